From an optimization exercise on the open Yosys and OpenROAD flow, aimed at small area, a short achievable clock period and few clock cycles per item; shortcuts taken in it are not production practice.
RTL that was checked went through simulation tests only; none was proved equivalent to the original.
Runs are listed by start time; runs that overlapped did not see each other's results, and the first one shown may already differ from the original design.
The series may have gaps, and a smaller design here may also do less where the tests do not look.
For runs 4 and 22, only the layout was checked, not whether the RTL still works.

<file path="design/flow/run.sh">
#!/bin/bash
# synth_recipe.tcl (not shown) runs the flow's synth.tcl, then flattens the netlist and writes it again
# the make line also repeats each setting of config.mk as NAME=value (left out here)
make -C /OpenROAD-flow-scripts/flow DESIGN_CONFIG=/design/flow/config.mk WORK_HOME=/design/flow/orfs CLKGATE_MAP_FILE= SYNTH_SCRIPT=/design/flow/synth_recipe.tcl finish
</file>
<file path="design/flow/config.mk">
export PLATFORM = sky130hd
export DESIGN_NAME = INV
export DESIGN_NICKNAME = INV
export VERILOG_FILES = /design/flow/design.v
export SDC_FILE = /design/flow/constraint.sdc
export NUM_CORES = 4
export LEC_CHECK = 0
export CAP_MARGIN = 20
export CORE_MARGIN = 2
export CORE_UTILIZATION = 40
export SLEW_MARGIN = 20
</file>
<file path="design/flow/constraint.sdc">
create_clock -name core_clock -period 12.0 [get_ports {clk}]
set_input_delay 2.4000 -clock core_clock [delete_from_list [all_inputs] [get_ports {clk}]]
set_output_delay 2.4000 -clock core_clock [all_outputs]
set_load 0.01 [all_outputs]
</file>
<file path="design/flow/design.v">
module MUL #(
    parameter DATA_W = 32,
    parameter INT_BITS = 8,  
    parameter FRAC_BITS = 24
 ) (
     input  wire [DATA_W-1:0]         a,
     input  wire [DATA_W-1:0]         b,
     output wire [DATA_W-1:0]         p
 );
    wire signed [2*DATA_W-1:0] mult_full;
    assign mult_full = $signed(a) * $signed(b);  
    assign p = mult_full >>> FRAC_BITS;  
endmodule
module INV #(
    parameter DATA_W    = 32,
    parameter INT_BITS  = 8,
    parameter FRAC_BITS = 24,
    parameter N_ITER    = 3
)(
    input  wire                 clk,
    input  wire                 rstn,
    input  wire                 start,
    input  wire [DATA_W-1:0]    dd,      
    output reg  [DATA_W-1:0]    q,       
    output reg                  done
);
    localparam IDLE  = 3'd0;
    localparam INIT  = 3'd1;
    localparam MUL1  = 3'd2;
    localparam SUB   = 3'd3;
    localparam MUL2  = 3'd4;
    localparam CHECK = 3'd5;
    localparam DONE  = 3'd6;
    reg [2:0] state;
    reg [1:0] iter;
    reg [DATA_W-1:0] x;       
    reg [DATA_W-1:0] t1;      
    reg [DATA_W-1:0] t2;      
    wire signed [2*DATA_W-1:0] mult_full;
    wire signed [2*DATA_W-1:0] mult2_full;
    assign mult_full = $signed(dd) * $signed(x);
    assign mult2_full = $signed(x) * $signed(t2);
    always @(posedge clk or negedge rstn) begin
        if (!rstn) begin
            state <= IDLE;
            done  <= 1'b0;
        end else begin
            case (state)
                IDLE: begin
                    done <= 1'b0;
                    if (start) begin
                        iter  <= 0;
                        state <= INIT;
                    end
                end
                INIT: begin
                    x     <= (1 << FRAC_BITS);  
                    state <= MUL1;
                end
                MUL1: begin
                    t1    <= mult_full >>> FRAC_BITS;  
                    state <= SUB;
                end
                SUB: begin
                    t2    <= (2 << FRAC_BITS) - t1;
                    state <= MUL2;
                end
                MUL2: begin
                    x     <= mult2_full >>> FRAC_BITS;
                    state <= CHECK;
                end
                CHECK: begin
                    if (iter == N_ITER-1)
                        state <= DONE;
                    else begin
                        iter  <= iter + 1;
                        state <= MUL1;
                    end
                end
                DONE: begin
                    q    <= x;
                    done <= 1'b1;
                    if (!start)
                        state <= IDLE;
                end
            endcase
        end
    end
endmodule
</file>
==> summary.txt, run 1 <==
Mapped Area 69,700 µm²; post-route ant nets 0; synth unique cells 65; Worst Path Max Fanout 24; Critical Path AT 11.05 ns; register area share after synthesis ~5.7%; Synth async-reset ratio 2.99%; max-cap viol count 0; flop-to-flop setup slack 2.56 ns; EDFF count, synth 130; average size of a mapped cell 9.60 µm²; fin nets 9,430; setup bufs post-CTS 0; initial antenna violation count 11; cell taking the most area after synthesis fa_1; Synth Flop Type edfxtp_1; Starting Density about 40%; core area 174,000 µm²; # port buffers 67; gr ovfl total 0; CP required 12.22 ns; DRC errors left 0; min-delay src x[14]; Slew HR 14.3%; synth-to-layout area growth 5.49%; worst min path class reg2reg; setup_tns 0 ns; crit path kind in2reg; routed vias/inst 5.05; placed instance area between 70,000 and 80,000 µm²; startpoint types primary input; Critical Path Most Common Cell fa_1; CTS Root Cell clkbuf_16; 1st-iter DRT viols 2,739; R2R Path End x[25]; Fmax 92.3 MHz; Period minus WS final 10.83 ns; die area approximately 180,000 µm²; final worst path period share about nine tenths; TritonCTS clock tree done; RR Startpoint t2[5]; dpl hpwl 153 mm; slowest stage cell, crit path o311ai_1; # setup viols final 0; worst setup path endpoint t1[31]; layout cells sized above 1 2.83%; Mapped Cells 7,268; status complete, no violations; Yosys top cell area share 56.4%; first-pass GRT wire length between 300 and 400 mm; Yosys reg bits around 130; FILL cells 17,000; final hold vios 0; Tightest Pin Transition around 1.3 ns; H-tree levels 4; DRT Wirelength 192 mm; routability cong. 0.879; commonest non-fill, non-tap cells in the layout fa_1 (1,964), inv_1 (1,769), nand2_1 (1,114), and2_1 (877), ha_1 (344); RSZ-0062 raised after global routing no; Wirelength per Cell 20.3 µm; # clock sinks approximately 130; Setup crit end kind register; IO Count 68; largest net degree at the start of global routing between 60 and 70; Clock Skew 0.0217 ns; Synth area leaders fa_1 (56%), inv_1 (9.5%), and2_1 (7.9%), ha_1 (6.2%), nand2_1 (6.0%); Non-Filler Instances 9,426; Die Height 422 µm; Reg2Reg Depth 23; routed vias between 40,000 and 50,000; post-cts sizing count 0; post-route cell area approximately 74,000 µm²; total track usage 22.5%; Reg clk slew, reported paths approximately 0.070 ns; Die X 422 µm; Final Max Tran Viols 0; hold_buf cts 0; first drt pass iteration count 5; worst-case clock buffer depth 2; vias in the first global route 53,300; leading cell type in the layout, fill and taps excluded fa_1; placed cell count 9,392; clk latency of the worst-skew pair ~0.50 ns; synth warn 1; CTS buffer count 17; crit-path max cell delay 1.03 ns; row cnt 153; CP startpoint dd[11]
==> area by class of cell <==
| class | count | area [µm²] | area share [%] |
|---|---|---|---|
| Multi-Input combinational cell | 4951 | 57600 | 78.2 |
| Inverter | 1769 | 6640 | 9.03 |
| Sequential cell | 134 | 4000 | 5.44 |
| Tap cell | 2325 | 2910 | 3.95 |
| Timing Repair Buffer | 214 | 1830 | 2.49 |
| Clock buffer | 17 | 425 | 0.578 |
| Clock inverter | 15 | 199 | 0.270 |
| Antenna cell | 1 | 2.50 | 0.00340 |
==> state kept, by name (all words and copies together) (netlist names) <==
register,flops
t1,32
done,1
t2,32
q,32
iter,2
state,3
x,32
==> Yosys cell counts (23+ instances only) <==
cell type,n
fa_1,1964
inv_1,1769
nand2_1,1114
and2_1,877
clkbuf_1,395
ha_1,344
edfxtp_1,130
xnor2_1,93
a21oi_1,85
nor2_1,75
o21ai_0,48
xor2_1,44
nor2b_1,43
a21o_1,27
nand2b_1,27
nand3_1,23
nor3_1,23
==> worst min-delay path by stage <==
stage / endpoint / depth (start not counted)
after floorplan: q[0] / 0
after global routing: q[10] / 0
after CTS: q[10] / 0
final: q[14] / 0
after detailed placement: q[14] / 0
after global placement: q[10] / 0
==> worst max-delay path, delay by kind of cell <==
kind / cells / cell delay, ns
simple gates: 3 / 0.50
buf+inv: 7 / 1.51
fa+ha+maj: 9 / 4.25
xor+xnor: 1 / 0.12
compound gates: 5 / 2.26
==> through the flow <==
| step | util [%] | hold WS [ns] | setup WS, ns |
|---|---|---|---|
| 2_1_floorplan | - | 0.424 | 2.51 |
| 3_3_place_gp | 42.0 | 0.435 | 0.976 |
| 3_5_place_dp | 42.0 | 0.433 | 0.859 |
| 4_1_cts | 42.4 | 0.451 | 1.36 |
| 5_1_grt | 42.4 | 0.458 | 0.938 |
| 6_report | 42.4 | 0.453 | 1.17 |
==> layer usage <==
metal | routed length [µm] | vias up | track usage [%] | part of all wire (%)
li1 | - | 20300 | - | -
met1 | 77100 | 25600 | 29.3 | 40
met2 | 98500 | 1402 | 39.5 | 51
met3 | 9950 | 264 | 2.39 | 5.2
met4 | 6070 | 12 | 6.89 | 3.2
met5 | 84 | - | 0 | 0.044
==> cells by family (layout without fill, tap and decap cells) <==
| family | Yosys count | count (layout) | synth area share [%] |
|---|---|---|---|
| buf+inv | 2183 | 2015 | 11.8 |
| xor+xnor | 137 | 137 | 1.72 |
| simple gates | 2257 | 2257 | 16.0 |
| other cells | 0 | 1 | 0 |
| fa+ha+maj | 2308 | 2308 | 62.6 |
| mux | 1 | 1 | 0.0144 |
| flops | 134 | 134 | 5.74 |
| compound gates | 248 | 248 | 2.24 |
Testbench counts, summed over its fixed seeds: cycles 27,200, items 1,600.
Power of run 1 is not shown: default switching activity piles up to over one toggle a cycle in this logic, so the estimate is an artifact.
==> run 2: changes to the inputs <==
==> design/flow/design.v (replaced) <==
module INV #(
    parameter DATA_W    = 32,
    parameter INT_BITS  = 8,
    parameter FRAC_BITS = 24,
    parameter N_ITER    = 3
)(
    input  wire                 clk,
    input  wire                 rstn,
    input  wire                 start,
    input  wire [DATA_W-1:0]    dd,      
    output reg  [DATA_W-1:0]    q,       
    output reg                  done
);
    localparam [DATA_W-1:0] TWO = 2 << FRAC_BITS;
    reg [2:0]        ph;      
    reg [DATA_W-1:0] d;       
    reg [DATA_W-1:0] x;       
    reg [DATA_W-1:0] t;       
    wire [DATA_W-1:0]          b = ph[0] ? d : t;
    wire signed [2*DATA_W-1:0] p = $signed(x) * $signed(b);
    wire [DATA_W-1:0]          r = p[FRAC_BITS +: DATA_W];
    always @(posedge clk or negedge rstn) begin
        if (!rstn) begin
            ph   <= 3'd0;
            done <= 1'b0;
        end else begin
            case (ph)
                3'd0: if (start) ph <= 3'd1;
                3'd4: begin ph <= 3'd5; done <= 1'b1; end
                3'd5: if (!start) begin ph <= 3'd0; done <= 1'b0; end
                default: ph <= ph + 3'd1;
            endcase
        end
    end
    always @(posedge clk) begin
        case (ph)
            3'd0: begin d <= dd; x <= TWO - dd; end
            3'd1, 3'd3: t <= TWO - r;
            3'd2: x <= r;
            3'd4: q <= r;
            default: ;
        endcase
    end
endmodule
==> summary.txt, run 2 <==
status complete, no violations; TritonCTS clock tree done; min setup slack post-route between 1 and 1.5 ns; Yosys top cell area share 50.0%; commonest non-fill, non-tap cells in the layout fa_1 (982), inv_1 (912), nand2_1 (573), and2_1 (398), ha_1 (179); cell taking the most area after synthesis fa_1; slowest stage cell, crit path dfrtp_2; Starting Density roughly two fifths; worst min path class reg2reg; Synth Flop Type edfxtp_1; synth unique cells 75; synth warn 1; crit path kind reg2reg; CP delay by family, top adder cells; post-route cell area 41,900 µm²; worst-case clock buffer depth 2; final worst path period share between 80% and 90%; core area 98,000 µm²; Mapped Cells ~4,100; die area 101,000 µm²; first drt pass iteration count 5; initial antenna violation count 2; CP required 12.14 ns; setup_tns 0 ns; largest net degree at the start of global routing 63; # clock sinks 132; routed vias 27,300; Critical Path AT 10.90 ns; Final Max Tran Viols 0; most common cell in the netlist fa_1; dpl hpwl 86.4 mm; RR Startpoint ph[0]; CP startpoint ph[0]; Yosys reg bits 132; Worst Path Max Fanout 30; min-delay src done; hold_buf cts 0; max-cap viol count 0; 1st-iter DRT viols 1,559; RSZ-0062 raised after global routing no; Place WS 1.42 ns; synth-to-layout area growth 6.51%; fin nets slightly above 5,000; CTS Root Cell clkbuf_16; routability cong. 0.903; Slew HR a little under a third; top cells by count, synth fa_1 (982), inv_1 (912), nand2_1 (574); post-cts sizing count 0; routed vias/inst between 5 and 6; register area share after synthesis between 10% and 20%; placed instance area slightly above 40,000 µm²; gr ovfl total 0; EDFF count, synth 128; Synth async-reset ratio 3.03%; layout cells sized above 1 4.06%; startpoint types register; final hold vios 0; IO Count ~70; Tightest Pin Transition 1.04 ns; average size of a mapped cell 9.67 µm²; DRT Wirelength 108 mm; H-tree levels 4; Period minus WS final 10.76 ns; row cnt 115; Clock Skew 0.0125 ns; setup bufs post-CTS 0; Reg clk slew, reported paths 0.06 ns; clk latency of the worst-skew pair 0.43 ns; CTS buffer count 17; vias in the first global route around 30,000; Crit path buffers/inverters 4; Die Height 318 µm; Critical Path Most Common Cell fa_1; crit-path max cell delay between 0.8 and 0.9 ns; Wirelength per Cell 20.3 µm; leading cell type in the layout, fill and taps excluded fa_1; Synth area leaders fa_1 (50%), edfxtp_1 (9.8%), inv_1 (8.7%), and2_1 (6.3%), ha_1 (5.7%); Die X 318 µm; Mapped Area 39,300 µm²; # port buffers 67; # setup viols final 0; first-pass GRT wire length 173 mm; post-route ant nets 0; Setup crit end kind register; Fmax 93.0 MHz; DRC errors left 0; total track usage 22.2%
-- run 2: cells by family (layout without fill, tap and decap cells) --
kind of cell	count (synthesis)	count (layout)	share of synthesized area [%]
buf+inv	1130	1072	10.8
other cells	0	1	0
simple gates	1279	1279	16.2
compound gates	225	225	3.89
xor+xnor	104	104	2.33
flops	132	132	10.0
mux	38	38	1.09
fa+ha+maj	1161	1161	55.7
-- run 2: worst paths after layout --
| path | depth (start not counted) | slack [ns] | to |
|---|---|---|---|
| hold reg to reg | 2 | 0.57 | done |
| setup reg to reg | 26 | 1.24 | t[30] |
| setup / recovery | 26 | 1.24 | t[30] |
| min in group asynchronous | 1 | 2.19 | ph[1] |
| hold / removal | 2 | 0.57 | done |
| max in group asynchronous | 1 | 9.60 | ph[0] |
-- run 2: layer usage --
layer | GRT usage (%) | vias to the layer above | part of all wire [%]
met3 | 2.60 | 143 | 5.1
met5 | 0.520 | - | 0.059
li1 | - | 11900 | -
met2 | 38.6 | 765 | 50
met4 | 6.02 | 2 | 2.9
met1 | 29.4 | 14600 | 42
-- run 2: per-stage QoR --
step,cells,util [%],hold WS [ns]
floorplan,4069,-,0.516
global placement,5263,42.1,0.545
detailed placement,5265,42.1,0.564
CTS,5297,42.7,0.578
global route,5298,42.8,0.605
finish,5299,42.8,0.574
-- run 2: layout make-up --
type / instances / area, µm²
tap: 1287 / 1610
clock inverter: 15 / 161
sequential: 132 / 3950
inverter: 912 / 3420
multi-input combinational: 2807 / 31200
timing repair buffer: 128 / 1150
antenna: 1 / 2.50
clock buffer: 17 / 425
fill: 9452 / 56100
-- run 2: worst reg2reg max path, stage by stage, from the launching register on --
cell       delay [ns]
dfrtp_2          0.83
buf_4            0.35
mux2_2           0.70
nand2_1          0.24
fa_1             0.57
inv_1            0.06
fa_1             0.55
fa_1             0.42
fa_1             0.50
fa_1             0.56
fa_1             0.44
fa_1             0.50
inv_1            0.05
fa_1             0.48
inv_1            0.04
ha_1             0.40
a21oi_1          0.31
o21ai_0          0.25
a2111oi_0        0.58
o211ai_1         0.28
a41oi_1          0.61
o21ba_2          0.25
xnor2_1          0.21
nor4_1           0.54
nand3_1          0.28
a211oi_1         0.36
xnor2_1          0.10
Testbench counts for the RTL of run 2, summed over its fixed seeds: cycles 9,600, items 1,600.
Power of run 2 is left out for the same reason.
==> run 3: changes to the inputs <==
--- a/design/flow/config.mk
+++ b/design/flow/config.mk
@@ -7,2 +7,3 @@
 export LEC_CHECK = 0
+export ABC_CLOCK_PERIOD_IN_PS = 5000
 export CAP_MARGIN = 20
@@ -10,2 +11,3 @@
 export CORE_UTILIZATION = 40
+export SETUP_SLACK_MARGIN = 5
 export SLEW_MARGIN = 20
==> summary.txt, run 3 <==
status complete, no violations; CP required 12.17 ns; # setup viols final 0; # clock sinks 132; cell taking the most area after synthesis fa_1; RSZ-0062 raised after global routing yes; dpl hpwl 86.7 mm; Setup crit end kind register; Synth area leaders fa_1 (50%), edfxtp_1 (9.8%), inv_1 (8.7%), and2_1 (6.3%), ha_1 (5.7%); hold_buf cts 0; RR Startpoint ph[0]; Synth Flop Type edfxtp_1; max-cap viol count 0; routability cong. about 0.9; routed wl met2 63.5 mm; Slew HR about two fifths; row cnt 115; DR WL met3 ~12 mm; Critical Path AT roughly 9.4 ns; IO Count 68; Clock Skew approximately 0.013 ns; EDFF count, synth about 130; crit path kind reg2reg; Fmax about 110 MHz; H-tree levels 4; CTS buffer count 17; Mapped Cells 4,069; Yosys reg bits ~130; vias in the first global route between 30,000 and 40,000; first drt pass iteration count 6; routed vias roughly 30,000; CP delay by family, top adder cells; gr ovfl total 0; DRT met1 WL 48.0 mm; # port buffers 67; CTS Root Cell clkbuf_16; total track usage between 20% and 30%; commonest non-fill, non-tap cells in the layout fa_1 (941), inv_1 (887), nand2_1 (555), and2_1 (381), buf_4 (225); routed vias/inst 5.36; Wirelength per Cell 23.3 µm; Worst Path Max Fanout 10; first-pass GRT wire length approximately 190 mm; Tightest Pin Transition approximately 0.89 ns; top sig layer met5; most common cell in the netlist fa_1; synth-to-layout area growth 20.4%; average size of a mapped cell 9.67 µm²; layout cells sized above 1 17.9%; synth warn 1; Starting Density 40.1%; Reg clk slew, reported paths 0.06 ns; CP startpoint ph[0]; Synth async-reset ratio just over 3%; slowest stage cell, crit path fa_1; Final Max Tran Viols 0; Die X 318 µm; register area share after synthesis 10.0%; clk latency of the worst-skew pair 0.43 ns; worst min path class reg2reg; initial antenna violation count 11; min-delay src done; Die Height 318 µm; final hold vios 0; DRT Wirelength 130 mm; startpoint types register; 1st-iter DRT viols 2,243; synth unique cells 75; post-route ant nets 0; core area 98,000 µm²; fin nets roughly 5,500; largest net degree at the start of global routing between 60 and 70; crit-path max cell delay 0.60 ns; die area 101,000 µm²; Period minus WS final roughly 9.2 ns; top cells by count, synth fa_1 (982), inv_1 (912), nand2_1 (574); Crit path buffers/inverters 5; DRC errors left 0; TritonCTS clock tree done; setup_tns 0 ns; worst-case clock buffer depth 2; leading cell type in the layout, fill and taps excluded fa_1; Yosys top cell area share 50.0%; Mapped Area 39,300 µm²; Critical Path Most Common Cell fa_1; final worst path period share 76.9%
==> run 3: cell count changes in the layout (fill, tap and decap cells not counted), sizes merged <==
cell | previous run | this run
buf | 61 | 304
bufbuf | 0 | 4
bufinv | 0 | 1
clkbuf | 17 | 18
clkinv | 3 | 6
clkinvlp | 4 | 5
diode | 1 | 5
inv | 920 | 915
mux2 | 32 | 57
==> run 3: final cells by class <==
| type | count | area [µm²] |
|---|---|---|
| Antenna cell | 5 | 12.5 |
| Clock buffer | 17 | 425 |
| Clock inverter | 15 | 129 |
| Fill cell | 8806 | 50600 |
| Inverter | 912 | 3440 |
| Multi-Input combinational cell | 2832 | 34100 |
| Sequential cell | 132 | 3950 |
| Tap cell | 1287 | 1610 |
| Timing Repair Buffer | 376 | 3710 |
==> run 3: final timing paths <==
| path | endpoint | slack, ns | cells after the start |
|---|---|---|---|
| max | t[23] | 2.77 | 26 |
| min | done | 0.59 | 2 |
| max reg2reg | t[23] | 2.77 | 26 |
| min reg2reg | done | 0.59 | 2 |
| max in group asynchronous | ph[0] | 9.56 | 1 |
| min in group asynchronous | ph[1] | 2.21 | 1 |
==> run 3: what timing repair did <==
action                     4_1_cts  5_1_grt
setup endpoints to repair       96       96
resized for setup              330      187
buffers inserted               129      115
pin swaps                       84       99
cloned                          26        8
==> run 3: logic make-up after synthesis <==
logic type | count (synthesis) | share of synthesized area, %
buffers and inverters | 1130 | 10.8
and+or+nand+nor | 1279 | 16.2
AOI/OAI and AO/OA | 225 | 3.89
xor gates and xnor gates | 104 | 2.33
DFF | 132 | 10.0
adders and majority gates | 1161 | 55.7
muxes | 38 | 1.09
==> run 3: worst min-delay path, delay by kind of cell, from the launching register on <==
kind            cells  cell delay, ns
compound gates      2            0.16
flops               1            0.39
==> run 3: stage by stage <==
step,setup slack [ns],utilization [%],hold slack [ns],instance area (µm²),instances
floorplan,3.05,-,0.516,40200,4069
global placement,1.90,42.7,0.549,41800,5261
detailed placement,1.71,42.7,0.587,41800,5261
CTS,2.80,46.5,0.601,45600,5448
global route,2.56,48.3,0.649,47300,5571
finish,2.77,48.3,0.595,47400,5576
==> run 3: metal layers <==
| metal | track usage (%) | up-vias |
|---|---|---|
| met5 | 0 | - |
| met4 | 10.6 | 14 |
| met3 | 4.45 | 328 |
| met2 | 42.8 | 1380 |
| met1 | 32.6 | 15800 |
| li1 | - | 12400 |
Power of run 3 is left out for the same reason.
## Run 4: large edit since run 3, in outline
design/flow/design.v: 44 -> 1554 lines; modules unchanged: 0
  INV: edited, 44 -> 1554 lines, shown in part
==> module INV, changes in run 4, first 40 of 1529 lines <==
@@ -13,10 +13,1520 @@
 );
-    localparam [DATA_W-1:0] TWO = 2 << FRAC_BITS;
-    reg [2:0]        ph;      
-    reg [DATA_W-1:0] d;       
-    reg [DATA_W-1:0] x;       
-    reg [DATA_W-1:0] t;       
-    wire [DATA_W-1:0]          b = ph[0] ? d : t;
-    wire signed [2*DATA_W-1:0] p = $signed(x) * $signed(b);
-    wire [DATA_W-1:0]          r = p[FRAC_BITS +: DATA_W];
+    localparam [31:0] TWO = 32'h0200_0000;
+    reg [2:0]  ph;      
+    reg [31:0] d;       
+    reg [31:0] x;       
+    reg [31:0] t;       
+    wire [31:0] ma = ph[0] ? d : t;
+    wire m1 = 1'b0 ^ x[0];
+    wire m2 = (x[1] & ~x[0] & ~1'b0) | (~x[1] & x[0] & 1'b0);
+    wire m3 = x[1];
+    wire m4 = ((m1 & ma[0]) | (m2 & 1'b0)) ^ m3;
+    wire m5 = ((m1 & ma[1]) | (m2 & ma[0])) ^ m3;
+    wire m6 = ((m1 & ma[2]) | (m2 & ma[1])) ^ m3;
+    wire m7 = ((m1 & ma[3]) | (m2 & ma[2])) ^ m3;
+    wire m8 = ((m1 & ma[4]) | (m2 & ma[3])) ^ m3;
+    wire m9 = ((m1 & ma[5]) | (m2 & ma[4])) ^ m3;
+    wire m10 = ((m1 & ma[6]) | (m2 & ma[5])) ^ m3;
+    wire m11 = ((m1 & ma[7]) | (m2 & ma[6])) ^ m3;
+    wire m12 = ((m1 & ma[8]) | (m2 & ma[7])) ^ m3;
+    wire m13 = ((m1 & ma[9]) | (m2 & ma[8])) ^ m3;
+    wire m14 = ((m1 & ma[10]) | (m2 & ma[9])) ^ m3;
+    wire m15 = ((m1 & ma[11]) | (m2 & ma[10])) ^ m3;
+    wire m16 = ((m1 & ma[12]) | (m2 & ma[11])) ^ m3;
+    wire m17 = ((m1 & ma[13]) | (m2 & ma[12])) ^ m3;
+    wire m18 = ((m1 & ma[14]) | (m2 & ma[13])) ^ m3;
+    wire m19 = ((m1 & ma[15]) | (m2 & ma[14])) ^ m3;
+    wire m20 = ((m1 & ma[16]) | (m2 & ma[15])) ^ m3;
+    wire m21 = ((m1 & ma[17]) | (m2 & ma[16])) ^ m3;
+    wire m22 = ((m1 & ma[18]) | (m2 & ma[17])) ^ m3;
+    wire m23 = ((m1 & ma[19]) | (m2 & ma[18])) ^ m3;
+    wire m24 = ((m1 & ma[20]) | (m2 & ma[19])) ^ m3;
--- a/design/flow/config.mk
+++ b/design/flow/config.mk
@@ -7,3 +7,2 @@
 export LEC_CHECK = 0
-export ABC_CLOCK_PERIOD_IN_PS = 5000
 export CAP_MARGIN = 20
@@ -11,3 +10,2 @@
 export CORE_UTILIZATION = 40
-export SETUP_SLACK_MARGIN = 5
 export SLEW_MARGIN = 20
==> summary.txt, run 4 <==
status complete, no violations; commonest non-fill, non-tap cells in the layout nand2_1 (740), a21oi_1 (640), nor2_1 (638), o21ai_0 (402), fa_1 (400); Non-Filler Instances 6,556; Die Height 320 µm; top cells by count, synth nand2_1 (744), nor2_1 (647), a21oi_1 (640); gr ovfl total 0; fin nets 5,803; DRC errors left 0; CTS buffer count 17; RSZ-0062 raised after global routing no; diode count 0; worst min path class reg2reg; vias in the first global route 38,200; Place WS 1.70 ns; Yosys top cell area share 20.1%; Yosys reg bits 132; Synth area leaders fa_1 (20%), edfxtp_1 (9.6%), a21oi_1 (8.0%), nand2_1 (7.0%), nor2_1 (6.1%); row cnt 115; Die X 320 µm; Reg clk slew, reported paths about 0.06 ns; DRT Wirelength roughly 160 mm; routed vias between 40,000 and 50,000; adder-cell share of the synthesized area 29.5%; leading cell type in the layout, fill and taps excluded nand2_1; Setup crit end kind register; first-pass GRT wire length 248 mm; post-route ant nets 0; Mapped Cells 5,674; Mapped Area 39,900 µm²; TritonCTS clock tree done; synth-to-layout area growth 4.75%; Slew HR 16.5%; proportion of synthesized area in mux cells around 2%; cell taking the most area after synthesis fa_1; Synth Flop Type edfxtp_1; 1st-iter DRT viols roughly 6,200; Wirelength per Cell 25.2 µm; Fmax between 90 and 100 MHz; min setup slack post-route 1.47 ns; core area between 90,000 and 100,000 µm²; H-tree levels 4; routability cong. 0.995; crit path kind reg2reg; hold_buf cts 0; Worst Path Max Fanout 57; dpl hpwl around 120 mm; largest net degree at the start of global routing 170; CTS Root Cell clkbuf_16; xor/xnor share of the synthesized area under 10%; routed vias/inst 6.48; startpoint types register; average size of a mapped cell 7.03 µm²; register area share after synthesis 9.89%; Clock Skew between 0.008 and 0.009 ns; post-cts sizing count 0; Post-Synth Simple-Gate Area 17.3%; Period minus WS final 10.53 ns; synth warn 1; worst-case clock buffer depth 2; Critical Path AT ~11 ns; most common cell in the netlist nand2_1; total track usage 31.4%; final hold vios 0; first drt pass iteration count 7; # port buffers 67; placed cell count 6,522; initial antenna violation count 2; Tightest Pin Transition approximately 1.3 ns; Synth async-reset ratio 3.03%; setup bufs post-CTS 0; EDFF count, synth between 100 and 150; # setup viols final 0; IO Count 68; # clock sinks 132; clk latency of the worst-skew pair 0.43 ns; die area 102,000 µm²; largest family of logic cells by synthesized area adder cells; CP required 12.16 ns; Synth Area in Compound Gates 28.6%; Starting Density 40.4%; max-cap viol count 0; final worst path period share 87.8%; Final Max Tran Viols 0; setup_tns 0 ns; synth unique cells 91; layout cells sized above 1 under 10%
[run 4: cell types whose count changed in the layout (fill, tap and decap cells not counted), moves of 97 or more]
cell,change
a21oi_1,+601
nor2_1,+575
fa_1,-541
inv_1,-499
o21ai_0,+387
and2_1,-368
o22ai_1,+333
maj3_1,+234
nand2_1,+185
o221ai_1,+128
a221oi_1,+101
nand3_1,+97
[run 4: routing by layer]
layer | wire, µm | part of all wire, % | vias to the layer above | GRT usage, %
met3 | 22800 | 14 | 347 | 8.89
met2 | 68200 | 41 | 2713 | 45.6
met1 | 68300 | 41 | 20400 | 44.9
met4 | 5720 | 3.5 | 2 | 9.94
li1 | - | - | 19000 | -
met5 | 13 | 0.0079 | - | 0
[run 4: critical path, stage by stage (launching register included)]
cell and delay (ns):
dfrtp_4 1.18, buf_4 0.43, mux2_2 0.59, buf_4 0.35, maj3_1 0.40, o22ai_1 0.15
a21oi_1 0.08, fa_1 0.55, fa_1 0.60, fa_1 0.48, fa_1 0.61, fa_1 0.44
ha_1 0.45, nand2_1 0.15, or4_1 0.63, or2_2 0.31, o32a_1 0.34, nand2_1 0.10
xnor2_1 0.25, ha_1 0.28, o211ai_1 0.17, nor4_2 0.38, nand4bb_1 0.39, o41ai_2 0.56
nand3_1 0.16, xor2_1 0.18
[run 4: worst paths after layout]
path,from,end,slack (ns),cells past startpoint
min in group asynchronous,rstn,ph[1],2.20,1
setup / recovery,ph[0],t[30],1.47,25
hold / removal,ph[1],ph[1],0.57,1
hold reg to reg,ph[1],ph[1],0.57,1
setup reg to reg,ph[0],t[30],1.47,25
max in group asynchronous,rstn,ph[0],9.59,1
[run 4: area by class of cell]
class	count	area, µm²
tap	1287	1610
timing repair buffer	247	2080
inverter	390	1460
fill	10000	56800
clock inverter	15	134
sequential	132	3950
multi-input combinational	4468	32100
clock buffer	17	425
[run 4: metrics by stage]
step / util, % / area, µm² / hold slack [ns]
6_report: 42.4 / 41800 / 0.571
5_1_grt: 42.4 / 41800 / 0.593
4_1_cts: 42.3 / 41700 / 0.570
3_5_place_dp: 41.8 / 41200 / 0.542
3_3_place_gp: 41.7 / 41100 / 0.539
2_1_floorplan: - / 39900 / 0.516
[run 4: logic make-up (layout without fill, tap and decap cells)]
| family | Yosys count | in the layout |
|---|---|---|
| compound gates | 1858 | 1858 |
| simple gates | 1671 | 1671 |
| buf+inv | 1074 | 669 |
| fa+ha+maj | 746 | 746 |
| flops | 132 | 132 |
| xor+xnor | 118 | 118 |
| mux | 75 | 75 |
Power of run 4 is left out for the same reason.
==> run 5: too many edits to list; what changed since run 4 <==
design/flow/design.v: 1554 -> 1639 lines; modules unchanged: 0
  INV: edited, 1554 -> 1639 lines, shown in part
==> module INV, changes in run 5, first 40 of 3065 lines <==
@@ -10,3 +10,3 @@
     input  wire [DATA_W-1:0]    dd,      
-    output reg  [DATA_W-1:0]    q,       
+    output wire [DATA_W-1:0]    q,       
     output reg                  done
@@ -15,6 +15,7 @@
     reg [2:0]  ph;      
-    reg [31:0] d;       
+    reg [32:0] nd;      
     reg [31:0] x;       
     reg [31:0] t;       
-    wire [31:0] ma = ph[0] ? d : t;
+    wire        tstep = ph[0];                  
+    wire [32:0] ma    = tstep ? nd : {t[31], t};
     wire m1 = 1'b0 ^ x[0];
@@ -54,1479 +55,1564 @@
     wire m35 = ((m1 & ma[31]) | (m2 & ma[30])) ^ m3;
-    wire m36 = ((m1 & ma[31]) | (m2 & ma[31])) ^ m3;
-    wire m37 = ~m36;
-    wire m38 = x[1] ^ x[2];
-    wire m39 = (x[3] & ~x[2] & ~x[1]) | (~x[3] & x[2] & x[1]);
-    wire m40 = x[3];
-    wire m41 = ((m38 & ma[0]) | (m39 & 1'b0)) ^ m40;
-    wire m42 = ((m38 & ma[1]) | (m39 & ma[0])) ^ m40;
-    wire m43 = ((m38 & ma[2]) | (m39 & ma[1])) ^ m40;
-    wire m44 = ((m38 & ma[3]) | (m39 & ma[2])) ^ m40;
-    wire m45 = ((m38 & ma[4]) | (m39 & ma[3])) ^ m40;
-    wire m46 = ((m38 & ma[5]) | (m39 & ma[4])) ^ m40;
-    wire m47 = ((m38 & ma[6]) | (m39 & ma[5])) ^ m40;
-    wire m48 = ((m38 & ma[7]) | (m39 & ma[6])) ^ m40;
-    wire m49 = ((m38 & ma[8]) | (m39 & ma[7])) ^ m40;
-    wire m50 = ((m38 & ma[9]) | (m39 & ma[8])) ^ m40;
-    wire m51 = ((m38 & ma[10]) | (m39 & ma[9])) ^ m40;
-    wire m52 = ((m38 & ma[11]) | (m39 & ma[10])) ^ m40;
-    wire m53 = ((m38 & ma[12]) | (m39 & ma[11])) ^ m40;
-    wire m54 = ((m38 & ma[13]) | (m39 & ma[12])) ^ m40;
-    wire m55 = ((m38 & ma[14]) | (m39 & ma[13])) ^ m40;
-    wire m56 = ((m38 & ma[15]) | (m39 & ma[14])) ^ m40;
-    wire m57 = ((m38 & ma[16]) | (m39 & ma[15])) ^ m40;
-    wire m58 = ((m38 & ma[17]) | (m39 & ma[16])) ^ m40;
--- a/design/flow/config.mk
+++ b/design/flow/config.mk
@@ -7,2 +7,3 @@
 export LEC_CHECK = 0
+export ABC_AREA = 1
 export CAP_MARGIN = 20
==> summary.txt, run 5 <==
first drt pass iteration count 7; Starting Density 40.2%; Clock Skew between 0.009 and 0.01 ns; crit path kind reg2reg; slowest stage cell, crit path dfrtp_4; synth-to-layout area growth 6.62%; Setup crit end kind register; WHS 0.547 ns; RR Startpoint ph[0]; setup_tns 0 ns; routed vias 27,900; Final Max Tran Viols 0; worst-case clock buffer depth 2; Reg clk slew, reported paths 0.07 ns; flop-to-flop setup slack 2.83 ns; synth unique cells between 40 and 50; post-route cell area 31,700 µm²; post-cts sizing count 0; RSZ-0062 raised after global routing no; CP required 12.13 ns; cell taking the most area after synthesis fa_1; fin nets 4,214; Synth Flop Type edfxtp_1; Synth async-reset ratio 3.96%; Critical Path AT 9.29 ns; Util after Layout 42.8%; hold_buf cts 0; 1st-iter DRT viols around 3,300; max FFs per register 33; TritonCTS clock tree done; setup bufs post-CTS 0; core area 74,100 µm²; Reg2Reg Depth 27; Slew HR 29.6%; dpl hpwl 89.3 mm; max-cap viol count 0; diode count 0; IO Count 68; post-route ant nets 0; # clock sinks 101; die area 76,600 µm²; final hold vios 0; register area share after synthesis 10.1%; Yosys top cell area share 29.1%; largest register by flop count nd; routed vias/inst 6.07; # port buffers 67; synth warn 1; clk latency of the worst-skew pair 0.37 ns; worst hold stages 2; routability cong. 1.06; top cells by count, synth inv_1 (638), xor2_1 (545), o22ai_1 (494); R2R Path End t[26]; CTS Root Cell clkbuf_16; Mapped Area between 20,000 and 30,000 µm²; vias in the first global route 28,700; Period minus WS final 9.17 ns; # setup viols final 0; Hold Path Sink done; startpoint types register; placed instance area 31,500 µm²; Mapped Cells 3,719; FILL cells 7,484; worst min path class reg2reg; Critical Path Most Common Cell nand2_1; largest net degree at the start of global routing 36; Yosys reg bits between 100 and 150; status complete, no violations; commonest non-fill, non-tap cells in the layout inv_1 (630), xor2_1 (545), o22ai_1 (494), fa_1 (433), nand2_1 (424); average size of a mapped cell ~8 µm²; CTS buffer count 9; total track usage 32.6%; row cnt 100; most common cell in the netlist inv_1; Die X between 200 and 300 µm; area of the multi-input gates roughly 23,000 µm²; initial antenna violation count 1; Die Height 277 µm; DRT Wirelength 126 mm; Tightest Pin Transition 1.03 ns; EDFF count, synth just under 100; DRC errors left 0; first-pass GRT wire length 186 mm; Wirelength per Cell 27.4 µm; crit-path max cell delay 0.74 ns; FF+latch area 3020 µm²; Worst Path Max Fanout 21; gr ovfl total 0; final worst path period share between 70% and 80%; H-tree levels 3; top flop regs nd x33, t x32, x x32; Fmax 109 MHz; min-delay src done; Synth area leaders fa_1 (29%), xor2_1 (16%), o22ai_1 (10%), edfxtp_1 (9.8%), inv_1 (8.0%); layout cells sized above 1 4.93%; leading cell type in the layout, fill and taps excluded inv_1
run 5: layout make-up:
class / count / share of cell area, %
Sequential cell: 101 / 9.51
Clock buffer: 9 / 0.710
Timing Repair Buffer: 171 / 4.57
Multi-Input combinational cell: 2684 / 73.4
Tap cell: 969 / 3.82
Clock inverter: 7 / 0.181
Inverter: 660 / 7.81
run 5: kinds of logic (layout without fill, tap and decap cells):
group | Yosys count | count (layout) | synth area share (%)
and+or+nand+nor | 843 | 843 | 11.9
AOI/OAI and AO/OA | 716 | 716 | 14.4
muxes | 19 | 19 | 0.639
adders and majority gates | 552 | 552 | 34.1
DFF | 101 | 101 | 10.1
xor gates and xnor gates | 554 | 554 | 16.4
buffers and inverters | 934 | 847 | 12.5
run 5: worst max path at each step:
stage | from | to | slack, ns | cells past startpoint
floorplan | ph[0] | t[27] | 5.13 | 25
global placement | ph[0] | t[28] | 2.69 | 24
detailed placement | ph[0] | t[26] | 3.15 | 27
CTS | ph[0] | t[26] | 3.09 | 27
global route | ph[0] | t[26] | 2.67 | 27
finish | ph[0] | t[26] | 2.83 | 27
run 5: stage by stage:
step,instances,setup WS (ns)
floorplan,3719,5.13
global placement,4585,2.69
detailed placement,4585,3.15
CTS,4601,3.09
global route,4601,2.67
finish,4601,2.83
run 5: routing by layer:
layer	vias to the layer above	wire [µm]	part of all wire [%]	global-route usage, %
li1	11800	-	-	-
met1	13700	46800	37	40.3
met2	1939	55400	44	51.2
met3	503	15000	12	9.41
met4	4	8530	6.8	17.9
met5	-	38	0.030	0.125
run 5: worst max-delay path, delay by kind of cell, from the launching register on:
kind            cells  cell delay, ns
simple gates       12            2.12
fa+ha+maj           7            3.78
buf+inv             6            1.30
compound gates      2            0.94
flops               1            0.74
Testbench counts for the RTL of run 5, summed over its fixed seeds: cycles 9,600, items 1,600.
Power of run 5 is left out for the same reason.
==> run 6: changes to the inputs <==
--- a/design/flow/config.mk
+++ b/design/flow/config.mk
@@ -11,2 +11,3 @@
 export CORE_UTILIZATION = 40
+export SETUP_SLACK_MARGIN = 5
 export SLEW_MARGIN = 20
==> summary.txt, run 6 <==
FF+latch area around 3000 µm²; leading cell type in the layout, fill and taps excluded inv_1; hold_buf cts 0; dpl hpwl 89.3 mm; Reg clk slew, reported paths 0.07 ns; vias in the first global route 29,200; Synth area leaders fa_1 (29%), xor2_1 (16%), o22ai_1 (10%), edfxtp_1 (9.8%), inv_1 (8.0%); EDFF count, synth 97; FILL cells around 7,000; worst-case clock buffer depth 2; routed vias/inst about 6.1; fin nets approximately 4,400; Synth async-reset ratio 3.96%; Slew HR approximately 41%; # setup viols final 0; total track usage 33.4%; # clock sinks 101; status complete, no violations; Die X ~280 µm; final hold vios 0; IO Count between 60 and 70; # port buffers 67; synth-to-layout area growth 20.7%; core area 74,100 µm²; synth warn 1; Mapped Cells between 3,000 and 4,000; most common cell in the netlist inv_1; row cnt 100; max FFs per register 33; Starting Density 40.2%; top flop regs nd x33, t x32, x x32; post-route ant nets 0; slowest stage cell, crit path fa_2; register area share after synthesis 10.1%; Clock Skew around 0.0086 ns; WHS around 0.55 ns; die area 76,600 µm²; initial antenna violation count 3; first-pass GRT wire length roughly 190 mm; Worst Path Max Fanout 8; Critical Path Most Common Cell inv_1; largest net degree at the start of global routing 36; RSZ-0062 raised after global routing yes; 1st-iter DRT viols 3,500; TritonCTS clock tree done; Period minus WS final 7.00 ns; top cells by count, synth inv_1 (638), xor2_1 (545), o22ai_1 (494); CTS Root Cell clkbuf_16; CTS buffer count 9; routability cong. between 1 and 1.5; clk latency of the worst-skew pair 0.37 ns; worst min path class reg2reg; Critical Path AT roughly 7.1 ns; final worst path period share 58.3%; routed vias 29,200; area of the multi-input gates 24,600 µm²; Final Max Tran Viols 0; first drt pass iteration count 10; Synth Flop Type edfxtp_1; Yosys top cell area share roughly 29%; setup_tns 0 ns; Yosys reg bits roughly 100; Setup crit end kind register; max-cap viol count 0; H-tree levels 3; Tightest Pin Transition a little under 0.9 ns; cell taking the most area after synthesis fa_1; Mapped Area 29,800 µm²; CP required between 10 and 15 ns; average size of a mapped cell 8.00 µm²; Wirelength per Cell 28.1 µm; Fmax between 100 and 150 MHz; layout cells sized above 1 16.5%; synth unique cells 44; largest register by flop count nd; Die Height 277 µm; commonest non-fill, non-tap cells in the layout inv_1 (604), xor2_1 (526), o22ai_1 (473), fa_1 (419), nand2_1 (388); startpoint types register; crit-path max cell delay approximately 0.66 ns; DRT Wirelength 135 mm; gr ovfl total 0; crit path kind reg2reg; DRC errors left 0
run 6: cell counts after synthesis:
Identical to the previous run, type by type.
run 6: routing by layer:
layer / global-route usage, % / routed length (µm) / share of wire [%] / vias to the layer above
li1: - / - / - / 12200
met1: 40.9 / 47500 / 35 / 14100
met2: 51.8 / 57800 / 43 / 2244
met3: 10.6 / 18300 / 14 / 661
met4: 19.2 / 10900 / 8.1 / 8
met5: 0.188 / 140 / 0.10 / -
run 6: worst max-delay path: cells and delay by family, from the launching register on:
kind                     cells  cell delay (ns)
adder cells (fa/ha/maj)      7             3.59
AO/OA/AOI/OAI                2             0.15
flip-flops                   1             0.46
XOR/XNOR                     1             0.19
AND/OR/NAND/NOR             11             1.24
buffers and inverters       11             1.12
run 6: final timing paths:
path | to | slack [ns] | startpoint | depth (start not counted)
hold / removal | done | 0.55 | done | 2
setup / recovery | t[24] | 5.00 | x[5] | 32
hold reg to reg | done | 0.55 | done | 2
min in group asynchronous | done | 2.22 | rstn | 1
setup reg to reg | t[24] | 5.00 | x[5] | 32
max in group asynchronous | ph[0] | 9.59 | rstn | 1
run 6: area by class of cell:
class	instances	area share [%]
Timing Repair inverter	3	0.0557
Antenna cell	1	0.00697
Clock buffer	9	0.627
Timing Repair Buffer	359	11.6
Multi-Input combinational cell	2684	68.5
Inverter	660	7.25
Sequential cell	101	8.40
Clock inverter	7	0.160
Tap cell	969	3.37
run 6: cell families (layout without fill, tap and decap cells):
family / after synthesis / after routing / share of synthesized area [%]
DFF: 101 / 101 / 10.1
muxes: 19 / 19 / 0.639
buffers and inverters: 934 / 1038 / 12.5
other: 0 / 1 / 0
and+or+nand+nor: 843 / 843 / 11.9
AOI/OAI and AO/OA: 716 / 716 / 14.4
xor gates and xnor gates: 554 / 554 / 16.4
adders and majority gates: 552 / 552 / 34.1
run 6: per-stage QoR:
step | setup slack [ns] | instances | instance area [µm²] | utilization (%)
detailed placement | 3.15 | 4585 | 31500 | 42.5
finish | 5.00 | 4793 | 35900 | 48.5
floorplan | 5.13 | 3719 | 29800 | -
global placement | 2.69 | 4585 | 31500 | 42.5
global route | 4.86 | 4792 | 35900 | 48.5
CTS | 5.00 | 4660 | 33300 | 45.0
run 6: timing repair:
action | CTS | global route
setup endpoints to repair | 64 | 64
cloned | 7 | 20
pin swaps | 16 | 114
resized for setup | 239 | 332
setup buffers | 52 | 112
Power of run 6 is left out for the same reason.
==> run 7: changes to the inputs <==
--- a/design/flow/design.v
+++ b/design/flow/design.v
@@ -17,5 +17,4 @@
     reg [31:0] x;       
-    reg [31:0] t;       
-    wire        tstep = ph[0];                  
-    wire [32:0] ma    = tstep ? nd : {t[31], t};
+    reg [32:0] ma;      
+    reg        tstep;   
     wire m1 = 1'b0 ^ x[0];
@@ -1632,5 +1631,7 @@
         case (ph)
-            3'd0: begin nd <= -{dd[31], dd}; x <= TWO - dd; end
-            3'd1, 3'd3: t <= r;
-            3'd2, 3'd4: x <= r;
+            3'd0: begin nd <= -{dd[31], dd}; x <= TWO - dd;
+                        ma <= -{dd[31], dd}; tstep <= 1'b1; end
+            3'd1, 3'd3: begin ma <= {r[31], r}; tstep <= 1'b0; end
+            3'd2: begin x <= r; ma <= nd; tstep <= 1'b1; end
+            3'd4: x <= r;
             default: ;
==> summary.txt, run 7 <==
status complete, no violations; Starting Density about 40%; synth unique cells 51; min setup slack post-route 4.87 ns; leading cell type in the layout, fill and taps excluded inv_1; xor/xnor share of the synthesized area 16.1%; Critical Path Most Common Cell nand2_1; post-route cell area 34,700 µm²; Mapped Cells 3,738; most common cell in the netlist inv_1; adder-cell share of the synthesized area 34.1%; placed instance area 31,300 µm²; FILL cells 7,305; diode count 0; crit path kind reg2reg; CP startpoint x[7]; max-cap viol count 0; setup_tns 0 ns; average size of a mapped cell 7.98 µm²; R2R Path End ma[24]; final hold vios 0; vias in the first global route 28,100; register area share after synthesis 10.3%; min-delay src nd[21]; proportion of synthesized area in mux cells 0%; Yosys top cell area share 29.1%; worst hold stages 2; RR Startpoint x[7]; dpl hpwl 90.1 mm; synth-to-layout area growth 16.5%; Fmax approximately 140 MHz; CP required 12.13 ns; RSZ-0062 raised after global routing yes; H-tree levels 3; die area 76,800 µm²; layout cells sized above 1 13.0%; crit-path max cell delay roughly 0.67 ns; core area around 74,000 µm²; routability cong. just under 1; IO Count slightly below 70; Yosys reg bits 103; cell taking the most area after synthesis fa_1; TritonCTS clock tree done; Period minus WS final 7.13 ns; Wirelength per Cell around 28 µm; # setup viols final 0; Synth Area in Compound Gates 15.1%; Hold Path Sink ma[21]; Final Max Tran Viols 0; clk latency of the worst-skew pair 0.38 ns; row cnt 100; commonest non-fill, non-tap cells in the layout inv_1 (623), xor2_1 (529), o22ai_1 (483), fa_1 (424), nand2_1 (419); top cells by count, synth inv_1 (646), xor2_1 (533), o22ai_1 (491); first-pass GRT wire length 188 mm; total track usage 33.2%; DRT Wirelength 134 mm; slowest stage cell, crit path xor2_1; worst-case clock buffer depth 2; # clock sinks between 100 and 150; Mapped Area 29,800 µm²; Post-Synth Simple-Gate Area 12.1%; Synth area leaders fa_1 (29%), xor2_1 (16%), o22ai_1 (10%), edfxtp_1 (10%), inv_1 (8.1%); CP delay by family, top adder cells; Tightest Pin Transition approximately 1.0 ns; flop-to-flop setup slack approximately 4.9 ns; post-route ant nets 0; first drt pass iteration count 7; Critical Path AT 7.26 ns; Slew HR 32.0%; DRC errors left 0; startpoint types register; gr ovfl total 0; CTS Root Cell clkbuf_16; # port buffers 67; Die Height 277 µm; Place WS around 3.4 ns; largest net degree at the start of global routing 40; Crit path buffers/inverters 7; Clock Skew 0.0148 ns; Reg clk slew, reported paths 0.09 ns; EDFF count, synth 99; final worst path period share 59.4%; Setup crit end kind register; synth warn 1; fin nets about 4,400; Synth Flop Type edfxtp_1; routed vias/inst around 6; CTS buffer count 9; Die X between 200 and 300 µm; worst min path class reg2reg; 1st-iter DRT viols between 3,000 and 4,000; Worst Path Max Fanout 12; top flop regs ma x33, nd x33, x x32; Reg2Reg Depth 28; routed vias roughly 29,000; largest family of logic cells by synthesized area adder cells; hold_buf cts 0; Synth async-reset ratio 3.88%; initial antenna violation count 1
run 7: cell type report:
type | count | area (µm²) | area share, %
flip-flops and latches | 103 | 3070 | 8.84
inverters | 671 | 2610 | 7.51
repair buffers | 294 | 3390 | 9.77
clock inverters | 7 | 86.3 | 0.248
clock buffers | 9 | 225 | 0.648
multi-input cells | 2689 | 24100 | 69.5
well taps | 969 | 1210 | 3.49
run 7: timing repair:
action	4_1_cts	5_1_grt
gates resized for setup	222	191
gates cloned	7	20
buffers inserted	24	83
endpoints found under the setup margin	65	65
pin swaps	22	75
run 7: how the worst max path moves through the flow:
stage                  end  slack (ns)  depth (start not counted)
global route        ma[19]        4.79                         29
detailed placement  ma[32]        3.42                         27
CTS                 ma[32]        4.95                         28
finish              ma[24]        4.87                         28
floorplan           ma[13]        5.58                         25
global placement    ma[32]        3.46                         27
run 7: per-layer routing:
layer  GRT usage, %  vias up  wire (µm)
met1           42.3    13900      49400
met4           15.1        2       9090
met2           53.4     2140      59200
met5              0        -         43
met3           7.89      539      16300
li1               -    12100          -
run 7: stage by stage:
stage          instances  util, %  hold slack [ns]
6_report            4742     46.9            0.537
2_1_floorplan       3738        -            0.492
3_3_place_gp        4592     42.3            0.521
3_5_place_dp        4592     42.3            0.523
4_1_cts             4639     44.4            0.542
5_1_grt             4742     46.9            0.560
run 7: tightest hold or removal path, delay by kind of cell (launching register included):
kind / cells / cell delay [ns]
and+or+nand+nor: 2 / 0.12
DFF: 1 / 0.32
run 7: cell families (layout without fill, tap and decap cells):
| logic type | Yosys count | in the layout |
|---|---|---|
| buf+inv | 948 | 981 |
| simple gates | 839 | 841 |
| compound gates | 750 | 750 |
| fa+ha+maj | 552 | 552 |
| xor+xnor | 546 | 546 |
| flops | 103 | 103 |
Testbench counts for the RTL of run 7, summed over its fixed seeds: cycles 9,600, items 1,600.
Power of run 7 is left out for the same reason.
## Run 8: large edit since run 7, in outline
design/flow/design.v: 1640 -> 1660 lines; modules unchanged: 0
  INV: edited, 1640 -> 1640 lines, shown in part
  FA: new, 4 lines
  FAX: new, 6 lines
  XOR2: new, 3 lines
  MAJ3: new, 3 lines
  HA: new, 4 lines
==> module INV as of run 8, first 44 of 1640 lines <==
module INV #(
    parameter DATA_W    = 32,
    parameter INT_BITS  = 8,
    parameter FRAC_BITS = 24,
    parameter N_ITER    = 3
)(
    input  wire                 clk,
    input  wire                 rstn,
    input  wire                 start,
    input  wire [DATA_W-1:0]    dd,      
    output wire [DATA_W-1:0]    q,       
    output reg                  done
);
    localparam [31:0] TWO = 32'h0200_0000;
    reg [2:0]  ph;      
    reg [32:0] nd;      
    reg [31:0] x;       
    reg [32:0] ma;      
    reg        tstep;   
    wire m1 = 1'b0 ^ x[0];
    wire m2 = (x[1] & ~x[0] & ~1'b0) | (~x[1] & x[0] & 1'b0);
    wire m3 = x[1];
    wire m4 = ((m1 & ma[0]) | (m2 & 1'b0)) ^ m3;
    wire m5 = ((m1 & ma[1]) | (m2 & ma[0])) ^ m3;
    wire m6 = ((m1 & ma[2]) | (m2 & ma[1])) ^ m3;
    wire m7 = ((m1 & ma[3]) | (m2 & ma[2])) ^ m3;
    wire m8 = ((m1 & ma[4]) | (m2 & ma[3])) ^ m3;
    wire m9 = ((m1 & ma[5]) | (m2 & ma[4])) ^ m3;
    wire m10 = ((m1 & ma[6]) | (m2 & ma[5])) ^ m3;
    wire m11 = ((m1 & ma[7]) | (m2 & ma[6])) ^ m3;
    wire m12 = ((m1 & ma[8]) | (m2 & ma[7])) ^ m3;
    wire m13 = ((m1 & ma[9]) | (m2 & ma[8])) ^ m3;
    wire m14 = ((m1 & ma[10]) | (m2 & ma[9])) ^ m3;
    wire m15 = ((m1 & ma[11]) | (m2 & ma[10])) ^ m3;
    wire m16 = ((m1 & ma[12]) | (m2 & ma[11])) ^ m3;
    wire m17 = ((m1 & ma[13]) | (m2 & ma[12])) ^ m3;
    wire m18 = ((m1 & ma[14]) | (m2 & ma[13])) ^ m3;
    wire m19 = ((m1 & ma[15]) | (m2 & ma[14])) ^ m3;
    wire m20 = ((m1 & ma[16]) | (m2 & ma[15])) ^ m3;
    wire m21 = ((m1 & ma[17]) | (m2 & ma[16])) ^ m3;
    wire m22 = ((m1 & ma[18]) | (m2 & ma[17])) ^ m3;
    wire m23 = ((m1 & ma[19]) | (m2 & ma[18])) ^ m3;
    wire m24 = ((m1 & ma[20]) | (m2 & ma[19])) ^ m3;
    wire m25 = ((m1 & ma[21]) | (m2 & ma[20])) ^ m3;
==> module FA as of run 8 <==
module FA (input a, input b, input c, output s, output co);
    assign s  = a ^ b ^ c;
    assign co = (a & b) | (a & c) | (b & c);
endmodule
==> module FAX as of run 8 <==
module FAX (input a, input b, input c, output s, output co);
    wire t;
    XOR2 u_x0 (.a(a), .b(b), .y(t));
    XOR2 u_x1 (.a(t), .b(c), .y(s));
    MAJ3 u_m (.a(a), .b(b), .c(c), .y(co));
endmodule
==> module XOR2 as of run 8 <==
module XOR2 (input a, input b, output y);
    assign y = a ^ b;
endmodule
==> module MAJ3 as of run 8 <==
module MAJ3 (input a, input b, input c, output y);
    assign y = (a & b) | (a & c) | (b & c);
endmodule
==> module HA as of run 8 <==
module HA (input a, input b, output s, output co);
    assign s  = a ^ b;
    assign co = a & b;
endmodule
--- a/design/flow/config.mk
+++ b/design/flow/config.mk
@@ -13 +13,3 @@
 export SLEW_MARGIN = 20
+export SYNTH_HIERARCHICAL = 1
+export SYNTH_MINIMUM_KEEP_SIZE = 0
==> summary.txt, run 8 <==
status complete, no violations; xor/xnor share of the synthesized area 15.1%; top flop regs ma x33, nd x33, x x32; Critical Path AT roughly 7.0 ns; IO Count 68; dpl hpwl about 86 mm; Crit path buffers/inverters 3; first-pass GRT wire length between 150 and 200 mm; Slew HR 31.5%; CP delay by family, top adder cells; Post-Synth Simple-Gate Area 16.4%; startpoint types register; average size of a mapped cell ~8.1 µm²; H-tree levels 3; synth warn 7; core area 73,200 µm²; Period minus WS final 6.87 ns; largest family of logic cells by synthesized area adder cells; Mapped Cells roughly 3,700; die area between 70,000 and 80,000 µm²; # clock sinks 103; Die X 276 µm; crit-path max cell delay 0.58 ns; largest net degree at the start of global routing 67; layout cells sized above 1 8.38%; Synth area leaders fa_1 (31%), xor2_1 (15%), edfxtp_1 (10%), o22ai_1 (9.8%), nand2_1 (9.3%); Yosys top cell area share 31.1%; routed vias/inst 6.03; WHS 0.529 ns; vias in the first global route 27,900; TritonCTS clock tree done; Die Height 276 µm; commonest non-fill, non-tap cells in the layout nand2_1 (720), xor2_1 (501), o22ai_1 (465), fa_1 (456), inv_1 (375); final worst path period share 57.3%; first drt pass iteration count 6; gr ovfl total 0; Synth async-reset ratio slightly below 4%; Yosys reg bits between 100 and 150; CP required 12.13 ns; RSZ-0062 raised after global routing no; cell breakdown of the critical path inv_4, buf_4, a211oi_1, a21oi_2, fa_1, fa_1, fa_1, fa_1, fa_1, fa_1, ha_2, nand2_1, nor2_2, inv_1, nor2_1, nand2_1, nor3_2, nand2_1, nand2_1, nand2_1, nand3_1, nand2_1; initial antenna violation count 1; cell taking the most area after synthesis fa_1; Worst Path Max Fanout 20; proportion of synthesized area in mux cells 0%; post-route ant nets 0; Reg clk slew, reported paths 0.08 ns; Setup crit end kind register; Tightest Pin Transition 1.03 ns; Final Max Tran Viols 0; leading cell type in the layout, fill and taps excluded nand2_1; final hold vios 0; total track usage 31.7%; # setup viols final 0; worst-case clock buffer depth 2; CTS Root Cell clkbuf_16; CTS buffer count 9; routability cong. slightly above 1; crit path kind reg2reg; top cells by count, synth nand2_1 (736), xor2_1 (504), o22ai_1 (466); Mapped Area 29,600 µm²; synth unique cells 45; synth-to-layout area growth 9.70%; fin nets 4,199; Clock Skew 0.0122 ns; register area share after synthesis 10.4%; most common cell in the netlist nand2_1; adder-cell share of the synthesized area between 30% and 40%; EDFF count, synth 99; slowest stage cell, crit path fa_1; worst min path class reg2reg; Starting Density 40.5%; flop-to-flop setup slack 5.13 ns; row cnt 99; FILL cells 7,315; Synth Area in Compound Gates 13.2%; routed vias 27,500; setup_tns 0 ns; DRC errors left 0; Util after Layout 44.4%; Place WS 3.89 ns; clk latency of the worst-skew pair 0.38 ns; Synth Flop Type edfxtp_1; min setup slack post-route 5.13 ns; Fmax 146 MHz; 1st-iter DRT viols 2,918; # port buffers 67; max-cap viol count 0; DRT Wirelength 124 mm; Wirelength per Cell between 20 and 30 µm
==> run 8: stage by stage <==
step	std cells	area, µm²
floorplan	3681	29700
detailed placement	4510	31000
global route	4563	32500
finish	4565	32500
CTS	4539	31700
global placement	4510	31000
==> run 8: routing by layer <==
metal / GRT usage (%) / vias to the layer above / wire length, µm
met4: 13.8 / 0 / 6150
met2: 50.2 / 1811 / 55400
li1: - / 11800 / -
met3: 7.80 / 375 / 14900
met5: 0 / - / 0
met1: 41.3 / 13600 / 47700
==> run 8: worst paths after layout <==
path,startpoint,to,cells after the start
worst min-delay path,done,done,2
worst max register to register,ma[32],ma[30],22
worst min register to register,done,done,2
min in group asynchronous,rstn,done,1
max in group asynchronous,rstn,ph[1],1
worst max-delay path,ma[32],ma[30],22
==> run 8: cell type report <==
type	count	area, µm²	area share [%]
clock inverters	6	60.1	0.185
diodes	2	5.00	0.0154
flip-flops and latches	103	3070	9.45
multi-input cells	2893	24300	74.8
well taps	959	1200	3.69
inverters	401	1510	4.65
clock buffers	10	229	0.704
repair buffers	191	2110	6.50
==> run 8: kinds of logic after synthesis <==
kind of cell	after synthesis
and+or+nand+nor	1157
adders and majority gates	565
xor gates and xnor gates	511
AOI/OAI and AO/OA	648
buffers and inverters	685
DFF	103
other	1
==> run 8: tightest hold or removal path: stages, from the launching register on <==
cell and delay, ns:
dfrtp_1 0.35, o21ai_0 0.07, o21ai_0 0.07
==> run 8: modules after synthesis (local to each module, per instance) <==
module | cells | cell area [µm²]
HA | 1 | 12.5
FA | 1 | 20.0
INV | 3166 | 19900
==> run 8: timing repair <==
item                       CTS  global route
pin swaps                    1             3
gates resized for setup     61           131
setup endpoints to repair   65            65
cloned                       1             8
hold buffers                 0             0
buffers inserted            12            16
Testbench counts for the RTL of run 8, summed over its fixed seeds: cycles 9,600, items 1,600.
Power of run 8 is left out for the same reason.
--- run 9: outline of the changes from run 8 ---
design/flow/design.v: 1660 -> 1590 lines; modules unchanged: 5
  INV: edited, 1640 -> 1570 lines, shown in part
==> module INV as of run 9, first 41 of 1570 lines <==
module INV #(
    parameter DATA_W    = 32,
    parameter INT_BITS  = 8,
    parameter FRAC_BITS = 24,
    parameter N_ITER    = 3
)(
    input  wire                 clk,
    input  wire                 rstn,
    input  wire                 start,
    input  wire [DATA_W-1:0]    dd,      
    output wire [DATA_W-1:0]    q,       
    output reg                  done
);
    localparam [31:0] TWO = 32'h0200_0000;
    reg [2:0]  ph;      
    reg [31:0] d;       
    reg [31:0] x;       
    reg [31:0] a;       
    reg [15:0] b_one, b_two, b_neg;    
    reg        tstep;   
    wire [31:0] nb   = (ph == 3'd0) ? dd : (ph == 3'd2) ? d : x;
    wire        nneg = (ph == 3'd0) | (ph == 3'd2);
    wire [32:0] nbw  = {nb, 1'b0};
    wire [15:0] e_one, e_two, e_neg;
    genvar k;
    generate for (k = 0; k < 16; k = k + 1) begin : enc
        assign e_one[k] = nbw[2*k+1] ^ nbw[2*k];
        assign e_two[k] = (nbw[2*k+2] & ~nbw[2*k+1] & ~nbw[2*k]) |
                          (~nbw[2*k+2] & nbw[2*k+1] & nbw[2*k]);
        assign e_neg[k] = nbw[2*k+2] ^ nneg;
    end endgenerate
    wire m1 = ((b_one[0] & a[0]) | (b_two[0] & 1'b0)) ^ b_neg[0];
    wire m2 = ((b_one[0] & a[1]) | (b_two[0] & a[0])) ^ b_neg[0];
    wire m3 = ((b_one[0] & a[2]) | (b_two[0] & a[1])) ^ b_neg[0];
    wire m4 = ((b_one[0] & a[3]) | (b_two[0] & a[2])) ^ b_neg[0];
    wire m5 = ((b_one[0] & a[4]) | (b_two[0] & a[3])) ^ b_neg[0];
    wire m6 = ((b_one[0] & a[5]) | (b_two[0] & a[4])) ^ b_neg[0];
    wire m7 = ((b_one[0] & a[6]) | (b_two[0] & a[5])) ^ b_neg[0];
    wire m8 = ((b_one[0] & a[7]) | (b_two[0] & a[6])) ^ b_neg[0];
    wire m9 = ((b_one[0] & a[8]) | (b_two[0] & a[7])) ^ b_neg[0];
    wire m10 = ((b_one[0] & a[9]) | (b_two[0] & a[8])) ^ b_neg[0];
removed: design/flow/run.sh
==> design/flow/flow/run.sh (new file) <==
#!/bin/bash
set -e
cp standard.sh standard_sh_copy.log
cp config.mk config_orig_copy.log
cat >> config.mk <<'EOC'
export SETUP_SLACK_MARGIN = 6.5
EOC
bash standard.sh > standard_flow.log 2>&1
==> design/flow/standard.sh (new file) <==
#!/bin/bash
# synth_recipe.tcl (not shown) runs the flow's synth.tcl, then flattens the netlist and writes it again
# the make line also repeats each setting of config.mk as NAME=value (left out here)
make -C /OpenROAD-flow-scripts/flow DESIGN_CONFIG=/design/flow/config.mk WORK_HOME=/design/flow/orfs CLKGATE_MAP_FILE= SYNTH_SCRIPT=/design/flow/synth_recipe.tcl "${@:-finish}"
--- a/design/flow/config.mk
+++ b/design/flow/config.mk
@@ -11,3 +11,2 @@
 export CORE_UTILIZATION = 40
-export SETUP_SLACK_MARGIN = 5
 export SLEW_MARGIN = 20
@@ -15 +14,2 @@
 export SYNTH_MINIMUM_KEEP_SIZE = 0
+export SETUP_SLACK_MARGIN = 6.5
==> summary.txt, run 9 <==
Crit path buffers/inverters 3; synth unique cells 51; placed instance area 31,300 µm²; first drt pass iteration count 8; Synth async-reset ratio 2.68%; status complete, no violations; worst min path class reg2reg; routed vias 27,800; max-cap viol count 0; dpl hpwl approximately 83 mm; initial antenna violation count 2; register area share after synthesis 12.2%; WHS approximately 0.51 ns; Critical Path AT 6.15 ns; top cells by count, synth nand2_1 (682), xor2_1 (545), o22ai_1 (485); # port buffers 67; layout cells sized above 1 20.6%; FF+latch area about 3700 µm²; Die X 277 µm; H-tree levels 4; die area roughly 77,000 µm²; final hold vios 0; final worst path period share 49.5%; Reg clk slew, reported paths 0.07 ns; Yosys reg bits 149; CTS buffer count 17; synth warn 7; CTS Root Cell clkbuf_16; CP delay by family, top adder cells; # setup viols final 0; routability cong. 0.977; Setup crit end kind register; 1st-iter DRT viols 3,588; routed vias/inst 6.00; vias in the first global route around 28,000; EDFF count, synth 64; average size of a mapped cell 8.25 µm²; FILL cells approximately 7,000; post-route ant nets 0; fin nets between 4,000 and 5,000; commonest non-fill, non-tap cells in the layout nand2_1 (554), xor2_1 (526), o22ai_1 (440), fa_1 (412), inv_1 (339); Period minus WS final 5.94 ns; Worst Path Max Fanout 8; crit-path max cell delay just over 0.6 ns; core area 74,200 µm²; Mapped Cells approximately 3,600; Synth Flop Type dfxtp_1; startpoint types register; Wirelength per Cell 26.6 µm; Slew HR 32.7%; RSZ-0062 raised after global routing yes; hold_buf cts 0; DRC errors left 0; DRT Wirelength about 120 mm; synth-to-layout area growth 20.9%; clk latency of the worst-skew pair 0.47 ns; post-route cell area 36,100 µm²; Synth area leaders fa_1 (30%), xor2_1 (16%), o22ai_1 (10%), nand2_1 (8.6%), edfxtp_1 (6.4%); cell taking the most area after synthesis fa_1; Die Height 277 µm; worst-case clock buffer depth 2; largest net degree at the start of global routing 70; top flop regs a x32, d x32, x x32; setup_tns 0 ns; TritonCTS clock tree done; Tightest Pin Transition 1.00 ns; most common cell in the netlist nand2_1; gr ovfl total 0; row cnt 100; Mapped Area 29,900 µm²; slowest stage cell, crit path fa_2; total track usage 32.0%; IO Count 68; Fmax approximately 170 MHz; crit path kind reg2reg; area of the multi-input gates 25,700 µm²; Final Max Tran Viols 0; first-pass GRT wire length about 180 mm; # clock sinks 149; Clock Skew 0.0269 ns; CP required 12.21 ns; leading cell type in the layout, fill and taps excluded nand2_1; cell breakdown of the critical path buf_12, clkinvlp_4, o22ai_2, xor2_1, fa_1, fa_2, fa_1, fa_2, fa_2, fa_2, ha_4, nand2_4, nor2_4, inv_2, nor2_4, nand2_2, nor3_2, nand2_2, nand2_2, nand2_2, nand3_2, nand2_1; Starting Density 40.2%; Yosys top cell area share roughly 30%
run 9: cell types whose count changed in the layout (fill, tap and decap cells not counted), moves of 35 or more:
cell      delta
nor2_1      -95
a21oi_1     -38
fa_1        -44
edfxtp_1    -35
nand2_1    -166
nand2_2     +75
o22ai_2     +41
dfxtp_1     +41
inv_1       -36
run 9: per-module statistics from Yosys (local to each module, per instance):
module | copies in the design | cell area, µm² | flops+latches | cells inside
HA | 42 | 12.5 | 0 | 1
INV | 1 | 20300 | 149 | 3125
FA | 450 | 20.0 | 0 | 1
run 9: worst reg2reg max path, stage by stage (launching register included):
cell        delay, ns
dfxtp_2          0.34
buf_12           0.14
clkinvlp_4       0.26
o22ai_2          0.24
xor2_1           0.21
fa_1             0.49
fa_2             0.62
fa_1             0.44
fa_2             0.45
fa_2             0.58
fa_2             0.47
ha_4             0.34
nand2_4          0.09
nor2_4           0.16
inv_2            0.07
nor2_4           0.10
nand2_2          0.07
nor3_2           0.19
nand2_2          0.12
nand2_2          0.10
nand2_2          0.06
nand3_2          0.07
nand2_1          0.07
run 9: repair_timing:
| item | in CTS | in global routing |
|---|---|---|
| endpoints found under the setup margin | 64 | 64 |
| pin swaps | 239 | 69 |
| buffers inserted | 84 | 15 |
| resized for setup | 613 | 131 |
| cloned | 20 | 2 |
run 9: layout make-up:
| cell class | instances | area share [%] |
|---|---|---|
| well taps | 969 | 3.36 |
| clock buffers | 19 | 1.23 |
| multi-input cells | 2792 | 71.3 |
| flip-flops and latches | 149 | 10.3 |
| repair buffers | 258 | 8.61 |
| inverters | 419 | 4.60 |
| diodes | 1 | 0.00694 |
| repair inverters | 8 | 0.160 |
| clock inverters | 13 | 0.409 |
run 9: kinds of logic after synthesis:
kind of cell	share of synthesized area [%]
flops	12.2
simple gates	14.0
mux	0.0671
xor+xnor	16.7
buf+inv	8.89
compound gates	13.7
other cells	0.0126
fa+ha+maj	34.4
run 9: worst paths after layout:
kind	depth (start not counted)	from	to	slack, ns
min	2	x[31]	b_neg[15]	0.51
min reg2reg	2	x[31]	b_neg[15]	0.51
max	22	a[31]	x[30]	6.06
min in group asynchronous	1	rstn	done	2.13
max in group asynchronous	1	rstn	ph[0]	9.71
max reg2reg	22	a[31]	x[30]	6.06
run 9: metrics by stage:
step | utilization [%] | worst slack, ns | instances
6_report | 48.6 | 6.06 | 4628
5_1_grt | 48.6 | 5.95 | 4627
4_1_cts | 47.6 | 6.19 | 4610
3_5_place_dp | 42.2 | 5.14 | 4474
3_3_place_gp | 42.2 | 5.17 | 4474
2_1_floorplan | - | 6.49 | 3629
run 9: metal layers:
metal	global-route usage, %	routed length [µm]	vias to the layer above
met4	15.6	7040	0
met3	8.93	15500	396
li1	-	-	11800
met2	48.3	53300	1969
met5	0	0	-
met1	42.3	47200	13600
Testbench counts for the RTL of run 9, summed over its fixed seeds: cycles 9,600, items 1,600.
Power of run 9 is left out for the same reason.
==> run 10: changes to the inputs <==
==> design/flow/run.sh (new file) <==
#!/bin/bash
# synth_recipe.tcl (not shown) runs the flow's synth.tcl, then flattens the netlist and writes it again
# the make line also repeats each setting of config.mk as NAME=value (left out here)
make -C /OpenROAD-flow-scripts/flow DESIGN_CONFIG=/design/flow/config.mk WORK_HOME=/design/flow/orfs CLKGATE_MAP_FILE= SYNTH_SCRIPT=/design/flow/synth_recipe.tcl finish
--- a/design/flow/config.mk
+++ b/design/flow/config.mk
@@ -11,2 +11,3 @@
 export CORE_UTILIZATION = 40
+export SETUP_SLACK_MARGIN = 5
 export SLEW_MARGIN = 20
@@ -14,2 +15 @@
 export SYNTH_MINIMUM_KEEP_SIZE = 0
-export SETUP_SLACK_MARGIN = 6.5
removed: design/flow/flow/run.sh
removed: design/flow/standard.sh
==> summary.txt, run 10 <==
crit-path max cell delay between 0.7 and 0.8 ns; Synth Flop Type dfxtp_1; synth unique cells 51; initial antenna violation count 0; FILL cells about 7,400; row cnt 100; gr ovfl total 0; crit path kind reg2reg; CTS buffer count 17; clk latency of the worst-skew pair 0.46 ns; proportion of synthesized area in mux cells less than 1%; Crit path buffers/inverters 3; Setup crit end kind register; synth-to-layout area growth 6.94%; flop-to-flop setup slack 5.16 ns; routability cong. 1.00; Post-Synth Simple-Gate Area 14.0%; worst min path class reg2reg; top flop regs a x32, d x32, x x32; Final Max Tran Viols 0; largest family of logic cells by synthesized area adder cells; fin nets 4,110; Wirelength per Cell approximately 26 µm; register area share after synthesis 12.2%; Critical Path AT 7.15 ns; Reg clk slew, reported paths 0.08 ns; RSZ-0062 raised after global routing no; Mapped Cells 3,617; Synth Area in Compound Gates 13.7%; Yosys top cell area share a little under a third; H-tree levels 4; # setup viols final 0; post-route ant nets 0; CP required between 10 and 15 ns; vias in the first global route 27,300; CTS Root Cell clkbuf_16; Yosys reg bits 149; DRT Wirelength between 100 and 150 mm; core area 74,200 µm²; largest net degree at the start of global routing 80; Die X 277 µm; 1st-iter DRT viols 3,055; cell taking the most area after synthesis fa_1; # clock sinks 149; IO Count slightly below 70; xor/xnor share of the synthesized area ~17%; hold_buf cts 0; average size of a mapped cell slightly above 8 µm²; cell breakdown of the critical path inv_2, o22ai_1, xor2_1, fa_1, fa_1, fa_1, fa_1, fa_1, fa_1, ha_1, nand2_1, nor2_1, inv_1, nor2_2, nand2_1, inv_1, nand2_1, nand2_1, xor2_1, nand2_1, nand2_1; Slew HR 28.0%; Mapped Area 29,900 µm²; setup_tns 0 ns; Fmax 146 MHz; # port buffers 67; dpl hpwl around 80 mm; status complete, no violations; routed vias 26,700; worst-case clock buffer depth 2; Die Height 277 µm; leading cell type in the layout, fill and taps excluded nand2_1; first drt pass iteration count 6; TritonCTS clock tree done; most common cell in the netlist nand2_1; slowest stage cell, crit path inv_2; adder-cell share of the synthesized area 34.4%; Synth area leaders fa_1 (30%), xor2_1 (16%), o22ai_1 (10%), nand2_1 (8.6%), edfxtp_1 (6.4%); commonest non-fill, non-tap cells in the layout nand2_1 (682), xor2_1 (545), o22ai_1 (485), fa_1 (450), inv_1 (389); EDFF count, synth 64; final hold vios 0; total track usage between 30% and 40%; top cells by count, synth nand2_1 (682), xor2_1 (545), o22ai_1 (485); CP delay by family, top adder cells; Synth async-reset ratio between 2 and 3%; diode count 0; DRC errors left 0; Clock Skew 0.0158 ns; routed vias/inst a little under 6; Starting Density 40.2%; Period minus WS final 6.84 ns; startpoint types register; die area 76,800 µm²; first-pass GRT wire length roughly 170 mm; max-cap viol count 0; Tightest Pin Transition 1.08 ns; layout cells sized above 1 5.32%; final worst path period share between 50% and 60%; Worst Path Max Fanout 32; synth warn 7
-- run 10: cell types whose count changed in the layout (fill, tap and decap cells not counted), sizes merged --
cell,before,now
clkbuf,21,20
diode,1,0
inv,400,414
clkinv,17,14
bufinv,2,0
bufbuf,12,0
buf,177,78
clkinvlp,21,3
-- run 10: kinds of logic after synthesis --
logic type,Yosys count
compound gates,647
flops,149
xor+xnor,568
simple gates,1011
mux,2
other cells,1
fa+ha+maj,551
buf+inv,688
-- run 10: timing repair --
action,CTS,global route
resized for setup,0,11
setup buffers,0,3
setup endpoints to repair,0,26
-- run 10: layout make-up --
type                    count  area (µm²)  area share [%]
multi-input cells        2792       23600            73.9
flip-flops and latches    149        3670            11.5
inverters                 419        1590            4.99
repair buffers            145        1260            3.95
well taps                 969        1210            3.80
clock buffers              20         479            1.50
clock inverters            12         106           0.333
-- run 10: metal layers --
| layer | part of all wire, % | GRT usage (%) | vias up |
|---|---|---|---|
| met1 | 40 | 40.5 | 12900 |
| met5 | 0 | 0 | - |
| met3 | 12 | 8.08 | 351 |
| met2 | 44 | 46.6 | 1872 |
| met4 | 4.8 | 12.4 | 0 |
| li1 | - | - | 11600 |
-- run 10: Yosys stat by module (local to each module, per instance) --
module  flops+latches  copies in the design
FA                  0                   450
HA                  0                    42
INV               149                     1
-- run 10: worst register-to-register path: cells and delay by family (launching register included) --
kind / cells / cell delay [ns]
XOR/XNOR: 2 / 0.50
AO/OA/AOI/OAI: 1 / 0.19
adder cells (fa/ha/maj): 7 / 3.56
AND/OR/NAND/NOR: 8 / 1.11
buffers and inverters: 3 / 0.95
flip-flops: 1 / 0.36
-- run 10: stage by stage --
stage	utilization, %	hold WS [ns]	cells	setup slack, ns	instance area [µm²]
after floorplan	-	0.456	3629	6.22	29900
after global routing	43.0	0.521	4506	5.01	31900
after global placement	42.2	0.482	4471	5.14	31300
after detailed placement	42.2	0.475	4471	5.16	31300
after CTS	43.0	0.491	4503	5.14	31900
final	43.0	0.495	4506	5.16	31900
-- run 10: worst paths after layout --
path / cells after the start / to / startpoint
worst max-delay path: 21 / x[7] / a[15]
worst min-delay path: 2 / b_one[0] / d[0]
worst max register to register: 21 / x[7] / a[15]
worst min register to register: 2 / b_one[0] / d[0]
max in group asynchronous: 1 / ph[2] / rstn
min in group asynchronous: 1 / ph[1] / rstn
Power of run 10 is left out for the same reason.
==> run 11: changes to the inputs <==
--- a/design/flow/design.v
+++ b/design/flow/design.v
@@ -15,3 +15,2 @@
     reg [2:0]  ph;      
-    reg [31:0] d;       
     reg [31:0] x;       
@@ -20,3 +19,3 @@
     reg        tstep;   
-    wire [31:0] nb   = (ph == 3'd0) ? dd : (ph == 3'd2) ? d : x;
+    wire [31:0] nb   = (ph == 3'd0) | (ph == 3'd2) ? dd : x;
     wire        nneg = (ph == 3'd0) | (ph == 3'd2);
@@ -1564,3 +1563,3 @@
         case (ph)
-            3'd0: begin d <= dd; x <= TWO - dd; end
+            3'd0: x <= TWO - dd;
             3'd2, 3'd4: x <= r;
==> summary.txt, run 11 <==
status complete, no violations; routed wl met2 51.4 mm; clk latency of the worst-skew pair 0.45 ns; routability cong. between 0.9 and 1; DRT Wirelength ~120 mm; Final Max Tran Viols 0; Mapped Area 28,600 µm²; cell taking the most area after synthesis fa_1; final hold vios 0; register area share after synthesis 9.39%; Tightest Pin Transition 1.01 ns; crit path kind reg2reg; top cells by count, synth nand2_1 (683), xor2_1 (538), o22ai_1 (485); fin nets approximately 4,000; Yosys top cell area share between 30% and 40%; CTS buffer count 17; DR WL met3 about 13 mm; commonest non-fill, non-tap cells in the layout nand2_1 (683), xor2_1 (538), o22ai_1 (485), fa_1 (450), inv_1 (384); # port buffers 67; Setup crit end kind register; TritonCTS clock tree done; worst-case clock buffer depth 2; Mapped Cells approximately 3,500; layout cells sized above 1 under 10%; DRT met1 WL 45.8 mm; FILL cells approximately 7,200; CP required 12.19 ns; Starting Density 40.6%; die area approximately 74,000 µm²; top flop regs a x32, x x32; leading cell type in the layout, fill and taps excluded nand2_1; core area 70,400 µm²; worst min path class reg2reg; gr ovfl total 0; initial antenna violation count 0; # setup viols final 0; H-tree levels 4; CTS Root Cell clkbuf_16; Die Height around 270 µm; hold_buf cts 0; top sig layer met5; row cnt between 90 and 100; Period minus WS final around 6.8 ns; synth unique cells 43; Slew HR 31.7%; 1st-iter DRT viols 3,533; IO Count 68; DRC errors left 0; first-pass GRT wire length between 150 and 200 mm; synth warn 7; largest net degree at the start of global routing 44; Critical Path AT ~7 ns; routed vias between 20,000 and 30,000; Reg clk slew, reported paths 0.06 ns; Die X 271 µm; vias in the first global route approximately 27,000; final worst path period share 56.8%; Clock Skew 0.00960 ns; # clock sinks roughly 120; total track usage 31.4%; max-cap viol count 0; average size of a mapped cell 8.08 µm²; Synth async-reset ratio 3.42%; dpl hpwl between 80 and 90 mm; startpoint types register; Fmax approximately 150 MHz; synth-to-layout area growth 7.48%; setup_tns 0 ns; Yosys reg bits 117; Worst Path Max Fanout 34; EDFF count, synth 32; Wirelength per Cell between 20 and 30 µm; Synth area leaders fa_1 (32%), xor2_1 (16%), o22ai_1 (11%), nand2_1 (9.0%), dfxtp_1 (5.7%); most common cell in the netlist nand2_1; first drt pass iteration count 6; post-route ant nets 0; Synth Flop Type dfxtp_1; RSZ-0062 raised after global routing no; routed vias/inst 5.89
## run 11: stage by stage
stage	cells	worst slack, ns	hold slack (ns)	cell area (µm²)	utilization [%]
after floorplan	3547	6.24	0.528	28600	-
after global placement	4369	4.95	0.505	30000	42.7
after detailed placement	4369	4.90	0.496	30000	42.7
after CTS	4403	5.01	0.517	30600	43.5
after global routing	4411	5.00	0.551	30700	43.6
final	4412	5.19	0.506	30700	43.6
## run 11: path summary, 6_finish.rpt
kind	startpoint	to	slack, ns	cells after the start
max	b_neg[2]	x[29]	5.19	20
min	done	done	0.51	2
max reg2reg	b_neg[2]	x[29]	5.19	20
min reg2reg	done	done	0.51	2
max in group asynchronous	rstn	ph[0]	9.70	1
min in group asynchronous	rstn	done	2.14	1
## run 11: layout make-up
type                    instances  area (µm²)  area share (%)
diodes                          1        2.50         0.00815
clock buffers                  21         472            1.54
clock inverters                11        73.8           0.240
inverters                     407        1550            5.05
multi-input cells            2757       23300            76.0
flip-flops and latches        117        2710            8.82
well taps                     940        1180            3.83
repair buffers                158        1380            4.50
## run 11: worst max-delay path, cell delays in order, from the launching register on
cell and delay (ns):
dfxtp_2 0.31, buf_4 0.60, xor2_1 0.50, fa_1 0.52, fa_1 0.49, fa_1 0.58
fa_1 0.46, fa_1 0.59, fa_1 0.47, ha_1 0.47, nand2_1 0.15, nor2_1 0.22
inv_1 0.08, nor2_2 0.23, nand2_1 0.17, nor2_1 0.14, nand2_1 0.11, nand2_1 0.10
nand2_1 0.06, nand3_1 0.17, nand2_1 0.10
## run 11: timing repair
action	CTS	global route
endpoints found under the hold margin	0	0
endpoints found under the setup margin	4	16
cloned	0	0
setup buffers	2	8
gates resized for setup	4	14
## run 11: per-layer routing
layer,vias to the layer above,track usage (%)
met1,12600,41.8
met4,2,13.0
met2,1747,49.0
met5,-,0.770
met3,336,7.39
li1,11300,-
## run 11: kinds of logic (layout without fill, tap and decap cells)
kind of cell / after synthesis / in the layout / share of synthesized area [%]
simple gates: 1003 / 1003 / 14.5
mux: 14 / 14 / 0.490
xor+xnor: 557 / 557 / 17.1
buf+inv: 673 / 597 / 9.09
fa+ha+maj: 551 / 551 / 36.0
flops: 117 / 117 / 9.39
other cells: 1 / 14 / 0.0131
compound gates: 619 / 619 / 13.5
## run 11: Yosys stat by module, one instance, submodules excluded
module	flops+latches	cells inside	area, µm²	times used
INV	117	3043	19000	1
FA	0	1	20.0	450
HA	0	1	12.5	42
Testbench counts for the RTL of run 11, summed over its fixed seeds: cycles 9,600, items 1,600.
Power of run 11 is left out for the same reason.
==> run 12: changes to the inputs <==
--- a/design/flow/config.mk
+++ b/design/flow/config.mk
@@ -10,3 +10,4 @@
 export CORE_MARGIN = 2
-export CORE_UTILIZATION = 40
+export CORE_UTILIZATION = 60
+export PLACE_DENSITY = 0.75
 export SETUP_SLACK_MARGIN = 5
==> summary.txt, run 12 <==
cell taking the most area after synthesis fa_1; row cnt 79; top flop regs a x32, x x32; # port buffers 67; # setup viols final 0; WHS between 0.5 and 0.6 ns; leading cell type in the layout, fill and taps excluded nand2_1; register area share after synthesis 9.39%; EDFF count, synth 32; crit path kind reg2reg; Synth async-reset ratio 3.42%; layout cells sized above 1 6.28%; total track usage 46.7%; Non-Filler Instances between 4,000 and 5,000; TritonCTS clock tree done; H-tree levels 4; routed wl met2 47.1 mm; Tightest Pin Transition roughly 1.1 ns; Clock Skew 0.0115 ns; gr ovfl total 0; Slew HR 25.8%; placed cell count ~4,000; RSZ-0062 raised after global routing no; DRT Wirelength about 110 mm; routed vias 27,700; commonest non-fill, non-tap cells in the layout nand2_1 (683), xor2_1 (538), o22ai_1 (485), fa_1 (450), inv_1 (379); hold_buf cts 0; worst hold stages 2; final hold vios 0; DR WL met3 18.3 mm; CTS buffer count 17; setup_tns 0 ns; Die X approximately 220 µm; final worst path period share roughly 58%; FILL cells between 4,000 and 5,000; Util after Layout approximately two thirds; Reg2Reg Depth 21; Mapped Area 28,600 µm²; DRC errors left 0; most common cell in the netlist nand2_1; top sig layer met5; vias in the first global route 28,600; post-route ant nets 0; Final Max Tran Viols 0; dpl hpwl 79.6 mm; synth-to-layout area growth 6.49%; Synth Flop Type dfxtp_1; flop-to-flop setup slack 5.06 ns; Worst Path Max Fanout 31; die area 49,400 µm²; Starting Density 61.1%; average size of a mapped cell 8.08 µm²; synth warn 7; routed vias/inst 6.76; CTS Root Cell clkbuf_16; 1st-iter DRT viols 4,405; startpoint types register; first-pass GRT wire length between 150 and 200 mm; worst-case clock buffer depth 2; synth unique cells 43; Period minus WS final 6.94 ns; Critical Path AT 7.14 ns; worst min path class reg2reg; CP required 12.20 ns; core area between 40,000 and 50,000 µm²; Reg clk slew, reported paths ~0.060 ns; # clock sinks 117; status complete, no violations; IO Count 68; Mapped Cells 3,535; clk latency of the worst-skew pair between 0.4 and 0.5 ns; Wirelength per Cell 28.1 µm; fin nets 4,058; DRT met1 WL 41.0 mm; top cells by count, synth nand2_1 (683), xor2_1 (538), o22ai_1 (485); Die Height 222 µm; Yosys top cell area share 31.5%; first drt pass iteration count 7; Yosys reg bits 117; max-cap viol count 0; routability cong. 1.07; initial antenna violation count 3; largest net degree at the start of global routing 47; Fmax ~140 MHz; Setup crit end kind register; Synth area leaders fa_1 (32%), xor2_1 (16%), o22ai_1 (11%), nand2_1 (9.0%), dfxtp_1 (5.7%)
-- run 12: cell counts after synthesis --
No cell type changed its count.
-- run 12: layout make-up --
| class | instances | area, µm² | area share, % |
|---|---|---|---|
| Clock buffer | 18 | 439 | 1.44 |
| Multi-Input combinational cell | 2757 | 23400 | 76.8 |
| Clock inverter | 14 | 128 | 0.419 |
| Antenna cell | 1 | 2.50 | 0.00822 |
| Sequential cell | 117 | 2710 | 8.90 |
| Inverter | 407 | 1580 | 5.18 |
| Timing Repair Buffer | 172 | 1460 | 4.79 |
| Tap cell | 607 | 759 | 2.50 |
-- run 12: per-module statistics from Yosys, one instance, submodules excluded --
| module | area, µm² | copies in the design | flip-flops and latches |
|---|---|---|---|
| FA | 20.0 | 450 | 0 |
| HA | 12.5 | 42 | 0 |
| INV | 19000 | 1 | 117 |
-- run 12: repair_timing --
item                       4_1_cts  5_1_grt
setup endpoints to repair       20       33
buffers inserted                 3       22
gates resized for setup          4       18
-- run 12: critical path, stage by stage (launching register included) --
cell	delay (ns)
dfxtp_1	0.59
inv_1	0.07
buf_4	0.32
o22ai_1	0.27
xor2_1	0.20
fa_1	0.49
fa_1	0.51
fa_1	0.55
fa_1	0.51
fa_1	0.66
fa_1	0.45
ha_1	0.45
nand2_1	0.14
nor2_1	0.23
nand2_1	0.19
nor3_2	0.26
and2_1	0.17
nand2_1	0.17
nand2_1	0.13
nand2_1	0.07
nand3_1	0.13
nand2_1	0.08
-- run 12: metrics by stage --
stage          area, µm²  setup slack (ns)
2_1_floorplan      28600              6.24
6_report           30400              5.06
4_1_cts            30200              5.05
3_3_place_gp       29600              4.62
3_5_place_dp       29600              4.69
5_1_grt            30400              5.00
-- run 12: logic make-up after synthesis --
kind of cell,Yosys count,synth area share [%]
fa+ha+maj,551,36.0
mux,14,0.490
other cells,1,0.0131
xor+xnor,557,17.1
simple gates,1003,14.5
buf+inv,673,9.09
flops,117,9.39
compound gates,619,13.5
-- run 12: routing by layer --
layer / vias up / track usage (%)
met4: 2 / 25.6
met1: 13100 / 59.0
met2: 2585 / 68.3
met3: 666 / 18.8
li1: 11300 / -
met5: - / 0
-- run 12: final timing paths --
| kind | to | startpoint |
|---|---|---|
| setup / recovery | x[25] | b_one[5] |
| hold / removal | done | done |
| setup reg to reg | x[25] | b_one[5] |
| hold reg to reg | done | done |
| max in group asynchronous | ph[0] | rstn |
| min in group asynchronous | done | rstn |
Power of run 12 is left out for the same reason.
==> run 13: changes to the inputs <==
==> design/flow/flow/run.sh (new file) <==
#!/bin/bash
set -euo pipefail
cat >> config.mk <<'EOC'
export SETUP_SLACK_MARGIN = 6.5
EOC
bash standard.sh > standard_flow.log 2>&1
==> design/flow/standard.sh (new file) <==
#!/bin/bash
# synth_recipe.tcl (not shown) runs the flow's synth.tcl, then flattens the netlist and writes it again
# the make line also repeats each setting of config.mk as NAME=value (left out here)
make -C /OpenROAD-flow-scripts/flow DESIGN_CONFIG=/design/flow/config.mk WORK_HOME=/design/flow/orfs CLKGATE_MAP_FILE= SYNTH_SCRIPT=/design/flow/synth_recipe.tcl "${@:-finish}"
--- a/design/flow/config.mk
+++ b/design/flow/config.mk
@@ -10,5 +10,3 @@
 export CORE_MARGIN = 2
-export CORE_UTILIZATION = 60
-export PLACE_DENSITY = 0.75
-export SETUP_SLACK_MARGIN = 5
+export CORE_UTILIZATION = 40
 export SLEW_MARGIN = 20
@@ -16 +14,2 @@
 export SYNTH_MINIMUM_KEEP_SIZE = 0
+export SETUP_SLACK_MARGIN = 6.5
removed: design/flow/run.sh
==> summary.txt, run 13 <==
dpl hpwl 80.6 mm; row cnt 97; Yosys reg bits 117; Mapped Area 28,600 µm²; Reg clk slew, reported paths 0.07 ns; final hold vios 0; Clock Skew 0.0113 ns; Tightest Pin Transition 1.10 ns; fin nets 4,136; IO Count 68; first drt pass iteration count 6; Die X 271 µm; GR peak layer met2; top cells by count, synth nand2_1 (683), xor2_1 (538), o22ai_1 (485); 1st-iter DRT viols roughly 3,300; largest net degree at the start of global routing 44; die area 73,600 µm²; clk latency of the worst-skew pair 0.45 ns; setup_tns 0 ns; FF+latch area approximately 2700 µm²; Period minus WS final approximately 6.0 ns; status complete, no violations; layout cells sized above 1 22.8%; initial antenna violation count 2; synth warn 7; Slew HR 26.5%; FILL cells 6,695; register area share after synthesis 9.39%; Synth area leaders fa_1 (32%), xor2_1 (16%), o22ai_1 (11%), nand2_1 (9.0%), dfxtp_1 (5.7%); EDFF count, synth 32; Place WS 5.16 ns; first-pass GRT wire length about 180 mm; Final Max Tran Viols 0; Mapped Cells 3,535; worst min path class reg2reg; cell taking the most area after synthesis fa_1; gr ovfl total 0; routability cong. 0.976; Starting Density between 40% and 50%; most common cell in the netlist nand2_1; # port buffers 67; crit path kind reg2reg; CTS buffer count 17; # setup viols final 0; GRT met3 Usage under 10%; commonest non-fill, non-tap cells in the layout nand2_1 (527), xor2_1 (515), o22ai_1 (440), fa_1 (403), inv_1 (336); Synth async-reset ratio under 10%; Die Height 271 µm; Yosys top cell area share 31.5%; average size of a mapped cell 8.08 µm²; TritonCTS clock tree done; DRC errors left 0; Wirelength per Cell approximately 26 µm; RSZ-0062 raised after global routing yes; Critical Path AT 6.23 ns; grt met1 use 42.0%; final worst path period share around half; startpoint types register; routed vias around 27,000; hold_buf cts 0; vias in the first global route approximately 27,000; synth unique cells 43; core area 70,400 µm²; # clock sinks 117; CTS Root Cell clkbuf_16; leading cell type in the layout, fill and taps excluded nand2_1; CP required 12.20 ns; max-cap viol count 0; post-route ant nets 0; Setup crit end kind register; Worst Path Max Fanout 32; min setup slack post-route 5.97 ns; Fmax between 150 and 200 MHz; total track usage 31.9%; area of the multi-input gates 26,000 µm²; worst-case clock buffer depth 2; diode count 0; DRT Wirelength 118 mm; routed vias/inst 5.96; H-tree levels 4; Synth Flop Type dfxtp_1; top flop regs a x32, x x32; synth-to-layout area growth 22.5%; met2 GRT Util between 40 and 50%
-- run 13: worst paths after layout --
kind | startpoint | end | slack [ns] | depth (start not counted)
max in group asynchronous | rstn | ph[0] | 9.68 | 1
max reg2reg | a[17] | x[25] | 5.97 | 23
max | a[17] | x[25] | 5.97 | 23
min reg2reg | done | done | 0.51 | 2
min | done | done | 0.51 | 2
min in group asynchronous | rstn | ph[1] | 2.15 | 1
-- run 13: per-module statistics from Yosys (local to each module, per instance) --
module / area (µm²) / flops+latches / copies in the design
HA: 12.5 / 0 / 42
FA: 20.0 / 0 / 450
INV: 19000 / 117 / 1
-- run 13: routing by layer --
metal / routed length [µm] / up-vias
met1: 45900 / 13100
met3: 13800 / 352
met2: 52300 / 1908
li1: - / 11500
met5: 0 / -
met4: 6030 / 0
-- run 13: area by class of cell --
cell class | count | share of cell area (%)
clock inverter | 14 | 0.397
timing repair buffer | 248 | 8.25
timing repair inverter | 2 | 0.0286
tap | 940 | 3.36
clock buffer | 18 | 1.29
sequential | 117 | 7.85
multi-input combinational | 2757 | 74.2
inverter | 407 | 4.58
-- run 13: cells by family after synthesis --
group	Yosys count	share of synthesized area (%)
xor gates and xnor gates	557	17.1
DFF	117	9.39
buffers and inverters	673	9.09
AOI/OAI and AO/OA	619	13.5
and+or+nand+nor	1003	14.5
muxes	14	0.490
other	1	0.0131
adders and majority gates	551	36.0
-- run 13: through the flow --
step                      area (µm²)  cells  hold WS, ns  utilization [%]
final                          35000   4503        0.515             49.7
after global routing           35000   4503        0.563             49.7
after CTS                      33900   4480        0.525             48.1
after detailed placement       30000   4368        0.504             42.6
after global placement         30000   4368        0.507             42.6
after floorplan                28700   3547        0.528                -
-- run 13: repair_timing --
| action | in CTS | in global routing |
|---|---|---|
| pin swaps | 222 | 127 |
| gates resized for setup | 634 | 235 |
| endpoints found under the setup margin | 64 | 64 |
| setup buffers | 69 | 23 |
| gates cloned | 11 | 0 |
-- run 13: critical path: stages, from the launching register on --
cell and delay [ns]:
dfxtp_1 0.30, inv_1 0.04, clkbuf_8 0.23, o22ai_1 0.32
xor2_1 0.22, fa_1 0.49, fa_2 0.61, fa_1 0.46
fa_2 0.57, fa_1 0.47, fa_2 0.50, ha_4 0.35
nand2_4 0.09, nor2_4 0.13, inv_4 0.06, nor2_4 0.10
inv_2 0.08, nor2_4 0.13, and2_4 0.17, nand2_4 0.06
nand2_2 0.08, nand2_2 0.07, nand3_2 0.10, nand2_2 0.06
Power of run 13 is left out for the same reason.
==> run 14: changes to the inputs <==
--- a/design/flow/design.v
+++ b/design/flow/design.v
@@ -14,4 +14,4 @@
     localparam [31:0] TWO = 32'h0200_0000;
+    localparam [31:0] ONE = 32'h0100_0000;
     reg [2:0]  ph;      
-    reg [31:0] x;       
     reg [31:0] a;       
@@ -19,3 +19,4 @@
     reg        tstep;   
-    wire [31:0] nb   = (ph == 3'd0) | (ph == 3'd2) ? dd : x;
+    wire [31:0] nb   = (ph == 3'd0) | (ph == 3'd2) ? dd :
+                       (ph == 3'd4) | (ph == 3'd5) ? ONE : a;
     wire        nneg = (ph == 3'd0) | (ph == 3'd2);
@@ -1542,3 +1543,3 @@
     wire [31:0] r  = p[55:24];
-    assign q = x;
+    assign q = a;
     always @(posedge clk or negedge rstn) begin
@@ -1562,7 +1563,2 @@
         a     <= (ph == 3'd0) ? TWO - dd : r;
-        case (ph)
-            3'd0: x <= TWO - dd;
-            3'd2, 3'd4: x <= r;
-            default: ;
-        endcase
     end
==> design/flow/run.sh (new file) <==
#!/bin/bash
# synth_recipe.tcl (not shown) runs the flow's synth.tcl, then flattens the netlist and writes it again
# the make line also repeats each setting of config.mk as NAME=value (left out here)
make -C /OpenROAD-flow-scripts/flow DESIGN_CONFIG=/design/flow/config.mk WORK_HOME=/design/flow/orfs CLKGATE_MAP_FILE= SYNTH_SCRIPT=/design/flow/synth_recipe.tcl finish
--- a/design/flow/config.mk
+++ b/design/flow/config.mk
@@ -11,2 +11,3 @@
 export CORE_UTILIZATION = 40
+export SETUP_SLACK_MARGIN = 5
 export SLEW_MARGIN = 20
@@ -14,2 +15 @@
 export SYNTH_MINIMUM_KEEP_SIZE = 0
-export SETUP_SLACK_MARGIN = 6.5
removed: design/flow/flow/run.sh
removed: design/flow/standard.sh
==> summary.txt, run 14 <==
status complete, no violations; Synth async-reset ratio 4.71%; Clock Skew between 0.015 and 0.02 ns; Non-Filler Instances 4,189; most common cell in the netlist nand2_1; grt met1 use 43.0%; synth-to-layout area growth 6.48%; vias in the first global route 26,100; Mapped Area 27,300 µm²; CP required ~12 ns; worst min path class reg2reg; met2 GRT Util 50.8%; DRC errors left 0; Period minus WS final just under 7 ns; Mapped Cells 3,397; leading cell type in the layout, fill and taps excluded nand2_1; Place WS 5.08 ns; GRT met3 Usage under 10%; first-pass GRT wire length around 170 mm; initial antenna violation count 1; worst-case clock buffer depth 2; DRT Wirelength roughly 120 mm; crit-path max cell delay approximately 0.6 ns; largest register by flop count a; adder-cell share of the synthesized area a little under two fifths; Starting Density between 40% and 50%; layout cells sized above 1 6.00%; final hold vios 0; final worst path period share 56.4%; FF+latch area 1750 µm²; Reg clk slew, reported paths 0.08 ns; CTS Root Cell clkbuf_16; GR peak layer met2; # clock sinks 85; Critical Path AT between 7 and 8 ns; CTS buffer count 9; WHS 0.517 ns; Worst Path Max Fanout 27; fin nets 3,897; Tightest Pin Transition 0.965 ns; CP delay by family, top adder cells; Post-Synth Simple-Gate Area around 14%; Yosys reg bits 85; dpl hpwl 80.4 mm; commonest non-fill, non-tap cells in the layout nand2_1 (608), xor2_1 (510), o22ai_1 (506), fa_1 (450), inv_1 (355); min setup slack post-route 5.23 ns; synth unique cells 50; largest net degree at the start of global routing 46; Setup crit end kind register; clk latency of the worst-skew pair about 0.36 ns; area of the multi-input gates 23,000 µm²; slowest stage cell, crit path dfxtp_2; H-tree levels 3; post-route ant nets 0; core area 67,400 µm²; first drt pass iteration count 8; Die X between 200 and 300 µm; Yosys top cell area share between 30% and 40%; EDFF count, synth 0; gr ovfl total 0; Synth area leaders fa_1 (33%), xor2_1 (16%), o22ai_1 (12%), nand2_1 (8.4%), dfxtp_1 (5.9%); cell breakdown of the critical path buf_6, xor2_1, fa_1, fa_1, fa_1, fa_1, fa_1, fa_1, ha_1, nand2_1, nor2_1, nand2_1, nor3_1, and2_1, nand2_1, nand2_1, nand2_1, nand3_1, nand2_1; # port buffers 67; proportion of synthesized area in mux cells less than 1%; FILL cells 6,765; Die Height approximately 270 µm; routed vias/inst 6.11; routed vias 25,600; xor/xnor share of the synthesized area around 17%; startpoint types register; average size of a mapped cell 8.03 µm²; IO Count 68; RSZ-0062 raised after global routing no; setup_tns 0 ns; cell taking the most area after synthesis fa_1; Synth Flop Type dfxtp_1; 1st-iter DRT viols around 2,800; max FFs per register 32; die area 70,300 µm²; total track usage roughly a third; diode count 0; crit path kind reg2reg; Final Max Tran Viols 0; largest family of logic cells by synthesized area adder cells; Wirelength per Cell 27.8 µm; register area share after synthesis ~6.3%; synth warn 7; Slew HR 35.0%; Crit path buffers/inverters 1; top cells by count, synth nand2_1 (608), xor2_1 (510), o22ai_1 (506); Synth Area in Compound Gates 15.0%; routability cong. 1.06; Fmax 148 MHz; row cnt 95; TritonCTS clock tree done; max-cap viol count 0; placed cell count 4,167; hold_buf cts 0; # setup viols final 0
==> run 14: changes by cell type in the layout (fill, tap and decap cells not counted), sizes merged, moves of 11 or more <==
cell    delta
buf       -83
clkbuf    -11
edfxtp    -32
inv       -25
nand2     -85
nand3     -19
nor2      +11
o21ai     -32
o22ai     +45
xor2      -28
==> run 14: area by class of cell <==
cell class              instances  share of cell area (%)
clock buffers                   9                   0.776
clock inverters                 7                   0.353
inverters                     394                    5.17
multi-input cells            2666                    79.3
flip-flops and latches         85                    6.01
well taps                     873                    3.76
repair buffers                155                    4.65
==> run 14: cell families after synthesis <==
kind of cell             Yosys count
AND/OR/NAND/NOR                  917
flip-flops                        85
other                              1
adder cells (fa/ha/maj)          551
AO/OA/AOI/OAI                    645
XOR/XNOR                         532
buffers and inverters            658
multiplexers                       8
==> run 14: path summary, 6_finish.rpt <==
check | startpoint | end | slack, ns | cells after the start
worst max-delay path | b_neg[1] | a[26] | 5.23 | 19
worst min-delay path | done | done | 0.52 | 1
worst max register to register | b_neg[1] | a[26] | 5.23 | 19
worst min register to register | done | done | 0.52 | 1
max in group asynchronous | rstn | ph[2] | 9.58 | 1
min in group asynchronous | rstn | ph[1] | 2.24 | 1
==> run 14: per-layer routing <==
layer  part of all wire [%]  wire length, µm
met5                      0                0
met4                    6.1             7140
met3                     12            13900
met1                     39            45100
met2                     43            50100
==> run 14: what timing repair did <==
item,4_1_cts,5_1_grt
setup endpoints to repair,0,16
setup buffers,0,6
hold endpoints to repair,0,0
resized for setup,0,12
==> run 14: worst register-to-register path, delay by kind of cell, from the launching register on <==
kind	cells	cell delay (ns)
xor gates and xnor gates	1	0.57
adders and majority gates	7	3.66
buffers and inverters	1	0.42
DFF	1	0.60
and+or+nand+nor	10	1.39
==> run 14: per-stage QoR <==
stage / util [%] / instance area [µm²]
2_1_floorplan: - / 27300
3_3_place_gp: 42.5 / 28600
3_5_place_dp: 42.5 / 28600
4_1_cts: 43.0 / 29000
5_1_grt: 43.1 / 29000
6_report: 43.1 / 29000
==> run 14: Yosys stat by module, one instance, submodules excluded <==
module,times used,cells
FA,450,1
INV,1,2905
HA,42,1
Testbench counts for the RTL of run 14, summed over its fixed seeds: cycles 9,600, items 1,600.
Power of run 14 is left out for the same reason.
==> run 15: changes to the inputs <==
==> design/flow/flow/run.sh (new file) <==
#!/bin/bash
set -euo pipefail
cat >> config.mk <<'EOC'
export SETUP_SLACK_MARGIN = 6.0
EOC
bash standard.sh > standard_flow.log 2>&1
==> design/flow/standard.sh (new file) <==
#!/bin/bash
# synth_recipe.tcl (not shown) runs the flow's synth.tcl, then flattens the netlist and writes it again
# the make line also repeats each setting of config.mk as NAME=value (left out here)
make -C /OpenROAD-flow-scripts/flow DESIGN_CONFIG=/design/flow/config.mk WORK_HOME=/design/flow/orfs CLKGATE_MAP_FILE= SYNTH_SCRIPT=/design/flow/synth_recipe.tcl "${@:-finish}"
--- a/design/flow/config.mk
+++ b/design/flow/config.mk
@@ -11,3 +11,2 @@
 export CORE_UTILIZATION = 40
-export SETUP_SLACK_MARGIN = 5
 export SLEW_MARGIN = 20
@@ -15 +14,2 @@
 export SYNTH_MINIMUM_KEEP_SIZE = 0
+export SETUP_SLACK_MARGIN = 6.0
removed: design/flow/run.sh
==> summary.txt, run 15 <==
top cells by count, synth nand2_1 (608), xor2_1 (510), o22ai_1 (506); Synth area leaders fa_1 (33%), xor2_1 (16%), o22ai_1 (12%), nand2_1 (8.4%), dfxtp_1 (5.9%); worst-case clock buffer depth 2; synth warn 7; most common cell in the netlist nand2_1; Clock Skew approximately 0.015 ns; final hold vios 0; Yosys reg bits 85; cell taking the most area after synthesis fa_1; post-route ant nets 0; DRC errors left 0; Synth Flop Type dfxtp_1; Wirelength per Cell around 28 µm; TritonCTS clock tree done; synth-to-layout area growth 13.7%; post-route cell area 31,000 µm²; gr ovfl total 0; core area 67,400 µm²; Fmax 167 MHz; Die X 265 µm; setup_tns 0 ns; Critical Path AT 6.24 ns; hold_buf cts 0; Mapped Cells 3,397; initial antenna violation count 1; vias in the first global route 26,200; synth unique cells 50; # clock sinks 85; placed instance area ~29,000 µm²; startpoint types register; FILL cells 6,535; DRT Wirelength between 100 and 150 mm; Setup crit end kind register; Tightest Pin Transition 0.918 ns; routed vias 26,000; routed vias/inst ~6; CTS buffer count 9; max-cap viol count 0; 1st-iter DRT viols 3,068; average size of a mapped cell 8.03 µm²; largest register by flop count a; crit path kind reg2reg; CP required around 12 ns; leading cell type in the layout, fill and taps excluded nand2_1; Mapped Area 27,300 µm²; Util after Layout between 40 and 50%; Worst Path Max Fanout 16; CTS Root Cell clkbuf_16; register area share after synthesis 6.31%; Period minus WS final 5.99 ns; first-pass GRT wire length 172 mm; WHS 0.517 ns; EDFF count, synth 0; worst min path class reg2reg; die area 70,300 µm²; clk latency of the worst-skew pair 0.37 ns; fin nets a little under 4,000; # port buffers 67; total track usage 33.1%; Starting Density 40.5%; Final Max Tran Viols 0; dpl hpwl 80.4 mm; Synth async-reset ratio 4.71%; Yosys top cell area share 33.0%; # setup viols final 0; max FFs per register 32; row cnt 95; largest net degree at the start of global routing 46; first drt pass iteration count 7; layout cells sized above 1 11.8%; final worst path period share 49.9%; commonest non-fill, non-tap cells in the layout nand2_1 (594), xor2_1 (493), o22ai_1 (469), fa_1 (446), inv_1 (344); Slew HR 38.7%; IO Count 68; Die Height 265 µm; RSZ-0062 raised after global routing yes; H-tree levels 3; status complete, no violations; routability cong. 1.06; Reg clk slew, reported paths approximately 0.080 ns
## run 15: area by class of cell
cell class / instances / area (µm²) / share of cell area [%]
clock buffers: 9 / 225 / 0.726
flip-flops and latches: 85 / 1810 / 5.83
repair buffers: 189 / 2360 / 7.62
multi-input cells: 2666 / 23900 / 77.0
clock inverters: 7 / 103 / 0.331
diodes: 1 / 2.50 / 0.00807
inverters: 394 / 1550 / 5.00
well taps: 873 / 1090 / 3.52
## run 15: per-module statistics from Yosys, one instance, submodules excluded
module  cells inside  area (µm²)  flops+latches  copies in the design
INV             2905       17700             85                     1
FA                 1        20.0              0                   450
HA                 1        12.5              0                    42
## run 15: timing repair
action                     CTS  global route
resized for setup          152           239
buffers inserted            11            20
setup endpoints to repair   32            31
cloned                       1             8
pin swaps                    1            50
## run 15: kinds of logic after synthesis
logic type	after synthesis	synth area share (%)
other	1	0.0137
AOI/OAI and AO/OA	645	15.0
and+or+nand+nor	917	14.1
muxes	8	0.294
adders and majority gates	551	37.7
xor gates and xnor gates	532	17.1
buffers and inverters	658	9.45
DFF	85	6.31
## run 15: final timing paths
kind | start | end | slack (ns) | cells past startpoint
worst max-delay path | a[16] | a[19] | 6.01 | 22
worst min-delay path | done | done | 0.52 | 1
worst max register to register | a[16] | a[19] | 6.01 | 22
worst min register to register | done | done | 0.52 | 1
max in group asynchronous | rstn | ph[2] | 9.59 | 1
min in group asynchronous | rstn | ph[1] | 2.24 | 1
## run 15: critical path: stages, from the launching register on
cell	delay, ns
dfxtp_2	0.39
clkinvlp_4	0.14
buf_12	0.17
o22ai_1	0.21
xor2_1	0.12
fa_1	0.68
fa_1	0.48
fa_1	0.57
fa_1	0.45
fa_1	0.58
fa_1	0.49
ha_4	0.35
nand2_2	0.10
nor2_2	0.13
inv_1	0.08
nor2_2	0.14
nand2_1	0.13
nor2_1	0.12
nand2_1	0.11
nand3_1	0.11
nand2_1	0.05
nand3_1	0.14
nand2_1	0.07
## run 15: layer usage
metal	global-route usage, %	up-vias	part of all wire (%)
li1	-	11000	-
met5	0.208	-	0
met2	50.2	1898	43
met3	9.07	415	13
met4	18.4	0	6.0
met1	42.7	12700	38
## run 15: metrics by stage
| stage | worst slack [ns] | cells |
|---|---|---|
| 6_report | 6.01 | 4224 |
| 2_1_floorplan | 6.39 | 3409 |
| 5_1_grt | 5.91 | 4223 |
| 4_1_cts | 6.00 | 4195 |
| 3_5_place_dp | 5.08 | 4167 |
| 3_3_place_gp | 5.04 | 4167 |
Power of run 15 is left out for the same reason.
==> run 16: changes to the inputs <==
==> design/flow/run.sh (new file) <==
#!/bin/bash
# synth_recipe.tcl (not shown) runs the flow's synth.tcl, then flattens the netlist and writes it again
# the make line also repeats each setting of config.mk as NAME=value (left out here)
make -C /OpenROAD-flow-scripts/flow DESIGN_CONFIG=/design/flow/config.mk WORK_HOME=/design/flow/orfs CLKGATE_MAP_FILE= SYNTH_SCRIPT=/design/flow/synth_recipe.tcl finish
--- a/design/flow/config.mk
+++ b/design/flow/config.mk
@@ -7,3 +7,2 @@
 export LEC_CHECK = 0
-export ABC_AREA = 1
 export CAP_MARGIN = 20
@@ -11,2 +10,3 @@
 export CORE_UTILIZATION = 40
+export SETUP_SLACK_MARGIN = 5
 export SLEW_MARGIN = 20
@@ -14,2 +14 @@
 export SYNTH_MINIMUM_KEEP_SIZE = 0
-export SETUP_SLACK_MARGIN = 6.0
removed: design/flow/flow/run.sh
removed: design/flow/standard.sh
==> summary.txt, run 16 <==
# port buffers 67; routed vias/inst 6.69; Wirelength per Cell about 30 µm; startpoint types register; Worst Path Max Fanout 32; commonest non-fill, non-tap cells in the layout xnor2_1 (537), a22oi_1 (496), fa_1 (450), nand2_1 (167), ha_1 (101); dpl hpwl approximately 66 mm; die area roughly 66,000 µm²; EDFF count, synth 0; layout cells sized above 1 6.86%; most common cell in the netlist xnor2_1; CTS buffer count 9; Synth async-reset ratio between 4 and 5%; Mapped Area 25,500 µm²; TritonCTS clock tree done; first drt pass iteration count 6; Die X 256 µm; Die Height 256 µm; gr ovfl total 0; Mapped Cells 2,697; WHS 0.571 ns; Synth Flop Type dfxtp_1; IO Count between 60 and 70; cell taking the most area after synthesis fa_1; Fmax 147 MHz; register area share after synthesis 6.76%; DRT Wirelength a little over 100 mm; Synth area leaders fa_1 (35%), xnor2_1 (18%), a22oi_1 (15%), dfxtp_1 (6.4%), ha_1 (5.0%); Clock Skew 0.0169 ns; setup bufs post-CTS 0; worst min path class reg2reg; synth-to-layout area growth 6.78%; leading cell type in the layout, fill and taps excluded xnor2_1; fin nets 3,132; final hold vios 0; status complete, no violations; Yosys reg bits 85; Starting Density 40.4%; vias in the first global route 24,300; min setup slack post-route a little over 5 ns; H-tree levels 3; synth unique cells 68; 1st-iter DRT viols slightly above 3,000; # clock sinks 85; worst-case clock buffer depth 2; clk latency of the worst-skew pair 0.36 ns; Tightest Pin Transition 0.951 ns; Setup crit end kind register; DRC errors left 0; diode count 0; post-route ant nets 0; Yosys top cell area share between 30 and 40%; first-pass GRT wire length 154 mm; final worst path period share 56.8%; average size of a mapped cell about 9.4 µm²; synth warn 7; Critical Path AT between 7 and 8 ns; initial antenna violation count 0; Util after Layout 43.1%; Period minus WS final 6.82 ns; routability cong. 0.977; top cells by count, synth xnor2_1 (537), a22oi_1 (496), fa_1 (450); CP required 12.25 ns; RSZ-0062 raised after global routing no; total track usage 31.0%; largest register by flop count a; CTS Root Cell clkbuf_16; Reg clk slew, reported paths 0.07 ns; setup_tns 0 ns; routed vias 22,700; Place WS 4.83 ns; crit path kind reg2reg; core area 63,100 µm²; Final Max Tran Viols 0; # setup viols final 0; Slew HR 36.6%; max FFs per register 32; row cnt 92; largest net degree at the start of global routing 43; max-cap viol count 0
-- run 16: worst paths after layout --
check                      slack (ns)   from  cells past startpoint  endpoint
setup / recovery                 5.18  a[10]                     18     a[28]
hold / removal                   0.57   a[9]                      2  b_neg[4]
setup reg to reg                 5.18  a[10]                     18     a[28]
hold reg to reg                  0.57   a[9]                      2  b_neg[4]
max in group asynchronous        9.57   rstn                      1      done
min in group asynchronous        2.25   rstn                      1     ph[1]
-- run 16: per-layer routing --
metal / vias to the layer above / routed length (µm) / GRT usage (%)
met1: 11400 / 39200 / 41.4
met5: - / 0 / 0
met4: 0 / 4420 / 13.5
met3: 344 / 13700 / 9.06
li1: 9058 / - / -
met2: 1856 / 45000 / 46.6
-- run 16: cell families (layout without fill, tap and decap cells) --
logic type      count (synthesis)  in the layout  share of synthesized area, %
compound gates                779            779                          21.4
xor+xnor                      575            575                          19.8
fa+ha+maj                     551            551                          40.3
simple gates                  354            354                          6.36
buf+inv                       350            191                          5.27
flops                          85             85                          6.76
mux                             2              2                        0.0786
other cells                     1             13                        0.0147
-- run 16: per-stage QoR --
| stage | std cells | area [µm²] |
|---|---|---|
| 3_3_place_gp | 3381 | 26700 |
| 2_1_floorplan | 2709 | 25500 |
| 6_report | 3396 | 27200 |
| 5_1_grt | 3396 | 27200 |
| 4_1_cts | 3396 | 27000 |
| 3_5_place_dp | 3381 | 26700 |
-- run 16: Yosys stat by module, one instance, submodules excluded --
| module | cells | flip-flops and latches |
|---|---|---|
| HA | 1 | 0 |
| FA | 1 | 0 |
| INV | 2205 | 85 |
-- run 16: layout make-up --
class                           instances  area (µm²)
Sequential cell                        85        1800
Fill cell                            6226       35900
Inverter                               22        82.6
Multi-Input combinational cell       2274       22500
Clock buffer                           11         243
Clock inverter                          4        56.3
Timing Repair Buffer                  154        1470
Tap cell                              846        1060
-- run 16: timing repair --
item                                   CTS  global route
pin swaps                                0             1
setup endpoints to repair                9            21
resized for setup                       11            64
endpoints found under the hold margin    0             0
hold buffers                             0             0
-- run 16: worst max-delay path, stage by stage (launching register included) --
cell and delay (ns):
dfxtp_1 0.47, buf_4 0.59, a22oi_1 0.17, xnor2_1 0.18, ha_1 0.38, fa_1 0.60
fa_1 0.45, fa_1 0.53, fa_1 0.59, fa_1 0.44, ha_1 0.45, nand4_1 0.20
nor2_1 0.15, nor4b_1 0.34, a21oi_2 0.22, o31ai_4 0.33, nor2_1 0.14, o21a_1 0.20
o311a_1 0.28
Power of run 16 is left out for the same reason.
==> run 17: changes to the inputs <==
--- a/design/flow/design.v
+++ b/design/flow/design.v
@@ -761,4 +761,4 @@
     FA u_m729 (.a(m417), .b(m447), .c(m475), .s(m729), .co(m730));
-    wire m731, m732;
-    FA u_m731 (.a(m501), .b(1'b1), .c(m569), .s(m731), .co(m732));
+    wire m731 = ~(m501 ^ m569);
+    wire m732 = m501 | m569;
     wire m733, m734;
@@ -769,4 +769,4 @@
     FA u_m737 (.a(m418), .b(m448), .c(m476), .s(m737), .co(m738));
-    wire m739, m740;
-    FA u_m739 (.a(m502), .b(1'b1), .c(m577), .s(m739), .co(m740));
+    wire m739 = ~(m502 ^ m577);
+    wire m740 = m502 | m577;
     wire m741, m742;
@@ -787,4 +787,4 @@
     FA u_m755 (.a(m450), .b(m478), .c(m504), .s(m755), .co(m756));
-    wire m757, m758;
-    FA u_m757 (.a(1'b1), .b(m591), .c(m593), .s(m757), .co(m758));
+    wire m757 = ~(m591 ^ m593);
+    wire m758 = m591 | m593;
     wire m759, m760;
@@ -803,4 +803,4 @@
     FA u_m771 (.a(m390), .b(m422), .c(m452), .s(m771), .co(m772));
-    wire m773, m774;
-    FA u_m773 (.a(m480), .b(m506), .c(1'b1), .s(m773), .co(m774));
+    wire m773 = ~(m480 ^ m506);
+    wire m774 = m480 | m506;
     wire m775, m776;
@@ -821,4 +821,4 @@
     FA u_m789 (.a(m424), .b(m454), .c(m482), .s(m789), .co(m790));
-    wire m791, m792;
-    FA u_m791 (.a(m508), .b(1'b1), .c(m607), .s(m791), .co(m792));
+    wire m791 = ~(m508 ^ m607);
+    wire m792 = m508 | m607;
     wire m793, m794;
@@ -1049,4 +1049,4 @@
     FA u_m1017 (.a(m788), .b(m790), .c(m792), .s(m1017), .co(m1018));
-    wire m1019, m1020;
-    FA u_m1019 (.a(1'b1), .b(m801), .c(m803), .s(m1019), .co(m1020));
+    wire m1019 = ~(m801 ^ m803);
+    wire m1020 = m801 | m803;
     wire m1021, m1022;
@@ -1061,4 +1061,4 @@
     FA u_m1029 (.a(m804), .b(m806), .c(m808), .s(m1029), .co(m1030));
-    wire m1031, m1032;
-    FA u_m1031 (.a(m486), .b(m512), .c(1'b1), .s(m1031), .co(m1032));
+    wire m1031 = ~(m486 ^ m512);
+    wire m1032 = m486 | m512;
     wire m1033, m1034;
@@ -1075,4 +1075,4 @@
     FA u_m1043 (.a(m430), .b(m460), .c(m488), .s(m1043), .co(m1044));
-    wire m1045, m1046;
-    FA u_m1045 (.a(m514), .b(1'b1), .c(m825), .s(m1045), .co(m1046));
+    wire m1045 = ~(m514 ^ m825);
+    wire m1046 = m514 | m825;
     wire m1047, m1048;
@@ -1089,4 +1089,4 @@
     FA u_m1057 (.a(m462), .b(m490), .c(m516), .s(m1057), .co(m1058));
-    wire m1059, m1060;
-    FA u_m1059 (.a(1'b1), .b(m831), .c(m830), .s(m1059), .co(m1060));
+    wire m1059 = ~(m831 ^ m830);
+    wire m1060 = m831 | m830;
     wire m1061, m1062;
@@ -1101,4 +1101,4 @@
     FA u_m1069 (.a(m434), .b(m464), .c(m492), .s(m1069), .co(m1070));
-    wire m1071, m1072;
-    FA u_m1071 (.a(m518), .b(1'b1), .c(tstep), .s(m1071), .co(m1072));
+    wire m1071 = ~(m518 ^ tstep);
+    wire m1072 = m518 | tstep;
     wire m1073, m1074;
@@ -1299,4 +1299,4 @@
     FA u_m1267 (.a(m1068), .b(m1070), .c(m1072), .s(m1267), .co(m1268));
-    wire m1269, m1270;
-    FA u_m1269 (.a(m520), .b(1'b1), .c(m1077), .s(m1269), .co(m1270));
+    wire m1269 = ~(m520 ^ m1077);
+    wire m1270 = m520 | m1077;
     wire m1271, m1272;
@@ -1309,4 +1309,4 @@
     FA u_m1277 (.a(m468), .b(m496), .c(m522), .s(m1277), .co(m1278));
-    wire m1279, m1280;
-    FA u_m1279 (.a(1'b1), .b(m1083), .c(m1082), .s(m1279), .co(m1280));
+    wire m1279 = ~(m1083 ^ m1082);
+    wire m1280 = m1083 | m1082;
     wire m1281, m1282;
@@ -1541,4 +1541,443 @@
     wire [55:0] s1 = {m1506, m1504, m1502, m1500, m1498, m1496, m1494, m1492, m1490, m1488, m1486, m1484, m1482, m1480, m1478, m1476, m1474, m1472, m1470, m1468, m1466, m1464, m1462, m1460, m1458, m1456, m1454, m1452, m1450, m1448, m1446, m1444, m1442, m1440, m1438, m1436, m1434, m1432, m1430, m1428, m1426, m1424, m1422, m1420, m1418, m1416, m1414, m1412, m1410, m1408, m1406, m1404, m1402, m1400, m1398, m1397};
-    wire [55:0] p  = s0 + s1;
-    wire [31:0] r  = p[55:24];
+    wire m1509 = s0[0] ^ s1[0];
+    wire m1510 = s0[0] & s1[0];
+    wire m1511 = s0[1] ^ s1[1];
+    wire m1512 = s0[1] & s1[1];
+    wire m1513 = s0[2] ^ s1[2];
+    wire m1514 = s0[2] & s1[2];
+    wire m1515 = s0[3] ^ s1[3];
+    wire m1516 = s0[3] & s1[3];
+    wire m1517 = s0[4] ^ s1[4];
+    wire m1518 = s0[4] & s1[4];
+    wire m1519 = s0[5] ^ s1[5];
+    wire m1520 = s0[5] & s1[5];
+    wire m1521 = s0[6] ^ s1[6];
+    wire m1522 = s0[6] & s1[6];
+    wire m1523 = s0[7] ^ s1[7];
+    wire m1524 = s0[7] & s1[7];
+    wire m1525 = s0[8] ^ s1[8];
+    wire m1526 = s0[8] & s1[8];
+    wire m1527 = s0[9] ^ s1[9];
+    wire m1528 = s0[9] & s1[9];
+    wire m1529 = s0[10] ^ s1[10];
+    wire m1530 = s0[10] & s1[10];
+    wire m1531 = s0[11] ^ s1[11];
+    wire m1532 = s0[11] & s1[11];
+    wire m1533 = s0[12] ^ s1[12];
+    wire m1534 = s0[12] & s1[12];
+    wire m1535 = s0[13] ^ s1[13];
+    wire m1536 = s0[13] & s1[13];
+    wire m1537 = s0[14] ^ s1[14];
+    wire m1538 = s0[14] & s1[14];
+    wire m1539 = s0[15] ^ s1[15];
+    wire m1540 = s0[15] & s1[15];
+    wire m1541 = s0[16] ^ s1[16];
+    wire m1542 = s0[16] & s1[16];
+    wire m1543 = s0[17] ^ s1[17];
+    wire m1544 = s0[17] & s1[17];
+    wire m1545 = s0[18] ^ s1[18];
+    wire m1546 = s0[18] & s1[18];
+    wire m1547 = s0[19] ^ s1[19];
+    wire m1548 = s0[19] & s1[19];
+    wire m1549 = s0[20] ^ s1[20];
+    wire m1550 = s0[20] & s1[20];
+    wire m1551 = s0[21] ^ s1[21];
+    wire m1552 = s0[21] & s1[21];
+    wire m1553 = s0[22] ^ s1[22];
+    wire m1554 = s0[22] & s1[22];
+    wire m1555 = s0[23] ^ s1[23];
+    wire m1556 = s0[23] & s1[23];
+    wire m1557 = s0[24] ^ s1[24];
+    wire m1558 = s0[24] & s1[24];
+    wire m1559 = s0[25] ^ s1[25];
+    wire m1560 = s0[25] & s1[25];
+    wire m1561 = s0[26] ^ s1[26];
+    wire m1562 = s0[26] & s1[26];
+    wire m1563 = s0[27] ^ s1[27];
+    wire m1564 = s0[27] & s1[27];
+    wire m1565 = s0[28] ^ s1[28];
+    wire m1566 = s0[28] & s1[28];
+    wire m1567 = s0[29] ^ s1[29];
+    wire m1568 = s0[29] & s1[29];
+    wire m1569 = s0[30] ^ s1[30];
+    wire m1570 = s0[30] & s1[30];
+    wire m1571 = s0[31] ^ s1[31];
+    wire m1572 = s0[31] & s1[31];
+    wire m1573 = s0[32] ^ s1[32];
+    wire m1574 = s0[32] & s1[32];
+    wire m1575 = s0[33] ^ s1[33];
+    wire m1576 = s0[33] & s1[33];
+    wire m1577 = s0[34] ^ s1[34];
+    wire m1578 = s0[34] & s1[34];
+    wire m1579 = s0[35] ^ s1[35];
+    wire m1580 = s0[35] & s1[35];
+    wire m1581 = s0[36] ^ s1[36];
+    wire m1582 = s0[36] & s1[36];
+    wire m1583 = s0[37] ^ s1[37];
+    wire m1584 = s0[37] & s1[37];
+    wire m1585 = s0[38] ^ s1[38];
+    wire m1586 = s0[38] & s1[38];
+    wire m1587 = s0[39] ^ s1[39];
+    wire m1588 = s0[39] & s1[39];
+    wire m1589 = s0[40] ^ s1[40];
+    wire m1590 = s0[40] & s1[40];
+    wire m1591 = s0[41] ^ s1[41];
+    wire m1592 = s0[41] & s1[41];
+    wire m1593 = s0[42] ^ s1[42];
+    wire m1594 = s0[42] & s1[42];
+    wire m1595 = s0[43] ^ s1[43];
+    wire m1596 = s0[43] & s1[43];
+    wire m1597 = s0[44] ^ s1[44];
+    wire m1598 = s0[44] & s1[44];
+    wire m1599 = s0[45] ^ s1[45];
+    wire m1600 = s0[45] & s1[45];
+    wire m1601 = s0[46] ^ s1[46];
+    wire m1602 = s0[46] & s1[46];
+    wire m1603 = s0[47] ^ s1[47];
+    wire m1604 = s0[47] & s1[47];
+    wire m1605 = s0[48] ^ s1[48];
+    wire m1606 = s0[48] & s1[48];
+    wire m1607 = s0[49] ^ s1[49];
+    wire m1608 = s0[49] & s1[49];
+    wire m1609 = s0[50] ^ s1[50];
+    wire m1610 = s0[50] & s1[50];
+    wire m1611 = s0[51] ^ s1[51];
+    wire m1612 = s0[51] & s1[51];
+    wire m1613 = s0[52] ^ s1[52];
+    wire m1614 = s0[52] & s1[52];
+    wire m1615 = s0[53] ^ s1[53];
+    wire m1616 = s0[53] & s1[53];
+    wire m1617 = s0[54] ^ s1[54];
+    wire m1618 = s0[54] & s1[54];
+    wire m1619 = s0[55] ^ s1[55];
+    wire m1620 = s0[55] & s1[55];
+    wire m1621;
+    GC u_m1621 (.gh(m1512), .ph(m1511), .gl(m1510), .g(m1621));
+    wire m1622, m1623;
+    BC u_m1622 (.gh(m1516), .ph(m1515), .gl(m1514), .pl(m1513), .g(m1622), .p(m1623));
+    wire m1624, m1625;
+    BC u_m1624 (.gh(m1520), .ph(m1519), .gl(m1518), .pl(m1517), .g(m1624), .p(m1625));
+    wire m1626, m1627;
+    BC u_m1626 (.gh(m1524), .ph(m1523), .gl(m1522), .pl(m1521), .g(m1626), .p(m1627));
+    wire m1628, m1629;
+    BC u_m1628 (.gh(m1528), .ph(m1527), .gl(m1526), .pl(m1525), .g(m1628), .p(m1629));
+    wire m1630, m1631;
+    BC u_m1630 (.gh(m1532), .ph(m1531), .gl(m1530), .pl(m1529), .g(m1630), .p(m1631));
+    wire m1632, m1633;
+    BC u_m1632 (.gh(m1536), .ph(m1535), .gl(m1534), .pl(m1533), .g(m1632), .p(m1633));
+    wire m1634, m1635;
+    BC u_m1634 (.gh(m1540), .ph(m1539), .gl(m1538), .pl(m1537), .g(m1634), .p(m1635));
+    wire m1636, m1637;
+    BC u_m1636 (.gh(m1544), .ph(m1543), .gl(m1542), .pl(m1541), .g(m1636), .p(m1637));
+    wire m1638, m1639;
+    BC u_m1638 (.gh(m1548), .ph(m1547), .gl(m1546), .pl(m1545), .g(m1638), .p(m1639));
+    wire m1640, m1641;
+    BC u_m1640 (.gh(m1552), .ph(m1551), .gl(m1550), .pl(m1549), .g(m1640), .p(m1641));
+    wire m1642, m1643;
+    BC u_m1642 (.gh(m1556), .ph(m1555), .gl(m1554), .pl(m1553), .g(m1642), .p(m1643));
+    wire m1644, m1645;
+    BC u_m1644 (.gh(m1560), .ph(m1559), .gl(m1558), .pl(m1557), .g(m1644), .p(m1645));
+    wire m1646, m1647;
+    BC u_m1646 (.gh(m1564), .ph(m1563), .gl(m1562), .pl(m1561), .g(m1646), .p(m1647));
+    wire m1648, m1649;
+    BC u_m1648 (.gh(m1568), .ph(m1567), .gl(m1566), .pl(m1565), .g(m1648), .p(m1649));
+    wire m1650, m1651;
+    BC u_m1650 (.gh(m1572), .ph(m1571), .gl(m1570), .pl(m1569), .g(m1650), .p(m1651));
+    wire m1652, m1653;
+    BC u_m1652 (.gh(m1576), .ph(m1575), .gl(m1574), .pl(m1573), .g(m1652), .p(m1653));
+    wire m1654, m1655;
+    BC u_m1654 (.gh(m1580), .ph(m1579), .gl(m1578), .pl(m1577), .g(m1654), .p(m1655));
+    wire m1656, m1657;
+    BC u_m1656 (.gh(m1584), .ph(m1583), .gl(m1582), .pl(m1581), .g(m1656), .p(m1657));
+    wire m1658, m1659;
+    BC u_m1658 (.gh(m1588), .ph(m1587), .gl(m1586), .pl(m1585), .g(m1658), .p(m1659));
+    wire m1660, m1661;
+    BC u_m1660 (.gh(m1592), .ph(m1591), .gl(m1590), .pl(m1589), .g(m1660), .p(m1661));
+    wire m1662, m1663;
+    BC u_m1662 (.gh(m1596), .ph(m1595), .gl(m1594), .pl(m1593), .g(m1662), .p(m1663));
+    wire m1664, m1665;
+    BC u_m1664 (.gh(m1600), .ph(m1599), .gl(m1598), .pl(m1597), .g(m1664), .p(m1665));
+    wire m1666, m1667;
+    BC u_m1666 (.gh(m1604), .ph(m1603), .gl(m1602), .pl(m1601), .g(m1666), .p(m1667));
+    wire m1668, m1669;
+    BC u_m1668 (.gh(m1608), .ph(m1607), .gl(m1606), .pl(m1605), .g(m1668), .p(m1669));
+    wire m1670, m1671;
+    BC u_m1670 (.gh(m1612), .ph(m1611), .gl(m1610), .pl(m1609), .g(m1670), .p(m1671));
+    wire m1672, m1673;
+    BC u_m1672 (.gh(m1616), .ph(m1615), .gl(m1614), .pl(m1613), .g(m1672), .p(m1673));
+    wire m1674, m1675;
+    BC u_m1674 (.gh(m1620), .ph(m1619), .gl(m1618), .pl(m1617), .g(m1674), .p(m1675));
+    wire m1676, m1677;
+    BC u_m1676 (.gh(m1674), .ph(m1675), .gl(m1672), .pl(m1673), .g(m1676), .p(m1677));
+    wire m1678, m1679;
+    BC u_m1678 (.gh(m1672), .ph(m1673), .gl(m1670), .pl(m1671), .g(m1678), .p(m1679));
+    wire m1680, m1681;
+    BC u_m1680 (.gh(m1670), .ph(m1671), .gl(m1668), .pl(m1669), .g(m1680), .p(m1681));
+    wire m1682, m1683;
+    BC u_m1682 (.gh(m1668), .ph(m1669), .gl(m1666), .pl(m1667), .g(m1682), .p(m1683));
+    wire m1684, m1685;
+    BC u_m1684 (.gh(m1666), .ph(m1667), .gl(m1664), .pl(m1665), .g(m1684), .p(m1685));
+    wire m1686, m1687;
+    BC u_m1686 (.gh(m1664), .ph(m1665), .gl(m1662), .pl(m1663), .g(m1686), .p(m1687));
+    wire m1688, m1689;
+    BC u_m1688 (.gh(m1662), .ph(m1663), .gl(m1660), .pl(m1661), .g(m1688), .p(m1689));
+    wire m1690, m1691;
+    BC u_m1690 (.gh(m1660), .ph(m1661), .gl(m1658), .pl(m1659), .g(m1690), .p(m1691));
+    wire m1692, m1693;
+    BC u_m1692 (.gh(m1658), .ph(m1659), .gl(m1656), .pl(m1657), .g(m1692), .p(m1693));
+    wire m1694, m1695;
+    BC u_m1694 (.gh(m1656), .ph(m1657), .gl(m1654), .pl(m1655), .g(m1694), .p(m1695));
+    wire m1696, m1697;
+    BC u_m1696 (.gh(m1654), .ph(m1655), .gl(m1652), .pl(m1653), .g(m1696), .p(m1697));
+    wire m1698, m1699;
+    BC u_m1698 (.gh(m1652), .ph(m1653), .gl(m1650), .pl(m1651), .g(m1698), .p(m1699));
+    wire m1700, m1701;
+    BC u_m1700 (.gh(m1650), .ph(m1651), .gl(m1648), .pl(m1649), .g(m1700), .p(m1701));
+    wire m1702, m1703;
+    BC u_m1702 (.gh(m1648), .ph(m1649), .gl(m1646), .pl(m1647), .g(m1702), .p(m1703));
+    wire m1704, m1705;
+    BC u_m1704 (.gh(m1646), .ph(m1647), .gl(m1644), .pl(m1645), .g(m1704), .p(m1705));
+    wire m1706, m1707;
+    BC u_m1706 (.gh(m1644), .ph(m1645), .gl(m1642), .pl(m1643), .g(m1706), .p(m1707));
+    wire m1708, m1709;
+    BC u_m1708 (.gh(m1642), .ph(m1643), .gl(m1640), .pl(m1641), .g(m1708), .p(m1709));
+    wire m1710, m1711;
+    BC u_m1710 (.gh(m1640), .ph(m1641), .gl(m1638), .pl(m1639), .g(m1710), .p(m1711));
+    wire m1712, m1713;
+    BC u_m1712 (.gh(m1638), .ph(m1639), .gl(m1636), .pl(m1637), .g(m1712), .p(m1713));
+    wire m1714, m1715;
+    BC u_m1714 (.gh(m1636), .ph(m1637), .gl(m1634), .pl(m1635), .g(m1714), .p(m1715));
+    wire m1716, m1717;
+    BC u_m1716 (.gh(m1634), .ph(m1635), .gl(m1632), .pl(m1633), .g(m1716), .p(m1717));
+    wire m1718, m1719;
+    BC u_m1718 (.gh(m1632), .ph(m1633), .gl(m1630), .pl(m1631), .g(m1718), .p(m1719));
+    wire m1720, m1721;
+    BC u_m1720 (.gh(m1630), .ph(m1631), .gl(m1628), .pl(m1629), .g(m1720), .p(m1721));
+    wire m1722, m1723;
+    BC u_m1722 (.gh(m1628), .ph(m1629), .gl(m1626), .pl(m1627), .g(m1722), .p(m1723));
+    wire m1724, m1725;
+    BC u_m1724 (.gh(m1626), .ph(m1627), .gl(m1624), .pl(m1625), .g(m1724), .p(m1725));
+    wire m1726, m1727;
+    BC u_m1726 (.gh(m1624), .ph(m1625), .gl(m1622), .pl(m1623), .g(m1726), .p(m1727));
+    wire m1728;
+    GC u_m1728 (.gh(m1622), .ph(m1623), .gl(m1621), .g(m1728));
+    wire m1729, m1730;
+    BC u_m1729 (.gh(m1676), .ph(m1677), .gl(m1680), .pl(m1681), .g(m1729), .p(m1730));
+    wire m1731, m1732;
+    BC u_m1731 (.gh(m1678), .ph(m1679), .gl(m1682), .pl(m1683), .g(m1731), .p(m1732));
+    wire m1733, m1734;
+    BC u_m1733 (.gh(m1680), .ph(m1681), .gl(m1684), .pl(m1685), .g(m1733), .p(m1734));
+    wire m1735, m1736;
+    BC u_m1735 (.gh(m1682), .ph(m1683), .gl(m1686), .pl(m1687), .g(m1735), .p(m1736));
+    wire m1737, m1738;
+    BC u_m1737 (.gh(m1684), .ph(m1685), .gl(m1688), .pl(m1689), .g(m1737), .p(m1738));
+    wire m1739, m1740;
+    BC u_m1739 (.gh(m1686), .ph(m1687), .gl(m1690), .pl(m1691), .g(m1739), .p(m1740));
+    wire m1741, m1742;
+    BC u_m1741 (.gh(m1688), .ph(m1689), .gl(m1692), .pl(m1693), .g(m1741), .p(m1742));
+    wire m1743, m1744;
+    BC u_m1743 (.gh(m1690), .ph(m1691), .gl(m1694), .pl(m1695), .g(m1743), .p(m1744));
+    wire m1745, m1746;
+    BC u_m1745 (.gh(m1692), .ph(m1693), .gl(m1696), .pl(m1697), .g(m1745), .p(m1746));
+    wire m1747, m1748;
+    BC u_m1747 (.gh(m1694), .ph(m1695), .gl(m1698), .pl(m1699), .g(m1747), .p(m1748));
+    wire m1749, m1750;
+    BC u_m1749 (.gh(m1696), .ph(m1697), .gl(m1700), .pl(m1701), .g(m1749), .p(m1750));
+    wire m1751, m1752;
+    BC u_m1751 (.gh(m1698), .ph(m1699), .gl(m1702), .pl(m1703), .g(m1751), .p(m1752));
+    wire m1753, m1754;
+    BC u_m1753 (.gh(m1700), .ph(m1701), .gl(m1704), .pl(m1705), .g(m1753), .p(m1754));
+    wire m1755, m1756;
+    BC u_m1755 (.gh(m1702), .ph(m1703), .gl(m1706), .pl(m1707), .g(m1755), .p(m1756));
+    wire m1757, m1758;
+    BC u_m1757 (.gh(m1704), .ph(m1705), .gl(m1708), .pl(m1709), .g(m1757), .p(m1758));
+    wire m1759, m1760;
+    BC u_m1759 (.gh(m1706), .ph(m1707), .gl(m1710), .pl(m1711), .g(m1759), .p(m1760));
+    wire m1761, m1762;
+    BC u_m1761 (.gh(m1708), .ph(m1709), .gl(m1712), .pl(m1713), .g(m1761), .p(m1762));
+    wire m1763, m1764;
+    BC u_m1763 (.gh(m1710), .ph(m1711), .gl(m1714), .pl(m1715), .g(m1763), .p(m1764));
+    wire m1765, m1766;
+    BC u_m1765 (.gh(m1712), .ph(m1713), .gl(m1716), .pl(m1717), .g(m1765), .p(m1766));
+    wire m1767, m1768;
+    BC u_m1767 (.gh(m1714), .ph(m1715), .gl(m1718), .pl(m1719), .g(m1767), .p(m1768));
+    wire m1769, m1770;
+    BC u_m1769 (.gh(m1716), .ph(m1717), .gl(m1720), .pl(m1721), .g(m1769), .p(m1770));
+    wire m1771, m1772;
+    BC u_m1771 (.gh(m1718), .ph(m1719), .gl(m1722), .pl(m1723), .g(m1771), .p(m1772));
+    wire m1773, m1774;
+    BC u_m1773 (.gh(m1720), .ph(m1721), .gl(m1724), .pl(m1725), .g(m1773), .p(m1774));
+    wire m1775, m1776;
+    BC u_m1775 (.gh(m1722), .ph(m1723), .gl(m1726), .pl(m1727), .g(m1775), .p(m1776));
+    wire m1777;
+    GC u_m1777 (.gh(m1724), .ph(m1725), .gl(m1728), .g(m1777));
+    wire m1778;
+    GC u_m1778 (.gh(m1726), .ph(m1727), .gl(m1621), .g(m1778));
+    wire m1779, m1780;
+    BC u_m1779 (.gh(m1729), .ph(m1730), .gl(m1737), .pl(m1738), .g(m1779), .p(m1780));
+    wire m1781, m1782;
+    BC u_m1781 (.gh(m1731), .ph(m1732), .gl(m1739), .pl(m1740), .g(m1781), .p(m1782));
+    wire m1783, m1784;
+    BC u_m1783 (.gh(m1733), .ph(m1734), .gl(m1741), .pl(m1742), .g(m1783), .p(m1784));
+    wire m1785, m1786;
+    BC u_m1785 (.gh(m1735), .ph(m1736), .gl(m1743), .pl(m1744), .g(m1785), .p(m1786));
+    wire m1787, m1788;
+    BC u_m1787 (.gh(m1737), .ph(m1738), .gl(m1745), .pl(m1746), .g(m1787), .p(m1788));
+    wire m1789, m1790;
+    BC u_m1789 (.gh(m1739), .ph(m1740), .gl(m1747), .pl(m1748), .g(m1789), .p(m1790));
+    wire m1791, m1792;
+    BC u_m1791 (.gh(m1741), .ph(m1742), .gl(m1749), .pl(m1750), .g(m1791), .p(m1792));
+    wire m1793, m1794;
+    BC u_m1793 (.gh(m1743), .ph(m1744), .gl(m1751), .pl(m1752), .g(m1793), .p(m1794));
+    wire m1795, m1796;
+    BC u_m1795 (.gh(m1745), .ph(m1746), .gl(m1753), .pl(m1754), .g(m1795), .p(m1796));
+    wire m1797, m1798;
+    BC u_m1797 (.gh(m1747), .ph(m1748), .gl(m1755), .pl(m1756), .g(m1797), .p(m1798));
+    wire m1799, m1800;
+    BC u_m1799 (.gh(m1749), .ph(m1750), .gl(m1757), .pl(m1758), .g(m1799), .p(m1800));
+    wire m1801, m1802;
+    BC u_m1801 (.gh(m1751), .ph(m1752), .gl(m1759), .pl(m1760), .g(m1801), .p(m1802));
+    wire m1803, m1804;
+    BC u_m1803 (.gh(m1753), .ph(m1754), .gl(m1761), .pl(m1762), .g(m1803), .p(m1804));
+    wire m1805, m1806;
+    BC u_m1805 (.gh(m1755), .ph(m1756), .gl(m1763), .pl(m1764), .g(m1805), .p(m1806));
+    wire m1807, m1808;
+    BC u_m1807 (.gh(m1757), .ph(m1758), .gl(m1765), .pl(m1766), .g(m1807), .p(m1808));
+    wire m1809, m1810;
+    BC u_m1809 (.gh(m1759), .ph(m1760), .gl(m1767), .pl(m1768), .g(m1809), .p(m1810));
+    wire m1811, m1812;
+    BC u_m1811 (.gh(m1761), .ph(m1762), .gl(m1769), .pl(m1770), .g(m1811), .p(m1812));
+    wire m1813, m1814;
+    BC u_m1813 (.gh(m1763), .ph(m1764), .gl(m1771), .pl(m1772), .g(m1813), .p(m1814));
+    wire m1815, m1816;
+    BC u_m1815 (.gh(m1765), .ph(m1766), .gl(m1773), .pl(m1774), .g(m1815), .p(m1816));
+    wire m1817, m1818;
+    BC u_m1817 (.gh(m1767), .ph(m1768), .gl(m1775), .pl(m1776), .g(m1817), .p(m1818));
+    wire m1819;
+    GC u_m1819 (.gh(m1769), .ph(m1770), .gl(m1777), .g(m1819));
+    wire m1820;
+    GC u_m1820 (.gh(m1771), .ph(m1772), .gl(m1778), .g(m1820));
+    wire m1821;
+    GC u_m1821 (.gh(m1773), .ph(m1774), .gl(m1728), .g(m1821));
+    wire m1822;
+    GC u_m1822 (.gh(m1775), .ph(m1776), .gl(m1621), .g(m1822));
+    wire m1823, m1824;
+    BC u_m1823 (.gh(m1779), .ph(m1780), .gl(m1795), .pl(m1796), .g(m1823), .p(m1824));
+    wire m1825, m1826;
+    BC u_m1825 (.gh(m1781), .ph(m1782), .gl(m1797), .pl(m1798), .g(m1825), .p(m1826));
+    wire m1827, m1828;
+    BC u_m1827 (.gh(m1783), .ph(m1784), .gl(m1799), .pl(m1800), .g(m1827), .p(m1828));
+    wire m1829, m1830;
+    BC u_m1829 (.gh(m1785), .ph(m1786), .gl(m1801), .pl(m1802), .g(m1829), .p(m1830));
+    wire m1831, m1832;
+    BC u_m1831 (.gh(m1787), .ph(m1788), .gl(m1803), .pl(m1804), .g(m1831), .p(m1832));
+    wire m1833, m1834;
+    BC u_m1833 (.gh(m1789), .ph(m1790), .gl(m1805), .pl(m1806), .g(m1833), .p(m1834));
+    wire m1835, m1836;
+    BC u_m1835 (.gh(m1791), .ph(m1792), .gl(m1807), .pl(m1808), .g(m1835), .p(m1836));
+    wire m1837, m1838;
+    BC u_m1837 (.gh(m1793), .ph(m1794), .gl(m1809), .pl(m1810), .g(m1837), .p(m1838));
+    wire m1839, m1840;
+    BC u_m1839 (.gh(m1795), .ph(m1796), .gl(m1811), .pl(m1812), .g(m1839), .p(m1840));
+    wire m1841, m1842;
+    BC u_m1841 (.gh(m1797), .ph(m1798), .gl(m1813), .pl(m1814), .g(m1841), .p(m1842));
+    wire m1843, m1844;
+    BC u_m1843 (.gh(m1799), .ph(m1800), .gl(m1815), .pl(m1816), .g(m1843), .p(m1844));
+    wire m1845, m1846;
+    BC u_m1845 (.gh(m1801), .ph(m1802), .gl(m1817), .pl(m1818), .g(m1845), .p(m1846));
+    wire m1847;
+    GC u_m1847 (.gh(m1803), .ph(m1804), .gl(m1819), .g(m1847));
+    wire m1848;
+    GC u_m1848 (.gh(m1805), .ph(m1806), .gl(m1820), .g(m1848));
+    wire m1849;
+    GC u_m1849 (.gh(m1807), .ph(m1808), .gl(m1821), .g(m1849));
+    wire m1850;
+    GC u_m1850 (.gh(m1809), .ph(m1810), .gl(m1822), .g(m1850));
+    wire m1851;
+    GC u_m1851 (.gh(m1811), .ph(m1812), .gl(m1777), .g(m1851));
+    wire m1852;
+    GC u_m1852 (.gh(m1813), .ph(m1814), .gl(m1778), .g(m1852));
+    wire m1853;
+    GC u_m1853 (.gh(m1815), .ph(m1816), .gl(m1728), .g(m1853));
+    wire m1854;
+    GC u_m1854 (.gh(m1817), .ph(m1818), .gl(m1621), .g(m1854));
+    wire m1855;
+    GC u_m1855 (.gh(m1823), .ph(m1824), .gl(m1851), .g(m1855));
+    wire m1856;
+    GC u_m1856 (.gh(m1825), .ph(m1826), .gl(m1852), .g(m1856));
+    wire m1857;
+    GC u_m1857 (.gh(m1827), .ph(m1828), .gl(m1853), .g(m1857));
+    wire m1858;
+    GC u_m1858 (.gh(m1829), .ph(m1830), .gl(m1854), .g(m1858));
+    wire m1859;
+    GC u_m1859 (.gh(m1831), .ph(m1832), .gl(m1819), .g(m1859));
+    wire m1860;
+    GC u_m1860 (.gh(m1833), .ph(m1834), .gl(m1820), .g(m1860));
+    wire m1861;
+    GC u_m1861 (.gh(m1835), .ph(m1836), .gl(m1821), .g(m1861));
+    wire m1862;
+    GC u_m1862 (.gh(m1837), .ph(m1838), .gl(m1822), .g(m1862));
+    wire m1863;
+    GC u_m1863 (.gh(m1839), .ph(m1840), .gl(m1777), .g(m1863));
+    wire m1864;
+    GC u_m1864 (.gh(m1841), .ph(m1842), .gl(m1778), .g(m1864));
+    wire m1865;
+    GC u_m1865 (.gh(m1843), .ph(m1844), .gl(m1728), .g(m1865));
+    wire m1866;
+    GC u_m1866 (.gh(m1845), .ph(m1846), .gl(m1621), .g(m1866));
+    wire m1867;
+    GC u_m1867 (.gh(m1514), .ph(m1513), .gl(m1621), .g(m1867));
+    wire m1868;
+    GC u_m1868 (.gh(m1518), .ph(m1517), .gl(m1728), .g(m1868));
+    wire m1869;
+    GC u_m1869 (.gh(m1522), .ph(m1521), .gl(m1778), .g(m1869));
+    wire m1870;
+    GC u_m1870 (.gh(m1526), .ph(m1525), .gl(m1777), .g(m1870));
+    wire m1871;
+    GC u_m1871 (.gh(m1530), .ph(m1529), .gl(m1822), .g(m1871));
+    wire m1872;
+    GC u_m1872 (.gh(m1534), .ph(m1533), .gl(m1821), .g(m1872));
+    wire m1873;
+    GC u_m1873 (.gh(m1538), .ph(m1537), .gl(m1820), .g(m1873));
+    wire m1874;
+    GC u_m1874 (.gh(m1542), .ph(m1541), .gl(m1819), .g(m1874));
+    wire m1875;
+    GC u_m1875 (.gh(m1546), .ph(m1545), .gl(m1854), .g(m1875));
+    wire m1876;
+    GC u_m1876 (.gh(m1550), .ph(m1549), .gl(m1853), .g(m1876));
+    wire m1877;
+    GC u_m1877 (.gh(m1554), .ph(m1553), .gl(m1852), .g(m1877));
+    wire m1878;
+    GC u_m1878 (.gh(m1558), .ph(m1557), .gl(m1851), .g(m1878));
+    wire m1879;
+    GC u_m1879 (.gh(m1562), .ph(m1561), .gl(m1850), .g(m1879));
+    wire m1880;
+    GC u_m1880 (.gh(m1566), .ph(m1565), .gl(m1849), .g(m1880));
+    wire m1881;
+    GC u_m1881 (.gh(m1570), .ph(m1569), .gl(m1848), .g(m1881));
+    wire m1882;
+    GC u_m1882 (.gh(m1574), .ph(m1573), .gl(m1847), .g(m1882));
+    wire m1883;
+    GC u_m1883 (.gh(m1578), .ph(m1577), .gl(m1866), .g(m1883));
+    wire m1884;
+    GC u_m1884 (.gh(m1582), .ph(m1581), .gl(m1865), .g(m1884));
+    wire m1885;
+    GC u_m1885 (.gh(m1586), .ph(m1585), .gl(m1864), .g(m1885));
+    wire m1886;
+    GC u_m1886 (.gh(m1590), .ph(m1589), .gl(m1863), .g(m1886));
+    wire m1887;
+    GC u_m1887 (.gh(m1594), .ph(m1593), .gl(m1862), .g(m1887));
+    wire m1888;
+    GC u_m1888 (.gh(m1598), .ph(m1597), .gl(m1861), .g(m1888));
+    wire m1889;
+    GC u_m1889 (.gh(m1602), .ph(m1601), .gl(m1860), .g(m1889));
+    wire m1890;
+    GC u_m1890 (.gh(m1606), .ph(m1605), .gl(m1859), .g(m1890));
+    wire m1891;
+    GC u_m1891 (.gh(m1610), .ph(m1609), .gl(m1858), .g(m1891));
+    wire m1892;
+    GC u_m1892 (.gh(m1614), .ph(m1613), .gl(m1857), .g(m1892));
+    wire m1893;
+    GC u_m1893 (.gh(m1618), .ph(m1617), .gl(m1856), .g(m1893));
+    wire [31:0] r = {m1619 ^ m1893, m1617 ^ m1856, m1615 ^ m1892, m1613 ^ m1857, m1611 ^ m1891, m1609 ^ m1858, m1607 ^ m1890, m1605 ^ m1859, m1603 ^ m1889, m1601 ^ m1860, m1599 ^ m1888, m1597 ^ m1861, m1595 ^ m1887, m1593 ^ m1862, m1591 ^ m1886, m1589 ^ m1863, m1587 ^ m1885, m1585 ^ m1864, m1583 ^ m1884, m1581 ^ m1865, m1579 ^ m1883, m1577 ^ m1866, m1575 ^ m1882, m1573 ^ m1847, m1571 ^ m1881, m1569 ^ m1848, m1567 ^ m1880, m1565 ^ m1849, m1563 ^ m1879, m1561 ^ m1850, m1559 ^ m1878, m1557 ^ m1851};
     assign q = a;
@@ -1585 +2024,8 @@
 endmodule
+module GC (input gh, input ph, input gl, output g);
+    assign g = gh | (ph & gl);
+endmodule
+module BC (input gh, input ph, input gl, input pl, output g, output p);
+    assign g = gh | (ph & gl);
+    assign p = ph & pl;
+endmodule
==> design/flow/flow/run.sh (new file) <==
#!/bin/bash
set -euo pipefail
cat >> config.mk <<'EOC'
export SETUP_SLACK_MARGIN = 6.0
EOC
bash standard.sh > standard_flow.log 2>&1
==> design/flow/standard.sh (new file) <==
#!/bin/bash
# synth_recipe.tcl (not shown) runs the flow's synth.tcl, then flattens the netlist and writes it again
# the make line also repeats each setting of config.mk as NAME=value (left out here)
make -C /OpenROAD-flow-scripts/flow DESIGN_CONFIG=/design/flow/config.mk WORK_HOME=/design/flow/orfs CLKGATE_MAP_FILE= SYNTH_SCRIPT=/design/flow/synth_recipe.tcl "${@:-finish}"
--- a/design/flow/config.mk
+++ b/design/flow/config.mk
@@ -10,3 +10,2 @@
 export CORE_UTILIZATION = 40
-export SETUP_SLACK_MARGIN = 5
 export SLEW_MARGIN = 20
@@ -14 +13,2 @@
 export SYNTH_MINIMUM_KEEP_SIZE = 0
+export SETUP_SLACK_MARGIN = 6.0
removed: design/flow/run.sh
==> summary.txt, run 17 <==
Worst Path Max Fanout 6; Clock Skew ~0.015 ns; initial antenna violation count 1; routed vias/inst between 6 and 7; Mapped Area 25,700 µm²; worst-case clock buffer depth 2; Yosys top cell area share between 30% and 40%; final hold vios 0; most common cell in the netlist xnor2_1; GR peak layer met2; Synth Flop Type dfxtp_1; GRT met3 Usage 12.4%; 1st-iter DRT viols 3,968; Yosys reg bits 85; CP required 12.27 ns; DRT Wirelength 121 mm; status complete, no violations; Reg clk slew, reported paths 0.07 ns; RSZ-0062 raised after global routing yes; fin nets 3,300; gr ovfl total 0; largest net degree at the start of global routing 61; IO Count 68; synth warn 7; total track usage 35.3%; Period minus WS final 6.25 ns; # clock sinks 85; Die Height roughly 260 µm; Final Max Tran Viols 0; Tightest Pin Transition 0.834 ns; first drt pass iteration count 7; Setup crit end kind register; average size of a mapped cell around 9.6 µm²; routability cong. 0.983; layout cells sized above 1 19.0%; synth unique cells 54; cell taking the most area after synthesis fa_1; clk latency of the worst-skew pair 0.35 ns; synth-to-layout area growth 22.6%; Wirelength per Cell roughly 34 µm; final worst path period share 52.1%; first-pass GRT wire length 173 mm; EDFF count, synth 0; CTS buffer count 9; Slew HR about 44%; Synth area leaders fa_1 (34%), xnor2_1 (18%), a22oi_1 (14%), dfxtp_1 (6.3%), ha_1 (5.5%); Mapped Cells 2,680; dpl hpwl 64.8 mm; max-cap viol count 0; startpoint types register; flop-to-flop setup slack 5.75 ns; Critical Path AT 6.52 ns; H-tree levels 3; core area 63,300 µm²; TritonCTS clock tree done; largest register by flop count a; Starting Density 40.6%; setup_tns 0 ns; Fmax 160 MHz; # port buffers 67; top cells by count, synth xnor2_1 (524), a22oi_1 (484), fa_1 (438); Reg2Reg Depth 22; max FFs per register 32; DRC errors left 0; row cnt 92; vias in the first global route 25,200; routed vias 24,300; post-route ant nets 0; FILL cells ~5,700; CTS Root Cell clkbuf_16; grt met1 use 45.0%; commonest non-fill, non-tap cells in the layout xnor2_1 (510), a22oi_1 (429), fa_1 (413), a21o_1 (145), buf_4 (143); met2 GRT Util roughly half; Die X 258 µm; crit path kind reg2reg; worst min path class reg2reg; register area share after synthesis 6.70%; leading cell type in the layout, fill and taps excluded xnor2_1; # setup viols final 0; worst hold stages 2; die area 66,300 µm²; Synth async-reset ratio 4.71%
## run 17: path summary, 6_finish.rpt
check	to	start
max	a[31]	b_one[5]
min	done	done
max reg2reg	a[31]	b_one[5]
min reg2reg	done	done
max in group asynchronous	done	rstn
min in group asynchronous	ph[1]	rstn
## run 17: area by class of cell
type,instances,area [µm²],share of cell area [%]
repair buffers,344,4720,15.0
diodes,2,5.00,0.0159
multi-input cells,2228,23400,74.2
clock buffers,11,233,0.738
well taps,846,1060,3.36
inverters,46,173,0.548
clock inverters,4,51.3,0.163
flip-flops and latches,85,1900,6.01
## run 17: metal layers
layer | vias up | share of wire (%)
met5 | - | 0.11
li1 | 9285 | -
met2 | 2352 | 40
met4 | 8 | 9.2
met3 | 663 | 16
met1 | 12000 | 35
## run 17: metrics by stage
step	util, %	setup slack [ns]	cells	hold WS [ns]	area (µm²)
after detailed placement	42.4	5.03	3350	0.541	26900
after CTS	48.3	5.87	3522	0.567	30600
final	49.8	5.75	3566	0.559	31500
after floorplan	-	6.00	2680	0.559	25800
after global placement	42.4	5.10	3350	0.533	26900
after global routing	49.8	5.65	3564	0.620	31500
## run 17: kinds of logic after synthesis
logic type	share of synthesized area, %
xor gates and xnor gates	19.8
and+or+nand+nor	6.74
muxes	0.623
adders and majority gates	39.6
DFF	6.70
AOI/OAI and AO/OA	21.1
other	0.0146
buffers and inverters	5.36
## run 17: timing repair
item                       CTS  global route
gates resized for setup    303            94
hold buffers                 0             0
gates cloned                31             7
pin swaps                  130            53
setup endpoints to repair   32            32
buffers inserted           126            35
## run 17: per-module statistics from Yosys (local to each module, per instance)
module	area [µm²]	cells	flops+latches
INV	14700	1949	85
GC	7.51	1	0
BC	13.8	2	0
FA	20.0	1	0
HA	12.5	1	0
## run 17: critical path, stage by stage, from the launching register on
cell	delay [ns]
dfxtp_4	0.41
buf_8	0.17
buf_12	0.14
a22oi_2	0.27
xnor2_2	0.16
fa_2	0.47
fa_1	0.42
fa_1	0.48
fa_1	0.57
fa_1	0.45
fa_1	0.56
ha_4	0.23
a21o_1	0.24
a21o_1	0.20
a21o_1	0.20
a21o_1	0.18
a21o_1	0.16
a21o_1	0.21
a21o_1	0.20
xnor2_2	0.17
xnor2_1	0.14
nand2_1	0.08
o21ai_1	0.09
Testbench counts for the RTL of run 17, summed over its fixed seeds: cycles 9,600, items 1,600.
Power of run 17 is left out for the same reason.
==> run 18: changes to the inputs <==
==> design/flow/design.v: back to that of run 14 <==
==> summary.txt, run 18 <==
status complete, no violations; Fmax 161 MHz; 1st-iter DRT viols 3,909; met2 GRT Util about 49%; CP delay by family, top adder cells; core area 63,100 µm²; Critical Path AT around 6.5 ns; clk latency of the worst-skew pair 0.37 ns; Yosys top cell area share 35.4%; Die Height 256 µm; Synth area leaders fa_1 (35%), xnor2_1 (18%), a22oi_1 (15%), dfxtp_1 (6.4%), ha_1 (5.0%); GR peak layer met2; vias in the first global route 25,000; total track usage 33.7%; slowest stage cell, crit path fa_1; CTS Root Cell clkbuf_16; final hold vios 0; layout cells sized above 1 around 18%; Wirelength per Cell 32.1 µm; Synth Flop Type dfxtp_1; GRT met3 Usage 12.4%; average size of a mapped cell 9.45 µm²; Clock Skew 0.0177 ns; hold_buf cts 0; row cnt 92; max FFs per register 32; # setup viols final 0; CP required 12.26 ns; crit-path max cell delay 0.57 ns; routability cong. 0.988; flop-to-flop setup slack between 5 and 6 ns; IO Count 68; most common cell in the netlist xnor2_1; Mapped Area roughly 25,000 µm²; die area 65,700 µm²; Final Max Tran Viols 0; startpoint types register; grt met1 use between 40% and 50%; # port buffers 67; Worst Path Max Fanout 4; largest net degree at the start of global routing between 40 and 50; Slew HR 45.6%; leading cell type in the layout, fill and taps excluded xnor2_1; TritonCTS clock tree done; Period minus WS final 6.20 ns; dpl hpwl 66.1 mm; synth-to-layout area growth 21.2%; Reg clk slew, reported paths 0.08 ns; Starting Density 40.4%; post-route ant nets 0; synth unique cells 68; max-cap viol count 0; crit path kind reg2reg; fin nets 3,269; Tightest Pin Transition 0.815 ns; Critical Path Most Common Cell fa_1; FILL cells 5,782; Die X approximately 260 µm; Setup crit end kind register; CTS buffer count 9; worst-case clock buffer depth 2; first drt pass iteration count 10; routed vias/inst 6.83; final worst path period share 51.7%; initial antenna violation count 3; DRC errors left 0; synth warn 7; cell taking the most area after synthesis fa_1; routed vias 24,200; Crit path buffers/inverters 3; cell breakdown of the critical path buf_12, buf_12, buf_4, a22oi_2, xnor2_2, fa_1, fa_1, fa_1, fa_1, fa_1, fa_1, ha_4, nand4_1, nor2_2, nand3_1, nor2_2, o21ai_4, a211oi_2, o21ai_2, and3_1, o31a_1; first-pass GRT wire length 165 mm; Mapped Cells 2,697; largest register by flop count a; # clock sinks 85; EDFF count, synth 0; H-tree levels 3; gr ovfl total 0; top cells by count, synth xnor2_1 (537), a22oi_1 (496), fa_1 (450); register area share after synthesis 6.76%; RSZ-0062 raised after global routing yes; commonest non-fill, non-tap cells in the layout xnor2_1 (525), a22oi_1 (451), fa_1 (425), nand2_1 (166), buf_4 (104); DRT Wirelength 113 mm; Synth async-reset ratio 4.71%; Yosys reg bits 85; setup_tns 0 ns; worst min path class reg2reg
==> run 18: cell count changes in the layout (fill, tap and decap cells not counted), moves of 19 or more <==
| cell | previous run | this run |
|---|---|---|
| inv_1 | 46 | 22 |
| a22oi_1 | 429 | 451 |
| nand2_1 | 104 | 166 |
| nor2_1 | 23 | 52 |
| a21o_1 | 145 | 18 |
| and2_1 | 96 | 1 |
| ha_1 | 95 | 76 |
| a21oi_1 | 33 | 65 |
| buf_4 | 143 | 104 |
| o21ai_0 | 55 | 80 |
==> run 18: timing repair <==
| action | CTS | global route |
|---|---|---|
| setup endpoints to repair | 32 | 25 |
| buffers inserted | 66 | 33 |
| gates cloned | 28 | 4 |
| endpoints found under the hold margin | 0 | 0 |
| pin swaps | 73 | 118 |
| resized for setup | 309 | 146 |
==> run 18: metrics by stage <==
step | hold slack [ns] | cell area [µm²] | worst slack, ns | util [%] | cells
floorplan | 0.512 | 25600 | 5.97 | - | 2709
global placement | 0.531 | 26700 | 4.81 | 42.4 | 3387
detailed placement | 0.537 | 26700 | 4.65 | 42.4 | 3387
CTS | 0.571 | 29900 | 5.97 | 47.4 | 3497
global route | 0.603 | 30900 | 5.64 | 49.0 | 3534
finish | 0.562 | 30900 | 5.80 | 49.0 | 3538
==> run 18: cell type report <==
type / instances / area [µm²] / area share, %
Tap cell: 846 / 1060 / 3.43
Antenna cell: 4 / 10.0 / 0.0324
Timing Repair Buffer: 291 / 4120 / 13.3
Sequential cell: 85 / 1890 / 6.13
Multi-Input combinational cell: 2274 / 23400 / 75.8
Inverter: 22 / 82.6 / 0.267
Clock inverter: 4 / 55.1 / 0.178
Clock buffer: 12 / 246 / 0.798
==> run 18: routing by layer <==
metal,vias to the layer above,part of all wire (%)
li1,9363,-
met1,12100,36
met2,2177,42
met3,514,16
met4,6,6.2
met5,-,0.12
==> run 18: cells by family after synthesis <==
group,Yosys count,synth area share [%]
compound gates,779,21.4
fa+ha+maj,551,40.3
simple gates,354,6.36
buf+inv,350,5.27
other cells,1,0.0147
flops,85,6.76
mux,2,0.0786
xor+xnor,575,19.8
==> run 18: tightest hold or removal path, cell delays in order (launching register included) <==
cell and delay, ns:
dfrtp_1 0.37, o21ai_0 0.08, o21ai_0 0.07
==> run 18: final timing paths <==
check                       from  cells after the start     to
setup / recovery           a[22]                     21  a[31]
hold reg to reg             done                      2   done
min in group asynchronous   rstn                      1   done
setup reg to reg           a[22]                     21  a[31]
max in group asynchronous   rstn                      1  ph[0]
hold / removal              done                      2   done
==> run 18: modules after synthesis, one instance, submodules excluded <==
| module | area, µm² | flip-flops and latches |
|---|---|---|
| HA | 12.5 | 0 |
| INV | 15900 | 85 |
| FA | 20.0 | 0 |
Testbench counts for the RTL of run 18, summed over its fixed seeds: cycles 9,600, items 1,600.
Power of run 18 is left out for the same reason.
==> run 19: changes to the inputs <==
==> design/flow/design.v: back to that of run 17 <==
==> design/flow/run.sh (new file) <==
#!/bin/bash
# synth_recipe.tcl (not shown) runs the flow's synth.tcl, then flattens the netlist and writes it again
# the make line also repeats each setting of config.mk as NAME=value (left out here)
make -C /OpenROAD-flow-scripts/flow DESIGN_CONFIG=/design/flow/config.mk WORK_HOME=/design/flow/orfs CLKGATE_MAP_FILE= SYNTH_SCRIPT=/design/flow/synth_recipe.tcl finish
--- a/design/flow/config.mk
+++ b/design/flow/config.mk
@@ -10,2 +10,3 @@
 export CORE_UTILIZATION = 40
+export SETUP_SLACK_MARGIN = 5
 export SLEW_MARGIN = 20
@@ -13,2 +14 @@
 export SYNTH_MINIMUM_KEEP_SIZE = 0
-export SETUP_SLACK_MARGIN = 6.0
removed: design/flow/flow/run.sh
removed: design/flow/standard.sh
==> summary.txt, run 19 <==
status complete, no violations; FILL cells slightly above 6,000; Period minus WS final 6.94 ns; largest net degree at the start of global routing 61; synth-to-layout area growth 6.05%; setup_tns 0 ns; Post-Synth Simple-Gate Area 6.74%; Die Height 258 µm; final hold vios 0; Synth area leaders fa_1 (34%), xnor2_1 (18%), a22oi_1 (14%), dfxtp_1 (6.3%), ha_1 (5.5%); # port buffers 67; first drt pass iteration count 7; RR Startpoint a[9]; average size of a mapped cell 9.60 µm²; post-cts sizing count 2; startpoint types register; IO Count 68; Reg clk slew, reported paths approximately 0.070 ns; Mapped Area 25,700 µm²; cell breakdown of the critical path buf_4, a22oi_1, xnor2_1, fa_1, fa_1, fa_1, fa_1, fa_1, ha_1, and2_1, a21o_1, a21o_1, a21o_1, a21o_1, a21o_1, a21o_1, xor2_1, a21oi_1, a21oi_1; proportion of synthesized area in mux cells less than 1%; worst hold stages 2; H-tree levels 3; max FFs per register 32; routed vias 22,500; gr ovfl total 0; Mapped Cells ~2,700; RSZ-0062 raised after global routing no; Yosys reg bits 85; GRT met3 Usage 10.2%; setup bufs post-CTS 0; cell taking the most area after synthesis fa_1; Hold Path Sink b_neg[11]; Slew HR 38.0%; crit path kind reg2reg; synth warn 7; layout cells sized above 1 just under 6%; xor/xnor share of the synthesized area 19.8%; Worst Path Max Fanout 27; initial antenna violation count 1; Tightest Pin Transition 0.929 ns; CP required 12.29 ns; Reg2Reg Depth 19; routed vias/inst 6.68; largest register by flop count a; slowest stage cell, crit path dfxtp_1; EDFF count, synth 0; DRT Wirelength 107 mm; first-pass GRT wire length 159 mm; GR peak layer met2; Die X 258 µm; Synth Flop Type dfxtp_1; clk latency of the worst-skew pair 0.37 ns; fin nets 3,102; DRC errors left 0; total track usage between 30% and 40%; register area share after synthesis 6.70%; CTS buffer count 9; Starting Density between 40 and 50%; commonest non-fill, non-tap cells in the layout xnor2_1 (524), a22oi_1 (484), fa_1 (438), a21o_1 (149), ha_1 (113); final worst path period share 57.8%; row cnt 92; Critical Path AT approximately 7.2 ns; met2 GRT Util 48.7%; hold_buf cts 0; routability cong. 1.01; grt met1 use 41.0%; Synth async-reset ratio approximately 4.7%; top cells by count, synth xnor2_1 (524), a22oi_1 (484), fa_1 (438); # setup viols final 0; dpl hpwl 64.9 mm; CP delay by family, top adder cells; Yosys top cell area share 34.1%; vias in the first global route 24,400; R2R Path End a[27]; worst-case clock buffer depth 2; die area 66,300 µm²; synth unique cells 54; # clock sinks 85; Setup crit end kind register; worst min path class reg2reg; Clock Skew approximately 0.018 ns; 1st-iter DRT viols 3,009; flop-to-flop setup slack around 5 ns; Crit path buffers/inverters 1; Critical Path Most Common Cell a21o_1; CTS Root Cell clkbuf_16; most common cell in the netlist xnor2_1; crit-path max cell delay 0.67 ns; core area 63,300 µm²; Final Max Tran Viols 0; largest family of logic cells by synthesized area adder cells; Wirelength per Cell 31.7 µm; Synth Area in Compound Gates 21.1%; min-delay src a[23]; TritonCTS clock tree done; Fmax 144 MHz; adder-cell share of the synthesized area 39.6%; max-cap viol count 0; leading cell type in the layout, fill and taps excluded xnor2_1; post-route ant nets 0
run 19: changes by cell type in the layout (fill, tap and decap cells not counted), sizes merged, moves of 28 or more:
cell,before,now
buf,190,79
nand2,169,104
a21oi,85,33
a21o,19,149
o21ai,101,65
nor2,59,24
and2,1,110
bufbuf,28,0
run 19: layout make-up:
| cell class | count | area (µm²) | share of cell area (%) |
|---|---|---|---|
| inverters | 46 | 173 | 0.633 |
| well taps | 846 | 1060 | 3.88 |
| flip-flops and latches | 85 | 1780 | 6.54 |
| clock inverters | 6 | 93.8 | 0.344 |
| multi-input cells | 2228 | 22600 | 83.0 |
| repair buffers | 146 | 1300 | 4.77 |
| diodes | 1 | 2.50 | 0.00918 |
| clock buffers | 10 | 229 | 0.840 |
run 19: Yosys stat by module (local to each module, per instance):
module  times used  cells  cell area, µm²
BC             104      2            13.8
FA             438      1            20.0
HA              42      1            12.5
INV              1   1949           14700
GC              43      1            7.51
run 19: how the worst max path moves through the flow:
stage / start / endpoint / slack (ns) / depth (start not counted)
finish: a[9] / a[27] / 5.06 / 19
global placement: a[27] / a[27] / 5.06 / 20
floorplan: b_neg[4] / a[31] / 5.82 / 21
detailed placement: a[27] / a[27] / 5.03 / 20
CTS: b_one[3] / a[27] / 5.02 / 19
global route: a[9] / a[27] / 5.01 / 19
run 19: through the flow:
stage                     setup slack [ns]  hold WS [ns]  utilization [%]  cell area, µm²  cells
after floorplan                       5.82         0.559                -           25700   2680
after global placement                5.06         0.523             42.5           26900   3351
after detailed placement              5.03         0.522             42.5           26900   3351
after CTS                             5.02         0.521             43.0           27200   3367
after global routing                  5.01         0.574             43.1           27300   3368
final                                 5.06         0.529             43.1           27300   3368
run 19: routing by layer:
layer,vias to the layer above,routed length [µm]
met4,2,7060
li1,8852,-
met3,508,14400
met1,11300,39500
met2,1871,45700
met5,-,54
run 19: logic make-up after synthesis:
family / after synthesis
other: 1
XOR/XNOR: 582
AND/OR/NAND/NOR: 322
AO/OA/AOI/OAI: 756
flip-flops: 85
adder cells (fa/ha/maj): 551
buffers and inverters: 367
multiplexers: 16
run 19: worst reg2reg max path: stages, from the launching register on:
cell and delay (ns):
dfxtp_1 0.67, buf_4 0.55, a22oi_1 0.20, xnor2_1 0.19, fa_1 0.55, fa_1 0.58, fa_1 0.47, fa_1 0.61
fa_1 0.46, ha_1 0.30, and2_1 0.29, a21o_1 0.37, a21o_1 0.28, a21o_1 0.20, a21o_1 0.17, a21o_1 0.17
a21o_1 0.16, xor2_1 0.36, a21oi_1 0.13, a21oi_1 0.13
Testbench counts for the RTL of run 19, summed over its fixed seeds: cycles 9,600, items 1,600.
Power of run 19 is left out for the same reason.
==> run 20: changes to the inputs <==
==> design/flow/design.v: back to that of run 14 <==
--- a/design/flow/config.mk
+++ b/design/flow/config.mk
@@ -10,2 +10,3 @@
 export CORE_UTILIZATION = 40
+export PLACE_DENSITY = 0.7
 export SETUP_SLACK_MARGIN = 5
==> summary.txt, run 20 <==
EDFF count, synth 0; Worst Path Max Fanout 26; crit-path max cell delay ~0.7 ns; startpoint types register; cell breakdown of the critical path buf_4, a22oi_1, xnor2_1, fa_1, fa_1, fa_1, fa_1, fa_1, ha_1, a21oi_1, o21ai_0, a221oi_1, o21ai_0, a21oi_2, o21ai_0, xnor2_1, o21ai_0; Critical Path Most Common Cell fa_1; gr ovfl total 0; total track usage 27.8%; fin nets 3,134; hold_buf cts 0; first drt pass iteration count 7; largest register by flop count a; Setup crit end kind register; leading cell type in the layout, fill and taps excluded xnor2_1; worst-case clock buffer depth 2; top cells by count, synth xnor2_1 (537), a22oi_1 (496), fa_1 (450); Tightest Pin Transition roughly 0.89 ns; synth warn 7; status complete, no violations; slowest stage cell, crit path dfxtp_1; register area share after synthesis between 6 and 7%; routability cong. 0.966; core area 63,100 µm²; Synth Area in Compound Gates approximately 21%; Mapped Area 25,500 µm²; largest family of logic cells by synthesized area adder cells; CTS buffer count 9; Synth async-reset ratio 4.71%; die area 65,700 µm²; cell taking the most area after synthesis fa_1; max FFs per register 32; post-route cell area 27,200 µm²; CP required 12.23 ns; adder-cell share of the synthesized area 40.3%; vias in the first global route roughly 23,000; largest net degree at the start of global routing 43; Critical Path AT 7.09 ns; # clock sinks 85; final hold vios 0; first-pass GRT wire length 140 mm; setup bufs post-CTS 0; Die X 256 µm; most common cell in the netlist xnor2_1; Synth area leaders fa_1 (35%), xnor2_1 (18%), a22oi_1 (15%), dfxtp_1 (6.4%), ha_1 (5.0%); Post-Synth Simple-Gate Area 6.36%; synth-to-layout area growth 6.62%; average size of a mapped cell ~9.4 µm²; IO Count 68; setup_tns 0 ns; post-route ant nets 0; FILL cells 6,205; routed vias 22,400; Wirelength per Cell 27.2 µm; row cnt approximately 90; routed vias/inst 6.58; H-tree levels 3; layout cells sized above 1 6.46%; DRT Wirelength roughly 93 mm; Period minus WS final 6.86 ns; commonest non-fill, non-tap cells in the layout xnor2_1 (537), a22oi_1 (496), fa_1 (450), nand2_1 (167), ha_1 (101); Final Max Tran Viols 0; worst min path class reg2reg; xor/xnor share of the synthesized area approximately a fifth; Synth Flop Type dfxtp_1; Starting Density 40.4%; proportion of synthesized area in mux cells 0.0786%; Clock Skew 0.00888 ns; # port buffers 67; crit path kind reg2reg; Die Height between 200 and 300 µm; placed instance area 26,700 µm²; Mapped Cells approximately 2,700; max-cap viol count 0; min-delay src a[3]; TritonCTS clock tree done; RR Startpoint a[0]; WHS 0.487 ns; diode count 0; RSZ-0062 raised after global routing no; Reg clk slew, reported paths approximately 0.08 ns; Slew HR 40.7%; Fmax 146 MHz; # setup viols final 0; Yosys reg bits 85; 1st-iter DRT viols about 3,300; CTS Root Cell clkbuf_16; CP startpoint a[0]; synth unique cells 68; clk latency of the worst-skew pair 0.35 ns; dpl hpwl 60.3 mm; initial antenna violation count 0; DRC errors left 0; Yosys top cell area share 35.4%; final worst path period share 57.1%
## run 20: cell count changes after synthesis, sizes merged, moves of 24 or more
cell | previous run | this run
inv | 46 | 22
o21ai | 65 | 101
a21oi | 33 | 85
a21o | 149 | 19
nand2 | 104 | 169
and2 | 110 | 1
nor2 | 24 | 59
## run 20: what timing repair did
item | 4_1_cts | 5_1_grt
pin swaps | 0 | 2
endpoints found under the setup margin | 8 | 17
resized for setup | 3 | 55
## run 20: layout make-up
cell class	instances	area [µm²]	area share, %
Clock buffer	9	225	0.829
Clock inverter	7	75.1	0.276
Inverter	22	82.6	0.304
Multi-Input combinational cell	2274	22500	82.8
Sequential cell	85	1770	6.51
Tap cell	846	1060	3.90
Timing Repair Buffer	156	1470	5.40
## run 20: logic make-up after synthesis
logic type | after synthesis
AOI/OAI and AO/OA | 779
xor gates and xnor gates | 575
adders and majority gates | 551
and+or+nand+nor | 354
buffers and inverters | 350
DFF | 85
muxes | 2
other | 1
## run 20: Yosys stat by module, one instance, submodules excluded
module	times used	cells inside	flip-flops and latches	area, µm²
HA	42	1	0	12.5
FA	450	1	0	20.0
INV	1	2205	85	15900
## run 20: through the flow
stage	util (%)	cells	worst slack (ns)
2_1_floorplan	-	2709	5.70
3_3_place_gp	42.3	3383	5.01
3_5_place_dp	42.3	3383	4.91
4_1_cts	42.8	3399	5.00
5_1_grt	43.1	3399	4.99
6_report	43.1	3399	5.14
## run 20: final timing paths
| check | endpoint | slack, ns | cells past startpoint |
|---|---|---|---|
| max in group asynchronous | ph[2] | 9.58 | 1 |
| max | a[10] | 5.14 | 17 |
| min reg2reg | b_neg[1] | 0.49 | 2 |
| min | b_neg[1] | 0.49 | 2 |
| max reg2reg | a[10] | 5.14 | 17 |
| min in group asynchronous | done | 2.25 | 1 |
## run 20: layer usage
layer,wire (µm),global-route usage [%]
met5,44,0.512
met3,14000,9.30
met4,4500,11.1
met2,39200,41.0
met1,34800,37.3
## run 20: critical path: cells and delay by family, from the launching register on
family	cells	cell delay, ns
adder cells (fa/ha/maj)	6	3.04
AO/OA/AOI/OAI	8	1.82
flip-flops	1	0.70
XOR/XNOR	2	0.65
buffers and inverters	1	0.51
Testbench counts for the RTL of run 20, summed over its fixed seeds: cycles 9,600, items 1,600.
Power of run 20 is left out for the same reason.
==> run 21: changes to the inputs <==
--- a/design/flow/config.mk
+++ b/design/flow/config.mk
@@ -9,4 +9,3 @@
 export CORE_MARGIN = 2
-export CORE_UTILIZATION = 40
-export PLACE_DENSITY = 0.7
+export CORE_UTILIZATION = 30
 export SETUP_SLACK_MARGIN = 5
==> summary.txt, run 21 <==
status complete, no violations; initial antenna violation count 0; crit path kind reg2reg; # clock sinks 85; Slew HR 33.7%; DRT Wirelength roughly 97 mm; worst min path class reg2reg; flop-to-flop setup slack 5.18 ns; synth-to-layout area growth 8.21%; clk latency of the worst-skew pair about 0.36 ns; max FFs per register 32; Crit path buffers/inverters 1; H-tree levels 3; Wirelength per Cell about 26 µm; average size of a mapped cell 9.45 µm²; die area 87,300 µm²; FILL cells 8,713; setup bufs post-CTS 0; total track usage 22.5%; Synth area leaders fa_1 (35%), xnor2_1 (18%), a22oi_1 (15%), dfxtp_1 (6.4%), ha_1 (5.0%); 1st-iter DRT viols 2,937; diode count 0; # setup viols final 0; routed vias/inst 6.00; min-delay src a[3]; layout cells sized above 1 under 10%; final worst path period share between 50% and 60%; cell breakdown of the critical path buf_4, a22oi_1, xnor2_1, fa_1, fa_1, fa_1, fa_1, fa_1, fa_1, ha_1, a21oi_1, o21ai_0, or4_1, o21ai_1, a211oi_1, o21ai_1, a21oi_1, o31a_1; Period minus WS final roughly 6.8 ns; CTS buffer count 9; slowest stage cell, crit path or4_1; gr ovfl total 0; worst-case clock buffer depth 2; RSZ-0062 raised after global routing no; Die Height about 300 µm; most common cell in the netlist xnor2_1; Mapped Area 25,500 µm²; Worst Path Max Fanout 33; first-pass GRT wire length about 150 mm; Mapped Cells 2,697; leading cell type in the layout, fill and taps excluded xnor2_1; Die X a little under 300 µm; CTS Root Cell clkbuf_16; worst hold stages 2; Clock Skew 0.0129 ns; largest net degree at the start of global routing 43; Fmax 147 MHz; IO Count about 70; first drt pass iteration count 7; R2R Path End a[31]; hold_buf cts 0; synth warn 7; commonest non-fill, non-tap cells in the layout xnor2_1 (537), a22oi_1 (496), fa_1 (450), nand2_1 (167), ha_1 (101); Critical Path AT around 7.1 ns; crit-path max cell delay 0.67 ns; top cells by count, synth xnor2_1 (537), a22oi_1 (496), fa_1 (450); Starting Density 30.4%; fin nets 3,138; Setup crit end kind register; Reg clk slew, reported paths 0.08 ns; Critical Path Most Common Cell fa_1; Synth async-reset ratio approximately 4.7%; startpoint types register; core area between 80,000 and 90,000 µm²; row cnt 106; setup_tns 0 ns; dpl hpwl 62.9 mm; DRC errors left 0; vias in the first global route roughly 23,000; RR Startpoint b_one[2]; Yosys reg bits 85; TritonCTS clock tree done; largest register by flop count a; Yosys top cell area share 35.4%; # port buffers between 60 and 70; synth unique cells about 70; post-route ant nets 0; EDFF count, synth 0; CP required between 10 and 15 ns; Reg2Reg Depth 18; Final Max Tran Viols 0; routed vias roughly 22,000; CP delay by family, top adder cells; max-cap viol count 0; register area share after synthesis 6.76%; cell taking the most area after synthesis fa_1; Tightest Pin Transition between 0.9 and 1 ns; routability cong. slightly below 1; Synth Flop Type dfxtp_1; Hold Path Sink b_neg[1]; final hold vios 0
-- run 21: cell counts after synthesis --
Identical to the previous run, type by type.
-- run 21: worst max-delay path by stage --
stage	start	end	cells past startpoint
2_1_floorplan	b_neg[1]	a[31]	19
3_3_place_gp	a[25]	a[28]	17
3_5_place_dp	a[25]	a[28]	17
4_1_cts	b_neg[8]	a[28]	17
5_1_grt	b_two[2]	a[31]	19
6_report	b_one[2]	a[31]	18
-- run 21: metrics by stage --
| stage | utilization (%) | instance area (µm²) | setup WS, ns | hold WS [ns] | std cells |
|---|---|---|---|---|---|
| 6_report | 32.9 | 27600 | 5.18 | 0.514 | 3691 |
| 5_1_grt | 32.9 | 27600 | 4.98 | 0.549 | 3691 |
| 4_1_cts | 32.7 | 27400 | 4.97 | 0.509 | 3691 |
| 3_5_place_dp | 32.3 | 27100 | 4.88 | 0.512 | 3675 |
| 3_3_place_gp | 32.3 | 27100 | 4.89 | 0.507 | 3675 |
| 2_1_floorplan | - | 25500 | 5.70 | 0.512 | 2709 |
-- run 21: tightest hold or removal path, stage by stage (launching register included) --
cell and delay, ns:
dfxtp_1 0.34, nand2_1 0.07, o21ai_0 0.07
-- run 21: layer usage --
layer  track usage, %  part of all wire [%]  vias up
li1                 -                     -     9082
met1             31.7                    40    11100
met2             32.9                    42     1709
met3             6.21                    14      251
met4             7.52                   3.7        0
met5                0                     0        -
-- run 21: final cells by class --
class | instances | area (µm²) | share of cell area, %
timing repair buffer | 160 | 1510 | 5.47
inverter | 22 | 82.6 | 0.299
clock buffer | 9 | 225 | 0.817
tap | 1134 | 1420 | 5.15
multi-input combinational | 2274 | 22500 | 81.5
clock inverter | 7 | 86.3 | 0.313
sequential | 85 | 1770 | 6.42
-- run 21: cell families (layout without fill, tap and decap cells) --
logic type      Yosys count  in the layout  share of synthesized area, %
mux                       2              2                        0.0786
other cells               1             13                        0.0147
buf+inv                 350            198                          5.27
compound gates          779            779                          21.4
xor+xnor                575            575                          19.8
flops                    85             85                          6.76
simple gates            354            354                          6.36
fa+ha+maj               551            551                          40.3
-- run 21: repair_timing --
action                     4_1_cts  5_1_grt
gates cloned                     0        0
resized for setup                5       51
setup endpoints to repair        6       18
-- run 21: Yosys stat by module, one instance, submodules excluded --
module	cells inside	flip-flops and latches
INV	2205	85
HA	1	0
FA	1	0
Power of run 21 is left out for the same reason.
==> run 22: changes to the inputs <==
--- a/design/flow/design.v
+++ b/design/flow/design.v
@@ -17,2 +17,3 @@
     reg [31:0] a;       
+    reg [31:0] a_n;     
     reg [15:0] b_one, b_two, b_neg;    
@@ -303,254 +304,254 @@
     wire m272 = ~m271;
-    wire m273 = ((b_one[8] & a[0]) | (b_two[8] & 1'b0)) ^ b_neg[8];
-    wire m274 = ((b_one[8] & a[1]) | (b_two[8] & a[0])) ^ b_neg[8];
-    wire m275 = ((b_one[8] & a[2]) | (b_two[8] & a[1])) ^ b_neg[8];
-    wire m276 = ((b_one[8] & a[3]) | (b_two[8] & a[2])) ^ b_neg[8];
-    wire m277 = ((b_one[8] & a[4]) | (b_two[8] & a[3])) ^ b_neg[8];
-    wire m278 = ((b_one[8] & a[5]) | (b_two[8] & a[4])) ^ b_neg[8];
-    wire m279 = ((b_one[8] & a[6]) | (b_two[8] & a[5])) ^ b_neg[8];
-    wire m280 = ((b_one[8] & a[7]) | (b_two[8] & a[6])) ^ b_neg[8];
-    wire m281 = ((b_one[8] & a[8]) | (b_two[8] & a[7])) ^ b_neg[8];
-    wire m282 = ((b_one[8] & a[9]) | (b_two[8] & a[8])) ^ b_neg[8];
-    wire m283 = ((b_one[8] & a[10]) | (b_two[8] & a[9])) ^ b_neg[8];
-    wire m284 = ((b_one[8] & a[11]) | (b_two[8] & a[10])) ^ b_neg[8];
-    wire m285 = ((b_one[8] & a[12]) | (b_two[8] & a[11])) ^ b_neg[8];
-    wire m286 = ((b_one[8] & a[13]) | (b_two[8] & a[12])) ^ b_neg[8];
-    wire m287 = ((b_one[8] & a[14]) | (b_two[8] & a[13])) ^ b_neg[8];
-    wire m288 = ((b_one[8] & a[15]) | (b_two[8] & a[14])) ^ b_neg[8];
-    wire m289 = ((b_one[8] & a[16]) | (b_two[8] & a[15])) ^ b_neg[8];
-    wire m290 = ((b_one[8] & a[17]) | (b_two[8] & a[16])) ^ b_neg[8];
-    wire m291 = ((b_one[8] & a[18]) | (b_two[8] & a[17])) ^ b_neg[8];
-    wire m292 = ((b_one[8] & a[19]) | (b_two[8] & a[18])) ^ b_neg[8];
-    wire m293 = ((b_one[8] & a[20]) | (b_two[8] & a[19])) ^ b_neg[8];
-    wire m294 = ((b_one[8] & a[21]) | (b_two[8] & a[20])) ^ b_neg[8];
-    wire m295 = ((b_one[8] & a[22]) | (b_two[8] & a[21])) ^ b_neg[8];
-    wire m296 = ((b_one[8] & a[23]) | (b_two[8] & a[22])) ^ b_neg[8];
-    wire m297 = ((b_one[8] & a[24]) | (b_two[8] & a[23])) ^ b_neg[8];
-    wire m298 = ((b_one[8] & a[25]) | (b_two[8] & a[24])) ^ b_neg[8];
-    wire m299 = ((b_one[8] & a[26]) | (b_two[8] & a[25])) ^ b_neg[8];
-    wire m300 = ((b_one[8] & a[27]) | (b_two[8] & a[26])) ^ b_neg[8];
-    wire m301 = ((b_one[8] & a[28]) | (b_two[8] & a[27])) ^ b_neg[8];
-    wire m302 = ((b_one[8] & a[29]) | (b_two[8] & a[28])) ^ b_neg[8];
-    wire m303 = ((b_one[8] & a[30]) | (b_two[8] & a[29])) ^ b_neg[8];
-    wire m304 = ((b_one[8] & a[31]) | (b_two[8] & a[30])) ^ b_neg[8];
-    wire m305 = ((b_one[8] & a[31]) | (b_two[8] & a[31])) ^ b_neg[8];
+    wire m273 = ((b_one[8] & ~a_n[0]) | (b_two[8] & 1'b0)) ^ b_neg[8];
+    wire m274 = ((b_one[8] & ~a_n[1]) | (b_two[8] & ~a_n[0])) ^ b_neg[8];
+    wire m275 = ((b_one[8] & ~a_n[2]) | (b_two[8] & ~a_n[1])) ^ b_neg[8];
+    wire m276 = ((b_one[8] & ~a_n[3]) | (b_two[8] & ~a_n[2])) ^ b_neg[8];
+    wire m277 = ((b_one[8] & ~a_n[4]) | (b_two[8] & ~a_n[3])) ^ b_neg[8];
+    wire m278 = ((b_one[8] & ~a_n[5]) | (b_two[8] & ~a_n[4])) ^ b_neg[8];
+    wire m279 = ((b_one[8] & ~a_n[6]) | (b_two[8] & ~a_n[5])) ^ b_neg[8];
+    wire m280 = ((b_one[8] & ~a_n[7]) | (b_two[8] & ~a_n[6])) ^ b_neg[8];
+    wire m281 = ((b_one[8] & ~a_n[8]) | (b_two[8] & ~a_n[7])) ^ b_neg[8];
+    wire m282 = ((b_one[8] & ~a_n[9]) | (b_two[8] & ~a_n[8])) ^ b_neg[8];
+    wire m283 = ((b_one[8] & ~a_n[10]) | (b_two[8] & ~a_n[9])) ^ b_neg[8];
+    wire m284 = ((b_one[8] & ~a_n[11]) | (b_two[8] & ~a_n[10])) ^ b_neg[8];
+    wire m285 = ((b_one[8] & ~a_n[12]) | (b_two[8] & ~a_n[11])) ^ b_neg[8];
+    wire m286 = ((b_one[8] & ~a_n[13]) | (b_two[8] & ~a_n[12])) ^ b_neg[8];
+    wire m287 = ((b_one[8] & ~a_n[14]) | (b_two[8] & ~a_n[13])) ^ b_neg[8];
+    wire m288 = ((b_one[8] & ~a_n[15]) | (b_two[8] & ~a_n[14])) ^ b_neg[8];
+    wire m289 = ((b_one[8] & ~a_n[16]) | (b_two[8] & ~a_n[15])) ^ b_neg[8];
+    wire m290 = ((b_one[8] & ~a_n[17]) | (b_two[8] & ~a_n[16])) ^ b_neg[8];
+    wire m291 = ((b_one[8] & ~a_n[18]) | (b_two[8] & ~a_n[17])) ^ b_neg[8];
+    wire m292 = ((b_one[8] & ~a_n[19]) | (b_two[8] & ~a_n[18])) ^ b_neg[8];
+    wire m293 = ((b_one[8] & ~a_n[20]) | (b_two[8] & ~a_n[19])) ^ b_neg[8];
+    wire m294 = ((b_one[8] & ~a_n[21]) | (b_two[8] & ~a_n[20])) ^ b_neg[8];
+    wire m295 = ((b_one[8] & ~a_n[22]) | (b_two[8] & ~a_n[21])) ^ b_neg[8];
+    wire m296 = ((b_one[8] & ~a_n[23]) | (b_two[8] & ~a_n[22])) ^ b_neg[8];
+    wire m297 = ((b_one[8] & ~a_n[24]) | (b_two[8] & ~a_n[23])) ^ b_neg[8];
+    wire m298 = ((b_one[8] & ~a_n[25]) | (b_two[8] & ~a_n[24])) ^ b_neg[8];
+    wire m299 = ((b_one[8] & ~a_n[26]) | (b_two[8] & ~a_n[25])) ^ b_neg[8];
+    wire m300 = ((b_one[8] & ~a_n[27]) | (b_two[8] & ~a_n[26])) ^ b_neg[8];
+    wire m301 = ((b_one[8] & ~a_n[28]) | (b_two[8] & ~a_n[27])) ^ b_neg[8];
+    wire m302 = ((b_one[8] & ~a_n[29]) | (b_two[8] & ~a_n[28])) ^ b_neg[8];
+    wire m303 = ((b_one[8] & ~a_n[30]) | (b_two[8] & ~a_n[29])) ^ b_neg[8];
+    wire m304 = ((b_one[8] & ~a_n[31]) | (b_two[8] & ~a_n[30])) ^ b_neg[8];
+    wire m305 = ((b_one[8] & ~a_n[31]) | (b_two[8] & ~a_n[31])) ^ b_neg[8];
     wire m306 = ~m305;
-    wire m307 = ((b_one[9] & a[0]) | (b_two[9] & 1'b0)) ^ b_neg[9];
-    wire m308 = ((b_one[9] & a[1]) | (b_two[9] & a[0])) ^ b_neg[9];
-    wire m309 = ((b_one[9] & a[2]) | (b_two[9] & a[1])) ^ b_neg[9];
-    wire m310 = ((b_one[9] & a[3]) | (b_two[9] & a[2])) ^ b_neg[9];
-    wire m311 = ((b_one[9] & a[4]) | (b_two[9] & a[3])) ^ b_neg[9];
-    wire m312 = ((b_one[9] & a[5]) | (b_two[9] & a[4])) ^ b_neg[9];
-    wire m313 = ((b_one[9] & a[6]) | (b_two[9] & a[5])) ^ b_neg[9];
-    wire m314 = ((b_one[9] & a[7]) | (b_two[9] & a[6])) ^ b_neg[9];
-    wire m315 = ((b_one[9] & a[8]) | (b_two[9] & a[7])) ^ b_neg[9];
-    wire m316 = ((b_one[9] & a[9]) | (b_two[9] & a[8])) ^ b_neg[9];
-    wire m317 = ((b_one[9] & a[10]) | (b_two[9] & a[9])) ^ b_neg[9];
-    wire m318 = ((b_one[9] & a[11]) | (b_two[9] & a[10])) ^ b_neg[9];
-    wire m319 = ((b_one[9] & a[12]) | (b_two[9] & a[11])) ^ b_neg[9];
-    wire m320 = ((b_one[9] & a[13]) | (b_two[9] & a[12])) ^ b_neg[9];
-    wire m321 = ((b_one[9] & a[14]) | (b_two[9] & a[13])) ^ b_neg[9];
-    wire m322 = ((b_one[9] & a[15]) | (b_two[9] & a[14])) ^ b_neg[9];
-    wire m323 = ((b_one[9] & a[16]) | (b_two[9] & a[15])) ^ b_neg[9];
-    wire m324 = ((b_one[9] & a[17]) | (b_two[9] & a[16])) ^ b_neg[9];
-    wire m325 = ((b_one[9] & a[18]) | (b_two[9] & a[17])) ^ b_neg[9];
-    wire m326 = ((b_one[9] & a[19]) | (b_two[9] & a[18])) ^ b_neg[9];
-    wire m327 = ((b_one[9] & a[20]) | (b_two[9] & a[19])) ^ b_neg[9];
-    wire m328 = ((b_one[9] & a[21]) | (b_two[9] & a[20])) ^ b_neg[9];
-    wire m329 = ((b_one[9] & a[22]) | (b_two[9] & a[21])) ^ b_neg[9];
-    wire m330 = ((b_one[9] & a[23]) | (b_two[9] & a[22])) ^ b_neg[9];
-    wire m331 = ((b_one[9] & a[24]) | (b_two[9] & a[23])) ^ b_neg[9];
-    wire m332 = ((b_one[9] & a[25]) | (b_two[9] & a[24])) ^ b_neg[9];
-    wire m333 = ((b_one[9] & a[26]) | (b_two[9] & a[25])) ^ b_neg[9];
-    wire m334 = ((b_one[9] & a[27]) | (b_two[9] & a[26])) ^ b_neg[9];
-    wire m335 = ((b_one[9] & a[28]) | (b_two[9] & a[27])) ^ b_neg[9];
-    wire m336 = ((b_one[9] & a[29]) | (b_two[9] & a[28])) ^ b_neg[9];
-    wire m337 = ((b_one[9] & a[30]) | (b_two[9] & a[29])) ^ b_neg[9];
-    wire m338 = ((b_one[9] & a[31]) | (b_two[9] & a[30])) ^ b_neg[9];
-    wire m339 = ((b_one[9] & a[31]) | (b_two[9] & a[31])) ^ b_neg[9];
+    wire m307 = ((b_one[9] & ~a_n[0]) | (b_two[9] & 1'b0)) ^ b_neg[9];
+    wire m308 = ((b_one[9] & ~a_n[1]) | (b_two[9] & ~a_n[0])) ^ b_neg[9];
+    wire m309 = ((b_one[9] & ~a_n[2]) | (b_two[9] & ~a_n[1])) ^ b_neg[9];
+    wire m310 = ((b_one[9] & ~a_n[3]) | (b_two[9] & ~a_n[2])) ^ b_neg[9];
+    wire m311 = ((b_one[9] & ~a_n[4]) | (b_two[9] & ~a_n[3])) ^ b_neg[9];
+    wire m312 = ((b_one[9] & ~a_n[5]) | (b_two[9] & ~a_n[4])) ^ b_neg[9];
+    wire m313 = ((b_one[9] & ~a_n[6]) | (b_two[9] & ~a_n[5])) ^ b_neg[9];
+    wire m314 = ((b_one[9] & ~a_n[7]) | (b_two[9] & ~a_n[6])) ^ b_neg[9];
+    wire m315 = ((b_one[9] & ~a_n[8]) | (b_two[9] & ~a_n[7])) ^ b_neg[9];
+    wire m316 = ((b_one[9] & ~a_n[9]) | (b_two[9] & ~a_n[8])) ^ b_neg[9];
+    wire m317 = ((b_one[9] & ~a_n[10]) | (b_two[9] & ~a_n[9])) ^ b_neg[9];
+    wire m318 = ((b_one[9] & ~a_n[11]) | (b_two[9] & ~a_n[10])) ^ b_neg[9];
+    wire m319 = ((b_one[9] & ~a_n[12]) | (b_two[9] & ~a_n[11])) ^ b_neg[9];
+    wire m320 = ((b_one[9] & ~a_n[13]) | (b_two[9] & ~a_n[12])) ^ b_neg[9];
+    wire m321 = ((b_one[9] & ~a_n[14]) | (b_two[9] & ~a_n[13])) ^ b_neg[9];
+    wire m322 = ((b_one[9] & ~a_n[15]) | (b_two[9] & ~a_n[14])) ^ b_neg[9];
+    wire m323 = ((b_one[9] & ~a_n[16]) | (b_two[9] & ~a_n[15])) ^ b_neg[9];
+    wire m324 = ((b_one[9] & ~a_n[17]) | (b_two[9] & ~a_n[16])) ^ b_neg[9];
+    wire m325 = ((b_one[9] & ~a_n[18]) | (b_two[9] & ~a_n[17])) ^ b_neg[9];
+    wire m326 = ((b_one[9] & ~a_n[19]) | (b_two[9] & ~a_n[18])) ^ b_neg[9];
+    wire m327 = ((b_one[9] & ~a_n[20]) | (b_two[9] & ~a_n[19])) ^ b_neg[9];
+    wire m328 = ((b_one[9] & ~a_n[21]) | (b_two[9] & ~a_n[20])) ^ b_neg[9];
+    wire m329 = ((b_one[9] & ~a_n[22]) | (b_two[9] & ~a_n[21])) ^ b_neg[9];
+    wire m330 = ((b_one[9] & ~a_n[23]) | (b_two[9] & ~a_n[22])) ^ b_neg[9];
+    wire m331 = ((b_one[9] & ~a_n[24]) | (b_two[9] & ~a_n[23])) ^ b_neg[9];
+    wire m332 = ((b_one[9] & ~a_n[25]) | (b_two[9] & ~a_n[24])) ^ b_neg[9];
+    wire m333 = ((b_one[9] & ~a_n[26]) | (b_two[9] & ~a_n[25])) ^ b_neg[9];
+    wire m334 = ((b_one[9] & ~a_n[27]) | (b_two[9] & ~a_n[26])) ^ b_neg[9];
+    wire m335 = ((b_one[9] & ~a_n[28]) | (b_two[9] & ~a_n[27])) ^ b_neg[9];
+    wire m336 = ((b_one[9] & ~a_n[29]) | (b_two[9] & ~a_n[28])) ^ b_neg[9];
+    wire m337 = ((b_one[9] & ~a_n[30]) | (b_two[9] & ~a_n[29])) ^ b_neg[9];
+    wire m338 = ((b_one[9] & ~a_n[31]) | (b_two[9] & ~a_n[30])) ^ b_neg[9];
+    wire m339 = ((b_one[9] & ~a_n[31]) | (b_two[9] & ~a_n[31])) ^ b_neg[9];
     wire m340 = ~m339;
-    wire m341 = ((b_one[10] & a[0]) | (b_two[10] & 1'b0)) ^ b_neg[10];
-    wire m342 = ((b_one[10] & a[1]) | (b_two[10] & a[0])) ^ b_neg[10];
-    wire m343 = ((b_one[10] & a[2]) | (b_two[10] & a[1])) ^ b_neg[10];
-    wire m344 = ((b_one[10] & a[3]) | (b_two[10] & a[2])) ^ b_neg[10];
-    wire m345 = ((b_one[10] & a[4]) | (b_two[10] & a[3])) ^ b_neg[10];
-    wire m346 = ((b_one[10] & a[5]) | (b_two[10] & a[4])) ^ b_neg[10];
-    wire m347 = ((b_one[10] & a[6]) | (b_two[10] & a[5])) ^ b_neg[10];
-    wire m348 = ((b_one[10] & a[7]) | (b_two[10] & a[6])) ^ b_neg[10];
-    wire m349 = ((b_one[10] & a[8]) | (b_two[10] & a[7])) ^ b_neg[10];
-    wire m350 = ((b_one[10] & a[9]) | (b_two[10] & a[8])) ^ b_neg[10];
-    wire m351 = ((b_one[10] & a[10]) | (b_two[10] & a[9])) ^ b_neg[10];
-    wire m352 = ((b_one[10] & a[11]) | (b_two[10] & a[10])) ^ b_neg[10];
-    wire m353 = ((b_one[10] & a[12]) | (b_two[10] & a[11])) ^ b_neg[10];
-    wire m354 = ((b_one[10] & a[13]) | (b_two[10] & a[12])) ^ b_neg[10];
-    wire m355 = ((b_one[10] & a[14]) | (b_two[10] & a[13])) ^ b_neg[10];
-    wire m356 = ((b_one[10] & a[15]) | (b_two[10] & a[14])) ^ b_neg[10];
-    wire m357 = ((b_one[10] & a[16]) | (b_two[10] & a[15])) ^ b_neg[10];
-    wire m358 = ((b_one[10] & a[17]) | (b_two[10] & a[16])) ^ b_neg[10];
-    wire m359 = ((b_one[10] & a[18]) | (b_two[10] & a[17])) ^ b_neg[10];
-    wire m360 = ((b_one[10] & a[19]) | (b_two[10] & a[18])) ^ b_neg[10];
-    wire m361 = ((b_one[10] & a[20]) | (b_two[10] & a[19])) ^ b_neg[10];
-    wire m362 = ((b_one[10] & a[21]) | (b_two[10] & a[20])) ^ b_neg[10];
-    wire m363 = ((b_one[10] & a[22]) | (b_two[10] & a[21])) ^ b_neg[10];
-    wire m364 = ((b_one[10] & a[23]) | (b_two[10] & a[22])) ^ b_neg[10];
-    wire m365 = ((b_one[10] & a[24]) | (b_two[10] & a[23])) ^ b_neg[10];
-    wire m366 = ((b_one[10] & a[25]) | (b_two[10] & a[24])) ^ b_neg[10];
-    wire m367 = ((b_one[10] & a[26]) | (b_two[10] & a[25])) ^ b_neg[10];
-    wire m368 = ((b_one[10] & a[27]) | (b_two[10] & a[26])) ^ b_neg[10];
-    wire m369 = ((b_one[10] & a[28]) | (b_two[10] & a[27])) ^ b_neg[10];
-    wire m370 = ((b_one[10] & a[29]) | (b_two[10] & a[28])) ^ b_neg[10];
-    wire m371 = ((b_one[10] & a[30]) | (b_two[10] & a[29])) ^ b_neg[10];
-    wire m372 = ((b_one[10] & a[31]) | (b_two[10] & a[30])) ^ b_neg[10];
-    wire m373 = ((b_one[10] & a[31]) | (b_two[10] & a[31])) ^ b_neg[10];
+    wire m341 = ((b_one[10] & ~a_n[0]) | (b_two[10] & 1'b0)) ^ b_neg[10];
+    wire m342 = ((b_one[10] & ~a_n[1]) | (b_two[10] & ~a_n[0])) ^ b_neg[10];
+    wire m343 = ((b_one[10] & ~a_n[2]) | (b_two[10] & ~a_n[1])) ^ b_neg[10];
+    wire m344 = ((b_one[10] & ~a_n[3]) | (b_two[10] & ~a_n[2])) ^ b_neg[10];
+    wire m345 = ((b_one[10] & ~a_n[4]) | (b_two[10] & ~a_n[3])) ^ b_neg[10];
+    wire m346 = ((b_one[10] & ~a_n[5]) | (b_two[10] & ~a_n[4])) ^ b_neg[10];
+    wire m347 = ((b_one[10] & ~a_n[6]) | (b_two[10] & ~a_n[5])) ^ b_neg[10];
+    wire m348 = ((b_one[10] & ~a_n[7]) | (b_two[10] & ~a_n[6])) ^ b_neg[10];
+    wire m349 = ((b_one[10] & ~a_n[8]) | (b_two[10] & ~a_n[7])) ^ b_neg[10];
+    wire m350 = ((b_one[10] & ~a_n[9]) | (b_two[10] & ~a_n[8])) ^ b_neg[10];
+    wire m351 = ((b_one[10] & ~a_n[10]) | (b_two[10] & ~a_n[9])) ^ b_neg[10];
+    wire m352 = ((b_one[10] & ~a_n[11]) | (b_two[10] & ~a_n[10])) ^ b_neg[10];
+    wire m353 = ((b_one[10] & ~a_n[12]) | (b_two[10] & ~a_n[11])) ^ b_neg[10];
+    wire m354 = ((b_one[10] & ~a_n[13]) | (b_two[10] & ~a_n[12])) ^ b_neg[10];
+    wire m355 = ((b_one[10] & ~a_n[14]) | (b_two[10] & ~a_n[13])) ^ b_neg[10];
+    wire m356 = ((b_one[10] & ~a_n[15]) | (b_two[10] & ~a_n[14])) ^ b_neg[10];
+    wire m357 = ((b_one[10] & ~a_n[16]) | (b_two[10] & ~a_n[15])) ^ b_neg[10];
+    wire m358 = ((b_one[10] & ~a_n[17]) | (b_two[10] & ~a_n[16])) ^ b_neg[10];
+    wire m359 = ((b_one[10] & ~a_n[18]) | (b_two[10] & ~a_n[17])) ^ b_neg[10];
+    wire m360 = ((b_one[10] & ~a_n[19]) | (b_two[10] & ~a_n[18])) ^ b_neg[10];
+    wire m361 = ((b_one[10] & ~a_n[20]) | (b_two[10] & ~a_n[19])) ^ b_neg[10];
+    wire m362 = ((b_one[10] & ~a_n[21]) | (b_two[10] & ~a_n[20])) ^ b_neg[10];
+    wire m363 = ((b_one[10] & ~a_n[22]) | (b_two[10] & ~a_n[21])) ^ b_neg[10];
+    wire m364 = ((b_one[10] & ~a_n[23]) | (b_two[10] & ~a_n[22])) ^ b_neg[10];
+    wire m365 = ((b_one[10] & ~a_n[24]) | (b_two[10] & ~a_n[23])) ^ b_neg[10];
+    wire m366 = ((b_one[10] & ~a_n[25]) | (b_two[10] & ~a_n[24])) ^ b_neg[10];
+    wire m367 = ((b_one[10] & ~a_n[26]) | (b_two[10] & ~a_n[25])) ^ b_neg[10];
+    wire m368 = ((b_one[10] & ~a_n[27]) | (b_two[10] & ~a_n[26])) ^ b_neg[10];
+    wire m369 = ((b_one[10] & ~a_n[28]) | (b_two[10] & ~a_n[27])) ^ b_neg[10];
+    wire m370 = ((b_one[10] & ~a_n[29]) | (b_two[10] & ~a_n[28])) ^ b_neg[10];
+    wire m371 = ((b_one[10] & ~a_n[30]) | (b_two[10] & ~a_n[29])) ^ b_neg[10];
+    wire m372 = ((b_one[10] & ~a_n[31]) | (b_two[10] & ~a_n[30])) ^ b_neg[10];
+    wire m373 = ((b_one[10] & ~a_n[31]) | (b_two[10] & ~a_n[31])) ^ b_neg[10];
     wire m374 = ~m373;
-    wire m375 = ((b_one[11] & a[0]) | (b_two[11] & 1'b0)) ^ b_neg[11];
-    wire m376 = ((b_one[11] & a[1]) | (b_two[11] & a[0])) ^ b_neg[11];
-    wire m377 = ((b_one[11] & a[2]) | (b_two[11] & a[1])) ^ b_neg[11];
-    wire m378 = ((b_one[11] & a[3]) | (b_two[11] & a[2])) ^ b_neg[11];
-    wire m379 = ((b_one[11] & a[4]) | (b_two[11] & a[3])) ^ b_neg[11];
-    wire m380 = ((b_one[11] & a[5]) | (b_two[11] & a[4])) ^ b_neg[11];
-    wire m381 = ((b_one[11] & a[6]) | (b_two[11] & a[5])) ^ b_neg[11];
-    wire m382 = ((b_one[11] & a[7]) | (b_two[11] & a[6])) ^ b_neg[11];
-    wire m383 = ((b_one[11] & a[8]) | (b_two[11] & a[7])) ^ b_neg[11];
-    wire m384 = ((b_one[11] & a[9]) | (b_two[11] & a[8])) ^ b_neg[11];
-    wire m385 = ((b_one[11] & a[10]) | (b_two[11] & a[9])) ^ b_neg[11];
-    wire m386 = ((b_one[11] & a[11]) | (b_two[11] & a[10])) ^ b_neg[11];
-    wire m387 = ((b_one[11] & a[12]) | (b_two[11] & a[11])) ^ b_neg[11];
-    wire m388 = ((b_one[11] & a[13]) | (b_two[11] & a[12])) ^ b_neg[11];
-    wire m389 = ((b_one[11] & a[14]) | (b_two[11] & a[13])) ^ b_neg[11];
-    wire m390 = ((b_one[11] & a[15]) | (b_two[11] & a[14])) ^ b_neg[11];
-    wire m391 = ((b_one[11] & a[16]) | (b_two[11] & a[15])) ^ b_neg[11];
-    wire m392 = ((b_one[11] & a[17]) | (b_two[11] & a[16])) ^ b_neg[11];
-    wire m393 = ((b_one[11] & a[18]) | (b_two[11] & a[17])) ^ b_neg[11];
-    wire m394 = ((b_one[11] & a[19]) | (b_two[11] & a[18])) ^ b_neg[11];
-    wire m395 = ((b_one[11] & a[20]) | (b_two[11] & a[19])) ^ b_neg[11];
-    wire m396 = ((b_one[11] & a[21]) | (b_two[11] & a[20])) ^ b_neg[11];
-    wire m397 = ((b_one[11] & a[22]) | (b_two[11] & a[21])) ^ b_neg[11];
-    wire m398 = ((b_one[11] & a[23]) | (b_two[11] & a[22])) ^ b_neg[11];
-    wire m399 = ((b_one[11] & a[24]) | (b_two[11] & a[23])) ^ b_neg[11];
-    wire m400 = ((b_one[11] & a[25]) | (b_two[11] & a[24])) ^ b_neg[11];
-    wire m401 = ((b_one[11] & a[26]) | (b_two[11] & a[25])) ^ b_neg[11];
-    wire m402 = ((b_one[11] & a[27]) | (b_two[11] & a[26])) ^ b_neg[11];
-    wire m403 = ((b_one[11] & a[28]) | (b_two[11] & a[27])) ^ b_neg[11];
-    wire m404 = ((b_one[11] & a[29]) | (b_two[11] & a[28])) ^ b_neg[11];
-    wire m405 = ((b_one[11] & a[30]) | (b_two[11] & a[29])) ^ b_neg[11];
-    wire m406 = ((b_one[11] & a[31]) | (b_two[11] & a[30])) ^ b_neg[11];
-    wire m407 = ((b_one[11] & a[31]) | (b_two[11] & a[31])) ^ b_neg[11];
+    wire m375 = ((b_one[11] & ~a_n[0]) | (b_two[11] & 1'b0)) ^ b_neg[11];
+    wire m376 = ((b_one[11] & ~a_n[1]) | (b_two[11] & ~a_n[0])) ^ b_neg[11];
+    wire m377 = ((b_one[11] & ~a_n[2]) | (b_two[11] & ~a_n[1])) ^ b_neg[11];
+    wire m378 = ((b_one[11] & ~a_n[3]) | (b_two[11] & ~a_n[2])) ^ b_neg[11];
+    wire m379 = ((b_one[11] & ~a_n[4]) | (b_two[11] & ~a_n[3])) ^ b_neg[11];
+    wire m380 = ((b_one[11] & ~a_n[5]) | (b_two[11] & ~a_n[4])) ^ b_neg[11];
+    wire m381 = ((b_one[11] & ~a_n[6]) | (b_two[11] & ~a_n[5])) ^ b_neg[11];
+    wire m382 = ((b_one[11] & ~a_n[7]) | (b_two[11] & ~a_n[6])) ^ b_neg[11];
+    wire m383 = ((b_one[11] & ~a_n[8]) | (b_two[11] & ~a_n[7])) ^ b_neg[11];
+    wire m384 = ((b_one[11] & ~a_n[9]) | (b_two[11] & ~a_n[8])) ^ b_neg[11];
+    wire m385 = ((b_one[11] & ~a_n[10]) | (b_two[11] & ~a_n[9])) ^ b_neg[11];
+    wire m386 = ((b_one[11] & ~a_n[11]) | (b_two[11] & ~a_n[10])) ^ b_neg[11];
+    wire m387 = ((b_one[11] & ~a_n[12]) | (b_two[11] & ~a_n[11])) ^ b_neg[11];
+    wire m388 = ((b_one[11] & ~a_n[13]) | (b_two[11] & ~a_n[12])) ^ b_neg[11];
+    wire m389 = ((b_one[11] & ~a_n[14]) | (b_two[11] & ~a_n[13])) ^ b_neg[11];
+    wire m390 = ((b_one[11] & ~a_n[15]) | (b_two[11] & ~a_n[14])) ^ b_neg[11];
+    wire m391 = ((b_one[11] & ~a_n[16]) | (b_two[11] & ~a_n[15])) ^ b_neg[11];
+    wire m392 = ((b_one[11] & ~a_n[17]) | (b_two[11] & ~a_n[16])) ^ b_neg[11];
+    wire m393 = ((b_one[11] & ~a_n[18]) | (b_two[11] & ~a_n[17])) ^ b_neg[11];
+    wire m394 = ((b_one[11] & ~a_n[19]) | (b_two[11] & ~a_n[18])) ^ b_neg[11];
+    wire m395 = ((b_one[11] & ~a_n[20]) | (b_two[11] & ~a_n[19])) ^ b_neg[11];
+    wire m396 = ((b_one[11] & ~a_n[21]) | (b_two[11] & ~a_n[20])) ^ b_neg[11];
+    wire m397 = ((b_one[11] & ~a_n[22]) | (b_two[11] & ~a_n[21])) ^ b_neg[11];
+    wire m398 = ((b_one[11] & ~a_n[23]) | (b_two[11] & ~a_n[22])) ^ b_neg[11];
+    wire m399 = ((b_one[11] & ~a_n[24]) | (b_two[11] & ~a_n[23])) ^ b_neg[11];
+    wire m400 = ((b_one[11] & ~a_n[25]) | (b_two[11] & ~a_n[24])) ^ b_neg[11];
+    wire m401 = ((b_one[11] & ~a_n[26]) | (b_two[11] & ~a_n[25])) ^ b_neg[11];
+    wire m402 = ((b_one[11] & ~a_n[27]) | (b_two[11] & ~a_n[26])) ^ b_neg[11];
+    wire m403 = ((b_one[11] & ~a_n[28]) | (b_two[11] & ~a_n[27])) ^ b_neg[11];
+    wire m404 = ((b_one[11] & ~a_n[29]) | (b_two[11] & ~a_n[28])) ^ b_neg[11];
+    wire m405 = ((b_one[11] & ~a_n[30]) | (b_two[11] & ~a_n[29])) ^ b_neg[11];
+    wire m406 = ((b_one[11] & ~a_n[31]) | (b_two[11] & ~a_n[30])) ^ b_neg[11];
+    wire m407 = ((b_one[11] & ~a_n[31]) | (b_two[11] & ~a_n[31])) ^ b_neg[11];
     wire m408 = ~m407;
-    wire m409 = ((b_one[12] & a[0]) | (b_two[12] & 1'b0)) ^ b_neg[12];
-    wire m410 = ((b_one[12] & a[1]) | (b_two[12] & a[0])) ^ b_neg[12];
-    wire m411 = ((b_one[12] & a[2]) | (b_two[12] & a[1])) ^ b_neg[12];
-    wire m412 = ((b_one[12] & a[3]) | (b_two[12] & a[2])) ^ b_neg[12];
-    wire m413 = ((b_one[12] & a[4]) | (b_two[12] & a[3])) ^ b_neg[12];
-    wire m414 = ((b_one[12] & a[5]) | (b_two[12] & a[4])) ^ b_neg[12];
-    wire m415 = ((b_one[12] & a[6]) | (b_two[12] & a[5])) ^ b_neg[12];
-    wire m416 = ((b_one[12] & a[7]) | (b_two[12] & a[6])) ^ b_neg[12];
-    wire m417 = ((b_one[12] & a[8]) | (b_two[12] & a[7])) ^ b_neg[12];
-    wire m418 = ((b_one[12] & a[9]) | (b_two[12] & a[8])) ^ b_neg[12];
-    wire m419 = ((b_one[12] & a[10]) | (b_two[12] & a[9])) ^ b_neg[12];
-    wire m420 = ((b_one[12] & a[11]) | (b_two[12] & a[10])) ^ b_neg[12];
-    wire m421 = ((b_one[12] & a[12]) | (b_two[12] & a[11])) ^ b_neg[12];
-    wire m422 = ((b_one[12] & a[13]) | (b_two[12] & a[12])) ^ b_neg[12];
-    wire m423 = ((b_one[12] & a[14]) | (b_two[12] & a[13])) ^ b_neg[12];
-    wire m424 = ((b_one[12] & a[15]) | (b_two[12] & a[14])) ^ b_neg[12];
-    wire m425 = ((b_one[12] & a[16]) | (b_two[12] & a[15])) ^ b_neg[12];
-    wire m426 = ((b_one[12] & a[17]) | (b_two[12] & a[16])) ^ b_neg[12];
-    wire m427 = ((b_one[12] & a[18]) | (b_two[12] & a[17])) ^ b_neg[12];
-    wire m428 = ((b_one[12] & a[19]) | (b_two[12] & a[18])) ^ b_neg[12];
-    wire m429 = ((b_one[12] & a[20]) | (b_two[12] & a[19])) ^ b_neg[12];
-    wire m430 = ((b_one[12] & a[21]) | (b_two[12] & a[20])) ^ b_neg[12];
-    wire m431 = ((b_one[12] & a[22]) | (b_two[12] & a[21])) ^ b_neg[12];
-    wire m432 = ((b_one[12] & a[23]) | (b_two[12] & a[22])) ^ b_neg[12];
-    wire m433 = ((b_one[12] & a[24]) | (b_two[12] & a[23])) ^ b_neg[12];
-    wire m434 = ((b_one[12] & a[25]) | (b_two[12] & a[24])) ^ b_neg[12];
-    wire m435 = ((b_one[12] & a[26]) | (b_two[12] & a[25])) ^ b_neg[12];
-    wire m436 = ((b_one[12] & a[27]) | (b_two[12] & a[26])) ^ b_neg[12];
-    wire m437 = ((b_one[12] & a[28]) | (b_two[12] & a[27])) ^ b_neg[12];
-    wire m438 = ((b_one[12] & a[29]) | (b_two[12] & a[28])) ^ b_neg[12];
-    wire m439 = ((b_one[12] & a[30]) | (b_two[12] & a[29])) ^ b_neg[12];
-    wire m440 = ((b_one[12] & a[31]) | (b_two[12] & a[30])) ^ b_neg[12];
-    wire m441 = ((b_one[13] & a[0]) | (b_two[13] & 1'b0)) ^ b_neg[13];
-    wire m442 = ((b_one[13] & a[1]) | (b_two[13] & a[0])) ^ b_neg[13];
-    wire m443 = ((b_one[13] & a[2]) | (b_two[13] & a[1])) ^ b_neg[13];
-    wire m444 = ((b_one[13] & a[3]) | (b_two[13] & a[2])) ^ b_neg[13];
-    wire m445 = ((b_one[13] & a[4]) | (b_two[13] & a[3])) ^ b_neg[13];
-    wire m446 = ((b_one[13] & a[5]) | (b_two[13] & a[4])) ^ b_neg[13];
-    wire m447 = ((b_one[13] & a[6]) | (b_two[13] & a[5])) ^ b_neg[13];
-    wire m448 = ((b_one[13] & a[7]) | (b_two[13] & a[6])) ^ b_neg[13];
-    wire m449 = ((b_one[13] & a[8]) | (b_two[13] & a[7])) ^ b_neg[13];
-    wire m450 = ((b_one[13] & a[9]) | (b_two[13] & a[8])) ^ b_neg[13];
-    wire m451 = ((b_one[13] & a[10]) | (b_two[13] & a[9])) ^ b_neg[13];
-    wire m452 = ((b_one[13] & a[11]) | (b_two[13] & a[10])) ^ b_neg[13];
-    wire m453 = ((b_one[13] & a[12]) | (b_two[13] & a[11])) ^ b_neg[13];
-    wire m454 = ((b_one[13] & a[13]) | (b_two[13] & a[12])) ^ b_neg[13];
-    wire m455 = ((b_one[13] & a[14]) | (b_two[13] & a[13])) ^ b_neg[13];
-    wire m456 = ((b_one[13] & a[15]) | (b_two[13] & a[14])) ^ b_neg[13];
-    wire m457 = ((b_one[13] & a[16]) | (b_two[13] & a[15])) ^ b_neg[13];
-    wire m458 = ((b_one[13] & a[17]) | (b_two[13] & a[16])) ^ b_neg[13];
-    wire m459 = ((b_one[13] & a[18]) | (b_two[13] & a[17])) ^ b_neg[13];
-    wire m460 = ((b_one[13] & a[19]) | (b_two[13] & a[18])) ^ b_neg[13];
-    wire m461 = ((b_one[13] & a[20]) | (b_two[13] & a[19])) ^ b_neg[13];
-    wire m462 = ((b_one[13] & a[21]) | (b_two[13] & a[20])) ^ b_neg[13];
-    wire m463 = ((b_one[13] & a[22]) | (b_two[13] & a[21])) ^ b_neg[13];
-    wire m464 = ((b_one[13] & a[23]) | (b_two[13] & a[22])) ^ b_neg[13];
-    wire m465 = ((b_one[13] & a[24]) | (b_two[13] & a[23])) ^ b_neg[13];
-    wire m466 = ((b_one[13] & a[25]) | (b_two[13] & a[24])) ^ b_neg[13];
-    wire m467 = ((b_one[13] & a[26]) | (b_two[13] & a[25])) ^ b_neg[13];
-    wire m468 = ((b_one[13] & a[27]) | (b_two[13] & a[26])) ^ b_neg[13];
-    wire m469 = ((b_one[13] & a[28]) | (b_two[13] & a[27])) ^ b_neg[13];
-    wire m470 = ((b_one[13] & a[29]) | (b_two[13] & a[28])) ^ b_neg[13];
-    wire m471 = ((b_one[14] & a[0]) | (b_two[14] & 1'b0)) ^ b_neg[14];
-    wire m472 = ((b_one[14] & a[1]) | (b_two[14] & a[0])) ^ b_neg[14];
-    wire m473 = ((b_one[14] & a[2]) | (b_two[14] & a[1])) ^ b_neg[14];
-    wire m474 = ((b_one[14] & a[3]) | (b_two[14] & a[2])) ^ b_neg[14];
-    wire m475 = ((b_one[14] & a[4]) | (b_two[14] & a[3])) ^ b_neg[14];
-    wire m476 = ((b_one[14] & a[5]) | (b_two[14] & a[4])) ^ b_neg[14];
-    wire m477 = ((b_one[14] & a[6]) | (b_two[14] & a[5])) ^ b_neg[14];
-    wire m478 = ((b_one[14] & a[7]) | (b_two[14] & a[6])) ^ b_neg[14];
-    wire m479 = ((b_one[14] & a[8]) | (b_two[14] & a[7])) ^ b_neg[14];
-    wire m480 = ((b_one[14] & a[9]) | (b_two[14] & a[8])) ^ b_neg[14];
-    wire m481 = ((b_one[14] & a[10]) | (b_two[14] & a[9])) ^ b_neg[14];
-    wire m482 = ((b_one[14] & a[11]) | (b_two[14] & a[10])) ^ b_neg[14];
-    wire m483 = ((b_one[14] & a[12]) | (b_two[14] & a[11])) ^ b_neg[14];
-    wire m484 = ((b_one[14] & a[13]) | (b_two[14] & a[12])) ^ b_neg[14];
-    wire m485 = ((b_one[14] & a[14]) | (b_two[14] & a[13])) ^ b_neg[14];
-    wire m486 = ((b_one[14] & a[15]) | (b_two[14] & a[14])) ^ b_neg[14];
-    wire m487 = ((b_one[14] & a[16]) | (b_two[14] & a[15])) ^ b_neg[14];
-    wire m488 = ((b_one[14] & a[17]) | (b_two[14] & a[16])) ^ b_neg[14];
-    wire m489 = ((b_one[14] & a[18]) | (b_two[14] & a[17])) ^ b_neg[14];
-    wire m490 = ((b_one[14] & a[19]) | (b_two[14] & a[18])) ^ b_neg[14];
-    wire m491 = ((b_one[14] & a[20]) | (b_two[14] & a[19])) ^ b_neg[14];
-    wire m492 = ((b_one[14] & a[21]) | (b_two[14] & a[20])) ^ b_neg[14];
-    wire m493 = ((b_one[14] & a[22]) | (b_two[14] & a[21])) ^ b_neg[14];
-    wire m494 = ((b_one[14] & a[23]) | (b_two[14] & a[22])) ^ b_neg[14];
-    wire m495 = ((b_one[14] & a[24]) | (b_two[14] & a[23])) ^ b_neg[14];
-    wire m496 = ((b_one[14] & a[25]) | (b_two[14] & a[24])) ^ b_neg[14];
-    wire m497 = ((b_one[14] & a[26]) | (b_two[14] & a[25])) ^ b_neg[14];
-    wire m498 = ((b_one[14] & a[27]) | (b_two[14] & a[26])) ^ b_neg[14];
-    wire m499 = ((b_one[15] & a[0]) | (b_two[15] & 1'b0)) ^ b_neg[15];
-    wire m500 = ((b_one[15] & a[1]) | (b_two[15] & a[0])) ^ b_neg[15];
-    wire m501 = ((b_one[15] & a[2]) | (b_two[15] & a[1])) ^ b_neg[15];
-    wire m502 = ((b_one[15] & a[3]) | (b_two[15] & a[2])) ^ b_neg[15];
-    wire m503 = ((b_one[15] & a[4]) | (b_two[15] & a[3])) ^ b_neg[15];
-    wire m504 = ((b_one[15] & a[5]) | (b_two[15] & a[4])) ^ b_neg[15];
-    wire m505 = ((b_one[15] & a[6]) | (b_two[15] & a[5])) ^ b_neg[15];
-    wire m506 = ((b_one[15] & a[7]) | (b_two[15] & a[6])) ^ b_neg[15];
-    wire m507 = ((b_one[15] & a[8]) | (b_two[15] & a[7])) ^ b_neg[15];
-    wire m508 = ((b_one[15] & a[9]) | (b_two[15] & a[8])) ^ b_neg[15];
-    wire m509 = ((b_one[15] & a[10]) | (b_two[15] & a[9])) ^ b_neg[15];
-    wire m510 = ((b_one[15] & a[11]) | (b_two[15] & a[10])) ^ b_neg[15];
-    wire m511 = ((b_one[15] & a[12]) | (b_two[15] & a[11])) ^ b_neg[15];
-    wire m512 = ((b_one[15] & a[13]) | (b_two[15] & a[12])) ^ b_neg[15];
-    wire m513 = ((b_one[15] & a[14]) | (b_two[15] & a[13])) ^ b_neg[15];
-    wire m514 = ((b_one[15] & a[15]) | (b_two[15] & a[14])) ^ b_neg[15];
-    wire m515 = ((b_one[15] & a[16]) | (b_two[15] & a[15])) ^ b_neg[15];
-    wire m516 = ((b_one[15] & a[17]) | (b_two[15] & a[16])) ^ b_neg[15];
-    wire m517 = ((b_one[15] & a[18]) | (b_two[15] & a[17])) ^ b_neg[15];
-    wire m518 = ((b_one[15] & a[19]) | (b_two[15] & a[18])) ^ b_neg[15];
-    wire m519 = ((b_one[15] & a[20]) | (b_two[15] & a[19])) ^ b_neg[15];
-    wire m520 = ((b_one[15] & a[21]) | (b_two[15] & a[20])) ^ b_neg[15];
-    wire m521 = ((b_one[15] & a[22]) | (b_two[15] & a[21])) ^ b_neg[15];
-    wire m522 = ((b_one[15] & a[23]) | (b_two[15] & a[22])) ^ b_neg[15];
-    wire m523 = ((b_one[15] & a[24]) | (b_two[15] & a[23])) ^ b_neg[15];
-    wire m524 = ((b_one[15] & a[25]) | (b_two[15] & a[24])) ^ b_neg[15];
+    wire m409 = ((b_one[12] & ~a_n[0]) | (b_two[12] & 1'b0)) ^ b_neg[12];
+    wire m410 = ((b_one[12] & ~a_n[1]) | (b_two[12] & ~a_n[0])) ^ b_neg[12];
+    wire m411 = ((b_one[12] & ~a_n[2]) | (b_two[12] & ~a_n[1])) ^ b_neg[12];
+    wire m412 = ((b_one[12] & ~a_n[3]) | (b_two[12] & ~a_n[2])) ^ b_neg[12];
+    wire m413 = ((b_one[12] & ~a_n[4]) | (b_two[12] & ~a_n[3])) ^ b_neg[12];
+    wire m414 = ((b_one[12] & ~a_n[5]) | (b_two[12] & ~a_n[4])) ^ b_neg[12];
+    wire m415 = ((b_one[12] & ~a_n[6]) | (b_two[12] & ~a_n[5])) ^ b_neg[12];
+    wire m416 = ((b_one[12] & ~a_n[7]) | (b_two[12] & ~a_n[6])) ^ b_neg[12];
+    wire m417 = ((b_one[12] & ~a_n[8]) | (b_two[12] & ~a_n[7])) ^ b_neg[12];
+    wire m418 = ((b_one[12] & ~a_n[9]) | (b_two[12] & ~a_n[8])) ^ b_neg[12];
+    wire m419 = ((b_one[12] & ~a_n[10]) | (b_two[12] & ~a_n[9])) ^ b_neg[12];
+    wire m420 = ((b_one[12] & ~a_n[11]) | (b_two[12] & ~a_n[10])) ^ b_neg[12];
+    wire m421 = ((b_one[12] & ~a_n[12]) | (b_two[12] & ~a_n[11])) ^ b_neg[12];
+    wire m422 = ((b_one[12] & ~a_n[13]) | (b_two[12] & ~a_n[12])) ^ b_neg[12];
+    wire m423 = ((b_one[12] & ~a_n[14]) | (b_two[12] & ~a_n[13])) ^ b_neg[12];
+    wire m424 = ((b_one[12] & ~a_n[15]) | (b_two[12] & ~a_n[14])) ^ b_neg[12];
+    wire m425 = ((b_one[12] & ~a_n[16]) | (b_two[12] & ~a_n[15])) ^ b_neg[12];
+    wire m426 = ((b_one[12] & ~a_n[17]) | (b_two[12] & ~a_n[16])) ^ b_neg[12];
+    wire m427 = ((b_one[12] & ~a_n[18]) | (b_two[12] & ~a_n[17])) ^ b_neg[12];
+    wire m428 = ((b_one[12] & ~a_n[19]) | (b_two[12] & ~a_n[18])) ^ b_neg[12];
+    wire m429 = ((b_one[12] & ~a_n[20]) | (b_two[12] & ~a_n[19])) ^ b_neg[12];
+    wire m430 = ((b_one[12] & ~a_n[21]) | (b_two[12] & ~a_n[20])) ^ b_neg[12];
+    wire m431 = ((b_one[12] & ~a_n[22]) | (b_two[12] & ~a_n[21])) ^ b_neg[12];
+    wire m432 = ((b_one[12] & ~a_n[23]) | (b_two[12] & ~a_n[22])) ^ b_neg[12];
+    wire m433 = ((b_one[12] & ~a_n[24]) | (b_two[12] & ~a_n[23])) ^ b_neg[12];
+    wire m434 = ((b_one[12] & ~a_n[25]) | (b_two[12] & ~a_n[24])) ^ b_neg[12];
+    wire m435 = ((b_one[12] & ~a_n[26]) | (b_two[12] & ~a_n[25])) ^ b_neg[12];
+    wire m436 = ((b_one[12] & ~a_n[27]) | (b_two[12] & ~a_n[26])) ^ b_neg[12];
+    wire m437 = ((b_one[12] & ~a_n[28]) | (b_two[12] & ~a_n[27])) ^ b_neg[12];
+    wire m438 = ((b_one[12] & ~a_n[29]) | (b_two[12] & ~a_n[28])) ^ b_neg[12];
+    wire m439 = ((b_one[12] & ~a_n[30]) | (b_two[12] & ~a_n[29])) ^ b_neg[12];
+    wire m440 = ((b_one[12] & ~a_n[31]) | (b_two[12] & ~a_n[30])) ^ b_neg[12];
+    wire m441 = ((b_one[13] & ~a_n[0]) | (b_two[13] & 1'b0)) ^ b_neg[13];
+    wire m442 = ((b_one[13] & ~a_n[1]) | (b_two[13] & ~a_n[0])) ^ b_neg[13];
+    wire m443 = ((b_one[13] & ~a_n[2]) | (b_two[13] & ~a_n[1])) ^ b_neg[13];
+    wire m444 = ((b_one[13] & ~a_n[3]) | (b_two[13] & ~a_n[2])) ^ b_neg[13];
+    wire m445 = ((b_one[13] & ~a_n[4]) | (b_two[13] & ~a_n[3])) ^ b_neg[13];
+    wire m446 = ((b_one[13] & ~a_n[5]) | (b_two[13] & ~a_n[4])) ^ b_neg[13];
+    wire m447 = ((b_one[13] & ~a_n[6]) | (b_two[13] & ~a_n[5])) ^ b_neg[13];
+    wire m448 = ((b_one[13] & ~a_n[7]) | (b_two[13] & ~a_n[6])) ^ b_neg[13];
+    wire m449 = ((b_one[13] & ~a_n[8]) | (b_two[13] & ~a_n[7])) ^ b_neg[13];
+    wire m450 = ((b_one[13] & ~a_n[9]) | (b_two[13] & ~a_n[8])) ^ b_neg[13];
+    wire m451 = ((b_one[13] & ~a_n[10]) | (b_two[13] & ~a_n[9])) ^ b_neg[13];
+    wire m452 = ((b_one[13] & ~a_n[11]) | (b_two[13] & ~a_n[10])) ^ b_neg[13];
+    wire m453 = ((b_one[13] & ~a_n[12]) | (b_two[13] & ~a_n[11])) ^ b_neg[13];
+    wire m454 = ((b_one[13] & ~a_n[13]) | (b_two[13] & ~a_n[12])) ^ b_neg[13];
+    wire m455 = ((b_one[13] & ~a_n[14]) | (b_two[13] & ~a_n[13])) ^ b_neg[13];
+    wire m456 = ((b_one[13] & ~a_n[15]) | (b_two[13] & ~a_n[14])) ^ b_neg[13];
+    wire m457 = ((b_one[13] & ~a_n[16]) | (b_two[13] & ~a_n[15])) ^ b_neg[13];
+    wire m458 = ((b_one[13] & ~a_n[17]) | (b_two[13] & ~a_n[16])) ^ b_neg[13];
+    wire m459 = ((b_one[13] & ~a_n[18]) | (b_two[13] & ~a_n[17])) ^ b_neg[13];
+    wire m460 = ((b_one[13] & ~a_n[19]) | (b_two[13] & ~a_n[18])) ^ b_neg[13];
+    wire m461 = ((b_one[13] & ~a_n[20]) | (b_two[13] & ~a_n[19])) ^ b_neg[13];
+    wire m462 = ((b_one[13] & ~a_n[21]) | (b_two[13] & ~a_n[20])) ^ b_neg[13];
+    wire m463 = ((b_one[13] & ~a_n[22]) | (b_two[13] & ~a_n[21])) ^ b_neg[13];
+    wire m464 = ((b_one[13] & ~a_n[23]) | (b_two[13] & ~a_n[22])) ^ b_neg[13];
+    wire m465 = ((b_one[13] & ~a_n[24]) | (b_two[13] & ~a_n[23])) ^ b_neg[13];
+    wire m466 = ((b_one[13] & ~a_n[25]) | (b_two[13] & ~a_n[24])) ^ b_neg[13];
+    wire m467 = ((b_one[13] & ~a_n[26]) | (b_two[13] & ~a_n[25])) ^ b_neg[13];
+    wire m468 = ((b_one[13] & ~a_n[27]) | (b_two[13] & ~a_n[26])) ^ b_neg[13];
+    wire m469 = ((b_one[13] & ~a_n[28]) | (b_two[13] & ~a_n[27])) ^ b_neg[13];
+    wire m470 = ((b_one[13] & ~a_n[29]) | (b_two[13] & ~a_n[28])) ^ b_neg[13];
+    wire m471 = ((b_one[14] & ~a_n[0]) | (b_two[14] & 1'b0)) ^ b_neg[14];
+    wire m472 = ((b_one[14] & ~a_n[1]) | (b_two[14] & ~a_n[0])) ^ b_neg[14];
+    wire m473 = ((b_one[14] & ~a_n[2]) | (b_two[14] & ~a_n[1])) ^ b_neg[14];
+    wire m474 = ((b_one[14] & ~a_n[3]) | (b_two[14] & ~a_n[2])) ^ b_neg[14];
+    wire m475 = ((b_one[14] & ~a_n[4]) | (b_two[14] & ~a_n[3])) ^ b_neg[14];
+    wire m476 = ((b_one[14] & ~a_n[5]) | (b_two[14] & ~a_n[4])) ^ b_neg[14];
+    wire m477 = ((b_one[14] & ~a_n[6]) | (b_two[14] & ~a_n[5])) ^ b_neg[14];
+    wire m478 = ((b_one[14] & ~a_n[7]) | (b_two[14] & ~a_n[6])) ^ b_neg[14];
+    wire m479 = ((b_one[14] & ~a_n[8]) | (b_two[14] & ~a_n[7])) ^ b_neg[14];
+    wire m480 = ((b_one[14] & ~a_n[9]) | (b_two[14] & ~a_n[8])) ^ b_neg[14];
+    wire m481 = ((b_one[14] & ~a_n[10]) | (b_two[14] & ~a_n[9])) ^ b_neg[14];
+    wire m482 = ((b_one[14] & ~a_n[11]) | (b_two[14] & ~a_n[10])) ^ b_neg[14];
+    wire m483 = ((b_one[14] & ~a_n[12]) | (b_two[14] & ~a_n[11])) ^ b_neg[14];
+    wire m484 = ((b_one[14] & ~a_n[13]) | (b_two[14] & ~a_n[12])) ^ b_neg[14];
+    wire m485 = ((b_one[14] & ~a_n[14]) | (b_two[14] & ~a_n[13])) ^ b_neg[14];
+    wire m486 = ((b_one[14] & ~a_n[15]) | (b_two[14] & ~a_n[14])) ^ b_neg[14];
+    wire m487 = ((b_one[14] & ~a_n[16]) | (b_two[14] & ~a_n[15])) ^ b_neg[14];
+    wire m488 = ((b_one[14] & ~a_n[17]) | (b_two[14] & ~a_n[16])) ^ b_neg[14];
+    wire m489 = ((b_one[14] & ~a_n[18]) | (b_two[14] & ~a_n[17])) ^ b_neg[14];
+    wire m490 = ((b_one[14] & ~a_n[19]) | (b_two[14] & ~a_n[18])) ^ b_neg[14];
+    wire m491 = ((b_one[14] & ~a_n[20]) | (b_two[14] & ~a_n[19])) ^ b_neg[14];
+    wire m492 = ((b_one[14] & ~a_n[21]) | (b_two[14] & ~a_n[20])) ^ b_neg[14];
+    wire m493 = ((b_one[14] & ~a_n[22]) | (b_two[14] & ~a_n[21])) ^ b_neg[14];
+    wire m494 = ((b_one[14] & ~a_n[23]) | (b_two[14] & ~a_n[22])) ^ b_neg[14];
+    wire m495 = ((b_one[14] & ~a_n[24]) | (b_two[14] & ~a_n[23])) ^ b_neg[14];
+    wire m496 = ((b_one[14] & ~a_n[25]) | (b_two[14] & ~a_n[24])) ^ b_neg[14];
+    wire m497 = ((b_one[14] & ~a_n[26]) | (b_two[14] & ~a_n[25])) ^ b_neg[14];
+    wire m498 = ((b_one[14] & ~a_n[27]) | (b_two[14] & ~a_n[26])) ^ b_neg[14];
+    wire m499 = ((b_one[15] & ~a_n[0]) | (b_two[15] & 1'b0)) ^ b_neg[15];
+    wire m500 = ((b_one[15] & ~a_n[1]) | (b_two[15] & ~a_n[0])) ^ b_neg[15];
+    wire m501 = ((b_one[15] & ~a_n[2]) | (b_two[15] & ~a_n[1])) ^ b_neg[15];
+    wire m502 = ((b_one[15] & ~a_n[3]) | (b_two[15] & ~a_n[2])) ^ b_neg[15];
+    wire m503 = ((b_one[15] & ~a_n[4]) | (b_two[15] & ~a_n[3])) ^ b_neg[15];
+    wire m504 = ((b_one[15] & ~a_n[5]) | (b_two[15] & ~a_n[4])) ^ b_neg[15];
+    wire m505 = ((b_one[15] & ~a_n[6]) | (b_two[15] & ~a_n[5])) ^ b_neg[15];
+    wire m506 = ((b_one[15] & ~a_n[7]) | (b_two[15] & ~a_n[6])) ^ b_neg[15];
+    wire m507 = ((b_one[15] & ~a_n[8]) | (b_two[15] & ~a_n[7])) ^ b_neg[15];
+    wire m508 = ((b_one[15] & ~a_n[9]) | (b_two[15] & ~a_n[8])) ^ b_neg[15];
+    wire m509 = ((b_one[15] & ~a_n[10]) | (b_two[15] & ~a_n[9])) ^ b_neg[15];
+    wire m510 = ((b_one[15] & ~a_n[11]) | (b_two[15] & ~a_n[10])) ^ b_neg[15];
+    wire m511 = ((b_one[15] & ~a_n[12]) | (b_two[15] & ~a_n[11])) ^ b_neg[15];
+    wire m512 = ((b_one[15] & ~a_n[13]) | (b_two[15] & ~a_n[12])) ^ b_neg[15];
+    wire m513 = ((b_one[15] & ~a_n[14]) | (b_two[15] & ~a_n[13])) ^ b_neg[15];
+    wire m514 = ((b_one[15] & ~a_n[15]) | (b_two[15] & ~a_n[14])) ^ b_neg[15];
+    wire m515 = ((b_one[15] & ~a_n[16]) | (b_two[15] & ~a_n[15])) ^ b_neg[15];
+    wire m516 = ((b_one[15] & ~a_n[17]) | (b_two[15] & ~a_n[16])) ^ b_neg[15];
+    wire m517 = ((b_one[15] & ~a_n[18]) | (b_two[15] & ~a_n[17])) ^ b_neg[15];
+    wire m518 = ((b_one[15] & ~a_n[19]) | (b_two[15] & ~a_n[18])) ^ b_neg[15];
+    wire m519 = ((b_one[15] & ~a_n[20]) | (b_two[15] & ~a_n[19])) ^ b_neg[15];
+    wire m520 = ((b_one[15] & ~a_n[21]) | (b_two[15] & ~a_n[20])) ^ b_neg[15];
+    wire m521 = ((b_one[15] & ~a_n[22]) | (b_two[15] & ~a_n[21])) ^ b_neg[15];
+    wire m522 = ((b_one[15] & ~a_n[23]) | (b_two[15] & ~a_n[22])) ^ b_neg[15];
+    wire m523 = ((b_one[15] & ~a_n[24]) | (b_two[15] & ~a_n[23])) ^ b_neg[15];
+    wire m524 = ((b_one[15] & ~a_n[25]) | (b_two[15] & ~a_n[24])) ^ b_neg[15];
     wire m525, m526;
@@ -761,4 +762,4 @@
     FA u_m729 (.a(m417), .b(m447), .c(m475), .s(m729), .co(m730));
-    wire m731, m732;
-    FA u_m731 (.a(m501), .b(1'b1), .c(m569), .s(m731), .co(m732));
+    wire m731 = ~(m501 ^ m569);
+    wire m732 = m501 | m569;
     wire m733, m734;
@@ -769,4 +770,4 @@
     FA u_m737 (.a(m418), .b(m448), .c(m476), .s(m737), .co(m738));
-    wire m739, m740;
-    FA u_m739 (.a(m502), .b(1'b1), .c(m577), .s(m739), .co(m740));
+    wire m739 = ~(m502 ^ m577);
+    wire m740 = m502 | m577;
     wire m741, m742;
@@ -787,4 +788,4 @@
     FA u_m755 (.a(m450), .b(m478), .c(m504), .s(m755), .co(m756));
-    wire m757, m758;
-    FA u_m757 (.a(1'b1), .b(m591), .c(m593), .s(m757), .co(m758));
+    wire m757 = ~(m591 ^ m593);
+    wire m758 = m591 | m593;
     wire m759, m760;
@@ -803,4 +804,4 @@
     FA u_m771 (.a(m390), .b(m422), .c(m452), .s(m771), .co(m772));
-    wire m773, m774;
-    FA u_m773 (.a(m480), .b(m506), .c(1'b1), .s(m773), .co(m774));
+    wire m773 = ~(m480 ^ m506);
+    wire m774 = m480 | m506;
     wire m775, m776;
@@ -821,4 +822,4 @@
     FA u_m789 (.a(m424), .b(m454), .c(m482), .s(m789), .co(m790));
-    wire m791, m792;
-    FA u_m791 (.a(m508), .b(1'b1), .c(m607), .s(m791), .co(m792));
+    wire m791 = ~(m508 ^ m607);
+    wire m792 = m508 | m607;
     wire m793, m794;
@@ -1049,4 +1050,4 @@
     FA u_m1017 (.a(m788), .b(m790), .c(m792), .s(m1017), .co(m1018));
-    wire m1019, m1020;
-    FA u_m1019 (.a(1'b1), .b(m801), .c(m803), .s(m1019), .co(m1020));
+    wire m1019 = ~(m801 ^ m803);
+    wire m1020 = m801 | m803;
     wire m1021, m1022;
@@ -1061,4 +1062,4 @@
     FA u_m1029 (.a(m804), .b(m806), .c(m808), .s(m1029), .co(m1030));
-    wire m1031, m1032;
-    FA u_m1031 (.a(m486), .b(m512), .c(1'b1), .s(m1031), .co(m1032));
+    wire m1031 = ~(m486 ^ m512);
+    wire m1032 = m486 | m512;
     wire m1033, m1034;
@@ -1075,4 +1076,4 @@
     FA u_m1043 (.a(m430), .b(m460), .c(m488), .s(m1043), .co(m1044));
-    wire m1045, m1046;
-    FA u_m1045 (.a(m514), .b(1'b1), .c(m825), .s(m1045), .co(m1046));
+    wire m1045 = ~(m514 ^ m825);
+    wire m1046 = m514 | m825;
     wire m1047, m1048;
@@ -1089,4 +1090,4 @@
     FA u_m1057 (.a(m462), .b(m490), .c(m516), .s(m1057), .co(m1058));
-    wire m1059, m1060;
-    FA u_m1059 (.a(1'b1), .b(m831), .c(m830), .s(m1059), .co(m1060));
+    wire m1059 = ~(m831 ^ m830);
+    wire m1060 = m831 | m830;
     wire m1061, m1062;
@@ -1101,4 +1102,4 @@
     FA u_m1069 (.a(m434), .b(m464), .c(m492), .s(m1069), .co(m1070));
-    wire m1071, m1072;
-    FA u_m1071 (.a(m518), .b(1'b1), .c(tstep), .s(m1071), .co(m1072));
+    wire m1071 = ~(m518 ^ tstep);
+    wire m1072 = m518 | tstep;
     wire m1073, m1074;
@@ -1299,4 +1300,4 @@
     FA u_m1267 (.a(m1068), .b(m1070), .c(m1072), .s(m1267), .co(m1268));
-    wire m1269, m1270;
-    FA u_m1269 (.a(m520), .b(1'b1), .c(m1077), .s(m1269), .co(m1270));
+    wire m1269 = ~(m520 ^ m1077);
+    wire m1270 = m520 | m1077;
     wire m1271, m1272;
@@ -1309,4 +1310,4 @@
     FA u_m1277 (.a(m468), .b(m496), .c(m522), .s(m1277), .co(m1278));
-    wire m1279, m1280;
-    FA u_m1279 (.a(1'b1), .b(m1083), .c(m1082), .s(m1279), .co(m1280));
+    wire m1279 = ~(m1083 ^ m1082);
+    wire m1280 = m1083 | m1082;
     wire m1281, m1282;
@@ -1563,2 +1564,3 @@
         a     <= (ph == 3'd0) ? TWO - dd : r;
+        a_n   <= ~((ph == 3'd0) ? TWO - dd : r);
     end
--- a/design/flow/config.mk
+++ b/design/flow/config.mk
@@ -9,3 +9,3 @@
 export CORE_MARGIN = 2
-export CORE_UTILIZATION = 30
+export CORE_UTILIZATION = 40
 export SETUP_SLACK_MARGIN = 5
==> summary.txt, run 22 <==
TritonCTS clock tree done; row cnt 93; # clock sinks 117; startpoint types register; cell taking the most area after synthesis fa_1; core area about 64,000 µm²; routed wl met2 ~45 mm; gr ovfl total 0; setup_tns 0 ns; Reg clk slew, reported paths approximately 0.060 ns; CP startpoint a_n[1]; hold_buf cts 0; status complete, no violations; Yosys reg bits 117; initial antenna violation count 2; top cells by count, synth fa_1 (438), xnor2_1 (325), clkbuf_1 (261); H-tree levels 4; Tightest Pin Transition 1.04 ns; first drt pass iteration count 6; Period minus WS final 6.96 ns; Clock Skew 0.00744 ns; final hold vios 0; synth warn 7; Critical Path AT about 7.3 ns; worst-case clock buffer depth 2; placed cell count ~3,400; Mapped Cells 2,757; DR WL met3 13.5 mm; vias in the first global route 23,500; EDFF count, synth 0; routed vias around 23,000; average size of a mapped cell 9.44 µm²; layout cells sized above 1 approximately 7.4%; Mapped Area 26,000 µm²; Non-Filler Instances 3,476; max-cap viol count 0; # port buffers 67; CTS buffer count 17; Slew HR between 30% and 40%; CTS Root Cell clkbuf_16; Util after Layout 43.7%; Synth Flop Type dfxtp_1; CP required 12.32 ns; top flop regs a x32, a_n x32; min-delay src done; Setup crit end kind register; commonest non-fill, non-tap cells in the layout fa_1 (438), xnor2_1 (324), a22oi_1 (260), xor2_1 (257), o22ai_1 (240); first-pass GRT wire length 154 mm; IO Count 68; total track usage 30.7%; RSZ-0062 raised after global routing yes; leading cell type in the layout, fill and taps excluded fa_1; Die X 259 µm; final worst path period share 58.0%; RR Startpoint a_n[1]; Die Height 259 µm; routed vias/inst approximately 6.5; Final Max Tran Viols 0; DRT met1 WL 39.0 mm; fin nets 3,193; Wirelength per Cell about 30 µm; Yosys top cell area share around a third; Synth async-reset ratio approximately 3.4%; die area 67,100 µm²; register area share after synthesis 9.08%; routability cong. 0.980; worst min path class reg2reg; DRC errors left 0; clk latency of the worst-skew pair 0.42 ns; # setup viols final 0; top sig layer met5; Worst Path Max Fanout 16; dpl hpwl 71.6 mm; Starting Density 40.4%; Fmax 144 MHz; synth-to-layout area growth 8.15%; most common cell in the netlist fa_1; Synth area leaders fa_1 (34%), xnor2_1 (11%), dfxtp_1 (8.7%), xor2_1 (8.7%), a22oi_1 (7.5%); crit path kind reg2reg; post-route ant nets 0; DRT Wirelength 103 mm; 1st-iter DRT viols 2,836; synth unique cells 71; largest net degree at the start of global routing 53
[run 22: cell families (layout without fill, tap and decap cells)]
group / Yosys count / in the layout / share of synthesized area [%]
xor gates and xnor gates: 582 / 582 / 19.6
and+or+nand+nor: 322 / 322 / 5.60
adders and majority gates: 551 / 551 / 39.1
buffers and inverters: 405 / 268 / 5.85
DFF: 117 / 117 / 9.08
AOI/OAI and AO/OA: 752 / 752 / 19.6
other: 1 / 2 / 0.0144
muxes: 27 / 27 / 1.10
[run 22: repair_timing]
action	4_1_cts	5_1_grt
setup buffers	1	2
endpoints found under the setup margin	48	34
gates resized for setup	26	69
pin swaps	0	4
[run 22: layer usage]
layer / vias to the layer above / GRT usage, %
li1: 9208 / -
met1: 11500 / 39.3
met2: 1662 / 46.9
met3: 346 / 10.5
met4: 2 / 14.0
met5: - / 0
[run 22: path summary, 6_finish.rpt]
kind / to / slack, ns / cells past startpoint
worst min register to register: done / 0.56 / 2
min in group asynchronous: done / 2.19 / 1
max in group asynchronous: ph[2] / 9.64 / 1
worst max register to register: a[26] / 5.04 / 18
worst min-delay path: done / 0.56 / 2
worst max-delay path: a[26] / 5.04 / 18
[run 22: Yosys stat by module, one instance, submodules excluded]
module	times used	area [µm²]	flops+latches
INV	1	16700	117
HA	42	12.5	0
FA	438	20.0	0
[run 22: stage by stage]
step,cell area [µm²],hold slack (ns),worst slack (ns)
floorplan,26000,0.512,5.28
global placement,27200,0.541,4.66
detailed placement,27200,0.545,4.55
CTS,27900,0.561,5.00
global route,28100,0.610,4.98
finish,28100,0.556,5.04
[run 22: layout make-up]
class | instances | area, µm²
inverters | 89 | 334
diodes | 1 | 2.50
repair buffers | 147 | 1480
fillers | 6130 | 36200
multi-input cells | 2235 | 22200
flip-flops and latches | 117 | 2420
well taps | 855 | 1070
clock buffers | 20 | 437
clock inverters | 12 | 178
[run 22: worst max-delay path, cell delays in order (launching register included)]
cell and delay (ns):
dfxtp_1 0.97, o22ai_1 0.23, xor2_1 0.21, ha_1 0.35
fa_1 0.58, fa_1 0.47, fa_1 0.58, fa_1 0.42
ha_1 0.33, a21oi_1 0.20, o211ai_1 0.14, a41oi_1 0.49
a2111oi_4 0.18, o21ai_2 0.44, a2111oi_4 0.18, a21oi_2 0.34
nand2_1 0.17, a311oi_2 0.32, or2_1 0.24
Power of run 22 is left out for the same reason.
==> run 23: changes to the inputs <==
==> design/flow/design.v: back to that of run 14 <==
==> design/flow/flow/run.sh (new file) <==
#!/bin/bash
set -euo pipefail
cat >> config.mk <<'EOC'
export SETUP_SLACK_MARGIN = 5.3
EOC
bash standard.sh > standard_flow.log 2>&1
==> design/flow/standard.sh (new file) <==
#!/bin/bash
# synth_recipe.tcl (not shown) runs the flow's synth.tcl, then flattens the netlist and writes it again
# the make line also repeats each setting of config.mk as NAME=value (left out here)
make -C /OpenROAD-flow-scripts/flow DESIGN_CONFIG=/design/flow/config.mk WORK_HOME=/design/flow/orfs CLKGATE_MAP_FILE= SYNTH_SCRIPT=/design/flow/synth_recipe.tcl "${@:-finish}"
--- a/design/flow/config.mk
+++ b/design/flow/config.mk
@@ -10,3 +10,2 @@
 export CORE_UTILIZATION = 40
-export SETUP_SLACK_MARGIN = 5
 export SLEW_MARGIN = 20
@@ -14 +13,2 @@
 export SYNTH_MINIMUM_KEEP_SIZE = 0
+export SETUP_SLACK_MARGIN = 5.3
removed: design/flow/run.sh
==> summary.txt, run 23 <==
post-route ant nets 0; cell taking the most area after synthesis fa_1; first-pass GRT wire length approximately 150 mm; flop-to-flop setup slack 5.47 ns; initial antenna violation count 0; synth warn 7; Tightest Pin Transition 0.941 ns; worst hold stages 1; Starting Density 40.4%; Mapped Cells 2,697; leading cell type in the layout, fill and taps excluded xnor2_1; synth-to-layout area growth 8.18%; Clock Skew 0.0142 ns; dpl hpwl 66.1 mm; # port buffers 67; Slew HR 37.3%; TritonCTS clock tree done; Util after Layout 43.7%; 1st-iter DRT viols 3,318; row cnt 92; hold_buf cts 0; RR Startpoint b_neg[11]; routed vias/inst 6.71; Yosys top cell area share about 35%; clk latency of the worst-skew pair 0.36 ns; EDFF count, synth 0; min-delay src ph[0]; diode count 0; Reg2Reg Depth 17; Die Height ~260 µm; largest net degree at the start of global routing 43; CTS buffer count 9; crit path kind reg2reg; top cells by count, synth xnor2_1 (537), a22oi_1 (496), fa_1 (450); Final Max Tran Viols 0; Die X 256 µm; startpoint types register; register area share after synthesis 6.76%; worst-case clock buffer depth 2; CTS Root Cell clkbuf_16; max-cap viol count 0; routability cong. 0.977; Critical Path AT just under 7 ns; worst min path class reg2reg; final hold vios 0; core area 63,100 µm²; placed instance area 26,700 µm²; Setup crit end kind register; CP startpoint b_neg[11]; H-tree levels 3; synth unique cells 68; fin nets roughly 3,100; vias in the first global route 24,300; DRC errors left 0; Period minus WS final approximately 6.5 ns; DRT Wirelength 103 mm; routed vias 22,800; Fmax 153 MHz; layout cells sized above 1 7.55%; Worst Path Max Fanout 20; Yosys reg bits 85; # setup viols final 0; setup_tns 0 ns; post-route cell area 27,600 µm²; first drt pass iteration count 8; Synth async-reset ratio 4.71%; WHS 0.576 ns; # clock sinks between 80 and 90; average size of a mapped cell 9.45 µm²; largest register by flop count a; final worst path period share a little over half; gr ovfl total 0; CP required 12.25 ns; die area 65,700 µm²; Reg clk slew, reported paths approximately 0.08 ns; RSZ-0062 raised after global routing yes; Hold Path Sink ph[0]; commonest non-fill, non-tap cells in the layout xnor2_1 (537), a22oi_1 (495), fa_1 (449), nand2_1 (167), ha_1 (97); IO Count 68; status complete, no violations; Wirelength per Cell 30.3 µm; most common cell in the netlist xnor2_1; Synth area leaders fa_1 (35%), xnor2_1 (18%), a22oi_1 (15%), dfxtp_1 (6.4%), ha_1 (5.0%); max FFs per register 32; Mapped Area around 25,000 µm²; Synth Flop Type dfxtp_1; total track usage a little under a third; R2R Path End a[31]; FILL cells 6,190
run 23: how the worst max path moves through the flow:
stage,endpoint,cells past startpoint
after floorplan,a[31],19
after global placement,a[29],18
after detailed placement,a[29],17
after CTS,a[28],18
after global routing,a[22],18
final,a[31],17
run 23: cell families after synthesis:
kind of cell    Yosys count  synth area share (%)
compound gates          779                  21.4
xor+xnor                575                  19.8
fa+ha+maj               551                  40.3
buf+inv                 350                  5.27
flops                    85                  6.76
mux                       2                0.0786
other cells               1                0.0147
simple gates            354                  6.36
run 23: critical path, stage by stage (launching register included):
cell and delay, ns:
dfxtp_2 0.79, buf_4 0.53, xnor2_1 0.19, fa_1 0.56
fa_1 0.46, fa_1 0.52, fa_1 0.60, fa_1 0.50
ha_1 0.44, a21o_1 0.22, a21o_1 0.17, a21oi_1 0.31
o21bai_1 0.10, a31oi_1 0.22, o21ai_0 0.17, o21ai_1 0.22
a21oi_1 0.09, o31a_1 0.29
run 23: cell type report:
cell class,instances,area [µm²],share of cell area (%)
Clock buffer,11,243,0.881
Clock inverter,4,56.3,0.204
Inverter,22,82.6,0.300
Multi-Input combinational cell,2274,22500,81.8
Sequential cell,85,1830,6.63
Tap cell,846,1060,3.84
Timing Repair Buffer,160,1750,6.36
run 23: through the flow:
stage               setup slack [ns]  cells
floorplan                       5.70   2709
CTS                             5.30   3396
detailed placement              4.83   3381
global placement                4.67   3381
finish                          5.47   3402
global route                    5.24   3402
run 23: Yosys stat by module, one instance, submodules excluded:
module  flops+latches  cell area [µm²]
INV                85            15900
FA                  0             20.0
HA                  0             12.5
run 23: timing repair:
action | CTS | global route
pin swaps | 0 | 3
endpoints found under the setup margin | 23 | 23
gates resized for setup | 55 | 105
gates cloned | 0 | 2
setup buffers | 0 | 4
run 23: routing by layer:
layer	vias up	GRT usage, %	part of all wire, %
li1	9086	-	-
met1	11400	41.6	38
met2	1934	46.5	43
met3	370	8.71	14
met4	0	13.9	4.7
met5	-	0	0
Testbench counts for the RTL of run 23, summed over its fixed seeds: cycles 9,600, items 1,600.
Power of run 23 is left out for the same reason.
==> run 24: changes to the inputs <==
==> design/flow/design.v: back to that of run 17 <==
==> design/flow/run.sh (new file) <==
#!/bin/bash
# synth_recipe.tcl (not shown) runs the flow's synth.tcl, then flattens the netlist and writes it again
# the make line also repeats each setting of config.mk as NAME=value (left out here)
make -C /OpenROAD-flow-scripts/flow DESIGN_CONFIG=/design/flow/config.mk WORK_HOME=/design/flow/orfs CLKGATE_MAP_FILE= SYNTH_SCRIPT=/design/flow/synth_recipe.tcl finish
--- a/design/flow/config.mk
+++ b/design/flow/config.mk
@@ -7,2 +7,3 @@
 export LEC_CHECK = 0
+export ABC_AREA = 1
 export CAP_MARGIN = 20
@@ -10,2 +11,3 @@
 export CORE_UTILIZATION = 40
+export SETUP_SLACK_MARGIN = 5
 export SLEW_MARGIN = 20
@@ -13,2 +15 @@
 export SYNTH_MINIMUM_KEEP_SIZE = 0
-export SETUP_SLACK_MARGIN = 5.3
removed: design/flow/flow/run.sh
removed: design/flow/standard.sh
==> summary.txt, run 24 <==
commonest non-fill, non-tap cells in the layout nand2_1 (581), xor2_1 (536), o22ai_1 (491), fa_1 (438), inv_1 (396); DRT Wirelength 103 mm; hold_buf cts 0; max FFs per register 32; Synth Flop Type dfxtp_1; # port buffers 67; Tightest Pin Transition 1.03 ns; Die Height 260 µm; FILL cells 6,502; IO Count 68; diode count 0; clk latency of the worst-skew pair roughly 0.36 ns; Slew HR 30.3%; synth warn 7; post-route ant nets 0; TritonCTS clock tree done; crit-path max cell delay 0.61 ns; final hold vios 0; Critical Path Most Common Cell nand2_1; routed vias between 20,000 and 25,000; Critical Path AT 6.97 ns; largest register by flop count a; first-pass GRT wire length 156 mm; Setup crit end kind register; cell taking the most area after synthesis fa_1; setup_tns 0 ns; status complete, no violations; Wirelength per Cell 26.0 µm; Yosys top cell area share 33.5%; Fmax ~150 MHz; leading cell type in the layout, fill and taps excluded nand2_1; max-cap viol count 0; initial antenna violation count 0; H-tree levels 3; total track usage around 30%; crit path kind reg2reg; Final Max Tran Viols 0; 1st-iter DRT viols 2,720; # clock sinks 85; Worst Path Max Fanout 29; synth-to-layout area growth 6.15%; Clock Skew about 0.011 ns; gr ovfl total 0; layout cells sized above 1 5.23%; Period minus WS final 6.68 ns; Die X 260 µm; top cells by count, synth nand2_1 (581), xor2_1 (536), o22ai_1 (491); first drt pass iteration count 6; CTS Root Cell clkbuf_16; synth unique cells 35; most common cell in the netlist nand2_1; area of the multi-input gates 21,800 µm²; startpoint types register; routed vias/inst 5.96; FF+latch area 1740 µm²; DRC errors left 0; core area 64,600 µm²; Yosys reg bits 85; # setup viols final 0; Synth async-reset ratio between 4 and 5%; vias in the first global route about 24,000; Mapped Area 26,100 µm²; EDFF count, synth 0; RSZ-0062 raised after global routing no; final worst path period share roughly 56%; register area share after synthesis 6.59%; largest net degree at the start of global routing 43; Reg clk slew, reported paths 0.07 ns; Starting Density 40.5%; die area about 67,000 µm²; row cnt just over 90; worst min path class reg2reg; worst-case clock buffer depth 2; dpl hpwl 69.6 mm; routability cong. approximately 1.0; fin nets 3,696; Mapped Cells 3,214; Synth area leaders fa_1 (34%), xor2_1 (18%), o22ai_1 (12%), nand2_1 (8.3%), dfxtp_1 (6.2%); CTS buffer count 9; average size of a mapped cell 8.13 µm²; slowest stage cell, crit path fa_1; CP required 12.29 ns
[run 24: per-module statistics from Yosys (local to each module, per instance)]
module,times used,cells inside,flip-flops and latches
BC,104,5,0
INV,1,2085,85
FA,438,1,0
HA,42,1,0
GC,43,3,0
[run 24: kinds of logic (layout without fill, tap and decap cells)]
kind of cell	count (synthesis)	count (layout)	synth area share, %
and+or+nand+nor	720	720	10.7
xor gates and xnor gates	565	565	18.9
DFF	85	85	6.59
other	1	1	0.0143
AOI/OAI and AO/OA	605	605	14.6
buffers and inverters	687	588	10.2
adders and majority gates	551	551	39.0
[run 24: final cells by class]
class	instances	share of cell area [%]
Clock buffer	11	0.911
Clock inverter	5	0.207
Inverter	424	5.74
Timing Repair Buffer	148	4.61
Multi-Input combinational cell	2442	78.4
Sequential cell	85	6.28
Tap cell	855	3.86
[run 24: what timing repair did]
| action | 4_1_cts | 5_1_grt |
|---|---|---|
| endpoints found under the setup margin | 0 | 18 |
| setup buffers | 0 | 0 |
| gates resized for setup | 0 | 1 |
| endpoints found under the hold margin | 0 | 0 |
[run 24: worst max-delay path, delay by kind of cell (launching register included)]
family / cells / cell delay [ns]
fa+ha+maj: 7 / 3.63
buf+inv: 7 / 1.09
simple gates: 10 / 0.71
xor+xnor: 2 / 0.43
flops: 1 / 0.39
compound gates: 2 / 0.31
[run 24: routing by layer]
| layer | vias up | GRT usage, % | routed length, µm |
|---|---|---|---|
| met4 | 0 | 14.6 | 6180 |
| met3 | 425 | 8.90 | 12800 |
| met1 | 11400 | 40.5 | 40000 |
| li1 | 10100 | - | - |
| met2 | 1722 | 46.9 | 44100 |
| met5 | - | 0 | 0 |
[run 24: path summary, 6_finish.rpt]
kind | slack, ns | depth (start not counted) | startpoint | end
hold reg to reg | 0.54 | 2 | a[0] | b_one[0]
min in group asynchronous | 2.24 | 1 | rstn | done
setup reg to reg | 5.32 | 28 | a[25] | a[13]
hold / removal | 0.54 | 2 | a[0] | b_one[0]
setup / recovery | 5.32 | 28 | a[25] | a[13]
max in group asynchronous | 9.61 | 1 | rstn | ph[0]
[run 24: metrics by stage]
| stage | instances | setup WS, ns | area (µm²) | util, % | hold slack, ns |
|---|---|---|---|---|---|
| final | 3970 | 5.32 | 27700 | 43.0 | 0.536 |
| after global routing | 3970 | 5.05 | 27700 | 43.0 | 0.563 |
| after CTS | 3970 | 5.12 | 27700 | 43.0 | 0.521 |
| after detailed placement | 3954 | 5.20 | 27400 | 42.5 | 0.513 |
| after global placement | 3954 | 5.26 | 27400 | 42.5 | 0.513 |
| after floorplan | 3214 | 6.28 | 26100 | - | 0.529 |
Testbench counts for the RTL of run 24, summed over its fixed seeds: cycles 9,600, items 1,600.
Power of run 24 is left out for the same reason.
==> run 25: changes to the inputs <==
==> design/flow/design.v: back to that of run 14 <==
==> design/flow/flow/run.sh (new file) <==
#!/bin/bash
set -euo pipefail
cat >> config.mk <<'EOC'
export SETUP_SLACK_MARGIN = 5.6
EOC
bash standard.sh > standard_flow.log 2>&1
==> design/flow/standard.sh (new file) <==
#!/bin/bash
# synth_recipe.tcl (not shown) runs the flow's synth.tcl, then flattens the netlist and writes it again
# the make line also repeats each setting of config.mk as NAME=value (left out here)
make -C /OpenROAD-flow-scripts/flow DESIGN_CONFIG=/design/flow/config.mk WORK_HOME=/design/flow/orfs CLKGATE_MAP_FILE= SYNTH_SCRIPT=/design/flow/synth_recipe.tcl "${@:-finish}"
--- a/design/flow/config.mk
+++ b/design/flow/config.mk
@@ -7,3 +7,2 @@
 export LEC_CHECK = 0
-export ABC_AREA = 1
 export CAP_MARGIN = 20
@@ -11,3 +10,2 @@
 export CORE_UTILIZATION = 40
-export SETUP_SLACK_MARGIN = 5
 export SLEW_MARGIN = 20
@@ -15 +13,2 @@
 export SYNTH_MINIMUM_KEEP_SIZE = 0
+export SETUP_SLACK_MARGIN = 5.6
removed: design/flow/run.sh
==> summary.txt, run 25 <==
DRT Wirelength around 110 mm; H-tree levels 3; worst-case clock buffer depth 2; TritonCTS clock tree done; Setup crit end kind register; Mapped Cells around 2,700; average size of a mapped cell around 9.4 µm²; largest register by flop count a; Fmax 159 MHz; synth-to-layout area growth 12.7%; CP delay by family, top adder cells; row cnt between 90 and 100; Yosys reg bits 85; leading cell type in the layout, fill and taps excluded xnor2_1; Post-Synth Simple-Gate Area 6.36%; final worst path period share 52.4%; FILL cells 6,051; cell taking the most area after synthesis fa_1; Period minus WS final 6.29 ns; Critical Path Most Common Cell fa_1; diode count 0; startpoint types register; Synth Flop Type dfxtp_1; die area 65,700 µm²; Critical Path Stages 17; Worst Path Max Fanout 15; xor/xnor share of the synthesized area 19.8%; adder-cell share of the synthesized area 40.3%; post-route ant nets 0; EDFF count, synth 0; DRC errors left 0; Yosys top cell area share 35.4%; crit path kind reg2reg; Clock Skew 0.0157 ns; setup_tns 0 ns; final hold vios 0; DR WL met3 16.2 mm; clk latency of the worst-skew pair 0.36 ns; gr ovfl total 0; slowest stage cell, crit path dfxtp_4; Reg2Reg Depth 17; most common cell in the netlist xnor2_1; top sig layer met5; CTS Root Cell clkbuf_16; Starting Density 40.4%; register area share after synthesis 6.76%; crit-path max cell delay 0.58 ns; fin nets 3,191; max FFs per register 32; layout cells sized above 1 11.0%; routed wl met2 45.7 mm; Mapped Area about 25,000 µm²; Reg clk slew, reported paths 0.08 ns; core area 63,100 µm²; commonest non-fill, non-tap cells in the layout xnor2_1 (535), a22oi_1 (493), fa_1 (448), nand2_1 (167), o21ai_0 (90); Wirelength per Cell 31.2 µm; CP required 12.25 ns; Die Height 256 µm; RSZ-0062 raised after global routing yes; vias in the first global route about 24,000; routed vias/inst slightly below 7; hold_buf cts 0; # clock sinks 85; worst hold stages 2; routability cong. 0.977; first-pass GRT wire length 156 mm; top cells by count, synth xnor2_1 (537), a22oi_1 (496), fa_1 (450); synth unique cells 68; Synth Area in Compound Gates between 20 and 25%; Synth area leaders fa_1 (35%), xnor2_1 (18%), a22oi_1 (15%), dfxtp_1 (6.4%), ha_1 (5.0%); 1st-iter DRT viols 3,351; DRT met1 WL 39.8 mm; CTS buffer count 9; worst min path class reg2reg; routed vias 23,300; IO Count 68; total track usage 31.3%; first drt pass iteration count 6; proportion of synthesized area in mux cells 0.0786%; max-cap viol count 0; Final Max Tran Viols 0; cell breakdown of the critical path a22oi_1, xnor2_1, fa_1, fa_1, fa_1, fa_1, fa_1, fa_1, ha_2, a21o_1, a21oi_1, nor2_1, nor2_1, a211oi_4, or2_4, a311o_1, a32o_1; dpl hpwl 66.1 mm; Slew HR 40.0%; initial antenna violation count 0; Synth async-reset ratio 4.71%; Crit path buffers/inverters 0; Tightest Pin Transition roughly 0.9 ns; synth warn 7; # port buffers 67; # setup viols final 0; largest net degree at the start of global routing 43; Die X 256 µm; status complete, no violations; Critical Path AT roughly 6.5 ns; largest family of logic cells by synthesized area adder cells
[run 25: area by class of cell]
type	instances	area [µm²]	share of cell area [%]
clock buffer	11	243	0.846
clock inverter	4	56.3	0.196
inverter	22	82.6	0.288
multi-input combinational	2274	22700	79.1
sequential	85	1880	6.55
tap	846	1060	3.69
timing repair buffer	213	2680	9.32
[run 25: final timing paths]
check,to,slack (ns),from
worst max-delay path,a[19],5.71,a[23]
worst min-delay path,b_neg[15],0.57,a[31]
worst max register to register,a[19],5.71,a[23]
worst min register to register,b_neg[15],0.57,a[31]
max in group asynchronous,ph[0],9.57,rstn
min in group asynchronous,done,2.25,rstn
[run 25: worst min-delay path, stage by stage (launching register included)]
cell and delay, ns:
dfxtp_2 0.37, nand2_1 0.07, o21ai_0 0.07
[run 25: cell families (layout without fill, tap and decap cells)]
group                    after synthesis  in the layout
AO/OA/AOI/OAI                        779            779
XOR/XNOR                             575            575
adder cells (fa/ha/maj)              551            551
AND/OR/NAND/NOR                      354            354
buffers and inverters                350            250
flip-flops                            85             85
multiplexers                           2              2
other                                  1             13
[run 25: metrics by stage]
| step | setup WS [ns] | utilization (%) | hold slack (ns) | cell area (µm²) | cells |
|---|---|---|---|---|---|
| final | 5.71 | 45.5 | 0.571 | 28700 | 3455 |
| after CTS | 5.60 | 43.7 | 0.570 | 27600 | 3404 |
| after global placement | 4.67 | 42.3 | 0.522 | 26700 | 3381 |
| after detailed placement | 4.83 | 42.3 | 0.531 | 26700 | 3381 |
| after floorplan | 5.70 | - | 0.512 | 25500 | 2709 |
| after global routing | 5.58 | 45.5 | 0.608 | 28700 | 3455 |
[run 25: modules after synthesis, one instance, submodules excluded]
module / cells / flip-flops and latches / copies in the design / area (µm²)
INV: 2205 / 85 / 1 / 15900
FA: 1 / 0 / 450 / 20.0
HA: 1 / 0 / 42 / 12.5
[run 25: repair_timing]
| item | in CTS | in global routing |
|---|---|---|
| setup buffers | 6 | 37 |
| endpoints found under the setup margin | 27 | 26 |
| gates resized for setup | 142 | 137 |
| gates cloned | 2 | 14 |
| pin swaps | 0 | 20 |
[run 25: layer usage]
metal / vias up / track usage, %
li1: 9198 / -
met1: 11700 / 42.0
met2: 2051 / 46.6
met3: 412 / 9.08
met4: 2 / 14.6
met5: - / 0
Testbench counts for the RTL of run 25, summed over its fixed seeds: cycles 9,600, items 1,600.
Power of run 25 is left out for the same reason.
==> run 26: changes to the inputs <==
==> design/flow/design.v: back to that of run 17 <==
==> design/flow/flow/run.sh (replaced) <==
#!/bin/bash
set -euo pipefail
cat >> config.mk <<'EOC'
export SETUP_SLACK_MARGIN = 6.1
EOC
bash standard.sh > standard_flow.log 2>&1
--- a/design/flow/config.mk
+++ b/design/flow/config.mk
@@ -7,2 +7,3 @@
 export LEC_CHECK = 0
+export ABC_AREA = 1
 export CAP_MARGIN = 20
@@ -13,2 +14,2 @@
 export SYNTH_MINIMUM_KEEP_SIZE = 0
-export SETUP_SLACK_MARGIN = 5.6
+export SETUP_SLACK_MARGIN = 6.1
==> summary.txt, run 26 <==
status complete, no violations; CTS Root Cell clkbuf_16; Reg2Reg Depth 29; worst hold stages 2; Period minus WS final 6.05 ns; Die Height 260 µm; Post-Synth Simple-Gate Area approximately a tenth; largest net degree at the start of global routing 43; min-delay src a[0]; most common cell in the netlist nand2_1; vias in the first global route 24,900; startpoint types register; routed vias 24,700; Yosys reg bits 85; synth warn 7; Slew HR a little over a third; Mapped Area 26,100 µm²; CP delay by family, top adder cells; total track usage 33.1%; Clock Skew 0.0114 ns; synth-to-layout area growth 17.2%; gr ovfl total 0; post-route ant nets 0; clk latency of the worst-skew pair 0.37 ns; Wirelength per Cell 27.8 µm; Mapped Cells between 3,000 and 4,000; fin nets 3,766; RR Startpoint a[25]; max-cap viol count 0; Place WS approximately 5.2 ns; final hold vios 0; Synth area leaders fa_1 (34%), xor2_1 (18%), o22ai_1 (12%), nand2_1 (8.3%), dfxtp_1 (6.2%); TritonCTS clock tree done; layout cells sized above 1 14.3%; die area 67,400 µm²; 1st-iter DRT viols approximately 3,500; core area around 65,000 µm²; FILL cells 6,170; Critical Path Most Common Cell nand2_1; proportion of synthesized area in mux cells 0%; H-tree levels 3; Reg clk slew, reported paths 0.07 ns; synth unique cells 35; FF+latch area between 1500 and 2000 µm²; dpl hpwl about 70 mm; DRC errors left 0; setup_tns 0 ns; routability cong. 1.04; routed vias/inst 6.11; max FFs per register 32; # clock sinks 85; slowest stage cell, crit path fa_1; final worst path period share between 50% and 60%; largest register by flop count a; IO Count 68; RSZ-0062 raised after global routing yes; Critical Path AT 6.34 ns; initial antenna violation count 6; average size of a mapped cell 8.13 µm²; first drt pass iteration count 8; xor/xnor share of the synthesized area 18.9%; hold_buf cts 0; placed cell count a little under 4,000; register area share after synthesis 6.59%; R2R Path End a[13]; Fmax ~170 MHz; Yosys top cell area share 33.5%; top cells by count, synth nand2_1 (581), xor2_1 (536), o22ai_1 (491); Starting Density roughly two fifths; Worst Path Max Fanout 9; CP required 12.29 ns; # setup viols final 0; first-pass GRT wire length ~160 mm; # port buffers 67; cell taking the most area after synthesis fa_1; Final Max Tran Viols 0; Hold Path Sink b_one[0]; crit path kind reg2reg; Non-Filler Instances 4,045; CTS buffer count 9; Synth async-reset ratio 4.71%; worst-case clock buffer depth 2; Tightest Pin Transition 0.962 ns; largest family of logic cells by synthesized area adder cells; worst min path class reg2reg; adder-cell share of the synthesized area between 30% and 40%; EDFF count, synth 0; min setup slack post-route 5.95 ns; flop-to-flop setup slack 5.95 ns; commonest non-fill, non-tap cells in the layout nand2_1 (556), xor2_1 (507), o22ai_1 (448), fa_1 (416), inv_1 (353); leading cell type in the layout, fill and taps excluded nand2_1; row cnt slightly above 90; Setup crit end kind register; Synth Area in Compound Gates between 10 and 15%; Synth Flop Type dfxtp_1; Crit path buffers/inverters 7; area of the multi-input gates ~23,000 µm²; crit-path max cell delay 0.57 ns; Die X roughly 260 µm; DRT Wirelength 112 mm; WHS between 0.5 and 0.6 ns
run 26: cell count changes in the layout (fill, tap and decap cells not counted), sizes merged, moves of 30 or more:
cell	change
xnor2	-508
xor2	+498
a22oi	-493
o22ai	+486
nand2	+413
inv	+386
a21oi	-75
nor2	+30
run 26: worst max path at each step:
stage	startpoint	to	slack (ns)	cells after the start
3_5_place_dp	a[31]	a[13]	5.20	28
3_3_place_gp	a[31]	a[13]	5.26	28
2_1_floorplan	a[29]	a[13]	6.28	29
4_1_cts	a[25]	a[13]	6.10	28
5_1_grt	a[25]	a[13]	5.75	29
6_report	a[25]	a[13]	5.95	29
run 26: worst min-delay path, cell delays in order (launching register included):
cell      delay [ns]
dfxtp_1         0.31
clkinv_1        0.07
o22ai_1         0.10
run 26: area by class of cell:
type,instances,share of cell area (%)
Timing Repair Buffer,218,9.91
Sequential cell,85,5.91
Inverter,424,5.35
Antenna cell,5,0.0408
Tap cell,855,3.49
Multi-Input combinational cell,2442,74.3
Clock inverter,5,0.188
Clock buffer,11,0.825
run 26: per-layer routing:
layer	global-route usage (%)	part of all wire, %	routed length [µm]	vias up
li1	-	-	-	10200
met1	42.2	37	41100	11900
met2	48.4	42	47400	2001
met3	12.6	14	16100	527
met4	17.5	6.7	7580	10
met5	0	0.059	66	-
run 26: cell families after synthesis:
| family | Yosys count |
|---|---|
| buffers and inverters | 687 |
| other | 1 |
| XOR/XNOR | 565 |
| flip-flops | 85 |
| AND/OR/NAND/NOR | 720 |
| AO/OA/AOI/OAI | 605 |
| adder cells (fa/ha/maj) | 551 |
run 26: modules after synthesis, one instance, submodules excluded:
| module | area (µm²) | times used |
|---|---|---|
| BC | 18.8 | 104 |
| FA | 20.0 | 438 |
| GC | 11.3 | 43 |
| HA | 12.5 | 42 |
| INV | 14400 | 1 |
run 26: timing repair:
action                     4_1_cts  5_1_grt
cloned                          20        4
pin swaps                       68       59
setup endpoints to repair       32       31
setup buffers                   31       15
gates resized for setup        282      136
run 26: per-stage QoR:
stage                     instance area [µm²]  utilization, %
after global placement                  27400            42.5
after floorplan                         26100               -
after detailed placement                27400            42.5
after global routing                    30600            47.4
after CTS                               29700            46.1
final                                   30600            47.4
Testbench counts for the RTL of run 26, summed over its fixed seeds: cycles 9,600, items 1,600.
Power of run 26 is left out for the same reason.
==> run 27: changes to the inputs <==
==> design/flow/flow/run.sh (replaced) <==
#!/bin/bash
set -euo pipefail
cat >> config.mk <<'EOC'
export SETUP_SLACK_MARGIN = 5.5
EOC
bash standard.sh > standard_flow.log 2>&1
--- a/design/flow/config.mk
+++ b/design/flow/config.mk
@@ -14,2 +14,2 @@
 export SYNTH_MINIMUM_KEEP_SIZE = 0
-export SETUP_SLACK_MARGIN = 6.1
+export SETUP_SLACK_MARGIN = 5.5
==> summary.txt, run 27 <==
status complete, no violations; worst min path class reg2reg; max FFs per register 32; 1st-iter DRT viols 2,764; slowest stage cell, crit path fa_1; clk latency of the worst-skew pair ~0.36 ns; IO Count between 60 and 70; Synth Flop Type dfxtp_1; RSZ-0062 raised after global routing yes; Clock Skew 0.0113 ns; Synth async-reset ratio about 4.7%; Critical Path AT between 6 and 7 ns; row cnt 93; initial antenna violation count 0; Reg clk slew, reported paths 0.07 ns; hold_buf cts 0; synth unique cells 35; core area 64,600 µm²; Die X ~260 µm; Synth area leaders fa_1 (34%), xor2_1 (18%), o22ai_1 (12%), nand2_1 (8.3%), dfxtp_1 (6.2%); WHS 0.537 ns; TritonCTS clock tree done; diode count 0; Wirelength per Cell 26.0 µm; Yosys top cell area share 33.5%; DRT Wirelength 103 mm; CTS Root Cell clkbuf_16; DRC errors left 0; largest register by flop count a; vias in the first global route 24,400; die area about 67,000 µm²; cell taking the most area after synthesis fa_1; Tightest Pin Transition 1.14 ns; CP delay by family, top adder cells; synth warn 7; layout cells sized above 1 between 6 and 7%; crit-path max cell delay 0.57 ns; Yosys reg bits 85; synth-to-layout area growth 8.45%; Setup crit end kind register; H-tree levels 3; routed vias/inst between 5 and 6; Slew HR 23.2%; Worst Path Max Fanout 33; setup_tns 0 ns; register area share after synthesis 6.59%; Mapped Cells 3,214; most common cell in the netlist nand2_1; # clock sinks 85; total track usage 30.9%; Mapped Area 26,100 µm²; routability cong. 1.04; max-cap viol count 0; Crit path buffers/inverters 7; post-route ant nets 0; # setup viols final 0; crit path kind reg2reg; fin nets roughly 3,700; top cells by count, synth nand2_1 (581), xor2_1 (536), o22ai_1 (491); first drt pass iteration count 6; average size of a mapped cell 8.13 µm²; CTS buffer count 9; largest net degree at the start of global routing 43; Die Height 260 µm; FILL cells around 6,500; routed vias roughly 24,000; final hold vios 0; commonest non-fill, non-tap cells in the layout nand2_1 (581), xor2_1 (533), o22ai_1 (484), fa_1 (434), inv_1 (392); startpoint types register; leading cell type in the layout, fill and taps excluded nand2_1; Final Max Tran Viols 0; first-pass GRT wire length 156 mm; dpl hpwl around 70 mm; # port buffers 67; Critical Path Most Common Cell nand2_1; gr ovfl total 0; EDFF count, synth 0; Period minus WS final 6.28 ns; worst-case clock buffer depth 2; final worst path period share between 50 and 60%; Fmax 159 MHz; CP required 12.29 ns; Starting Density a little over 40%
[run 27: cell counts after synthesis]
No cell type changed its count.
[run 27: path summary, 6_finish.rpt]
kind / from / to / slack [ns] / cells after the start
max reg2reg: a[22] / a[13] / 5.72 / 28
min in group asynchronous: rstn / done / 2.23 / 1
min reg2reg: a[0] / b_one[0] / 0.54 / 2
max in group asynchronous: rstn / ph[0] / 9.61 / 1
min: a[0] / b_one[0] / 0.54 / 2
max: a[22] / a[13] / 5.72 / 28
[run 27: final cells by class]
cell class | instances | area (µm²) | share of cell area (%)
Clock buffer | 11 | 253 | 0.892
Clock inverter | 5 | 57.6 | 0.203
Inverter | 424 | 1600 | 5.65
Multi-Input combinational cell | 2442 | 21900 | 77.4
Sequential cell | 85 | 1760 | 6.20
Tap cell | 855 | 1070 | 3.77
Timing Repair Buffer | 154 | 1680 | 5.91
[run 27: metal layers]
| metal | part of all wire, % | GRT usage [%] | wire length, µm |
|---|---|---|---|
| met3 | 12 | 8.49 | 12700 |
| met4 | 5.3 | 13.9 | 5440 |
| met5 | 0 | 0 | 0 |
| met2 | 44 | 47.3 | 45000 |
| met1 | 39 | 40.8 | 40200 |
[run 27: logic make-up after synthesis]
group / Yosys count / share of synthesized area, %
AND/OR/NAND/NOR: 720 / 10.7
XOR/XNOR: 565 / 18.9
buffers and inverters: 687 / 10.2
flip-flops: 85 / 6.59
AO/OA/AOI/OAI: 605 / 14.6
other: 1 / 0.0143
adder cells (fa/ha/maj): 551 / 39.0
[run 27: per-module statistics from Yosys, one instance, submodules excluded]
module | cells | copies in the design | cell area, µm² | flops+latches
INV | 2085 | 1 | 14400 | 85
GC | 3 | 43 | 11.3 | 0
BC | 5 | 104 | 18.8 | 0
FA | 1 | 438 | 20.0 | 0
HA | 1 | 42 | 12.5 | 0
[run 27: worst min-delay path, cell delays in order, from the launching register on]
cell and delay, ns:
dfxtp_1 0.31, clkinv_1 0.06, o22ai_1 0.10
[run 27: metrics by stage]
| step | utilization [%] | setup WS (ns) | std cells | cell area [µm²] |
|---|---|---|---|---|
| after floorplan | - | 6.28 | 3214 | 26100 |
| after global placement | 42.5 | 5.26 | 3954 | 27400 |
| after detailed placement | 42.5 | 5.20 | 3954 | 27400 |
| after CTS | 43.0 | 5.51 | 3970 | 27800 |
| after global routing | 43.9 | 5.47 | 3976 | 28300 |
| final | 43.9 | 5.72 | 3976 | 28300 |
[run 27: what timing repair did]
action                     in CTS  in global routing
setup endpoints to repair      24                 27
gates cloned                    0                  1
setup buffers                   0                  5
pin swaps                       0                  9
resized for setup               5                127
Power of run 27 is left out for the same reason.
==> run 28: changes to the inputs <==
==> design/flow/flow/run.sh (replaced) <==
#!/bin/bash
set -euo pipefail
cat >> config.mk <<'EOC'
export SETUP_SLACK_MARGIN = 5.3
EOC
bash standard.sh > standard_flow.log 2>&1
--- a/design/flow/config.mk
+++ b/design/flow/config.mk
@@ -14,2 +14,2 @@
 export SYNTH_MINIMUM_KEEP_SIZE = 0
-export SETUP_SLACK_MARGIN = 5.5
+export SETUP_SLACK_MARGIN = 5.3
==> summary.txt, run 28 <==
Slew HR 23.0%; routed vias/inst 5.97; Setup crit end kind register; Die Height 260 µm; Period minus WS final around 6.5 ns; post-route ant nets 0; FILL cells between 6,000 and 7,000; DRT Wirelength 103 mm; Synth area leaders fa_1 (34%), xor2_1 (18%), o22ai_1 (12%), nand2_1 (8.3%), dfxtp_1 (6.2%); routability cong. 1.04; IO Count 68; synth unique cells 35; dpl hpwl 69.6 mm; Tightest Pin Transition 1.14 ns; DRC errors left 0; CTS buffer count 9; worst-case clock buffer depth 2; startpoint types register; # port buffers 67; first drt pass iteration count 5; largest net degree at the start of global routing 43; top cells by count, synth nand2_1 (581), xor2_1 (536), o22ai_1 (491); vias in the first global route 24,400; EDFF count, synth 0; Starting Density 40.5%; average size of a mapped cell 8.13 µm²; die area 67,400 µm²; max FFs per register 32; first-pass GRT wire length 156 mm; register area share after synthesis 6.59%; clk latency of the worst-skew pair 0.36 ns; Synth async-reset ratio 4.71%; status complete, no violations; crit path kind reg2reg; row cnt slightly above 90; diode count 0; setup_tns 0 ns; leading cell type in the layout, fill and taps excluded nand2_1; CTS Root Cell clkbuf_16; max-cap viol count 0; gr ovfl total 0; final worst path period share 53.8%; fin nets 3,698; cell taking the most area after synthesis fa_1; Mapped Area 26,100 µm²; Reg clk slew, reported paths 0.07 ns; final hold vios 0; Critical Path AT between 6 and 7 ns; largest register by flop count a; 1st-iter DRT viols 2,803; Final Max Tran Viols 0; worst min path class reg2reg; Fmax ~150 MHz; most common cell in the netlist nand2_1; Synth Flop Type dfxtp_1; Die X 260 µm; Clock Skew 0.0113 ns; commonest non-fill, non-tap cells in the layout nand2_1 (581), xor2_1 (536), o22ai_1 (490), fa_1 (436), inv_1 (394); total track usage ~31%; Wirelength per Cell 26.0 µm; routed vias 23,700; hold_buf cts 0; # clock sinks 85; RSZ-0062 raised after global routing no; layout cells sized above 1 under 10%; synth-to-layout area growth 6.80%; core area 64,600 µm²; Worst Path Max Fanout 17; WHS approximately 0.54 ns; TritonCTS clock tree done; synth warn 7; post-route cell area 27,900 µm²; initial antenna violation count 0; H-tree levels 3; CP required between 10 and 15 ns; # setup viols final 0; placed instance area 27,400 µm²; Yosys top cell area share 33.5%; Yosys reg bits 85; Mapped Cells 3,214
-- run 28: changes by cell type in the layout (fill, tap and decap cells not counted), sizes merged --
cell | before | now
buf | 84 | 81
clkinvlp | 3 | 1
clkbuf | 14 | 13
clkinv | 13 | 14
inv | 412 | 413
-- run 28: worst paths after layout --
path / cells past startpoint / from / slack [ns] / to
worst max-delay path: 26 / a[3] / 5.55 / a[13]
worst min-delay path: 2 / a[0] / 0.54 / b_one[0]
worst max register to register: 26 / a[3] / 5.55 / a[13]
worst min register to register: 2 / a[0] / 0.54 / b_one[0]
max in group asynchronous: 1 / rstn / 9.61 / ph[0]
min in group asynchronous: 1 / rstn / 2.23 / done
-- run 28: metal layers --
metal	global-route usage [%]	routed length [µm]	vias to the layer above	share of wire (%)
met4	14.7	6300	0	6.1
li1	-	-	10100	-
met5	0	0	-	0
met1	40.5	39500	11400	38
met2	46.9	44100	1769	43
met3	8.99	13200	445	13
-- run 28: worst max-delay path: stages, from the launching register on --
cell	delay [ns]
dfxtp_1	0.37
clkinv_1	0.70
o22ai_1	0.48
xor2_1	0.21
fa_1	0.48
fa_1	0.58
fa_1	0.45
fa_1	0.59
fa_1	0.43
ha_1	0.30
nand2_1	0.06
inv_1	0.25
nand2_1	0.09
inv_1	0.10
nand2_1	0.06
inv_1	0.12
nand2_1	0.06
inv_1	0.10
nand2_1	0.06
inv_1	0.05
nand2_1	0.05
nand2_1	0.12
nand2_1	0.07
nand2_1	0.08
xor2_1	0.23
nor2_1	0.10
a31oi_1	0.15
-- run 28: per-stage QoR --
stage	utilization (%)	worst slack, ns	instances
2_1_floorplan	-	6.28	3214
3_3_place_gp	42.5	5.26	3954
3_5_place_dp	42.5	5.20	3954
4_1_cts	43.0	5.43	3970
5_1_grt	43.2	5.29	3972
6_report	43.2	5.55	3972
-- run 28: kinds of logic after synthesis --
logic type | count (synthesis) | share of synthesized area (%)
simple gates | 720 | 10.7
flops | 85 | 6.59
other cells | 1 | 0.0143
compound gates | 605 | 14.6
buf+inv | 687 | 10.2
xor+xnor | 565 | 18.9
fa+ha+maj | 551 | 39.0
-- run 28: per-module statistics from Yosys (local to each module, per instance) --
module / area (µm²) / flops+latches / copies in the design
INV: 14400 / 85 / 1
HA: 12.5 / 0 / 42
BC: 18.8 / 0 / 104
FA: 20.0 / 0 / 438
GC: 11.3 / 0 / 43
-- run 28: repair_timing --
item | CTS | global route
endpoints found under the hold margin | 0 | 0
buffers inserted | 0 | 2
resized for setup | 1 | 44
endpoints found under the setup margin | 14 | 15
-- run 28: final cells by class --
class | count | area, µm² | share of cell area [%]
clock inverter | 5 | 57.6 | 0.206
inverter | 424 | 1600 | 5.71
multi-input combinational | 2442 | 21800 | 78.0
timing repair buffer | 150 | 1430 | 5.11
tap | 855 | 1070 | 3.83
sequential | 85 | 1750 | 6.26
clock buffer | 11 | 253 | 0.905
Power of run 28 is left out for the same reason.
==> run 29: changes to the inputs <==
==> design/flow/flow/run.sh (replaced) <==
#!/bin/bash
set -euo pipefail
cat >> config.mk <<'EOC'
export SETUP_SLACK_MARGIN = 5.7
EOC
bash standard.sh > standard_flow.log 2>&1
--- a/design/flow/config.mk
+++ b/design/flow/config.mk
@@ -14,2 +14,2 @@
 export SYNTH_MINIMUM_KEEP_SIZE = 0
-export SETUP_SLACK_MARGIN = 5.3
+export SETUP_SLACK_MARGIN = 5.7
==> summary.txt, run 29 <==
most common cell in the netlist nand2_1; startpoint types register; max-cap viol count 0; final worst path period share 51.3%; Critical Path Most Common Cell nand2_1; FF+latch area about 1800 µm²; 1st-iter DRT viols 2,954; register area share after synthesis 6.59%; Synth Flop Type dfxtp_1; worst setup path endpoint a[13]; xor/xnor share of the synthesized area 18.9%; DRT Wirelength between 100 and 150 mm; Non-Filler Instances 3,997; CP startpoint a[29]; CP required 12.28 ns; largest net degree at the start of global routing 43; vias in the first global route 24,400; status complete, no violations; routed vias/inst 6.04; adder-cell share of the synthesized area 39.0%; Reg2Reg Depth 28; Fmax 162 MHz; synth warn 7; leading cell type in the layout, fill and taps excluded nand2_1; Post-Synth Simple-Gate Area 10.7%; largest register by flop count a; area of the multi-input gates between 20,000 and 25,000 µm²; Synth area leaders fa_1 (34%), xor2_1 (18%), o22ai_1 (12%), nand2_1 (8.3%), dfxtp_1 (6.2%); R2R Path End a[13]; RR Startpoint a[29]; proportion of synthesized area in mux cells 0%; DRT met1 WL 40.7 mm; crit-path max cell delay 0.67 ns; CTS Root Cell clkbuf_16; EDFF count, synth 0; top sig layer met5; synth-to-layout area growth 12.7%; Reg clk slew, reported paths ~0.070 ns; synth unique cells 35; die area 67,400 µm²; final hold vios 0; commonest non-fill, non-tap cells in the layout nand2_1 (572), xor2_1 (517), o22ai_1 (452), fa_1 (425), inv_1 (381); Mapped Cells 3,214; Critical Path AT 6.44 ns; # port buffers 67; Slew HR between 10% and 20%; first drt pass iteration count 5; Clock Skew about 0.011 ns; setup_tns 0 ns; # setup viols final 0; Final Max Tran Viols 0; # clock sinks 85; routed vias 24,100; largest family of logic cells by synthesized area adder cells; Tightest Pin Transition 1.23 ns; DR WL met3 between 10 and 15 mm; post-route ant nets 0; Die X between 200 and 300 µm; cell taking the most area after synthesis fa_1; fin nets 3,722; flop-to-flop setup slack between 5 and 6 ns; Worst Path Max Fanout 29; max FFs per register 32; average size of a mapped cell 8.13 µm²; gr ovfl total 0; FILL cells between 6,000 and 7,000; dpl hpwl 69.6 mm; Mapped Area between 20,000 and 30,000 µm²; total track usage 31.1%; core area 64,600 µm²; placed cell count 3,954; routed wl met2 46.3 mm; worst-case clock buffer depth 2; slowest stage cell, crit path fa_1; DRC errors left 0; Die Height 260 µm; Synth Area in Compound Gates 14.6%; worst hold stages 2; worst min path class reg2reg; Yosys top cell area share ~34%; Starting Density 40.5%; initial antenna violation count 1; Wirelength per Cell 27.1 µm; hold_buf cts 0; row cnt 93; crit path kind reg2reg; Period minus WS final 6.15 ns; CTS buffer count 9; Yosys reg bits 85; IO Count 68; top cells by count, synth nand2_1 (581), xor2_1 (536), o22ai_1 (491); RSZ-0062 raised after global routing yes; layout cells sized above 1 between 10% and 20%; TritonCTS clock tree done; Setup crit end kind register; first-pass GRT wire length 156 mm; clk latency of the worst-skew pair around 0.36 ns; H-tree levels 3; Synth async-reset ratio 4.71%; routability cong. 1.04
[run 29: cell counts after synthesis]
Identical to the previous run, type by type.
[run 29: worst max-delay path, delay by kind of cell, from the launching register on]
kind,cells,cell delay (ns)
xor+xnor,2,0.38
compound gates,2,0.32
buf+inv,7,0.79
flops,1,0.32
simple gates,10,0.69
fa+ha+maj,7,3.52
[run 29: per-stage QoR]
stage	hold WS (ns)	setup slack (ns)	cell area [µm²]	util, %
floorplan	0.529	6.28	26100	-
global placement	0.513	5.26	27400	42.5
detailed placement	0.513	5.20	27400	42.5
CTS	0.521	5.70	28000	43.4
global route	0.557	5.60	29500	45.6
finish	0.532	5.85	29500	45.6
[run 29: how the worst min path moves through the flow]
stage	from	end	slack [ns]
after floorplan	ph[2]	done	0.53
after global placement	a[0]	b_one[0]	0.51
after detailed placement	a[0]	b_one[0]	0.51
after CTS	a[0]	b_one[0]	0.52
after global routing	a[0]	b_one[0]	0.56
final	a[0]	b_one[0]	0.53
[run 29: kinds of logic after synthesis]
kind of cell | Yosys count
other | 1
buffers and inverters | 687
AND/OR/NAND/NOR | 720
flip-flops | 85
AO/OA/AOI/OAI | 605
XOR/XNOR | 565
adder cells (fa/ha/maj) | 551
[run 29: repair_timing]
item / 4_1_cts / 5_1_grt
buffers inserted: 5 / 7
cloned: 1 / 13
setup endpoints to repair: 28 / 31
pin swaps: 0 / 54
resized for setup: 52 / 252
[run 29: per-layer routing]
metal,vias to the layer above,global-route usage (%)
met2,1835,47.1
met3,434,9.05
li1,10200,-
met1,11700,40.7
met5,-,0
met4,4,14.7
[run 29: area by class of cell]
cell class                 count  share of cell area, %
antenna                        1                0.00849
clock buffer                  11                  0.858
clock inverter                 5                  0.195
inverter                     424                   5.57
multi-input combinational   2442                   76.1
sequential                    85                   6.07
tap                          855                   3.63
timing repair buffer         174                   7.51
[run 29: modules after synthesis (local to each module, per instance)]
| module | cells | cell area, µm² |
|---|---|---|
| BC | 5 | 18.8 |
| GC | 3 | 11.3 |
| FA | 1 | 20.0 |
| INV | 2085 | 14400 |
| HA | 1 | 12.5 |
Power of run 29 is left out for the same reason.
==> run 30: changes to the inputs <==
==> design/flow/flow/run.sh (replaced) <==
#!/bin/bash
set -euo pipefail
cat >> config.mk <<'EOC'
export SETUP_SLACK_MARGIN = 5.4
EOC
bash standard.sh > standard_flow.log 2>&1
--- a/design/flow/config.mk
+++ b/design/flow/config.mk
@@ -14,2 +14,2 @@
 export SYNTH_MINIMUM_KEEP_SIZE = 0
-export SETUP_SLACK_MARGIN = 5.7
+export SETUP_SLACK_MARGIN = 5.4
==> summary.txt, run 30 <==
total track usage 30.9%; # clock sinks 85; Mapped Cells 3,214; Starting Density 40.5%; Setup crit end kind register; startpoint types register; dpl hpwl 69.6 mm; Worst Path Max Fanout 34; leading cell type in the layout, fill and taps excluded nand2_1; top cells by count, synth nand2_1 (581), xor2_1 (536), o22ai_1 (491); row cnt 93; DRT Wirelength 103 mm; status complete, no violations; synth-to-layout area growth 7.47%; Synth area leaders fa_1 (34%), xor2_1 (18%), o22ai_1 (12%), nand2_1 (8.3%), dfxtp_1 (6.2%); Critical Path AT 6.74 ns; Yosys top cell area share 33.5%; routed vias 23,600; Synth Flop Type dfxtp_1; first-pass GRT wire length 156 mm; GR peak layer met2; core area 64,600 µm²; GRT met3 Usage 8.99%; final hold vios 0; most common cell in the netlist nand2_1; TritonCTS clock tree done; CTS Root Cell clkbuf_16; Period minus WS final 6.44 ns; hold_buf cts 0; vias in the first global route roughly 24,000; met2 GRT Util 46.9%; CP delay by family, top adder cells; max-cap viol count 0; fin nets between 3,000 and 4,000; crit-path max cell delay just under 0.6 ns; diode count 0; CP required 12.30 ns; first drt pass iteration count 5; final worst path period share 53.6%; DRC errors left 0; Final Max Tran Viols 0; die area 67,400 µm²; largest net degree at the start of global routing between 40 and 50; Reg clk slew, reported paths 0.07 ns; gr ovfl total 0; register area share after synthesis 6.59%; clk latency of the worst-skew pair 0.36 ns; Die X roughly 260 µm; Die Height 260 µm; Slew HR 28.9%; worst-case clock buffer depth 2; Fmax about 160 MHz; routed vias/inst approximately 5.9; average size of a mapped cell 8.13 µm²; RSZ-0062 raised after global routing yes; synth warn 7; initial antenna violation count 0; Mapped Area 26,100 µm²; # port buffers 67; Clock Skew 0.0104 ns; Critical Path Most Common Cell nand2_1; cell taking the most area after synthesis fa_1; commonest non-fill, non-tap cells in the layout nand2_1 (581), xor2_1 (534), o22ai_1 (488), fa_1 (436), inv_1 (393); crit path kind reg2reg; IO Count 68; H-tree levels 3; max FFs per register 32; Synth async-reset ratio 4.71%; worst min path class reg2reg; 1st-iter DRT viols 2,734; Yosys reg bits 85; largest register by flop count a; routability cong. about 1.0; CTS buffer count 9; Tightest Pin Transition 1.06 ns; Wirelength per Cell 25.9 µm; grt met1 use 40.5%; slowest stage cell, crit path fa_1; layout cells sized above 1 5.96%; setup_tns 0 ns; Crit path buffers/inverters 6; post-route ant nets 0; # setup viols final 0; EDFF count, synth 0; synth unique cells 35
run 30: cell counts after synthesis:
No cell type changed its count.
run 30: cell families (layout without fill, tap and decap cells):
kind of cell    Yosys count  in the layout  synth area share, %
buf+inv                 687            592                 10.2
fa+ha+maj               551            551                 39.0
simple gates            720            720                 10.7
xor+xnor                565            565                 18.9
other cells               1              1               0.0143
compound gates          605            605                 14.6
flops                    85             85                 6.59
run 30: repair_timing:
action                                  in CTS  in global routing
endpoints found under the hold margin        0                  0
resized for setup                            1                 83
pin swaps                                    0                  1
setup buffers                                0                  4
endpoints found under the setup margin      21                 26
run 30: path summary, 6_finish.rpt:
| check | from | endpoint | slack (ns) | depth (start not counted) |
|---|---|---|---|---|
| setup / recovery | b_neg[3] | a[29] | 5.56 | 26 |
| hold / removal | a[0] | b_one[0] | 0.53 | 2 |
| setup reg to reg | b_neg[3] | a[29] | 5.56 | 26 |
| hold reg to reg | a[0] | b_one[0] | 0.53 | 2 |
| max in group asynchronous | rstn | ph[0] | 9.61 | 1 |
| min in group asynchronous | rstn | done | 2.23 | 1 |
run 30: through the flow:
| step | hold slack, ns | utilization, % | std cells | area [µm²] | worst slack [ns] |
|---|---|---|---|---|---|
| after floorplan | 0.529 | - | 3214 | 26100 | 6.28 |
| after global placement | 0.513 | 42.5 | 3954 | 27400 | 5.26 |
| after detailed placement | 0.513 | 42.5 | 3954 | 27400 | 5.20 |
| after CTS | 0.521 | 43.0 | 3970 | 27700 | 5.43 |
| after global routing | 0.563 | 43.5 | 3974 | 28100 | 5.36 |
| final | 0.533 | 43.5 | 3974 | 28100 | 5.56 |
run 30: layout make-up:
class	count	area [µm²]
Inverter	424	1600
Sequential cell	85	1750
Fill cell	6476	36500
Clock inverter	5	57.6
Timing Repair Buffer	152	1540
Clock buffer	11	253
Multi-Input combinational cell	2442	21800
Tap cell	855	1070
run 30: per-layer routing:
metal	up-vias	share of wire [%]	wire length, µm
li1	10100	-	-
met1	11400	39	39800
met2	1710	43	44400
met3	404	12	12900
met4	0	5.9	6040
met5	-	0	0
run 30: worst min-delay path, stage by stage, from the launching register on:
cell,delay [ns]
dfxtp_1,0.31
clkinv_1,0.06
o22ai_1,0.10
run 30: modules after synthesis, one instance, submodules excluded:
module,cell area [µm²],cells,flip-flops and latches,copies in the design
INV,14400,2085,85,1
FA,20.0,1,0,438
BC,18.8,5,0,104
HA,12.5,1,0,42
GC,11.3,3,0,43
Power of run 30 is left out for the same reason.

==> afterwards: timing with drivers on the ports <==
The results above use ideal ports. As a check the final layouts listed here were re-extracted and re-timed, cells and wires unchanged.
Step 1: set_driving_cell puts a clkbuf_16 on clk and a buf_2 on each other input, an assumption about the parent block.
Step 2 adds t to the input delays and takes it off the output delays; t is the mean of the earliest and latest rising clock arrival at the registers after step 1. Input paths then give back, and output paths get back, about the clock's delay inside the block.
Three values: ideal, step 1, step 2; two values: the first two.
run	shift t [ns]	setup WS [ns]	latest minus earliest clock arrival (ns)
run 1	0.570	1.168 / 1.155 / 0.585	0.022 / 0.022
run 2	0.463	1.245 / 1.245 / 1.245	0.012 / 0.013
run 3	0.465	2.767 / 2.767 / 2.767	0.012 / 0.013
run 4	0.467	1.465 / 1.465 / 1.465	0.009 / 0.008
run 5	0.411	2.831 / 2.831 / 2.831	0.009 / 0.009
run 6	0.403	5.003 / 5.003 / 5.003	0.008 / 0.008
run 7	0.422	4.866 / 4.866 / 4.866	0.014 / 0.015
run 8	0.423	5.128 / 5.128 / 5.128	0.012 / 0.013
run 9	0.508	6.060 / 6.060 / 6.060	0.026 / 0.026
run 10	0.506	5.164 / 5.164 / 5.164	0.016 / 0.016
run 11	0.490	5.189 / 5.189 / 5.189	0.010 / 0.009
run 12	0.493	5.062 / 5.062 / 5.062	0.011 / 0.012
run 13	0.490	5.968 / 5.968 / 5.968	0.011 / 0.011
run 14	0.409	5.231 / 5.231 / 5.231	0.016 / 0.015
run 15	0.413	6.007 / 6.007 / 6.007	0.015 / 0.015
run 16	0.398	5.183 / 5.183 / 5.183	0.017 / 0.017
run 17	0.390	5.747 / 5.747 / 5.747	0.014 / 0.015
run 18	0.402	5.796 / 5.796 / 5.796	0.017 / 0.017
run 19	0.401	5.061 / 5.061 / 5.061	0.017 / 0.018
run 20	0.396	5.144 / 5.144 / 5.144	0.009 / 0.009
run 21	0.394	5.179 / 5.179 / 5.179	0.013 / 0.012
run 22	0.460	5.043 / 5.043 / 5.043	0.008 / 0.007
run 23	0.394	5.470 / 5.470 / 5.470	0.015 / 0.014
run 24	0.396	5.316 / 5.316 / 5.316	0.011 / 0.011
run 25	0.394	5.714 / 5.714 / 5.714	0.016 / 0.016
run 26	0.401	5.946 / 5.946 / 5.946	0.011 / 0.012
run 27	0.395	5.724 / 5.724 / 5.724	0.011 / 0.012
run 28	0.400	5.545 / 5.545 / 5.545	0.011 / 0.011
run 29	0.398	5.846 / 5.846 / 5.846	0.010 / 0.011
run 30	0.397	5.564 / 5.564 / 5.564	0.010 / 0.010
After both steps every run listed still meets setup and hold. For run 1, which loses most, drivers alone change the setup slack by -0.013 ns; drivers and shift together by -0.583 ns.
